Background: an optimization exercise with open tools, aiming at small area, a short achievable clock period and few clock cycles. Do not read the settings as production practice. RTL that was checked went through simulation tests only; none was proved equivalent to the original. The runs stand in the order in which they began. Some may have run side by side, so a run need not build on the results above it, and the first need not be the original design. The series may have gaps, and a smaller design here may also do less where the tests do not look. No functional check of the RTL was part of runs 2 to 15, 23, 24, 33 and 38. No driver is modelled on the clock port, so clocking that relies on it looks cheaper here than on a real chip.

## design/flow/design.v

```verilog
`timescale 1 ns/1 ns
module Tresholding(Go, P_Addr, P_Data, B_Addr, I_RW, I_En, O_RW, O_En, Done, T_Out, Clk, Rst);
	input Go;
	input [7:0] P_Data;
	output reg [16:0] P_Addr, B_Addr;
	output [7:0] T_Out;
	output I_RW, O_RW;
	output reg I_En, O_En, Done;
	input Clk, Rst;
	localparam K  = 8;           
	localparam L  = K + 4;       
	localparam NS = 320 / K;     
	localparam RW = 4;             
	assign I_RW = 1'b0;
	assign O_RW = 1'b1;
	reg         busy;            
	reg         run;             
	reg [RW-1:0] r;              
	reg [7:0]   cc;              
	reg [5:0]   s;               
	wire start   = Go & (~busy | Done);
	wire r_last  = (r == L-1);
	wire s_last  = (s == NS-1);
	wire c_end   = s_last ? (cc == 8'd241) : (cc == 8'd239);
	wire f_last  = r_last & s_last & (cc == 8'd241);
	wire rd_ok   = run & (cc < 8'd240) & ~((s == 0) & (r < 2)) & ~(s_last & (r >= L-2));
	wire ov      = run & (r >= 4) & ((cc >= 8'd2) | (s != 0));
	wire o_rlast = r_last;
	wire o_c239  = (cc == 8'd1) | (cc == 8'd241);
	wire [2:0] mcode = (cc == 8'd0) ? 3'd1 : (cc == 8'd1) ? 3'd2 : (cc == 8'd2) ? 3'd3 :
	                   (cc == 8'd3) ? 3'd4 : 3'd0;
	always @(posedge Clk) begin
		if (Rst) begin
			busy <= 1'b0;
			run  <= 1'b0;
		end else begin
			if (start) begin
				busy <= 1'b1;
				run  <= 1'b1;
			end else begin
				if (Done) busy <= 1'b0;
				if (f_last) run <= 1'b0;
			end
		end
	end
	always @(posedge Clk) begin
		if (start) begin
			r  <= 0;
			cc <= 0;
			s  <= 0;
		end else if (run) begin
			if (r_last) begin
				r <= 0;
				if (c_end) begin
					cc <= 0;
					s  <= s + 1'b1;
				end else
					cc <= cc + 1'b1;
			end else
				r <= r + 1'b1;
		end
	end
	always @(posedge Clk) begin
		if (start)
			P_Addr <= 17'd479;
		else if (r != 0)
			P_Addr <= P_Addr + 17'd240;
		else if (cc != 0)
			P_Addr <= P_Addr - (17'd240*(L-1) - 17'd1);
		else
			P_Addr <= P_Addr - 17'd959;
	end
	reg       rv;
	reg [2:0] m1, m2, m3;
	reg [3:0] ov1, ov2, ov3, ov4;    
	reg       o_rl5, o_c5;
	always @(posedge Clk) begin
		if (Rst) begin
			I_En <= 1'b0;
			rv   <= 1'b0;
			ov1 <= 0; ov2 <= 0; ov3 <= 0; ov4 <= 0;
			O_En <= 1'b0;
			Done <= 1'b0;
		end else begin
			I_En <= rd_ok;
			rv   <= I_En;
			ov1  <= {f_last, o_c239, o_rlast, ov};
			ov2  <= ov1;
			ov3  <= ov2;
			ov4  <= ov3;
			O_En <= ov4[0];
			Done <= ov4[3];
		end
	end
	always @(posedge Clk) begin
		m1 <= mcode; m2 <= m1; m3 <= m2;
		o_rl5 <= ov4[1];
		o_c5  <= ov4[2];
	end
	always @(posedge Clk) begin
		if (start)
			B_Addr <= 17'd0;
		else if (O_En) begin
			if (~o_rl5)
				B_Addr <= B_Addr + 17'd240;
			else if (~o_c5)
				B_Addr <= B_Addr - (17'd240*(K-1) - 17'd1);
			else
				B_Addr <= B_Addr + 17'd1;
		end
	end
	localparam N = 4*L + 1;
	reg [7:0] sr [0:N-1];
	integer i;
	always @(posedge Clk) begin
		sr[0] <= rv ? P_Data : 8'd0;
		for (i = 1; i < N; i = i + 1)
			sr[i] <= sr[i-1];
	end
	wire mx4 = (m3 == 3'd1) | (m3 == 3'd2);
	wire mx3 = (m3 == 3'd2);
	wire mx1 = (m3 == 3'd3);
	wire mx0 = (m3 == 3'd3) | (m3 == 3'd4);
	wire [7:0] x4 = mx4 ? 8'd0 : sr[0];
	wire [7:0] x3 = mx3 ? 8'd0 : sr[L];
	wire [7:0] x2 = sr[2*L];
	wire [7:0] x1 = mx1 ? 8'd0 : sr[3*L];
	wire [7:0] x0 = mx0 ? 8'd0 : sr[4*L];
	wire [8:0] s04 = x0 + x4;
	wire [8:0] s13 = x1 + x3;
	reg [12:0] H0;
	reg [14:0] H1;
	reg [16:0] H2;
	always @(posedge Clk) begin
		H0 <= s04 + 4*s13 + 7*x2;
		H1 <= 4*s04 + 16*s13 + 26*x2;
		H2 <= 7*s04 + 26*s13 + 41*x2 + {~x2, 8'd0};
	end
	reg [12:0] Q1;
	reg [14:0] Q2;
	reg [16:0] Q3, Q4;
	wire [17:0] acc = Q4 + H0;
	reg  t;
	always @(posedge Clk) begin
		Q1 <= H0;
		Q2 <= Q1 + H1;
		Q3 <= Q2 + H2;
		Q4 <= Q3 + H1;
		t  <= acc[17] | acc[16];
	end
	assign T_Out = {8{t}};
endmodule
```

## design/flow/run.sh

```bash
#!/bin/bash
# synth_recipe.tcl (not shown) runs the flow's synth.tcl, then flattens the netlist and writes it again
# the make line also repeats each setting of config.mk as NAME=value (left out here)
make -C /OpenROAD-flow-scripts/flow DESIGN_CONFIG=/design/flow/config.mk WORK_HOME=/design/flow/orfs CLKGATE_MAP_FILE= SYNTH_SCRIPT=/design/flow/synth_recipe.tcl finish
```

## design/flow/config.mk

```make
export PLATFORM = sky130hd
export DESIGN_NAME = Tresholding
export DESIGN_NICKNAME = Tresholding
export VERILOG_FILES = /design/flow/design.v
export SDC_FILE = /design/flow/constraint.sdc
export NUM_CORES = 4
export LEC_CHECK = 0
export CAP_MARGIN = 20
export CORE_MARGIN = 2
export CORE_UTILIZATION = 40
export SLEW_MARGIN = 20
```

## design/flow/constraint.sdc

```tcl
create_clock -name core_clock -period 8.0 [get_ports {Clk}]
set_input_delay 1.6000 -clock core_clock [delete_from_list [all_inputs] [get_ports {Clk}]]
set_output_delay 1.6000 -clock core_clock [all_outputs]
set_load 0.01 [all_outputs]
```

==> metrics.yaml, run 1 <==
status:
  status: "complete, no violations"
sta:
  final_max_slew_viol_count: 0
  skew_ns: 0.03624
  tightestPinTransition_ns: 0.8534
  rsz0062_at_grt: "false"
  timing.slew.headroom: 0.4290
  finalSetupTns_ns: 0
  holdWs_ns: 0.3090
  finalHoldViolations: 0
  max_freq_mhz: 133.7
  finalCritPeriodShare: 0.9353
  setup_violations: 0
  min_period_ns: 7.482
global_route:
  globalRouteOverflowTotal: 0
  first_global_vias: 13818
  antenna_found_initial: 3
  grt_max_degree: 35
  grt_first_pass_wirelength_um: 68830
  grt_use_total: 0.1448
yosys:
  async_flop_share: 0
  synth-seq-area-share: 0.5156
  synthCells: 2019
  netlist_area_mm2: 0.02260
  synth.most_common_cell: "dfxtp_1"
  synth_flop_cell: "dfxtp_1"
  ys_ff_latch: 582
  yosys.area.top_type_share: 0.5156
  synth.largest_area_cell: "dfxtp_1"
  synth_edf_count: 0
  yosys-top-cells-area: "dfxtp_1 52%, ha_1 12%, fa_1 8.0%"
  synthTopCellsByCount: "582 x dfxtp_1, 225 x inv_1, 217 x ha_1"
  yosysUniqueCellTypes: 75
  avgSynthCellArea_um2: 11.19
  syn-num-nets: 2337
  yosys_warnings: 2
final_layout:
  multi_input_area_mm2: 0.009957
  utilization: 0.4633
  n_antenna_cell: 0
  final_nets: 2429
  synthToLayoutAreaGrowth_pct: 15.16
  fin_area_mm2: 0.02602
  nFillCells: 5263
  drive_above_1_share: 0.06392
  regArea_mm2: 0.01165
placement:
  dpl.hpwl_um: 31330
  placed_cell_area_mm2: 0.02400
  port_buffers: 55
  gp_congestion: 0.8711
floorplanning:
  io_pins: 58
  start_util: 0.4023
  dieHeight_um: 241.7
  rows: 87
  dieWidth_um: 241.7
  die-area_mm2: 0.05841
  fp.coreArea_mm2: 0.05617
critical_path:
  start_kind: "flop"
  path_buf_inv: 4
  arrival_ns: 7.98
  end_kind: "flop"
  critPathRequiredTime_ns: 8.50
  cp_slowest_cell: "fa_1"
  path_delay_family: "adder cells"
  slowest_delay_ns: 0.54
  crit_fanout: 7
  path_class: "reg -> reg"
clocking:
  clk_pin_slew_ns: 0.07
  tritoncts: "yes"
  numCtsBuffers: 56
  ctsLongestPathBuffers: 3
  clock_sinks: 582
  cts_hold_buf: 0
  clock_latency_ns: 0.61
  cts_max_level: 2
  root_buffer: "clkbuf_16"
drt:
  drt_iter0_markers: 732
  via_count: 13776
  vias_per_cell: 4.726
  dr.pass1.iters: 5
  route.antenna.remaining_nets: 0
  drc: 0
  routedWlPerCell_um: 14.43
  wl_um: 42050
worst_hold_path:
  min_path_type: "reg -> reg"
job:
  cap_violations: 0
[stage by stage]
stage	std cells	worst slack, ns
floorplan	2019	0.5583
global placement	2807	0.3392
detailed placement	2807	0.2201
CTS	2913	0.1720
global route	2915	0.008889
finish	2915	0.5177
[sequential cells by signal, summed over array words and instances (netlist names), 15 cells and up]
name	count
P_Addr	17
sr	392
Q2	15
H2	17
B_Addr	17
Q4	17
Q3	17
[timing repair]
action / 4_1_cts / 5_1_grt
gates resized for setup: 0 / 4
setup buffers: 0 / 2
setup endpoints to repair: 0 / 4
[metal layers]
layer | global-route usage | vias to the layer above | share of wire
met3 | 0.02664 | 51 | 0.042
met4 | 0.04194 | 0 | 0.018
li1 | - | 6930 | -
met5 | 0 | - | 0
met2 | 0.2404 | 255 | 0.46
met1 | 0.1926 | 6540 | 0.48
[cells in the final DEF (no fill, tap or decap), types with 6 or more instances in the layout]
master / synthesis / layout
ha_1: 217 / 217
nor4_1: 14 / 14
a31oi_1: 12 / 12
inv_1: 225 / 225
clkinv_2: 0 / 7
xnor2_1: 91 / 90
o21a_1: 17 / 17
a211oi_1: 11 / 11
a21oi_1: 94 / 93
xor2_1: 39 / 39
or3_1: 8 / 8
o21bai_1: 7 / 7
nor2_1: 116 / 116
dfxtp_1: 582 / 582
nand3_1: 29 / 29
and2_1: 33 / 33
nand4_1: 16 / 16
fa_1: 90 / 90
nor2b_1: 52 / 52
clkdlybuf4s50_1: 0 / 55
buf_4: 10 / 10
nand2_1: 67 / 67
a31o_2: 6 / 6
nor3_1: 24 / 24
o21ai_0: 58 / 56
a21o_1: 26 / 26
clkbuf_16: 0 / 56
clkinvlp_4: 0 / 8
nand2b_1: 13 / 13
o211ai_1: 6 / 6
o31ai_1: 12 / 12
or2_2: 10 / 10
and3_1: 15 / 15
clkbuf_8: 0 / 12
clkbuf_1: 19 / 6
o31a_1: 6 / 6
[worst reg2reg max path: cells and delay by family (launching register included)]
family	cells	cell delay [ns]
adder cells (fa/ha/maj)	8	3.13
AND/OR/NAND/NOR	7	1.69
AO/OA/AOI/OAI	8	1.44
XOR/XNOR	2	0.43
flip-flops	1	0.39
buffers and inverters	4	0.28
[cell families after synthesis]
family / count (synthesis) / share of synthesized area
other: 2 / 0.0003323
AO/OA/AOI/OAI: 311 / 0.09009
buffers and inverters: 257 / 0.04446
flip-flops: 582 / 0.5156
XOR/XNOR: 130 / 0.05039
multiplexers: 3 / 0.001329
AND/OR/NAND/NOR: 427 / 0.09790
adder cells (fa/ha/maj): 307 / 0.1999
[layout make-up]
class | count | area share
clock buffer | 74 | 0.06106
clock inverter | 32 | 0.01558
inverter | 226 | 0.03260
multi-input combinational | 1180 | 0.3826
sequential | 582 | 0.4477
tap | 756 | 0.03635
timing repair buffer | 65 | 0.02404
[path summary, 6_finish.rpt]
kind | from | cells past startpoint | endpoint | slack, ns
worst max register to register | m3[0] | 29 | H2[16] | 0.52
worst min register to register | sr[9][1] | 0 | sr[10][1] | 0.31
worst max-delay path | m3[0] | 29 | H2[16] | 0.52
worst min-delay path | sr[9][1] | 0 | sr[10][1] | 0.31
Testbench counts, summed over its fixed seeds: cycles 345,687.
Power of run 1 is not shown: the default activity estimate is doubtful for this run.
==> run 2, diff against run 1 <==
--- a/design/flow/design.v
+++ b/design/flow/design.v
@@ -8,5 +8,5 @@
 	output reg I_En, O_En, Done;
 	input Clk, Rst;
-	localparam K  = 8;           
+	localparam K  = 10;          
 	localparam L  = K + 4;       
 	localparam NS = 320 / K;     
@@ -72,5 +72,5 @@
 	end
 	reg       rv;
-	reg [2:0] m1, m2, m3;
+	reg [3:0] m1, m2;                
 	reg [3:0] ov1, ov2, ov3, ov4;    
 	reg       o_rl5, o_c5;
@@ -94,5 +94,6 @@
 	end
 	always @(posedge Clk) begin
-		m1 <= mcode; m2 <= m1; m3 <= m2;
+		m1 <= {(cc == 8'd0) | (cc == 8'd1), (cc == 8'd1), (cc == 8'd2), (cc == 8'd2) | (cc == 8'd3)};
+		m2 <= m1;
 		o_rl5 <= ov4[1];
 		o_c5  <= ov4[2];
@@ -110,41 +111,43 @@
 		end
 	end
-	localparam N = 4*L + 1;
+	localparam N = 4*L;
 	reg [7:0] sr [0:N-1];
+	wire [7:0] din = rv ? P_Data : 8'd0;
 	integer i;
 	always @(posedge Clk) begin
-		sr[0] <= rv ? P_Data : 8'd0;
+		sr[0] <= din;
 		for (i = 1; i < N; i = i + 1)
 			sr[i] <= sr[i-1];
 	end
-	wire mx4 = (m3 == 3'd1) | (m3 == 3'd2);
-	wire mx3 = (m3 == 3'd2);
-	wire mx1 = (m3 == 3'd3);
-	wire mx0 = (m3 == 3'd3) | (m3 == 3'd4);
-	wire [7:0] x4 = mx4 ? 8'd0 : sr[0];
-	wire [7:0] x3 = mx3 ? 8'd0 : sr[L];
-	wire [7:0] x2 = sr[2*L];
-	wire [7:0] x1 = mx1 ? 8'd0 : sr[3*L];
-	wire [7:0] x0 = mx0 ? 8'd0 : sr[4*L];
-	wire [8:0] s04 = x0 + x4;
-	wire [8:0] s13 = x1 + x3;
-	reg [12:0] H0;
-	reg [14:0] H1;
-	reg [16:0] H2;
+	wire [7:0] x4 = m2[3] ? 8'd0 : din;
+	wire [7:0] x3 = m2[2] ? 8'd0 : sr[L-1];
+	wire [7:0] x2 = sr[2*L-1];
+	wire [7:0] x1 = m2[1] ? 8'd0 : sr[3*L-1];
+	wire [7:0] x0 = m2[0] ? 8'd0 : sr[4*L-1];
+	reg [8:0] a04, a13;
+	reg [7:0] c2;
 	always @(posedge Clk) begin
-		H0 <= s04 + 4*s13 + 7*x2;
-		H1 <= 4*s04 + 16*s13 + 26*x2;
-		H2 <= 7*s04 + 26*s13 + 41*x2 + {~x2, 8'd0};
+		a04 <= x0 + x4;
+		a13 <= x1 + x3;
+		c2  <= x2;
+	end
+	reg [12:0] G;
+	reg [16:0] X3;
+	reg [7:0]  c2d;
+	always @(posedge Clk) begin
+		G   <= a04 + {a13, 2'b00} + {c2, 3'b000} - c2;
+		X3  <= {~c2, 8'd0} + {~c2, 3'd0} - {a13, 1'b0} - 17'd2040;
+		c2d <= c2;
 	end
 	reg [12:0] Q1;
 	reg [14:0] Q2;
 	reg [16:0] Q3, Q4;
-	wire [17:0] acc = Q4 + H0;
+	wire [17:0] acc = Q4 + G;
 	reg  t;
 	always @(posedge Clk) begin
-		Q1 <= H0;
-		Q2 <= Q1 + H1;
-		Q3 <= Q2 + H2;
-		Q4 <= Q3 + H1;
+		Q1 <= G;
+		Q2 <= Q1 + {G, 2'b00} - {c2d, 1'b0};
+		Q3 <= Q2 + {G, 3'b000} - G + X3;
+		Q4 <= Q3 + {G, 2'b00} - {c2d, 1'b0};
 		t  <= acc[17] | acc[16];
 	end
==> metrics.yaml, run 2 <==
drt:
  drc: 0
  wl_um: 37500
  via_count: 12475
  vias_per_cell: 4.597
  drt_iter0_markers: 452
  dr.pass1.iters: 5
  routedWlPerCell_um: 13.82
  route.antenna.remaining_nets: 0
sta:
  final_max_slew_viol_count: 0
  max_freq_mhz: 248.2
  tightestPinTransition_ns: 0.8846
  layout_setup_ws_ns: 3.971
  setup_violations: 0
  skew_ns: 0.02276
  finalCritPeriodShare: 0.5036
  finalSetupTns_ns: 0
  finalHoldViolations: 0
  min_period_ns: 4.029
  rsz0062_at_grt: "false"
  timing.slew.headroom: 0.4026
global_route:
  grt_use_total: 0.1367
  first_global_vias: 12524
  antenna_found_initial: 0
  grt_max_degree: 34
  globalRouteOverflowTotal: 0
  grt_first_pass_wirelength_um: 62530
yosys:
  syn-num-nets: 2101
  synthTopCellsByCount: "642 x dfxtp_1, 237 x inv_1, 146 x ha_1"
  yosys_warnings: 2
  synth_top_family_by_area: "adder cells"
  synth_xor_area_frac: 0.04381
  synth_flop_cell: "dfxtp_1"
  synthSimpleGateAreaFrac: 0.09202
  yosys-top-cells-area: "dfxtp_1 60%, ha_1 8.5%, fa_1 5.4%"
  yosys.area.top_type_share: 0.5952
  netlist_area_mm2: 0.02159
  avgSynthCellArea_um2: 11.45
  yosysUniqueCellTypes: 66
  ys_ff_latch: 642
  synth_edf_count: 0
  synth_compound_area_frac: 0.07748
  synth.most_common_cell: "dfxtp_1"
  synth_mux_area_frac: 0.002781
  async_flop_share: 0
  synthCells: 1886
  synth-seq-area-share: 0.5952
  synth.largest_area_cell: "dfxtp_1"
  synth-adder-area-share: 0.1384
clocking:
  clock_sinks: 642
  tritoncts: "yes"
  cts_max_level: 2
  cts_hold_buf: 0
  ctsLongestPathBuffers: 3
  post_cts_buffers: 0
  clk_pin_slew_ns: 0.06
  numCtsBuffers: 61
  root_buffer: "clkbuf_16"
  cts_resized: 0
  clock_latency_ns: 0.63
final_layout:
  layout_commonest_cell: "dfxtp_1"
  synthToLayoutAreaGrowth_pct: 15.80
  nFillCells: 4916
  final_cell_mix: "642 x dfxtp_1, 237 x inv_1, 146 x ha_1, 111 x nor2_1"
  n_antenna_cell: 0
  drive_above_1_share: 0.06293
  utilization: 0.4665
  regMostFlops: "sr"
  multi_input_area_mm2: 0.007667
  regArea_mm2: 0.01285
  final_nets: 2181
  largest_reg_flops: 448
critical_path:
  cp_slowest_cell: "o41ai_1"
  start_kind: "flop"
  critPathRequiredTime_ns: 8.48
  arrival_ns: 4.51
  path_cells: "inv_1 -> fa_1 -> fa_1 -> ha_1 -> nor2b_1 -> o31a_1 -> o41a_1 -> o41ai_1 -> o311ai_0 -> xor2_1"
  end_kind: "flop"
  slowest_delay_ns: 0.74
  crit_fanout: 4
  cp_common_cell: "fa_1"
  path_class: "reg -> reg"
worst_hold_path:
  min_path_type: "reg -> reg"
floorplanning:
  io_pins: 58
  fp.coreArea_mm2: 0.05360
  rows: 85
  dieWidth_um: 236.3
  start_util: 0.4028
  die-area_mm2: 0.05585
  dieHeight_um: 236.3
status:
  status: "complete, no violations"
placement:
  port_buffers: 55
  gp_congestion: 0.8487
  dpl.hpwl_um: 26410
  pre_cts_slack_ns: 3.981
job:
  cap_violations: 0
==> run 2: logic make-up after synthesis <==
group / after synthesis
AOI/OAI and AO/OA: 256
xor gates and xnor gates: 108
adders and majority gates: 204
buffers and inverters: 277
DFF: 642
muxes: 6
other: 2
and+or+nand+nor: 391
==> run 2: through the flow <==
step	area, um2	std cells	hold slack [ns]
final	25000	2714	0.3219
after global routing	25000	2714	0.3266
after CTS	25000	2714	0.3245
after detailed placement	22850	2599	0.3121
after global placement	22850	2599	0.3099
after floorplan	21590	1886	0.3096
==> run 2: worst paths after layout <==
kind / from / to / slack (ns) / cells after the start
max: G[3] / Q3[15] / 3.97 / 10
min: sr[14][5] / sr[15][5] / 0.32 / 0
max reg2reg: G[3] / Q3[15] / 3.97 / 10
min reg2reg: sr[14][5] / sr[15][5] / 0.32 / 0
==> run 2: final cells by class <==
type / instances / share of cell area
Timing Repair Buffer: 57 / 0.02262
Clock inverter: 36 / 0.01852
Sequential cell: 642 / 0.5140
Clock buffer: 79 / 0.06776
Tap cell: 696 / 0.03483
Inverter: 237 / 0.03558
Multi-Input combinational cell: 967 / 0.3067
==> run 2: per-layer routing <==
metal,vias to the layer above,wire length (um),share of wire,global-route usage
met1,5851,18770,0.50,0.1911
met3,73,1475,0.039,0.02422
met4,0,921,0.025,0.04737
li1,6360,-,-,-
met5,-,0,0,0
met2,191,16330,0.44,0.2133
==> run 2: critical path, delay by kind of cell (launching register included) <==
kind / cells / cell delay (ns)
fa+ha+maj: 3 / 1.34
xor+xnor: 1 / 0.20
compound gates: 4 / 1.66
flops: 1 / 0.40
buf+inv: 1 / 0.15
simple gates: 1 / 0.16
Power of run 2 is not shown: the default activity estimate is doubtful for this run.
==> run 3, diff against run 2 <==
--- a/design/flow/design.v
+++ b/design/flow/design.v
@@ -8,5 +8,5 @@
 	output reg I_En, O_En, Done;
 	input Clk, Rst;
-	localparam K  = 10;          
+	localparam K  = 8;           
 	localparam L  = K + 4;       
 	localparam NS = 320 / K;     
==> metrics.yaml, run 3 <==
worst_hold_path:
  min_path_type: "reg -> reg"
  hp-start: "sr[20][7]"
yosys:
  synth.most_common_cell: "dfxtp_1"
  synth-seq-area-share: 0.5633
  synth_edf_count: 0
  async_flop_share: 0
  ys_ff_latch: 578
  yosys_warnings: 2
  netlist_area_mm2: 0.02054
  synth_xor_area_frac: 0.04562
  avgSynthCellArea_um2: 11.16
  synth_compound_area_frac: 0.09349
  yosys.area.top_type_share: 0.5633
  synthTopCellsByCount: "578 x dfxtp_1, 238 x inv_1, 148 x ha_1"
  synthCells: 1841
  synthSimpleGateAreaFrac: 0.09587
  yosys-top-cells-area: "dfxtp_1 56%, ha_1 9.0%, fa_1 5.7%"
  synth-adder-area-share: 0.1467
  yosysUniqueCellTypes: 76
  syn-num-nets: 2058
  synth_top_family_by_area: "adder cells"
  synth_flop_cell: "dfxtp_1"
  synth.largest_area_cell: "dfxtp_1"
  synth_mux_area_frac: 0.002985
sta:
  skew_ns: 0.03190
  final_max_slew_viol_count: 0
  timing.slew.headroom: 0.3588
  finalHoldViolations: 0
  max_freq_mhz: 284.5
  finalSetupTns_ns: 0
  rsz0062_at_grt: "false"
  finalCritPeriodShare: 0.4394
  setup_violations: 0
  min_period_ns: 3.515
  tightestPinTransition_ns: 0.9597
drt:
  drc: 0
  routedWlPerCell_um: 13.45
  route.antenna.remaining_nets: 0
  vias_per_cell: 4.633
  wl_um: 35630
  dr.pass1.iters: 5
  drt_iter0_markers: 586
  via_count: 12269
final_layout:
  regMostFlops: "sr"
  final_nets: 2140
  nFillCells: 4613
  final_cells: 2648
  drive_above_1_share: 0.05640
  n_antenna_cell: 0
  utilization: 0.4645
  synthToLayoutAreaGrowth_pct: 15.30
  largest_reg_flops: 384
  final_cell_mix: "578 x dfxtp_1, 238 x inv_1, 148 x ha_1, 106 x nor2_1, 81 x a21oi_1"
  layout_commonest_cell: "dfxtp_1"
floorplanning:
  start_util: 0.4029
  dieWidth_um: 230.6
  die-area_mm2: 0.05318
  rows: 83
  fp.coreArea_mm2: 0.05099
  io_pins: 58
  dieHeight_um: 230.6
placement:
  placed_cells: 2545
  port_buffers: 55
  gp_congestion: 0.8345
  dpl.hpwl_um: 25300
critical_path:
  crit_fanout: 14
  critPathRequiredTime_ns: 6.40
  end_kind: "output pin"
  path_buf_inv: 1
  path_cells: "clkdlybuf4s50_1"
  startpoint: "O_En"
  start_kind: "flop"
  cp_slowest_cell: "dfxtp_1"
  path_class: "reg -> out"
  slowest_delay_ns: 0.66
  path_delay_family: "flip-flops"
  arrival_ns: 1.92
  r2r_start: "G[6]"
clocking:
  ctsLongestPathBuffers: 3
  numCtsBuffers: 56
  cts_resized: 0
  clock_latency_ns: 0.61
  post_cts_buffers: 0
  cts_max_level: 2
  cts_hold_buf: 0
  tritoncts: "yes"
  clk_pin_slew_ns: 0.06
  root_buffer: "clkbuf_16"
  clock_sinks: 578
status:
  status: "complete, no violations"
global_route:
  globalRouteOverflowTotal: 0
  antenna_found_initial: 1
  grt_first_pass_wirelength_um: 59840
  grt_use_total: 0.1376
  grt_max_degree: 33
  first_global_vias: 12172
job:
  cap_violations: 0
==> run 3: changes by cell type after synthesis, moves of 8 or more <==
cell      before  now
o21ai_1        0   11
dfxtp_1      642  578
o21ai_0       57   40
nor4_1        13    5
clkbuf_1      28   19
a21oi_1       69   81
xor2_1        39   30
a21o_1        22   35
xnor2_1       69   77
==> run 3: per-layer routing <==
metal	global-route usage	routed length, um	vias to the layer above
met5	0	0	-
met4	0.04617	860	0
met3	0.02792	1315	69
met2	0.2233	16350	182
met1	0.1834	17100	5758
li1	-	-	6260
==> run 3: through the flow <==
step | hold slack [ns] | setup WS [ns] | instance area [um2]
finish | 0.3002 | 4.485 | 23690
global route | 0.3028 | 4.248 | 23690
CTS | 0.3036 | 4.457 | 23690
detailed placement | 0.3121 | 4.134 | 21790
global placement | 0.3099 | 4.151 | 21790
floorplan | 0.3096 | 4.722 | 20540
==> run 3: path summary, 6_finish.rpt <==
| check | end | slack [ns] | depth (start not counted) |
|---|---|---|---|
| worst min register to register | sr[21][7] | 0.30 | 0 |
| worst max register to register | Q3[14] | 4.49 | 12 |
| worst max-delay path | O_En | 4.48 | 1 |
| worst min-delay path | sr[21][7] | 0.30 | 0 |
==> run 3: cells by family after synthesis <==
kind of cell             count (synthesis)
multiplexers                             6
other                                    2
buffers and inverters                  272
flip-flops                             578
adder cells (fa/ha/maj)                206
XOR/XNOR                               107
AND/OR/NAND/NOR                        384
AO/OA/AOI/OAI                          286
==> run 3: cell type report <==
type                       count  area (um2)  share of cell area
sequential                   578       11570              0.4885
multi-input combinational    991        7909              0.3339
clock buffer                  70        1524             0.06434
inverter                     239       897.1             0.03788
tap                          680       850.8             0.03592
timing repair buffer          57       565.5             0.02388
clock inverter                33       367.9             0.01553
Power of run 3 is not shown: the default activity estimate is doubtful for this run.
==> run 4, diff against run 3 <==
--- a/design/flow/config.mk
+++ b/design/flow/config.mk
@@ -9,3 +9,4 @@
 export CORE_MARGIN = 2
 export CORE_UTILIZATION = 40
+export SETUP_SLACK_MARGIN = 5
 export SLEW_MARGIN = 20
==> metrics.yaml, run 4 <==
clocking:
  ctsLongestPathBuffers: 3
  cts_max_level: 2
  tritoncts: "yes"
  numCtsBuffers: 55
  clock_sinks: 578
  clock_latency_ns: 0.61
  root_buffer: "clkbuf_16"
  clk_pin_slew_ns: 0.07
global_route:
  grt_first_pass_wirelength_um: 61380
  busiest_layer: "met2"
  globalRouteOverflowTotal: 0
  gr-usage-met2: 0.2346
  grt_use_total: 0.1410
  first_global_vias: 12346
  grt_max_degree: 38
  antenna_found_initial: 1
  met1_usage: 0.1865
  grt_util_met3: 0.02705
placement:
  gp_congestion: 0.8328
  placed_cells: 2544
  dpl.hpwl_um: 25600
  port_buffers: 55
yosys:
  synth.most_common_cell: "dfxtp_1"
  avgSynthCellArea_um2: 11.16
  synthTopCellsByCount: "578 x dfxtp_1, 238 x inv_1, 148 x ha_1"
  synth_compound_area_frac: 0.09349
  synth_edf_count: 0
  synth-adder-area-share: 0.1467
  netlist_area_mm2: 0.02054
  synth-seq-area-share: 0.5633
  yosysUniqueCellTypes: 76
  synth_top_family_by_area: "adder cells"
  synthSimpleGateAreaFrac: 0.09587
  synth_flop_cell: "dfxtp_1"
  synth_mux_area_frac: 0.002985
  yosys_warnings: 2
  synth_xor_area_frac: 0.04562
  synthCells: 1841
  yosys.area.top_type_share: 0.5633
  syn-num-nets: 2058
  ys_ff_latch: 578
  synth.largest_area_cell: "dfxtp_1"
  yosys-top-cells-area: "dfxtp_1 56%, ha_1 9.0%, fa_1 5.7%"
  async_flop_share: 0
critical_path:
  r2r.worst_path.cells: 10
  path_class: "reg -> reg"
  arrival_ns: 3.50
  critPathRequiredTime_ns: 8.47
  end_kind: "flop"
  start_kind: "flop"
  crit_fanout: 2
final_layout:
  multi_input_area_mm2: 0.008422
  drive_above_1_share: 0.1376
  synthToLayoutAreaGrowth_pct: 19.76
  layout_commonest_cell: "dfxtp_1"
  final_cells: 2671
  final_cell_mix: "529 x dfxtp_1, 218 x inv_1, 126 x ha_1, 105 x nor2_1, 77 x xnor2_1"
  regArea_mm2: 0.01168
  largest_reg_flops: 384
  regMostFlops: "sr"
  nFillCells: 4526
  final_nets: 2165
  n_antenna_cell: 0
  utilization: 0.4825
drt:
  drc: 0
  route.antenna.remaining_nets: 0
  dr.pass1.iters: 5
  routedWlPerCell_um: 13.87
  wl_um: 37050
  vias_per_cell: 4.677
  drt_iter0_markers: 531
  via_count: 12491
sta:
  tightestPinTransition_ns: 0.9330
  finalHoldViolations: 0
  skew_ns: 0.03626
  finalCritPeriodShare: 0.3779
  timing.slew.headroom: 0.3767
  finalSetupTns_ns: 0
  final_max_slew_viol_count: 0
  rsz0062_at_grt: "true"
  max_freq_mhz: 330.8
  min_period_ns: 3.023
  setup_violations: 0
floorplanning:
  dieHeight_um: 230.6
  fp.coreArea_mm2: 0.05099
  rows: 83
  die-area_mm2: 0.05318
  dieWidth_um: 230.6
  start_util: 0.4029
  io_pins: 58
job:
  cap_violations: 0
status:
  status: "complete, no violations"
worst_hold_path:
  hold_path_depth: 0
  min_path_type: "reg -> reg"
-- run 4: cell counts after synthesis --
Identical to the previous run, type by type.
-- run 4: area by class of cell --
class	instances	share of cell area
clock buffer	70	0.06149
clock inverter	30	0.02075
inverter	239	0.03733
multi-input combinational	991	0.3423
sequential	578	0.4748
tap	680	0.03458
timing repair buffer	83	0.02879
-- run 4: final timing paths --
path	start	end	slack (ns)
worst max-delay path	sr[24][3]	G[12]	4.98
worst min-delay path	sr[23][4]	sr[24][4]	0.29
worst max register to register	sr[24][3]	G[12]	4.98
worst min register to register	sr[23][4]	sr[24][4]	0.29
-- run 4: what timing repair did --
action                     4_1_cts  5_1_grt
setup buffers                    8       19
pin swaps                       20       39
gates resized for setup        147       74
hold buffers                     0        0
setup endpoints to repair       76       33
-- run 4: metal layers --
metal / part of all wire / routed length (um)
met3: 0.037 / 1380
met4: 0.021 / 769
met5: 0 / 0
met1: 0.48 / 17730
met2: 0.46 / 17170
-- run 4: cells by family (layout without fill, tap and decap cells) --
family / count (synthesis) / in the layout
DFF: 578 / 578
other: 2 / 2
muxes: 6 / 6
xor gates and xnor gates: 107 / 107
and+or+nand+nor: 384 / 384
AOI/OAI and AO/OA: 286 / 286
adders and majority gates: 206 / 206
buffers and inverters: 272 / 422
-- run 4: through the flow --
stage | cell area, um2 | setup WS, ns | hold WS (ns)
after floorplan | 20590 | 4.896 | 0.3096
after global placement | 21830 | 4.296 | 0.3097
after detailed placement | 21830 | 4.258 | 0.3121
after CTS | 24110 | 4.857 | 0.2880
after global routing | 24600 | 4.876 | 0.3052
final | 24600 | 4.977 | 0.2940
-- run 4: worst max-delay path, cell delays in order, from the launching register on --
cell      delay [ns]
dfxtp_2         0.33
inv_2           0.04
fa_1            0.55
fa_1            0.47
fa_2            0.37
a21o_1          0.18
a21oi_2         0.18
o21ai_2         0.09
or4_4           0.43
a21o_1          0.18
o311ai_1        0.07
Power of run 4 is not shown: the default activity estimate is doubtful for this run.
==> run 5, diff against run 4 <==
--- a/design/flow/config.mk
+++ b/design/flow/config.mk
@@ -9,4 +9,4 @@
 export CORE_MARGIN = 2
 export CORE_UTILIZATION = 40
-export SETUP_SLACK_MARGIN = 5
+export SETUP_SLACK_MARGIN = 4.5
 export SLEW_MARGIN = 20
==> metrics.yaml, run 5 <==
status:
  status: "complete, no violations"
yosys:
  ys_ff_latch: 578
  synth_edf_count: 0
  async_flop_share: 0
  synth-seq-area-share: 0.5633
  yosysUniqueCellTypes: 76
  syn-num-nets: 2058
  synthCells: 1841
  synth.most_common_cell: "dfxtp_1"
  synthTopCellsByCount: "578 x dfxtp_1, 238 x inv_1, 148 x ha_1"
  avgSynthCellArea_um2: 11.16
  synth.largest_area_cell: "dfxtp_1"
  synth_flop_cell: "dfxtp_1"
  yosys-top-cells-area: "dfxtp_1 56%, ha_1 9.0%, fa_1 5.7%"
  yosys_warnings: 2
  yosys.area.top_type_share: 0.5633
  netlist_area_mm2: 0.02054
global_route:
  antenna_found_initial: 1
  grt_max_degree: 33
  grt_use_total: 0.1376
  first_global_vias: 12171
  globalRouteOverflowTotal: 0
  grt_first_pass_wirelength_um: 59830
drt:
  drt_iter0_markers: 563
  route.antenna.remaining_nets: 0
  vias_per_cell: 4.635
  wl_um: 35630
  routedWlPerCell_um: 13.45
  dr.pass1.iters: 5
  via_count: 12278
  drc: 0
final_layout:
  layout_commonest_cell: "dfxtp_1"
  multi_input_area_mm2: 0.007936
  drive_above_1_share: 0.06145
  final_cell_mix: "575 x dfxtp_1, 236 x inv_1, 148 x ha_1, 105 x nor2_1, 80 x a21oi_1"
  final_nets: 2141
  n_antenna_cell: 0
  regMostFlops: "sr"
  largest_reg_flops: 384
  regArea_mm2: 0.01157
  synthToLayoutAreaGrowth_pct: 15.49
  nFillCells: 4607
critical_path:
  startpoint: "P_Addr[10]"
  slowest_delay_ns: 0.62
  r2r_start: "G[7]"
  cp_slowest_cell: "clkdlybuf4s50_1"
  path_delay_family: "buffers and inverters"
  start_kind: "flop"
  path_buf_inv: 1
  arrival_ns: 1.81
  path_cells: "clkdlybuf4s50_1"
  r2r.worst_path.cells: 11
  crit_fanout: 10
  r2r_setup_slack_ns: 4.62
  end_kind: "output pin"
  crit_cells: 1
  cp-endpoint: "P_Addr[10]"
  r2r_end: "Q3[14]"
  path_class: "reg -> out"
  critPathRequiredTime_ns: 6.40
sta:
  setup_violations: 0
  skew_ns: 0.03309
  rsz0062_at_grt: "true"
  final_max_slew_viol_count: 0
  tightestPinTransition_ns: 0.9505
  finalCritPeriodShare: 0.4259
  max_freq_mhz: 293.5
  timing.slew.headroom: 0.3650
  min_period_ns: 3.407
  finalSetupTns_ns: 0
  finalHoldViolations: 0
floorplanning:
  die-area_mm2: 0.05318
  rows: 83
  io_pins: 58
  start_util: 0.4029
  fp.coreArea_mm2: 0.05099
  dieHeight_um: 230.6
  dieWidth_um: 230.6
clocking:
  clock_latency_ns: 0.61
  ctsLongestPathBuffers: 3
  cts_max_level: 2
  clk_pin_slew_ns: 0.06
  tritoncts: "yes"
  clock_sinks: 578
  numCtsBuffers: 56
  root_buffer: "clkbuf_16"
placement:
  dpl.hpwl_um: 25300
  port_buffers: 55
  gp_congestion: 0.8345
worst_hold_path:
  hold_path_depth: 0
  min_path_type: "reg -> reg"
job:
  cap_violations: 0
==> run 5: timing repair <==
| item | 4_1_cts | 5_1_grt |
|---|---|---|
| setup buffers | 0 | 1 |
| hold buffers | 0 | 0 |
| pin swaps | 0 | 1 |
| gates resized for setup | 2 | 9 |
| endpoints found under the hold margin | 0 | 0 |
| endpoints found under the setup margin | 2 | 9 |
==> run 5: through the flow <==
step / hold WS, ns / std cells / worst slack, ns / utilization / instance area, um2
2_1_floorplan: 0.3096 / 1841 / 4.722 / - / 20540
3_3_place_gp: 0.3099 / 2545 / 4.151 / 0.4274 / 21790
3_5_place_dp: 0.3121 / 2545 / 4.134 / 0.4274 / 21790
4_1_cts: 0.3036 / 2648 / 4.541 / 0.4647 / 23690
5_1_grt: 0.3028 / 2649 / 4.409 / 0.4653 / 23720
6_report: 0.2999 / 2649 / 4.593 / 0.4653 / 23720
==> run 5: cell type report <==
cell class	count	area share
sequential	578	0.4879
multi-input combinational	991	0.3345
clock buffer	70	0.06424
inverter	239	0.03781
tap	680	0.03586
timing repair buffer	58	0.02415
clock inverter	33	0.01551
==> run 5: routing by layer <==
| metal | share of wire | vias to the layer above | global-route usage | wire length, um |
|---|---|---|---|---|
| met2 | 0.46 | 183 | 0.2233 | 16370 |
| li1 | - | 6256 | - | - |
| met1 | 0.48 | 5768 | 0.1833 | 17090 |
| met3 | 0.036 | 71 | 0.02792 | 1298 |
| met5 | 0 | - | 0 | 0 |
| met4 | 0.024 | 0 | 0.04617 | 871 |
==> run 5: worst min-delay path by stage <==
stage | startpoint | endpoint | slack, ns
after detailed placement | sr[31][3] | sr[32][3] | 0.31
after global routing | sr[33][7] | sr[34][7] | 0.30
after global placement | sr[4][3] | sr[5][3] | 0.31
final | sr[20][7] | sr[21][7] | 0.30
after CTS | sr[20][7] | sr[21][7] | 0.30
after floorplan | Q1[0] | Q2[0] | 0.31
==> run 5: kinds of logic after synthesis <==
logic type,count (synthesis),synth area share
simple gates,384,0.09587
fa+ha+maj,206,0.1467
buf+inv,272,0.05171
flops,578,0.5633
other cells,2,0.0003656
mux,6,0.002985
xor+xnor,107,0.04562
compound gates,286,0.09350
Power of run 5 is not shown: the default activity estimate is doubtful for this run.
==> run 6, diff against run 5 <==
--- a/design/flow/design.v
+++ b/design/flow/design.v
@@ -8,5 +8,5 @@
 	output reg I_En, O_En, Done;
 	input Clk, Rst;
-	localparam K  = 8;           
+	localparam K  = 10;          
 	localparam L  = K + 4;       
 	localparam NS = 320 / K;     
--- a/design/flow/config.mk
+++ b/design/flow/config.mk
@@ -9,4 +9,4 @@
 export CORE_MARGIN = 2
 export CORE_UTILIZATION = 40
-export SETUP_SLACK_MARGIN = 4.5
+export SETUP_SLACK_MARGIN = 5
 export SLEW_MARGIN = 20
==> metrics.yaml, run 6 <==
clocking:
  clock_sinks: 642
  clock_latency_ns: 0.63
  root_buffer: "clkbuf_16"
  tritoncts: "yes"
  clk_pin_slew_ns: 0.06
  ctsLongestPathBuffers: 3
  numCtsBuffers: 61
  cts_max_level: 2
floorplanning:
  dieHeight_um: 236.3
  start_util: 0.4028
  fp.coreArea_mm2: 0.05360
  die-area_mm2: 0.05585
  io_pins: 58
  dieWidth_um: 236.3
  rows: 85
sta:
  setup_violations: 0
  finalCritPeriodShare: 0.4060
  skew_ns: 0.02690
  max_freq_mhz: 307.9
  rsz0062_at_grt: "true"
  tightestPinTransition_ns: 0.8577
  min_period_ns: 3.248
  finalHoldViolations: 0
  final_max_slew_viol_count: 0
  timing.slew.headroom: 0.4274
  finalSetupTns_ns: 0
final_layout:
  regArea_mm2: 0.01297
  multi_input_area_mm2: 0.008108
  drive_above_1_share: 0.1419
  final_cell_mix: "584 x dfxtp_1, 216 x inv_1, 127 x ha_1, 111 x nor2_1, 68 x xnor2_1"
  layout_commonest_cell: "dfxtp_1"
  final_cells: 2740
  largest_reg_flops: 448
  regMostFlops: "sr"
  final_nets: 2205
  nFillCells: 4862
  synthToLayoutAreaGrowth_pct: 18.86
yosys:
  yosysUniqueCellTypes: 66
  synth-seq-area-share: 0.5952
  syn-num-nets: 2101
  netlist_area_mm2: 0.02159
  synth.most_common_cell: "dfxtp_1"
  synth_edf_count: 0
  synth_flop_cell: "dfxtp_1"
  avgSynthCellArea_um2: 11.45
  synth.largest_area_cell: "dfxtp_1"
  synthCells: 1886
  yosys-top-cells-area: "dfxtp_1 60%, ha_1 8.5%, fa_1 5.4%"
  ys_ff_latch: 642
  yosys_warnings: 2
  async_flop_share: 0
  synthTopCellsByCount: "642 x dfxtp_1, 237 x inv_1, 146 x ha_1"
  yosys.area.top_type_share: 0.5952
drt:
  via_count: 12697
  vias_per_cell: 4.634
  dr.pass1.iters: 7
  routedWlPerCell_um: 13.73
  wl_um: 37620
  drt_iter0_markers: 589
  route.antenna.remaining_nets: 0
  drc: 0
global_route:
  grt_first_pass_wirelength_um: 63130
  antenna_found_initial: 2
  globalRouteOverflowTotal: 0
  first_global_vias: 12942
  grt_use_total: 0.1375
  grt_max_degree: 34
worst_hold_path:
  min_path_type: "reg -> reg"
placement:
  port_buffers: 55
  placed_cells: 2599
  dpl.hpwl_um: 25830
  gp_congestion: 0.8393
critical_path:
  path_delay_family: "adder cells"
  cp_common_cell: "fa_1"
  slowest_delay_ns: 0.56
  critPathRequiredTime_ns: 8.53
  cp_slowest_cell: "fa_1"
  start_kind: "flop"
  path_buf_inv: 0
  end_kind: "flop"
  arrival_ns: 3.78
  crit_fanout: 2
  path_cells: "fa_1 -> fa_1 -> fa_2 -> a21oi_2 -> nor2b_1 -> o31a_1 -> or4_4 -> a2111oi_4 -> nand4bb_1"
  path_class: "reg -> reg"
job:
  cap_violations: 0
status:
  status: "complete, no violations"
[run 6: cell count changes after synthesis, sizes merged, moves of 9 or more]
cell	before	now
dfxtp	578	642
a21o	35	22
a21oi	81	69
clkbuf	19	28
xor2	30	39
[run 6: metal layers]
layer | part of all wire | routed length [um] | vias up | track usage
met5 | 0 | 0 | - | 0
met4 | 0.023 | 876 | 0 | 0.04718
met3 | 0.040 | 1513 | 74 | 0.02727
met2 | 0.45 | 17120 | 210 | 0.2245
met1 | 0.48 | 18110 | 6021 | 0.1820
li1 | - | - | 6392 | -
[run 6: worst reg2reg max path, stage by stage (launching register included)]
cell       delay, ns
dfxtp_2         0.33
fa_1            0.56
fa_1            0.46
fa_2            0.38
a21oi_2         0.14
nor2b_1         0.07
o31a_1          0.26
or4_4           0.46
a2111oi_4       0.35
nand4bb_1       0.16
[run 6: layout make-up]
type / count / share of cell area
tap: 696 / 0.03393
antenna: 1 / 0.00009751
sequential: 642 / 0.5054
inverter: 237 / 0.03535
clock buffer: 80 / 0.06577
timing repair buffer: 81 / 0.02701
multi-input combinational: 967 / 0.3159
clock inverter: 36 / 0.01653
[run 6: timing repair]
action,in CTS,in global routing
pin swaps,12,17
resized for setup,124,52
endpoints found under the setup margin,68,30
setup buffers,12,12
hold buffers,0,0
cloned,0,0
[run 6: cells by family (layout without fill, tap and decap cells)]
group | count (synthesis) | after routing | share of synthesized area
AO/OA/AOI/OAI | 256 | 256 | 0.07748
AND/OR/NAND/NOR | 391 | 391 | 0.09202
other | 2 | 3 | 0.0003478
flip-flops | 642 | 642 | 0.5952
adder cells (fa/ha/maj) | 204 | 204 | 0.1384
XOR/XNOR | 108 | 108 | 0.04381
multiplexers | 6 | 6 | 0.002782
buffers and inverters | 277 | 434 | 0.04995
[run 6: final timing paths]
check	startpoint	endpoint	slack (ns)	depth (start not counted)
max	a04[3]	G[12]	4.75	9
min	sr[30][6]	sr[31][6]	0.30	0
max reg2reg	a04[3]	G[12]	4.75	9
min reg2reg	sr[30][6]	sr[31][6]	0.30	0
[run 6: through the flow]
stage | utilization | setup slack (ns) | hold slack [ns] | cell area (um2)
floorplan | - | 4.811 | 0.3095 | 21760
global placement | 0.4293 | 4.275 | 0.3097 | 23010
detailed placement | 0.4293 | 4.276 | 0.3120 | 23010
CTS | 0.4728 | 4.732 | 0.3075 | 25340
global route | 0.4787 | 4.647 | 0.3114 | 25660
finish | 0.4788 | 4.752 | 0.3038 | 25660
Power of run 6 is not shown: the default activity estimate is doubtful for this run.
==> run 7, diff against run 6 <==
--- a/design/flow/design.v
+++ b/design/flow/design.v
@@ -8,5 +8,5 @@
 	output reg I_En, O_En, Done;
 	input Clk, Rst;
-	localparam K  = 10;          
+	localparam K  = 8;           
 	localparam L  = K + 4;       
 	localparam NS = 320 / K;     
--- a/design/flow/config.mk
+++ b/design/flow/config.mk
@@ -9,4 +9,5 @@
 export CORE_MARGIN = 2
 export CORE_UTILIZATION = 40
+export CTS_BUF_LIST = sky130_fd_sc_hd__clkbuf_8
 export SETUP_SLACK_MARGIN = 5
 export SLEW_MARGIN = 20
==> metrics.yaml, run 7 <==
status:
  status: "complete, no violations"
global_route:
  grt_use_total: 0.1442
  busiest_layer: "met2"
  grt_first_pass_wirelength_um: 62390
  grt_util_met3: 0.03014
  gr-usage-met2: 0.2352
  first_global_vias: 12786
  globalRouteOverflowTotal: 0
  met1_usage: 0.1861
  grt_max_degree: 38
  antenna_found_initial: 1
critical_path:
  arrival_ns: 3.55
  r2r_start: "sr[24][4]"
  start_kind: "flop"
  end_kind: "flop"
  critPathRequiredTime_ns: 8.55
  path_cells: "clkinv_4 -> fa_1 -> inv_2 -> fa_1 -> inv_2 -> ha_4 -> a21o_1 -> a21oi_2 -> o21ai_2 -> or4_4 -> a21o_1 -> o311ai_1"
  path_buf_inv: 3
  r2r_setup_slack_ns: 5.00
  r2r.worst_path.cells: 12
  crit_fanout: 4
  r2r_end: "G[12]"
  slowest_delay_ns: 0.52
  path_delay_family: "adder cells"
  path_class: "reg -> reg"
  cp_slowest_cell: "fa_1"
yosys:
  yosysUniqueCellTypes: 76
  synth.most_common_cell: "dfxtp_1"
  synthTopCellsByCount: "578 x dfxtp_1, 238 x inv_1, 148 x ha_1"
  ys_ff_latch: 578
  synth-seq-area-share: 0.5633
  yosys_warnings: 2
  synthCells: 1841
  synth.largest_area_cell: "dfxtp_1"
  synth_flop_cell: "dfxtp_1"
  yosys-top-cells-area: "dfxtp_1 56%, ha_1 9.0%, fa_1 5.7%"
  syn-num-nets: 2058
  netlist_area_mm2: 0.02054
  yosys.area.top_type_share: 0.5633
  async_flop_share: 0
  synth_edf_count: 0
  avgSynthCellArea_um2: 11.16
final_layout:
  final_nets: 2198
  final_cell_mix: "525 x dfxtp_1, 238 x inv_1, 130 x ha_1, 105 x nor2_1, 102 x clkbuf_8"
  synthToLayoutAreaGrowth_pct: 18.87
  multi_input_area_mm2: 0.008358
  regMostFlops: "sr"
  layout_commonest_cell: "dfxtp_1"
  largest_reg_flops: 384
  drive_above_1_share: 0.1564
  n_antenna_cell: 0
  regArea_mm2: 0.01170
  nFillCells: 4566
placement:
  port_buffers: 55
  dpl.hpwl_um: 25600
  pre_cts_slack_ns: 4.258
  gp_congestion: 0.8328
sta:
  holdWs_ns: 0.2957
  finalCritPeriodShare: 0.3747
  timing.slew.headroom: 0.3715
  final_max_slew_viol_count: 0
  rsz0062_at_grt: "true"
  finalHoldViolations: 0
  layout_setup_ws_ns: 5.002
  min_period_ns: 2.998
  tightestPinTransition_ns: 0.9407
  finalSetupTns_ns: 0
  max_freq_mhz: 333.6
  skew_ns: 0.04013
  setup_violations: 0
drt:
  drt_iter0_markers: 561
  dr.pass1.iters: 5
  drc: 0
  routedWlPerCell_um: 13.63
  via_count: 12594
  wl_um: 37170
  route.antenna.remaining_nets: 0
  vias_per_cell: 4.620
clocking:
  cts_max_level: 3
  numCtsBuffers: 89
  clk_pin_slew_ns: 0.06
  ctsLongestPathBuffers: 3
  tritoncts: "yes"
  clock_latency_ns: 0.67
  root_buffer: "clkbuf_8"
  cts_hold_buf: 0
  clock_sinks: 578
floorplanning:
  die-area_mm2: 0.05318
  start_util: 0.4029
  dieHeight_um: 230.6
  io_pins: 58
  fp.coreArea_mm2: 0.05099
  rows: 83
  dieWidth_um: 230.6
worst_hold_path:
  hp-start: "sr[44][6]"
  hold_path_depth: 0
  whs_endpoint: "sr[45][6]"
  min_path_type: "reg -> reg"
job:
  cap_violations: 0
[run 7: cell types whose count changed in the layout (fill, tap and decap cells not counted), moves of 10 or more]
cell / before / now
dfxtp_2: 40 / 28
clkbuf_1: 10 / 0
a21o_1: 22 / 35
dfxtp_1: 584 / 525
clkbuf_8: 9 / 102
clkbuf_16: 61 / 0
inv_1: 216 / 238
o21ai_0: 48 / 36
dlygate4sd2_1: 44 / 30
[run 7: kinds of logic (layout without fill, tap and decap cells)]
family	Yosys count	count (layout)	share of synthesized area
flip-flops	578	578	0.5633
adder cells (fa/ha/maj)	206	206	0.1467
multiplexers	6	6	0.002985
AO/OA/AOI/OAI	286	286	0.09350
XOR/XNOR	107	107	0.04562
other	2	2	0.0003656
AND/OR/NAND/NOR	384	384	0.09587
buffers and inverters	272	477	0.05171
[run 7: per-stage QoR]
stage | std cells | cell area (um2) | utilization
final | 2726 | 24420 | 0.4789
after global routing | 2726 | 24420 | 0.4789
after floorplan | 1841 | 20590 | -
after global placement | 2544 | 21830 | 0.4282
after CTS | 2708 | 24080 | 0.4722
after detailed placement | 2544 | 21830 | 0.4282
[run 7: layout make-up]
type / instances / share of cell area
Clock buffer: 102 / 0.05749
Timing Repair Buffer: 82 / 0.02900
Multi-Input combinational cell: 991 / 0.3423
Clock inverter: 54 / 0.01978
Inverter: 239 / 0.03746
Tap cell: 680 / 0.03484
Sequential cell: 578 / 0.4791
[run 7: worst max path at each step]
stage | endpoint | from | cells past startpoint | slack, ns
2_1_floorplan | a04[7] | P_Data[2] | 8 | 4.90
4_1_cts | O_En | O_En | 1 | 4.87
3_3_place_gp | a04[6] | P_Data[0] | 12 | 4.30
5_1_grt | G[12] | sr[24][4] | 12 | 4.91
6_report | G[12] | sr[24][4] | 12 | 5.00
3_5_place_dp | a04[6] | P_Data[0] | 12 | 4.26
[run 7: timing repair]
item | CTS | global route
resized for setup | 185 | 58
buffers inserted | 8 | 18
endpoints found under the setup margin | 68 | 33
pin swaps | 17 | 35
[run 7: routing by layer]
metal  part of all wire  routed length, um
met1               0.47              17660
met2               0.46              17220
met3              0.040               1479
met4              0.022                809
met5                  0                  0
Power of run 7 is not shown: the default activity estimate is doubtful for this run.
==> run 8, diff against run 7 <==
--- a/design/flow/design.v
+++ b/design/flow/design.v
@@ -26,8 +26,6 @@
 	wire rd_ok   = run & (cc < 8'd240) & ~((s == 0) & (r < 2)) & ~(s_last & (r >= L-2));
 	wire ov      = run & (r >= 4) & ((cc >= 8'd2) | (s != 0));
-	wire o_rlast = r_last;
-	wire o_c239  = (cc == 8'd1) | (cc == 8'd241);
-	wire [2:0] mcode = (cc == 8'd0) ? 3'd1 : (cc == 8'd1) ? 3'd2 : (cc == 8'd2) ? 3'd3 :
-	                   (cc == 8'd3) ? 3'd4 : 3'd0;
+	wire [1:0] otype = ~ov ? 2'd0 : ~r_last ? 2'd1 :
+	                   ((cc == 8'd1) | (cc == 8'd241)) ? 2'd3 : 2'd2;
 	always @(posedge Clk) begin
 		if (Rst) begin
@@ -61,10 +59,20 @@
 		end
 	end
+	reg p_r0, p_c0;                  
+	always @(posedge Clk) begin
+		if (start) begin
+			p_r0 <= 1'b1;
+			p_c0 <= 1'b1;
+		end else if (run) begin
+			p_r0 <= r_last;
+			p_c0 <= r_last & c_end;
+		end
+	end
 	always @(posedge Clk) begin
 		if (start)
 			P_Addr <= 17'd479;
-		else if (r != 0)
+		else if (~p_r0)
 			P_Addr <= P_Addr + 17'd240;
-		else if (cc != 0)
+		else if (~p_c0)
 			P_Addr <= P_Addr - (17'd240*(L-1) - 17'd1);
 		else
@@ -73,11 +81,10 @@
 	reg       rv;
 	reg [3:0] m1, m2;                
-	reg [3:0] ov1, ov2, ov3, ov4;    
-	reg       o_rl5, o_c5;
+	reg [1:0] ot1, ot2, ot3, ot4, ot5, ot6;
 	always @(posedge Clk) begin
 		if (Rst) begin
 			I_En <= 1'b0;
 			rv   <= 1'b0;
-			ov1 <= 0; ov2 <= 0; ov3 <= 0; ov4 <= 0;
+			ot1 <= 0; ot2 <= 0; ot3 <= 0; ot4 <= 0; ot5 <= 0;
 			O_En <= 1'b0;
 			Done <= 1'b0;
@@ -85,10 +92,11 @@
 			I_En <= rd_ok;
 			rv   <= I_En;
-			ov1  <= {f_last, o_c239, o_rlast, ov};
-			ov2  <= ov1;
-			ov3  <= ov2;
-			ov4  <= ov3;
-			O_En <= ov4[0];
-			Done <= ov4[3];
+			ot1  <= otype;
+			ot2  <= ot1;
+			ot3  <= ot2;
+			ot4  <= ot3;
+			ot5  <= ot4;
+			O_En <= (ot5 != 2'd0);
+			Done <= (ot5 == 2'd3) & ~run;
 		end
 	end
@@ -96,6 +104,5 @@
 		m1 <= {(cc == 8'd0) | (cc == 8'd1), (cc == 8'd1), (cc == 8'd2), (cc == 8'd2) | (cc == 8'd3)};
 		m2 <= m1;
-		o_rl5 <= ov4[1];
-		o_c5  <= ov4[2];
+		ot6 <= ot5;
 	end
 	always @(posedge Clk) begin
@@ -103,7 +110,7 @@
 			B_Addr <= 17'd0;
 		else if (O_En) begin
-			if (~o_rl5)
+			if (ot6 == 2'd1)
 				B_Addr <= B_Addr + 17'd240;
-			else if (~o_c5)
+			else if (ot6 == 2'd2)
 				B_Addr <= B_Addr - (17'd240*(K-1) - 17'd1);
 			else
@@ -125,29 +132,37 @@
 	wire [7:0] x1 = m2[1] ? 8'd0 : sr[3*L-1];
 	wire [7:0] x0 = m2[0] ? 8'd0 : sr[4*L-1];
-	reg [8:0] a04, a13;
-	reg [7:0] c2;
+	reg [8:0]  a04, a13;
+	reg [10:0] c7;
 	always @(posedge Clk) begin
 		a04 <= x0 + x4;
 		a13 <= x1 + x3;
-		c2  <= x2;
+		c7  <= {x2, 3'b000} - x2;
 	end
+	wire [7:0] c2 = sr[2*L];         
 	reg [12:0] G;
 	reg [16:0] X3;
-	reg [7:0]  c2d;
 	always @(posedge Clk) begin
-		G   <= a04 + {a13, 2'b00} + {c2, 3'b000} - c2;
+		G   <= a04 + {a13, 2'b00} + c7;
 		X3  <= {~c2, 8'd0} + {~c2, 3'd0} - {a13, 1'b0} - 17'd2040;
-		c2d <= c2;
+	end
+	wire [7:0] c3 = sr[2*L+1];       
+	reg [12:0] H0;
+	reg [14:0] H1;
+	reg [16:0] H3;
+	always @(posedge Clk) begin
+		H0 <= G;
+		H1 <= {G, 2'b00} - {c3, 1'b0};
+		H3 <= {G, 3'b000} - G + X3;
 	end
 	reg [12:0] Q1;
 	reg [14:0] Q2;
 	reg [16:0] Q3, Q4;
-	wire [17:0] acc = Q4 + G;
+	wire [17:0] acc = Q4 + H0;
 	reg  t;
 	always @(posedge Clk) begin
-		Q1 <= G;
-		Q2 <= Q1 + {G, 2'b00} - {c2d, 1'b0};
-		Q3 <= Q2 + {G, 3'b000} - G + X3;
-		Q4 <= Q3 + {G, 2'b00} - {c2d, 1'b0};
+		Q1 <= H0;
+		Q2 <= Q1 + H1;
+		Q3 <= Q2 + H3;
+		Q4 <= Q3 + H1;
 		t  <= acc[17] | acc[16];
 	end
==> metrics.yaml, run 8 <==
yosys:
  synth.most_common_cell: "dfxtp_1"
  yosys-top-cells-area: "dfxtp_1 58%, ha_1 8.6%, xnor2_1 3.3%"
  ys_ff_latch: 626
  synthTopCellsByCount: "626 x dfxtp_1, 147 x ha_1, 125 x inv_1"
  avgSynthCellArea_um2: 11.24
  async_flop_share: 0
  synth-seq-area-share: 0.5846
  yosysUniqueCellTypes: 73
  synth_edf_count: 0
  yosys_warnings: 2
  synth_flop_cell: "dfxtp_1"
  syn-num-nets: 2093
  synthCells: 1908
  netlist_area_mm2: 0.02144
  yosys.area.top_type_share: 0.5846
  synth.largest_area_cell: "dfxtp_1"
global_route:
  gr-usage-met2: 0.2462
  busiest_layer: "met2"
  globalRouteOverflowTotal: 0
  grt_use_total: 0.1463
  antenna_found_initial: 0
  grt_first_pass_wirelength_um: 66540
  grt_max_degree: 21
  first_global_vias: 13747
  met1_usage: 0.1838
  grt_util_met3: 0.03295
final_layout:
  layout_commonest_cell: "dfxtp_1"
  final_cell_mix: "592 x dfxtp_1, 155 x inv_1, 143 x ha_1, 114 x clkbuf_8, 107 x nor2_1"
  utilization: 0.4720
  multi_input_area_mm2: 0.008278
  final_cells: 2789
  largest_reg_flops: 384
  regMostFlops: "sr"
  synthToLayoutAreaGrowth_pct: 16.18
  n_antenna_cell: 0
  final_nets: 2214
  nFillCells: 4836
  drive_above_1_share: 0.1166
  regArea_mm2: 0.01263
drt:
  route.antenna.remaining_nets: 0
  drt_iter0_markers: 637
  wl_um: 40060
  drc: 0
  via_count: 13554
  routedWlPerCell_um: 14.36
  dr.pass1.iters: 5
  vias_per_cell: 4.860
job:
  cap_violations: 0
clocking:
  root_buffer: "clkbuf_8"
  numCtsBuffers: 96
  clock_sinks: 626
  ctsLongestPathBuffers: 3
  cts_hold_buf: 0
  cts_max_level: 3
  tritoncts: "yes"
  clk_pin_slew_ns: 0.06
  clock_latency_ns: 0.70
critical_path:
  end_kind: "flop"
  start_kind: "input pin"
  path_class: "in -> reg"
  crit_fanout: 2
  r2r.worst_path.cells: 6
  arrival_ns: 3.55
  critPathRequiredTime_ns: 8.58
sta:
  finalHoldViolations: 0
  timing.slew.headroom: 0.4243
  tightestPinTransition_ns: 0.8616
  max_freq_mhz: 336.5
  layout_setup_ws_ns: 5.028
  skew_ns: 0.05240
  finalCritPeriodShare: 0.3715
  final_max_slew_viol_count: 0
  rsz0062_at_grt: "true"
  finalSetupTns_ns: 0
  min_period_ns: 2.972
  setup_violations: 0
floorplanning:
  die-area_mm2: 0.05546
  start_util: 0.4063
  io_pins: 58
  rows: 84
  dieWidth_um: 235.5
  dieHeight_um: 235.5
  fp.coreArea_mm2: 0.05276
status:
  status: "complete, no violations"
placement:
  pre_cts_slack_ns: 4.215
  dpl.hpwl_um: 27470
  placed_cells: 2608
  port_buffers: 55
  gp_congestion: 0.8353
worst_hold_path:
  hold_path_depth: 0
  min_path_type: "reg -> reg"
-- run 8: stage by stage --
| step | hold WS, ns | instance area, um2 |
|---|---|---|
| global placement | 0.3098 | 22640 |
| finish | 0.3020 | 24910 |
| floorplan | 0.3096 | 21460 |
| global route | 0.3155 | 24910 |
| CTS | 0.3135 | 24860 |
| detailed placement | 0.3121 | 22640 |
-- run 8: worst paths after layout --
kind	start	to	slack [ns]
worst max register to register	ot6[1]	B_Addr[12]	5.17
worst min register to register	sr[27][6]	sr[28][6]	0.30
worst max-delay path	P_Data[2]	a04[7]	5.03
worst min-delay path	sr[27][6]	sr[28][6]	0.30
-- run 8: critical path, cell delays in order --
cell             delay, ns
clkdlybuf4s50_1       0.44
and2_1                0.12
nor2b_2               0.17
ha_4                  0.23
a21oi_4               0.14
nor2b_1               0.06
o21a_1                0.20
o41a_1                0.43
xor2_1                0.15
-- run 8: what timing repair did --
item	CTS	global route
pin swaps	6	1
gates resized for setup	151	21
buffers inserted	9	1
setup endpoints to repair	46	27
hold endpoints to repair	0	0
cloned	1	0
-- run 8: per-layer routing --
metal	up-vias	share of wire
li1	6816	-
met1	6377	0.47
met2	265	0.47
met3	96	0.037
met4	0	0.027
met5	-	0
-- run 8: logic make-up (layout without fill, tap and decap cells) --
| group | Yosys count | in the layout | synth area share |
|---|---|---|---|
| adder cells (fa/ha/maj) | 174 | 174 | 0.1110 |
| multiplexers | 7 | 7 | 0.003269 |
| other | 2 | 2 | 0.0003503 |
| XOR/XNOR | 128 | 128 | 0.05230 |
| buffers and inverters | 170 | 363 | 0.03374 |
| flip-flops | 626 | 626 | 0.5846 |
| AND/OR/NAND/NOR | 449 | 449 | 0.1088 |
| AO/OA/AOI/OAI | 352 | 352 | 0.1059 |
-- run 8: layout make-up --
| type | instances | share of cell area |
|---|---|---|
| Clock buffer | 114 | 0.06300 |
| Clock inverter | 56 | 0.01743 |
| Inverter | 125 | 0.01884 |
| Multi-Input combinational cell | 1112 | 0.3324 |
| Sequential cell | 626 | 0.5070 |
| Tap cell | 688 | 0.03456 |
| Timing Repair Buffer | 68 | 0.02678 |
Power of run 8 is not shown: the default activity estimate is doubtful for this run.
==> run 9, diff against run 8 <==
==> design/flow/flow/run.sh (new file) <==
#!/bin/bash
# The standard layout, with ORFS's timing repair aiming at a larger setup margin.
bash standard.sh SETUP_SLACK_MARGIN=5.4 finish > standard.log 2>&1
==> design/flow/standard.sh (new file) <==
#!/bin/bash
# synth_recipe.tcl (not shown) runs the flow's synth.tcl, then flattens the netlist and writes it again
# the make line also repeats each setting of config.mk as NAME=value (left out here)
make -C /OpenROAD-flow-scripts/flow DESIGN_CONFIG=/design/flow/config.mk WORK_HOME=/design/flow/orfs CLKGATE_MAP_FILE= SYNTH_SCRIPT=/design/flow/synth_recipe.tcl "${@:-finish}"
removed: design/flow/run.sh
==> metrics.yaml, run 9 <==
placement:
  port_buffers: 55
  gp_congestion: 0.8224
  dpl.hpwl_um: 27500
clocking:
  ctsLongestPathBuffers: 3
  cts_max_level: 3
  clk_pin_slew_ns: 0.06
  numCtsBuffers: 96
  clock_latency_ns: 0.70
  root_buffer: "clkbuf_8"
  tritoncts: "yes"
  clock_sinks: 626
sta:
  finalCritPeriodShare: 0.3528
  skew_ns: 0.04586
  max_freq_mhz: 354.3
  tightestPinTransition_ns: 0.8006
  finalHoldViolations: 0
  final_max_slew_viol_count: 0
  timing.slew.headroom: 0.4651
  min_period_ns: 2.822
  setup_violations: 0
  rsz0062_at_grt: "true"
  finalSetupTns_ns: 0
  holdWs_ns: 0.3127
drt:
  route.antenna.remaining_nets: 0
  routedWlPerCell_um: 14.46
  drc: 0
  via_count: 13791
  dr.pass1.iters: 6
  drt_iter0_markers: 701
  vias_per_cell: 4.856
  wl_um: 41060
yosys:
  yosys.area.top_type_share: 0.5846
  synth_edf_count: 0
  synth.largest_area_cell: "dfxtp_1"
  yosys-top-cells-area: "dfxtp_1 58%, ha_1 8.6%, xnor2_1 3.3%"
  synth-seq-area-share: 0.5846
  yosys_warnings: 2
  synth_flop_cell: "dfxtp_1"
  synthCells: 1908
  async_flop_share: 0
  syn-num-nets: 2093
  ys_ff_latch: 626
  synth.most_common_cell: "dfxtp_1"
  yosysUniqueCellTypes: 73
  netlist_area_mm2: 0.02144
  avgSynthCellArea_um2: 11.24
  synthTopCellsByCount: "626 x dfxtp_1, 147 x ha_1, 125 x inv_1"
critical_path:
  crit_fanout: 2
  critPathRequiredTime_ns: 6.40
  arrival_ns: 1.22
  slowest_delay_ns: 0.30
  start_kind: "flop"
  cp_slowest_cell: "dfxtp_1"
  path_class: "reg -> out"
  path_buf_inv: 2
  path_cells: "buf_6 -> buf_6"
  path_delay_family: "flip-flops"
  end_kind: "output pin"
  cp_common_cell: "buf_6"
floorplanning:
  dieWidth_um: 235.5
  fp.coreArea_mm2: 0.05276
  io_pins: 58
  start_util: 0.4063
  dieHeight_um: 235.5
  rows: 84
  die-area_mm2: 0.05546
final_layout:
  regMostFlops: "sr"
  largest_reg_flops: 384
  drive_above_1_share: 0.1761
  n_antenna_cell: 0
  final_cell_mix: "578 x dfxtp_1, 154 x inv_1, 133 x ha_1, 114 x clkbuf_8, 107 x nor2_1"
  layout_commonest_cell: "dfxtp_1"
  final_nets: 2262
  synthToLayoutAreaGrowth_pct: 19.95
  utilization: 0.4874
global_route:
  globalRouteOverflowTotal: 0
  antenna_found_initial: 0
  first_global_vias: 13985
  gr-usage-met2: 0.2510
  busiest_layer: "met2"
  grt_use_total: 0.1496
  grt_max_degree: 21
  grt_first_pass_wirelength_um: 67790
  met1_usage: 0.1829
  grt_util_met3: 0.03858
job:
  cap_violations: 0
status:
  status: "complete, no violations"
worst_hold_path:
  min_path_type: "reg -> reg"
==> run 9: cell counts after synthesis <==
No cell type changed its count.
==> run 9: logic make-up (layout without fill, tap and decap cells) <==
| family | after synthesis | count (layout) | share of synthesized area |
|---|---|---|---|
| DFF | 626 | 626 | 0.5846 |
| AOI/OAI and AO/OA | 352 | 352 | 0.1059 |
| and+or+nand+nor | 449 | 449 | 0.1088 |
| other | 2 | 2 | 0.0003503 |
| xor gates and xnor gates | 128 | 128 | 0.05230 |
| buffers and inverters | 170 | 414 | 0.03374 |
| adders and majority gates | 174 | 174 | 0.1110 |
| muxes | 7 | 7 | 0.003269 |
==> run 9: final timing paths <==
path         startpoint        end  slack [ns]  cells past startpoint
max           B_Addr[5]  B_Addr[5]        5.18                      2
min            sr[9][4]  sr[10][4]        0.31                      0
max reg2reg        G[3]     H3[16]        5.47                      9
min reg2reg    sr[9][4]  sr[10][4]        0.31                      0
==> run 9: timing repair <==
item	in CTS	in global routing
pin swaps	20	31
endpoints found under the setup margin	69	82
hold buffers	0	0
gates resized for setup	350	60
setup buffers	49	10
==> run 9: layout make-up <==
type,instances,area [um2]
fillers,4739,27050
repair buffers,116,1095
clock buffers,114,1569
well taps,688,860.8
flip-flops and latches,626,12680
multi-input cells,1112,8576
inverters,125,469.2
clock inverters,59,464.2
==> run 9: metrics by stage <==
stage / worst slack (ns) / instances / cell area [um2]
after floorplan: 4.787 / 1908 / 21470
after global placement: 4.266 / 2608 / 22640
after detailed placement: 4.256 / 2608 / 22640
after CTS: 5.108 / 2830 / 25350
after global routing: 5.114 / 2840 / 25710
final: 5.178 / 2840 / 25710
==> run 9: per-layer routing <==
layer	vias to the layer above	wire length [um]
met5	-	0
met4	0	1081
met3	92	1926
met2	301	19320
met1	6499	18730
li1	6899	-
Power of run 9 is not shown: the default activity estimate is doubtful for this run.
==> run 10, diff against run 9 <==
==> design/flow/flow/run.sh (replaced) <==
#!/bin/bash
# The standard layout, with ORFS's timing repair aiming at a larger setup margin.
bash standard.sh SETUP_SLACK_MARGIN=5.6 finish > standard.log 2>&1
--- a/design/flow/config.mk
+++ b/design/flow/config.mk
@@ -9,5 +9,5 @@
 export CORE_MARGIN = 2
 export CORE_UTILIZATION = 40
-export CTS_BUF_LIST = sky130_fd_sc_hd__clkbuf_8
+export CTS_BUF_LIST = sky130_fd_sc_hd__clkbuf_16
 export SETUP_SLACK_MARGIN = 5
 export SLEW_MARGIN = 20
==> metrics.yaml, run 10 <==
status:
  status: "complete, no violations"
yosys:
  synth_compound_area_frac: 0.1059
  synth_top_family_by_area: "adder cells"
  synth.largest_area_cell: "dfxtp_1"
  yosys_warnings: 2
  synth-adder-area-share: 0.1110
  ys_ff_latch: 626
  avgSynthCellArea_um2: 11.24
  synth_flop_cell: "dfxtp_1"
  yosysUniqueCellTypes: 73
  async_flop_share: 0
  synthCells: 1908
  synth.most_common_cell: "dfxtp_1"
  netlist_area_mm2: 0.02144
  synth_edf_count: 0
  syn-num-nets: 2093
  synth-seq-area-share: 0.5846
  synthTopCellsByCount: "626 x dfxtp_1, 147 x ha_1, 125 x inv_1"
  synth_mux_area_frac: 0.003269
  yosys-top-cells-area: "dfxtp_1 58%, ha_1 8.6%, xnor2_1 3.3%"
  yosys.area.top_type_share: 0.5846
  synthSimpleGateAreaFrac: 0.1088
  synth_xor_area_frac: 0.05230
drt:
  dr.pass1.iters: 5
  routedWlPerCell_um: 15.13
  wl_um: 42500
  via_count: 13775
  drt_iter0_markers: 644
  route.antenna.remaining_nets: 0
  drc: 0
  vias_per_cell: 4.904
sta:
  min_period_ns: 2.831
  skew_ns: 0.02729
  tightestPinTransition_ns: 0.8480
  finalHoldViolations: 0
  finalCritPeriodShare: 0.3539
  holdWs_ns: 0.3204
  rsz0062_at_grt: "true"
  final_max_slew_viol_count: 0
  max_freq_mhz: 353.2
  setup_violations: 0
  timing.slew.headroom: 0.4334
  finalSetupTns_ns: 0
clocking:
  clk_pin_slew_ns: 0.06
  ctsLongestPathBuffers: 3
  cts_hold_buf: 0
  numCtsBuffers: 66
  root_buffer: "clkbuf_16"
  clock_sinks: 626
  cts_max_level: 3
  clock_latency_ns: 0.60
  tritoncts: "yes"
final_layout:
  largest_reg_flops: 384
  nFillCells: 4651
  utilization: 0.5015
  drive_above_1_share: 0.1962
  layout_commonest_cell: "dfxtp_1"
  regMostFlops: "sr"
  final_cell_mix: "562 x dfxtp_1, 127 x ha_1, 123 x inv_1, 102 x nor2_1, 83 x a21oi_1"
  final_nets: 2253
  synthToLayoutAreaGrowth_pct: 23.43
worst_hold_path:
  min_path_type: "reg -> reg"
global_route:
  globalRouteOverflowTotal: 0
  first_global_vias: 13717
  grt_first_pass_wirelength_um: 68300
  grt_use_total: 0.1512
  grt_max_degree: 36
  antenna_found_initial: 0
floorplanning:
  io_pins: 58
  start_util: 0.4063
  rows: 84
  fp.coreArea_mm2: 0.05276
  dieHeight_um: 235.5
  dieWidth_um: 235.5
  die-area_mm2: 0.05546
placement:
  dpl.hpwl_um: 27560
  port_buffers: 55
  gp_congestion: 0.8219
critical_path:
  start_kind: "input pin"
  crit_fanout: 2
  end_kind: "flop"
  arrival_ns: 3.32
  path_class: "in -> reg"
  critPathRequiredTime_ns: 8.49
job:
  cap_violations: 0
## run 10: cell counts after synthesis
Identical to the previous run, type by type.
## run 10: critical path: stages
cell	delay, ns
buf_6	0.09
and2_4	0.14
nor2b_4	0.13
ha_4	0.23
a21o_1	0.18
a21oi_4	0.17
nor2b_4	0.06
o21a_1	0.20
o41a_1	0.35
xor2_1	0.16
## run 10: metrics by stage
stage,instances,cell area [um2],worst slack [ns]
3_3_place_gp,2606,22650,4.253
2_1_floorplan,1908,21500,4.787
4_1_cts,2783,25950,5.079
6_report,2809,26460,5.169
5_1_grt,2808,26460,5.150
3_5_place_dp,2606,22650,4.234
## run 10: final timing paths
path | from | to | slack, ns | depth (start not counted)
setup reg to reg | a13[0] | G[11] | 5.49 | 10
hold reg to reg | sr[36][7] | sr[37][7] | 0.32 | 0
hold / removal | sr[36][7] | sr[37][7] | 0.32 | 0
setup / recovery | P_Data[1] | a04[7] | 5.17 | 10
## run 10: routing by layer
metal	part of all wire	global-route usage	vias to the layer above	routed length, um
met5	0	0	-	0
met4	0.023	0.05829	0	984
met3	0.043	0.03131	76	1841
met2	0.48	0.2563	261	20220
met1	0.46	0.1889	6570	19460
li1	-	-	6868	-
## run 10: cells by family after synthesis
| kind of cell | after synthesis |
|---|---|
| compound gates | 352 |
| flops | 626 |
| mux | 7 |
| other cells | 2 |
| simple gates | 449 |
| buf+inv | 170 |
| xor+xnor | 128 |
| fa+ha+maj | 174 |
## run 10: timing repair
| action | 4_1_cts | 5_1_grt |
|---|---|---|
| resized for setup | 418 | 83 |
| setup endpoints to repair | 93 | 99 |
| pin swaps | 43 | 54 |
| setup buffers | 57 | 23 |
| cloned | 0 | 2 |
## run 10: final cells by class
type | count | area, um2 | area share
antenna | 1 | 2.502 | 0.00009458
sequential | 626 | 12720 | 0.4807
multi-input combinational | 1114 | 8912 | 0.3368
clock inverter | 53 | 556.8 | 0.02104
tap | 688 | 860.8 | 0.03253
timing repair buffer | 135 | 1259 | 0.04757
clock buffer | 67 | 1677 | 0.06337
inverter | 125 | 471.7 | 0.01783
Power of run 10 is not shown: the default activity estimate is doubtful for this run.
==> run 11, diff against run 10 <==
--- a/design/flow/config.mk
+++ b/design/flow/config.mk
@@ -10,4 +10,6 @@
 export CORE_UTILIZATION = 40
 export CTS_BUF_LIST = sky130_fd_sc_hd__clkbuf_16
+export CTS_CLUSTER_DIAMETER = 100
+export CTS_CLUSTER_SIZE = 30
 export SETUP_SLACK_MARGIN = 5
 export SLEW_MARGIN = 20
==> metrics.yaml, run 11 <==
status:
  status: "complete, no violations"
clocking:
  clk_pin_slew_ns: 0.11
  root_buffer: "clkbuf_16"
  cts_max_level: 1
  clock_latency_ns: 0.60
  tritoncts: "yes"
  clock_sinks: 626
  numCtsBuffers: 26
  ctsLongestPathBuffers: 3
critical_path:
  end_kind: "flop"
  path_cells: "buf_6 -> and2_4 -> nor2b_4 -> ha_1 -> a21o_1 -> a21oi_4 -> nor2b_4 -> o21a_1 -> o41a_1 -> xor2_1"
  r2r_setup_slack_ns: 5.49
  arrival_ns: 3.39
  crit_fanout: 2
  cp_common_cell: "nor2b_4"
  slowest_delay_ns: 0.34
  path_class: "in -> reg"
  r2r_end: "G[11]"
  critPathRequiredTime_ns: 8.50
  r2r.worst_path.cells: 10
  cp_slowest_cell: "o41a_1"
  start_kind: "input pin"
  r2r_start: "a13[0]"
final_layout:
  largest_reg_flops: 384
  utilization: 0.4729
  nFillCells: 4816
  layout_commonest_cell: "dfxtp_1"
  final_cell_mix: "562 x dfxtp_1, 129 x ha_1, 114 x inv_1, 103 x nor2_1, 84 x a21oi_1"
  n_antenna_cell: 0
  regMostFlops: "sr"
  regArea_mm2: 0.01271
  multi_input_area_mm2: 0.008877
  final_nets: 2215
  drive_above_1_share: 0.1690
  synthToLayoutAreaGrowth_pct: 16.40
yosys:
  netlist_area_mm2: 0.02144
  synth.most_common_cell: "dfxtp_1"
  synth-seq-area-share: 0.5846
  syn-num-nets: 2093
  async_flop_share: 0
  synth_edf_count: 0
  avgSynthCellArea_um2: 11.24
  synthCells: 1908
  synth_flop_cell: "dfxtp_1"
  synth.largest_area_cell: "dfxtp_1"
  synthTopCellsByCount: "626 x dfxtp_1, 147 x ha_1, 125 x inv_1"
  yosys.area.top_type_share: 0.5846
  yosys-top-cells-area: "dfxtp_1 58%, ha_1 8.6%, xnor2_1 3.3%"
  yosysUniqueCellTypes: 73
  yosys_warnings: 2
  ys_ff_latch: 626
floorplanning:
  io_pins: 58
  start_util: 0.4063
  dieHeight_um: 235.5
  dieWidth_um: 235.5
  die-area_mm2: 0.05546
  fp.coreArea_mm2: 0.05276
  rows: 84
global_route:
  antenna_found_initial: 0
  grt_first_pass_wirelength_um: 65670
  first_global_vias: 13135
  grt_max_degree: 36
  globalRouteOverflowTotal: 0
  grt_use_total: 0.1431
drt:
  route.antenna.remaining_nets: 0
  met2WireLength_um: 19260
  m1WireLength_um: 18970
  routedWlPerCell_um: 14.88
  vias_per_cell: 4.936
  via_count: 13447
  top_layer: "met4"
  drt_iter0_markers: 619
  route.met3.wl_um: 1284
  drc: 0
  dr.pass1.iters: 5
  wl_um: 40540
worst_hold_path:
  whs_endpoint: "sr[39][3]"
  hp-start: "sr[38][3]"
  min_path_type: "reg -> reg"
  hold_path_depth: 0
sta:
  finalCritPeriodShare: 0.3605
  timing.slew.headroom: 0.4289
  min_period_ns: 2.884
  holdWs_ns: 0.3116
  finalHoldViolations: 0
  tightestPinTransition_ns: 0.8548
  final_max_slew_viol_count: 0
  finalSetupTns_ns: 0
  max_freq_mhz: 346.8
  rsz0062_at_grt: "true"
  skew_ns: 0.02297
  setup_violations: 0
placement:
  dpl.hpwl_um: 27560
  gp_congestion: 0.8219
  port_buffers: 55
job:
  cap_violations: 0
[run 11: cell count changes in the layout (fill, tap and decap cells not counted), sizes merged, moves of 3 or more]
cell / before / now
clkbuf: 67 / 26
clkinv: 30 / 4
inv: 137 / 129
bufinv: 7 / 0
clkinvlp: 4 / 0
buf: 127 / 130
[run 11: worst max path at each step]
stage	from	end	slack, ns
6_report	P_Data[1]	a04[7]	5.12
5_1_grt	P_Data[1]	a04[7]	5.09
4_1_cts	P_Data[1]	a04[7]	5.08
3_5_place_dp	P_Data[0]	a04[6]	4.23
3_3_place_gp	P_Data[1]	a04[7]	4.25
2_1_floorplan	P_Data[1]	a04[7]	4.79
[run 11: per-stage QoR]
step | worst slack [ns] | instances | instance area (um2)
after floorplan | 4.787 | 1908 | 21500
final | 5.116 | 2724 | 24950
after CTS | 5.081 | 2704 | 24530
after detailed placement | 4.234 | 2606 | 22650
after global routing | 5.092 | 2724 | 24950
after global placement | 4.253 | 2606 | 22650
[run 11: final cells by class]
| class | instances | share of cell area |
|---|---|---|
| clock buffer | 26 | 0.02608 |
| clock inverter | 8 | 0.004262 |
| inverter | 125 | 0.01890 |
| multi-input combinational | 1113 | 0.3558 |
| sequential | 626 | 0.5096 |
| tap | 688 | 0.03450 |
| timing repair buffer | 138 | 0.05090 |
[run 11: what timing repair did]
action | 4_1_cts | 5_1_grt
hold buffers | 0 | 0
resized for setup | 414 | 77
setup buffers | 64 | 19
pin swaps | 45 | 40
setup endpoints to repair | 94 | 99
gates cloned | 0 | 1
[run 11: routing by layer]
metal,up-vias,track usage
met5,-,0
met4,0,0.03783
met3,70,0.01712
met2,225,0.2499
met1,6412,0.1873
li1,6740,-
[run 11: cells by family after synthesis]
group                      Yosys count  synth area share
DFF                                626            0.5846
and+or+nand+nor                    449            0.1088
AOI/OAI and AO/OA                  352            0.1059
adders and majority gates          174            0.1110
buffers and inverters              170           0.03374
xor gates and xnor gates           128           0.05230
muxes                                7          0.003269
other                                2         0.0003503
[run 11: critical path, delay by kind of cell]
family          cells  cell delay, ns
compound gates      4            0.89
xor+xnor            1            0.17
fa+ha+maj           1            0.31
buf+inv             1            0.09
simple gates        3            0.31
Power of run 11 is not shown: the default activity estimate is doubtful for this run.
==> run 12, diff against run 11 <==
==> design/flow/flow/run.sh (replaced) <==
#!/bin/bash
# The standard layout, with ORFS's timing repair aiming at a larger setup
# margin and a clock tree without dummy loads.
bash standard.sh SETUP_SLACK_MARGIN=5.4 "CTS_ARGS=-sink_clustering_enable -repair_clock_nets -dont_use_dummy_load -buf_list sky130_fd_sc_hd__clkbuf_8" finish > standard.log 2>&1
--- a/design/flow/config.mk
+++ b/design/flow/config.mk
@@ -9,7 +9,5 @@
 export CORE_MARGIN = 2
 export CORE_UTILIZATION = 40
-export CTS_BUF_LIST = sky130_fd_sc_hd__clkbuf_16
-export CTS_CLUSTER_DIAMETER = 100
-export CTS_CLUSTER_SIZE = 30
+export CTS_BUF_LIST = sky130_fd_sc_hd__clkbuf_8
 export SETUP_SLACK_MARGIN = 5
 export SLEW_MARGIN = 20
==> metrics.yaml, run 12 <==
yosys:
  yosys-top-cells-area: "dfxtp_1 58%, ha_1 8.6%, xnor2_1 3.3%"
  yosysUniqueCellTypes: 73
  avgSynthCellArea_um2: 11.24
  yosys_warnings: 2
  synth-adder-area-share: 0.1110
  synth-seq-area-share: 0.5846
  synth_compound_area_frac: 0.1059
  synthTopCellsByCount: "626 x dfxtp_1, 147 x ha_1, 125 x inv_1"
  netlist_area_mm2: 0.02144
  synth_xor_area_frac: 0.05230
  synth_edf_count: 0
  synthCells: 1908
  synthSimpleGateAreaFrac: 0.1088
  synth_top_family_by_area: "adder cells"
  async_flop_share: 0
  synth_flop_cell: "dfxtp_1"
  synth_mux_area_frac: 0.003269
  ys_ff_latch: 626
  syn-num-nets: 2093
  yosys.area.top_type_share: 0.5846
  synth.largest_area_cell: "dfxtp_1"
  synth.most_common_cell: "dfxtp_1"
sta:
  timing.slew.headroom: 0.4669
  tightestPinTransition_ns: 0.7979
  finalHoldViolations: 0
  final_max_slew_viol_count: 0
  rsz0062_at_grt: "true"
  finalCritPeriodShare: 0.3457
  setup_violations: 0
  finalSetupTns_ns: 0
  skew_ns: 0.08764
  min_period_ns: 2.766
  max_freq_mhz: 361.6
  layout_setup_ws_ns: 5.234
placement:
  dpl.hpwl_um: 27500
  gp_congestion: 0.8224
  port_buffers: 55
  pre_cts_slack_ns: 4.256
critical_path:
  critPathRequiredTime_ns: 8.56
  arrival_ns: 3.33
  r2r_start: "B_Addr[0]"
  crit_fanout: 3
  end_kind: "flop"
  r2r.worst_path.cells: 9
  path_class: "in -> reg"
  start_kind: "input pin"
  r2r_end: "B_Addr[12]"
  r2r_setup_slack_ns: 5.42
status:
  status: "complete, no violations"
worst_hold_path:
  hold_path_depth: 0
  hp-start: "sr[28][6]"
  min_path_type: "reg -> reg"
  whs_endpoint: "sr[29][6]"
floorplanning:
  dieHeight_um: 235.5
  rows: 84
  dieWidth_um: 235.5
  die-area_mm2: 0.05546
  io_pins: 58
  start_util: 0.4063
  fp.coreArea_mm2: 0.05276
clocking:
  tritoncts: "yes"
  clock_latency_ns: 0.67
  clk_pin_slew_ns: 0.06
  cts_max_level: 3
  ctsLongestPathBuffers: 3
  root_buffer: "clkbuf_8"
  numCtsBuffers: 96
  cts_hold_buf: 0
  clock_sinks: 626
drt:
  vias_per_cell: 4.955
  drc: 0
  drt_iter0_markers: 676
  dr.pass1.iters: 5
  wl_um: 40860
  routedWlPerCell_um: 14.80
  via_count: 13682
  route.antenna.remaining_nets: 0
final_layout:
  utilization: 0.4731
  final_nets: 2260
  synthToLayoutAreaGrowth_pct: 16.44
  n_antenna_cell: 0
  drive_above_1_share: 0.1597
  final_cell_mix: "577 x dfxtp_1, 135 x ha_1, 122 x inv_1, 107 x nor2_1, 96 x clkbuf_8"
  largest_reg_flops: 384
  regMostFlops: "sr"
  nFillCells: 4818
  layout_commonest_cell: "dfxtp_1"
global_route:
  first_global_vias: 13872
  globalRouteOverflowTotal: 0
  grt_max_degree: 21
  grt_use_total: 0.1485
  grt_first_pass_wirelength_um: 67230
  antenna_found_initial: 0
job:
  cap_violations: 0
[run 12: changes by cell type in the layout (fill, tap and decap cells not counted), moves of 8 or more]
| cell | previous run | this run |
|---|---|---|
| clkbuf_8 | 0 | 96 |
| clkbuf_16 | 26 | 0 |
| buf_4 | 73 | 53 |
| dfxtp_1 | 562 | 577 |
| dfxtp_2 | 23 | 15 |
| inv_1 | 114 | 122 |
| inv_2 | 11 | 3 |
[run 12: worst max path at each step]
stage / startpoint / endpoint / cells past startpoint / slack (ns)
2_1_floorplan: P_Data[1] / a04[7] / 9 / 4.79
3_3_place_gp: P_Data[1] / a04[7] / 10 / 4.27
3_5_place_dp: P_Data[1] / a04[7] / 10 / 4.26
4_1_cts: B_Addr[5] / B_Addr[5] / 2 / 5.19
5_1_grt: B_Addr[5] / B_Addr[5] / 2 / 5.19
6_report: P_Data[4] / a04[7] / 7 / 5.23
[run 12: per-layer routing]
metal	share of wire	up-vias	track usage	wire length (um)
met1	0.46	6461	0.1821	18640
met4	0.028	0	0.06427	1137
met5	0	-	0	0
met3	0.044	93	0.03389	1817
li1	-	6829	-	-
met2	0.47	299	0.2500	19270
[run 12: timing repair]
item,in CTS,in global routing
setup buffers,50,7
gates cloned,0,0
gates resized for setup,356,52
pin swaps,21,23
endpoints found under the setup margin,71,84
[run 12: final cells by class]
class / instances / area [um2] / area share
clock buffer: 96 / 1321 / 0.05293
inverter: 125 / 469.2 / 0.01880
multi-input combinational: 1112 / 8569 / 0.3433
sequential: 626 / 12680 / 0.5079
tap: 688 / 860.8 / 0.03449
timing repair buffer: 114 / 1062 / 0.04256
[run 12: through the flow]
stage          area [um2]  instances  hold slack [ns]
5_1_grt             24960       2761           0.2899
6_report            24960       2761           0.2758
4_1_cts             24670       2754           0.2795
3_5_place_dp        22640       2608           0.3121
3_3_place_gp        22640       2608           0.3097
2_1_floorplan       21470       1908           0.3096
[run 12: cell families after synthesis]
kind of cell / after synthesis
adder cells (fa/ha/maj): 174
buffers and inverters: 170
AND/OR/NAND/NOR: 449
other: 2
multiplexers: 7
flip-flops: 626
AO/OA/AOI/OAI: 352
XOR/XNOR: 128
[run 12: critical path, cell delays in order]
cell and delay [ns]:
clkdlybuf4s50_1 0.40, and2_1 0.17, nor2b_1 0.13, ha_1 0.36, o21a_1 0.15, o41a_1 0.38, xor2_1 0.15
Power of run 12 is not shown: the default activity estimate is doubtful for this run.
==> run 13, diff against run 12 <==
==> design/flow/flow/run.sh (replaced) <==
#!/bin/bash
# The standard layout, with ORFS's timing repair aiming at a larger setup
# margin and a clock tree without dummy loads.
bash standard.sh SETUP_SLACK_MARGIN=5.4 "CTS_ARGS=-sink_clustering_enable -repair_clock_nets -dont_use_dummy_load -buf_list sky130_fd_sc_hd__clkbuf_8 -sink_clustering_size 20 -sink_clustering_max_diameter 50" finish > standard.log 2>&1
==> metrics.yaml, run 13 <==
status:
  status: "complete, no violations"
clocking:
  numCtsBuffers: 51
  cts_max_level: 2
  tritoncts: "yes"
  clk_pin_slew_ns: 0.11
  ctsLongestPathBuffers: 3
  clock_latency_ns: 0.68
  root_buffer: "clkbuf_8"
  clock_sinks: 626
critical_path:
  arrival_ns: 1.18
  cp_common_cell: "buf_6"
  path_delay_family: "flip-flops"
  start_kind: "flop"
  path_class: "reg -> out"
  path_buf_inv: 2
  crit_fanout: 2
  slowest_delay_ns: 0.32
  path_cells: "buf_6 -> buf_6"
  cp_slowest_cell: "dfxtp_2"
  end_kind: "output pin"
  critPathRequiredTime_ns: 6.40
final_layout:
  utilization: 0.4623
  largest_reg_flops: 384
  regArea_mm2: 0.01268
  final_nets: 2212
  synthToLayoutAreaGrowth_pct: 13.79
  regMostFlops: "sr"
  layout_commonest_cell: "dfxtp_1"
  final_cell_mix: "574 x dfxtp_1, 131 x ha_1, 121 x inv_1, 107 x nor2_1, 85 x a21oi_1"
  final_cells: 2714
  nFillCells: 4867
  drive_above_1_share: 0.1447
  multi_input_area_mm2: 0.008633
sta:
  holdWs_ns: 0.2563
  final_max_slew_viol_count: 0
  timing.slew.headroom: 0.4659
  setup_violations: 0
  rsz0062_at_grt: "true"
  finalSetupTns_ns: 0
  min_period_ns: 2.779
  max_freq_mhz: 359.9
  skew_ns: 0.08416
  finalHoldViolations: 0
  finalCritPeriodShare: 0.3473
  tightestPinTransition_ns: 0.7995
placement:
  placed_cells: 2608
  dpl.hpwl_um: 27500
  port_buffers: 55
  gp_congestion: 0.8224
yosys:
  avgSynthCellArea_um2: 11.24
  netlist_area_mm2: 0.02144
  yosys-top-cells-area: "dfxtp_1 58%, ha_1 8.6%, xnor2_1 3.3%"
  syn-num-nets: 2093
  synth.most_common_cell: "dfxtp_1"
  synth_flop_cell: "dfxtp_1"
  synth.largest_area_cell: "dfxtp_1"
  yosysUniqueCellTypes: 73
  synth-seq-area-share: 0.5846
  async_flop_share: 0
  synthTopCellsByCount: "626 x dfxtp_1, 147 x ha_1, 125 x inv_1"
  synth_edf_count: 0
  yosys.area.top_type_share: 0.5846
  synthCells: 1908
  yosys_warnings: 2
  ys_ff_latch: 626
floorplanning:
  start_util: 0.4063
  dieHeight_um: 235.5
  rows: 84
  die-area_mm2: 0.05546
  dieWidth_um: 235.5
  fp.coreArea_mm2: 0.05276
  io_pins: 58
drt:
  drc: 0
  dr.pass1.iters: 5
  routedWlPerCell_um: 14.79
  wl_um: 40150
  vias_per_cell: 4.917
  drt_iter0_markers: 631
  route.antenna.remaining_nets: 0
  via_count: 13346
global_route:
  antenna_found_initial: 0
  grt_first_pass_wirelength_um: 66020
  grt_max_degree: 21
  globalRouteOverflowTotal: 0
  grt_use_total: 0.1449
  first_global_vias: 13439
worst_hold_path:
  min_path_type: "reg -> reg"
job:
  cap_violations: 0
==> run 13: cell counts after synthesis <==
Identical to the previous run, type by type.
==> run 13: through the flow <==
step                      setup slack, ns  cell area, um2
after CTS                           5.162           24010
after global placement              4.266           22640
final                               5.221           24390
after floorplan                     4.787           21470
after detailed placement            4.256           22640
after global routing                5.148           24390
==> run 13: kinds of logic after synthesis <==
logic type               after synthesis  share of synthesized area
adder cells (fa/ha/maj)              174                     0.1110
AND/OR/NAND/NOR                      449                     0.1088
buffers and inverters                170                    0.03374
multiplexers                           7                   0.003269
other                                  2                  0.0003503
AO/OA/AOI/OAI                        352                     0.1059
flip-flops                           626                     0.5846
XOR/XNOR                             128                    0.05230
==> run 13: final timing paths <==
path | cells after the start | slack, ns | start | to
setup / recovery | 2 | 5.22 | B_Addr[5] | B_Addr[5]
setup reg to reg | 8 | 5.48 | B_Addr[0] | B_Addr[12]
hold / removal | 0 | 0.26 | sr[22][3] | sr[23][3]
hold reg to reg | 0 | 0.26 | sr[22][3] | sr[23][3]
==> run 13: metal layers <==
metal	vias to the layer above	part of all wire	GRT usage
met1	6318	0.47	0.1828
met3	75	0.037	0.02744
li1	6723	-	-
met4	0	0.023	0.04536
met2	230	0.47	0.2503
met5	-	0	0
==> run 13: what timing repair did <==
item,in CTS,in global routing
setup buffers,48,6
hold endpoints to repair,0,0
hold buffers,0,0
gates cloned,0,0
endpoints found under the setup margin,69,83
pin swaps,18,36
gates resized for setup,350,69
==> run 13: cell type report <==
| class | count | share of cell area |
|---|---|---|
| repair buffers | 111 | 0.04257 |
| multi-input cells | 1112 | 0.3539 |
| flip-flops and latches | 626 | 0.5199 |
| well taps | 688 | 0.03529 |
| inverters | 125 | 0.01944 |
| diodes | 1 | 0.0001026 |
| clock buffers | 51 | 0.02878 |
Power of run 13 is not shown: the default activity estimate is doubtful for this run.
==> run 14, diff against run 13 <==
==> design/flow/flow/run.sh (replaced) <==
#!/bin/bash
# The standard layout, with ORFS's timing repair aiming at a larger setup
# margin and a clock tree without dummy loads.
bash standard.sh SETUP_SLACK_MARGIN=5.4 "CTS_ARGS=-sink_clustering_enable -repair_clock_nets -dont_use_dummy_load -buf_list sky130_fd_sc_hd__clkbuf_8 -sink_clustering_size 16 -sink_clustering_max_diameter 80" finish > standard.log 2>&1
==> metrics.yaml, run 14 <==
final_layout:
  n_antenna_cell: 0
  largest_reg_flops: 384
  drive_above_1_share: 0.1400
  layout_commonest_cell: "dfxtp_1"
  final_nets: 2208
  synthToLayoutAreaGrowth_pct: 13.10
  final_cell_mix: "574 x dfxtp_1, 134 x ha_1, 122 x inv_1, 107 x nor2_1, 85 x a21oi_1"
  regMostFlops: "sr"
floorplanning:
  start_util: 0.4063
  dieWidth_um: 235.5
  rows: 84
  fp.coreArea_mm2: 0.05276
  io_pins: 58
  dieHeight_um: 235.5
  die-area_mm2: 0.05546
yosys:
  ys_ff_latch: 626
  syn-num-nets: 2093
  synthCells: 1908
  netlist_area_mm2: 0.02144
  synth_flop_cell: "dfxtp_1"
  yosysUniqueCellTypes: 73
  synth_edf_count: 0
  yosys-top-cells-area: "dfxtp_1 58%, ha_1 8.6%, xnor2_1 3.3%"
  synthTopCellsByCount: "626 x dfxtp_1, 147 x ha_1, 125 x inv_1"
  synth.most_common_cell: "dfxtp_1"
  async_flop_share: 0
  yosys_warnings: 2
  synth-seq-area-share: 0.5846
  synth.largest_area_cell: "dfxtp_1"
  yosys.area.top_type_share: 0.5846
  avgSynthCellArea_um2: 11.24
global_route:
  gr-usage-met2: 0.2493
  first_global_vias: 13452
  met1_usage: 0.1826
  busiest_layer: "met2"
  grt_util_met3: 0.02146
  grt_first_pass_wirelength_um: 66010
  globalRouteOverflowTotal: 0
  grt_use_total: 0.1448
  grt_max_degree: 21
  antenna_found_initial: 0
clocking:
  cts_hold_buf: 0
  clock_latency_ns: 0.65
  ctsLongestPathBuffers: 3
  numCtsBuffers: 46
  clk_pin_slew_ns: 0.09
  root_buffer: "clkbuf_8"
  cts_max_level: 2
  tritoncts: "yes"
  clock_sinks: 626
critical_path:
  path_cells: "buf_6 -> buf_6"
  cp_slowest_cell: "dfxtp_2"
  startpoint: "B_Addr[5]"
  path_delay_family: "flip-flops"
  start_kind: "flop"
  critPathRequiredTime_ns: 6.40
  path_class: "reg -> out"
  slowest_delay_ns: 0.33
  arrival_ns: 1.14
  path_buf_inv: 2
  cp_common_cell: "buf_6"
  crit_fanout: 2
  r2r_start: "sr[24][0]"
  end_kind: "output pin"
drt:
  drt_iter0_markers: 599
  route.antenna.remaining_nets: 0
  drc: 0
  vias_per_cell: 4.956
  routedWlPerCell_um: 14.79
  dr.pass1.iters: 5
  wl_um: 40070
  via_count: 13426
sta:
  finalCritPeriodShare: 0.3431
  final_max_slew_viol_count: 0
  min_period_ns: 2.745
  timing.slew.headroom: 0.4688
  setup_violations: 0
  tightestPinTransition_ns: 0.7951
  max_freq_mhz: 364.3
  finalSetupTns_ns: 0
  finalHoldViolations: 0
  rsz0062_at_grt: "true"
  skew_ns: 0.09285
job:
  cap_violations: 0
placement:
  gp_congestion: 0.8224
  dpl.hpwl_um: 27500
  port_buffers: 55
worst_hold_path:
  min_path_type: "reg -> reg"
  hp-start: "sr[31][5]"
status:
  status: "complete, no violations"
==> run 14: path summary, 6_finish.rpt <==
check              end  slack, ns  depth (start not counted)
max          B_Addr[5]       5.26                          2
min reg2reg  sr[32][5]       0.30                          0
max reg2reg     X3[12]       5.49                          9
min          sr[32][5]       0.30                          0
==> run 14: area by class of cell <==
cell class	instances	area (um2)
Clock buffer	46	633.1
Fill cell	4875	28510
Inverter	125	471.7
Multi-Input combinational cell	1112	8568
Sequential cell	626	12680
Tap cell	688	860.8
Timing Repair Buffer	112	1027
==> run 14: cell families after synthesis <==
logic type	after synthesis	synth area share
AOI/OAI and AO/OA	352	0.1059
DFF	626	0.5846
buffers and inverters	170	0.03374
muxes	7	0.003269
other	2	0.0003503
xor gates and xnor gates	128	0.05230
adders and majority gates	174	0.1110
and+or+nand+nor	449	0.1088
==> run 14: layer usage <==
layer / share of wire / vias up
li1: - / 6724
met1: 0.47 / 6372
met2: 0.47 / 241
met3: 0.032 / 89
met4: 0.032 / 0
met5: 0 / -
==> run 14: through the flow <==
step / area [um2] / cells / hold slack (ns) / utilization / worst slack, ns
final: 24250 / 2709 / 0.2970 / 0.4595 / 5.255
after floorplan: 21470 / 1908 / 0.3096 / - / 4.787
after detailed placement: 22640 / 2608 / 0.3121 / 0.4291 / 4.256
after CTS: 23970 / 2705 / 0.2799 / 0.4543 / 5.190
after global placement: 22640 / 2608 / 0.3097 / 0.4291 / 4.266
after global routing: 24250 / 2709 / 0.3049 / 0.4595 / 5.191
==> run 14: repair_timing <==
action                     CTS  global route
resized for setup          356            51
setup endpoints to repair   69            87
buffers inserted            51             4
hold endpoints to repair     0             0
pin swaps                   26            28
Power of run 14 is not shown: the default activity estimate is doubtful for this run.
==> run 15, diff against run 14 <==
--- a/design/flow/design.v
+++ b/design/flow/design.v
@@ -8,5 +8,5 @@
 	output reg I_En, O_En, Done;
 	input Clk, Rst;
-	localparam K  = 8;           
+	localparam K  = 10;          
 	localparam L  = K + 4;       
 	localparam NS = 320 / K;     
@@ -79,12 +79,13 @@
 			P_Addr <= P_Addr - 17'd959;
 	end
-	reg       rv;
-	reg [3:0] m1, m2;                
-	reg [1:0] ot1, ot2, ot3, ot4, ot5, ot6;
+	reg       rv, rvd;
+	reg [3:0] m1, m2, m3;            
+	reg [1:0] ot1, ot2, ot3, ot4, ot5, ot6, ot7;
 	always @(posedge Clk) begin
 		if (Rst) begin
 			I_En <= 1'b0;
 			rv   <= 1'b0;
-			ot1 <= 0; ot2 <= 0; ot3 <= 0; ot4 <= 0; ot5 <= 0;
+			rvd  <= 1'b0;
+			ot1 <= 0; ot2 <= 0; ot3 <= 0; ot4 <= 0; ot5 <= 0; ot6 <= 0;
 			O_En <= 1'b0;
 			Done <= 1'b0;
@@ -92,4 +93,5 @@
 			I_En <= rd_ok;
 			rv   <= I_En;
+			rvd  <= rv;
 			ot1  <= otype;
 			ot2  <= ot1;
@@ -97,6 +99,7 @@
 			ot4  <= ot3;
 			ot5  <= ot4;
-			O_En <= (ot5 != 2'd0);
-			Done <= (ot5 == 2'd3) & ~run;
+			ot6  <= ot5;
+			O_En <= (ot6 != 2'd0);
+			Done <= (ot6 == 2'd3) & ~run;
 		end
 	end
@@ -104,5 +107,6 @@
 		m1 <= {(cc == 8'd0) | (cc == 8'd1), (cc == 8'd1), (cc == 8'd2), (cc == 8'd2) | (cc == 8'd3)};
 		m2 <= m1;
-		ot6 <= ot5;
+		m3 <= m2;
+		ot7 <= ot6;
 	end
 	always @(posedge Clk) begin
@@ -110,7 +114,7 @@
 			B_Addr <= 17'd0;
 		else if (O_En) begin
-			if (ot6 == 2'd1)
+			if (ot7 == 2'd1)
 				B_Addr <= B_Addr + 17'd240;
-			else if (ot6 == 2'd2)
+			else if (ot7 == 2'd2)
 				B_Addr <= B_Addr - (17'd240*(K-1) - 17'd1);
 			else
@@ -120,16 +124,18 @@
 	localparam N = 4*L;
 	reg [7:0] sr [0:N-1];
-	wire [7:0] din = rv ? P_Data : 8'd0;
+	reg [7:0] pd;                    
+	wire [7:0] din = rvd ? pd : 8'd0;
 	integer i;
 	always @(posedge Clk) begin
+		pd    <= P_Data;
 		sr[0] <= din;
 		for (i = 1; i < N; i = i + 1)
 			sr[i] <= sr[i-1];
 	end
-	wire [7:0] x4 = m2[3] ? 8'd0 : din;
-	wire [7:0] x3 = m2[2] ? 8'd0 : sr[L-1];
+	wire [7:0] x4 = m3[3] ? 8'd0 : din;
+	wire [7:0] x3 = m3[2] ? 8'd0 : sr[L-1];
 	wire [7:0] x2 = sr[2*L-1];
-	wire [7:0] x1 = m2[1] ? 8'd0 : sr[3*L-1];
-	wire [7:0] x0 = m2[0] ? 8'd0 : sr[4*L-1];
+	wire [7:0] x1 = m3[1] ? 8'd0 : sr[3*L-1];
+	wire [7:0] x0 = m3[0] ? 8'd0 : sr[4*L-1];
 	reg [8:0]  a04, a13;
 	reg [10:0] c7;
==> metrics.yaml, run 15 <==
floorplanning:
  dieHeight_um: 242.4
  dieWidth_um: 242.4
  start_util: 0.4039
  io_pins: 58
  rows: 87
  fp.coreArea_mm2: 0.05628
  die-area_mm2: 0.05875
drt:
  vias_per_cell: 4.663
  dr.pass1.iters: 4
  drt_iter0_markers: 469
  drc: 0
  routedWlPerCell_um: 13.81
  route.antenna.remaining_nets: 0
  wl_um: 38860
  via_count: 13125
critical_path:
  path_class: "reg -> reg"
  start_kind: "flop"
  end_kind: "flop"
  critPathRequiredTime_ns: 8.49
  crit_fanout: 2
  arrival_ns: 3.24
yosys:
  yosysUniqueCellTypes: 83
  synthCells: 1936
  synth_flop_cell: "dfxtp_1"
  synth_top_family_by_area: "adder cells"
  synth_compound_area_frac: 0.08895
  synth_edf_count: 0
  synthTopCellsByCount: "705 x dfxtp_1, 147 x ha_1, 139 x nor2_1"
  netlist_area_mm2: 0.02273
  synthSimpleGateAreaFrac: 0.09500
  yosys.area.top_type_share: 0.6209
  avgSynthCellArea_um2: 11.74
  yosys-top-cells-area: "dfxtp_1 62%, ha_1 8.1%, xnor2_1 3.4%"
  synth_mux_area_frac: 0.003578
  ys_ff_latch: 705
  synth-seq-area-share: 0.6209
  synth.largest_area_cell: "dfxtp_1"
  yosys_warnings: 2
  synth.most_common_cell: "dfxtp_1"
  synth_xor_area_frac: 0.05394
  syn-num-nets: 2121
  async_flop_share: 0
  synth-adder-area-share: 0.1056
sta:
  finalSetupTns_ns: 0
  rsz0062_at_grt: "true"
  timing.slew.headroom: 0.4526
  max_freq_mhz: 363.9
  final_max_slew_viol_count: 0
  min_period_ns: 2.748
  finalHoldViolations: 0
  tightestPinTransition_ns: 0.8105
  setup_violations: 0
  skew_ns: 0.07759
  finalCritPeriodShare: 0.3435
status:
  status: "complete, no violations"
worst_hold_path:
  min_path_type: "reg -> reg"
global_route:
  grt_max_degree: 26
  first_global_vias: 13340
  grt_first_pass_wirelength_um: 64780
  grt_use_total: 0.1339
  antenna_found_initial: 1
  globalRouteOverflowTotal: 0
final_layout:
  synthToLayoutAreaGrowth_pct: 12.89
  largest_reg_flops: 448
  final_cell_mix: "651 x dfxtp_1, 135 x ha_1, 133 x nor2_1, 121 x inv_1, 87 x xnor2_1"
  fin_area_mm2: 0.02566
  drive_above_1_share: 0.1370
  layout_commonest_cell: "dfxtp_1"
  final_nets: 2245
  regMostFlops: "sr"
clocking:
  root_buffer: "clkbuf_8"
  clock_latency_ns: 0.66
  tritoncts: "yes"
  ctsLongestPathBuffers: 3
  cts_hold_buf: 0
  clk_pin_slew_ns: 0.10
  numCtsBuffers: 51
  cts_max_level: 2
  clock_sinks: 705
placement:
  port_buffers: 55
  dpl.hpwl_um: 27180
  placed_cell_area_mm2: 0.02400
  gp_congestion: 0.8233
job:
  cap_violations: 0
run 15: kinds of logic after synthesis:
kind of cell,Yosys count
flip-flops,705
AND/OR/NAND/NOR,427
AO/OA/AOI/OAI,307
adder cells (fa/ha/maj),176
buffers and inverters,171
XOR/XNOR,140
multiplexers,8
other,2
run 15: stage by stage:
| stage | cells | utilization | setup WS (ns) | hold slack [ns] |
|---|---|---|---|---|
| after CTS | 2801 | 0.4505 | 5.206 | 0.2787 |
| after global routing | 2814 | 0.4559 | 5.181 | 0.2860 |
| after global placement | 2706 | 0.4265 | 4.555 | 0.3096 |
| after detailed placement | 2706 | 0.4265 | 4.488 | 0.3121 |
| final | 2815 | 0.4560 | 5.252 | 0.2808 |
| after floorplan | 1936 | - | 5.421 | 0.3096 |
run 15: what timing repair did:
action                                  in CTS  in global routing
hold endpoints to repair                     0                  0
buffers inserted                            44                 13
pin swaps                                   17                 32
resized for setup                          336                 47
endpoints found under the setup margin      76                 68
run 15: worst paths after layout:
check                 start        end  slack [ns]  depth (start not counted)
hold reg to reg   sr[18][2]  sr[19][2]        0.28                          0
hold / removal    sr[18][2]  sr[19][2]        0.28                          0
setup reg to reg       G[0]     H3[15]        5.25                          9
setup / recovery       G[0]     H3[15]        5.25                          9
run 15: routing by layer:
| metal | part of all wire | global-route usage | wire (um) |
|---|---|---|---|
| met4 | 0.025 | 0.04357 | 984 |
| met5 | 0.00036 | 0 | 14 |
| met1 | 0.47 | 0.1710 | 18340 |
| met3 | 0.036 | 0.02703 | 1381 |
| met2 | 0.47 | 0.2264 | 18140 |
run 15: cell type report:
| cell class | count | area (um2) |
|---|---|---|
| fillers | 5158 | 30620 |
| flip-flops and latches | 705 | 14280 |
| multi-input cells | 1060 | 8237 |
| repair buffers | 114 | 1010 |
| well taps | 756 | 945.9 |
| clock buffers | 51 | 701.9 |
| inverters | 128 | 483.0 |
| diodes | 1 | 2.502 |
run 15: critical path, stage by stage, from the launching register on:
cell and delay (ns):
dfxtp_4 0.37, fa_1 0.58, ha_4 0.22, nor2b_4 0.12
o31a_1 0.31, o31a_1 0.34, o2111ai_2 0.22, and3_4 0.25
o31ai_4 0.07, xor2_1 0.15
Power of run 15 is not shown: the default activity estimate is doubtful for this run.
==> run 16, diff against run 15 <==
--- a/design/flow/design.v
+++ b/design/flow/design.v
@@ -8,5 +8,5 @@
 	output reg I_En, O_En, Done;
 	input Clk, Rst;
-	localparam K  = 10;          
+	localparam K  = 8;           
 	localparam L  = K + 4;       
 	localparam NS = 320 / K;     
==> metrics.yaml, run 16 <==
global_route:
  globalRouteOverflowTotal: 0
  grt_use_total: 0.1393
  first_global_vias: 13038
  antenna_found_initial: 1
  grt_first_pass_wirelength_um: 63530
  grt_max_degree: 39
floorplanning:
  dieHeight_um: 235.1
  fp.coreArea_mm2: 0.05266
  die-area_mm2: 0.05528
  start_util: 0.4058
  io_pins: 58
  dieWidth_um: 235.1
  rows: 84
drt:
  via_count: 12809
  drt_iter0_markers: 473
  routedWlPerCell_um: 14.16
  drc: 0
  dr.pass1.iters: 5
  vias_per_cell: 4.769
  route.antenna.remaining_nets: 0
  wl_um: 38040
yosys:
  synthTopCellsByCount: "641 x dfxtp_1, 147 x ha_1, 136 x inv_1"
  yosys_warnings: 2
  ys_ff_latch: 641
  yosys-top-cells-area: "dfxtp_1 60%, ha_1 8.6%, xnor2_1 3.7%"
  yosys.area.top_type_share: 0.6005
  synth.most_common_cell: "dfxtp_1"
  synth_flop_cell: "dfxtp_1"
  synth_edf_count: 0
  synthCells: 1874
  yosysUniqueCellTypes: 73
  netlist_area_mm2: 0.02137
  synth.largest_area_cell: "dfxtp_1"
  synth-seq-area-share: 0.6005
  avgSynthCellArea_um2: 11.40
  syn-num-nets: 2059
  async_flop_share: 0
final_layout:
  utilization: 0.4604
  largest_reg_flops: 384
  regArea_mm2: 0.01299
  synthToLayoutAreaGrowth_pct: 13.46
  drive_above_1_share: 0.1432
  regMostFlops: "sr"
  multi_input_area_mm2: 0.008187
  final_cell_mix: "584 x dfxtp_1, 135 x ha_1, 124 x inv_1, 122 x nor2_1, 91 x xnor2_1"
  final_nets: 2184
  nFillCells: 4843
  layout_commonest_cell: "dfxtp_1"
critical_path:
  path_delay_family: "flip-flops"
  startpoint: "P_Addr[0]"
  start_kind: "flop"
  path_cells: "buf_6"
  r2r_end: "G[10]"
  r2r_setup_slack_ns: 5.42
  crit_fanout: 2
  path_buf_inv: 1
  cp-endpoint: "P_Addr[0]"
  r2r_start: "c7[2]"
  slowest_delay_ns: 0.36
  end_kind: "output pin"
  arrival_ns: 1.12
  crit_cells: 1
  path_class: "reg -> out"
  r2r.worst_path.cells: 11
  critPathRequiredTime_ns: 6.40
  cp_slowest_cell: "dfxtp_4"
sta:
  finalHoldViolations: 0
  max_freq_mhz: 367.0
  tightestPinTransition_ns: 0.8190
  rsz0062_at_grt: "true"
  finalCritPeriodShare: 0.3406
  skew_ns: 0.06415
  finalSetupTns_ns: 0
  setup_violations: 0
  timing.slew.headroom: 0.4533
  final_max_slew_viol_count: 0
  min_period_ns: 2.725
clocking:
  ctsLongestPathBuffers: 3
  cts_max_level: 2
  clock_sinks: 641
  cts_hold_buf: 0
  tritoncts: "yes"
  clock_latency_ns: 0.65
  numCtsBuffers: 47
  root_buffer: "clkbuf_8"
  clk_pin_slew_ns: 0.10
worst_hold_path:
  min_path_type: "reg -> reg"
placement:
  port_buffers: 55
  gp_congestion: 0.8188
  dpl.hpwl_um: 26460
status:
  status: "complete, no violations"
job:
  cap_violations: 0
-- run 16: cell types whose count changed after synthesis, moves of 6 or more --
cell	delta
nand3_1	+18
dfxtp_1	-64
xor2_1	-6
o21ai_1	-16
inv_1	+10
nor2_1	-17
nand2_1	+11
a21oi_1	+8
nand2b_1	-6
o21a_1	-10
-- run 16: cell families (layout without fill, tap and decap cells) --
kind of cell	count (synthesis)	after routing	share of synthesized area
AOI/OAI and AO/OA	295	295	0.08889
xor gates and xnor gates	138	138	0.05656
adders and majority gates	174	174	0.1114
buffers and inverters	178	301	0.03443
DFF	641	641	0.6005
muxes	7	7	0.003338
other	2	3	0.0003515
and+or+nand+nor	439	439	0.1045
-- run 16: through the flow --
step | area [um2] | std cells | hold slack [ns] | setup WS [ns]
after floorplan | 21410 | 1874 | 0.3096 | 5.378
after CTS | 24000 | 2673 | 0.2862 | 5.204
after detailed placement | 22620 | 2579 | 0.3121 | 4.813
after global routing | 24240 | 2686 | 0.2840 | 5.191
after global placement | 22620 | 2579 | 0.3097 | 4.854
final | 24240 | 2686 | 0.2870 | 5.275
-- run 16: worst min-delay path by stage --
stage                          from         to  slack (ns)  cells after the start
after global placement    sr[45][4]  sr[46][4]        0.31                      0
after global routing      sr[16][2]  sr[17][2]        0.28                      0
after CTS                 sr[16][2]  sr[17][2]        0.29                      0
final                     sr[16][2]  sr[17][2]        0.29                      0
after floorplan               Q1[0]      Q2[0]        0.31                      0
after detailed placement  sr[39][7]  sr[40][7]        0.31                      0
-- run 16: final cells by class --
class / count / area share
sequential: 641 / 0.5358
multi-input combinational: 1055 / 0.3377
timing repair buffer: 117 / 0.04299
tap: 688 / 0.03551
clock buffer: 47 / 0.02668
inverter: 137 / 0.02121
antenna: 1 / 0.0001032
-- run 16: layer usage --
| layer | share of wire | GRT usage | vias up |
|---|---|---|---|
| li1 | - | - | 6500 |
| met1 | 0.47 | 0.1790 | 6052 |
| met2 | 0.46 | 0.2348 | 186 |
| met3 | 0.034 | 0.02310 | 71 |
| met4 | 0.029 | 0.05255 | 0 |
| met5 | 0 | 0 | - |
-- run 16: what timing repair did --
action | 4_1_cts | 5_1_grt
pin swaps | 32 | 34
gates resized for setup | 343 | 45
endpoints found under the setup margin | 62 | 75
buffers inserted | 47 | 12
cloned | 0 | 0
Testbench counts for the RTL of run 16, summed over its fixed seeds: cycles 345,693.
Power of run 16 is not shown: the default activity estimate is doubtful for this run.
==> run 17, diff against run 16 <==
--- a/design/flow/config.mk
+++ b/design/flow/config.mk
@@ -6,4 +6,5 @@
 export NUM_CORES = 4
 export LEC_CHECK = 0
+export ABC_AREA = 1
 export CAP_MARGIN = 20
 export CORE_MARGIN = 2
==> metrics.yaml, run 17 <==
sta:
  min_period_ns: 2.744
  rsz0062_at_grt: "true"
  timing.slew.headroom: 0.5485
  final_max_slew_viol_count: 0
  skew_ns: 0.09528
  max_freq_mhz: 364.4
  setup_violations: 0
  holdWs_ns: 0.2749
  finalSetupTns_ns: 0
  finalHoldViolations: 0
  tightestPinTransition_ns: 0.6764
  finalCritPeriodShare: 0.3430
drt:
  wl_um: 42010
  route.antenna.remaining_nets: 0
  dr.pass1.iters: 5
  vias_per_cell: 4.740
  drt_iter0_markers: 596
  routedWlPerCell_um: 13.79
  via_count: 14437
  drc: 0
worst_hold_path:
  hp-start: "sr[45][0]"
  min_path_type: "reg -> reg"
  hold_path_depth: 0
  whs_endpoint: "sr[46][0]"
clocking:
  root_buffer: "clkbuf_8"
  cts_max_level: 2
  clock_latency_ns: 0.65
  clock_sinks: 641
  tritoncts: "yes"
  ctsLongestPathBuffers: 3
  numCtsBuffers: 47
  clk_pin_slew_ns: 0.10
critical_path:
  slowest_delay_ns: 0.37
  r2r_start: "G[5]"
  path_buf_inv: 1
  path_delay_family: "flip-flops"
  critPathRequiredTime_ns: 6.40
  start_kind: "flop"
  r2r.worst_path.cells: 9
  end_kind: "output pin"
  r2r_setup_slack_ns: 5.56
  path_class: "reg -> out"
  cp_slowest_cell: "dfxtp_4"
  crit_fanout: 2
  path_cells: "buf_6"
  arrival_ns: 1.14
  r2r_end: "H3[15]"
final_layout:
  largest_reg_flops: 384
  drive_above_1_share: 0.08284
  n_antenna_cell: 0
  fin_area_mm2: 0.02445
  synthToLayoutAreaGrowth_pct: 10.89
  final_cell_mix: "599 x dfxtp_1, 305 x nand2_1, 280 x inv_1, 174 x nor2_1, 147 x ha_1"
  layout_commonest_cell: "dfxtp_1"
  regMostFlops: "sr"
  multi_input_area_mm2: 0.007998
  regArea_mm2: 0.01295
  nFillCells: 5222
  final_nets: 2529
yosys:
  synth-seq-area-share: 0.5819
  synthCells: 2233
  async_flop_share: 0
  yosysUniqueCellTypes: 44
  avgSynthCellArea_um2: 9.876
  yosys-top-cells-area: "dfxtp_1 58%, ha_1 8.3%, nand2_1 5.2%"
  synthTopCellsByCount: "641 x dfxtp_1, 305 x nand2_1, 281 x inv_1"
  yosys_warnings: 2
  synth.most_common_cell: "dfxtp_1"
  synth.largest_area_cell: "dfxtp_1"
  yosys.area.top_type_share: 0.5819
  synth_edf_count: 0
  syn-num-nets: 2418
  synth_flop_cell: "dfxtp_1"
  ys_ff_latch: 641
  netlist_area_mm2: 0.02205
floorplanning:
  dieHeight_um: 238.8
  fp.coreArea_mm2: 0.05477
  die-area_mm2: 0.05703
  dieWidth_um: 238.8
  start_util: 0.4027
  io_pins: 58
  rows: 86
global_route:
  antenna_found_initial: 0
  grt_use_total: 0.1500
  grt_first_pass_wirelength_um: 69260
  globalRouteOverflowTotal: 0
  first_global_vias: 14296
  grt_max_degree: 38
placement:
  port_buffers: 55
  placed_cell_area_mm2: 0.02331
  gp_congestion: 0.9021
  dpl.hpwl_um: 30740
job:
  cap_violations: 0
status:
  status: "complete, no violations"
## run 17: changes by cell type after synthesis, moves of 53 or more
cell / before / now
nor2_1: 122 / 175
xnor2_1: 91 / 28
inv_1: 136 / 281
nor2b_1: 63 / 0
nand3_1: 36 / 126
nand2_1: 81 / 305
a21oi_1: 88 / 149
## run 17: per-layer routing
metal,GRT usage,vias to the layer above,share of wire
li1,-,7385,-
met1,0.1944,6720,0.47
met2,0.2515,249,0.47
met3,0.02667,83,0.039
met4,0.05246,0,0.026
met5,0,-,0
## run 17: how the worst max path moves through the flow
stage	cells after the start	from	end	slack, ns
finish	1	P_Addr[8]	P_Addr[8]	5.26
floorplan	10	G[1]	H3[11]	5.61
global placement	7	Go	cc[1]	4.57
detailed placement	7	Go	cc[1]	4.56
global route	1	t	T_Out[1]	5.17
CTS	1	P_Addr[16]	P_Addr[16]	5.19
## run 17: kinds of logic (layout without fill, tap and decap cells)
| kind of cell | count (synthesis) | count (layout) | synth area share |
|---|---|---|---|
| AND/OR/NAND/NOR | 678 | 678 | 0.1304 |
| flip-flops | 641 | 641 | 0.5819 |
| buffers and inverters | 322 | 431 | 0.05730 |
| AO/OA/AOI/OAI | 298 | 298 | 0.07529 |
| adder cells (fa/ha/maj) | 174 | 174 | 0.1079 |
| XOR/XNOR | 118 | 118 | 0.04686 |
| other | 2 | 2 | 0.0003405 |
## run 17: worst reg2reg max path, cell delays in order, from the launching register on
cell and delay (ns):
dfxtp_1 0.44, inv_1 0.12, fa_1 0.54, inv_1 0.04, ha_1 0.39, a21oi_2 0.22
o21ai_0 0.11, a21oi_1 0.15, o21ai_0 0.14, xor2_1 0.17
## run 17: cell type report
cell class,instances,share of cell area
inverter,287,0.04421
tap,704,0.03602
timing repair buffer,97,0.03674
sequential,641,0.5295
multi-input combinational,1270,0.3270
clock buffer,47,0.02645
## run 17: metrics by stage
stage	cells	setup slack, ns	util
after floorplan	2233	5.613	-
after global placement	2959	4.571	0.4257
after detailed placement	2959	4.557	0.4257
after CTS	3041	5.189	0.4451
after global routing	3046	5.170	0.4465
final	3046	5.256	0.4465
## run 17: what timing repair did
| item | CTS | global route |
|---|---|---|
| setup endpoints to repair | 58 | 56 |
| gates cloned | 0 | 0 |
| setup buffers | 35 | 5 |
| hold buffers | 0 | 0 |
| pin swaps | 0 | 2 |
| gates resized for setup | 290 | 15 |
Power of run 17 is not shown: the default activity estimate is doubtful for this run.
==> run 18, diff against run 17 <==
--- a/design/flow/design.v
+++ b/design/flow/design.v
@@ -147,13 +147,12 @@
 	wire [7:0] c2 = sr[2*L];         
 	reg [12:0] G;
-	reg [16:0] X3;
+	reg [14:0] X3;
 	always @(posedge Clk) begin
 		G   <= a04 + {a13, 2'b00} + c7;
-		X3  <= {~c2, 8'd0} + {~c2, 3'd0} - {a13, 1'b0} - 17'd2040;
+		X3  <= 15'd0 - {a13, 1'b0} - {c2, 3'b000};
 	end
 	wire [7:0] c3 = sr[2*L+1];       
 	reg [12:0] H0;
-	reg [14:0] H1;
-	reg [16:0] H3;
+	reg [14:0] H1, H3;
 	always @(posedge Clk) begin
 		H0 <= G;
@@ -161,8 +160,9 @@
 		H3 <= {G, 3'b000} - G + X3;
 	end
+	wire [7:0] c4 = sr[2*L+4];       
 	reg [12:0] Q1;
 	reg [14:0] Q2;
-	reg [16:0] Q3, Q4;
-	wire [17:0] acc = Q4 + H0;
+	reg [15:0] Q3, Q4;
+	wire [17:0] acc = Q4 + H0 + {~c4, 8'd0};
 	reg  t;
 	always @(posedge Clk) begin
--- a/design/flow/config.mk
+++ b/design/flow/config.mk
@@ -6,5 +6,4 @@
 export NUM_CORES = 4
 export LEC_CHECK = 0
-export ABC_AREA = 1
 export CAP_MARGIN = 20
 export CORE_MARGIN = 2
==> metrics.yaml, run 18 <==
status:
  status: "complete, no violations"
floorplanning:
  rows: 84
  io_pins: 58
  start_util: 0.4059
  die-area_mm2: 0.05541
  fp.coreArea_mm2: 0.05276
  dieHeight_um: 235.4
  dieWidth_um: 235.4
yosys:
  yosys_warnings: 2
  synthTopCellsByCount: "633 x dfxtp_1, 159 x ha_1, 128 x inv_1"
  netlist_area_mm2: 0.02142
  synthCells: 1859
  avgSynthCellArea_um2: 11.52
  synth-seq-area-share: 0.5917
  yosys-top-cells-area: "dfxtp_1 59%, ha_1 9.3%, xnor2_1 3.8%"
  yosys.area.top_type_share: 0.5917
  synth.most_common_cell: "dfxtp_1"
  yosysUniqueCellTypes: 75
  synth.largest_area_cell: "dfxtp_1"
  synth_edf_count: 0
  ys_ff_latch: 633
  async_flop_share: 0
  synth_flop_cell: "dfxtp_1"
  syn-num-nets: 2060
final_layout:
  multi_input_area_mm2: 0.008392
  drive_above_1_share: 0.1420
  final_cells: 2683
  layout_commonest_cell: "dfxtp_1"
  synthToLayoutAreaGrowth_pct: 13.37
  largest_reg_flops: 384
  nFillCells: 4818
  regMostFlops: "sr"
  top_regs: "sr: 384 flops, B_Addr: 17 flops, P_Addr: 17 flops"
  final_cell_mix: "577 x dfxtp_1, 151 x ha_1, 118 x inv_1, 112 x nor2_1, 93 x xnor2_1"
  utilization: 0.4602
  regArea_mm2: 0.01284
  final_nets: 2196
global_route:
  grt_max_degree: 35
  grt_use_total: 0.1422
  first_global_vias: 13075
  antenna_found_initial: 0
  grt_first_pass_wirelength_um: 64240
  globalRouteOverflowTotal: 0
drt:
  dr.pass1.iters: 5
  route.antenna.remaining_nets: 0
  vias_per_cell: 4.811
  drc: 0
  via_count: 12909
  routedWlPerCell_um: 14.65
  wl_um: 39320
  drt_iter0_markers: 496
critical_path:
  path_buf_inv: 1
  arrival_ns: 1.14
  end_kind: "output pin"
  r2r.worst_path.cells: 10
  critPathRequiredTime_ns: 6.40
  path_class: "reg -> out"
  startpoint: "B_Addr[5]"
  r2r_end: "H3[14]"
  path_delay_family: "flip-flops"
  r2r_setup_slack_ns: 5.43
  cp_slowest_cell: "dfxtp_4"
  r2r_start: "X3[5]"
  start_kind: "flop"
  path_cells: "buf_6"
  slowest_delay_ns: 0.38
  crit_fanout: 2
worst_hold_path:
  hold_path_depth: 0
  whs_endpoint: "sr[1][0]"
  hp-start: "sr[0][0]"
  min_path_type: "reg -> reg"
clocking:
  root_buffer: "clkbuf_8"
  clk_pin_slew_ns: 0.11
  tritoncts: "yes"
  ctsLongestPathBuffers: 3
  cts_hold_buf: 0
  cts_max_level: 2
  clock_latency_ns: 0.65
  clock_sinks: 633
  numCtsBuffers: 46
sta:
  skew_ns: 0.07280
  holdWs_ns: 0.2742
  finalCritPeriodShare: 0.3428
  timing.slew.headroom: 0.3692
  min_period_ns: 2.742
  tightestPinTransition_ns: 0.9443
  finalHoldViolations: 0
  max_freq_mhz: 364.7
  rsz0062_at_grt: "true"
  setup_violations: 0
  finalSetupTns_ns: 0
  final_max_slew_viol_count: 0
placement:
  port_buffers: 55
  dpl.hpwl_um: 27440
  placed_cells: 2575
  gp_congestion: 0.8155
job:
  cap_violations: 0
## run 18: changes by cell type after synthesis, moves of 13 or more
cell | previous run | this run
inv_1 | 281 | 128
a21o_1 | 12 | 29
o21a_1 | 0 | 20
a21oi_1 | 149 | 78
o21ai_0 | 77 | 58
nand2b_1 | 0 | 13
nor2b_1 | 0 | 61
and2_1 | 0 | 15
nand3_1 | 126 | 30
nand2_1 | 305 | 83
nor2_1 | 175 | 115
xnor2_1 | 28 | 93
xor2_1 | 90 | 46
## run 18: metrics by stage
stage	setup slack [ns]	area (um2)
2_1_floorplan	5.410	21430
3_3_place_gp	4.846	22700
3_5_place_dp	4.813	22700
4_1_cts	5.179	24000
5_1_grt	5.163	24280
6_report	5.258	24280
## run 18: repair_timing
item,CTS,global route
pin swaps,14,28
setup buffers,49,11
gates resized for setup,335,51
setup endpoints to repair,69,64
## run 18: layout make-up
cell class	count	share of cell area
diodes	2	0.0002061
clock buffers	46	0.02607
inverters	128	0.01989
repair buffers	116	0.04400
well taps	688	0.03545
flip-flops and latches	633	0.5288
multi-input cells	1070	0.3456
## run 18: worst max path at each step
stage                      endpoint  depth (start not counted)
after CTS                 P_Addr[4]                          1
after global placement         p_c0                          5
after floorplan              H3[14]                         10
after detailed placement       p_c0                          5
after global routing      P_Addr[6]                          1
final                     B_Addr[5]                          1
## run 18: cell families after synthesis
family	share of synthesized area
buf+inv	0.02933
other cells	0.0003506
xor+xnor	0.05684
simple gates	0.1057
mux	0.002804
fa+ha+maj	0.1219
flops	0.5917
compound gates	0.09148
## run 18: layer usage
metal | track usage | vias up | share of wire
met5 | 0 | - | 0
met3 | 0.02967 | 76 | 0.041
met2 | 0.2477 | 235 | 0.47
li1 | - | 6513 | -
met4 | 0.04517 | 0 | 0.025
met1 | 0.1759 | 6085 | 0.46
Testbench counts for the RTL of run 18, summed over its fixed seeds: cycles 345,693.
Power of run 18 is not shown: the default activity estimate is doubtful for this run.
==> run 19, diff against run 18 <==
--- a/design/flow/design.v
+++ b/design/flow/design.v
@@ -147,12 +147,13 @@
 	wire [7:0] c2 = sr[2*L];         
 	reg [12:0] G;
-	reg [14:0] X3;
+	reg [16:0] X3;
 	always @(posedge Clk) begin
 		G   <= a04 + {a13, 2'b00} + c7;
-		X3  <= 15'd0 - {a13, 1'b0} - {c2, 3'b000};
+		X3  <= {~c2, 8'd0} + {~c2, 3'd0} - {a13, 1'b0} - 17'd2040;
 	end
 	wire [7:0] c3 = sr[2*L+1];       
 	reg [12:0] H0;
-	reg [14:0] H1, H3;
+	reg [14:0] H1;
+	reg [16:0] H3;
 	always @(posedge Clk) begin
 		H0 <= G;
@@ -160,9 +161,8 @@
 		H3 <= {G, 3'b000} - G + X3;
 	end
-	wire [7:0] c4 = sr[2*L+4];       
 	reg [12:0] Q1;
 	reg [14:0] Q2;
-	reg [15:0] Q3, Q4;
-	wire [17:0] acc = Q4 + H0 + {~c4, 8'd0};
+	reg [16:0] Q3, Q4;
+	wire [17:0] acc = Q4 + H0;
 	reg  t;
 	always @(posedge Clk) begin
--- a/design/flow/config.mk
+++ b/design/flow/config.mk
@@ -8,5 +8,5 @@
 export CAP_MARGIN = 20
 export CORE_MARGIN = 2
-export CORE_UTILIZATION = 40
+export CORE_UTILIZATION = 60
 export CTS_BUF_LIST = sky130_fd_sc_hd__clkbuf_8
 export SETUP_SLACK_MARGIN = 5
==> metrics.yaml, run 19 <==
clocking:
  cts_hold_buf: 0
  clock_sinks: 641
  numCtsBuffers: 46
  cts_max_level: 2
  clk_pin_slew_ns: 0.10
  tritoncts: "yes"
  root_buffer: "clkbuf_8"
  clock_latency_ns: 0.64
  ctsLongestPathBuffers: 3
critical_path:
  end_kind: "output pin"
  critPathRequiredTime_ns: 6.40
  arrival_ns: 1.13
  cp_slowest_cell: "dfxtp_4"
  path_cells: "buf_6"
  slowest_delay_ns: 0.43
  path_buf_inv: 1
  start_kind: "flop"
  path_class: "reg -> out"
  path_delay_family: "flip-flops"
  crit_fanout: 8
status:
  status: "complete, no violations"
sta:
  setup_violations: 0
  rsz0062_at_grt: "true"
  finalHoldViolations: 0
  min_period_ns: 2.732
  final_max_slew_viol_count: 0
  max_freq_mhz: 366.0
  tightestPinTransition_ns: 0.7943
  finalCritPeriodShare: 0.3415
  timing.slew.headroom: 0.4697
  finalSetupTns_ns: 0
  skew_ns: 0.07331
yosys:
  synth.most_common_cell: "dfxtp_1"
  synth_edf_count: 0
  synth-adder-area-share: 0.1114
  avgSynthCellArea_um2: 11.40
  synthSimpleGateAreaFrac: 0.1045
  synth_mux_area_frac: 0.003338
  synth_xor_area_frac: 0.05656
  netlist_area_mm2: 0.02137
  syn-num-nets: 2059
  synth-seq-area-share: 0.6005
  synth_top_family_by_area: "adder cells"
  yosys_warnings: 2
  ys_ff_latch: 641
  yosys-top-cells-area: "dfxtp_1 60%, ha_1 8.6%, xnor2_1 3.7%"
  async_flop_share: 0
  yosys.area.top_type_share: 0.6005
  synthTopCellsByCount: "641 x dfxtp_1, 147 x ha_1, 136 x inv_1"
  synth_compound_area_frac: 0.08889
  yosysUniqueCellTypes: 73
  synth.largest_area_cell: "dfxtp_1"
  synth_flop_cell: "dfxtp_1"
  synthCells: 1874
final_layout:
  final_cell_mix: "583 x dfxtp_1, 133 x ha_1, 122 x nor2_1, 121 x inv_1, 91 x xnor2_1"
  synthToLayoutAreaGrowth_pct: 12.74
  layout_commonest_cell: "dfxtp_1"
  regArea_mm2: 0.01299
  final_nets: 2193
  multi_input_area_mm2: 0.008217
  drive_above_1_share: 0.1515
  fin_area_mm2: 0.02409
  largest_reg_flops: 384
  regMostFlops: "sr"
  nFillCells: 2693
floorplanning:
  dieWidth_um: 192.7
  rows: 69
  die-area_mm2: 0.03714
  start_util: 0.6052
  io_pins: 58
  dieHeight_um: 192.7
  fp.coreArea_mm2: 0.03531
drt:
  drt_iter0_markers: 617
  drc: 0
  dr.pass1.iters: 6
  via_count: 12729
  route.antenna.remaining_nets: 0
  wl_um: 36410
  routedWlPerCell_um: 14.75
  vias_per_cell: 5.158
global_route:
  grt_max_degree: 39
  globalRouteOverflowTotal: 0
  antenna_found_initial: 2
  grt_first_pass_wirelength_um: 60110
  grt_use_total: 0.2031
  first_global_vias: 12778
worst_hold_path:
  min_path_type: "reg -> reg"
placement:
  port_buffers: 55
  dpl.hpwl_um: 25490
  placed_cell_area_mm2: 0.02233
  gp_congestion: 0.8176
job:
  cap_violations: 0
run 19: changes by cell type in the layout (fill, tap and decap cells not counted), moves of 7 or more:
cell	change
ha_1	-18
buf_4	+11
a21oi_1	+7
dfxtp_2	+7
nor2_1	+10
a21o_1	-8
run 19: path summary, 6_finish.rpt:
kind	from	slack [ns]	cells after the start	end
setup / recovery	t	5.27	1	T_Out[1]
hold / removal	sr[46][0]	0.31	0	sr[47][0]
hold reg to reg	sr[46][0]	0.31	0	sr[47][0]
setup reg to reg	G[1]	5.41	12	H3[15]
run 19: metal layers:
metal,vias up,global-route usage,routed length (um)
met5,-,0,0
met4,0,0.07663,934
met3,63,0.03055,1216
met2,209,0.3587,17690
met1,5935,0.2502,16560
li1,6522,-,-
run 19: what timing repair did:
| action | CTS | global route |
|---|---|---|
| setup buffers | 56 | 14 |
| gates resized for setup | 358 | 45 |
| pin swaps | 38 | 34 |
| cloned | 0 | 0 |
| endpoints found under the setup margin | 67 | 70 |
run 19: cell type report:
cell class	instances	share of cell area
Clock buffer	46	0.02628
Antenna cell	1	0.0001039
Timing Repair Buffer	127	0.04789
Sequential cell	641	0.5392
Inverter	137	0.02145
Multi-Input combinational cell	1055	0.3411
Tap cell	461	0.02394
run 19: kinds of logic after synthesis:
| family | Yosys count |
|---|---|
| other cells | 2 |
| compound gates | 295 |
| flops | 641 |
| buf+inv | 178 |
| simple gates | 439 |
| xor+xnor | 138 |
| mux | 7 |
| fa+ha+maj | 174 |
run 19: per-stage QoR:
step           cells  hold slack, ns    util  worst slack (ns)
5_1_grt         2467          0.2981  0.6822             5.204
3_5_place_dp    2351          0.3121  0.6323             4.824
2_1_floorplan   1874          0.3096       -             5.378
4_1_cts         2453          0.2992  0.6748             5.194
6_report        2468          0.3089  0.6822             5.268
3_3_place_gp    2351          0.3097  0.6323             4.846
Testbench counts for the RTL of run 19, summed over its fixed seeds: cycles 345,693.
Power of run 19 is not shown: the default activity estimate is doubtful for this run.
==> run 20, diff against run 19 <==
==> design/flow/flow/run.sh (replaced) <==
#!/bin/bash
# The standard layout, with ORFS's timing repair aiming at a larger setup
# margin and a clock tree without dummy loads.
bash standard.sh SETUP_SLACK_MARGIN=5.4 "CTS_ARGS=-sink_clustering_enable -repair_clock_nets -dont_use_dummy_load -root_buf sky130_fd_sc_hd__clkbuf_16 -buf_list sky130_fd_sc_hd__clkbuf_16 -sink_clustering_size 24 -sink_clustering_max_diameter 80" finish > standard.log 2>&1
--- a/design/flow/config.mk
+++ b/design/flow/config.mk
@@ -8,5 +8,5 @@
 export CAP_MARGIN = 20
 export CORE_MARGIN = 2
-export CORE_UTILIZATION = 60
+export CORE_UTILIZATION = 40
 export CTS_BUF_LIST = sky130_fd_sc_hd__clkbuf_8
 export SETUP_SLACK_MARGIN = 5
==> metrics.yaml, run 20 <==
status:
  status: "complete, no violations"
sta:
  tightestPinTransition_ns: 0.8092
  setup_violations: 0
  max_freq_mhz: 372.6
  final_max_slew_viol_count: 0
  finalHoldViolations: 0
  finalSetupTns_ns: 0
  layout_setup_ws_ns: 5.316
  skew_ns: 0.07722
  min_period_ns: 2.684
  rsz0062_at_grt: "true"
  timing.slew.headroom: 0.4598
  finalCritPeriodShare: 0.3354
clocking:
  cts_hold_buf: 0
  ctsLongestPathBuffers: 3
  numCtsBuffers: 37
  root_buffer: "clkbuf_16"
  clock_latency_ns: 0.58
  tritoncts: "yes"
  clk_pin_slew_ns: 0.09
  clock_sinks: 641
  cts_max_level: 2
job:
  cap_violations: 0
final_layout:
  synthToLayoutAreaGrowth_pct: 14.48
  final_cells: 2674
  nFillCells: 4809
  layout_commonest_cell: "dfxtp_1"
  drive_above_1_share: 0.1336
  final_nets: 2171
  regMostFlops: "sr"
  fin_area_mm2: 0.02446
  final_cell_mix: "587 x dfxtp_1, 137 x ha_1, 126 x inv_1, 122 x nor2_1, 91 x xnor2_1"
  largest_reg_flops: 384
critical_path:
  cp_slowest_cell: "dfxtp_4"
  critPathRequiredTime_ns: 6.40
  end_kind: "output pin"
  path_buf_inv: 1
  arrival_ns: 1.08
  slowest_delay_ns: 0.43
  start_kind: "flop"
  path_cells: "buf_6"
  path_delay_family: "flip-flops"
  path_class: "reg -> out"
  crit_fanout: 8
placement:
  pre_cts_slack_ns: 4.813
  port_buffers: 55
  dpl.hpwl_um: 26460
  placed_cells: 2579
  gp_congestion: 0.8188
  placed_cell_area_mm2: 0.02262
floorplanning:
  dieHeight_um: 235.1
  dieWidth_um: 235.1
  die-area_mm2: 0.05528
  fp.coreArea_mm2: 0.05266
  rows: 84
  io_pins: 58
  start_util: 0.4058
yosys:
  yosys.area.top_type_share: 0.6005
  ys_ff_latch: 641
  netlist_area_mm2: 0.02137
  async_flop_share: 0
  yosys_warnings: 2
  synth-seq-area-share: 0.6005
  synth.most_common_cell: "dfxtp_1"
  yosys-top-cells-area: "dfxtp_1 60%, ha_1 8.6%, xnor2_1 3.7%"
  syn-num-nets: 2059
  synth.largest_area_cell: "dfxtp_1"
  synthCells: 1874
  synth_edf_count: 0
  synthTopCellsByCount: "641 x dfxtp_1, 147 x ha_1, 136 x inv_1"
  avgSynthCellArea_um2: 11.40
  yosysUniqueCellTypes: 73
  synth_flop_cell: "dfxtp_1"
drt:
  m1WireLength_um: 17730
  route.antenna.remaining_nets: 0
  routedWlPerCell_um: 14.19
  drc: 0
  wl_um: 37940
  route.met3.wl_um: 1535
  vias_per_cell: 4.773
  met2WireLength_um: 17660
  via_count: 12762
  drt_iter0_markers: 514
  dr.pass1.iters: 7
  top_layer: "met4"
global_route:
  grt_use_total: 0.1391
  antenna_found_initial: 0
  first_global_vias: 12950
  globalRouteOverflowTotal: 0
  grt_first_pass_wirelength_um: 63380
  grt_max_degree: 39
worst_hold_path:
  min_path_type: "reg -> reg"
[run 20: changes by cell type in the layout (fill, tap and decap cells not counted), moves of 3 or more]
cell and change:
buf_4 -13, clkbuf_16 +37, clkbuf_8 -46, dfxtp_1 +4, dfxtp_4 -3, ha_1 +4, ha_4 -3, inv_1 +5
inv_2 -4
[run 20: cell families (layout without fill, tap and decap cells)]
family	count (synthesis)	count (layout)	share of synthesized area
other cells	2	4	0.0003515
flops	641	641	0.6005
fa+ha+maj	174	174	0.1114
mux	7	7	0.003338
xor+xnor	138	138	0.05656
buf+inv	178	288	0.03443
compound gates	295	295	0.08889
simple gates	439	439	0.1045
[run 20: final timing paths]
kind                   from   endpoint  slack, ns  cells after the start
setup / recovery          t   T_Out[5]       5.32                      1
hold / removal    sr[21][7]  sr[22][7]       0.29                      0
setup reg to reg       G[1]     H3[15]       5.36                     12
hold reg to reg   sr[21][7]  sr[22][7]       0.29                      0
[run 20: what timing repair did]
action,in CTS,in global routing
endpoints found under the setup margin,63,70
pin swaps,35,23
gates resized for setup,336,38
buffers inserted,48,8
gates cloned,0,0
[run 20: layout make-up]
| type | instances | area, um2 | share of cell area |
|---|---|---|---|
| Sequential cell | 641 | 12980 | 0.5305 |
| Clock buffer | 37 | 925.9 | 0.03785 |
| Timing Repair Buffer | 114 | 1040 | 0.04250 |
| Multi-Input combinational cell | 1055 | 8139 | 0.3327 |
| Inverter | 137 | 514.2 | 0.02102 |
| Antenna cell | 2 | 5.005 | 0.0002046 |
| Tap cell | 688 | 860.8 | 0.03519 |
[run 20: through the flow]
step	util	hold WS (ns)
2_1_floorplan	-	0.3096
3_3_place_gp	0.4296	0.3097
3_5_place_dp	0.4296	0.3121
4_1_cts	0.4603	0.2885
5_1_grt	0.4645	0.3038
6_report	0.4646	0.2893
[run 20: routing by layer]
metal | global-route usage | vias to the layer above
li1 | - | 6485
met2 | 0.2339 | 183
met5 | 0 | -
met4 | 0.05063 | 0
met3 | 0.02392 | 66
met1 | 0.1794 | 6028
Power of run 20 is not shown: the default activity estimate is doubtful for this run.
==> run 21, diff against run 20 <==
==> design/flow/flow/run.sh (replaced) <==
#!/bin/bash
# The standard layout, with ORFS's timing repair aiming at a larger setup
# margin and a clock tree without dummy loads.
bash standard.sh SETUP_SLACK_MARGIN=5.4 "CTS_ARGS=-sink_clustering_enable -repair_clock_nets -dont_use_dummy_load -root_buf sky130_fd_sc_hd__clkbuf_16 -buf_list {sky130_fd_sc_hd__clkbuf_8 sky130_fd_sc_hd__clkbuf_16} -sink_clustering_size 16 -sink_clustering_max_diameter 80" finish > standard.log 2>&1
==> metrics.yaml, run 21 <==
drt:
  via_count: 12810
  wl_um: 37950
  drt_iter0_markers: 436
  dr.pass1.iters: 5
  routedWlPerCell_um: 14.16
  route.antenna.remaining_nets: 0
  drc: 0
  vias_per_cell: 4.778
final_layout:
  final_nets: 2180
  regMostFlops: "sr"
  layout_commonest_cell: "dfxtp_1"
  final_cell_mix: "586 x dfxtp_1, 136 x ha_1, 126 x inv_1, 122 x nor2_1, 91 x xnor2_1"
  largest_reg_flops: 384
  nFillCells: 4799
  multi_input_area_mm2: 0.008139
  n_antenna_cell: 0
  regArea_mm2: 0.01298
  drive_above_1_share: 0.1375
  synthToLayoutAreaGrowth_pct: 15.59
floorplanning:
  start_util: 0.4058
  dieWidth_um: 235.1
  rows: 84
  die-area_mm2: 0.05528
  dieHeight_um: 235.1
  fp.coreArea_mm2: 0.05266
  io_pins: 58
clocking:
  cts_hold_buf: 0
  ctsLongestPathBuffers: 3
  numCtsBuffers: 47
  clk_pin_slew_ns: 0.07
  clock_latency_ns: 0.60
  tritoncts: "yes"
  cts_max_level: 2
  root_buffer: "clkbuf_16"
  clock_sinks: 641
yosys:
  async_flop_share: 0
  netlist_area_mm2: 0.02137
  yosys-top-cells-area: "dfxtp_1 60%, ha_1 8.6%, xnor2_1 3.7%"
  syn-num-nets: 2059
  synth_edf_count: 0
  synth_flop_cell: "dfxtp_1"
  avgSynthCellArea_um2: 11.40
  synth.most_common_cell: "dfxtp_1"
  yosys_warnings: 2
  synth-seq-area-share: 0.6005
  synth.largest_area_cell: "dfxtp_1"
  synthCells: 1874
  synthTopCellsByCount: "641 x dfxtp_1, 147 x ha_1, 136 x inv_1"
  yosys.area.top_type_share: 0.6005
  ys_ff_latch: 641
  yosysUniqueCellTypes: 73
critical_path:
  cp_slowest_cell: "dfxtp_4"
  start_kind: "flop"
  crit_fanout: 8
  critPathRequiredTime_ns: 6.40
  path_delay_family: "flip-flops"
  path_buf_inv: 1
  path_cells: "buf_2"
  slowest_delay_ns: 0.40
  path_class: "reg -> out"
  end_kind: "output pin"
  arrival_ns: 1.08
placement:
  port_buffers: 55
  gp_congestion: 0.8188
  pre_cts_slack_ns: 4.813
  dpl.hpwl_um: 26460
global_route:
  first_global_vias: 13055
  grt_max_degree: 39
  globalRouteOverflowTotal: 0
  grt_use_total: 0.1397
  antenna_found_initial: 0
  grt_first_pass_wirelength_um: 63880
sta:
  skew_ns: 0.06637
  finalCritPeriodShare: 0.3344
  min_period_ns: 2.675
  max_freq_mhz: 373.8
  rsz0062_at_grt: "true"
  layout_setup_ws_ns: 5.325
  tightestPinTransition_ns: 0.8209
  finalSetupTns_ns: 0
  timing.slew.headroom: 0.4520
  final_max_slew_viol_count: 0
  finalHoldViolations: 0
  setup_violations: 0
status:
  status: "complete, no violations"
worst_hold_path:
  min_path_type: "reg -> reg"
job:
  cap_violations: 0
run 21: cell count changes in the layout (fill, tap and decap cells not counted), moves of 2 or more:
cell	previous run	this run
clkbuf_16	37	47
buf_2	2	4
buf_4	58	56
diode_2	2	0
run 21: kinds of logic (layout without fill, tap and decap cells):
family	count (synthesis)	count (layout)	share of synthesized area
buffers and inverters	178	297	0.03443
AO/OA/AOI/OAI	295	295	0.08889
AND/OR/NAND/NOR	439	439	0.1045
flip-flops	641	641	0.6005
other	2	2	0.0003515
XOR/XNOR	138	138	0.05656
multiplexers	7	7	0.003338
adder cells (fa/ha/maj)	174	174	0.1114
run 21: what timing repair did:
item                                    in CTS  in global routing
hold endpoints to repair                     0                  0
gates resized for setup                    340                 35
endpoints found under the setup margin      62                 76
buffers inserted                            46                  9
pin swaps                                   37                 24
run 21: path summary, 6_finish.rpt:
kind	from	end	slack (ns)	cells past startpoint
max	t	T_Out[3]	5.32	1
min	sr[16][2]	sr[17][2]	0.28	0
max reg2reg	G[1]	H3[15]	5.39	12
min reg2reg	sr[16][2]	sr[17][2]	0.28	0
run 21: layout make-up:
class	count	share of cell area
flip-flops and latches	641	0.5256
repair buffers	113	0.04159
inverters	137	0.02082
clock buffers	47	0.04762
well taps	688	0.03485
multi-input cells	1055	0.3295
run 21: stage by stage:
step	area [um2]	utilization	instances	hold slack, ns
6_report	24700	0.4691	2681	0.2782
5_1_grt	24700	0.4691	2681	0.2814
4_1_cts	24510	0.4655	2672	0.2813
3_5_place_dp	22620	0.4296	2579	0.3121
3_3_place_gp	22620	0.4296	2579	0.3097
2_1_floorplan	21410	-	1874	0.3096
run 21: metal layers:
layer	GRT usage	up-vias	wire length [um]
met5	0	-	0
li1	-	6507	-
met3	0.02615	60	1359
met2	0.2377	184	17810
met4	0.04258	0	903
met1	0.1799	6059	17880
Power of run 21 is not shown: the default activity estimate is doubtful for this run.
==> run 22, diff against run 21 <==
==> design/flow/flow/run.sh (replaced) <==
#!/bin/bash
# The standard layout, with ORFS's timing repair aiming at a larger setup
# margin and a clock tree without dummy loads.
bash standard.sh SETUP_SLACK_MARGIN=5.4 "CTS_ARGS=-sink_clustering_enable -repair_clock_nets -dont_use_dummy_load -root_buf sky130_fd_sc_hd__clkbuf_16 -buf_list sky130_fd_sc_hd__clkbuf_16 -sink_clustering_size 36 -sink_clustering_max_diameter 100" finish > standard.log 2>&1
==> metrics.yaml, run 22 <==
critical_path:
  r2r_end: "H3[15]"
  r2r.worst_path.cells: 11
  r2r_start: "G[2]"
  path_class: "reg -> out"
  path_buf_inv: 1
  end_kind: "output pin"
  crit_fanout: 2
  r2r_setup_slack_ns: 5.38
  path_cells: "buf_6"
  cp_slowest_cell: "dfxtp_4"
  slowest_delay_ns: 0.38
  arrival_ns: 1.11
  critPathRequiredTime_ns: 6.40
  path_delay_family: "flip-flops"
  start_kind: "flop"
sta:
  finalHoldViolations: 0
  tightestPinTransition_ns: 0.8210
  min_period_ns: 2.706
  timing.slew.headroom: 0.4519
  skew_ns: 0.08266
  max_freq_mhz: 369.6
  finalCritPeriodShare: 0.3382
  setup_violations: 0
  final_max_slew_viol_count: 0
  finalSetupTns_ns: 0
  rsz0062_at_grt: "true"
global_route:
  antenna_found_initial: 0
  grt_use_total: 0.1352
  globalRouteOverflowTotal: 0
  first_global_vias: 12700
  grt_first_pass_wirelength_um: 62350
  grt_max_degree: 39
floorplanning:
  rows: 84
  die-area_mm2: 0.05528
  dieHeight_um: 235.1
  fp.coreArea_mm2: 0.05266
  dieWidth_um: 235.1
  io_pins: 58
  start_util: 0.4058
final_layout:
  regMostFlops: "sr"
  final_nets: 2155
  synthToLayoutAreaGrowth_pct: 13.07
  largest_reg_flops: 384
  utilization: 0.4588
  layout_commonest_cell: "dfxtp_1"
  drive_above_1_share: 0.1316
  final_cell_mix: "582 x dfxtp_1, 137 x ha_1, 123 x inv_1, 122 x nor2_1, 91 x xnor2_1"
clocking:
  root_buffer: "clkbuf_16"
  clock_latency_ns: 0.60
  clock_sinks: 641
  clk_pin_slew_ns: 0.12
  numCtsBuffers: 24
  ctsLongestPathBuffers: 3
  cts_max_level: 1
  tritoncts: "yes"
yosys:
  synth_mux_area_frac: 0.003338
  yosys-top-cells-area: "dfxtp_1 60%, ha_1 8.6%, xnor2_1 3.7%"
  synth-seq-area-share: 0.6005
  synthCells: 1874
  synthSimpleGateAreaFrac: 0.1045
  yosys.area.top_type_share: 0.6005
  synth_flop_cell: "dfxtp_1"
  synth_xor_area_frac: 0.05656
  synth_edf_count: 0
  async_flop_share: 0
  synthTopCellsByCount: "641 x dfxtp_1, 147 x ha_1, 136 x inv_1"
  yosysUniqueCellTypes: 73
  synth_compound_area_frac: 0.08889
  ys_ff_latch: 641
  synth.largest_area_cell: "dfxtp_1"
  netlist_area_mm2: 0.02137
  synth_top_family_by_area: "adder cells"
  synth.most_common_cell: "dfxtp_1"
  synth-adder-area-share: 0.1114
  avgSynthCellArea_um2: 11.40
  syn-num-nets: 2059
  yosys_warnings: 2
worst_hold_path:
  min_path_type: "reg -> reg"
  whs_endpoint: "sr[22][7]"
  hp-start: "sr[21][7]"
  hold_path_depth: 0
drt:
  route.antenna.remaining_nets: 0
  vias_per_cell: 4.768
  wl_um: 37260
  drc: 0
  dr.pass1.iters: 5
  via_count: 12668
  drt_iter0_markers: 466
  routedWlPerCell_um: 14.02
placement:
  gp_congestion: 0.8188
  port_buffers: 55
  dpl.hpwl_um: 26460
job:
  cap_violations: 0
status:
  status: "complete, no violations"
## run 22: cell counts after synthesis
No cell type changed its count.
## run 22: kinds of logic (layout without fill, tap and decap cells)
kind of cell | count (synthesis) | count (layout)
muxes | 7 | 7
DFF | 641 | 641
buffers and inverters | 178 | 272
adders and majority gates | 174 | 174
and+or+nand+nor | 439 | 439
xor gates and xnor gates | 138 | 138
AOI/OAI and AO/OA | 295 | 295
other | 2 | 3
## run 22: per-stage QoR
step	cell area (um2)	instances	worst slack (ns)	hold WS, ns
after floorplan	21410	1874	5.378	0.3096
after global placement	22620	2579	4.854	0.3097
after detailed placement	22620	2579	4.813	0.3121
after CTS	23950	2648	5.238	0.2451
after global routing	24160	2656	5.231	0.2596
final	24160	2657	5.294	0.2506
## run 22: worst max path at each step
stage                         start         to  slack (ns)  cells past startpoint
after global placement          Rst     ot1[0]        4.85                      3
after detailed placement        Rst     ot1[0]        4.81                      3
after CTS                 B_Addr[9]  B_Addr[9]        5.24                      1
final                          I_En       I_En        5.29                      1
after global routing              t   T_Out[1]        5.23                      1
after floorplan              a13[0]      G[11]        5.38                     11
## run 22: per-layer routing
layer,GRT usage,vias to the layer above,routed length (um)
li1,-,6451,-
met1,0.1795,6004,17930
met2,0.2313,156,17350
met3,0.01771,57,1057
met4,0.03702,0,921
met5,0,-,0
## run 22: layout make-up
| class | count | area, um2 |
|---|---|---|
| clock buffers | 24 | 600.6 |
| inverters | 137 | 514.2 |
| fillers | 4824 | 28490 |
| flip-flops and latches | 641 | 12990 |
| diodes | 1 | 2.502 |
| multi-input cells | 1055 | 8160 |
| repair buffers | 111 | 1033 |
| well taps | 688 | 860.8 |
## run 22: timing repair
action,CTS,global route
setup endpoints to repair,61,71
setup buffers,45,8
hold endpoints to repair,0,0
hold buffers,0,0
pin swaps,30,21
gates resized for setup,347,42
Power of run 22 is not shown: the default activity estimate is doubtful for this run.
==> run 23, diff against run 22 <==
--- a/design/flow/design.v
+++ b/design/flow/design.v
@@ -22,10 +22,10 @@
 	wire r_last  = (r == L-1);
 	wire s_last  = (s == NS-1);
-	wire c_end   = s_last ? (cc == 8'd241) : (cc == 8'd239);
+	wire c_end   = (cc == 8'd241);
+	wire pre     = (s == 6'h3f);
 	wire f_last  = r_last & s_last & (cc == 8'd241);
 	wire rd_ok   = run & (cc < 8'd240) & ~((s == 0) & (r < 2)) & ~(s_last & (r >= L-2));
-	wire ov      = run & (r >= 4) & ((cc >= 8'd2) | (s != 0));
-	wire [1:0] otype = ~ov ? 2'd0 : ~r_last ? 2'd1 :
-	                   ((cc == 8'd1) | (cc == 8'd241)) ? 2'd3 : 2'd2;
+	wire ov      = run & (r >= 4) & (cc >= 8'd2) & ~pre;
+	wire [1:0] otype = ~ov ? 2'd0 : ~r_last ? 2'd1 : c_end ? 2'd3 : 2'd2;
 	always @(posedge Clk) begin
 		if (Rst) begin
@@ -45,6 +45,6 @@
 		if (start) begin
 			r  <= 0;
-			cc <= 0;
-			s  <= 0;
+			cc <= 8'd240;
+			s  <= 6'h3f;
 		end else if (run) begin
 			if (r_last) begin
@@ -63,5 +63,5 @@
 		if (start) begin
 			p_r0 <= 1'b1;
-			p_c0 <= 1'b1;
+			p_c0 <= 1'b0;
 		end else if (run) begin
 			p_r0 <= r_last;
@@ -77,8 +77,7 @@
 			P_Addr <= P_Addr - (17'd240*(L-1) - 17'd1);
 		else
-			P_Addr <= P_Addr - 17'd959;
+			P_Addr <= P_Addr - 17'd961;
 	end
 	reg       rv, rvd;
-	reg [3:0] m1, m2, m3;            
 	reg [1:0] ot1, ot2, ot3, ot4, ot5, ot6, ot7;
 	always @(posedge Clk) begin
@@ -105,7 +104,4 @@
 	end
 	always @(posedge Clk) begin
-		m1 <= {(cc == 8'd0) | (cc == 8'd1), (cc == 8'd1), (cc == 8'd2), (cc == 8'd2) | (cc == 8'd3)};
-		m2 <= m1;
-		m3 <= m2;
 		ot7 <= ot6;
 	end
@@ -133,9 +129,9 @@
 			sr[i] <= sr[i-1];
 	end
-	wire [7:0] x4 = m3[3] ? 8'd0 : din;
-	wire [7:0] x3 = m3[2] ? 8'd0 : sr[L-1];
+	wire [7:0] x4 = din;
+	wire [7:0] x3 = sr[L-1];
 	wire [7:0] x2 = sr[2*L-1];
-	wire [7:0] x1 = m3[1] ? 8'd0 : sr[3*L-1];
-	wire [7:0] x0 = m3[0] ? 8'd0 : sr[4*L-1];
+	wire [7:0] x1 = sr[3*L-1];
+	wire [7:0] x0 = sr[4*L-1];
 	reg [8:0]  a04, a13;
 	reg [10:0] c7;
==> design/flow/flow/run.sh (replaced) <==
#!/bin/bash
# The standard layout, with ORFS's timing repair aiming at a larger setup
# margin and a clock tree without dummy loads.
bash standard.sh SETUP_SLACK_MARGIN=5.4 "CTS_ARGS=-sink_clustering_enable -repair_clock_nets -dont_use_dummy_load -buf_list sky130_fd_sc_hd__clkbuf_8 -sink_clustering_size 16 -sink_clustering_max_diameter 80 -root_buf sky130_fd_sc_hd__clkbuf_16" finish > standard.log 2>&1
==> metrics.yaml, run 23 <==
status:
  status: "complete, no violations"
drt:
  dr.pass1.iters: 5
  drt_iter0_markers: 628
  vias_per_cell: 4.900
  route.antenna.remaining_nets: 0
  drc: 0
  wl_um: 39780
  via_count: 13280
  routedWlPerCell_um: 14.68
global_route:
  first_global_vias: 13100
  busiest_layer: "met2"
  grt_use_total: 0.1422
  grt_first_pass_wirelength_um: 64770
  antenna_found_initial: 2
  grt_max_degree: 34
  globalRouteOverflowTotal: 0
  grt_util_met3: 0.02106
  met1_usage: 0.1871
  gr-usage-met2: 0.2370
critical_path:
  cp-endpoint: "G[5]"
  crit_fanout: 2
  cp_common_cell: "buf_4"
  r2r_end: "G[5]"
  path_cells: "inv_2 -> fa_1 -> inv_2 -> fa_2 -> a21o_1 -> a21oi_2 -> buf_4 -> buf_4 -> buf_4 -> buf_4 -> buf_4 -> buf_4 -> buf_6 -> buf_6 -> buf_6 -> xnor2_2"
  r2r_setup_slack_ns: 5.25
  end_kind: "flop"
  slowest_delay_ns: 0.54
  start_kind: "flop"
  r2r_start: "a04[2]"
  r2r.worst_path.cells: 16
  path_class: "reg -> reg"
  cp_slowest_cell: "fa_1"
  critPathRequiredTime_ns: 8.46
  arrival_ns: 3.21
  startpoint: "a04[2]"
yosys:
  synth_edf_count: 0
  avgSynthCellArea_um2: 11.26
  yosys_warnings: 2
  async_flop_share: 0
  synth.most_common_cell: "dfxtp_1"
  synth_flop_cell: "dfxtp_1"
  yosys.area.top_type_share: 0.5860
  synth.largest_area_cell: "dfxtp_1"
  synth-seq-area-share: 0.5860
  synthCells: 1908
  ys_ff_latch: 629
  syn-num-nets: 2092
  synthTopCellsByCount: "629 x dfxtp_1, 145 x ha_1, 129 x inv_1"
  netlist_area_mm2: 0.02149
  yosysUniqueCellTypes: 78
  yosys-top-cells-area: "dfxtp_1 59%, ha_1 8.4%, xnor2_1 3.5%"
floorplanning:
  fp.coreArea_mm2: 0.05287
  start_util: 0.4065
  io_pins: 58
  die-area_mm2: 0.05559
  dieHeight_um: 235.8
  rows: 84
  dieWidth_um: 235.8
sta:
  min_period_ns: 2.754
  skew_ns: 0.05829
  finalCritPeriodShare: 0.3442
  max_freq_mhz: 363.1
  setup_violations: 0
  rsz0062_at_grt: "true"
  finalSetupTns_ns: 0
  tightestPinTransition_ns: 0.9465
  finalHoldViolations: 0
  final_max_slew_viol_count: 0
  timing.slew.headroom: 0.3677
final_layout:
  regMostFlops: "sr"
  n_antenna_cell: 0
  final_cell_mix: "571 x dfxtp_1, 134 x ha_1, 121 x inv_1, 110 x nor2_1, 89 x nand2_1"
  final_cells: 2710
  synthToLayoutAreaGrowth_pct: 13.38
  final_nets: 2208
  drive_above_1_share: 0.1390
  layout_commonest_cell: "dfxtp_1"
  largest_reg_flops: 384
worst_hold_path:
  min_path_type: "reg -> reg"
clocking:
  clock_sinks: 629
  cts_max_level: 2
  root_buffer: "clkbuf_16"
  clk_pin_slew_ns: 0.10
  tritoncts: "yes"
  numCtsBuffers: 47
  ctsLongestPathBuffers: 3
  clock_latency_ns: 0.55
placement:
  placed_cells: 2599
  gp_congestion: 0.8244
  port_buffers: 55
  dpl.hpwl_um: 27340
job:
  cap_violations: 0
-- run 23: worst min path at each step --
stage / start / endpoint / depth (start not counted)
CTS: sr[32][0] / sr[33][0] / 0
global route: sr[32][0] / sr[33][0] / 0
finish: sr[32][0] / sr[33][0] / 0
floorplan: Q1[0] / Q2[0] / 0
detailed placement: sr[26][3] / sr[27][3] / 0
global placement: Q1[0] / Q2[0] / 0
-- run 23: layout make-up --
cell class	instances	area (um2)
fillers	4785	28500
repair buffers	121	1125
well taps	688	860.8
inverters	130	488.0
multi-input cells	1095	8437
clock buffers	47	703.2
flip-flops and latches	629	12750
-- run 23: routing by layer --
metal | wire (um) | up-vias | part of all wire
li1 | - | 6726 | -
met1 | 18790 | 6216 | 0.47
met2 | 18210 | 255 | 0.46
met3 | 1566 | 83 | 0.039
met4 | 1215 | 0 | 0.031
met5 | 0 | - | 0
-- run 23: cell families (layout without fill, tap and decap cells) --
family,Yosys count,count (layout),synth area share
multiplexers,13,13,0.006055
AO/OA/AOI/OAI,340,340,0.1053
adder cells (fa/ha/maj),173,173,0.1105
flip-flops,629,629,0.5860
AND/OR/NAND/NOR,437,437,0.1042
buffers and inverters,184,298,0.03464
XOR/XNOR,130,130,0.05299
other,2,2,0.0003495
-- run 23: metrics by stage --
| stage | utilization | hold slack, ns | setup slack [ns] | cell area (um2) |
|---|---|---|---|---|
| 4_1_cts | 0.4561 | 0.2779 | 5.205 | 24110 |
| 3_3_place_gp | 0.4288 | 0.3098 | 4.572 | 22670 |
| 2_1_floorplan | - | 0.3096 | 5.406 | 21500 |
| 6_report | 0.4609 | 0.2718 | 5.246 | 24360 |
| 5_1_grt | 0.4609 | 0.2788 | 5.189 | 24360 |
| 3_5_place_dp | 0.4288 | 0.3121 | 4.563 | 22670 |
-- run 23: critical path: cells and delay by family (launching register included) --
kind                     cells  cell delay, ns
adder cells (fa/ha/maj)      2            0.90
flip-flops                   1            0.33
AO/OA/AOI/OAI                2            0.40
XOR/XNOR                     1            0.09
buffers and inverters       11            0.97
-- run 23: repair_timing --
item                                    4_1_cts  5_1_grt
endpoints found under the setup margin       75       65
setup buffers                                57        7
hold buffers                                  0        0
resized for setup                           334       50
pin swaps                                    18       30
Power of run 23 is not shown: the default activity estimate is doubtful for this run.
==> run 24, diff against run 23 <==
--- a/design/flow/design.v
+++ b/design/flow/design.v
@@ -8,5 +8,5 @@
 	output reg I_En, O_En, Done;
 	input Clk, Rst;
-	localparam K  = 8;           
+	localparam K  = 10;          
 	localparam L  = K + 4;       
 	localparam NS = 320 / K;     
@@ -22,10 +22,10 @@
 	wire r_last  = (r == L-1);
 	wire s_last  = (s == NS-1);
-	wire c_end   = (cc == 8'd241);
-	wire pre     = (s == 6'h3f);
+	wire c_end   = s_last ? (cc == 8'd241) : (cc == 8'd239);
 	wire f_last  = r_last & s_last & (cc == 8'd241);
 	wire rd_ok   = run & (cc < 8'd240) & ~((s == 0) & (r < 2)) & ~(s_last & (r >= L-2));
-	wire ov      = run & (r >= 4) & (cc >= 8'd2) & ~pre;
-	wire [1:0] otype = ~ov ? 2'd0 : ~r_last ? 2'd1 : c_end ? 2'd3 : 2'd2;
+	wire ov      = run & (r >= 4) & ((cc >= 8'd2) | (s != 0));
+	wire [1:0] otype = ~ov ? 2'd0 : ~r_last ? 2'd1 :
+	                   ((cc == 8'd1) | (cc == 8'd241)) ? 2'd3 : 2'd2;
 	always @(posedge Clk) begin
 		if (Rst) begin
@@ -45,6 +45,6 @@
 		if (start) begin
 			r  <= 0;
-			cc <= 8'd240;
-			s  <= 6'h3f;
+			cc <= 0;
+			s  <= 0;
 		end else if (run) begin
 			if (r_last) begin
@@ -63,5 +63,5 @@
 		if (start) begin
 			p_r0 <= 1'b1;
-			p_c0 <= 1'b0;
+			p_c0 <= 1'b1;
 		end else if (run) begin
 			p_r0 <= r_last;
@@ -77,7 +77,8 @@
 			P_Addr <= P_Addr - (17'd240*(L-1) - 17'd1);
 		else
-			P_Addr <= P_Addr - 17'd961;
+			P_Addr <= P_Addr - 17'd959;
 	end
 	reg       rv, rvd;
+	reg [3:0] m1, m2, m3;            
 	reg [1:0] ot1, ot2, ot3, ot4, ot5, ot6, ot7;
 	always @(posedge Clk) begin
@@ -104,4 +105,7 @@
 	end
 	always @(posedge Clk) begin
+		m1 <= {(cc == 8'd0) | (cc == 8'd1), (cc == 8'd1), (cc == 8'd2), (cc == 8'd2) | (cc == 8'd3)};
+		m2 <= m1;
+		m3 <= m2;
 		ot7 <= ot6;
 	end
@@ -129,9 +133,9 @@
 			sr[i] <= sr[i-1];
 	end
-	wire [7:0] x4 = din;
-	wire [7:0] x3 = sr[L-1];
+	wire [7:0] x4 = m3[3] ? 8'd0 : din;
+	wire [7:0] x3 = m3[2] ? 8'd0 : sr[L-1];
 	wire [7:0] x2 = sr[2*L-1];
-	wire [7:0] x1 = sr[3*L-1];
-	wire [7:0] x0 = sr[4*L-1];
+	wire [7:0] x1 = m3[1] ? 8'd0 : sr[3*L-1];
+	wire [7:0] x0 = m3[0] ? 8'd0 : sr[4*L-1];
 	reg [8:0]  a04, a13;
 	reg [10:0] c7;
==> metrics.yaml, run 24 <==
critical_path:
  cp_slowest_cell: "fa_1"
  path_cells: "inv_4 -> fa_1 -> ha_4 -> nor2b_4 -> o31a_1 -> o31a_1 -> o2111ai_2 -> and3_4 -> o31ai_4 -> xor2_1"
  r2r_start: "G[3]"
  critPathRequiredTime_ns: 8.42
  crit_fanout: 3
  end_kind: "flop"
  start_kind: "flop"
  cp_common_cell: "o31a_1"
  arrival_ns: 3.14
  startpoint: "G[3]"
  path_class: "reg -> reg"
  slowest_delay_ns: 0.57
drt:
  routedWlPerCell_um: 13.81
  route.antenna.remaining_nets: 0
  dr.pass1.iters: 4
  vias_per_cell: 4.677
  drt_iter0_markers: 456
  wl_um: 38810
  via_count: 13142
  drc: 0
clocking:
  tritoncts: "yes"
  cts_max_level: 2
  cts_hold_buf: 0
  clock_sinks: 705
  root_buffer: "clkbuf_16"
  numCtsBuffers: 51
  clock_latency_ns: 0.57
  clk_pin_slew_ns: 0.10
  ctsLongestPathBuffers: 3
global_route:
  grt_max_degree: 26
  antenna_found_initial: 1
  first_global_vias: 13304
  grt_first_pass_wirelength_um: 64710
  grt_use_total: 0.1338
  globalRouteOverflowTotal: 0
placement:
  dpl.hpwl_um: 27180
  port_buffers: 55
  gp_congestion: 0.8233
sta:
  finalHoldViolations: 0
  final_max_slew_viol_count: 0
  finalSetupTns_ns: 0
  finalCritPeriodShare: 0.3389
  skew_ns: 0.05731
  rsz0062_at_grt: "true"
  max_freq_mhz: 368.8
  setup_violations: 0
  tightestPinTransition_ns: 0.8102
  min_period_ns: 2.712
  timing.slew.headroom: 0.4528
floorplanning:
  fp.coreArea_mm2: 0.05628
  die-area_mm2: 0.05875
  dieHeight_um: 242.4
  dieWidth_um: 242.4
  io_pins: 58
  start_util: 0.4039
  rows: 87
job:
  cap_violations: 0
final_layout:
  drive_above_1_share: 0.1271
  largest_reg_flops: 448
  final_cell_mix: "653 x dfxtp_1, 138 x nor2_1, 138 x ha_1, 123 x inv_1, 87 x xnor2_1"
  layout_commonest_cell: "dfxtp_1"
  synthToLayoutAreaGrowth_pct: 12.78
  regMostFlops: "sr"
  final_nets: 2240
yosys:
  yosysUniqueCellTypes: 83
  synth.most_common_cell: "dfxtp_1"
  synthCells: 1936
  yosys-top-cells-area: "dfxtp_1 62%, ha_1 8.1%, xnor2_1 3.4%"
  ys_ff_latch: 705
  synth-seq-area-share: 0.6209
  synthTopCellsByCount: "705 x dfxtp_1, 147 x ha_1, 139 x nor2_1"
  synth.largest_area_cell: "dfxtp_1"
  yosys_warnings: 2
  syn-num-nets: 2121
  yosys.area.top_type_share: 0.6209
  netlist_area_mm2: 0.02273
  avgSynthCellArea_um2: 11.74
  async_flop_share: 0
  synth_edf_count: 0
  synth_flop_cell: "dfxtp_1"
worst_hold_path:
  min_path_type: "reg -> reg"
  hp-start: "sr[18][2]"
status:
  status: "complete, no violations"
## run 24: cell types whose count changed after synthesis, sizes merged, moves of 19 or more
cell	before	now
nand2	91	71
dfxtp	629	705
nand3	37	18
nor2	110	139
nor2b	29	61
## run 24: repair_timing
item                       in CTS  in global routing
setup endpoints to repair      76                 67
buffers inserted               44                  8
resized for setup             334                 37
pin swaps                      11                 22
## run 24: stage by stage
stage / setup slack, ns / hold slack (ns) / area [um2] / std cells / utilization
floorplan: 5.421 / 0.3096 / 22730 / 1936 / -
global placement: 4.555 / 0.3096 / 24000 / 2706 / 0.4265
detailed placement: 4.488 / 0.3121 / 24000 / 2706 / 0.4265
CTS: 5.259 / 0.2985 / 25400 / 2801 / 0.4513
global route: 5.202 / 0.3026 / 25630 / 2809 / 0.4555
finish: 5.288 / 0.2985 / 25640 / 2810 / 0.4555
## run 24: final timing paths
| check | to | slack (ns) | depth (start not counted) |
|---|---|---|---|
| setup / recovery | H3[15] | 5.29 | 10 |
| hold / removal | sr[19][2] | 0.30 | 0 |
| setup reg to reg | H3[15] | 5.29 | 10 |
| hold reg to reg | sr[19][2] | 0.30 | 0 |
## run 24: cell families (layout without fill, tap and decap cells)
| group | Yosys count | after routing | synth area share |
|---|---|---|---|
| DFF | 705 | 705 | 0.6209 |
| other | 2 | 3 | 0.0003304 |
| muxes | 8 | 8 | 0.003578 |
| AOI/OAI and AO/OA | 307 | 307 | 0.08895 |
| and+or+nand+nor | 427 | 427 | 0.09500 |
| adders and majority gates | 176 | 176 | 0.1056 |
| buffers and inverters | 171 | 288 | 0.03170 |
| xor gates and xnor gates | 140 | 140 | 0.05394 |
## run 24: cell type report
| cell class | instances | area, um2 |
|---|---|---|
| timing repair buffer | 109 | 1018 |
| fill | 5163 | 30640 |
| sequential | 705 | 14280 |
| antenna | 1 | 2.502 |
| multi-input combinational | 1060 | 8150 |
| clock buffer | 51 | 758.2 |
| tap | 756 | 945.9 |
| inverter | 128 | 485.5 |
## run 24: layer usage
| layer | routed length (um) | up-vias | global-route usage |
|---|---|---|---|
| met1 | 18290 | 6234 | 0.1708 |
| met5 | 14 | - | 0 |
| met2 | 18110 | 178 | 0.2267 |
| met3 | 1370 | 70 | 0.02670 |
| met4 | 1028 | 2 | 0.04394 |
| li1 | - | 6658 | - |
## run 24: worst max-delay path, delay by kind of cell (launching register included)
family,cells,cell delay (ns)
AO/OA/AOI/OAI,4,0.87
adder cells (fa/ha/maj),2,0.78
flip-flops,1,0.38
AND/OR/NAND/NOR,2,0.36
XOR/XNOR,1,0.15
buffers and inverters,1,0.04
Power of run 24 is not shown: the default activity estimate is doubtful for this run.
==> run 25, diff against run 24 <==
--- a/design/flow/design.v
+++ b/design/flow/design.v
@@ -8,5 +8,5 @@
 	output reg I_En, O_En, Done;
 	input Clk, Rst;
-	localparam K  = 10;          
+	localparam K  = 8;           
 	localparam L  = K + 4;       
 	localparam NS = 320 / K;     
==> metrics.yaml, run 25 <==
floorplanning:
  die-area_mm2: 0.05528
  fp.coreArea_mm2: 0.05266
  start_util: 0.4058
  io_pins: 58
  rows: 84
  dieWidth_um: 235.1
  dieHeight_um: 235.1
drt:
  drt_iter0_markers: 457
  vias_per_cell: 4.767
  drc: 0
  via_count: 12794
  routedWlPerCell_um: 14.14
  dr.pass1.iters: 5
  route.antenna.remaining_nets: 0
  wl_um: 37960
sta:
  finalHoldViolations: 0
  rsz0062_at_grt: "true"
  max_freq_mhz: 372.9
  timing.slew.headroom: 0.4600
  final_max_slew_viol_count: 0
  tightestPinTransition_ns: 0.8089
  holdWs_ns: 0.2996
  finalSetupTns_ns: 0
  min_period_ns: 2.682
  setup_violations: 0
  finalCritPeriodShare: 0.3353
  skew_ns: 0.04550
clocking:
  clock_latency_ns: 0.56
  root_buffer: "clkbuf_16"
  cts_hold_buf: 0
  cts_max_level: 2
  clock_sinks: 641
  tritoncts: "yes"
  numCtsBuffers: 47
  clk_pin_slew_ns: 0.09
  ctsLongestPathBuffers: 3
final_layout:
  drive_above_1_share: 0.1383
  largest_reg_flops: 384
  final_nets: 2182
  layout_commonest_cell: "dfxtp_1"
  final_cell_mix: "586 x dfxtp_1, 137 x ha_1, 126 x inv_1, 122 x nor2_1, 91 x xnor2_1"
  regMostFlops: "sr"
  synthToLayoutAreaGrowth_pct: 13.45
critical_path:
  path_delay_family: "flip-flops"
  path_cells: "buf_2"
  start_kind: "flop"
  slowest_delay_ns: 0.41
  path_class: "reg -> out"
  critPathRequiredTime_ns: 6.40
  path_buf_inv: 1
  cp_slowest_cell: "dfxtp_4"
  arrival_ns: 1.08
  end_kind: "output pin"
  crit_fanout: 8
yosys:
  synth.most_common_cell: "dfxtp_1"
  yosys-top-cells-area: "dfxtp_1 60%, ha_1 8.6%, xnor2_1 3.7%"
  synth-seq-area-share: 0.6005
  yosys_warnings: 2
  avgSynthCellArea_um2: 11.40
  syn-num-nets: 2059
  yosysUniqueCellTypes: 73
  synth_flop_cell: "dfxtp_1"
  async_flop_share: 0
  synthCells: 1874
  synthTopCellsByCount: "641 x dfxtp_1, 147 x ha_1, 136 x inv_1"
  ys_ff_latch: 641
  yosys.area.top_type_share: 0.6005
  synth.largest_area_cell: "dfxtp_1"
  netlist_area_mm2: 0.02137
  synth_edf_count: 0
global_route:
  grt_use_total: 0.1390
  met1_usage: 0.1787
  grt_first_pass_wirelength_um: 63470
  first_global_vias: 13047
  gr-usage-met2: 0.2348
  grt_util_met3: 0.02650
  globalRouteOverflowTotal: 0
  busiest_layer: "met2"
  antenna_found_initial: 0
  grt_max_degree: 39
job:
  cap_violations: 0
status:
  status: "complete, no violations"
worst_hold_path:
  min_path_type: "reg -> reg"
placement:
  gp_congestion: 0.8188
  dpl.hpwl_um: 26460
  port_buffers: 55
run 25: changes by cell type after synthesis, moves of 8 or more:
cell,delta
dfxtp_1,-64
nand3_1,+18
nor2_1,-17
o21ai_1,-16
nand2_1,+11
inv_1,+10
o21a_1,-10
a21oi_1,+8
run 25: routing by layer:
metal,vias up,share of wire
met2,193,0.47
met5,-,0
li1,6494,-
met1,6038,0.47
met3,69,0.036
met4,0,0.026
run 25: layout make-up:
cell class	count	area [um2]
Sequential cell	641	12980
Timing Repair Buffer	115	1045
Antenna cell	1	2.502
Inverter	137	514.2
Multi-Input combinational cell	1055	8133
Fill cell	4847	28410
Clock buffer	47	703.2
Tap cell	688	860.8
run 25: path summary, 6_finish.rpt:
| kind | start | end | slack (ns) | cells after the start |
|---|---|---|---|---|
| setup / recovery | t | T_Out[5] | 5.32 | 1 |
| hold / removal | sr[1][1] | sr[2][1] | 0.30 | 0 |
| setup reg to reg | X3[4] | H3[15] | 5.38 | 11 |
| hold reg to reg | sr[1][1] | sr[2][1] | 0.30 | 0 |
run 25: cells by family (layout without fill, tap and decap cells):
kind of cell               Yosys count  in the layout  share of synthesized area
AOI/OAI and AO/OA                  295            295                    0.08889
xor gates and xnor gates           138            138                    0.05656
adders and majority gates          174            174                     0.1114
buffers and inverters              178            299                    0.03443
DFF                                641            641                     0.6005
muxes                                7              7                   0.003338
other                                2              3                  0.0003515
and+or+nand+nor                    439            439                     0.1045
run 25: what timing repair did:
item / in CTS / in global routing
buffers inserted: 46 / 11
hold endpoints to repair: 0 / 0
resized for setup: 338 / 38
setup endpoints to repair: 61 / 73
pin swaps: 35 / 23
run 25: through the flow:
step	worst slack (ns)	cells	util	area [um2]
5_1_grt	5.236	2683	0.4603	24240
6_report	5.318	2684	0.4604	24240
2_1_floorplan	5.378	1874	-	21410
3_5_place_dp	4.813	2579	0.4296	22620
4_1_cts	5.294	2672	0.4561	24010
3_3_place_gp	4.854	2579	0.4296	22620
Testbench counts for the RTL of run 25, summed over its fixed seeds: cycles 345,693.
Power of run 25 is not shown: the default activity estimate is doubtful for this run.
==> run 26, diff against run 25 <==
==> design/flow/flow/run.sh (replaced) <==
#!/bin/bash
# The standard layout, with ORFS's timing repair aiming at a larger setup
# margin and a clock tree without dummy loads.
bash standard.sh SETUP_SLACK_MARGIN=5.6 "CTS_ARGS=-sink_clustering_enable -repair_clock_nets -dont_use_dummy_load -buf_list sky130_fd_sc_hd__clkbuf_8 -sink_clustering_size 16 -sink_clustering_max_diameter 80 -root_buf sky130_fd_sc_hd__clkbuf_16" finish > standard.log 2>&1
==> metrics.yaml, run 26 <==
yosys:
  netlist_area_mm2: 0.02137
  yosys-top-cells-area: "dfxtp_1 60%, ha_1 8.6%, xnor2_1 3.7%"
  synth_flop_cell: "dfxtp_1"
  synthCells: 1874
  synth-seq-area-share: 0.6005
  synth.most_common_cell: "dfxtp_1"
  avgSynthCellArea_um2: 11.40
  yosysUniqueCellTypes: 73
  ys_ff_latch: 641
  synthTopCellsByCount: "641 x dfxtp_1, 147 x ha_1, 136 x inv_1"
  syn-num-nets: 2059
  async_flop_share: 0
  yosys.area.top_type_share: 0.6005
  synth.largest_area_cell: "dfxtp_1"
  synth_edf_count: 0
  yosys_warnings: 2
drt:
  wl_um: 38130
  routedWlPerCell_um: 14.15
  drc: 0
  dr.pass1.iters: 4
  vias_per_cell: 4.735
  route.antenna.remaining_nets: 0
  drt_iter0_markers: 473
  via_count: 12761
clocking:
  clock_sinks: 641
  clock_latency_ns: 0.55
  ctsLongestPathBuffers: 3
  tritoncts: "yes"
  cts_max_level: 2
  root_buffer: "clkbuf_16"
  numCtsBuffers: 47
  clk_pin_slew_ns: 0.10
  cts_hold_buf: 0
global_route:
  grt_max_degree: 24
  globalRouteOverflowTotal: 0
  met1_usage: 0.1834
  grt_util_met3: 0.02416
  gr-usage-met2: 0.2334
  grt_use_total: 0.1392
  antenna_found_initial: 1
  first_global_vias: 12927
  busiest_layer: "met2"
  grt_first_pass_wirelength_um: 63800
final_layout:
  final_nets: 2192
  synthToLayoutAreaGrowth_pct: 15.21
  regMostFlops: "sr"
  drive_above_1_share: 0.1716
  final_cell_mix: "577 x dfxtp_1, 128 x ha_1, 121 x nor2_1, 119 x inv_1, 90 x xnor2_1"
  fin_area_mm2: 0.02462
  nFillCells: 4763
  largest_reg_flops: 384
  layout_commonest_cell: "dfxtp_1"
critical_path:
  cp_slowest_cell: "dfxtp_4"
  path_cells: "buf_6"
  arrival_ns: 1.06
  slowest_delay_ns: 0.43
  path_buf_inv: 1
  start_kind: "flop"
  critPathRequiredTime_ns: 6.40
  path_delay_family: "flip-flops"
  end_kind: "output pin"
  path_class: "reg -> out"
  crit_fanout: 8
floorplanning:
  io_pins: 58
  dieWidth_um: 235.1
  start_util: 0.4058
  die-area_mm2: 0.05528
  fp.coreArea_mm2: 0.05266
  dieHeight_um: 235.1
  rows: 84
sta:
  setup_violations: 0
  rsz0062_at_grt: "true"
  skew_ns: 0.05118
  timing.slew.headroom: 0.4306
  max_freq_mhz: 375.3
  min_period_ns: 2.665
  finalCritPeriodShare: 0.3331
  final_max_slew_viol_count: 0
  finalHoldViolations: 0
  tightestPinTransition_ns: 0.8529
  finalSetupTns_ns: 0
placement:
  placed_cell_area_mm2: 0.02273
  gp_congestion: 0.8220
  port_buffers: 55
  dpl.hpwl_um: 26030
status:
  status: "complete, no violations"
worst_hold_path:
  min_path_type: "reg -> reg"
job:
  cap_violations: 0
-- run 26: cell counts after synthesis --
No cell type changed its count.
-- run 26: area by class of cell --
class                      instances  area, um2  share of cell area
multi-input combinational       1056       8379              0.3404
inverter                         137      520.5             0.02114
clock buffer                      47      703.2             0.02856
antenna                            2      5.005           0.0002033
timing repair buffer             124       1139             0.04625
tap                              688      860.8             0.03497
sequential                       641      13010              0.5285
-- run 26: per-layer routing --
layer / share of wire / vias up
li1: - / 6504
met1: 0.48 / 6050
met2: 0.47 / 140
met3: 0.030 / 67
met4: 0.025 / 0
met5: 0 / -
-- run 26: metrics by stage --
step / util / hold slack [ns] / worst slack [ns] / instances
after floorplan: - / 0.3096 / 5.522 / 1874
after global placement: 0.4317 / 0.3097 / 4.785 / 2578
after detailed placement: 0.4317 / 0.3121 / 4.782 / 2578
after CTS: 0.4607 / 0.2910 / 5.288 / 2681
after global routing: 0.4674 / 0.2947 / 5.189 / 2693
final: 0.4675 / 0.2922 / 5.335 / 2695
-- run 26: cell families (layout without fill, tap and decap cells) --
| kind of cell | Yosys count | count (layout) | share of synthesized area |
|---|---|---|---|
| XOR/XNOR | 138 | 138 | 0.05656 |
| multiplexers | 7 | 7 | 0.003338 |
| AO/OA/AOI/OAI | 295 | 295 | 0.08889 |
| AND/OR/NAND/NOR | 439 | 440 | 0.1045 |
| buffers and inverters | 178 | 308 | 0.03443 |
| adder cells (fa/ha/maj) | 174 | 174 | 0.1114 |
| other | 2 | 4 | 0.0003515 |
| flip-flops | 641 | 641 | 0.6005 |
-- run 26: final timing paths --
| path | start | endpoint | slack (ns) | cells after the start |
|---|---|---|---|---|
| hold / removal | sr[37][2] | sr[38][2] | 0.29 | 0 |
| setup reg to reg | G[1] | H3[15] | 5.35 | 12 |
| hold reg to reg | sr[37][2] | sr[38][2] | 0.29 | 0 |
| setup / recovery | t | T_Out[1] | 5.34 | 1 |
-- run 26: timing repair --
action / 4_1_cts / 5_1_grt
setup endpoints to repair: 92 / 94
gates cloned: 1 / 0
pin swaps: 27 / 32
buffers inserted: 55 / 12
gates resized for setup: 358 / 70
Power of run 26 is not shown: the default activity estimate is doubtful for this run.
==> run 27, diff against run 26 <==
--- a/design/flow/design.v
+++ b/design/flow/design.v
@@ -147,13 +147,12 @@
 	wire [7:0] c2 = sr[2*L];         
 	reg [12:0] G;
-	reg [16:0] X3;
+	reg [14:0] X3;
 	always @(posedge Clk) begin
 		G   <= a04 + {a13, 2'b00} + c7;
-		X3  <= {~c2, 8'd0} + {~c2, 3'd0} - {a13, 1'b0} - 17'd2040;
+		X3  <= 15'd0 - {a13, 1'b0} - {c2, 3'b000};
 	end
 	wire [7:0] c3 = sr[2*L+1];       
 	reg [12:0] H0;
-	reg [14:0] H1;
-	reg [16:0] H3;
+	reg [14:0] H1, H3;
 	always @(posedge Clk) begin
 		H0 <= G;
@@ -161,8 +160,9 @@
 		H3 <= {G, 3'b000} - G + X3;
 	end
+	wire [7:0] c4 = sr[2*L+4];       
 	reg [12:0] Q1;
 	reg [14:0] Q2;
-	reg [16:0] Q3, Q4;
-	wire [17:0] acc = Q4 + H0;
+	reg [15:0] Q3, Q4;
+	wire [17:0] acc = Q4 + H0 + {~c4, 8'd0};
 	reg  t;
 	always @(posedge Clk) begin
==> design/flow/flow/run.sh (replaced) <==
#!/bin/bash
# The standard layout, with ORFS's timing repair aiming at a larger setup
# margin and a clock tree without dummy loads.
bash standard.sh SETUP_SLACK_MARGIN=5.4 "CTS_ARGS=-sink_clustering_enable -repair_clock_nets -dont_use_dummy_load -buf_list sky130_fd_sc_hd__clkbuf_8 -sink_clustering_size 16 -sink_clustering_max_diameter 80 -root_buf sky130_fd_sc_hd__clkbuf_16" RECOVER_POWER=50 finish > standard.log 2>&1
==> metrics.yaml, run 27 <==
worst_hold_path:
  min_path_type: "reg -> reg"
  hold_path_depth: 0
  hp-start: "sr[0][0]"
  whs_endpoint: "sr[1][0]"
drt:
  route.antenna.remaining_nets: 0
  via_count: 12946
  drc: 0
  drt_iter0_markers: 491
  dr.pass1.iters: 6
  routedWlPerCell_um: 14.65
  wl_um: 39310
  vias_per_cell: 4.825
yosys:
  yosys-top-cells-area: "dfxtp_1 59%, ha_1 9.3%, xnor2_1 3.8%"
  synthTopCellsByCount: "633 x dfxtp_1, 159 x ha_1, 128 x inv_1"
  syn-num-nets: 2060
  synth.largest_area_cell: "dfxtp_1"
  synth.most_common_cell: "dfxtp_1"
  ys_ff_latch: 633
  synthCells: 1859
  synth_edf_count: 0
  synth-seq-area-share: 0.5917
  yosysUniqueCellTypes: 75
  async_flop_share: 0
  yosys_warnings: 2
  netlist_area_mm2: 0.02142
  avgSynthCellArea_um2: 11.52
  synth_flop_cell: "dfxtp_1"
  yosys.area.top_type_share: 0.5917
status:
  status: "complete, no violations"
placement:
  port_buffers: 55
  placed_cell_area_mm2: 0.02270
  gp_congestion: 0.8155
  dpl.hpwl_um: 27440
  placed_cells: 2575
critical_path:
  r2r.worst_path.cells: 10
  start_kind: "flop"
  path_class: "reg -> out"
  critPathRequiredTime_ns: 6.40
  path_delay_family: "flip-flops"
  end_kind: "output pin"
  path_buf_inv: 1
  r2r_end: "H3[14]"
  cp_slowest_cell: "dfxtp_4"
  arrival_ns: 1.06
  slowest_delay_ns: 0.38
  startpoint: "B_Addr[5]"
  r2r_start: "X3[5]"
  crit_fanout: 2
  path_cells: "buf_6"
  r2r_setup_slack_ns: 5.43
sta:
  setup_violations: 0
  finalCritPeriodShare: 0.3325
  max_freq_mhz: 375.9
  final_max_slew_viol_count: 0
  tightestPinTransition_ns: 0.9420
  holdWs_ns: 0.2743
  min_period_ns: 2.660
  skew_ns: 0.05568
  rsz0062_at_grt: "true"
  timing.slew.headroom: 0.3707
  finalSetupTns_ns: 0
  finalHoldViolations: 0
clocking:
  cts_max_level: 2
  clock_sinks: 633
  root_buffer: "clkbuf_16"
  cts_hold_buf: 0
  clock_latency_ns: 0.57
  ctsLongestPathBuffers: 3
  numCtsBuffers: 46
  tritoncts: "yes"
  clk_pin_slew_ns: 0.11
final_layout:
  synthToLayoutAreaGrowth_pct: 13.55
  final_cell_mix: "577 x dfxtp_1, 151 x ha_1, 118 x inv_1, 112 x nor2_1, 93 x xnor2_1"
  final_cells: 2683
  regMostFlops: "sr"
  drive_above_1_share: 0.1415
  largest_reg_flops: 384
  final_nets: 2196
  fin_area_mm2: 0.02432
  top_regs: "sr: 384 flops, B_Addr: 17 flops, P_Addr: 17 flops"
  layout_commonest_cell: "dfxtp_1"
global_route:
  grt_first_pass_wirelength_um: 64230
  grt_max_degree: 35
  antenna_found_initial: 0
  grt_use_total: 0.1422
  globalRouteOverflowTotal: 0
  first_global_vias: 13076
floorplanning:
  fp.coreArea_mm2: 0.05276
  rows: 84
  dieWidth_um: 235.4
  io_pins: 58
  die-area_mm2: 0.05541
  start_util: 0.4059
  dieHeight_um: 235.4
job:
  cap_violations: 0
run 27: changes by cell type in the layout (fill, tap and decap cells not counted), moves of 7 or more:
cell / delta
a21oi_2: -9
ha_1: +23
a21o_1: +8
nand3_1: -7
nor2_1: -9
buf_4: -7
ha_4: -7
dfxtp_2: -8
run 27: per-layer routing:
| layer | share of wire | vias to the layer above | track usage | routed length [um] |
|---|---|---|---|---|
| li1 | - | 6518 | - | - |
| met1 | 0.46 | 6076 | 0.1758 | 18060 |
| met2 | 0.47 | 266 | 0.2480 | 18450 |
| met3 | 0.045 | 86 | 0.02838 | 1752 |
| met4 | 0.027 | 0 | 0.04652 | 1050 |
| met5 | 0 | - | 0 | 0 |
run 27: kinds of logic (layout without fill, tap and decap cells):
family / after synthesis / count (layout) / synth area share
AO/OA/AOI/OAI: 295 / 295 / 0.09148
multiplexers: 6 / 6 / 0.002804
other: 2 / 4 / 0.0003506
AND/OR/NAND/NOR: 438 / 438 / 0.1057
XOR/XNOR: 139 / 139 / 0.05684
flip-flops: 633 / 633 / 0.5917
buffers and inverters: 156 / 290 / 0.02933
adder cells (fa/ha/maj): 190 / 190 / 0.1219
run 27: area by class of cell:
class / count / area [um2]
diodes: 2 / 5.005
well taps: 688 / 860.8
fillers: 4817 / 28440
flip-flops and latches: 633 / 12840
multi-input cells: 1070 / 8401
repair buffers: 116 / 1044
clock buffers: 46 / 689.4
inverters: 128 / 480.5
run 27: repair_timing:
item,4_1_cts,5_1_grt
gates resized for setup,332,49
pin swaps,14,26
buffers inserted,49,11
setup endpoints to repair,68,64
hold endpoints to repair,0,0
run 27: worst max path at each step:
| stage | to | cells after the start |
|---|---|---|
| after floorplan | H3[14] | 10 |
| after global placement | p_c0 | 5 |
| after detailed placement | p_c0 | 5 |
| after CTS | B_Addr[5] | 1 |
| after global routing | P_Addr[6] | 1 |
| final | B_Addr[5] | 1 |
run 27: through the flow:
step	utilization	setup slack [ns]
after floorplan	-	5.410
after global placement	0.4302	4.846
after detailed placement	0.4302	4.813
after CTS	0.4558	5.288
after global routing	0.4608	5.278
final	0.4609	5.340
Testbench counts for the RTL of run 27, summed over its fixed seeds: cycles 345,693.
Power of run 27 is not shown: the default activity estimate is doubtful for this run.
==> run 28, diff against run 27 <==
==> design/flow/flow/run.sh (replaced) <==
#!/bin/bash
# The standard layout, with ORFS's timing repair aiming at a larger setup
# margin and a clock tree without dummy loads.
bash standard.sh SETUP_SLACK_MARGIN=5.4 "CTS_ARGS=-sink_clustering_enable -repair_clock_nets -dont_use_dummy_load -buf_list sky130_fd_sc_hd__clkbuf_8 -sink_clustering_size 16 -sink_clustering_max_diameter 80 -root_buf sky130_fd_sc_hd__clkbuf_16" SETUP_MOVE_SEQUENCE=unbuffer,sizeup,swap,clone finish > standard.log 2>&1
==> metrics.yaml, run 28 <==
status:
  status: "complete, no violations"
floorplanning:
  start_util: 0.4059
  rows: 84
  fp.coreArea_mm2: 0.05276
  io_pins: 58
  dieHeight_um: 235.4
  die-area_mm2: 0.05541
  dieWidth_um: 235.4
critical_path:
  r2r_start: "G[2]"
  cp_slowest_cell: "dfxtp_4"
  r2r_setup_slack_ns: 5.33
  start_kind: "flop"
  path_delay_family: "flip-flops"
  crit_fanout: 24
  path_class: "reg -> out"
  path_buf_inv: 1
  end_kind: "output pin"
  crit_cells: 1
  r2r_end: "H3[14]"
  critPathRequiredTime_ns: 6.40
  r2r.worst_path.cells: 10
  path_cells: "buf_6"
  arrival_ns: 1.24
  slowest_delay_ns: 0.52
worst_hold_path:
  hp-start: "sr[0][0]"
  whs_endpoint: "sr[1][0]"
  min_path_type: "reg -> reg"
  hold_path_depth: 0
global_route:
  globalRouteOverflowTotal: 0
  grt_max_degree: 35
  first_global_vias: 12804
  grt_first_pass_wirelength_um: 62710
  antenna_found_initial: 0
  grt_use_total: 0.1387
final_layout:
  top_regs: "sr: 384 flops, B_Addr: 17 flops, P_Addr: 17 flops"
  largest_reg_flops: 384
  final_cell_mix: "580 x dfxtp_1, 152 x ha_1, 118 x inv_1, 115 x nor2_1, 93 x xnor2_1"
  final_nets: 2137
  nFillCells: 4853
  synthToLayoutAreaGrowth_pct: 11.50
  drive_above_1_share: 0.1127
  utilization: 0.4526
  regMostFlops: "sr"
  layout_commonest_cell: "dfxtp_1"
clocking:
  root_buffer: "clkbuf_16"
  ctsLongestPathBuffers: 3
  clock_sinks: 633
  numCtsBuffers: 46
  cts_max_level: 2
  clk_pin_slew_ns: 0.11
  clock_latency_ns: 0.57
  tritoncts: "yes"
yosys:
  synth-seq-area-share: 0.5917
  yosys-top-cells-area: "dfxtp_1 59%, ha_1 9.3%, xnor2_1 3.8%"
  syn-num-nets: 2060
  synthCells: 1859
  synthTopCellsByCount: "633 x dfxtp_1, 159 x ha_1, 128 x inv_1"
  synth.most_common_cell: "dfxtp_1"
  async_flop_share: 0
  netlist_area_mm2: 0.02142
  synth_flop_cell: "dfxtp_1"
  synth_edf_count: 0
  avgSynthCellArea_um2: 11.52
  yosys_warnings: 2
  yosys.area.top_type_share: 0.5917
  ys_ff_latch: 633
  yosysUniqueCellTypes: 75
  synth.largest_area_cell: "dfxtp_1"
sta:
  finalSetupTns_ns: 0
  timing.slew.headroom: 0.3928
  max_freq_mhz: 352.7
  finalHoldViolations: 0
  setup_violations: 0
  final_max_slew_viol_count: 0
  rsz0062_at_grt: "true"
  skew_ns: 0.05527
  min_period_ns: 2.835
  finalCritPeriodShare: 0.3544
  tightestPinTransition_ns: 0.9089
drt:
  wl_um: 38110
  routedWlPerCell_um: 14.52
  via_count: 12649
  drt_iter0_markers: 448
  drc: 0
  vias_per_cell: 4.821
  dr.pass1.iters: 4
  route.antenna.remaining_nets: 0
placement:
  dpl.hpwl_um: 27440
  port_buffers: 55
  gp_congestion: 0.8155
job:
  cap_violations: 0
==> run 28: worst max-delay path by stage <==
stage,startpoint,to
4_1_cts,O_En,O_En
3_5_place_dp,Go,p_c0
5_1_grt,O_En,O_En
6_report,O_En,O_En
2_1_floorplan,G[2],H3[14]
3_3_place_gp,Go,p_c0
==> run 28: layer usage <==
metal | wire length (um) | vias to the layer above | GRT usage
li1 | - | 6405 | -
met5 | 0 | - | 0
met2 | 18010 | 207 | 0.2422
met3 | 1405 | 71 | 0.02709
met4 | 994 | 0 | 0.04613
met1 | 17700 | 5966 | 0.1713
==> run 28: logic make-up after synthesis <==
family	Yosys count	share of synthesized area
AO/OA/AOI/OAI	295	0.09148
flip-flops	633	0.5917
buffers and inverters	156	0.02933
XOR/XNOR	139	0.05684
AND/OR/NAND/NOR	438	0.1057
multiplexers	6	0.002804
other	2	0.0003506
adder cells (fa/ha/maj)	190	0.1219
==> run 28: per-stage QoR <==
| step | cell area (um2) | hold slack, ns | setup WS (ns) | cells |
|---|---|---|---|---|
| 2_1_floorplan | 21430 | 0.3096 | 5.410 | 1859 |
| 6_report | 23880 | 0.2733 | 5.165 | 2624 |
| 4_1_cts | 23720 | 0.2771 | 5.111 | 2621 |
| 3_5_place_dp | 22700 | 0.3121 | 4.813 | 2575 |
| 5_1_grt | 23880 | 0.2786 | 5.082 | 2622 |
| 3_3_place_gp | 22700 | 0.3096 | 4.846 | 2575 |
==> run 28: repair_timing <==
item | 4_1_cts | 5_1_grt
setup buffers | 0 | 0
pin swaps | 6 | 24
endpoints found under the setup margin | 68 | 64
cloned | 0 | 1
gates resized for setup | 333 | 51
hold buffers | 0 | 0
==> run 28: layout make-up <==
cell class / instances / area (um2) / share of cell area
Multi-Input combinational cell: 1071 / 8387 / 0.3512
Tap cell: 688 / 860.8 / 0.03605
Sequential cell: 633 / 12840 / 0.5377
Timing Repair Buffer: 56 / 614.3 / 0.02573
Inverter: 128 / 483.0 / 0.02022
Antenna cell: 2 / 5.005 / 0.0002096
Clock buffer: 46 / 689.4 / 0.02887
Power of run 28 is not shown: the default activity estimate is doubtful for this run.
==> run 29, diff against run 28 <==
==> design/flow/flow/run.sh (replaced) <==
#!/bin/bash
# The standard layout, with ORFS's timing repair aiming at a larger setup
# margin and a clock tree without dummy loads.
bash standard.sh SETUP_SLACK_MARGIN=5.4 "CTS_ARGS=-sink_clustering_enable -repair_clock_nets -dont_use_dummy_load -buf_list sky130_fd_sc_hd__clkbuf_8 -sink_clustering_size 16 -sink_clustering_max_diameter 80 -root_buf sky130_fd_sc_hd__clkbuf_16" finish > standard.log 2>&1
==> metrics.yaml, run 29 <==
floorplanning:
  fp.coreArea_mm2: 0.05276
  start_util: 0.4059
  die-area_mm2: 0.05541
  rows: 84
  dieHeight_um: 235.4
  dieWidth_um: 235.4
  io_pins: 58
global_route:
  antenna_found_initial: 0
  grt_use_total: 0.1422
  grt_max_degree: 35
  first_global_vias: 13076
  globalRouteOverflowTotal: 0
  grt_first_pass_wirelength_um: 64230
drt:
  drt_iter0_markers: 491
  drc: 0
  routedWlPerCell_um: 14.65
  route.antenna.remaining_nets: 0
  dr.pass1.iters: 6
  via_count: 12946
  vias_per_cell: 4.825
  wl_um: 39310
clocking:
  clock_latency_ns: 0.57
  root_buffer: "clkbuf_16"
  cts_max_level: 2
  tritoncts: "yes"
  ctsLongestPathBuffers: 3
  numCtsBuffers: 46
  clk_pin_slew_ns: 0.11
  clock_sinks: 633
  cts_hold_buf: 0
sta:
  timing.slew.headroom: 0.3707
  finalSetupTns_ns: 0
  min_period_ns: 2.660
  setup_violations: 0
  finalCritPeriodShare: 0.3325
  tightestPinTransition_ns: 0.9420
  final_max_slew_viol_count: 0
  max_freq_mhz: 375.9
  rsz0062_at_grt: "true"
  finalHoldViolations: 0
  skew_ns: 0.05568
critical_path:
  path_class: "reg -> out"
  critPathRequiredTime_ns: 6.40
  path_delay_family: "flip-flops"
  start_kind: "flop"
  slowest_delay_ns: 0.38
  path_buf_inv: 1
  crit_fanout: 2
  cp_slowest_cell: "dfxtp_4"
  arrival_ns: 1.06
  end_kind: "output pin"
  path_cells: "buf_6"
yosys:
  yosys-top-cells-area: "dfxtp_1 59%, ha_1 9.3%, xnor2_1 3.8%"
  async_flop_share: 0
  synth-seq-area-share: 0.5917
  synth_flop_cell: "dfxtp_1"
  synth.most_common_cell: "dfxtp_1"
  ys_ff_latch: 633
  synth_edf_count: 0
  yosys_warnings: 2
  synthCells: 1859
  yosysUniqueCellTypes: 75
  syn-num-nets: 2060
  avgSynthCellArea_um2: 11.52
  netlist_area_mm2: 0.02142
  yosys.area.top_type_share: 0.5917
  synthTopCellsByCount: "633 x dfxtp_1, 159 x ha_1, 128 x inv_1"
  synth.largest_area_cell: "dfxtp_1"
placement:
  port_buffers: 55
  gp_congestion: 0.8155
  dpl.hpwl_um: 27440
final_layout:
  drive_above_1_share: 0.1415
  final_cell_mix: "577 x dfxtp_1, 151 x ha_1, 118 x inv_1, 112 x nor2_1, 93 x xnor2_1"
  regMostFlops: "sr"
  utilization: 0.4609
  top_regs: "sr: 384 flops, B_Addr: 17 flops, P_Addr: 17 flops"
  final_nets: 2196
  synthToLayoutAreaGrowth_pct: 13.55
  largest_reg_flops: 384
  layout_commonest_cell: "dfxtp_1"
status:
  status: "complete, no violations"
job:
  cap_violations: 0
worst_hold_path:
  min_path_type: "reg -> reg"
==> run 29: repair_timing <==
item | in CTS | in global routing
setup endpoints to repair | 68 | 64
resized for setup | 332 | 49
pin swaps | 14 | 26
buffers inserted | 49 | 11
gates cloned | 0 | 0
==> run 29: worst paths after layout <==
check	startpoint	endpoint	slack, ns	cells past startpoint
worst min register to register	sr[0][0]	sr[1][0]	0.27	0
worst max-delay path	B_Addr[5]	B_Addr[5]	5.34	1
worst max register to register	X3[5]	H3[14]	5.43	10
worst min-delay path	sr[0][0]	sr[1][0]	0.27	0
==> run 29: cell type report <==
| type | instances | area, um2 |
|---|---|---|
| Fill cell | 4817 | 28440 |
| Sequential cell | 633 | 12840 |
| Multi-Input combinational cell | 1070 | 8401 |
| Timing Repair Buffer | 116 | 1044 |
| Tap cell | 688 | 860.8 |
| Clock buffer | 46 | 689.4 |
| Inverter | 128 | 480.5 |
| Antenna cell | 2 | 5.005 |
==> run 29: per-stage QoR <==
stage / worst slack (ns) / instance area, um2 / hold slack (ns) / cells
after detailed placement: 4.813 / 22700 / 0.3121 / 2575
after CTS: 5.288 / 24050 / 0.2771 / 2670
final: 5.340 / 24320 / 0.2743 / 2683
after global placement: 4.846 / 22700 / 0.3096 / 2575
after floorplan: 5.410 / 21430 / 0.3096 / 1859
after global routing: 5.278 / 24310 / 0.2786 / 2681
==> run 29: cell families (layout without fill, tap and decap cells) <==
group / Yosys count / in the layout / share of synthesized area
mux: 6 / 6 / 0.002804
xor+xnor: 139 / 139 / 0.05684
flops: 633 / 633 / 0.5917
other cells: 2 / 4 / 0.0003506
buf+inv: 156 / 290 / 0.02933
fa+ha+maj: 190 / 190 / 0.1219
simple gates: 438 / 438 / 0.1057
compound gates: 295 / 295 / 0.09148
==> run 29: layer usage <==
| layer | up-vias | track usage | wire length, um |
|---|---|---|---|
| met2 | 266 | 0.2480 | 18450 |
| met1 | 6076 | 0.1758 | 18060 |
| met4 | 0 | 0.04652 | 1050 |
| met3 | 86 | 0.02838 | 1752 |
| met5 | - | 0 | 0 |
| li1 | 6518 | - | - |
==> run 29: worst reg2reg max path: stages, from the launching register on <==
cell and delay (ns):
dfxtp_2 0.34, inv_2 0.03, fa_1 0.54, inv_2 0.05
ha_4 0.23, nand2_1 0.07, o211ai_1 0.14, or4_4 0.47
a31oi_4 0.26, nor2_2 0.05, a211o_1 0.27
Power of run 29 is not shown: the default activity estimate is doubtful for this run.
==> run 30, diff against run 29 <==
--- a/design/flow/design.v
+++ b/design/flow/design.v
@@ -8,5 +8,5 @@
 	output reg I_En, O_En, Done;
 	input Clk, Rst;
-	localparam K  = 8;           
+	localparam K  = 10;          
 	localparam L  = K + 4;       
 	localparam NS = 320 / K;     
==> metrics.yaml, run 30 <==
status:
  status: "complete, no violations"
critical_path:
  r2r_end: "H3[13]"
  path_buf_inv: 1
  r2r.worst_path.cells: 9
  path_class: "reg -> out"
  slowest_delay_ns: 0.38
  r2r_setup_slack_ns: 5.49
  path_delay_family: "flip-flops"
  path_cells: "buf_6"
  arrival_ns: 1.06
  critPathRequiredTime_ns: 6.40
  cp_slowest_cell: "dfxtp_4"
  start_kind: "flop"
  r2r_start: "G[0]"
  end_kind: "output pin"
  crit_fanout: 2
floorplanning:
  start_util: 0.4056
  io_pins: 58
  rows: 86
  dieHeight_um: 240.6
  fp.coreArea_mm2: 0.05520
  die-area_mm2: 0.05789
  dieWidth_um: 240.6
yosys:
  synth_compound_area_frac: 0.08561
  netlist_area_mm2: 0.02239
  ys_ff_latch: 697
  synth_top_family_by_area: "adder cells"
  synth_xor_area_frac: 0.05320
  synth.most_common_cell: "dfxtp_1"
  yosys.area.top_type_share: 0.6232
  avgSynthCellArea_um2: 11.87
  synthSimpleGateAreaFrac: 0.08873
  synthCells: 1887
  synth-adder-area-share: 0.1160
  yosys-top-cells-area: "dfxtp_1 62%, ha_1 8.8%, xnor2_1 3.3%"
  synth_flop_cell: "dfxtp_1"
  synthTopCellsByCount: "697 x dfxtp_1, 158 x ha_1, 132 x inv_1"
  synth-seq-area-share: 0.6232
  yosysUniqueCellTypes: 65
  synth_mux_area_frac: 0.003129
  synth.largest_area_cell: "dfxtp_1"
  synth_edf_count: 0
  async_flop_share: 0
  yosys_warnings: 2
  syn-num-nets: 2087
clocking:
  ctsLongestPathBuffers: 3
  clock_latency_ns: 0.56
  tritoncts: "yes"
  clk_pin_slew_ns: 0.11
  numCtsBuffers: 50
  root_buffer: "clkbuf_16"
  cts_hold_buf: 0
  clock_sinks: 697
  cts_max_level: 2
drt:
  met2WireLength_um: 17280
  wl_um: 37400
  top_layer: "met4"
  dr.pass1.iters: 5
  drt_iter0_markers: 434
  route.antenna.remaining_nets: 0
  drc: 0
  routedWlPerCell_um: 13.57
  vias_per_cell: 4.631
  m1WireLength_um: 17780
  route.met3.wl_um: 1240
  via_count: 12762
final_layout:
  top_regs: "sr: 448 flops, B_Addr: 17 flops, P_Addr: 17 flops"
  final_cell_mix: "644 x dfxtp_1, 151 x ha_1, 128 x inv_1, 102 x nor2_1, 85 x xnor2_1"
  regMostFlops: "sr"
  final_nets: 2210
  n_antenna_cell: 0
  drive_above_1_share: 0.1260
  synthToLayoutAreaGrowth_pct: 12.68
  largest_reg_flops: 448
  layout_commonest_cell: "dfxtp_1"
sta:
  max_freq_mhz: 375.5
  holdWs_ns: 0.3006
  timing.slew.headroom: 0.3923
  rsz0062_at_grt: "true"
  finalHoldViolations: 0
  finalSetupTns_ns: 0
  finalCritPeriodShare: 0.3329
  layout_setup_ws_ns: 5.337
  tightestPinTransition_ns: 0.9096
  final_max_slew_viol_count: 0
  setup_violations: 0
  min_period_ns: 2.663
  skew_ns: 0.04592
placement:
  pre_cts_slack_ns: 4.651
  dpl.hpwl_um: 25890
  gp_congestion: 0.8471
  port_buffers: 55
worst_hold_path:
  hp-start: "sr[26][5]"
  hold_path_depth: 0
  min_path_type: "reg -> reg"
  whs_endpoint: "sr[27][5]"
global_route:
  first_global_vias: 12848
  grt_max_degree: 30
  grt_first_pass_wirelength_um: 61640
  globalRouteOverflowTotal: 0
  grt_use_total: 0.1321
  antenna_found_initial: 1
job:
  cap_violations: 0
[run 30: kinds of logic (layout without fill, tap and decap cells)]
logic type,Yosys count,after routing
AO/OA/AOI/OAI,302,302
XOR/XNOR,136,136
adder cells (fa/ha/maj),189,189
buffers and inverters,165,286
flip-flops,697,697
multiplexers,7,7
other,2,2
AND/OR/NAND/NOR,389,389
[run 30: how the worst max path moves through the flow]
stage / start / end / cells past startpoint
after floorplan: a13[0] / G[11] / 11
after global placement: Go / cc[3] / 5
after detailed placement: Go / p_c0 / 5
after CTS: P_Addr[8] / P_Addr[8] / 1
after global routing: t / T_Out[1] / 1
final: B_Addr[5] / B_Addr[5] / 1
[run 30: per-stage QoR]
step	util	cell area (um2)	instances
2_1_floorplan	-	22390	1887
3_3_place_gp	0.4296	23710	2658
3_5_place_dp	0.4296	23710	2658
4_1_cts	0.4530	25010	2747
5_1_grt	0.4571	25230	2756
6_report	0.4571	25230	2756
[run 30: metal layers]
| layer | vias up | global-route usage |
|---|---|---|
| li1 | 6475 | - |
| met1 | 6048 | 0.1729 |
| met2 | 160 | 0.2187 |
| met3 | 79 | 0.02299 |
| met4 | 0 | 0.05007 |
| met5 | - | 0 |
[run 30: timing repair]
item / CTS / global route
endpoints found under the hold margin: 0 / 0
pin swaps: 7 / 18
gates resized for setup: 314 / 45
setup buffers: 39 / 9
endpoints found under the setup margin: 64 / 72
[run 30: cell type report]
type / count / area [um2]
Clock buffer: 50 / 744.5
Fill cell: 5060 / 29970
Multi-Input combinational cell: 1025 / 8006
Timing Repair Buffer: 104 / 949.7
Sequential cell: 697 / 14100
Tap cell: 748 / 935.9
Inverter: 132 / 495.5
Testbench counts for the RTL of run 30, summed over its fixed seeds: cycles 322,665.
Power of run 30 is not shown: the default activity estimate is doubtful for this run.
==> run 31, diff against run 30 <==
--- a/design/flow/config.mk
+++ b/design/flow/config.mk
@@ -8,6 +8,7 @@
 export CAP_MARGIN = 20
 export CORE_MARGIN = 2
-export CORE_UTILIZATION = 40
+export CORE_UTILIZATION = 55
 export CTS_BUF_LIST = sky130_fd_sc_hd__clkbuf_8
+export PLACE_DENSITY = 0.75
 export SETUP_SLACK_MARGIN = 5
 export SLEW_MARGIN = 20
==> metrics.yaml, run 31 <==
clocking:
  clock_sinks: 697
  tritoncts: "yes"
  cts_max_level: 2
  clk_pin_slew_ns: 0.11
  root_buffer: "clkbuf_16"
  cts_hold_buf: 0
  numCtsBuffers: 50
  ctsLongestPathBuffers: 3
  clock_latency_ns: 0.59
sta:
  rsz0062_at_grt: "true"
  finalHoldViolations: 0
  tightestPinTransition_ns: 0.9042
  timing.slew.headroom: 0.3960
  final_max_slew_viol_count: 0
  finalSetupTns_ns: 0
  max_freq_mhz: 372.9
  finalCritPeriodShare: 0.3352
  setup_violations: 0
  min_period_ns: 2.681
  skew_ns: 0.09246
final_layout:
  utilization: 0.6291
  drive_above_1_share: 0.1312
  final_nets: 2214
  final_cell_mix: "650 x dfxtp_1, 146 x ha_1, 128 x inv_1, 101 x nor2_1, 85 x xnor2_1"
  multi_input_area_mm2: 0.008119
  top_regs: "sr: 448 flops, B_Addr: 17 flops, P_Addr: 17 flops"
  n_antenna_cell: 0
  nFillCells: 3023
  regMostFlops: "sr"
  synthToLayoutAreaGrowth_pct: 12.15
  largest_reg_flops: 448
  regArea_mm2: 0.01409
  layout_commonest_cell: "dfxtp_1"
critical_path:
  path_buf_inv: 1
  critPathRequiredTime_ns: 6.40
  cp_slowest_cell: "dfxtp_4"
  path_class: "reg -> out"
  end_kind: "output pin"
  path_delay_family: "flip-flops"
  slowest_delay_ns: 0.38
  path_cells: "buf_6"
  crit_fanout: 2
  arrival_ns: 1.08
  start_kind: "flop"
worst_hold_path:
  min_path_type: "reg -> reg"
yosys:
  synthCells: 1887
  synth_flop_cell: "dfxtp_1"
  async_flop_share: 0
  synth_edf_count: 0
  syn-num-nets: 2087
  synthTopCellsByCount: "697 x dfxtp_1, 158 x ha_1, 132 x inv_1"
  yosys-top-cells-area: "dfxtp_1 62%, ha_1 8.8%, xnor2_1 3.3%"
  yosys_warnings: 2
  yosysUniqueCellTypes: 65
  synth-seq-area-share: 0.6232
  synth.most_common_cell: "dfxtp_1"
  ys_ff_latch: 697
  synth.largest_area_cell: "dfxtp_1"
  netlist_area_mm2: 0.02239
  yosys.area.top_type_share: 0.6232
  avgSynthCellArea_um2: 11.87
drt:
  via_count: 12820
  drc: 0
  drt_iter0_markers: 572
  route.antenna.remaining_nets: 0
  routedWlPerCell_um: 14.90
  vias_per_cell: 5.053
  wl_um: 37790
  dr.pass1.iters: 5
global_route:
  globalRouteOverflowTotal: 0
  grt_use_total: 0.1815
  grt_max_degree: 40
  first_global_vias: 12909
  antenna_found_initial: 2
  grt_first_pass_wirelength_um: 61900
floorplanning:
  die-area_mm2: 0.04234
  rows: 73
  io_pins: 58
  dieHeight_um: 205.8
  start_util: 0.5610
  dieWidth_um: 205.8
  fp.coreArea_mm2: 0.03991
placement:
  gp_congestion: 0.8299
  port_buffers: 55
  dpl.hpwl_um: 25730
status:
  status: "complete, no violations"
job:
  cap_violations: 0
## run 31: cell counts after synthesis
No cell type changed its count.
## run 31: final timing paths
kind / from / to / slack [ns] / depth (start not counted)
min: sr[39][0] / sr[40][0] / 0.30 / 0
max reg2reg: ot7[0] / B_Addr[16] / 5.43 / 11
min reg2reg: sr[39][0] / sr[40][0] / 0.30 / 0
max: O_En / O_En / 5.32 / 1
## run 31: kinds of logic after synthesis
family,share of synthesized area
AOI/OAI and AO/OA,0.08561
xor gates and xnor gates,0.05320
adders and majority gates,0.1160
buffers and inverters,0.02984
DFF,0.6232
muxes,0.003129
other,0.0003354
and+or+nand+nor,0.08874
## run 31: per-layer routing
layer	vias to the layer above	GRT usage	share of wire
met2	201	0.3106	0.48
met3	69	0.03310	0.032
met5	-	0	0
met4	0	0.05128	0.022
met1	6059	0.2359	0.46
li1	6491	-	-
## run 31: layout make-up
| class | count | area share |
|---|---|---|
| clock buffers | 50 | 0.02965 |
| inverters | 132 | 0.01988 |
| multi-input cells | 1025 | 0.3233 |
| flip-flops and latches | 697 | 0.5610 |
| well taps | 525 | 0.02616 |
| repair buffers | 108 | 0.04001 |
## run 31: repair_timing
action	CTS	global route
setup endpoints to repair	64	67
setup buffers	39	13
pin swaps	7	27
gates resized for setup	316	55
## run 31: per-stage QoR
step | hold slack, ns | setup slack (ns) | std cells | area (um2)
finish | 0.2969 | 5.319 | 2537 | 25110
global route | 0.2962 | 5.259 | 2537 | 25110
CTS | 0.2947 | 5.268 | 2524 | 24720
detailed placement | 0.3121 | 4.860 | 2435 | 23430
global placement | 0.3098 | 4.890 | 2435 | 23430
floorplan | 0.3096 | 5.406 | 1887 | 22390
Power of run 31 is not shown: the default activity estimate is doubtful for this run.
==> run 32, diff against run 31 <==
--- a/design/flow/config.mk
+++ b/design/flow/config.mk
@@ -8,7 +8,7 @@
 export CAP_MARGIN = 20
 export CORE_MARGIN = 2
-export CORE_UTILIZATION = 55
+export CORE_UTILIZATION = 40
 export CTS_BUF_LIST = sky130_fd_sc_hd__clkbuf_8
-export PLACE_DENSITY = 0.75
+export PLACE_DENSITY = 0.8
 export SETUP_SLACK_MARGIN = 5
 export SLEW_MARGIN = 20
==> metrics.yaml, run 32 <==
critical_path:
  crit_cells: 1
  path_buf_inv: 1
  r2r_end: "H3[13]"
  path_class: "reg -> out"
  cp_slowest_cell: "dfxtp_4"
  critPathRequiredTime_ns: 6.40
  path_cells: "buf_6"
  slowest_delay_ns: 0.38
  start_kind: "flop"
  r2r_setup_slack_ns: 5.37
  end_kind: "output pin"
  crit_fanout: 2
  r2r_start: "G[1]"
  arrival_ns: 1.06
  r2r.worst_path.cells: 11
  path_delay_family: "flip-flops"
drt:
  vias_per_cell: 4.753
  drt_iter0_markers: 603
  via_count: 13108
  routedWlPerCell_um: 14.34
  drc: 0
  wl_um: 39550
  route.antenna.remaining_nets: 0
  dr.pass1.iters: 5
global_route:
  grt_use_total: 0.1354
  globalRouteOverflowTotal: 0
  grt_max_degree: 26
  grt_first_pass_wirelength_um: 63470
  first_global_vias: 13378
  antenna_found_initial: 0
floorplanning:
  dieHeight_um: 240.6
  io_pins: 58
  die-area_mm2: 0.05789
  fp.coreArea_mm2: 0.05520
  rows: 86
  dieWidth_um: 240.6
  start_util: 0.4056
sta:
  tightestPinTransition_ns: 0.9388
  min_period_ns: 2.659
  rsz0062_at_grt: "true"
  setup_violations: 0
  skew_ns: 0.05917
  finalHoldViolations: 0
  finalCritPeriodShare: 0.3323
  final_max_slew_viol_count: 0
  max_freq_mhz: 376.1
  timing.slew.headroom: 0.3728
  holdWs_ns: 0.2801
  finalSetupTns_ns: 0
final_layout:
  final_cells: 2758
  largest_reg_flops: 448
  drive_above_1_share: 0.1289
  final_nets: 2212
  final_cell_mix: "646 x dfxtp_1, 150 x ha_1, 126 x inv_1, 102 x nor2_1, 85 x xnor2_1"
  n_antenna_cell: 0
  layout_commonest_cell: "dfxtp_1"
  top_regs: "sr: 448 flops, B_Addr: 17 flops, P_Addr: 17 flops"
  synthToLayoutAreaGrowth_pct: 12.73
  regMostFlops: "sr"
  fin_area_mm2: 0.02524
placement:
  gp_congestion: 0.8549
  dpl.hpwl_um: 26790
  port_buffers: 55
  placed_cell_area_mm2: 0.02371
  placed_cells: 2658
yosys:
  synthTopCellsByCount: "697 x dfxtp_1, 158 x ha_1, 132 x inv_1"
  synthCells: 1887
  yosysUniqueCellTypes: 65
  synth-seq-area-share: 0.6232
  synth_flop_cell: "dfxtp_1"
  ys_ff_latch: 697
  synth.most_common_cell: "dfxtp_1"
  async_flop_share: 0
  syn-num-nets: 2087
  synth.largest_area_cell: "dfxtp_1"
  yosys.area.top_type_share: 0.6232
  synth_edf_count: 0
  yosys-top-cells-area: "dfxtp_1 62%, ha_1 8.8%, xnor2_1 3.3%"
  netlist_area_mm2: 0.02239
  yosys_warnings: 2
  avgSynthCellArea_um2: 11.87
clocking:
  cts_max_level: 2
  numCtsBuffers: 50
  clock_sinks: 697
  cts_hold_buf: 0
  clk_pin_slew_ns: 0.10
  tritoncts: "yes"
  root_buffer: "clkbuf_16"
  clock_latency_ns: 0.57
  ctsLongestPathBuffers: 3
worst_hold_path:
  min_path_type: "reg -> reg"
  hold_path_depth: 0
  hp-start: "sr[45][0]"
  whs_endpoint: "sr[46][0]"
status:
  status: "complete, no violations"
job:
  cap_violations: 0
## run 32: cell counts after synthesis
No cell type changed its count.
## run 32: final cells by class
cell class	count	area [um2]
Inverter	132	500.5
Sequential cell	697	14100
Tap cell	748	935.9
Fill cell	4857	29960
Timing Repair Buffer	106	945.9
Multi-Input combinational cell	1025	8013
Clock buffer	50	744.5
## run 32: logic make-up (layout without fill, tap and decap cells)
family | Yosys count | in the layout | synth area share
AO/OA/AOI/OAI | 302 | 302 | 0.08561
XOR/XNOR | 136 | 136 | 0.05320
adder cells (fa/ha/maj) | 189 | 189 | 0.1160
buffers and inverters | 165 | 288 | 0.02984
flip-flops | 697 | 697 | 0.6232
multiplexers | 7 | 7 | 0.003129
other | 2 | 2 | 0.0003354
AND/OR/NAND/NOR | 389 | 389 | 0.08874
## run 32: how the worst max path moves through the flow
stage               startpoint    endpoint  slack [ns]
finish              B_Addr[13]  B_Addr[13]        5.34
global route                 t    T_Out[5]        5.28
CTS                          t    T_Out[1]        5.30
detailed placement          Go        p_c0        4.57
global placement            Go       cc[5]        4.62
floorplan               a13[0]       G[11]        5.41
## run 32: stage by stage
| stage | utilization | worst slack (ns) |
|---|---|---|
| floorplan | - | 5.406 |
| global placement | 0.4296 | 4.616 |
| detailed placement | 0.4296 | 4.569 |
| CTS | 0.4528 | 5.298 |
| global route | 0.4573 | 5.281 |
| finish | 0.4573 | 5.341 |
## run 32: metal layers
layer / vias up / global-route usage / share of wire
li1: 6494 / - / -
met1: 6213 / 0.1681 / 0.45
met2: 310 / 0.2312 / 0.47
met3: 91 / 0.02608 / 0.047
met4: 0 / 0.05458 / 0.030
met5: - / 0 / 0
## run 32: what timing repair did
action,CTS,global route
pin swaps,9,24
buffers inserted,41,9
gates resized for setup,313,53
setup endpoints to repair,85,70
Power of run 32 is not shown: the default activity estimate is doubtful for this run.
==> run 33, diff against run 32 <==
--- a/design/flow/design.v
+++ b/design/flow/design.v
@@ -79,6 +79,12 @@
 			P_Addr <= P_Addr - 17'd959;
 	end
+	wire [4:0] e  = {cc == 8'd4, cc == 8'd3, cc == 8'd2, cc == 8'd1, cc == 8'd0};
+	wire       rb = (r < 2);
+	wire k0 = rb ? e[1] : e[0];
+	wire k1 = rb ? e[2] : e[1];
+	wire k2 = rb ? e[3] : e[2];
+	wire k3 = rb ? e[4] : e[3];
 	reg       rv, rvd;
-	reg [3:0] m1, m2, m3;            
+	reg [3:0] mk;                    
 	reg [1:0] ot1, ot2, ot3, ot4, ot5, ot6, ot7;
 	always @(posedge Clk) begin
@@ -105,7 +111,5 @@
 	end
 	always @(posedge Clk) begin
-		m1 <= {(cc == 8'd0) | (cc == 8'd1), (cc == 8'd1), (cc == 8'd2), (cc == 8'd2) | (cc == 8'd3)};
-		m2 <= m1;
-		m3 <= m2;
+		mk <= {k0 | k1, k1, k2, k2 | k3};
 		ot7 <= ot6;
 	end
@@ -133,9 +137,9 @@
 			sr[i] <= sr[i-1];
 	end
-	wire [7:0] x4 = m3[3] ? 8'd0 : din;
-	wire [7:0] x3 = m3[2] ? 8'd0 : sr[L-1];
+	wire [7:0] x4 = mk[3] ? 8'd0 : din;
+	wire [7:0] x3 = mk[2] ? 8'd0 : sr[L-1];
 	wire [7:0] x2 = sr[2*L-1];
-	wire [7:0] x1 = m3[1] ? 8'd0 : sr[3*L-1];
-	wire [7:0] x0 = m3[0] ? 8'd0 : sr[4*L-1];
+	wire [7:0] x1 = mk[1] ? 8'd0 : sr[3*L-1];
+	wire [7:0] x0 = mk[0] ? 8'd0 : sr[4*L-1];
 	reg [8:0]  a04, a13;
 	reg [10:0] c7;
--- a/design/flow/config.mk
+++ b/design/flow/config.mk
@@ -10,5 +10,4 @@
 export CORE_UTILIZATION = 40
 export CTS_BUF_LIST = sky130_fd_sc_hd__clkbuf_8
-export PLACE_DENSITY = 0.8
 export SETUP_SLACK_MARGIN = 5
 export SLEW_MARGIN = 20
==> metrics.yaml, run 33 <==
yosys:
  synth_top_family_by_area: "adder cells"
  synthCells: 1919
  synth_flop_cell: "dfxtp_1"
  async_flop_share: 0
  yosys-top-cells-area: "dfxtp_1 61%, ha_1 8.8%, xnor2_1 3.4%"
  synth_mux_area_frac: 0.002725
  synth.most_common_cell: "dfxtp_1"
  syn-num-nets: 2119
  synthSimpleGateAreaFrac: 0.09499
  synth_compound_area_frac: 0.08948
  yosys_warnings: 2
  synthTopCellsByCount: "689 x dfxtp_1, 158 x ha_1, 136 x inv_1"
  synth_edf_count: 0
  ys_ff_latch: 689
  yosys.area.top_type_share: 0.6131
  avgSynthCellArea_um2: 11.72
  synth-seq-area-share: 0.6131
  yosysUniqueCellTypes: 83
  synth-adder-area-share: 0.1155
  synth.largest_area_cell: "dfxtp_1"
  netlist_area_mm2: 0.02250
  synth_xor_area_frac: 0.05411
drt:
  met2WireLength_um: 17510
  route.met3.wl_um: 1364
  vias_per_cell: 4.651
  via_count: 13038
  route.antenna.remaining_nets: 0
  wl_um: 38860
  drc: 0
  top_layer: "met4"
  routedWlPerCell_um: 13.87
  drt_iter0_markers: 622
  m1WireLength_um: 19200
  dr.pass1.iters: 5
final_layout:
  final_cell_mix: "638 x dfxtp_1, 150 x ha_1, 130 x inv_1, 99 x nor2_1, 88 x xnor2_1"
  final_nets: 2256
  drive_above_1_share: 0.1271
  layout_commonest_cell: "dfxtp_1"
  top_regs: "sr: 448 flops, B_Addr: 17 flops, P_Addr: 17 flops"
  synthToLayoutAreaGrowth_pct: 13.30
  largest_reg_flops: 448
  regMostFlops: "sr"
  nFillCells: 5141
floorplanning:
  start_util: 0.4068
  rows: 86
  fp.coreArea_mm2: 0.05531
  die-area_mm2: 0.05816
  io_pins: 58
  dieWidth_um: 241.2
  dieHeight_um: 241.2
sta:
  timing.slew.headroom: 0.3780
  final_max_slew_viol_count: 0
  holdWs_ns: 0.3195
  tightestPinTransition_ns: 0.9245
  rsz0062_at_grt: "true"
  finalCritPeriodShare: 0.3449
  finalSetupTns_ns: 0
  skew_ns: 0.02817
  min_period_ns: 2.759
  max_freq_mhz: 362.4
  finalHoldViolations: 0
  setup_violations: 0
placement:
  gp_congestion: 0.8523
  dpl.hpwl_um: 26820
  port_buffers: 55
job:
  cap_violations: 0
clocking:
  numCtsBuffers: 49
  tritoncts: "yes"
  cts_max_level: 2
  clock_latency_ns: 0.55
  root_buffer: "clkbuf_16"
  clk_pin_slew_ns: 0.10
  clock_sinks: 689
  ctsLongestPathBuffers: 3
  cts_hold_buf: 0
global_route:
  grt_use_total: 0.1384
  antenna_found_initial: 0
  first_global_vias: 13318
  grt_max_degree: 27
  globalRouteOverflowTotal: 0
  grt_first_pass_wirelength_um: 65080
critical_path:
  r2r_setup_slack_ns: 5.38
  critPathRequiredTime_ns: 6.40
  path_class: "reg -> out"
  arrival_ns: 1.16
  end_kind: "output pin"
  crit_fanout: 7
  start_kind: "flop"
status:
  status: "complete, no violations"
worst_hold_path:
  min_path_type: "reg -> reg"
## run 33: layout make-up
type / count / area (um2) / area share
Clock buffer: 49 / 730.7 / 0.02867
Antenna cell: 1 / 2.502 / 0.00009817
Tap cell: 748 / 935.9 / 0.03672
Timing Repair Buffer: 116 / 1100 / 0.04315
Multi-Input combinational cell: 1063 / 8262 / 0.3241
Inverter: 137 / 516.7 / 0.02027
Sequential cell: 689 / 13940 / 0.5470
## run 33: per-layer routing
| metal | track usage | vias up |
|---|---|---|
| met3 | 0.02688 | 65 |
| met2 | 0.2268 | 167 |
| met5 | 0 | - |
| met1 | 0.1866 | 6128 |
| li1 | - | 6678 |
| met4 | 0.03797 | 0 |
## run 33: what timing repair did
action / 4_1_cts / 5_1_grt
gates resized for setup: 314 / 47
cloned: 0 / 0
endpoints found under the setup margin: 87 / 71
setup buffers: 47 / 13
pin swaps: 13 / 19
## run 33: path summary, 6_finish.rpt
kind | start | endpoint | depth (start not counted)
setup / recovery | t | T_Out[5] | 2
hold / removal | sr[24][3] | sr[25][3] | 0
setup reg to reg | G[0] | H3[13] | 9
hold reg to reg | sr[24][3] | sr[25][3] | 0
## run 33: critical path, cell delays in order (launching register included)
cell,delay (ns)
dfxtp_4,0.42
buf_6,0.12
buf_6,0.09
## run 33: cells by family after synthesis
group | count (synthesis)
compound gates | 306
xor+xnor | 139
fa+ha+maj | 189
buf+inv | 167
flops | 689
mux | 6
other cells | 2
simple gates | 421
## run 33: per-stage QoR
stage | instances | instance area [um2] | utilization | setup slack [ns]
2_1_floorplan | 1919 | 22520 | - | 5.401
3_3_place_gp | 2693 | 23850 | 0.4313 | 4.658
3_5_place_dp | 2693 | 23850 | 0.4313 | 4.543
4_1_cts | 2789 | 25240 | 0.4563 | 5.167
5_1_grt | 2802 | 25490 | 0.4608 | 5.166
6_report | 2803 | 25490 | 0.4609 | 5.241
Power of run 33 is not shown: the default activity estimate is doubtful for this run.
==> run 34, diff against run 33 <==
--- a/design/flow/design.v
+++ b/design/flow/design.v
@@ -79,12 +79,6 @@
 			P_Addr <= P_Addr - 17'd959;
 	end
-	wire [4:0] e  = {cc == 8'd4, cc == 8'd3, cc == 8'd2, cc == 8'd1, cc == 8'd0};
-	wire       rb = (r < 2);
-	wire k0 = rb ? e[1] : e[0];
-	wire k1 = rb ? e[2] : e[1];
-	wire k2 = rb ? e[3] : e[2];
-	wire k3 = rb ? e[4] : e[3];
 	reg       rv, rvd;
-	reg [3:0] mk;                    
+	reg [3:0] m1, m2, m3;            
 	reg [1:0] ot1, ot2, ot3, ot4, ot5, ot6, ot7;
 	always @(posedge Clk) begin
@@ -111,5 +105,7 @@
 	end
 	always @(posedge Clk) begin
-		mk <= {k0 | k1, k1, k2, k2 | k3};
+		m1 <= {(cc == 8'd0) | (cc == 8'd1), (cc == 8'd1), (cc == 8'd2), (cc == 8'd2) | (cc == 8'd3)};
+		m2 <= m1;
+		m3 <= m2;
 		ot7 <= ot6;
 	end
@@ -137,9 +133,9 @@
 			sr[i] <= sr[i-1];
 	end
-	wire [7:0] x4 = mk[3] ? 8'd0 : din;
-	wire [7:0] x3 = mk[2] ? 8'd0 : sr[L-1];
+	wire [7:0] x4 = m3[3] ? 8'd0 : din;
+	wire [7:0] x3 = m3[2] ? 8'd0 : sr[L-1];
 	wire [7:0] x2 = sr[2*L-1];
-	wire [7:0] x1 = mk[1] ? 8'd0 : sr[3*L-1];
-	wire [7:0] x0 = mk[0] ? 8'd0 : sr[4*L-1];
+	wire [7:0] x1 = m3[1] ? 8'd0 : sr[3*L-1];
+	wire [7:0] x0 = m3[0] ? 8'd0 : sr[4*L-1];
 	reg [8:0]  a04, a13;
 	reg [10:0] c7;
==> design/flow/flow/run.sh (replaced) <==
#!/bin/bash
# The standard layout, with ORFS's timing repair aiming at a larger setup
# margin and a clock tree without dummy loads.
bash standard.sh SETUP_SLACK_MARGIN=5.35 "CTS_ARGS=-sink_clustering_enable -repair_clock_nets -dont_use_dummy_load -buf_list sky130_fd_sc_hd__clkbuf_8 -sink_clustering_size 16 -sink_clustering_max_diameter 80 -root_buf sky130_fd_sc_hd__clkbuf_16" finish > standard.log 2>&1
==> metrics.yaml, run 34 <==
yosys:
  yosys.area.top_type_share: 0.6232
  synth.largest_area_cell: "dfxtp_1"
  yosysUniqueCellTypes: 65
  yosys_warnings: 2
  synthCells: 1887
  netlist_area_mm2: 0.02239
  synth-seq-area-share: 0.6232
  ys_ff_latch: 697
  synth.most_common_cell: "dfxtp_1"
  yosys-top-cells-area: "dfxtp_1 62%, ha_1 8.8%, xnor2_1 3.3%"
  syn-num-nets: 2087
  async_flop_share: 0
  avgSynthCellArea_um2: 11.87
  synth_flop_cell: "dfxtp_1"
  synthTopCellsByCount: "697 x dfxtp_1, 158 x ha_1, 132 x inv_1"
  synth_edf_count: 0
floorplanning:
  start_util: 0.4056
  dieHeight_um: 240.6
  io_pins: 58
  die-area_mm2: 0.05789
  rows: 86
  dieWidth_um: 240.6
  fp.coreArea_mm2: 0.05520
critical_path:
  slowest_delay_ns: 0.40
  end_kind: "output pin"
  r2r.worst_path.cells: 11
  critPathRequiredTime_ns: 6.40
  crit_fanout: 8
  arrival_ns: 1.07
  r2r_end: "H3[14]"
  path_cells: "buf_2"
  r2r_start: "G[3]"
  path_delay_family: "flip-flops"
  startpoint: "t"
  r2r_setup_slack_ns: 5.46
  start_kind: "flop"
  path_class: "reg -> out"
  crit_cells: 1
  path_buf_inv: 1
  cp_slowest_cell: "dfxtp_4"
worst_hold_path:
  min_path_type: "reg -> reg"
  hold_path_depth: 0
  hp-start: "sr[26][5]"
  whs_endpoint: "sr[27][5]"
final_layout:
  final_nets: 2204
  regMostFlops: "sr"
  drive_above_1_share: 0.1154
  n_antenna_cell: 0
  layout_commonest_cell: "dfxtp_1"
  largest_reg_flops: 448
  synthToLayoutAreaGrowth_pct: 12.04
  top_regs: "sr: 448 flops, B_Addr: 17 flops, P_Addr: 17 flops"
  final_cell_mix: "649 x dfxtp_1, 155 x ha_1, 131 x inv_1, 102 x nor2_1, 85 x xnor2_1"
sta:
  tightestPinTransition_ns: 0.9079
  min_period_ns: 2.668
  finalSetupTns_ns: 0
  rsz0062_at_grt: "true"
  skew_ns: 0.04560
  holdWs_ns: 0.2999
  final_max_slew_viol_count: 0
  timing.slew.headroom: 0.3935
  max_freq_mhz: 374.9
  setup_violations: 0
  finalHoldViolations: 0
  finalCritPeriodShare: 0.3334
drt:
  drt_iter0_markers: 435
  route.antenna.remaining_nets: 0
  dr.pass1.iters: 4
  vias_per_cell: 4.616
  via_count: 12695
  routedWlPerCell_um: 13.52
  drc: 0
  wl_um: 37190
clocking:
  cts_hold_buf: 0
  numCtsBuffers: 50
  clk_pin_slew_ns: 0.10
  root_buffer: "clkbuf_16"
  clock_sinks: 697
  cts_max_level: 2
  clock_latency_ns: 0.56
  tritoncts: "yes"
  ctsLongestPathBuffers: 3
placement:
  port_buffers: 55
  gp_congestion: 0.8471
  dpl.hpwl_um: 25890
global_route:
  grt_use_total: 0.1315
  first_global_vias: 12805
  antenna_found_initial: 1
  grt_first_pass_wirelength_um: 61340
  globalRouteOverflowTotal: 0
  grt_max_degree: 30
job:
  cap_violations: 0
status:
  status: "complete, no violations"
[run 34: repair_timing]
item	4_1_cts	5_1_grt
buffers inserted	38	4
hold endpoints to repair	0	0
endpoints found under the setup margin	62	63
pin swaps	4	11
gates resized for setup	303	34
[run 34: layout make-up]
cell class | instances | area [um2]
Timing Repair Buffer | 98 | 889.6
Inverter | 132 | 495.5
Sequential cell | 697 | 14090
Clock buffer | 50 | 744.5
Fill cell | 5070 | 30110
Multi-Input combinational cell | 1025 | 7931
Tap cell | 748 | 935.9
[run 34: worst max-delay path by stage]
stage,endpoint,slack [ns]
floorplan,G[11],5.41
global placement,cc[3],4.68
detailed placement,p_c0,4.65
CTS,T_Out[4],5.29
global route,T_Out[4],5.27
finish,T_Out[7],5.33
[run 34: kinds of logic (layout without fill, tap and decap cells)]
logic type / after synthesis / count (layout) / synth area share
buffers and inverters: 165 / 280 / 0.02984
adder cells (fa/ha/maj): 189 / 189 / 0.1160
other: 2 / 2 / 0.0003354
AO/OA/AOI/OAI: 302 / 302 / 0.08561
flip-flops: 697 / 697 / 0.6232
XOR/XNOR: 136 / 136 / 0.05320
multiplexers: 7 / 7 / 0.003129
AND/OR/NAND/NOR: 389 / 389 / 0.08874
[run 34: per-layer routing]
| metal | track usage | up-vias | share of wire | wire length [um] |
|---|---|---|---|---|
| met2 | 0.2177 | 153 | 0.46 | 17120 |
| met5 | 0 | - | 0 | 0 |
| met1 | 0.1721 | 6005 | 0.48 | 17740 |
| met4 | 0.04950 | 0 | 0.029 | 1077 |
| met3 | 0.02288 | 79 | 0.033 | 1242 |
| li1 | - | 6458 | - | - |
[run 34: through the flow]
stage	cell area [um2]	util	setup slack [ns]	instances
floorplan	22390	-	5.406	1887
global placement	23710	0.4296	4.683	2658
detailed placement	23710	0.4296	4.651	2658
CTS	24940	0.4519	5.288	2746
global route	25090	0.4545	5.273	2750
finish	25090	0.4545	5.332	2750
Testbench counts for the RTL of run 34, summed over its fixed seeds: cycles 322,665.
Power of run 34 is not shown: the default activity estimate is doubtful for this run.
==> run 35, diff against run 34 <==
==> design/flow/flow/run.sh (replaced) <==
#!/bin/bash
# The standard layout, with ORFS's timing repair aiming at a larger setup
# margin and a clock tree without dummy loads.
bash standard.sh SETUP_SLACK_MARGIN=5.2 "CTS_ARGS=-sink_clustering_enable -repair_clock_nets -dont_use_dummy_load -buf_list sky130_fd_sc_hd__clkbuf_8 -sink_clustering_size 16 -sink_clustering_max_diameter 80 -root_buf sky130_fd_sc_hd__clkbuf_16" finish > standard.log 2>&1
==> metrics.yaml, run 35 <==
floorplanning:
  die-area_mm2: 0.05789
  fp.coreArea_mm2: 0.05520
  start_util: 0.4056
  rows: 86
  io_pins: 58
  dieHeight_um: 240.6
  dieWidth_um: 240.6
global_route:
  grt_first_pass_wirelength_um: 61220
  globalRouteOverflowTotal: 0
  first_global_vias: 12734
  grt_max_degree: 30
  antenna_found_initial: 1
  grt_use_total: 0.1313
final_layout:
  utilization: 0.4492
  layout_commonest_cell: "dfxtp_1"
  final_cell_mix: "658 x dfxtp_1, 158 x ha_1, 132 x inv_1, 102 x nor2_1, 85 x xnor2_1"
  regMostFlops: "sr"
  top_regs: "sr: 448 flops, B_Addr: 17 flops, P_Addr: 17 flops"
  largest_reg_flops: 448
  synthToLayoutAreaGrowth_pct: 10.74
  drive_above_1_share: 0.09875
  final_cells: 2743
  n_antenna_cell: 0
  final_nets: 2197
yosys:
  synth_top_family_by_area: "adder cells"
  yosys_warnings: 2
  ys_ff_latch: 697
  yosys-top-cells-area: "dfxtp_1 62%, ha_1 8.8%, xnor2_1 3.3%"
  yosys.area.top_type_share: 0.6232
  yosysUniqueCellTypes: 65
  avgSynthCellArea_um2: 11.87
  synth-seq-area-share: 0.6232
  synthTopCellsByCount: "697 x dfxtp_1, 158 x ha_1, 132 x inv_1"
  synthSimpleGateAreaFrac: 0.08873
  synth-adder-area-share: 0.1160
  synth_mux_area_frac: 0.003129
  synth.largest_area_cell: "dfxtp_1"
  synth_edf_count: 0
  async_flop_share: 0
  synth_compound_area_frac: 0.08561
  syn-num-nets: 2087
  synth_xor_area_frac: 0.05320
  synth_flop_cell: "dfxtp_1"
  synthCells: 1887
  synth.most_common_cell: "dfxtp_1"
  netlist_area_mm2: 0.02239
sta:
  timing.slew.headroom: 0.4000
  finalCritPeriodShare: 0.3437
  finalSetupTns_ns: 0
  skew_ns: 0.04625
  rsz0062_at_grt: "false"
  max_freq_mhz: 363.7
  setup_violations: 0
  finalHoldViolations: 0
  min_period_ns: 2.750
  final_max_slew_viol_count: 0
  tightestPinTransition_ns: 0.8981
critical_path:
  end_kind: "output pin"
  path_class: "reg -> out"
  path_cells: "clkdlybuf4s15_2"
  path_buf_inv: 1
  r2r_start: "G[3]"
  startpoint: "B_Addr[14]"
  arrival_ns: 1.15
  crit_fanout: 2
  start_kind: "flop"
  critPathRequiredTime_ns: 6.40
  cp_slowest_cell: "dfxtp_4"
  slowest_delay_ns: 0.37
  path_delay_family: "flip-flops"
placement:
  port_buffers: 55
  placed_cells: 2658
  gp_congestion: 0.8471
  dpl.hpwl_um: 25890
drt:
  drt_iter0_markers: 426
  routedWlPerCell_um: 13.51
  route.antenna.remaining_nets: 0
  via_count: 12661
  wl_um: 37060
  vias_per_cell: 4.616
  drc: 0
  dr.pass1.iters: 5
clocking:
  tritoncts: "yes"
  numCtsBuffers: 50
  root_buffer: "clkbuf_16"
  clk_pin_slew_ns: 0.09
  clock_latency_ns: 0.56
  cts_hold_buf: 0
  cts_max_level: 2
  ctsLongestPathBuffers: 3
  clock_sinks: 697
job:
  cap_violations: 0
worst_hold_path:
  hp-start: "sr[26][5]"
  min_path_type: "reg -> reg"
status:
  status: "complete, no violations"
[run 35: final timing paths]
kind	endpoint	slack, ns	depth (start not counted)
setup / recovery	B_Addr[14]	5.25	1
setup reg to reg	H3[14]	5.32	10
hold / removal	sr[27][5]	0.30	0
hold reg to reg	sr[27][5]	0.30	0
[run 35: what timing repair did]
action / 4_1_cts / 5_1_grt
cloned: 0 / 0
buffers inserted: 32 / 3
resized for setup: 201 / 34
endpoints found under the setup margin: 47 / 32
pin swaps: 0 / 5
[run 35: per-stage QoR]
stage	worst slack, ns	hold slack [ns]	cell area, um2
floorplan	5.406	0.3096	22390
global placement	4.683	0.3097	23710
detailed placement	4.651	0.3121	23710
CTS	5.148	0.2838	24790
global route	5.174	0.2960	24800
finish	5.250	0.2999	24800
[run 35: metal layers]
metal | global-route usage | vias to the layer above | wire length, um
met5 | 0 | - | 0
met2 | 0.2168 | 164 | 16950
met4 | 0.05101 | 0 | 1101
met3 | 0.02265 | 75 | 1369
li1 | - | 6454 | -
met1 | 0.1717 | 5968 | 17640
[run 35: area by class of cell]
| type | count | area [um2] |
|---|---|---|
| flip-flops and latches | 697 | 14070 |
| multi-input cells | 1025 | 7835 |
| repair buffers | 91 | 710.7 |
| inverters | 132 | 495.5 |
| clock buffers | 50 | 744.5 |
| fillers | 5102 | 30400 |
| well taps | 748 | 935.9 |
[run 35: logic make-up after synthesis]
kind of cell / after synthesis
AND/OR/NAND/NOR: 389
multiplexers: 7
adder cells (fa/ha/maj): 189
XOR/XNOR: 136
buffers and inverters: 165
AO/OA/AOI/OAI: 302
flip-flops: 697
other: 2
Power of run 35 is not shown: the default activity estimate is doubtful for this run.
==> run 36, diff against run 35 <==
==> design/flow/flow/run.sh (replaced) <==
#!/bin/bash
# The standard layout, with ORFS's timing repair aiming at a larger setup
# margin and a clock tree without dummy loads.
bash standard.sh SETUP_SLACK_MARGIN=5.25 "CTS_ARGS=-sink_clustering_enable -repair_clock_nets -dont_use_dummy_load -buf_list sky130_fd_sc_hd__clkbuf_8 -sink_clustering_size 16 -sink_clustering_max_diameter 80 -root_buf sky130_fd_sc_hd__clkbuf_16" finish > standard.log 2>&1
==> metrics.yaml, run 36 <==
final_layout:
  synthToLayoutAreaGrowth_pct: 10.44
  regMostFlops: "sr"
  top_regs: "sr: 448 flops, B_Addr: 17 flops, P_Addr: 17 flops"
  nFillCells: 5106
  largest_reg_flops: 448
  final_nets: 2197
  n_antenna_cell: 0
  drive_above_1_share: 0.1023
  final_cell_mix: "655 x dfxtp_1, 158 x ha_1, 131 x inv_1, 102 x nor2_1, 85 x xnor2_1"
  layout_commonest_cell: "dfxtp_1"
critical_path:
  r2r_end: "H3[14]"
  slowest_delay_ns: 0.34
  arrival_ns: 1.09
  cp_slowest_cell: "dfxtp_4"
  path_buf_inv: 1
  path_delay_family: "flip-flops"
  path_class: "reg -> out"
  start_kind: "flop"
  r2r_setup_slack_ns: 5.33
  r2r.worst_path.cells: 10
  r2r_start: "G[3]"
  critPathRequiredTime_ns: 6.40
  end_kind: "output pin"
  crit_fanout: 2
  path_cells: "clkdlybuf4s15_2"
worst_hold_path:
  hp-start: "sr[26][5]"
  whs_endpoint: "sr[27][5]"
  hold_path_depth: 0
  min_path_type: "reg -> reg"
global_route:
  globalRouteOverflowTotal: 0
  first_global_vias: 12723
  grt_max_degree: 30
  antenna_found_initial: 1
  grt_use_total: 0.1311
  grt_first_pass_wirelength_um: 61130
floorplanning:
  dieHeight_um: 240.6
  fp.coreArea_mm2: 0.05520
  die-area_mm2: 0.05789
  start_util: 0.4056
  io_pins: 58
  dieWidth_um: 240.6
  rows: 86
job:
  cap_violations: 0
clocking:
  tritoncts: "yes"
  numCtsBuffers: 50
  clock_latency_ns: 0.56
  root_buffer: "clkbuf_16"
  ctsLongestPathBuffers: 3
  clock_sinks: 697
  cts_max_level: 2
  clk_pin_slew_ns: 0.09
  cts_hold_buf: 0
drt:
  drc: 0
  via_count: 12672
  route.antenna.remaining_nets: 0
  wl_um: 37060
  vias_per_cell: 4.620
  routedWlPerCell_um: 13.51
  dr.pass1.iters: 5
  drt_iter0_markers: 408
placement:
  port_buffers: 55
  dpl.hpwl_um: 25890
  gp_congestion: 0.8471
yosys:
  netlist_area_mm2: 0.02239
  ys_ff_latch: 697
  syn-num-nets: 2087
  synth.most_common_cell: "dfxtp_1"
  yosys.area.top_type_share: 0.6232
  synth_edf_count: 0
  synthTopCellsByCount: "697 x dfxtp_1, 158 x ha_1, 132 x inv_1"
  synth-seq-area-share: 0.6232
  synthCells: 1887
  yosysUniqueCellTypes: 65
  avgSynthCellArea_um2: 11.87
  synth.largest_area_cell: "dfxtp_1"
  synth_flop_cell: "dfxtp_1"
  yosys-top-cells-area: "dfxtp_1 62%, ha_1 8.8%, xnor2_1 3.3%"
  async_flop_share: 0
  yosys_warnings: 2
sta:
  max_freq_mhz: 371.5
  skew_ns: 0.04596
  finalHoldViolations: 0
  setup_violations: 0
  finalCritPeriodShare: 0.3365
  final_max_slew_viol_count: 0
  timing.slew.headroom: 0.4094
  rsz0062_at_grt: "true"
  finalSetupTns_ns: 0
  min_period_ns: 2.692
  tightestPinTransition_ns: 0.8841
status:
  status: "complete, no violations"
## run 36: cell counts after synthesis
No cell type changed its count.
## run 36: worst max-delay path by stage
stage	startpoint	end	slack, ns	cells after the start
3_5_place_dp	Go	p_c0	4.65	5
2_1_floorplan	a13[0]	G[11]	5.41	11
3_3_place_gp	Go	cc[3]	4.68	5
4_1_cts	O_En	O_En	5.19	1
5_1_grt	G[1]	H3[13]	5.17	11
6_report	P_Addr[12]	P_Addr[12]	5.31	1
## run 36: cell type report
cell class	count	area, um2	area share
Multi-Input combinational cell	1025	7849	0.3174
Timing Repair Buffer	91	620.6	0.02510
Sequential cell	697	14080	0.5695
Inverter	132	495.5	0.02004
Clock buffer	50	744.5	0.03011
Tap cell	748	935.9	0.03785
## run 36: metrics by stage
step | area [um2] | util | hold slack, ns | setup slack, ns | cells
6_report | 24730 | 0.4480 | 0.3013 | 5.308 | 2743
3_3_place_gp | 23710 | 0.4296 | 0.3097 | 4.683 | 2658
2_1_floorplan | 22390 | - | 0.3096 | 5.406 | 1887
4_1_cts | 24650 | 0.4466 | 0.2838 | 5.185 | 2742
5_1_grt | 24730 | 0.4480 | 0.2960 | 5.171 | 2743
3_5_place_dp | 23710 | 0.4296 | 0.3121 | 4.651 | 2658
## run 36: what timing repair did
action | 4_1_cts | 5_1_grt
buffers inserted | 34 | 1
gates resized for setup | 245 | 22
setup endpoints to repair | 49 | 22
gates cloned | 0 | 0
pin swaps | 0 | 7
## run 36: kinds of logic after synthesis
| kind of cell | Yosys count | share of synthesized area |
|---|---|---|
| xor gates and xnor gates | 136 | 0.05320 |
| other | 2 | 0.0003354 |
| buffers and inverters | 165 | 0.02984 |
| adders and majority gates | 189 | 0.1160 |
| DFF | 697 | 0.6232 |
| muxes | 7 | 0.003129 |
| and+or+nand+nor | 389 | 0.08874 |
| AOI/OAI and AO/OA | 302 | 0.08561 |
## run 36: routing by layer
| metal | routed length, um | vias up | track usage |
|---|---|---|---|
| li1 | - | 6449 | - |
| met1 | 17550 | 5971 | 0.1716 |
| met2 | 17030 | 175 | 0.2170 |
| met3 | 1392 | 77 | 0.02265 |
| met4 | 1083 | 0 | 0.04969 |
| met5 | 0 | - | 0 |
## run 36: worst register-to-register path, stage by stage (launching register included)
cell,delay [ns]
dfxtp_1,0.37
inv_1,0.11
fa_1,0.46
ha_1,0.26
a211oi_1,0.30
o21bai_2,0.17
o31ai_4,0.29
a31oi_2,0.14
a21o_1,0.19
a21oi_1,0.17
xnor2_1,0.14
Power of run 36 is not shown: the default activity estimate is doubtful for this run.
==> run 37, diff against run 36 <==
==> design/flow/flow/run.sh (replaced) <==
#!/bin/bash
# The standard layout, with ORFS's timing repair aiming at a larger setup
# margin and a clock tree without dummy loads.
bash standard.sh SETUP_SLACK_MARGIN=5.3 "CTS_ARGS=-sink_clustering_enable -repair_clock_nets -dont_use_dummy_load -buf_list sky130_fd_sc_hd__clkbuf_8 -sink_clustering_size 16 -sink_clustering_max_diameter 80 -root_buf sky130_fd_sc_hd__clkbuf_16" finish > standard.log 2>&1
==> metrics.yaml, run 37 <==
yosys:
  yosys-top-cells-area: "dfxtp_1 62%, ha_1 8.8%, xnor2_1 3.3%"
  synth_flop_cell: "dfxtp_1"
  syn-num-nets: 2087
  synthCells: 1887
  synthTopCellsByCount: "697 x dfxtp_1, 158 x ha_1, 132 x inv_1"
  synth-seq-area-share: 0.6232
  synth_edf_count: 0
  synth_mux_area_frac: 0.003129
  async_flop_share: 0
  synth_compound_area_frac: 0.08561
  yosys.area.top_type_share: 0.6232
  synth.most_common_cell: "dfxtp_1"
  synth_top_family_by_area: "adder cells"
  synthSimpleGateAreaFrac: 0.08873
  netlist_area_mm2: 0.02239
  avgSynthCellArea_um2: 11.87
  synth_xor_area_frac: 0.05320
  yosys_warnings: 2
  yosysUniqueCellTypes: 65
  ys_ff_latch: 697
  synth.largest_area_cell: "dfxtp_1"
  synth-adder-area-share: 0.1160
critical_path:
  start_kind: "flop"
  r2r_start: "G[3]"
  arrival_ns: 1.06
  path_class: "reg -> out"
  slowest_delay_ns: 0.37
  critPathRequiredTime_ns: 6.40
  cp_slowest_cell: "dfxtp_4"
  startpoint: "B_Addr[5]"
  crit_fanout: 2
  path_delay_family: "flip-flops"
  path_cells: "buf_6"
  end_kind: "output pin"
  path_buf_inv: 1
  r2r_setup_slack_ns: 5.40
clocking:
  ctsLongestPathBuffers: 3
  clk_pin_slew_ns: 0.11
  root_buffer: "clkbuf_16"
  tritoncts: "yes"
  clock_latency_ns: 0.56
  numCtsBuffers: 50
  cts_max_level: 2
  clock_sinks: 697
  cts_hold_buf: 0
placement:
  gp_congestion: 0.8471
  dpl.hpwl_um: 25890
  port_buffers: 55
drt:
  via_count: 12667
  vias_per_cell: 4.616
  wl_um: 37080
  dr.pass1.iters: 4
  routedWlPerCell_um: 13.51
  drc: 0
  route.antenna.remaining_nets: 0
  drt_iter0_markers: 433
sta:
  max_freq_mhz: 375.8
  timing.slew.headroom: 0.3913
  finalSetupTns_ns: 0
  setup_violations: 0
  tightestPinTransition_ns: 0.9111
  final_max_slew_viol_count: 0
  min_period_ns: 2.661
  skew_ns: 0.04476
  finalHoldViolations: 0
  rsz0062_at_grt: "true"
  finalCritPeriodShare: 0.3326
final_layout:
  synthToLayoutAreaGrowth_pct: 11.14
  regMostFlops: "sr"
  nFillCells: 5089
  final_nets: 2198
  top_regs: "sr: 448 flops, B_Addr: 17 flops, P_Addr: 17 flops"
  final_cell_mix: "653 x dfxtp_1, 156 x ha_1, 130 x inv_1, 102 x nor2_1, 85 x xnor2_1"
  n_antenna_cell: 0
  drive_above_1_share: 0.1077
  largest_reg_flops: 448
  layout_commonest_cell: "dfxtp_1"
floorplanning:
  dieWidth_um: 240.6
  start_util: 0.4056
  fp.coreArea_mm2: 0.05520
  rows: 86
  die-area_mm2: 0.05789
  dieHeight_um: 240.6
  io_pins: 58
global_route:
  grt_use_total: 0.1312
  globalRouteOverflowTotal: 0
  first_global_vias: 12747
  antenna_found_initial: 1
  grt_first_pass_wirelength_um: 61150
  grt_max_degree: 30
status:
  status: "complete, no violations"
worst_hold_path:
  min_path_type: "reg -> reg"
  hp-start: "sr[26][5]"
job:
  cap_violations: 0
==> run 37: repair_timing <==
item                                    CTS  global route
resized for setup                       279            25
endpoints found under the setup margin   54            31
pin swaps                                 0             8
buffers inserted                         34             2
==> run 37: area by class of cell <==
cell class	count	area [um2]	area share
flip-flops and latches	697	14080	0.5659
multi-input cells	1025	7879	0.3166
well taps	748	935.9	0.03761
repair buffers	92	747.0	0.03002
clock buffers	50	744.5	0.02992
inverters	132	495.5	0.01991
==> run 37: metrics by stage <==
step / util / instance area [um2] / setup WS, ns / hold slack [ns] / cells
floorplan: - / 22390 / 5.406 / 0.3096 / 1887
global placement: 0.4296 / 23710 / 4.683 / 0.3097 / 2658
detailed placement: 0.4296 / 23710 / 4.651 / 0.3121 / 2658
CTS: 0.4489 / 24780 / 5.290 / 0.2838 / 2742
global route: 0.4508 / 24890 / 5.202 / 0.2960 / 2744
finish: 0.4508 / 24890 / 5.339 / 0.3001 / 2744
==> run 37: logic make-up after synthesis <==
group	after synthesis
other	2
adders and majority gates	189
buffers and inverters	165
xor gates and xnor gates	136
AOI/OAI and AO/OA	302
muxes	7
DFF	697
and+or+nand+nor	389
==> run 37: final timing paths <==
path | cells past startpoint | end
worst min register to register | 0 | sr[27][5]
worst max-delay path | 1 | B_Addr[5]
worst min-delay path | 0 | sr[27][5]
worst max register to register | 10 | H3[14]
==> run 37: metal layers <==
metal  up-vias  track usage  wire length (um)
li1       6448            -                 -
met1      5989       0.1716             17730
met2       157       0.2167             17030
met3        73      0.02288              1264
met4         0      0.05007              1052
met5         -            0                 0
Power of run 37 is not shown: the default activity estimate is doubtful for this run.
==> run 38, diff against run 37 <==
--- a/design/flow/design.v
+++ b/design/flow/design.v
@@ -165,5 +165,5 @@
 	reg [15:0] Q3, Q4;
 	wire [17:0] acc = Q4 + H0 + {~c4, 8'd0};
-	reg  t;
+	reg  t, tw;
 	always @(posedge Clk) begin
 		Q1 <= H0;
@@ -172,5 +172,6 @@
 		Q4 <= Q3 + H1;
 		t  <= acc[17] | acc[16];
+		tw <= (acc[17] | acc[16]) & (ot6 != 2'd0);    
 	end
-	assign T_Out = {8{t}};
+	assign T_Out = {{4{tw}}, {4{t}}};
 endmodule
==> metrics.yaml, run 38 <==
floorplanning:
  die-area_mm2: 0.05948
  io_pins: 58
  rows: 87
  fp.coreArea_mm2: 0.05660
  dieWidth_um: 243.9
  start_util: 0.4066
  dieHeight_um: 243.9
sta:
  finalCritPeriodShare: 0.3424
  timing.slew.headroom: 0.3950
  max_freq_mhz: 365.1
  rsz0062_at_grt: "true"
  skew_ns: 0.04983
  min_period_ns: 2.739
  final_max_slew_viol_count: 0
  finalHoldViolations: 0
  finalSetupTns_ns: 0
  tightestPinTransition_ns: 0.9063
  setup_violations: 0
clocking:
  ctsLongestPathBuffers: 3
  tritoncts: "yes"
  numCtsBuffers: 50
  root_buffer: "clkbuf_16"
  cts_max_level: 2
  clock_sinks: 698
  clock_latency_ns: 0.57
  clk_pin_slew_ns: 0.10
yosys:
  yosys-top-cells-area: "dfxtp_1 61%, ha_1 8.6%, xnor2_1 2.7%"
  yosys.area.top_type_share: 0.6071
  async_flop_share: 0
  synthTopCellsByCount: "698 x dfxtp_1, 158 x ha_1, 132 x inv_1"
  synth_flop_cell: "dfxtp_1"
  synth_edf_count: 0
  avgSynthCellArea_um2: 11.58
  netlist_area_mm2: 0.02302
  syn-num-nets: 2188
  synth-seq-area-share: 0.6071
  ys_ff_latch: 698
  yosysUniqueCellTypes: 75
  yosys_warnings: 2
  synth.most_common_cell: "dfxtp_1"
  synth.largest_area_cell: "dfxtp_1"
  synthCells: 1988
critical_path:
  path_class: "reg -> out"
  arrival_ns: 1.14
  end_kind: "output pin"
  crit_fanout: 2
  startpoint: "O_En"
  start_kind: "flop"
  r2r_start: "G[3]"
  critPathRequiredTime_ns: 6.40
final_layout:
  final_cell_mix: "647 x dfxtp_1, 151 x ha_1, 131 x inv_1, 119 x nor2_1, 85 x a21oi_1"
  largest_reg_flops: 448
  synthToLayoutAreaGrowth_pct: 11.82
  regMostFlops: "sr"
  fin_area_mm2: 0.02574
  top_regs: "sr: 448 flops, B_Addr: 17 flops, P_Addr: 17 flops"
  layout_commonest_cell: "dfxtp_1"
  drive_above_1_share: 0.1159
  final_nets: 2299
job:
  cap_violations: 0
placement:
  gp_congestion: 0.8376
  placed_cell_area_mm2: 0.02434
  dpl.hpwl_um: 28470
  port_buffers: 55
global_route:
  grt_first_pass_wirelength_um: 68540
  busiest_layer: "met2"
  gr-usage-met2: 0.2350
  grt_max_degree: 32
  grt_use_total: 0.1411
  antenna_found_initial: 4
  globalRouteOverflowTotal: 0
  met1_usage: 0.1854
  grt_util_met3: 0.02115
  first_global_vias: 13818
drt:
  vias_per_cell: 4.747
  route.antenna.remaining_nets: 0
  drt_iter0_markers: 619
  drc: 0
  via_count: 13548
  dr.pass1.iters: 5
  wl_um: 41300
  routedWlPerCell_um: 14.47
status:
  status: "complete, no violations"
worst_hold_path:
  hp-start: "sr[1][4]"
  min_path_type: "reg -> reg"
## run 38: changes by cell type after synthesis, sizes merged, moves of 7 or more
cell,previous run,this run
nand3,26,42
o21bai,13,5
nor3,22,39
nand4,11,18
nor2,102,119
xnor2,85,72
## run 38: metrics by stage
stage          setup slack (ns)  utilization  std cells  hold slack (ns)
4_1_cts                   5.216       0.4511       2850           0.2931
3_3_place_gp              4.411       0.4300       2762           0.3098
2_1_floorplan             5.396            -       1988           0.3096
6_report                  5.261       0.4547       2854           0.2950
3_5_place_dp              4.431       0.4300       2762           0.3121
5_1_grt                   5.216       0.4546       2853           0.3036
## run 38: layout make-up
class	count	area, um2
clock buffer	50	744.5
antenna	1	2.502
multi-input combinational	1121	8558
sequential	698	14130
fill	5239	30870
timing repair buffer	96	859.6
inverter	132	495.5
tap	756	945.9
## run 38: worst paths after layout
path | endpoint | slack [ns] | depth (start not counted)
setup / recovery | O_En | 5.26 | 2
hold / removal | sr[2][4] | 0.29 | 0
setup reg to reg | H3[11] | 5.34 | 9
hold reg to reg | sr[2][4] | 0.29 | 0
## run 38: timing repair
item	CTS	global route
endpoints found under the setup margin	58	22
setup buffers	36	3
gates resized for setup	300	44
hold buffers	0	0
pin swaps	1	8
cloned	2	0
## run 38: kinds of logic (layout without fill, tap and decap cells)
kind of cell               after synthesis  count (layout)  share of synthesized area
AOI/OAI and AO/OA                      329             329                    0.09399
xor gates and xnor gates               129             129                    0.04909
adders and majority gates              189             189                     0.1129
buffers and inverters                  170             278                    0.02957
DFF                                    698             698                     0.6071
muxes                                    7               7                   0.003044
other                                    2               3                  0.0003263
and+or+nand+nor                        464             465                     0.1040
## run 38: worst max-delay path: stages, from the launching register on
cell and delay, ns:
dfxtp_2 0.34, buf_8 0.12, buf_6 0.11
## run 38: metal layers
metal	vias to the layer above	share of wire	wire length, um
met4	0	0.028	1141
met3	75	0.033	1348
li1	6900	-	-
met1	6349	0.48	19730
met2	224	0.46	19080
met5	-	0	0
Power of run 38 is not shown: the default activity estimate is doubtful for this run.
==> run 39, diff against run 38 <==
--- a/design/flow/design.v
+++ b/design/flow/design.v
@@ -165,5 +165,5 @@
 	reg [15:0] Q3, Q4;
 	wire [17:0] acc = Q4 + H0 + {~c4, 8'd0};
-	reg  t, tw;
+	reg  t;
 	always @(posedge Clk) begin
 		Q1 <= H0;
@@ -172,6 +172,5 @@
 		Q4 <= Q3 + H1;
 		t  <= acc[17] | acc[16];
-		tw <= (acc[17] | acc[16]) & (ot6 != 2'd0);    
 	end
-	assign T_Out = {{4{tw}}, {4{t}}};
+	assign T_Out = {8{t}};
 endmodule
--- a/design/flow/config.mk
+++ b/design/flow/config.mk
@@ -6,8 +6,8 @@
 export NUM_CORES = 4
 export LEC_CHECK = 0
-export CAP_MARGIN = 20
+export CAP_MARGIN = 10
 export CORE_MARGIN = 2
 export CORE_UTILIZATION = 40
 export CTS_BUF_LIST = sky130_fd_sc_hd__clkbuf_8
 export SETUP_SLACK_MARGIN = 5
-export SLEW_MARGIN = 20
+export SLEW_MARGIN = 10
==> metrics.yaml, run 39 <==
status:
  status: "complete, no violations"
yosys:
  ys_ff_latch: 697
  synthCells: 1887
  synth_flop_cell: "dfxtp_1"
  yosys-top-cells-area: "dfxtp_1 62%, ha_1 8.8%, xnor2_1 3.3%"
  synth_edf_count: 0
  avgSynthCellArea_um2: 11.87
  synth.largest_area_cell: "dfxtp_1"
  synth-seq-area-share: 0.6232
  netlist_area_mm2: 0.02239
  synth.most_common_cell: "dfxtp_1"
  yosysUniqueCellTypes: 65
  yosys.area.top_type_share: 0.6232
  synthTopCellsByCount: "697 x dfxtp_1, 158 x ha_1, 132 x inv_1"
  async_flop_share: 0
  yosys_warnings: 2
  syn-num-nets: 2087
final_layout:
  drive_above_1_share: 0.1077
  final_cell_mix: "653 x dfxtp_1, 156 x ha_1, 130 x inv_1, 102 x nor2_1, 85 x xnor2_1"
  layout_commonest_cell: "dfxtp_1"
  final_nets: 2198
  nFillCells: 5089
  regArea_mm2: 0.01408
  synthToLayoutAreaGrowth_pct: 11.14
  multi_input_area_mm2: 0.007879
  top_regs: "sr: 448 flops, B_Addr: 17 flops, P_Addr: 17 flops"
  n_antenna_cell: 0
  regMostFlops: "sr"
  largest_reg_flops: 448
sta:
  final_max_slew_viol_count: 0
  setup_violations: 0
  finalSetupTns_ns: 0
  skew_ns: 0.04476
  rsz0062_at_grt: "true"
  max_freq_mhz: 375.8
  holdWs_ns: 0.3001
  finalCritPeriodShare: 0.3326
  tightestPinTransition_ns: 0.9111
  timing.slew.headroom: 0.3913
  finalHoldViolations: 0
  min_period_ns: 2.661
drt:
  drt_iter0_markers: 433
  drc: 0
  route.antenna.remaining_nets: 0
  via_count: 12667
  dr.pass1.iters: 4
  routedWlPerCell_um: 13.51
  vias_per_cell: 4.616
  wl_um: 37080
clocking:
  clk_pin_slew_ns: 0.11
  clock_sinks: 697
  ctsLongestPathBuffers: 3
  numCtsBuffers: 50
  cts_hold_buf: 0
  tritoncts: "yes"
  cts_max_level: 2
  root_buffer: "clkbuf_16"
  clock_latency_ns: 0.56
global_route:
  grt_first_pass_wirelength_um: 61150
  grt_use_total: 0.1312
  globalRouteOverflowTotal: 0
  grt_max_degree: 30
  first_global_vias: 12747
  antenna_found_initial: 1
floorplanning:
  dieWidth_um: 240.6
  dieHeight_um: 240.6
  die-area_mm2: 0.05789
  io_pins: 58
  start_util: 0.4056
  rows: 86
  fp.coreArea_mm2: 0.05520
critical_path:
  slowest_delay_ns: 0.37
  path_class: "reg -> out"
  path_cells: "buf_6"
  start_kind: "flop"
  critPathRequiredTime_ns: 6.40
  crit_fanout: 2
  r2r_start: "G[3]"
  end_kind: "output pin"
  path_delay_family: "flip-flops"
  cp_slowest_cell: "dfxtp_4"
  path_buf_inv: 1
  arrival_ns: 1.06
  startpoint: "B_Addr[5]"
placement:
  port_buffers: 55
  gp_congestion: 0.8471
  dpl.hpwl_um: 25890
job:
  cap_violations: 0
worst_hold_path:
  hp-start: "sr[26][5]"
  min_path_type: "reg -> reg"
-- run 39: cell types whose count changed in the layout (fill, tap and decap cells not counted), moves of 8 or more --
cell,delta
nand3_1,-16
xnor2_1,+13
buf_2,+8
nor3_1,-15
buf_6,-8
nor2_1,-17
-- run 39: what timing repair did --
action	4_1_cts	5_1_grt
resized for setup	279	25
cloned	0	0
setup endpoints to repair	54	31
setup buffers	34	2
pin swaps	0	8
-- run 39: worst paths after layout --
| path | end | slack (ns) | cells after the start |
|---|---|---|---|
| max reg2reg | H3[14] | 5.40 | 10 |
| min reg2reg | sr[27][5] | 0.30 | 0 |
| max | B_Addr[5] | 5.34 | 1 |
| min | sr[27][5] | 0.30 | 0 |
-- run 39: worst reg2reg max path, cell delays in order, from the launching register on --
cell and delay, ns:
dfxtp_2 0.37, inv_2 0.06, fa_1 0.45, ha_1 0.36, o21ai_0 0.23, o21bai_2 0.15, o31ai_4 0.29, a31oi_2 0.14
a21o_1 0.20, a21oi_2 0.15, xnor2_1 0.13
-- run 39: layer usage --
metal	global-route usage	wire length [um]	part of all wire
met1	0.1716	17730	0.48
met4	0.05007	1052	0.028
met2	0.2167	17030	0.46
met3	0.02288	1264	0.034
met5	0	0	0
-- run 39: final cells by class --
class,instances,area share
Tap cell,748,0.03761
Clock buffer,50,0.02992
Multi-Input combinational cell,1025,0.3166
Inverter,132,0.01991
Timing Repair Buffer,92,0.03002
Sequential cell,697,0.5659
-- run 39: cell families after synthesis --
family,count (synthesis),synth area share
simple gates,389,0.08874
fa+ha+maj,189,0.1160
flops,697,0.6232
xor+xnor,136,0.05320
other cells,2,0.0003354
compound gates,302,0.08561
buf+inv,165,0.02984
mux,7,0.003129
-- run 39: metrics by stage --
stage                     cell area [um2]  cells  utilization  setup WS (ns)
final                               24890   2744       0.4508          5.339
after global routing                24890   2744       0.4508          5.202
after CTS                           24780   2742       0.4489          5.290
after detailed placement            23710   2658       0.4296          4.651
after global placement              23710   2658       0.4296          4.683
after floorplan                     22390   1887            -          5.406
Testbench counts for the RTL of run 39, summed over its fixed seeds: cycles 322,665.
Power of run 39 is not shown: the default activity estimate is doubtful for this run.
==> run 40, diff against run 39 <==
==> design/flow/flow/run.sh (replaced) <==
#!/bin/bash
# The standard layout, with ORFS's timing repair aiming at a larger setup
# margin and a clock tree without dummy loads.
bash standard.sh SETUP_SLACK_MARGIN=5.3 "CTS_ARGS=-sink_clustering_enable -repair_clock_nets -dont_use_dummy_load -buf_list sky130_fd_sc_hd__clkbuf_8 -sink_clustering_size 12 -sink_clustering_max_diameter 60 -root_buf sky130_fd_sc_hd__clkbuf_16" finish > standard.log 2>&1
--- a/design/flow/config.mk
+++ b/design/flow/config.mk
@@ -6,8 +6,8 @@
 export NUM_CORES = 4
 export LEC_CHECK = 0
-export CAP_MARGIN = 10
+export CAP_MARGIN = 20
 export CORE_MARGIN = 2
 export CORE_UTILIZATION = 40
 export CTS_BUF_LIST = sky130_fd_sc_hd__clkbuf_8
 export SETUP_SLACK_MARGIN = 5
-export SLEW_MARGIN = 10
+export SLEW_MARGIN = 20
==> metrics.yaml, run 40 <==
sta:
  rsz0062_at_grt: "true"
  finalCritPeriodShare: 0.3310
  min_period_ns: 2.648
  skew_ns: 0.04084
  tightestPinTransition_ns: 0.9133
  final_max_slew_viol_count: 0
  setup_violations: 0
  max_freq_mhz: 377.6
  finalSetupTns_ns: 0
  timing.slew.headroom: 0.3899
  finalHoldViolations: 0
final_layout:
  n_antenna_cell: 0
  drive_above_1_share: 0.1137
  regArea_mm2: 0.01408
  synthToLayoutAreaGrowth_pct: 12.25
  nFillCells: 5053
  layout_commonest_cell: "dfxtp_1"
  largest_reg_flops: 448
  multi_input_area_mm2: 0.007871
  final_cell_mix: "654 x dfxtp_1, 156 x ha_1, 131 x inv_1, 102 x nor2_1, 85 x xnor2_1"
  top_regs: "sr: 448 flops, B_Addr: 17 flops, P_Addr: 17 flops"
  utilization: 0.4553
  regMostFlops: "sr"
  final_nets: 2216
yosys:
  netlist_area_mm2: 0.02239
  synth_edf_count: 0
  synth_flop_cell: "dfxtp_1"
  syn-num-nets: 2087
  async_flop_share: 0
  synth.largest_area_cell: "dfxtp_1"
  synth-seq-area-share: 0.6232
  ys_ff_latch: 697
  yosys_warnings: 2
  avgSynthCellArea_um2: 11.87
  synthTopCellsByCount: "697 x dfxtp_1, 158 x ha_1, 132 x inv_1"
  synth.most_common_cell: "dfxtp_1"
  synthCells: 1887
  yosysUniqueCellTypes: 65
  yosys.area.top_type_share: 0.6232
  yosys-top-cells-area: "dfxtp_1 62%, ha_1 8.8%, xnor2_1 3.3%"
worst_hold_path:
  hold_path_depth: 0
  whs_endpoint: "sr[39][1]"
  min_path_type: "reg -> reg"
  hp-start: "sr[38][1]"
floorplanning:
  die-area_mm2: 0.05789
  rows: 86
  dieWidth_um: 240.6
  start_util: 0.4056
  dieHeight_um: 240.6
  io_pins: 58
  fp.coreArea_mm2: 0.05520
drt:
  route.met3.wl_um: 1379
  dr.pass1.iters: 5
  via_count: 12757
  m1WireLength_um: 17610
  drc: 0
  route.antenna.remaining_nets: 0
  met2WireLength_um: 17420
  routedWlPerCell_um: 13.47
  wl_um: 37200
  top_layer: "met4"
  drt_iter0_markers: 469
  vias_per_cell: 4.619
global_route:
  globalRouteOverflowTotal: 0
  grt_max_degree: 30
  grt_use_total: 0.1335
  first_global_vias: 12946
  antenna_found_initial: 1
  grt_first_pass_wirelength_um: 61700
critical_path:
  r2r_start: "a13[0]"
  start_kind: "flop"
  path_class: "reg -> reg"
  r2r_end: "G[11]"
  crit_fanout: 6
  arrival_ns: 3.13
  critPathRequiredTime_ns: 8.48
  end_kind: "flop"
  r2r_setup_slack_ns: 5.35
  r2r.worst_path.cells: 11
clocking:
  clock_latency_ns: 0.57
  numCtsBuffers: 71
  cts_hold_buf: 0
  clock_sinks: 697
  cts_max_level: 3
  tritoncts: "yes"
  clk_pin_slew_ns: 0.08
  root_buffer: "clkbuf_16"
  ctsLongestPathBuffers: 3
placement:
  dpl.hpwl_um: 25890
  port_buffers: 55
  gp_congestion: 0.8471
status:
  status: "complete, no violations"
job:
  cap_violations: 0
run 40: how the worst max path moves through the flow:
stage	start	end	slack, ns	cells after the start
after CTS	O_En	O_En	5.20	1
final	a13[0]	G[11]	5.35	11
after global routing	a13[0]	G[11]	5.20	11
after detailed placement	Go	p_c0	4.65	5
after global placement	Go	cc[3]	4.68	5
after floorplan	a13[0]	G[11]	5.41	11
run 40: repair_timing:
item	CTS	global route
gates resized for setup	262	30
setup endpoints to repair	51	29
pin swaps	0	9
buffers inserted	31	2
run 40: cells by family after synthesis:
kind of cell / after synthesis / share of synthesized area
flip-flops: 697 / 0.6232
AND/OR/NAND/NOR: 389 / 0.08874
AO/OA/AOI/OAI: 302 / 0.08561
adder cells (fa/ha/maj): 189 / 0.1160
buffers and inverters: 165 / 0.02984
XOR/XNOR: 136 / 0.05320
multiplexers: 7 / 0.003129
other: 2 / 0.0003354
run 40: worst max-delay path: stages, from the launching register on:
cell and delay (ns):
dfxtp_4 0.40, inv_1 0.08, fa_1 0.50, inv_1 0.07, fa_1 0.45, a21o_1 0.21
a21oi_2 0.17, o21bai_1 0.10, a21boi_1 0.20, o31ai_1 0.10, a21oi_1 0.17, xnor2_1 0.15
run 40: metal layers:
metal	track usage	vias up
met5	0	-
met4	0.04574	0
met3	0.03214	62
met2	0.2195	173
met1	0.1720	6029
li1	-	6493
run 40: metrics by stage:
stage | cells | cell area [um2] | hold slack (ns) | setup slack (ns)
floorplan | 1887 | 22390 | 0.3096 | 5.406
global placement | 2658 | 23710 | 0.3097 | 4.683
detailed placement | 2658 | 23710 | 0.3121 | 4.651
CTS | 2760 | 25010 | 0.3170 | 5.204
global route | 2762 | 25130 | 0.3244 | 5.201
finish | 2762 | 25130 | 0.3143 | 5.352
run 40: area by class of cell:
| class | instances | area share |
|---|---|---|
| multi-input combinational | 1025 | 0.3132 |
| timing repair buffer | 89 | 0.02658 |
| clock buffer | 71 | 0.04291 |
| inverter | 132 | 0.01971 |
| sequential | 697 | 0.5604 |
| tap | 748 | 0.03724 |
Power of run 40 is not shown: the default activity estimate is doubtful for this run.
==> run 41, diff against run 40 <==
==> design/flow/flow/run.sh (replaced) <==
#!/bin/bash
# The standard layout, with ORFS's timing repair aiming at a larger setup
# margin and a clock tree without dummy loads.
bash standard.sh SETUP_SLACK_MARGIN=5.3 "CTS_ARGS=-sink_clustering_enable -repair_clock_nets -dont_use_dummy_load -buf_list sky130_fd_sc_hd__clkbuf_8 -sink_clustering_size 20 -sink_clustering_max_diameter 70 -root_buf sky130_fd_sc_hd__clkbuf_16" finish > standard.log 2>&1
==> metrics.yaml, run 41 <==
global_route:
  globalRouteOverflowTotal: 0
  met1_usage: 0.1716
  grt_first_pass_wirelength_um: 61190
  grt_max_degree: 30
  grt_util_met3: 0.02288
  busiest_layer: "met2"
  first_global_vias: 12728
  antenna_found_initial: 1
  gr-usage-met2: 0.2168
  grt_use_total: 0.1312
yosys:
  synthTopCellsByCount: "697 x dfxtp_1, 158 x ha_1, 132 x inv_1"
  syn-num-nets: 2087
  async_flop_share: 0
  synth.largest_area_cell: "dfxtp_1"
  synth-seq-area-share: 0.6232
  yosysUniqueCellTypes: 65
  yosys_warnings: 2
  synth_edf_count: 0
  netlist_area_mm2: 0.02239
  yosys.area.top_type_share: 0.6232
  synthCells: 1887
  synth.most_common_cell: "dfxtp_1"
  synth_flop_cell: "dfxtp_1"
  yosys-top-cells-area: "dfxtp_1 62%, ha_1 8.8%, xnor2_1 3.3%"
  ys_ff_latch: 697
  avgSynthCellArea_um2: 11.87
final_layout:
  n_antenna_cell: 0
  final_nets: 2196
  utilization: 0.4488
  largest_reg_flops: 448
  regMostFlops: "sr"
  drive_above_1_share: 0.1058
  synthToLayoutAreaGrowth_pct: 10.64
  layout_commonest_cell: "dfxtp_1"
  final_cells: 2742
  final_cell_mix: "652 x dfxtp_1, 156 x ha_1, 131 x inv_1, 102 x nor2_1, 85 x xnor2_1"
  fin_area_mm2: 0.02478
  top_regs: "sr: 448 flops, B_Addr: 17 flops, P_Addr: 17 flops"
job:
  cap_violations: 0
sta:
  max_freq_mhz: 374.3
  final_max_slew_viol_count: 0
  setup_violations: 0
  tightestPinTransition_ns: 0.9170
  min_period_ns: 2.672
  finalCritPeriodShare: 0.3340
  timing.slew.headroom: 0.3874
  finalSetupTns_ns: 0
  rsz0062_at_grt: "true"
  skew_ns: 0.05556
  finalHoldViolations: 0
drt:
  wl_um: 37140
  vias_per_cell: 4.624
  drc: 0
  via_count: 12678
  routedWlPerCell_um: 13.54
  dr.pass1.iters: 5
  drt_iter0_markers: 484
  route.antenna.remaining_nets: 0
critical_path:
  crit_fanout: 8
  r2r_end: "H3[14]"
  startpoint: "t"
  cp_slowest_cell: "dfxtp_4"
  r2r_setup_slack_ns: 5.35
  crit_cells: 1
  r2r.worst_path.cells: 10
  critPathRequiredTime_ns: 6.40
  path_cells: "buf_2"
  slowest_delay_ns: 0.40
  end_kind: "output pin"
  path_class: "reg -> out"
  start_kind: "flop"
  arrival_ns: 1.07
  path_buf_inv: 1
  path_delay_family: "flip-flops"
  r2r_start: "G[3]"
clocking:
  clk_pin_slew_ns: 0.11
  cts_max_level: 2
  root_buffer: "clkbuf_16"
  ctsLongestPathBuffers: 3
  tritoncts: "yes"
  clock_latency_ns: 0.57
  clock_sinks: 697
  cts_hold_buf: 0
  numCtsBuffers: 44
floorplanning:
  start_util: 0.4056
  io_pins: 58
  rows: 86
  dieHeight_um: 240.6
  dieWidth_um: 240.6
  fp.coreArea_mm2: 0.05520
  die-area_mm2: 0.05789
placement:
  port_buffers: 55
  gp_congestion: 0.8471
  placed_cells: 2658
  dpl.hpwl_um: 25890
  placed_cell_area_mm2: 0.02371
worst_hold_path:
  hp-start: "sr[36][0]"
  hold_path_depth: 0
  min_path_type: "reg -> reg"
  whs_endpoint: "sr[37][0]"
status:
  status: "complete, no violations"
==> run 41: what timing repair did <==
| item | 4_1_cts | 5_1_grt |
|---|---|---|
| setup endpoints to repair | 58 | 40 |
| pin swaps | 1 | 7 |
| setup buffers | 37 | 3 |
| hold endpoints to repair | 0 | 0 |
| gates resized for setup | 257 | 38 |
==> run 41: logic make-up (layout without fill, tap and decap cells) <==
group,Yosys count,after routing,synth area share
and+or+nand+nor,389,389,0.08874
xor gates and xnor gates,136,136,0.05320
DFF,697,697,0.6232
AOI/OAI and AO/OA,302,302,0.08561
other,2,2,0.0003354
muxes,7,7,0.003129
adders and majority gates,189,189,0.1160
buffers and inverters,165,272,0.02984
==> run 41: worst max path at each step <==
stage                     to  slack [ns]
CTS                     O_En        5.21
floorplan              G[11]        5.41
global placement       cc[3]        4.68
global route          X3[11]        5.24
finish              T_Out[7]        5.33
detailed placement      p_c0        4.65
==> run 41: stage by stage <==
step,worst slack (ns),hold slack (ns)
detailed placement,4.651,0.3121
global route,5.245,0.2934
floorplan,5.406,0.3096
CTS,5.213,0.2933
finish,5.328,0.2820
global placement,4.683,0.3097
==> run 41: final cells by class <==
type                       instances  area, um2
fill                            5093      30430
sequential                       697      14080
multi-input combinational       1025       7864
tap                              748      935.9
timing repair buffer              96      735.7
clock buffer                      44      661.9
inverter                         132      495.5
==> run 41: layer usage <==
layer / part of all wire / vias up
met5: 0 / -
met4: 0.027 / 0
met3: 0.037 / 66
met2: 0.46 / 192
met1: 0.47 / 5975
li1: - / 6445
==> run 41: worst register-to-register path, stage by stage, from the launching register on <==
cell and delay, ns:
dfxtp_2 0.36, inv_1 0.09, fa_1 0.46, ha_1 0.36, o21ai_0 0.17, o21bai_1 0.17, o31ai_2 0.34, a31oi_2 0.16
a21o_1 0.21, a21oi_2 0.15, xnor2_1 0.13
Power of run 41 is not shown: the default activity estimate is doubtful for this run.
==> run 42, diff against run 41 <==
--- a/design/flow/design.v
+++ b/design/flow/design.v
@@ -11,5 +11,5 @@
 	localparam L  = K + 4;       
 	localparam NS = 320 / K;     
-	localparam RW = 4;             
+	localparam RW = 4;           
 	assign I_RW = 1'b0;
 	assign O_RW = 1'b1;
==> design/flow/flow/run.sh (replaced) <==
#!/bin/bash
# The standard layout, with ORFS's timing repair aiming at a larger setup
# margin and a clock tree without dummy loads.
bash standard.sh SETUP_SLACK_MARGIN=5.3 "CTS_ARGS=-sink_clustering_enable -repair_clock_nets -dont_use_dummy_load -buf_list sky130_fd_sc_hd__clkbuf_8 -sink_clustering_size 16 -sink_clustering_max_diameter 80 -root_buf sky130_fd_sc_hd__clkbuf_16" finish > standard.log 2>&1
==> metrics.yaml, run 42 <==
status:
  status: "complete, no violations"
final_layout:
  final_nets: 2198
  utilization: 0.4508
  final_cells: 2744
  regMostFlops: "sr"
  drive_above_1_share: 0.1077
  final_cell_mix: "653 x dfxtp_1, 156 x ha_1, 130 x inv_1, 102 x nor2_1, 85 x xnor2_1"
  largest_reg_flops: 448
  n_antenna_cell: 0
  synthToLayoutAreaGrowth_pct: 11.14
  layout_commonest_cell: "dfxtp_1"
  top_regs: "sr: 448 flops, B_Addr: 17 flops, P_Addr: 17 flops"
sta:
  finalCritPeriodShare: 0.3326
  skew_ns: 0.04476
  timing.slew.headroom: 0.3913
  final_max_slew_viol_count: 0
  finalHoldViolations: 0
  rsz0062_at_grt: "true"
  max_freq_mhz: 375.8
  tightestPinTransition_ns: 0.9111
  min_period_ns: 2.661
  finalSetupTns_ns: 0
  holdWs_ns: 0.3001
  setup_violations: 0
yosys:
  async_flop_share: 0
  synthTopCellsByCount: "697 x dfxtp_1, 158 x ha_1, 132 x inv_1"
  synth_flop_cell: "dfxtp_1"
  synthCells: 1887
  yosysUniqueCellTypes: 65
  avgSynthCellArea_um2: 11.87
  ys_ff_latch: 697
  synth.largest_area_cell: "dfxtp_1"
  synth_edf_count: 0
  yosys-top-cells-area: "dfxtp_1 62%, ha_1 8.8%, xnor2_1 3.3%"
  yosys_warnings: 2
  yosys.area.top_type_share: 0.6232
  synth.most_common_cell: "dfxtp_1"
  syn-num-nets: 2087
  netlist_area_mm2: 0.02239
  synth-seq-area-share: 0.6232
placement:
  dpl.hpwl_um: 25890
  port_buffers: 55
  gp_congestion: 0.8471
  placed_cells: 2658
global_route:
  grt_max_degree: 30
  grt_first_pass_wirelength_um: 61150
  globalRouteOverflowTotal: 0
  grt_use_total: 0.1312
  first_global_vias: 12747
  antenna_found_initial: 1
drt:
  wl_um: 37080
  dr.pass1.iters: 4
  routedWlPerCell_um: 13.51
  drc: 0
  via_count: 12667
  vias_per_cell: 4.616
  drt_iter0_markers: 433
  route.antenna.remaining_nets: 0
worst_hold_path:
  hp-start: "sr[26][5]"
  min_path_type: "reg -> reg"
critical_path:
  start_kind: "flop"
  r2r_start: "G[3]"
  path_delay_family: "flip-flops"
  startpoint: "B_Addr[5]"
  end_kind: "output pin"
  path_cells: "buf_6"
  critPathRequiredTime_ns: 6.40
  crit_fanout: 2
  path_buf_inv: 1
  cp_slowest_cell: "dfxtp_4"
  path_class: "reg -> out"
  arrival_ns: 1.06
  slowest_delay_ns: 0.37
floorplanning:
  start_util: 0.4056
  dieHeight_um: 240.6
  fp.coreArea_mm2: 0.05520
  dieWidth_um: 240.6
  rows: 86
  die-area_mm2: 0.05789
  io_pins: 58
clocking:
  cts_max_level: 2
  clock_sinks: 697
  root_buffer: "clkbuf_16"
  tritoncts: "yes"
  ctsLongestPathBuffers: 3
  numCtsBuffers: 50
  cts_hold_buf: 0
  clk_pin_slew_ns: 0.11
  clock_latency_ns: 0.56
job:
  cap_violations: 0
run 42: cell counts after synthesis:
No cell type changed its count.
run 42: timing repair:
item,in CTS,in global routing
resized for setup,279,25
buffers inserted,34,2
pin swaps,0,8
setup endpoints to repair,54,31
run 42: kinds of logic after synthesis:
| family | Yosys count | share of synthesized area |
|---|---|---|
| flops | 697 | 0.6232 |
| simple gates | 389 | 0.08874 |
| compound gates | 302 | 0.08561 |
| fa+ha+maj | 189 | 0.1160 |
| buf+inv | 165 | 0.02984 |
| xor+xnor | 136 | 0.05320 |
| mux | 7 | 0.003129 |
| other cells | 2 | 0.0003354 |
run 42: final cells by class:
type | count | area [um2]
Clock buffer | 50 | 744.5
Fill cell | 5089 | 30320
Inverter | 132 | 495.5
Multi-Input combinational cell | 1025 | 7879
Sequential cell | 697 | 14080
Tap cell | 748 | 935.9
Timing Repair Buffer | 92 | 747.0
run 42: stage by stage:
stage                     instance area (um2)  setup WS (ns)
after floorplan                         22390          5.406
after global placement                  23710          4.683
after detailed placement                23710          4.651
after CTS                               24780          5.290
after global routing                    24890          5.202
final                                   24890          5.339
run 42: routing by layer:
layer / wire, um / up-vias / track usage
li1: - / 6448 / -
met5: 0 / - / 0
met3: 1264 / 73 / 0.02288
met1: 17730 / 5989 / 0.1716
met2: 17030 / 157 / 0.2167
met4: 1052 / 0 / 0.05007
run 42: final timing paths:
path	endpoint	slack, ns	cells after the start
max reg2reg	H3[14]	5.40	10
min	sr[27][5]	0.30	0
min reg2reg	sr[27][5]	0.30	0
max	B_Addr[5]	5.34	1
Testbench counts for the RTL of run 42, summed over its fixed seeds: cycles 322,665.
Power of run 42 is not shown: the default activity estimate is doubtful for this run.
==> run 43, diff against run 42 <==
--- a/design/flow/config.mk
+++ b/design/flow/config.mk
@@ -10,4 +10,5 @@
 export CORE_UTILIZATION = 40
 export CTS_BUF_LIST = sky130_fd_sc_hd__clkbuf_8
+export GPL_TIMING_DRIVEN = 0
 export SETUP_SLACK_MARGIN = 5
 export SLEW_MARGIN = 20
==> metrics.yaml, run 43 <==
status:
  status: "complete, no violations"
critical_path:
  path_class: "reg -> out"
  crit_fanout: 8
  end_kind: "output pin"
  critPathRequiredTime_ns: 6.40
  start_kind: "flop"
  path_buf_inv: 2
  arrival_ns: 1.15
  path_delay_family: "flip-flops"
  cp_slowest_cell: "dfxtp_4"
  r2r.worst_path.cells: 10
  cp_common_cell: "buf_6"
  path_cells: "buf_6 -> buf_6"
  crit_cells: 2
  slowest_delay_ns: 0.43
sta:
  tightestPinTransition_ns: 0.7768
  max_freq_mhz: 363.4
  rsz0062_at_grt: "true"
  setup_violations: 0
  timing.slew.headroom: 0.4774
  final_max_slew_viol_count: 0
  layout_setup_ws_ns: 5.248
  min_period_ns: 2.752
  finalSetupTns_ns: 0
  finalHoldViolations: 0
  skew_ns: 0.04125
  finalCritPeriodShare: 0.3440
yosys:
  synthSimpleGateAreaFrac: 0.08873
  synthCells: 1887
  synth_edf_count: 0
  synth.largest_area_cell: "dfxtp_1"
  yosys_warnings: 2
  synthTopCellsByCount: "697 x dfxtp_1, 158 x ha_1, 132 x inv_1"
  synth_top_family_by_area: "adder cells"
  syn-num-nets: 2087
  yosys.area.top_type_share: 0.6232
  netlist_area_mm2: 0.02239
  synth_flop_cell: "dfxtp_1"
  avgSynthCellArea_um2: 11.87
  synth_mux_area_frac: 0.003129
  yosysUniqueCellTypes: 65
  ys_ff_latch: 697
  yosys-top-cells-area: "dfxtp_1 62%, ha_1 8.8%, xnor2_1 3.3%"
  synth-seq-area-share: 0.6232
  synth_compound_area_frac: 0.08561
  synth.most_common_cell: "dfxtp_1"
  async_flop_share: 0
  synth_xor_area_frac: 0.05320
  synth-adder-area-share: 0.1160
floorplanning:
  dieWidth_um: 240.6
  dieHeight_um: 240.6
  start_util: 0.4056
  fp.coreArea_mm2: 0.05520
  die-area_mm2: 0.05789
  rows: 86
  io_pins: 58
final_layout:
  n_antenna_cell: 0
  layout_commonest_cell: "dfxtp_1"
  largest_reg_flops: 448
  final_cell_mix: "652 x dfxtp_1, 153 x ha_1, 131 x inv_1, 102 x nor2_1, 84 x xnor2_1"
  final_nets: 2229
  drive_above_1_share: 0.1194
  synthToLayoutAreaGrowth_pct: 12.37
  top_regs: "sr: 448 flops, B_Addr: 17 flops, P_Addr: 17 flops"
  regMostFlops: "sr"
placement:
  dpl.hpwl_um: 26920
  pre_cts_slack_ns: 4.321
  gp_congestion: 0.8167
  port_buffers: 55
drt:
  dr.pass1.iters: 6
  wl_um: 37440
  routedWlPerCell_um: 13.49
  route.antenna.remaining_nets: 0
  via_count: 12728
  vias_per_cell: 4.587
  drc: 0
  drt_iter0_markers: 507
global_route:
  antenna_found_initial: 1
  globalRouteOverflowTotal: 0
  grt_first_pass_wirelength_um: 61290
  grt_use_total: 0.1307
  grt_max_degree: 17
  first_global_vias: 12730
clocking:
  root_buffer: "clkbuf_16"
  clock_latency_ns: 0.56
  cts_hold_buf: 0
  tritoncts: "yes"
  cts_max_level: 2
  clock_sinks: 697
  ctsLongestPathBuffers: 3
  clk_pin_slew_ns: 0.09
  numCtsBuffers: 49
worst_hold_path:
  hold_path_depth: 0
  min_path_type: "reg -> reg"
job:
  cap_violations: 0
-- run 43: cell counts after synthesis --
Identical to the previous run, type by type.
-- run 43: path summary, 6_finish.rpt --
| path | from | end | slack, ns |
|---|---|---|---|
| max reg2reg | ot7[0] | B_Addr[16] | 5.40 |
| min reg2reg | sr[25][3] | sr[26][3] | 0.30 |
| min | sr[25][3] | sr[26][3] | 0.30 |
| max | t | T_Out[6] | 5.25 |
-- run 43: metal layers --
layer,vias up,track usage,share of wire
li1,6526,-,-
met1,5990,0.1751,0.49
met2,145,0.2157,0.46
met3,67,0.02150,0.029
met4,0,0.04216,0.024
met5,-,0,0
-- run 43: worst reg2reg max path, delay by kind of cell, from the launching register on --
kind            cells  cell delay (ns)
flops               1             0.35
simple gates        3             0.58
compound gates      3             0.63
buf+inv             1             0.18
xor+xnor            1             0.22
mux                 1             0.21
fa+ha+maj           1             0.38
-- run 43: logic make-up (layout without fill, tap and decap cells) --
family,after synthesis,count (layout)
AND/OR/NAND/NOR,389,389
AO/OA/AOI/OAI,302,302
multiplexers,7,7
flip-flops,697,697
XOR/XNOR,136,136
other,2,2
adder cells (fa/ha/maj),189,189
buffers and inverters,165,305
-- run 43: cell type report --
type | instances | area (um2)
clock buffer | 49 | 730.7
tap | 748 | 935.9
fill | 5104 | 30040
timing repair buffer | 91 | 770.7
inverter | 132 | 499.2
sequential | 697 | 14080
buffer | 33 | 209.0
multi-input combinational | 1025 | 7939
-- run 43: through the flow --
stage	cells	area [um2]	util	hold WS [ns]
6_report	2775	25160	0.4558	0.3034
5_1_grt	2775	25160	0.4558	0.3192
4_1_cts	2770	24970	0.4523	0.3101
3_5_place_dp	2690	23880	0.4326	0.3121
3_3_place_gp	2690	23880	0.4326	0.3097
2_1_floorplan	1887	22390	-	0.3096
-- run 43: what timing repair did --
item | in CTS | in global routing
pin swaps | 3 | 10
gates resized for setup | 292 | 43
setup buffers | 31 | 5
endpoints found under the setup margin | 87 | 42
Power of run 43 is not shown: the default activity estimate is doubtful for this run.
==> run 44, diff against run 43 <==
--- a/design/flow/config.mk
+++ b/design/flow/config.mk
@@ -10,5 +10,5 @@
 export CORE_UTILIZATION = 40
 export CTS_BUF_LIST = sky130_fd_sc_hd__clkbuf_8
-export GPL_TIMING_DRIVEN = 0
+export GPL_ROUTABILITY_DRIVEN = 0
 export SETUP_SLACK_MARGIN = 5
 export SLEW_MARGIN = 20
==> metrics.yaml, run 44 <==
yosys:
  yosys-top-cells-area: "dfxtp_1 62%, ha_1 8.8%, xnor2_1 3.3%"
  netlist_area_mm2: 0.02239
  syn-num-nets: 2087
  synthCells: 1887
  synth.largest_area_cell: "dfxtp_1"
  yosys.area.top_type_share: 0.6232
  yosys_warnings: 2
  avgSynthCellArea_um2: 11.87
  synth.most_common_cell: "dfxtp_1"
  ys_ff_latch: 697
  synth_flop_cell: "dfxtp_1"
  synth-seq-area-share: 0.6232
  yosysUniqueCellTypes: 65
  synthTopCellsByCount: "697 x dfxtp_1, 158 x ha_1, 132 x inv_1"
  async_flop_share: 0
  synth_edf_count: 0
critical_path:
  slowest_delay_ns: 0.37
  path_cells: "buf_6"
  r2r_end: "H3[14]"
  critPathRequiredTime_ns: 6.40
  start_kind: "flop"
  end_kind: "output pin"
  arrival_ns: 1.06
  path_delay_family: "flip-flops"
  r2r.worst_path.cells: 10
  crit_fanout: 2
  r2r_start: "G[3]"
  cp_slowest_cell: "dfxtp_4"
  path_buf_inv: 1
  path_class: "reg -> out"
  r2r_setup_slack_ns: 5.40
sta:
  tightestPinTransition_ns: 0.9111
  setup_violations: 0
  max_freq_mhz: 375.8
  finalHoldViolations: 0
  final_max_slew_viol_count: 0
  rsz0062_at_grt: "true"
  min_period_ns: 2.661
  finalSetupTns_ns: 0
  skew_ns: 0.04476
  finalCritPeriodShare: 0.3326
  timing.slew.headroom: 0.3913
clocking:
  clock_latency_ns: 0.56
  clk_pin_slew_ns: 0.11
  cts_max_level: 2
  clock_sinks: 697
  root_buffer: "clkbuf_16"
  numCtsBuffers: 50
  ctsLongestPathBuffers: 3
  tritoncts: "yes"
global_route:
  grt_use_total: 0.1312
  globalRouteOverflowTotal: 0
  first_global_vias: 12747
  grt_first_pass_wirelength_um: 61150
  grt_max_degree: 30
  antenna_found_initial: 1
floorplanning:
  fp.coreArea_mm2: 0.05520
  io_pins: 58
  dieHeight_um: 240.6
  start_util: 0.4056
  die-area_mm2: 0.05789
  dieWidth_um: 240.6
  rows: 86
final_layout:
  largest_reg_flops: 448
  top_regs: "sr: 448 flops, B_Addr: 17 flops, P_Addr: 17 flops"
  n_antenna_cell: 0
  final_cell_mix: "653 x dfxtp_1, 156 x ha_1, 130 x inv_1, 102 x nor2_1, 85 x xnor2_1"
  layout_commonest_cell: "dfxtp_1"
  synthToLayoutAreaGrowth_pct: 11.14
  drive_above_1_share: 0.1077
  final_nets: 2198
  regMostFlops: "sr"
job:
  cap_violations: 0
drt:
  via_count: 12667
  drc: 0
  vias_per_cell: 4.616
  dr.pass1.iters: 4
  wl_um: 37080
  drt_iter0_markers: 433
  route.antenna.remaining_nets: 0
  routedWlPerCell_um: 13.51
worst_hold_path:
  hp-start: "sr[26][5]"
  min_path_type: "reg -> reg"
  whs_endpoint: "sr[27][5]"
  hold_path_depth: 0
status:
  status: "complete, no violations"
placement:
  port_buffers: 55
  dpl.hpwl_um: 25890
run 44: final cells by class:
class,instances,area (um2)
clock buffer,50,744.5
fill,5089,30320
inverter,132,495.5
multi-input combinational,1025,7879
sequential,697,14080
tap,748,935.9
timing repair buffer,92,747.0
run 44: through the flow:
step	worst slack, ns	util	std cells	hold WS (ns)	cell area (um2)
CTS	5.290	0.4489	2742	0.2838	24780
global route	5.202	0.4508	2744	0.2960	24890
floorplan	5.406	-	1887	0.3096	22390
detailed placement	4.651	0.4296	2658	0.3121	23710
finish	5.339	0.4508	2744	0.3001	24890
global placement	4.683	0.4296	2658	0.3097	23710
run 44: timing repair:
| item | in CTS | in global routing |
|---|---|---|
| endpoints found under the hold margin | 0 | 0 |
| pin swaps | 0 | 8 |
| hold buffers | 0 | 0 |
| endpoints found under the setup margin | 54 | 31 |
| buffers inserted | 34 | 2 |
| resized for setup | 279 | 25 |
run 44: layer usage:
metal / global-route usage / wire (um) / vias up
met2: 0.2167 / 17030 / 157
met1: 0.1716 / 17730 / 5989
met3: 0.02288 / 1264 / 73
li1: - / - / 6448
met4: 0.05007 / 1052 / 0
met5: 0 / 0 / -
run 44: how the worst max path moves through the flow:
stage	to	slack (ns)	start	cells past startpoint
2_1_floorplan	G[11]	5.41	a13[0]	11
3_3_place_gp	cc[3]	4.68	Go	5
3_5_place_dp	p_c0	4.65	Go	5
4_1_cts	P_Addr[8]	5.29	P_Addr[8]	1
5_1_grt	X3[11]	5.20	a13[1]	12
6_report	B_Addr[5]	5.34	B_Addr[5]	1
run 44: cells by family (layout without fill, tap and decap cells):
group	after synthesis	after routing	synth area share
AO/OA/AOI/OAI	302	302	0.08561
adder cells (fa/ha/maj)	189	189	0.1160
multiplexers	7	7	0.003129
buffers and inverters	165	274	0.02984
XOR/XNOR	136	136	0.05320
flip-flops	697	697	0.6232
other	2	2	0.0003354
AND/OR/NAND/NOR	389	389	0.08874
Power of run 44 is not shown: the default activity estimate is doubtful for this run.

port drivers added, routing unchanged:
In the flow no input, the clock included, has a driving cell. The finished layouts below were timed again as built, in two steps.
Step 1 assumes that a clkbuf_16 drives the clock port and a buf_2 every other input.
Step 2, shift: input delay + t, output delay - t, t = (earliest + latest rising clock arrival at the registers) / 2. This alone moves slack from input paths to output paths.
a / b / c = no drivers / after step 1 / after step 2; a / b = the first two.
run | t (ns) | setup WS [ns] | worst setup path at the end | latest minus earliest clock arrival (ns) | worst data-port slew with drivers (ns)
run 1 | 0.657 | 0.518 / 0.518 / 0.518 | register to register | 0.052 / 0.052 | 0.03
run 2 | 0.673 | 3.971 / 3.971 / 3.971 | register to register | 0.029 / 0.029 | 0.03
run 3 | 0.647 | 4.485 / 4.431 / 4.157 | input to register | 0.035 / 0.035 | 0.03
run 4 | 0.643 | 4.977 / 4.977 / 4.484 | input to register | 0.038 / 0.039 | 0.03
run 5 | 0.646 | 4.593 / 4.539 / 4.159 | input to register | 0.035 / 0.034 | 0.03
run 6 | 0.669 | 4.752 / 4.752 / 4.406 | input to register | 0.028 / 0.029 | 0.03
run 7 | 0.706 | 5.002 / 5.002 / 4.411 | input to register | 0.042 / 0.042 | 0.03
run 8 | 0.728 | 5.028 / 5.014 / 4.325 | input to register | 0.055 / 0.055 | 0.03
run 9 | 0.731 | 5.178 / 5.124 / 4.619 | input to register | 0.047 / 0.046 | 0.04
run 10 | 0.647 | 5.169 / 5.157 / 4.549 | input to register | 0.028 / 0.028 | 0.04
run 11 | 0.655 | 5.116 / 5.109 / 4.485 | input to register | 0.039 / 0.039 | 0.04
run 12 | 0.680 | 5.234 / 5.200 / 4.582 | input to register | 0.096 / 0.096 | 0.04
run 13 | 0.680 | 5.221 / 5.168 / 4.652 | input to register | 0.101 / 0.101 | 0.04
run 14 | 0.654 | 5.255 / 5.202 / 4.638 | input to register | 0.093 / 0.093 | 0.04
run 15 | 0.659 | 5.252 / 5.234 / 4.809 | input to register | 0.101 / 0.100 | 0.03
run 16 | 0.671 | 5.275 / 5.222 / 4.827 | input to register | 0.072 / 0.072 | 0.03
run 17 | 0.652 | 5.256 / 5.209 / 4.850 | input to register | 0.104 / 0.104 | 0.04
run 18 | 0.667 | 5.258 / 5.205 / 4.838 | input to register | 0.080 / 0.079 | 0.04
run 19 | 0.651 | 5.268 / 5.219 / 4.868 | input to register | 0.074 / 0.074 | 0.03
run 20 | 0.605 | 5.316 / 5.258 / 4.889 | input to register | 0.078 / 0.079 | 0.03
run 21 | 0.623 | 5.325 / 5.267 / 4.880 | input to register | 0.067 / 0.067 | 0.03
run 22 | 0.617 | 5.294 / 5.236 / 4.917 | input to register | 0.096 / 0.096 | 0.03
run 23 | 0.582 | 5.246 / 5.197 / 4.934 | input to register | 0.086 / 0.086 | 0.06
run 24 | 0.589 | 5.288 / 5.258 / 4.868 | input to register | 0.079 / 0.078 | 0.03
run 25 | 0.593 | 5.318 / 5.259 / 4.906 | input to register | 0.058 / 0.057 | 0.03
run 26 | 0.586 | 5.335 / 5.279 / 5.182 | input to register | 0.062 / 0.061 | 0.03
run 27 | 0.593 | 5.340 / 5.283 / 4.923 | input to register | 0.061 / 0.061 | 0.04
run 28 | 0.592 | 5.165 / 5.111 / 4.919 | input to register | 0.061 / 0.061 | 0.03
run 29 | 0.593 | 5.340 / 5.283 / 4.923 | input to register | 0.061 / 0.061 | 0.04
run 30 | 0.584 | 5.337 / 5.281 / 4.901 | input to register | 0.086 / 0.086 | 0.03
run 31 | 0.587 | 5.319 / 5.267 / 4.799 | input to register | 0.102 / 0.103 | 0.03
run 32 | 0.592 | 5.341 / 5.288 / 4.923 | input to register | 0.059 / 0.059 | 0.05
run 33 | 0.591 | 5.241 / 5.189 / 4.842 | input to register | 0.029 / 0.029 | 0.03
run 34 | 0.585 | 5.332 / 5.277 / 4.836 | input to register | 0.085 / 0.085 | 0.03
run 35 | 0.584 | 5.250 / 5.195 / 4.772 | input to register | 0.085 / 0.085 | 0.03
run 36 | 0.583 | 5.308 / 5.253 / 4.769 | input to register | 0.085 / 0.085 | 0.03
run 37 | 0.585 | 5.339 / 5.284 / 4.834 | input to register | 0.086 / 0.086 | 0.03
run 38 | 0.601 | 5.261 / 5.204 / 4.864 | input to register | 0.053 / 0.053 | 0.04
run 39 | 0.585 | 5.339 / 5.284 / 4.834 | input to register | 0.086 / 0.086 | 0.03
run 40 | 0.597 | 5.352 / 5.298 / 4.815 | input to register | 0.054 / 0.054 | 0.04
run 41 | 0.590 | 5.328 / 5.272 / 4.781 | input to register | 0.067 / 0.067 | 0.03
run 42 | 0.585 | 5.339 / 5.284 / 4.834 | input to register | 0.086 / 0.086 | 0.03
run 43 | 0.592 | 5.248 / 5.196 / 4.792 | input to register | 0.042 / 0.042 | 0.03
run 44 | 0.585 | 5.339 / 5.284 / 4.834 | input to register | 0.086 / 0.086 | 0.03
After both steps setup and hold are still met in every run listed. The setup slack of run 8, which loses most, moves by -0.014 ns with the drivers and by -0.703 ns with both steps.
